Source: an optimization exercise on an open RTL-to-GDS flow (aim: small area, a short achievable clock period and few clock cycles per item). Production flows keep margins and buffers that such runs may drop. At most, simulation tests tie the RTL to the original design; equivalence was not proved. Runs are listed by start time; runs that overlapped did not see each other's results, and the first one shown may already differ from the original design. Not every run is shown, and edits may drop behaviour that the tests do not exercise. Only the layout flow was run in runs 1 to 7, 9, 19, 20, 23, 32 and 44; the RTL was not checked for function there. Power and IR drop assume default switching activity.

<file path="flow/run.sh">
#!/bin/bash
# synth_recipe.tcl (not shown) runs the flow's synth.tcl, then flattens the netlist and writes it again
# the make line also repeats each setting of config.mk as NAME=value (left out here)
make -C /OpenROAD-flow-scripts/flow DESIGN_CONFIG=/design/flow/config.mk WORK_HOME=/design/flow/orfs CLKGATE_MAP_FILE= SYNTH_SCRIPT=/design/flow/synth_recipe.tcl finish
</file>
<file path="flow/config.mk">
export PLATFORM = sky130hd
export DESIGN_NAME = average
export DESIGN_NICKNAME = average
export VERILOG_FILES = /design/flow/design.v
export SDC_FILE = /design/flow/constraint.sdc
export NUM_CORES = 4
export LEC_CHECK = 0
export CAP_MARGIN = 20
export CORE_MARGIN = 2
export CORE_UTILIZATION = 40
export SLEW_MARGIN = 20
</file>
<file path="flow/constraint.sdc">
create_clock -name core_clock -period 8.0 [get_ports {clk}]
set_input_delay 1.6000 -clock core_clock [delete_from_list [all_inputs] [get_ports {clk}]]
set_output_delay 1.6000 -clock core_clock [all_outputs]
set_load 0.01 [all_outputs]
</file>
<file path="flow/design.v">
`timescale 1ns/1ps
module Sum_mod #(
    parameter NOF_BITS = 32
) (
    input wire clk,
    input wire rst_n,
    input wire data_first,
    input wire data_last,
    input wire [NOF_BITS-1:0] data_in,
    output reg [NOF_BITS:0] data_out,
    output reg busy,    
    output reg done     
);
    reg [NOF_BITS:0] current_total;
    reg [NOF_BITS:0] current_total_next;
    reg [NOF_BITS:0] out_val_next;
    reg busy_flag_next;
    reg done_flag_next;
    always @(posedge clk or negedge rst_n) begin
        if (!rst_n) begin
            busy          <= 1'b0;
            done          <= 1'b0;
            current_total <= {(NOF_BITS+1){1'b0}};
            data_out      <= {(NOF_BITS+1){1'b0}};
        end else begin
            busy          <= busy_flag_next;
            done          <= done_flag_next;
            current_total <= current_total_next;
            data_out      <= out_val_next;
        end
    end
    always @(*) begin
        busy_flag_next = busy; 
        if (data_last) begin
            busy_flag_next = 1'b0;
        end else if (data_first) begin
            busy_flag_next = 1'b1;
        end
    end
    always @(*) begin
        current_total_next = current_total;
        if (data_first) begin
            current_total_next = {1'b0, data_in};
        end else if (busy && !data_last) begin
            current_total_next = current_total + {1'b0, data_in};
        end
    end
    always @(*) begin
        out_val_next = data_out;
        done_flag_next = 1'b0;
        if (data_last) begin
            done_flag_next = 1'b1;  
            if (data_first) begin
                out_val_next = {1'b0, data_in};
            end else begin
                out_val_next = current_total + {1'b0, data_in};
            end
        end
    end
endmodule
module divu_int #(parameter WIDTH=5) (  
    input wire clk,               
    input wire rst_n,               
    input wire start,             
    output reg    busy,              
    output reg    done,              
    output reg    valid,             
    output reg    dbz,               
    input wire [WIDTH-1:0] a,     
    input wire [WIDTH-1:0] b,     
    output     reg [WIDTH-1:0] val,   
    output     reg [WIDTH-1:0] rem    
    );
    reg [WIDTH-1:0] b1;              
    reg [WIDTH-1:0] quo, quo_next;   
    reg [WIDTH:0] acc, acc_next;     
    reg [$clog2(WIDTH)-1:0] i;       
    always_comb begin
        if (acc >= {1'b0, b1}) begin
            acc_next = acc - b1;
            {acc_next, quo_next} = {acc_next[WIDTH-1:0], quo, 1'b1};   
        end else begin
            {acc_next, quo_next} = {acc, quo} << 1;
        end
    end
    always @(posedge clk or negedge rst_n) begin
        if (!rst_n) begin
            busy <= 0;
            done <= 0;
            valid <= 0;
            dbz <= 0;
            val <= 0;
            rem <= 0;
        end else begin
            done <= 0;
            if (start) begin
                valid <= 0;
                if (b == 0) begin   
                    busy <= 0;
                    done <= 1;
                    dbz <= 1;
                end else begin
                    busy <= 1;
                    dbz <= 0;
                end
            end else if (busy) begin
                if (i == WIDTH-1) begin   
                    busy <= 0;
                    done <= 1;
                    valid <= 1;
                    val <= quo_next;
                    rem <= acc_next[WIDTH:1];   
                end
            end
        end
    end
    always @(posedge clk) begin
        if (start) begin
            i <= 0;
            if (b != 0) begin
                b1 <= b;
                {acc, quo} <= {{WIDTH{1'b0}}, a, 1'b0};   
            end
        end else if (busy) begin
            if (i != WIDTH-1) begin   
                i <= i + 1;
                acc <= acc_next;
                quo <= quo_next;
            end
        end
    end
endmodule
`timescale 1ns/1ps
module average #(
    parameter NOF_BITS = 32,
    parameter WIDTH = 32
) (
    input  wire                     clk,
    input  wire                     rst_n,
    input  wire                     start,
    input  wire                     data_first,
    input  wire                     data_last,
    input  wire [NOF_BITS-1:0]      data_in,
    output wire [NOF_BITS:0]        data_out,
    output reg                      busy,
    output reg                      TO,
    output reg                      done
);
    typedef enum logic [1:0] { S_IDLE = 2'b00, S_WAIT = 2'b01, S_BUSY = 2'b10 } state_e;
    state_e state, next_state;
    reg [3:0] timeout_cnt;
    reg [NOF_BITS:0] elem_cnt;
    wire [NOF_BITS:0] sum_out;
    wire              sum_done;
    wire              sum_busy;
    wire              div_done;
    wire              div_valid;
    wire              div_dbz;
    Sum_mod #(.NOF_BITS(NOF_BITS)) u_sum (
        .clk(clk),
        .rst_n(rst_n),
        .data_first(data_first),
        .data_last(data_last),
        .data_in(data_in),
        .data_out(sum_out),
        .busy(sum_busy),
        .done(sum_done)
    );
    divu_int #(.WIDTH(NOF_BITS+1)) u_div (
        .clk(clk),
        .rst_n(rst_n),
        .start(sum_done),
        .busy(),
        .done(div_done),
        .valid(div_valid),
        .dbz(div_dbz),
        .a(sum_out),
        .b(elem_cnt),
        .val(data_out),
        .rem()
    );
    always @(*) begin
        next_state = state;
        case (state)
            S_IDLE: begin
                if (start) next_state = S_WAIT;
            end
            S_WAIT: begin
                if (timeout_cnt == 4'd10) next_state = S_IDLE;  
                else if (data_first) next_state = S_BUSY;      
            end
            S_BUSY: begin
                if (div_done) next_state = S_IDLE;  
            end
            default: next_state = S_IDLE;
        endcase
    end
    always @(posedge clk or negedge rst_n) begin
        if (!rst_n) begin
            timeout_cnt <= 4'd0;
        end else begin
            if (state == S_WAIT) begin
                if (data_first) timeout_cnt <= 4'd0;  
                else if (timeout_cnt < 4'd10) timeout_cnt <= timeout_cnt + 1'b1;
            end else begin
                timeout_cnt <= 4'd0;
            end
        end
    end
    always @(posedge clk or negedge rst_n) begin
        if (!rst_n) begin
            elem_cnt <= {(NOF_BITS+1){1'b0}};
        end else begin
            if (state == S_WAIT && data_first) begin
                elem_cnt <= {{NOF_BITS{1'b0}}, 1'b1};
            end else if (state == S_BUSY) begin
                if (!sum_done && sum_busy) begin
                    elem_cnt <= elem_cnt + 1'b1;
                end
            end else begin
                elem_cnt <= {(NOF_BITS+1){1'b0}};
            end
        end
    end
    reg TO_reg;
    reg done_reg;
    always @(posedge clk or negedge rst_n) begin
        if (!rst_n) begin
            state   <= S_IDLE;
            busy    <= 1'b0;
            TO_reg  <= 1'b0;
            done_reg<= 1'b0;
        end else begin
            state <= next_state;
            busy <= (next_state == S_BUSY) || (state == S_BUSY);
            if (state == S_WAIT && timeout_cnt == 4'd10)
                TO_reg <= 1'b1;
            else
                TO_reg <= 1'b0;
            if (div_done && div_valid && !div_dbz)
                done_reg <= 1'b1;
            else
                done_reg <= 1'b0;
        end
    end
    always @(posedge clk or negedge rst_n) begin
        if (!rst_n) begin
            TO   <= 1'b0;
            done <= 1'b0;
        end else begin
            TO   <= TO_reg;
            done <= done_reg;
        end
    end
endmodule
</file>
==> flow_summary.yaml, run 1 <==
yosys:
  syn_avg_cell_area_um2: 10.3
  synth_edf_count: 100
  synthTopCellsByArea: "dfrtp_1 (26%), edfxtp_1 (21%), ha_1 (6.2%), mux2_2 (5.9%), nor2_1 (4.1%)"
  yosys.area.top_type_share: 0.261
  ys_types: 69
  synth-seq-area-share: 0.480
  ys_ff_latch: 255
  synth_flop_cell: "dfrtp_1"
  syn_nets: 1495
  synth_top_cell_by_area: "dfrtp_1"
  yosys_warnings: 3
  synth_cells: 1385
  synthArstFlopShare: 0.584
  syn_area_um2: 14300
setup_path:
  r2r_end: "u_div.acc[32]$_SDFFCE_PP0P_"
  cpLargestDelayFamily: "compound AO/OA/AOI/OAI gates"
  cp.required_ns: 8.44
  ff2ff_setup_slack_ns: 4.25
  worstPathArrival_ns: 4.65
  crit_cells: 12
  startpoint_type: "input port"
  cp_max_fo: 4
  crit_type: "input port to flip-flop"
  cpPeakStageDelay_ns: 0.43
  timing.rr.start: "u_div.acc[0]$_DFFE_PP_"
  worstPathCellList: "clkdlybuf4s50_1, ha_1, fa_1, a21oi_1, o211ai_1, a31oi_1, a31oi_2, a21boi_1, o21ai_1, o21ai_0, mux2i_1, a311o_1"
  critPathCapture: "u_sum.data_out[22]$_DFFE_PN0P_"
  end_kind: "flip-flop"
  reg2reg_depth: 14
  crit_start: "data_in[0]"
  crit_buf_inv: 1
  crit_slowest_cell: "clkdlybuf4s50_1"
drt:
  routedWlPerCell_um: 16.6
  dr.pass1.iters: 5
  vias_per_cell: 5.31
  final_antenna_net_count: 0
  drc: 0
  dr.first_iter.drc_count: 644
  vias: 10200
  finalWirelength_mm: 31.8
clocking:
  clkSinkCount: 255
  root_buffer: "clkbuf_16"
  clk_latency_ns: 0.56
  cts_inserted_buffers: 29
  ctsHoldBuffers: 0
  cts_tree: "built"
  post_cts_resized: 0
  htree_levels: 1
  clockBufferDepth: 3
  cts_setup_buffers: 0
  path_clk_slew_ns: 0.06
floorplan:
  die_x_um: 193
  rows: 69
  dieArea_um2: 37200
  initial_core_util: 0.404
  ioPinCount: 73
  core-area_um2: 35300
  fp.dieH_um: 193
timing:
  setup_slack_ns: 3.79
  hold_violations: 0
  setup_viol_count_final: 0
  tns_ns: 0
  post-route-period-util: 0.526
  period_minus_slack_ns: 4.21
  drv_slew: 0
  slew_headroom: 0.382
  max_freq_ghz: 0.237
  clock_skew_ns: 0.0189
  grt_setup_unrepaired: "false"
  worst_slew_pin_slew_ns: 0.927
power:
  comb_power_share: 0.324
  seqPwrFrac: 0.385
  p_switching_mw: 1.52
  clock_power_share: 0.291
  power_leakage_nw: 6.79
  p_int_mw: 3.06
  p_per_area_nw_per_um2: 281
  power_mw: 4.58
  ir_drop_mv: 0.172
  sw_frac_of_total: 0.332
global_route:
  antenna_found_initial: 0
  grt_pass1_wl_mm: 52.8
  grt_max_degree: 100
  grt-ovfl-total: 0
  track_usage: 0.176
  grt_pass1_vias: 10200
layout:
  insertedDiodeCount: 0
  syn_to_final_growth_pct: 14.5
  top_register: "u_div.acc"
  post-route-util: 0.463
  final_nets: 1544
  fillers: 3283
  post_route_cells_drive_above_1_share: 0.106
  largest_reg_flops: 34
place:
  dpl.hpwl_mm: 22.3
  dpl_worst_slack_ns: 3.24
  gp_congestion: 0.892
  port-buffer-count: 72
job:
  maxCapViolCount: 0
worst_hold_path:
  hold_path.class: "flip-flop to flip-flop"
outcome:
  status: "no timing/DRC/antenna violations"
Yosys cell counts, drive strengths merged, types with 5 or more instances:
| master | count |
|---|---|
| o21a | 12 |
| dfrtp | 149 |
| nand3 | 37 |
| nand4 | 23 |
| buf | 19 |
| o21bai | 12 |
| clkbuf | 45 |
| a21boi | 5 |
| dfxtp | 6 |
| edfxtp | 100 |
| mux2i | 41 |
| and3 | 14 |
| a21oi | 101 |
| or3 | 10 |
| mux2 | 75 |
| ha | 71 |
| inv | 67 |
| a211oi | 11 |
| a21o | 26 |
| o211ai | 17 |
| nor2b | 13 |
| nor4 | 11 |
| o21ai | 67 |
| xnor2 | 45 |
| nand2 | 84 |
| a31oi | 22 |
| nand2b | 22 |
| xor2 | 42 |
| nor3 | 20 |
| nor2 | 156 |
power by group through the flow:
| stage | Combinational (mW) | Clock (mW) | Sequential, mW |
|---|---|---|---|
| 2_1_floorplan | 1.19 | 0 | 1.74 |
| 3_3_place_gp | 1.47 | 0 | 1.78 |
| 3_5_place_dp | 1.49 | 0 | 1.78 |
| 4_1_cts | 1.50 | 1.38 | 1.76 |
| 5_1_grt | 1.68 | 1.43 | 1.79 |
| 6_report | 1.49 | 1.33 | 1.76 |
layout by cell type, fill, tap and decap left out, drive strengths merged, types with 10 or more instances in the layout:
cell type	n
o211ai	17
a21oi	101
nor3	20
a31oi	22
nand3	37
xor2	42
nand2b	22
o21ai	67
inv	71
nor2b	13
o21bai	12
mux2i	41
nor4	11
dfrtp	149
buf	13
clkdlybuf4s50	69
a21o	26
xnor2	45
nand2	84
a211oi	11
and3	14
ha	71
nor2	156
nand4	23
o21a	12
mux2	75
edfxtp	100
or3	10
clkbuf	42
cells by family (layout without fill, tap and decap cells):
family	after synthesis	after routing	synth area share
compound gates	308	308	0.138
simple gates	415	415	0.139
mux	116	116	0.0880
fa+ha+maj	73	73	0.0651
buf+inv	131	202	0.0368
flops	255	255	0.480
xor+xnor	87	87	0.0534
per-layer routing:
metal / wire [um] / GRT usage / share of wire
met5: 0 / 0 / 0
met4: 784 / 0.0449 / 0.025
met3: 1050 / 0.0231 / 0.033
met2: 15300 / 0.297 / 0.48
met1: 14700 / 0.238 / 0.46
how the worst min path moves through the flow:
stage	depth (start not counted)	end	startpoint	slack, ns
final	0	TO$_DFF_PN0_	TO_reg$_DFF_PN0_	0.35
after global routing	0	TO$_DFF_PN0_	TO_reg$_DFF_PN0_	0.37
after detailed placement	0	TO$_DFF_PN0_	TO_reg$_DFF_PN0_	0.34
after global placement	0	TO$_DFF_PN0_	TO_reg$_DFF_PN0_	0.34
after CTS	0	TO$_DFF_PN0_	TO_reg$_DFF_PN0_	0.36
after floorplan	0	TO$_DFF_PN0_	TO_reg$_DFF_PN0_	0.33
through the flow:
stage	area (um^2)	hold WS (ns)	std cells
2_1_floorplan	14300	0.331	1385
3_3_place_gp	15400	0.335	1864
3_5_place_dp	15400	0.342	1864
4_1_cts	16300	0.357	1917
6_report	16300	0.352	1917
5_1_grt	16300	0.367	1917
cell type report:
class / instances / area, um^2 / share of cell area
multi-input cells: 999 / 6900 / 0.422
flip-flops and latches: 255 / 6850 / 0.420
clock buffers: 42 / 847 / 0.0519
repair buffers: 82 / 787 / 0.0482
well taps: 461 / 577 / 0.0353
inverters: 67 / 251 / 0.0154
clock inverters: 11 / 121 / 0.00743
==> run 2: changes to the inputs <==
==> flow/design.v (replaced) <==
`timescale 1ns/1ps
module average #(
    parameter NOF_BITS = 32,
    parameter WIDTH = 32
) (
    input  wire                     clk,
    input  wire                     rst_n,
    input  wire                     start,
    input  wire                     data_first,
    input  wire                     data_last,
    input  wire [NOF_BITS-1:0]      data_in,
    output wire [NOF_BITS:0]        data_out,
    output reg                      busy,
    output reg                      TO,
    output reg                      done
);
    localparam K  = 5;                     
    localparam QW = ((33 + K - 1) / K) * K;  
    localparam [5:0] LOAD_FAST = QW / K - 1;
    localparam [5:0] LOAD_SLOW = QW - 1;
    reg        wt, dv;
    reg [5:0]  c;           
    reg [16:0] cnt;         
    reg [QW-1:0] q;         
    reg [15:0] r;           
    wire fast = (cnt[16:6] == 11'd0);
    reg [5:0]    fr;
    reg [QW-1:0] fq;
    reg [6:0]    ft;
    integer j;
    always @(*) begin
        fr = r[5:0];
        fq = q;
        for (j = 0; j < K; j = j + 1) begin
            ft = {fr, fq[QW-1]};
            if (ft >= {1'b0, cnt[5:0]}) begin
                ft = ft - {1'b0, cnt[5:0]};
                fq = {fq[QW-2:0], 1'b1};
            end else begin
                fq = {fq[QW-2:0], 1'b0};
            end
            fr = ft[5:0];
        end
    end
    wire [16:0] st = {r, q[QW-1]};
    wire        sge = (st >= cnt);
    wire [16:0] sd = st - cnt;
    wire [15:0] sr = sge ? sd[15:0] : st[15:0];
    wire [QW-1:0] sq = {q[QW-2:0], sge};
    wire [32:0] acc = (q[32:0] & {33{busy}}) + {1'b0, data_in};
    wire cnt_lt63 = fast && (cnt[5:0] != 6'd63);
    wire [5:0] load = (!busy || cnt_lt63) ? LOAD_FAST : LOAD_SLOW;
    always @(posedge clk) begin
        if (dv) begin
            q <= fast ? fq : sq;
            r <= fast ? {sr[15:6], fr} : sr;
        end else begin
            q <= {{(QW-33){1'b0}}, acc};
            r <= 16'd0;
        end
        if (!busy)    cnt <= 17'd1;
        else if (!dv) cnt <= cnt + 17'd1;
        if (wt) begin
            if (data_first) c <= load;
            else            c <= c + 6'd1;
        end else if (busy) begin
            if (dv) c <= c - 6'd1;
            else    c <= load;
        end else begin
            c <= 6'd0;
        end
    end
    always @(posedge clk or negedge rst_n) begin
        if (!rst_n) begin
            wt   <= 1'b0;
            busy <= 1'b0;
            dv   <= 1'b0;
            TO   <= 1'b0;
            done <= 1'b0;
        end else begin
            TO   <= 1'b0;
            done <= 1'b0;
            if (wt) begin
                if (c == 6'd11) begin
                    wt <= 1'b0;
                    TO <= 1'b1;
                end else if (data_first && c < 6'd10) begin
                    wt   <= 1'b0;
                    busy <= 1'b1;
                    dv   <= data_last;
                end
            end else if (busy) begin
                if (dv) begin
                    if (c == 6'd0) begin
                        busy <= 1'b0;
                        dv   <= 1'b0;
                        done <= 1'b1;
                    end
                end else if (data_last) begin
                    dv <= 1'b1;
                end
            end else if (start) begin
                wt <= 1'b1;
            end
        end
    end
    assign data_out = q[32:0];
endmodule
==> run 2 against run 1 <==
Net effect: the layout now fails its checks (setup timing); register-to-register slack worse by 4.7 ns; flip-flop and latch count decreased by 176; first-iteration DRC count decreased by 36%; via count down 28%; critical path depth grew 30; critical path type is now flip-flop to flip-flop.
==> flow_summary.yaml, run 2 <==
layout:
  top_register: "q"
  instances_no_fill: 1376
  insertedDiodeCount: 0
  fillers: 1845
  final_nets: 1257
  post-route-util: 0.529
  largest_reg_flops: 35
  top_regs: "q x35, cnt x17, r x16"
  post_route_cells_drive_above_1_share: 0.189
  final_common_cell: "nand2_1"
  syn_to_final_growth_pct: 30.4
  final_cell_mix: "nand2_1 (125), buf_4 (122), nor2_1 (84)"
timing:
  max_freq_ghz: 0.119
  worst_slew_pin_slew_ns: 1.05
  setup_slack_ns: -0.419
  grt_setup_unrepaired: "true"
  setup_viol_count_final: 7
  hold_violations: 0
  period_minus_slack_ns: 8.42
  post-route-period-util: 1.05
  slew_headroom: 0.301
  drv_slew: 0
  clock_skew_ns: 0.00902
setup_path:
  cp.required_ns: 8.27
  crit_type: "flip-flop to flip-flop"
  crit_slowest_cell: "or3_4"
  worst_path_most_repeated_cell: "ha_4"
  reg2reg_depth: 42
  end_kind: "flip-flop"
  cpPeakStageDelay_ns: 0.41
  cp_max_fo: 7
  startpoint_type: "flip-flop"
  worstPathArrival_ns: 8.69
floorplan:
  fp.dieH_um: 141
  ioPinCount: 73
  initial_core_util: 0.405
  rows: 50
  dieArea_um2: 20000
  core-area_um2: 18600
  die_x_um: 141
yosys:
  syn_area_um2: 7560
  yosysMostFrequentCell: "nand2_1"
  synth_compound_area_frac: 0.226
  synth-adder-area-share: 0.143
  ys_ff_latch: 79
  synth_cells: 995
  yosys_warnings: 1
  synthTopCellsByArea: "dfxtp_1 (20%), ha_1 (13%), nand2_1 (6.3%), xnor2_1 (5.1%), a21oi_1 (4.6%)"
  muxShareOfSynthArea: 0.0336
  synth-seq-area-share: 0.213
  synthArstFlopShare: 0.0633
  synth_top_family_by_area: "simple AND/OR/NAND/NOR gates"
  synth_edf_count: 0
  yosys-top-cells-count: "nand2_1 (127), nor2_1 (85), ha_1 (77)"
  synth_xor_area_frac: 0.0788
  ys_types: 65
  synth_flop_cell: "dfxtp_1"
  syn_nets: 1115
  synth_simple_gate_area_frac: 0.231
  synth_top_cell_by_area: "dfxtp_1"
  yosys.area.top_type_share: 0.196
  syn_avg_cell_area_um2: 7.59
clocking:
  clk_latency_ns: 0.35
  path_clk_slew_ns: 0.07
  cts_tree: "built"
  cts_inserted_buffers: 9
  root_buffer: "clkbuf_16"
  clkSinkCount: 79
  ctsHoldBuffers: 0
  clockBufferDepth: 2
  htree_levels: 3
place:
  placedCellCount: 1339
  dpl.hpwl_mm: 16.0
  port-buffer-count: 72
  gp_congestion: 0.858
drt:
  routedWlPerCell_um: 15.6
  drc: 0
  dr.first_iter.drc_count: 415
  dr.pass1.iters: 5
  vias_per_cell: 5.34
  final_antenna_net_count: 0
  vias: 7353
  finalWirelength_mm: 21.5
outcome:
  status: "finished with violations"
  so_faults: "setup timing"
global_route:
  grt_pass1_wl_mm: 35.2
  grt_pass1_vias: 7009
  track_usage: 0.217
  antenna_found_initial: 0
  grt-ovfl-total: 0
  grt_max_degree: 73
job:
  maxCapViolCount: 0
worst_hold_path:
  worstHoldPathCells: 2
  hold_path.class: "flip-flop to flip-flop"
-- run 2: cell count changes in the layout (fill, tap and decap cells not counted), moves of 41 or more --
cell and delta:
and2_1 +48, buf_4 +112, dfrtp_1 -144, dfxtp_1 +64, edfxtp_1 -100, mux2_2 -72, nand2_1 +41, nor2_1 -71
-- run 2: final cells by class --
class | count | area (um^2) | share of cell area
Sequential cell | 79 | 1620 | 0.164
Clock buffer | 10 | 239 | 0.0242
Tap cell | 234 | 293 | 0.0297
Multi-Input combinational cell | 801 | 5740 | 0.582
Timing Repair Buffer | 199 | 1720 | 0.174
Clock inverter | 6 | 66.3 | 0.00673
Inverter | 47 | 184 | 0.0187
-- run 2: final timing paths --
kind | slack, ns | endpoint | start
worst max-delay path | -0.42 | r[0]$_SDFF_PN0_ | cnt[3]$_SDFFE_PN0N_
worst min-delay path | 0.47 | r[12]$_SDFF_PN0_ | r[11]$_SDFF_PN0_
worst max register to register | -0.42 | r[0]$_SDFF_PN0_ | cnt[3]$_SDFFE_PN0N_
worst min register to register | 0.47 | r[12]$_SDFF_PN0_ | r[11]$_SDFF_PN0_
max in group asynchronous | 6.32 | dv$_DFFE_PN0P_ | rst_n
min in group asynchronous | 1.47 | done$_DFF_PN0_ | rst_n
-- run 2: critical path, delay by kind of cell (launching register included) --
| family | cells | cell delay (ns) |
|---|---|---|
| AND/OR/NAND/NOR | 7 | 1.45 |
| adder cells (fa/ha/maj) | 5 | 1.17 |
| AO/OA/AOI/OAI | 22 | 3.97 |
| flip-flops | 1 | 0.33 |
| buffers and inverters | 5 | 0.62 |
| multiplexers | 3 | 0.80 |
-- run 2: what timing repair did --
item                                    4_1_cts  5_1_grt
pin swaps                                    32       12
resized for setup                            23        7
endpoints found under the setup margin        7        7
setup buffers                                16        4
cloned                                        1        0
-- run 2: cell families after synthesis --
logic type,count (synthesis)
mux,24
simple gates,364
buf+inv,115
flops,79
compound gates,262
xor+xnor,68
fa+ha+maj,83
-- run 2: metrics by stage --
step                      TNS [ns]  worst slack (ns)  area [um^2]  hold WS, ns
after global routing         -5.18            -0.755         9860        0.527
after CTS                    -2.47            -0.399         9780        0.470
final                        -2.62            -0.419         9860        0.472
after floorplan              -7.45             -1.15         7760        0.436
after detailed placement     -4.70            -0.736         9200        0.458
after global placement       -3.52            -0.571         9200        0.461
-- run 2: layer usage --
layer  GRT usage  wire, um  vias up
met3      0.0263       584       22
met4      0.0500       279        0
met5           0         0        -
met1       0.306     10700     3446
li1            -         -     3779
met2       0.354      9970      106
Power of run 2 is left out: the tool's default activity adds up to more than one toggle a clock period on the data nets, which glitch-free logic cannot reach.
==> run 3: changes to the inputs <==
--- a/flow/design.v
+++ b/flow/design.v
@@ -16,3 +16,3 @@
 );
-    localparam K  = 5;                     
+    localparam K  = 1;                     
     localparam QW = ((33 + K - 1) / K) * K;  
@@ -25,3 +25,3 @@
     reg [15:0] r;           
-    wire fast = (cnt[16:6] == 11'd0);
+    wire fast = (K > 1) && (cnt[16:6] == 11'd0);
     reg [5:0]    fr;
--- a/flow/config.mk
+++ b/flow/config.mk
@@ -10,2 +10,3 @@
 export CORE_UTILIZATION = 40
+export SETUP_SLACK_MARGIN = 5
 export SLEW_MARGIN = 20
==> run 3 against run 2 <==
Net effect: the run now finishes clean; register-to-register slack improved by 5.6 ns; global-route usage is 0.43 points higher; via count down 17%.
==> flow_summary.yaml, run 3 <==
global_route:
  grt_pass1_vias: 5952
  grt-ovfl-total: 0
  track_usage: 0.221
  grt_pass1_wl_mm: 29.1
  grt_max_degree: 73
  antenna_found_initial: 1
yosys:
  synth_flop_cell: "dfxtp_1"
  yosys.area.top_type_share: 0.242
  syn_avg_cell_area_um2: 7.85
  syn_nets: 852
  synth_cells: 760
  synth-adder-area-share: 0.118
  synth-seq-area-share: 0.263
  yosys_warnings: 1
  synthArstFlopShare: 0.0649
  ys_types: 82
  yosysMostFrequentCell: "nand2_1"
  synthTopCellsByArea: "dfxtp_1 (24%), ha_1 (11%), a21oi_1 (5.6%), and2_1 (5.5%), nand2_1 (4.7%)"
  synth_top_family_by_area: "compound AO/OA/AOI/OAI gates"
  syn_area_um2: 5970
  muxShareOfSynthArea: 0.0103
  synth_xor_area_frac: 0.0661
  synth_compound_area_frac: 0.262
  synth_simple_gate_area_frac: 0.237
  synth_top_cell_by_area: "dfxtp_1"
  synth_edf_count: 0
  ys_ff_latch: 77
  yosys-top-cells-count: "nand2_1 (75), dfxtp_1 (72), a21oi_1 (67)"
outcome:
  status: "no timing/DRC/antenna violations"
clocking:
  clockBufferDepth: 2
  clk_latency_ns: 0.35
  cts_tree: "built"
  cts_inserted_buffers: 9
  ctsHoldBuffers: 0
  path_clk_slew_ns: 0.06
  htree_levels: 3
  clkSinkCount: 77
  root_buffer: "clkbuf_16"
floorplan:
  rows: 44
  ioPinCount: 73
  dieArea_um2: 15900
  initial_core_util: 0.411
  core-area_um2: 14500
  fp.dieH_um: 126
  die_x_um: 126
worst_hold_path:
  hold_path.class: "flip-flop to flip-flop"
setup_path:
  worstPathArrival_ns: 3.43
  crit_type: "input port to flip-flop"
  end_kind: "flip-flop"
  cp_max_fo: 6
  startpoint_type: "input port"
  cp.required_ns: 8.20
drt:
  finalWirelength_mm: 18.0
  final_antenna_net_count: 0
  dr.first_iter.drc_count: 415
  vias_per_cell: 5.68
  drc: 0
  routedWlPerCell_um: 16.8
  dr.pass1.iters: 5
  vias: 6096
layout:
  final_cell_mix: "dfxtp_1 (71), buf_4 (71), nand2_1 (69)"
  post_route_cells_drive_above_1_share: 0.265
  final_nets: 977
  syn_to_final_growth_pct: 43.7
  largest_reg_flops: 33
  insertedDiodeCount: 0
  top_register: "q"
  top_regs: "q x33, cnt x17, r x16"
timing:
  grt_setup_unrepaired: "true"
  worst_slew_pin_slew_ns: 0.751
  setup_viol_count_final: 0
  period_minus_slack_ns: 3.23
  clock_skew_ns: 0.00782
  post-route-period-util: 0.404
  tns_ns: 0
  slew_headroom: 0.500
  drv_slew: 0
  max_freq_ghz: 0.310
  hold_violations: 0
place:
  port-buffer-count: 72
  gp_congestion: 0.879
  dpl.hpwl_mm: 11.7
job:
  maxCapViolCount: 0
## run 3: path summary, 6_finish.rpt
kind	start	endpoint	slack, ns	depth (start not counted)
setup / recovery	data_in[0]	q[30]$_DFF_P_	4.77	11
max in group asynchronous	rst_n	dv$_DFFE_PN0P_	6.27	1
setup reg to reg	busy$_DFFE_PN0P_	q[21]$_DFF_P_	5.14	13
min in group asynchronous	rst_n	done$_DFF_PN0_	1.49	1
hold reg to reg	q[8]$_DFF_P_	q[9]$_DFF_P_	0.48	2
hold / removal	q[8]$_DFF_P_	q[9]$_DFF_P_	0.48	2
## run 3: cell families after synthesis
| family | Yosys count |
|---|---|
| AO/OA/AOI/OAI | 234 |
| adder cells (fa/ha/maj) | 55 |
| buffers and inverters | 67 |
| AND/OR/NAND/NOR | 276 |
| XOR/XNOR | 45 |
| multiplexers | 6 |
| flip-flops | 77 |
## run 3: critical path, cell delays in order
cell and delay (ns):
buf_6 0.10, ha_4 0.15, fa_2 0.37, a21oi_4 0.16, o21ai_2 0.10, a41oi_4 0.18
a21oi_4 0.12, buf_4 0.16, o2111ai_4 0.22, and3b_1 0.22, o31ai_2 0.06
## run 3: timing repair
item / CTS / global route
cloned: 0 / 0
setup buffers: 42 / 32
gates resized for setup: 146 / 60
setup endpoints to repair: 29 / 25
pin swaps: 75 / 58
## run 3: layer usage
layer,part of all wire,wire length (um),track usage
met1,0.46,8250,0.283
met2,0.47,8520,0.361
met3,0.045,812,0.0484
met4,0.023,411,0.0899
met5,0,0,0
## run 3: through the flow
step	std cells	area [um^2]	worst slack, ns	util	hold slack, ns
finish	1073	8570	4.77	0.590	0.476
global route	1073	8570	4.72	0.590	0.496
CTS	1041	8080	4.71	0.556	0.482
detailed placement	984	6970	3.92	0.479	0.472
global placement	984	6970	3.95	0.479	0.467
floorplan	760	6150	4.58	-	0.453
## run 3: cell type report
type                    count  area (um^2)
well taps                 184          230
clock inverters             2         35.0
clock buffers              13          260
fillers                  1278         5960
inverters                  32          120
repair buffers            149         1320
multi-input cells         616         5040
flip-flops and latches     77         1570
Power of run 3 is not shown: the default activity estimate is doubtful for this run.
==> run 4: changes to the inputs <==
--- a/flow/design.v
+++ b/flow/design.v
@@ -16,3 +16,3 @@
 );
-    localparam K  = 1;                     
+    localparam K  = 3;                     
     localparam QW = ((33 + K - 1) / K) * K;  
==> run 4 against run 3 <==
Net effect: global-route usage is 1.0 points higher; routed wire length is 16% higher; clock skew is 0.0028 ns higher.
==> flow_summary.yaml, run 4 <==
outcome:
  status: "no timing/DRC/antenna violations"
timing:
  max_freq_ghz: 0.190
  period_minus_slack_ns: 5.27
  tns_ns: 0
  worst_slew_pin_slew_ns: 0.839
  drv_slew: 0
  clock_skew_ns: 0.0107
  hold_violations: 0
  setup_viol_count_final: 0
  post-route-period-util: 0.658
  grt_setup_unrepaired: "true"
  hold_slack_ns: 0.488
  slew_headroom: 0.436
job:
  maxCapViolCount: 0
yosys:
  yosysMostFrequentCell: "nand2_1"
  synth_cells: 897
  ys_types: 64
  ys_ff_latch: 77
  synthTopCellsByArea: "dfxtp_1 (21%), ha_1 (12%), nand2_1 (6.5%), xnor2_1 (4.9%), and2_1 (4.3%)"
  syn_avg_cell_area_um2: 7.61
  yosys-top-cells-count: "nand2_1 (119), dfxtp_1 (72), nor2_1 (68)"
  yosys.area.top_type_share: 0.211
  synth_top_cell_by_area: "dfxtp_1"
  yosys_warnings: 1
  synth_flop_cell: "dfxtp_1"
  synth-seq-area-share: 0.230
  syn_area_um2: 6830
  synthArstFlopShare: 0.0649
  syn_nets: 1003
  synth_edf_count: 0
layout:
  fillers: 1462
  final_nets: 1133
  top_register: "q"
  stdcell_area_um2: 9900
  post_route_cells_drive_above_1_share: 0.274
  syn_to_final_growth_pct: 45.1
  largest_reg_flops: 33
  final_common_cell: "nand2_1"
  multi_input_area_um2: 6110
  final_cell_mix: "nand2_1 (115), buf_4 (68), dfxtp_1 (65)"
  instances_no_fill: 1252
  insertedDiodeCount: 0
  top_regs: "q x33, cnt x17, r x16"
  seq_area_um2: 1580
floorplan:
  fp.dieH_um: 135
  core-area_um2: 16600
  die_x_um: 135
  ioPinCount: 73
  initial_core_util: 0.410
  dieArea_um2: 18100
  rows: 47
setup_path:
  reg2reg_depth: 24
  worstPathCellList: "inv_6, ha_4, o21ai_4, a21oi_2, o31a_1, nor2_4, mux2_4, ha_4, o21a_1, o31a_1, o21a_1, o31a_1, nor3_4, buf_6, mux2_4, ha_4, and3_4, a311o_1, o32ai_2, o311ai_2, mux2i_4, buf_12, mux2i_1, mux2_2"
  cp_max_fo: 7
  startpoint_type: "flip-flop"
  worstPathArrival_ns: 5.51
  crit_slowest_cell: "dfxtp_4"
  crit_type: "flip-flop to flip-flop"
  cp.required_ns: 8.24
  timing.rr.start: "cnt[2]$_SDFFE_PN0N_"
  cpPeakStageDelay_ns: 0.37
  r2r_end: "q[0]$_DFF_P_"
  end_kind: "flip-flop"
  ff2ff_setup_slack_ns: 2.73
place:
  placed_area_um2: 8130
  dpl.hpwl_mm: 13.8
  port-buffer-count: 72
  gp_congestion: 0.848
  placedCellCount: 1157
global_route:
  grt_max_degree: 74
  antenna_found_initial: 0
  grt_pass1_vias: 6658
  track_usage: 0.231
  grt-ovfl-total: 0
  grt_pass1_wl_mm: 33.8
drt:
  dr.first_iter.drc_count: 319
  finalWirelength_mm: 20.9
  final_antenna_net_count: 0
  dr.pass1.iters: 5
  routedWlPerCell_um: 16.7
  vias_per_cell: 5.52
  vias: 6916
  drc: 0
clocking:
  clockBufferDepth: 2
  cts_tree: "built"
  root_buffer: "clkbuf_16"
  path_clk_slew_ns: 0.06
  clk_latency_ns: 0.36
  htree_levels: 3
  clkSinkCount: 77
  cts_inserted_buffers: 9
worst_hold_path:
  worstHoldPathCells: 2
  hold_start: "r[13]$_SDFF_PN0_"
  holdPathEnd: "r[14]$_SDFF_PN0_"
  hold_path.class: "flip-flop to flip-flop"
-- run 4: how the worst max path moves through the flow --
stage               slack [ns]  cells after the start                 from               to
global placement          1.95                     22  cnt[4]$_SDFFE_PN0N_     q[0]$_DFF_P_
floorplan                 2.59                     22  cnt[2]$_SDFFE_PN0N_     q[0]$_DFF_P_
finish                    2.73                     24  cnt[2]$_SDFFE_PN0N_     q[0]$_DFF_P_
CTS                       2.79                     24  cnt[2]$_SDFFE_PN0N_     q[0]$_DFF_P_
detailed placement        1.83                     22  cnt[4]$_SDFFE_PN0N_     q[0]$_DFF_P_
global route              2.60                     24        q[32]$_DFF_P_  r[1]$_SDFF_PN0_
-- run 4: layout make-up --
cell class | count | share of cell area
Multi-Input combinational cell | 739 | 0.617
Sequential cell | 77 | 0.160
Timing Repair Buffer | 157 | 0.145
Tap cell | 220 | 0.0278
Clock buffer | 9 | 0.0227
Inverter | 43 | 0.0176
Clock inverter | 7 | 0.00985
-- run 4: logic make-up (layout without fill, tap and decap cells) --
group / count (synthesis) / after routing / share of synthesized area
buffers and inverters: 81 / 216 / 0.0449
and+or+nand+nor: 341 / 341 / 0.244
DFF: 77 / 77 / 0.230
muxes: 35 / 35 / 0.0537
adders and majority gates: 69 / 69 / 0.131
AOI/OAI and AO/OA: 233 / 233 / 0.219
xor gates and xnor gates: 61 / 61 / 0.0783
-- run 4: per-layer routing --
metal,wire (um),part of all wire,track usage
met4,454,0.022,0.0848
met5,0,0,0
met1,9990,0.48,0.313
met2,9760,0.47,0.378
met3,722,0.035,0.0285
-- run 4: critical path: cells and delay by family (launching register included) --
family | cells | cell delay (ns)
AO/OA/AOI/OAI | 10 | 2.02
multiplexers | 5 | 1.20
adder cells (fa/ha/maj) | 3 | 0.71
AND/OR/NAND/NOR | 3 | 0.46
flip-flops | 1 | 0.37
buffers and inverters | 3 | 0.37
-- run 4: per-stage QoR --
step	setup WS, ns	utilization
detailed placement	1.83	0.489
global route	2.60	0.595
global placement	1.95	0.489
CTS	2.79	0.570
floorplan	2.59	-
finish	2.73	0.595
-- run 4: repair_timing --
item | CTS | global route
setup endpoints to repair | 48 | 42
hold buffers | 0 | 0
setup buffers | 53 | 26
resized for setup | 199 | 47
pin swaps | 76 | 46
Power of run 4 is left out: the tool's default activity adds up to more than one toggle a clock period on the data nets, which glitch-free logic cannot reach.
==> run 5: changes to the inputs <==
--- a/flow/design.v
+++ b/flow/design.v
@@ -16,6 +16,2 @@
 );
-    localparam K  = 3;                     
-    localparam QW = ((33 + K - 1) / K) * K;  
-    localparam [5:0] LOAD_FAST = QW / K - 1;
-    localparam [5:0] LOAD_SLOW = QW - 1;
     reg        wt, dv;
@@ -23,41 +19,36 @@
     reg [16:0] cnt;         
-    reg [QW-1:0] q;         
+    reg [7:0]  n3;          
+    reg [33:0] q;           
     reg [15:0] r;           
-    wire fast = (K > 1) && (cnt[16:6] == 11'd0);
-    reg [5:0]    fr;
-    reg [QW-1:0] fq;
-    reg [6:0]    ft;
-    integer j;
-    always @(*) begin
-        fr = r[5:0];
-        fq = q;
-        for (j = 0; j < K; j = j + 1) begin
-            ft = {fr, fq[QW-1]};
-            if (ft >= {1'b0, cnt[5:0]}) begin
-                ft = ft - {1'b0, cnt[5:0]};
-                fq = {fq[QW-2:0], 1'b1};
-            end else begin
-                fq = {fq[QW-2:0], 1'b0};
-            end
-            fr = ft[5:0];
-        end
-    end
-    wire [16:0] st = {r, q[QW-1]};
-    wire        sge = (st >= cnt);
-    wire [16:0] sd = st - cnt;
+    wire fast = (cnt[16:6] == 11'd0);
+    wire [7:0] t  = {r[5:0], q[33:32]};
+    wire [8:0] d1 = {1'b0, t} - {3'b0, cnt[5:0]};
+    wire [8:0] d2 = {1'b0, t} - {2'b0, cnt[5:0], 1'b0};
+    wire [8:0] d3 = {1'b0, t} - {1'b0, n3};
+    wire ge1 = !d1[8];
+    wire ge2 = !d2[8];
+    wire ge3 = !d3[8];
+    wire [5:0] fr = ge3 ? d3[5:0] : ge2 ? d2[5:0] : ge1 ? d1[5:0] : t[5:0];
+    wire [1:0] fd = {ge2, ge3 | (ge1 & !ge2)};
+    wire [16:0] st = {r, q[33]};
+    wire [17:0] sd = {1'b0, st} - {1'b0, cnt};
+    wire        sge = !sd[17];
     wire [15:0] sr = sge ? sd[15:0] : st[15:0];
-    wire [QW-1:0] sq = {q[QW-2:0], sge};
     wire [32:0] acc = (q[32:0] & {33{busy}}) + {1'b0, data_in};
-    wire cnt_lt63 = fast && (cnt[5:0] != 6'd63);
-    wire [5:0] load = (!busy || cnt_lt63) ? LOAD_FAST : LOAD_SLOW;
+    wire [5:0] load = (!busy || (fast && cnt[5:0] != 6'd63)) ? 6'd16 : 6'd33;
     always @(posedge clk) begin
         if (dv) begin
-            q <= fast ? fq : sq;
+            q <= fast ? {q[31:0], fd} : {q[32:0], sge};
             r <= fast ? {sr[15:6], fr} : sr;
         end else begin
-            q <= {{(QW-33){1'b0}}, acc};
+            q <= {1'b0, acc};
             r <= 16'd0;
         end
-        if (!busy)    cnt <= 17'd1;
-        else if (!dv) cnt <= cnt + 17'd1;
+        if (!busy) begin
+            cnt <= 17'd1;
+            n3  <= 8'd3;
+        end else if (!dv) begin
+            cnt <= cnt + 17'd1;
+            n3  <= n3 + 8'd3;
+        end
         if (wt) begin
--- a/flow/config.mk
+++ b/flow/config.mk
@@ -9,3 +9,3 @@
 export CORE_MARGIN = 2
-export CORE_UTILIZATION = 40
+export CORE_UTILIZATION = 60
 export SETUP_SLACK_MARGIN = 5
==> run 5 against run 4 <==
Net effect: global-route usage grew 7.5 points; maximum frequency grew 42%; final cell count shrank 9.0%; cell area shrank 7.6%; synthesized cell count grew 2.7%; highest routed layer unchanged; clock skew shrank 0.0033 ns; area after synthesis grew 5.3%; first-iteration DRC count grew 53%; still clean on timing, DRC and antenna; clock-buffer cell count grew 1; routed wire length shrank 2.3%; non-clock buffer count shrank 32.
==> flow_summary.yaml, run 5 <==
outcome:
  status: "no timing/DRC/antenna violations"
setup_path:
  startpoint_type: "input port"
  crit_slowest_cell: "fa_2"
  worstPathCellList: "buf_6, ha_4, fa_2, a21oi_2, nor2_2, o31a_1, o211ai_2, a31oi_4, a21o_1, a211o_1, a21oi_2, a31oi_1"
  cp_max_fo: 4
  cpPeakStageDelay_ns: 0.36
  crit_type: "input port to flip-flop"
  worstPathArrival_ns: 3.91
  cpLargestDelayFamily: "compound AO/OA/AOI/OAI gates"
  crit_buf_inv: 1
  end_kind: "flip-flop"
  cp.required_ns: 8.19
  worst_path_most_repeated_cell: "a21oi_2"
layout:
  largest_reg_flops: 34
  final_nets: 1100
  instances_no_fill: 1139
  final_common_cell: "nand2_1"
  syn_to_final_growth_pct: 27.3
  top_regs: "q x34, cnt x17, r x16"
  post_route_cells_drive_above_1_share: 0.180
  final_cell_mix: "nand2_1 (106), dfxtp_1 (79), nor2_1 (59)"
  fillers: 787
  top_register: "q"
  insertedDiodeCount: 0
floorplan:
  rows: 39
  dieArea_um2: 12900
  initial_core_util: 0.621
  fp.dieH_um: 113
  core-area_um2: 11600
  die_x_um: 113
  ioPinCount: 73
yosys:
  syn_nets: 1030
  syn_area_um2: 7190
  synth_flop_cell: "dfxtp_1"
  synth-seq-area-share: 0.243
  yosys.area.top_type_share: 0.226
  synth_top_cell_by_area: "dfxtp_1"
  synth_cells: 921
  ys_types: 71
  yosys_warnings: 1
  yosysMostFrequentCell: "nand2_1"
  syn_avg_cell_area_um2: 7.80
  synthTopCellsByArea: "dfxtp_1 (23%), ha_1 (12%), nand2_1 (5.7%), xnor2_1 (5.2%), and2_1 (5.1%)"
  synthArstFlopShare: 0.0581
  yosys-top-cells-count: "nand2_1 (109), dfxtp_1 (81), ha_1 (68)"
  synth_edf_count: 0
  ys_ff_latch: 86
timing:
  clock_skew_ns: 0.00740
  post-route-period-util: 0.465
  max_freq_ghz: 0.269
  slew_headroom: 0.468
  setup_slack_ns: 4.28
  hold_violations: 0
  worst_slew_pin_slew_ns: 0.798
  drv_slew: 0
  grt_setup_unrepaired: "true"
  tns_ns: 0
  period_minus_slack_ns: 3.72
  setup_viol_count_final: 0
clocking:
  path_clk_slew_ns: 0.06
  clockBufferDepth: 2
  clk_latency_ns: 0.36
  ctsHoldBuffers: 0
  clkSinkCount: 86
  htree_levels: 3
  cts_inserted_buffers: 9
  root_buffer: "clkbuf_16"
  cts_tree: "built"
global_route:
  grt_max_degree: 72
  grt_pass1_wl_mm: 32.1
  track_usage: 0.306
  antenna_found_initial: 0
  grt-ovfl-total: 0
  grt_pass1_vias: 6717
drt:
  dr.pass1.iters: 5
  drc: 0
  routedWlPerCell_um: 17.9
  finalWirelength_mm: 20.4
  vias: 6931
  final_antenna_net_count: 0
  vias_per_cell: 6.09
  dr.first_iter.drc_count: 487
place:
  dpl.hpwl_mm: 12.7
  port-buffer-count: 72
  placedCellCount: 1073
  dpl_worst_slack_ns: 3.34
  gp_congestion: 0.866
job:
  maxCapViolCount: 0
worst_hold_path:
  hold_path.class: "flip-flop to flip-flop"
[run 5: tightest hold or removal path, cell delays in order, from the launching register on]
cell,delay (ns)
dfxtp_1,0.33
nand2_1,0.06
a31oi_1,0.06
[run 5: metrics by stage]
step | instance area [um^2] | hold WS, ns | util
after floorplan | 7390 | 0.454 | -
after global placement | 7930 | 0.463 | 0.685
after detailed placement | 7930 | 0.493 | 0.685
after CTS | 8910 | 0.507 | 0.771
after global routing | 9150 | 0.533 | 0.791
final | 9150 | 0.501 | 0.791
[run 5: metal layers]
| layer | GRT usage | up-vias | part of all wire |
|---|---|---|---|
| met1 | 0.392 | 3308 | 0.44 |
| met4 | 0.111 | 0 | 0.024 |
| met5 | 0 | - | 0 |
| li1 | - | 3368 | - |
| met3 | 0.0643 | 42 | 0.052 |
| met2 | 0.511 | 213 | 0.49 |
[run 5: cell type report]
class / instances / area (um^2) / area share
multi-input combinational: 728 / 5530 / 0.605
sequential: 86 / 1750 / 0.192
timing repair buffer: 125 / 1210 / 0.132
clock buffer: 10 / 250 / 0.0274
tap: 143 / 179 / 0.0196
inverter: 41 / 154 / 0.0168
clock inverter: 6 / 72.6 / 0.00793
[run 5: kinds of logic (layout without fill, tap and decap cells)]
group | after synthesis | in the layout | share of synthesized area
AO/OA/AOI/OAI | 229 | 231 | 0.207
XOR/XNOR | 62 | 62 | 0.0756
adder cells (fa/ha/maj) | 72 | 72 | 0.130
buffers and inverters | 109 | 182 | 0.0775
multiplexers | 19 | 19 | 0.0273
flip-flops | 86 | 86 | 0.243
AND/OR/NAND/NOR | 344 | 344 | 0.240
[run 5: path summary, 6_finish.rpt]
| kind | startpoint | endpoint | slack [ns] | cells past startpoint |
|---|---|---|---|---|
| max in group asynchronous | rst_n | busy$_DFFE_PN0P_ | 6.34 | 1 |
| worst max register to register | busy$_DFFE_PN0P_ | q[16]$_DFF_P_ | 4.76 | 13 |
| worst min-delay path | q[14]$_DFF_P_ | q[15]$_DFF_P_ | 0.50 | 2 |
| worst min register to register | q[14]$_DFF_P_ | q[15]$_DFF_P_ | 0.50 | 2 |
| min in group asynchronous | rst_n | TO$_DFF_PN0_ | 1.46 | 1 |
| worst max-delay path | data_in[0] | q[16]$_DFF_P_ | 4.28 | 12 |
[run 5: repair_timing]
item	CTS	global route
setup buffers	39	8
cloned	3	0
setup endpoints to repair	48	43
resized for setup	116	39
pin swaps	59	36
Power of run 5 is not shown: the default activity estimate is doubtful for this run.
==> run 6: changes to the inputs <==
--- a/flow/design.v
+++ b/flow/design.v
@@ -16,4 +16,5 @@
 );
-    reg        wt, dv;
+    reg        wt, dv, fst, lst;
     reg [5:0]  c;           
+    reg [31:0] din;         
     reg [16:0] cnt;         
@@ -36,5 +37,6 @@
     wire [15:0] sr = sge ? sd[15:0] : st[15:0];
-    wire [32:0] acc = (q[32:0] & {33{busy}}) + {1'b0, data_in};
-    wire [5:0] load = (!busy || (fast && cnt[5:0] != 6'd63)) ? 6'd16 : 6'd33;
+    wire [32:0] acc = (q[32:0] & {33{!fst}}) + {1'b0, din};
+    wire [5:0] load = (fst || (fast && cnt[5:0] != 6'd63)) ? 6'd47 : 6'd30;
     always @(posedge clk) begin
+        din <= data_in;
         if (dv) begin
@@ -46,3 +48,3 @@
         end
-        if (!busy) begin
+        if (fst) begin
             cnt <= 17'd1;
@@ -53,11 +55,5 @@
         end
-        if (wt) begin
-            if (data_first) c <= load;
-            else            c <= c + 6'd1;
-        end else if (busy) begin
-            if (dv) c <= c - 6'd1;
-            else    c <= load;
-        end else begin
-            c <= 6'd0;
-        end
+        if (wt || dv) c <= c + 6'd1;
+        else if (busy) c <= load;
+        else c <= 6'd0;
     end
@@ -68,2 +64,4 @@
             dv   <= 1'b0;
+            fst  <= 1'b0;
+            lst  <= 1'b0;
             TO   <= 1'b0;
@@ -73,2 +71,4 @@
             done <= 1'b0;
+            fst  <= 1'b0;
+            lst  <= data_last;
             if (wt) begin
@@ -80,3 +80,3 @@
                     busy <= 1'b1;
-                    dv   <= data_last;
+                    fst  <= 1'b1;
                 end
@@ -84,3 +84,3 @@
                 if (dv) begin
-                    if (c == 6'd0) begin
+                    if (c == 6'd63) begin
                         busy <= 1'b0;
@@ -89,3 +89,3 @@
                     end
-                end else if (data_last) begin
+                end else if (lst) begin
                     dv <= 1'b1;
==> run 6 against run 5 <==
Net effect: die area increased by 14%; final cell count rose by 8.5%; area after synthesis rose by 14%; critical path depth is 11 lower; flip-flop and latch count up 34; via count increased by 5.2%; clock-buffer cell count rose by 12; clock skew fell by 0.0020 ns; maximum frequency grew 25%; global-route usage shrank 2.8 points; highest routed layer unchanged.
==> flow_summary.yaml, run 6 <==
worst_hold_path:
  holdPathEnd: "r[7]$_SDFF_PN0_"
  hold_path.class: "flip-flop to flip-flop"
  worstHoldPathCells: 2
  hold_start: "r[6]$_SDFF_PN0_"
setup_path:
  ff2ff_setup_slack_ns: 5.08
  crit_type: "flip-flop to output port"
  cpLargestDelayFamily: "buffers and inverters"
  r2r_end: "q[32]$_DFF_P_"
  worstPathCellList: "clkdlybuf4s50_1"
  reg2reg_depth: 11
  crit_buf_inv: 1
  crit_slowest_cell: "clkdlybuf4s50_1"
  cp_max_fo: 4
  cpPeakStageDelay_ns: 0.56
  end_kind: "output port"
  worstPathArrival_ns: 1.37
  startpoint_type: "flip-flop"
  cp.required_ns: 6.40
  timing.rr.start: "fst$_DFF_PN0_"
drt:
  routedWlPerCell_um: 16.0
  finalWirelength_mm: 19.8
  vias_per_cell: 5.90
  dr.pass1.iters: 6
  final_antenna_net_count: 0
  dr.first_iter.drc_count: 453
  vias: 7294
  drc: 0
global_route:
  grt-ovfl-total: 0
  track_usage: 0.278
  grt_pass1_wl_mm: 32.7
  antenna_found_initial: 0
  grt_pass1_vias: 6861
  grt_max_degree: 67
yosys:
  synth_edf_count: 0
  yosys_warnings: 1
  syn_avg_cell_area_um2: 8.07
  synth_top_cell_by_area: "dfxtp_1"
  ys_ff_latch: 120
  synth_flop_cell: "dfxtp_1"
  synth_cells: 1017
  syn_nets: 1124
  yosys-top-cells-count: "nand2_1 (126), dfxtp_1 (113), nor2_1 (79)"
  synthTopCellsByArea: "dfxtp_1 (28%), ha_1 (10%), nand2_1 (5.8%), a21oi_1 (4.1%), xnor2_1 (3.6%)"
  synth-seq-area-share: 0.297
  yosysMostFrequentCell: "nand2_1"
  ys_types: 87
  synthArstFlopShare: 0.0583
  yosys.area.top_type_share: 0.276
  syn_area_um2: 8210
timing:
  setup_viol_count_final: 0
  hold_violations: 0
  period_minus_slack_ns: 2.97
  worst_slew_pin_slew_ns: 0.833
  tns_ns: 0
  max_freq_ghz: 0.336
  post-route-period-util: 0.372
  hold_slack_ns: 0.460
  slew_headroom: 0.440
  clock_skew_ns: 0.00536
  drv_slew: 0
  grt_setup_unrepaired: "true"
job:
  maxCapViolCount: 0
outcome:
  status: "no timing/DRC/antenna violations"
clocking:
  cts_tree: "built"
  clk_latency_ns: 0.42
  htree_levels: 4
  root_buffer: "clkbuf_16"
  clockBufferDepth: 2
  path_clk_slew_ns: 0.05
  ctsHoldBuffers: 0
  cts_inserted_buffers: 17
  clkSinkCount: 120
layout:
  insertedDiodeCount: 0
  top_register: "q"
  post_route_cells_drive_above_1_share: 0.0953
  largest_reg_flops: 34
  syn_to_final_growth_pct: 16.6
  final_common_cell: "nand2_1"
  top_regs: "q x34, din x32, cnt x17"
  final_cell_mix: "nand2_1 (125), dfxtp_1 (108), nor2_1 (77)"
  final_nets: 1156
floorplan:
  die_x_um: 121
  ioPinCount: 73
  core-area_um2: 13300
  fp.dieH_um: 121
  rows: 42
  dieArea_um2: 14600
  initial_core_util: 0.617
place:
  port-buffer-count: 72
  dpl.hpwl_mm: 13.8
  gp_congestion: 0.934
run 6: area by class of cell:
type                            instances  area [um^2]
Timing Repair Buffer                   81          867
Clock inverter                          8          120
Sequential cell                       120         2450
Inverter                               45          169
Clock buffer                           22          484
Tap cell                              176          220
Fill cell                            1074         3730
Multi-Input combinational cell        784         5260
run 6: cell families (layout without fill, tap and decap cells):
| kind of cell | count (synthesis) | count (layout) | synth area share |
|---|---|---|---|
| AOI/OAI and AO/OA | 263 | 263 | 0.215 |
| DFF | 120 | 120 | 0.297 |
| buffers and inverters | 113 | 156 | 0.0736 |
| adders and majority gates | 70 | 70 | 0.110 |
| and+or+nand+nor | 381 | 381 | 0.225 |
| muxes | 16 | 16 | 0.0206 |
| xor gates and xnor gates | 54 | 54 | 0.0576 |
run 6: worst max path at each step:
stage	slack, ns	cells past startpoint	from	end
2_1_floorplan	5.10	10	fst$_DFF_PN0_	q[31]$_DFF_P_
3_3_place_gp	4.67	10	fst$_DFF_PN0_	q[31]$_DFF_P_
3_5_place_dp	4.61	11	fst$_DFF_PN0_	q[30]$_DFF_P_
4_1_cts	5.00	11	fst$_DFF_PN0_	q[30]$_DFF_P_
5_1_grt	4.98	9	cnt[1]$_SDFFE_PP0N_	r[4]$_SDFF_PN0_
6_report	5.03	1	q[0]$_DFF_P_	data_out[0]
run 6: repair_timing:
item                                    CTS  global route
endpoints found under the setup margin   30            32
buffers inserted                          0             3
cloned                                    1             1
pin swaps                                 0             6
resized for setup                        16            34
run 6: layer usage:
| metal | track usage | routed length (um) | vias to the layer above |
|---|---|---|---|
| met5 | 0 | 0 | - |
| met2 | 0.442 | 9040 | 194 |
| met1 | 0.380 | 9420 | 3415 |
| met4 | 0.0901 | 412 | 0 |
| met3 | 0.0503 | 944 | 32 |
| li1 | - | - | 3653 |
run 6: stage by stage:
stage          instances  cell area (um^2)  worst slack [ns]  utilization
2_1_floorplan       1017              8210              5.10            -
3_3_place_gp        1201              8750              4.67        0.658
5_1_grt             1236              9570              4.98        0.720
4_1_cts             1232              9420              5.00        0.709
3_5_place_dp        1201              8750              4.61        0.658
6_report            1236              9570              5.03        0.720
run 6: worst min-delay path: cells and delay by family, from the launching register on:
kind	cells	cell delay [ns]
flops	1	0.31
simple gates	1	0.05
compound gates	1	0.05
Power of run 6 is not shown: the default activity estimate is doubtful for this run.
==> run 7: changes to the inputs <==
--- a/flow/design.v
+++ b/flow/design.v
@@ -16,3 +16,3 @@
 );
-    reg        wt, dv, fst, lst;
+    reg        wt, dv, lst;
     reg [5:0]  c;           
@@ -37,4 +37,4 @@
     wire [15:0] sr = sge ? sd[15:0] : st[15:0];
-    wire [32:0] acc = (q[32:0] & {33{!fst}}) + {1'b0, din};
-    wire [5:0] load = (fst || (fast && cnt[5:0] != 6'd63)) ? 6'd47 : 6'd30;
+    wire [32:0] acc = q[32:0] + {1'b0, din};
+    wire [5:0] load = (fast && cnt[5:0] != 6'd63) ? 6'd47 : 6'd30;
     always @(posedge clk) begin
@@ -44,9 +44,12 @@
             r <= fast ? {sr[15:6], fr} : sr;
-        end else begin
+        end else if (busy) begin
             q <= {1'b0, acc};
             r <= 16'd0;
+        end else begin
+            q <= 34'd0;    
+            r <= 16'd0;
         end
-        if (fst) begin
-            cnt <= 17'd1;
-            n3  <= 8'd3;
+        if (!busy) begin
+            cnt <= 17'd0;
+            n3  <= 8'd0;
         end else if (!dv) begin
@@ -64,3 +67,2 @@
             dv   <= 1'b0;
-            fst  <= 1'b0;
             lst  <= 1'b0;
@@ -71,3 +73,2 @@
             done <= 1'b0;
-            fst  <= 1'b0;
             lst  <= data_last;
@@ -80,3 +81,2 @@
                     busy <= 1'b1;
-                    fst  <= 1'b1;
                 end
==> run 7 against run 6 <==
Net effect: via count down 2.6%; largest cell class unchanged; critical path type unchanged; die area decreased by 4.0%; highest routed layer unchanged; maximum frequency rose by 0.20%.
==> flow_summary.yaml, run 7 <==
outcome:
  status: "no timing/DRC/antenna violations"
worst_hold_path:
  hold_path.class: "flip-flop to flip-flop"
  holdPathEnd: "cnt[16]$_SDFFE_PN0N_"
  hold_start: "cnt[16]$_SDFFE_PN0N_"
  worstHoldPathCells: 2
power:
  power_leakage_nw: 3.91
  seqPwrFrac: 0.240
  power_mw: 4.08
  p_int_mw: 2.32
  p_switching_mw: 1.76
  p_per_area_nw_per_um2: 447
  ir_drop_mv: 0.224
  clock_power_share: 0.189
  sw_frac_of_total: 0.432
  comb_power_share: 0.571
timing:
  grt_setup_unrepaired: "true"
  max_freq_ghz: 0.337
  setup_viol_count_final: 0
  clock_skew_ns: 0.00755
  hold_violations: 0
  post-route-period-util: 0.371
  slew_headroom: 0.347
  tns_ns: 0
  drv_slew: 0
  period_minus_slack_ns: 2.97
  worst_slew_pin_slew_ns: 0.979
yosys:
  synth_flop_cell: "dfxtp_1"
  synthArstFlopShare: 0.0504
  synth_simple_gate_area_frac: 0.164
  synth_cells: 940
  syn_nets: 1047
  synth-seq-area-share: 0.307
  ys_types: 66
  ys_ff_latch: 119
  synth_top_family_by_area: "compound AO/OA/AOI/OAI gates"
  synth_edf_count: 0
  yosys-top-cells-count: "dfxtp_1 (113), nand2_1 (75), nor2_1 (73)"
  syn_area_um2: 7870
  synth_top_cell_by_area: "dfxtp_1"
  synth_compound_area_frac: 0.233
  synth-adder-area-share: 0.115
  yosysMostFrequentCell: "dfxtp_1"
  syn_avg_cell_area_um2: 8.37
  synthTopCellsByArea: "dfxtp_1 (29%), ha_1 (10%), mux2i_1 (4.7%), xnor2_1 (3.9%), a21oi_1 (3.6%)"
  muxShareOfSynthArea: 0.0500
  yosys_warnings: 1
  yosys.area.top_type_share: 0.288
  synth_xor_area_frac: 0.0568
clocking:
  cts_inserted_buffers: 17
  path_clk_slew_ns: 0.06
  htree_levels: 4
  clk_latency_ns: 0.42
  root_buffer: "clkbuf_16"
  cts_tree: "built"
  ctsHoldBuffers: 0
  clkSinkCount: 119
  clockBufferDepth: 2
drt:
  dr.pass1.iters: 5
  finalWirelength_mm: 20.1
  vias_per_cell: 6.16
  final_antenna_net_count: 0
  dr.first_iter.drc_count: 683
  routedWlPerCell_um: 17.5
  vias: 7103
  drc: 0
setup_path:
  ff2ff_setup_slack_ns: 5.06
  end_kind: "output port"
  cp_max_fo: 4
  worstPathArrival_ns: 1.37
  cpLargestDelayFamily: "buffers and inverters"
  crit_buf_inv: 1
  startpoint_type: "flip-flop"
  timing.rr.start: "q[0]$_DFF_P_"
  worstPathCellList: "clkdlybuf4s50_1"
  crit_type: "flip-flop to output port"
  crit_slowest_cell: "clkdlybuf4s50_1"
  cp.required_ns: 6.40
  cpPeakStageDelay_ns: 0.56
  reg2reg_depth: 10
  r2r_end: "q[30]$_DFF_P_"
place:
  placedCellCount: 1117
  port-buffer-count: 72
  dpl.hpwl_mm: 14.1
  gp_congestion: 1.02
global_route:
  grt-ovfl-total: 0
  grt_pass1_wl_mm: 32.8
  grt_max_degree: 46
  grt_pass1_vias: 6911
  track_usage: 0.288
  antenna_found_initial: 0
layout:
  post_route_cells_drive_above_1_share: 0.0744
  instances_no_fill: 1153
  syn_to_final_growth_pct: 16.0
  largest_reg_flops: 34
  final_cell_mix: "dfxtp_1 (102), nand2_1 (75), nor2_1 (73)"
  insertedDiodeCount: 0
  final_common_cell: "dfxtp_1"
  top_register: "q"
  final_nets: 1076
  top_regs: "q x34, din x32, cnt x17"
floorplan:
  fp.dieH_um: 118
  die_x_um: 118
  ioPinCount: 73
  core-area_um2: 12700
  rows: 41
  dieArea_um2: 14000
  initial_core_util: 0.618
job:
  maxCapViolCount: 0
run 7: kinds of logic after synthesis:
group                      count (synthesis)
and+or+nand+nor                          272
AOI/OAI and AO/OA                        270
buffers and inverters                    119
DFF                                      119
adders and majority gates                 70
xor gates and xnor gates                  51
muxes                                     39
run 7: worst max path at each step:
stage / from / to / cells past startpoint
2_1_floorplan: cnt[1]$_SDFFE_PN0N_ / r[2]$_SDFF_PN0_ / 9
3_3_place_gp: cnt[1]$_SDFFE_PN0N_ / r[2]$_SDFF_PN0_ / 9
3_5_place_dp: cnt[1]$_SDFFE_PN0N_ / r[2]$_SDFF_PN0_ / 9
4_1_cts: q[31]$_DFF_P_ / data_out[31] / 1
5_1_grt: q[0]$_DFF_P_ / q[32]$_DFF_P_ / 10
6_report: q[8]$_DFF_P_ / data_out[8] / 1
run 7: per-layer routing:
metal	vias up	wire, um	GRT usage	share of wire
li1	3448	-	-	-
met1	3340	8860	0.368	0.44
met2	266	9620	0.484	0.48
met3	49	1220	0.0594	0.060
met4	0	429	0.0945	0.021
met5	-	0	0	0
run 7: repair_timing:
action                                  4_1_cts  5_1_grt
buffers inserted                              4        1
gates resized for setup                      13       20
pin swaps                                     1        1
endpoints found under the setup margin       21       18
run 7: power groups by stage:
stage,Combinational [mW],Clock [mW],Sequential [mW]
2_1_floorplan,1.80,0,0.914
3_3_place_gp,2.18,0,0.977
3_5_place_dp,2.23,0,0.984
4_1_cts,2.29,0.778,0.973
5_1_grt,2.56,0.807,1.00
6_report,2.33,0.771,0.978
run 7: area by class of cell:
| class | count | area (um^2) |
|---|---|---|
| Clock buffer | 18 | 439 |
| Clock inverter | 13 | 156 |
| Fill cell | 1008 | 3600 |
| Inverter | 48 | 180 |
| Multi-Input combinational cell | 702 | 4900 |
| Sequential cell | 119 | 2430 |
| Tap cell | 172 | 215 |
| Timing Repair Buffer | 81 | 803 |
run 7: stage by stage:
step	setup slack, ns	cell area [um^2]	utilization	hold slack (ns)
after floorplan	5.33	7870	-	0.455
after global placement	4.82	8430	0.663	0.486
after detailed placement	4.76	8430	0.663	0.487
after CTS	5.00	9060	0.712	0.510
after global routing	4.95	9120	0.717	0.548
final	5.03	9120	0.717	0.512
==> run 8: changes to the inputs <==
--- a/flow/design.v
+++ b/flow/design.v
@@ -21,6 +21,6 @@
     reg [7:0]  n3;          
-    reg [33:0] q;           
+    reg [32:0] q;           
     reg [15:0] r;           
     wire fast = (cnt[16:6] == 11'd0);
-    wire [7:0] t  = {r[5:0], q[33:32]};
+    wire [7:0] t  = {r[5:0], q[31:30]};
     wire [8:0] d1 = {1'b0, t} - {3'b0, cnt[5:0]};
@@ -33,3 +33,3 @@
     wire [1:0] fd = {ge2, ge3 | (ge1 & !ge2)};
-    wire [16:0] st = {r, q[33]};
+    wire [16:0] st = {r, q[31]};
     wire [17:0] sd = {1'b0, st} - {1'b0, cnt};
@@ -37,4 +37,5 @@
     wire [15:0] sr = sge ? sd[15:0] : st[15:0];
-    wire [32:0] acc = q[32:0] + {1'b0, din};
-    wire [5:0] load = (fast && cnt[5:0] != 6'd63) ? 6'd47 : 6'd30;
+    wire [32:0] acc = q + {1'b0, din};
+    wire [5:0] load = (fast && cnt[5:0] != 6'd63) ? 6'd48 : 6'd32;
+    wire       one  = fast && cnt[5:0] == 6'd0;    
     always @(posedge clk) begin
@@ -42,9 +43,9 @@
         if (dv) begin
-            q <= fast ? {q[31:0], fd} : {q[32:0], sge};
+            q <= fast ? {1'b0, q[29:0], fd} : {1'b0, q[30:0], sge};
             r <= fast ? {sr[15:6], fr} : sr;
         end else if (busy) begin
-            q <= {1'b0, acc};
-            r <= 16'd0;
+            q <= acc;
+            r <= {15'd0, acc[32]};
         end else begin
-            q <= 34'd0;    
+            q <= 33'd0;    
             r <= 16'd0;
@@ -90,3 +91,8 @@
                 end else if (lst) begin
-                    dv <= 1'b1;
+                    if (one) begin
+                        busy <= 1'b0;
+                        done <= 1'b1;
+                    end else begin
+                        dv <= 1'b1;
+                    end
                 end
==> run 8 against run 7 <==
Net effect: still clean on timing, DRC and antenna; non-clock buffer count decreased by 2; clock-buffer cell count grew 2; worst hold slack worse by 0.058 ns; die area shrank 6.0%; core utilization increased by 2.1 points; sequential power hardly changed; cell area shrank 2.9%; first-iteration DRC count shrank 11%; power up 1.1%; clock power increased by 2%; highest routed layer unchanged.
==> flow_summary.yaml, run 8 <==
outcome:
  status: "no timing/DRC/antenna violations"
floorplan:
  fp.dieH_um: 115
  core-area_um2: 12000
  ioPinCount: 73
  dieArea_um2: 13200
  die_x_um: 115
  initial_core_util: 0.614
  rows: 40
yosys:
  yosys-top-cells-count: "dfxtp_1 (112), ha_1 (67), nand2_1 (62)"
  synth_flop_cell: "dfxtp_1"
  yosysMostFrequentCell: "dfxtp_1"
  synthArstFlopShare: 0.0508
  synth_top_cell_by_area: "dfxtp_1"
  synth_edf_count: 0
  ys_ff_latch: 118
  syn_avg_cell_area_um2: 8.77
  synth_cells: 841
  yosys_warnings: 1
  syn_area_um2: 7380
  synthTopCellsByArea: "dfxtp_1 (30%), ha_1 (11%), xnor2_1 (5.0%), mux2i_1 (4.3%), a21oi_1 (4.1%)"
  yosys.area.top_type_share: 0.304
  syn_nets: 949
  ys_types: 80
  synth-seq-area-share: 0.324
timing:
  worst_slew_pin_slew_ns: 0.957
  max_freq_ghz: 0.338
  hold_slack_ns: 0.454
  grt_setup_unrepaired: "true"
  tns_ns: 0
  clock_skew_ns: 0.00436
  setup_viol_count_final: 0
  post-route-period-util: 0.370
  period_minus_slack_ns: 2.96
  slew_headroom: 0.362
  drv_slew: 0
  hold_violations: 0
layout:
  final_cell_mix: "dfxtp_1 (107), ha_1 (67), nand2_1 (62)"
  syn_to_final_growth_pct: 20.1
  top_regs: "q x33, din x32, cnt x17"
  fillers: 956
  final_common_cell: "dfxtp_1"
  insertedDiodeCount: 0
  stdcell_area_um2: 8860
  post-route-util: 0.738
  final_nets: 1018
  seq_area_um2: 2400
  post_route_cells_drive_above_1_share: 0.0845
  largest_reg_flops: 33
  top_register: "q"
  multi_input_area_um2: 4680
global_route:
  grt_max_degree: 44
  antenna_found_initial: 0
  grt-ovfl-total: 0
  grt_pass1_vias: 6508
  grt_pass1_wl_mm: 31.2
  track_usage: 0.298
setup_path:
  startpoint_type: "flip-flop"
  cp_max_fo: 4
  crit_buf_inv: 1
  worstPathArrival_ns: 1.36
  crit_type: "flip-flop to output port"
  cpPeakStageDelay_ns: 0.56
  end_kind: "output port"
  worstPathCellList: "clkdlybuf4s50_1"
  cpLargestDelayFamily: "buffers and inverters"
  cp.required_ns: 6.40
  ff2ff_setup_slack_ns: 5.15
  crit_slowest_cell: "clkdlybuf4s50_1"
power:
  power_mw: 4.12
  p_int_mw: 2.35
  power_leakage_nw: 3.68
  seqPwrFrac: 0.238
  ir_drop_mv: 0.265
  clock_power_share: 0.191
  sw_frac_of_total: 0.429
  p_per_area_nw_per_um2: 465
  p_switching_mw: 1.77
  comb_power_share: 0.571
drt:
  dr.first_iter.drc_count: 606
  routedWlPerCell_um: 17.6
  drc: 0
  final_antenna_net_count: 0
  vias: 6501
  finalWirelength_mm: 18.8
  dr.pass1.iters: 5
  vias_per_cell: 6.08
clocking:
  htree_levels: 4
  clk_latency_ns: 0.43
  cts_tree: "built"
  cts_inserted_buffers: 17
  clockBufferDepth: 2
  clkSinkCount: 118
  ctsHoldBuffers: 0
  path_clk_slew_ns: 0.05
  root_buffer: "clkbuf_16"
job:
  maxCapViolCount: 0
place:
  placed_area_um2: 8160
  gp_congestion: 0.914
  dpl.hpwl_mm: 13.1
  port-buffer-count: 72
worst_hold_path:
  hold_path.class: "flip-flop to flip-flop"
## run 8: routing by layer
metal	track usage	routed length [um]	up-vias
met4	0.126	485	0
met1	0.353	8000	3096
li1	-	-	3193
met3	0.0669	888	33
met5	0	0	-
met2	0.519	9410	179
## run 8: through the flow
stage | instances | setup slack [ns]
5_1_grt | 1070 | 5.00
6_report | 1070 | 5.04
2_1_floorplan | 841 | 5.54
3_3_place_gp | 1035 | 4.81
4_1_cts | 1069 | 5.00
3_5_place_dp | 1035 | 4.81
## run 8: final cells by class
| type | instances | share of cell area |
|---|---|---|
| multi-input cells | 649 | 0.528 |
| flip-flops and latches | 118 | 0.271 |
| repair buffers | 79 | 0.0911 |
| clock buffers | 20 | 0.0527 |
| well taps | 147 | 0.0208 |
| inverters | 44 | 0.0191 |
| clock inverters | 12 | 0.0169 |
| repair inverters | 1 | 0.000565 |
## run 8: path summary, 6_finish.rpt
kind,from,to,depth (start not counted)
worst max-delay path,q[17]$_DFF_P_,data_out[17],1
worst min-delay path,c[0]$_SDFF_PP0_,c[0]$_SDFF_PP0_,1
worst max register to register,q[30]$_DFF_P_,r[0]$_DFF_P_,11
worst min register to register,c[0]$_SDFF_PP0_,c[0]$_SDFF_PP0_,1
max in group asynchronous,rst_n,busy$_DFFE_PN0P_,1
min in group asynchronous,rst_n,lst$_DFF_PN0_,1
## run 8: cells by family (layout without fill, tap and decap cells)
group,count (synthesis),after routing,share of synthesized area
adder cells (fa/ha/maj),71,71,0.124
flip-flops,118,118,0.324
AND/OR/NAND/NOR,240,240,0.164
XOR/XNOR,64,64,0.0760
AO/OA/AOI/OAI,241,241,0.222
multiplexers,33,33,0.0449
buffers and inverters,74,156,0.0443
## run 8: repair_timing
action | in CTS | in global routing
buffers inserted | 2 | 0
gates resized for setup | 13 | 23
endpoints found under the setup margin | 13 | 33
gates cloned | 0 | 1
## run 8: power groups by stage
stage,logic (mW),registers (mW),clock network [mW]
3_5_place_dp,2.28,0.997,0
4_1_cts,2.33,0.977,0.799
2_1_floorplan,1.74,0.960,0
3_3_place_gp,2.22,0.990,0
5_1_grt,2.61,1.01,0.827
6_report,2.35,0.981,0.788
Testbench counts for the RTL of run 8, summed over its fixed seeds: cycles 27,663, items 800.
==> run 9: changes to the inputs <==
--- a/flow/design.v
+++ b/flow/design.v
@@ -25,8 +25,7 @@
     wire [7:0] t  = {r[5:0], q[31:30]};
-    wire [8:0] d1 = {1'b0, t} - {3'b0, cnt[5:0]};
-    wire [8:0] d2 = {1'b0, t} - {2'b0, cnt[5:0], 1'b0};
-    wire [8:0] d3 = {1'b0, t} - {1'b0, n3};
-    wire ge1 = !d1[8];
-    wire ge2 = !d2[8];
-    wire ge3 = !d3[8];
+    wire [7:0] d1, d2, d3;
+    wire ge1, ge2, ge3;
+    pfx_add #(8) u_d1 (.a(t), .b(~{2'b0, cnt[5:0]}),       .ci(1'b1), .s(d1), .co(ge1));
+    pfx_add #(8) u_d2 (.a(t), .b(~{1'b0, cnt[5:0], 1'b0}), .ci(1'b1), .s(d2), .co(ge2));
+    pfx_add #(8) u_d3 (.a(t), .b(~n3),                     .ci(1'b1), .s(d3), .co(ge3));
     wire [5:0] fr = ge3 ? d3[5:0] : ge2 ? d2[5:0] : ge1 ? d1[5:0] : t[5:0];
@@ -34,6 +33,8 @@
     wire [16:0] st = {r, q[31]};
-    wire [17:0] sd = {1'b0, st} - {1'b0, cnt};
-    wire        sge = !sd[17];
+    wire [16:0] sd;
+    wire        sge;
+    pfx_add #(17) u_sd (.a(st), .b(~cnt), .ci(1'b1), .s(sd), .co(sge));
     wire [15:0] sr = sge ? sd[15:0] : st[15:0];
-    wire [32:0] acc = q + {1'b0, din};
+    wire [32:0] acc;
+    pfx_add #(33) u_acc (.a(q), .b({1'b0, din}), .ci(1'b0), .s(acc), .co());
     wire [5:0] load = (fast && cnt[5:0] != 6'd63) ? 6'd48 : 6'd32;
@@ -105 +106,31 @@
 endmodule
+module pfx_add #(
+    parameter W = 8
+) (
+    input  wire [W-1:0] a,
+    input  wire [W-1:0] b,
+    input  wire         ci,
+    output wire [W-1:0] s,
+    output wire         co
+);
+    localparam L = $clog2(W + 1);
+    reg [W:0] g, p, gn, pn;
+    integer i, k;
+    always @(*) begin
+        g = {a & b, ci};
+        p = {a ^ b, 1'b0};
+        for (k = 0; k < L; k = k + 1) begin
+            gn = g;
+            pn = p;
+            for (i = 0; i <= W; i = i + 1)
+                if ((i >> k) & 1) begin
+                    gn[i] = g[i] | (p[i] & g[((i >> k) << k) - 1]);
+                    pn[i] = p[i] & p[((i >> k) << k) - 1];
+                end
+            g = gn;
+            p = pn;
+        end
+    end
+    assign s  = a ^ b ^ g[W-1:0];
+    assign co = g[W];
+endmodule
==> run 9 against run 8 <==
Net effect: sequential share of layout area grew 1.3 points; global-route usage shrank 2.3 points; via count shrank 11%; register-to-register slack lost 0.23 ns; die area shrank 7.2%; clock-buffer cell count grew 5; cell area shrank 4.0%; first-iteration DRC count shrank 30%; flip-flop and latch count is the same; routed wire length shrank 13%; largest cell class unchanged.
==> flow_summary.yaml, run 9 <==
outcome:
  status: "no timing/DRC/antenna violations"
timing:
  period_minus_slack_ns: 3.08
  tns_ns: 0
  setup_viol_count_final: 0
  clock_skew_ns: 0.00942
  max_freq_ghz: 0.324
  hold_violations: 0
  slew_headroom: 0.327
  worst_slew_pin_slew_ns: 1.01
  drv_slew: 0
  grt_setup_unrepaired: "true"
  post-route-period-util: 0.385
global_route:
  grt.busiest_layer: "met2"
  antenna_found_initial: 0
  grt_pass1_wl_mm: 27.6
  grt_use_met2: 0.435
  grt-ovfl-total: 0
  met3_usage: 0.0755
  grt_max_degree: 49
  track_usage: 0.275
  grt_pass1_vias: 5874
  use_met1: 0.355
drt:
  final_antenna_net_count: 0
  dr.pass1.iters: 7
  routedWlPerCell_um: 16.7
  vias: 5764
  drc: 0
  dr.first_iter.drc_count: 425
  finalWirelength_mm: 16.4
  vias_per_cell: 5.88
setup_path:
  crit_buf_inv: 0
  crit_type: "flip-flop to flip-flop"
  crit_start: "q[4]$_DFF_P_"
  cp.required_ns: 8.29
  worstPathCellList: "ha_4, o211ai_1, o211a_1, o21a_2, a211oi_4, o211ai_1, a21boi_1, o21a_1, nor2_1, fa_2, xor2_1, nor2_1, a311oi_2, nand3_1"
  startpoint_type: "flip-flop"
  end_kind: "flip-flop"
  crit_slowest_cell: "dfxtp_4"
  cp_max_fo: 4
  worstPathArrival_ns: 3.37
  cpPeakStageDelay_ns: 0.36
  cpLargestDelayFamily: "compound AO/OA/AOI/OAI gates"
  timing.rr.start: "q[4]$_DFF_P_"
layout:
  final_common_cell: "dfxtp_1"
  syn_to_final_growth_pct: 24.6
  fillers: 760
  final_nets: 946
  insertedDiodeCount: 0
  top_register: "q"
  largest_reg_flops: 33
  post_route_cells_drive_above_1_share: 0.0904
  top_regs: "q x33, din x32, cnt x17"
  final_cell_mix: "dfxtp_1 (99), nor2_1 (66), ha_1 (59)"
place:
  port-buffer-count: 72
  dpl.hpwl_mm: 11.1
  gp_congestion: 0.915
yosys:
  syn_nets: 861
  synth_edf_count: 0
  synth_xor_area_frac: 0.0718
  ys_types: 60
  synthTopCellsByArea: "dfxtp_1 (33%), ha_1 (12%), mux2i_1 (5.9%), xnor2_1 (4.9%), fa_1 (3.8%)"
  synth-seq-area-share: 0.350
  yosys-top-cells-count: "dfxtp_1 (112), ha_1 (67), nor2_1 (66)"
  yosysMostFrequentCell: "dfxtp_1"
  muxShareOfSynthArea: 0.0619
  synth_top_family_by_area: "compound AO/OA/AOI/OAI gates"
  ys_ff_latch: 118
  synth_flop_cell: "dfxtp_1"
  synth_compound_area_frac: 0.181
  yosys.area.top_type_share: 0.328
  yosys_warnings: 4
  synth_top_cell_by_area: "dfxtp_1"
  syn_area_um2: 6830
  syn_avg_cell_area_um2: 9.18
  synth-adder-area-share: 0.161
  synthArstFlopShare: 0.0508
  synth_simple_gate_area_frac: 0.131
  synth_cells: 744
worst_hold_path:
  hold_path.class: "flip-flop to flip-flop"
  hold_start: "r[11]$_SDFF_PN0_"
clocking:
  clk_latency_ns: 0.42
  htree_levels: 4
  cts_tree: "built"
  cts_inserted_buffers: 17
  root_buffer: "clkbuf_16"
  ctsHoldBuffers: 0
  clockBufferDepth: 2
  path_clk_slew_ns: 0.05
  clkSinkCount: 118
job:
  maxCapViolCount: 0
floorplan:
  initial_core_util: 0.622
  ioPinCount: 73
  dieArea_um2: 12300
  rows: 38
  die_x_um: 111
  core-area_um2: 11000
  fp.dieH_um: 111
==> run 9: what timing repair did <==
item	in CTS	in global routing
pin swaps	13	14
gates cloned	0	0
gates resized for setup	28	25
buffers inserted	4	7
endpoints found under the hold margin	0	0
setup endpoints to repair	21	30
==> run 9: worst paths after layout <==
path	to	slack (ns)	cells past startpoint
worst max register to register	r[0]$_DFF_P_	4.92	14
min in group asynchronous	done$_DFF_PN0_	1.42	1
worst min-delay path	r[12]$_SDFF_PN0_	0.46	2
worst max-delay path	r[0]$_DFF_P_	4.92	14
worst min register to register	r[12]$_SDFF_PN0_	0.46	2
max in group asynchronous	busy$_DFFE_PN0P_	6.37	1
==> run 9: cell type report <==
cell class                 count  area (um^2)  area share
timing repair buffer          85          845      0.0993
multi-input combinational    551         4270       0.502
tap                          140          175      0.0206
clock buffer                  25          527      0.0619
inverter                      56          210      0.0247
clock inverter                 6         63.8     0.00750
sequential                   118         2420       0.284
==> run 9: cells by family (layout without fill, tap and decap cells) <==
group | count (synthesis) | count (layout)
AND/OR/NAND/NOR | 194 | 194
AO/OA/AOI/OAI | 179 | 179
flip-flops | 118 | 118
adder cells (fa/ha/maj) | 80 | 80
buffers and inverters | 75 | 172
XOR/XNOR | 56 | 56
multiplexers | 42 | 42
==> run 9: tightest hold or removal path: cells and delay by family, from the launching register on <==
kind | cells | cell delay [ns]
AO/OA/AOI/OAI | 1 | 0.05
AND/OR/NAND/NOR | 1 | 0.05
flip-flops | 1 | 0.31
==> run 9: through the flow <==
| stage | std cells | area [um^2] | hold slack, ns | worst slack [ns] | util |
|---|---|---|---|---|---|
| 2_1_floorplan | 744 | 6830 | 0.430 | 5.01 | - |
| 3_3_place_gp | 939 | 7650 | 0.444 | 4.81 | 0.697 |
| 3_5_place_dp | 939 | 7650 | 0.452 | 4.72 | 0.697 |
| 4_1_cts | 974 | 8390 | 0.460 | 4.91 | 0.764 |
| 5_1_grt | 981 | 8510 | 0.487 | 4.71 | 0.775 |
| 6_report | 981 | 8510 | 0.458 | 4.92 | 0.775 |
==> run 9: per-layer routing <==
metal / routed length, um / vias to the layer above
met5: 0 / -
met4: 467 / 0
met3: 1140 / 45
met2: 7570 / 193
met1: 7210 / 2707
li1: - / 2819
Power of run 9 is not shown: the default activity estimate is doubtful for this run.
==> run 10: changes to the inputs <==
--- a/flow/design.v
+++ b/flow/design.v
@@ -24,3 +24,4 @@
     wire fast = (cnt[16:6] == 11'd0);
-    wire [7:0] t  = {r[5:0], q[31:30]};
+    wire [5:0] r0 = {r[5:1], r[0] | q[32]};    
+    wire [7:0] t  = {r0, q[31:30]};
     wire [7:0] d1, d2, d3;
@@ -32,3 +33,3 @@
     wire [1:0] fd = {ge2, ge3 | (ge1 & !ge2)};
-    wire [16:0] st = {r, q[31]};
+    wire [16:0] st = {r[15:1], r0[0], q[31]};
     wire [16:0] sd;
@@ -48,3 +49,3 @@
             q <= acc;
-            r <= {15'd0, acc[32]};
+            r <= 16'd0;
         end else begin
==> run 10 against run 9 <==
Net effect: flip-flop and latch count unchanged; worst hold slack better by 0.011 ns; area after synthesis up 0.60%; largest cell class unchanged; register-to-register slack better by 0.19 ns; critical path depth down 13; routed wire length down 3.5%; maximum frequency up 3.8%; critical path type is now flip-flop to output port.
==> flow_summary.yaml, run 10 <==
yosys:
  synthArstFlopShare: 0.0508
  synth_cells: 744
  syn_nets: 861
  synth_top_cell_by_area: "dfxtp_1"
  yosys.area.top_type_share: 0.326
  yosysMostFrequentCell: "dfxtp_1"
  ys_types: 68
  synth_edf_count: 0
  synth-seq-area-share: 0.348
  synthTopCellsByArea: "dfxtp_1 (33%), ha_1 (12%), mux2i_1 (6.7%), xnor2_1 (5.6%), fa_1 (3.8%)"
  ys_ff_latch: 118
  yosys-top-cells-count: "dfxtp_1 (112), ha_1 (67), nor2_1 (66)"
  syn_area_um2: 6870
  yosys_warnings: 4
  synth_flop_cell: "dfxtp_1"
  syn_avg_cell_area_um2: 9.23
global_route:
  track_usage: 0.270
  grt_max_degree: 51
  antenna_found_initial: 0
  grt-ovfl-total: 0
  grt_pass1_wl_mm: 27.0
  grt_pass1_vias: 5682
place:
  gp_congestion: 0.897
  port-buffer-count: 72
  dpl.hpwl_mm: 11.0
  placed_area_um2: 7680
clocking:
  ctsHoldBuffers: 0
  path_clk_slew_ns: 0.06
  cts_tree: "built"
  root_buffer: "clkbuf_16"
  clk_latency_ns: 0.43
  clockBufferDepth: 2
  clkSinkCount: 118
  cts_inserted_buffers: 17
  htree_levels: 4
setup_path:
  end_kind: "output port"
  cp_max_fo: 4
  worstPathCellList: "clkdlybuf4s50_1"
  cpLargestDelayFamily: "buffers and inverters"
  worstPathArrival_ns: 1.37
  ff2ff_setup_slack_ns: 5.11
  crit_slowest_cell: "clkdlybuf4s50_1"
  cp.required_ns: 6.40
  cpPeakStageDelay_ns: 0.57
  crit_type: "flip-flop to output port"
  startpoint_type: "flip-flop"
  crit_buf_inv: 1
floorplan:
  initial_core_util: 0.610
  fp.dieH_um: 111
  dieArea_um2: 12300
  ioPinCount: 73
  rows: 39
  die_x_um: 111
  core-area_um2: 11300
outcome:
  status: "no timing/DRC/antenna violations"
timing:
  tns_ns: 0
  max_freq_ghz: 0.337
  slew_headroom: 0.276
  clock_skew_ns: 0.0131
  hold_violations: 0
  worst_slew_pin_slew_ns: 1.09
  grt_setup_unrepaired: "true"
  period_minus_slack_ns: 2.97
  post-route-period-util: 0.371
  setup_viol_count_final: 0
  drv_slew: 0
layout:
  fillers: 836
  syn_to_final_growth_pct: 21.4
  insertedDiodeCount: 0
  final_common_cell: "dfxtp_1"
  top_regs: "q x33, din x32, cnt x17"
  final_nets: 937
  stdcell_area_um2: 8340
  largest_reg_flops: 33
  final_cell_mix: "dfxtp_1 (107), ha_1 (67), nor2_1 (66)"
  top_register: "q"
  post_route_cells_drive_above_1_share: 0.0792
drt:
  final_antenna_net_count: 0
  vias_per_cell: 5.70
  finalWirelength_mm: 15.8
  routedWlPerCell_um: 16.2
  vias: 5566
  dr.first_iter.drc_count: 417
  drc: 0
  dr.pass1.iters: 5
job:
  maxCapViolCount: 0
worst_hold_path:
  hold_path.class: "flip-flop to flip-flop"
==> run 10: final timing paths <==
kind	start	to	cells past startpoint
max reg2reg	q[4]$_DFF_P_	q[31]$_DFF_P_	11
min	c[0]$_SDFF_PP0_	c[0]$_SDFF_PP0_	1
max	q[29]$_DFF_P_	data_out[29]	1
min in group asynchronous	rst_n	wt$_DFF_PN0_	1
max in group asynchronous	rst_n	busy$_DFFE_PN0P_	1
min reg2reg	c[0]$_SDFF_PP0_	c[0]$_SDFF_PP0_	1
==> run 10: cell type report <==
| cell class | count | area, um^2 | share of cell area |
|---|---|---|---|
| clock inverter | 12 | 129 | 0.0154 |
| inverter | 58 | 218 | 0.0261 |
| sequential | 118 | 2400 | 0.288 |
| multi-input combinational | 546 | 4170 | 0.499 |
| clock buffer | 20 | 447 | 0.0535 |
| tap | 143 | 179 | 0.0214 |
| timing repair buffer | 79 | 802 | 0.0961 |
==> run 10: logic make-up (layout without fill, tap and decap cells) <==
logic type | Yosys count | count (layout) | synth area share
XOR/XNOR | 60 | 60 | 0.0765
AND/OR/NAND/NOR | 203 | 203 | 0.141
adder cells (fa/ha/maj) | 80 | 80 | 0.160
AO/OA/AOI/OAI | 155 | 156 | 0.158
flip-flops | 118 | 118 | 0.348
buffers and inverters | 81 | 169 | 0.0481
multiplexers | 47 | 47 | 0.0687
==> run 10: layer usage <==
metal	wire length, um	global-route usage
met1	7120	0.334
met2	7580	0.446
met3	707	0.0733
met4	405	0.114
met5	0	0
==> run 10: through the flow <==
step / cells / utilization / worst slack, ns / hold WS (ns)
2_1_floorplan: 744 / - / 5.28 / 0.430
3_3_place_gp: 939 / 0.681 / 5.08 / 0.442
3_5_place_dp: 939 / 0.681 / 5.02 / 0.465
4_1_cts: 972 / 0.733 / 4.97 / 0.472
5_1_grt: 976 / 0.740 / 4.96 / 0.516
6_report: 976 / 0.740 / 5.03 / 0.470
==> run 10: what timing repair did <==
| action | 4_1_cts | 5_1_grt |
|---|---|---|
| setup endpoints to repair | 15 | 23 |
| buffers inserted | 1 | 3 |
| gates resized for setup | 17 | 19 |
| gates cloned | 0 | 1 |
| pin swaps | 0 | 2 |
| hold endpoints to repair | 0 | 0 |
Testbench counts for the RTL of run 10, summed over its fixed seeds: cycles 27,663, items 800.
Power of run 10 is not shown: the default activity estimate is doubtful for this run.
==> run 11: changes to the inputs <==
==> flow/flow/run.sh (new file) <==
#!/bin/bash
set -euo pipefail
bash standard.sh SETUP_SLACK_MARGIN=5.3 finish > make_finish.log 2>&1
==> flow/standard.sh (new file) <==
#!/bin/bash
# synth_recipe.tcl (not shown) runs the flow's synth.tcl, then flattens the netlist and writes it again
# the make line also repeats each setting of config.mk as NAME=value (left out here)
make -C /OpenROAD-flow-scripts/flow DESIGN_CONFIG=/design/flow/config.mk WORK_HOME=/design/flow/orfs CLKGATE_MAP_FILE= SYNTH_SCRIPT=/design/flow/synth_recipe.tcl "${@:-finish}"
removed: flow/run.sh
==> run 11 against run 10 <==
Net effect: still clean; setup slack better by 0.24 ns; flip-flop and latch count unchanged; area after synthesis unchanged; register-to-register slack better by 0.16 ns; critical path type is now flip-flop to flip-flop.
==> flow_summary.yaml, run 11 <==
place:
  port-buffer-count: 72
  gp_congestion: 0.834
  dpl_worst_slack_ns: 5.02
  placedCellCount: 938
  placed_area_um2: 7670
  dpl.hpwl_mm: 11.6
yosys:
  yosys.area.top_type_share: 0.326
  synthArstFlopShare: 0.0508
  yosysMostFrequentCell: "dfxtp_1"
  syn_avg_cell_area_um2: 9.23
  ys_ff_latch: 118
  synth_edf_count: 0
  synth_cells: 744
  synth_compound_area_frac: 0.158
  synthTopCellsByArea: "dfxtp_1 (33%), ha_1 (12%), mux2i_1 (6.7%), xnor2_1 (5.6%), fa_1 (3.8%)"
  synth_top_family_by_area: "adder cells"
  synth_top_cell_by_area: "dfxtp_1"
  ys_types: 68
  syn_nets: 861
  synth_simple_gate_area_frac: 0.141
  synth-adder-area-share: 0.160
  syn_area_um2: 6870
  synth-seq-area-share: 0.348
  yosys-top-cells-count: "dfxtp_1 (112), ha_1 (67), nor2_1 (66)"
  muxShareOfSynthArea: 0.0687
  synth_xor_area_frac: 0.0765
  synth_flop_cell: "dfxtp_1"
  yosys_warnings: 4
layout:
  final_common_cell: "dfxtp_1"
  final_cell_mix: "dfxtp_1 (78), nor2_1 (64), inv_1 (53)"
  seq_area_um2: 2450
  stdcell_area_um2: 8680
  syn_to_final_growth_pct: 26.3
  final_nets: 946
  fillers: 798
  top_register: "q"
  insertedDiodeCount: 0
  top_regs: "q x33, din x32, cnt x17"
  instances_no_fill: 985
  post_route_cells_drive_above_1_share: 0.191
  largest_reg_flops: 33
  multi_input_area_um2: 4470
floorplan:
  fp.dieH_um: 111
  dieArea_um2: 12300
  ioPinCount: 73
  core-area_um2: 11300
  die_x_um: 111
  rows: 39
  initial_core_util: 0.610
clocking:
  cts_inserted_buffers: 17
  htree_levels: 4
  clockBufferDepth: 2
  clkSinkCount: 118
  cts_tree: "built"
  clk_latency_ns: 0.43
  path_clk_slew_ns: 0.06
  root_buffer: "clkbuf_16"
timing:
  post-route-period-util: 0.341
  tns_ns: 0
  setup_slack_ns: 5.27
  period_minus_slack_ns: 2.73
  drv_slew: 0
  grt_setup_unrepaired: "true"
  max_freq_ghz: 0.366
  slew_headroom: 0.394
  worst_slew_pin_slew_ns: 0.909
  setup_viol_count_final: 0
  hold_violations: 0
  clock_skew_ns: 0.00935
drt:
  dr.pass1.iters: 6
  drc: 0
  vias: 5880
  final_antenna_net_count: 0
  finalWirelength_mm: 17.8
  routedWlPerCell_um: 18.1
  dr.first_iter.drc_count: 373
  vias_per_cell: 5.97
job:
  maxCapViolCount: 0
worst_hold_path:
  hold_path.class: "flip-flop to flip-flop"
setup_path:
  startpoint_type: "flip-flop"
  worstPathArrival_ns: 3.02
  cp_max_fo: 4
  end_kind: "flip-flop"
  crit_type: "flip-flop to flip-flop"
  cp.required_ns: 8.29
outcome:
  status: "no timing/DRC/antenna violations"
global_route:
  grt_pass1_wl_mm: 29.0
  grt_pass1_vias: 6002
  track_usage: 0.292
  grt-ovfl-total: 0
  antenna_found_initial: 0
  grt_max_degree: 51
[run 11: cells by family (layout without fill, tap and decap cells)]
logic type | Yosys count | count (layout)
compound gates | 155 | 158
xor+xnor | 60 | 60
fa+ha+maj | 80 | 80
buf+inv | 81 | 176
flops | 118 | 118
mux | 47 | 47
simple gates | 203 | 203
[run 11: worst paths after layout]
kind | startpoint | endpoint | slack [ns] | cells past startpoint
min | c[0]$_SDFF_PP0_ | c[0]$_SDFF_PP0_ | 0.48 | 1
min reg2reg | c[0]$_SDFF_PP0_ | c[0]$_SDFF_PP0_ | 0.48 | 1
max in group asynchronous | rst_n | busy$_DFFE_PN0P_ | 6.36 | 1
max | q[4]$_DFF_P_ | q[31]$_DFF_P_ | 5.27 | 11
max reg2reg | q[4]$_DFF_P_ | q[31]$_DFF_P_ | 5.27 | 11
min in group asynchronous | rst_n | wt$_DFF_PN0_ | 1.42 | 1
[run 11: cell type report]
type | count | share of cell area
clock buffers | 20 | 0.0538
inverters | 58 | 0.0251
clock inverters | 12 | 0.0117
flip-flops and latches | 118 | 0.282
multi-input cells | 548 | 0.516
repair buffers | 86 | 0.0913
well taps | 143 | 0.0206
[run 11: what timing repair did]
item	CTS	global route
setup buffers	4	8
resized for setup	88	91
gates cloned	2	1
hold buffers	0	0
pin swaps	4	17
setup endpoints to repair	54	52
[run 11: through the flow]
| stage | utilization | hold slack [ns] |
|---|---|---|
| 2_1_floorplan | - | 0.430 |
| 3_3_place_gp | 0.681 | 0.439 |
| 3_5_place_dp | 0.681 | 0.476 |
| 4_1_cts | 0.740 | 0.489 |
| 5_1_grt | 0.770 | 0.525 |
| 6_report | 0.770 | 0.478 |
[run 11: worst max-delay path, stage by stage, from the launching register on]
cell      delay [ns]
dfxtp_4         0.36
ha_4            0.29
nand2_4         0.06
o311a_4         0.37
o211ai_4        0.23
nand3_4         0.13
a211oi_4        0.27
o41ai_2         0.11
o21bai_1        0.20
fa_1            0.44
nand2_1         0.08
o21ai_1         0.07
[run 11: per-layer routing]
metal | up-vias | share of wire | global-route usage | wire, um
met1 | 2815 | 0.43 | 0.355 | 7570
met3 | 51 | 0.056 | 0.0842 | 999
met5 | - | 0 | 0 | 0
li1 | 2819 | - | - | -
met4 | 0 | 0.033 | 0.125 | 588
met2 | 195 | 0.49 | 0.484 | 8650
Power of run 11 is not shown: the default activity estimate is doubtful for this run.
==> run 12: changes to the inputs <==
==> flow/flow/run.sh (replaced) <==
#!/bin/bash
set -euo pipefail
bash standard.sh SETUP_SLACK_MARGIN=5.5 finish > make_finish.log 2>&1
==> run 12 against run 11 <==
Net effect: area after synthesis unchanged; flip-flop and latch count stayed put; first-iteration DRC count rose by 10%; critical path depth unchanged; worst hold slack better by 0.0065 ns; cell area increased by 8.8%; critical endpoint unchanged.
==> flow_summary.yaml, run 12 <==
yosys:
  yosys_warnings: 4
  synth-seq-area-share: 0.348
  yosysMostFrequentCell: "dfxtp_1"
  synthTopCellsByArea: "dfxtp_1 (33%), ha_1 (12%), mux2i_1 (6.7%), xnor2_1 (5.6%), fa_1 (3.8%)"
  yosys.area.top_type_share: 0.326
  synth_edf_count: 0
  syn_nets: 861
  syn_avg_cell_area_um2: 9.23
  syn_area_um2: 6870
  yosys-top-cells-count: "dfxtp_1 (112), ha_1 (67), nor2_1 (66)"
  synthArstFlopShare: 0.0508
  synth_top_cell_by_area: "dfxtp_1"
  ys_types: 68
  synth_flop_cell: "dfxtp_1"
  synth_cells: 744
  ys_ff_latch: 118
timing:
  grt_setup_unrepaired: "true"
  clock_skew_ns: 0.00928
  period_minus_slack_ns: 2.68
  worst_slew_pin_slew_ns: 1.05
  slew_headroom: 0.299
  hold_violations: 0
  setup_viol_count_final: 0
  drv_slew: 0
  post-route-period-util: 0.335
  setup_slack_ns: 5.32
  tns_ns: 0
  max_freq_ghz: 0.373
worst_hold_path:
  worstHoldPathCells: 1
  hold_path.class: "flip-flop to flip-flop"
  hold_start: "c[0]$_SDFF_PP0_"
clocking:
  clockBufferDepth: 2
  clkSinkCount: 118
  clk_latency_ns: 0.42
  ctsHoldBuffers: 0
  cts_tree: "built"
  path_clk_slew_ns: 0.06
  htree_levels: 4
  cts_inserted_buffers: 17
  root_buffer: "clkbuf_16"
setup_path:
  timing.rr.start: "q[2]$_DFF_P_"
  cp.required_ns: 8.29
  worstPathCellList: "ha_4, nor2_1, o311a_1, o211ai_2, nand3_2, a211oi_4, o41ai_2, o21bai_1, fa_2, nand2_1, o21ai_1"
  worstPathArrival_ns: 2.97
  crit_type: "flip-flop to flip-flop"
  crit_slowest_cell: "fa_2"
  crit_start: "q[2]$_DFF_P_"
  startpoint_type: "flip-flop"
  reg2reg_depth: 11
  cp_max_fo: 3
  cpPeakStageDelay_ns: 0.46
  end_kind: "flip-flop"
drt:
  final_antenna_net_count: 0
  dr.first_iter.drc_count: 412
  vias_per_cell: 5.94
  routedWlPerCell_um: 18.3
  dr.pass1.iters: 7
  drc: 0
  finalWirelength_mm: 18.9
  vias: 6119
layout:
  multi_input_area_um2: 4690
  syn_to_final_growth_pct: 37.4
  final_nets: 993
  insertedDiodeCount: 0
  post_route_cells_drive_above_1_share: 0.302
  instances_no_fill: 1030
  stdcell_area_um2: 9440
  fillers: 615
  largest_reg_flops: 33
  final_common_cell: "dfxtp_1"
  top_register: "q"
  final_cell_mix: "dfxtp_1 (67), nor2_1 (63), buf_4 (59)"
  seq_area_um2: 2500
  top_regs: "q x33, din x32, cnt x17"
job:
  maxCapViolCount: 0
global_route:
  grt_pass1_wl_mm: 27.8
  antenna_found_initial: 0
  grt_pass1_vias: 5836
  grt-ovfl-total: 0
  grt_max_degree: 51
  track_usage: 0.278
place:
  placedCellCount: 939
  gp_congestion: 0.924
  port-buffer-count: 72
  placed_area_um2: 7720
  dpl_worst_slack_ns: 5.19
  dpl.hpwl_mm: 11.1
floorplan:
  fp.dieH_um: 111
  core-area_um2: 11300
  dieArea_um2: 12300
  ioPinCount: 73
  initial_core_util: 0.610
  rows: 39
  die_x_um: 111
outcome:
  status: "no timing/DRC/antenna violations"
run 12: cell counts after synthesis:
Identical to the previous run, type by type.
run 12: area by class of cell:
type | instances | share of cell area
multi-input cells | 547 | 0.496
flip-flops and latches | 118 | 0.265
repair buffers | 134 | 0.129
clock buffers | 24 | 0.0543
inverters | 58 | 0.0235
well taps | 143 | 0.0189
clock inverters | 6 | 0.0121
run 12: repair_timing:
item | 4_1_cts | 5_1_grt
buffers inserted | 34 | 25
cloned | 2 | 0
pin swaps | 11 | 33
endpoints found under the setup margin | 55 | 57
hold endpoints to repair | 0 | 0
gates resized for setup | 243 | 88
run 12: final timing paths:
check | end | slack, ns
min in group asynchronous | TO$_DFF_PN0_ | 1.42
min | c[0]$_SDFF_PP0_ | 0.48
max reg2reg | q[31]$_DFF_P_ | 5.32
max | q[31]$_DFF_P_ | 5.32
max in group asynchronous | busy$_DFFE_PN0P_ | 6.35
min reg2reg | c[0]$_SDFF_PP0_ | 0.48
run 12: kinds of logic (layout without fill, tap and decap cells):
family	count (synthesis)	in the layout	synth area share
mux	47	47	0.0687
fa+ha+maj	80	80	0.160
compound gates	155	157	0.158
flops	118	118	0.348
simple gates	203	203	0.141
buf+inv	81	222	0.0481
xor+xnor	60	60	0.0765
run 12: worst max-delay path, delay by kind of cell, from the launching register on:
family                   cells  cell delay, ns
adder cells (fa/ha/maj)      2            0.72
AO/OA/AOI/OAI                6            1.19
flip-flops                   1            0.36
AND/OR/NAND/NOR              3            0.28
run 12: per-layer routing:
metal  GRT usage  wire (um)  vias up
met3      0.0645       1120       47
met5           0          0        -
met4       0.103        535        0
li1            -          -     2913
met2       0.476       9560      226
met1       0.342       7630     2933
run 12: per-stage QoR:
step | utilization | hold slack, ns
5_1_grt | 0.838 | 0.498
6_report | 0.838 | 0.485
2_1_floorplan | - | 0.430
3_3_place_gp | 0.685 | 0.443
3_5_place_dp | 0.685 | 0.476
4_1_cts | 0.784 | 0.488
Power of run 12 is not shown: the default activity estimate is doubtful for this run.
==> run 13: changes to the inputs <==
--- a/flow/design.v
+++ b/flow/design.v
@@ -117,7 +117,9 @@
     localparam L = $clog2(W + 1);
-    reg [W:0] g, p, gn, pn;
+    reg [W:0] g0, p0, g, p, gn, pn;
     integer i, k;
     always @(*) begin
-        g = {a & b, ci};
-        p = {a ^ b, 1'b0};
+        g0 = {a & b, ci};
+        p0 = {a ^ b, 1'b0};
+        g = g0;
+        p = p0;
         for (k = 0; k < L; k = k + 1) begin
@@ -127,3 +129,6 @@
                 if ((i >> k) & 1) begin
-                    gn[i] = g[i] | (p[i] & g[((i >> k) << k) - 1]);
+                    if (k > 0 && i == (1 << k))
+                        gn[i] = (g0[i] | (p0[i] & g0[i-1])) | (p0[i] & p0[i-1] & g[i-2]);
+                    else
+                        gn[i] = g[i] | (p[i] & g[((i >> k) << k) - 1]);
                     pn[i] = p[i] & p[((i >> k) << k) - 1];
==> flow/run.sh (new file) <==
#!/bin/bash
# synth_recipe.tcl (not shown) runs the flow's synth.tcl, then flattens the netlist and writes it again
# the make line also repeats each setting of config.mk as NAME=value (left out here)
make -C /OpenROAD-flow-scripts/flow DESIGN_CONFIG=/design/flow/config.mk WORK_HOME=/design/flow/orfs CLKGATE_MAP_FILE= SYNTH_SCRIPT=/design/flow/synth_recipe.tcl finish
removed: flow/flow/run.sh
removed: flow/standard.sh
==> run 13 against run 12 <==
Net effect: die area is 0.42% higher; register-to-register slack worse by 0.15 ns; maximum frequency is 9.6% lower; global-route usage is 1.0 points lower; critical path type is now flip-flop to output port; via count is 4.9% lower; clock-buffer cell count is 3 lower; core utilization is 8.8 points lower; critical path depth is 10 lower; routed wire length is 15% lower; sequential share of layout area is 1.9 points higher; clock skew is 0.0019 ns lower.
==> flow_summary.yaml, run 13 <==
outcome:
  status: "no timing/DRC/antenna violations"
yosys:
  ys_ff_latch: 118
  synth-seq-area-share: 0.347
  synth_cells: 767
  ys_types: 69
  synth_flop_cell: "dfxtp_1"
  yosysMostFrequentCell: "dfxtp_1"
  syn_avg_cell_area_um2: 9.00
  syn_area_um2: 6900
  yosys.area.top_type_share: 0.325
  yosys_warnings: 4
  synthArstFlopShare: 0.0508
  synth_edf_count: 0
  syn_nets: 875
  synthTopCellsByArea: "dfxtp_1 (32%), ha_1 (13%), mux2i_1 (7.4%), xnor2_1 (5.2%), nor2_1 (4.3%)"
  yosys-top-cells-count: "dfxtp_1 (112), nor2_1 (79), ha_1 (70)"
  synth_top_cell_by_area: "dfxtp_1"
timing:
  period_minus_slack_ns: 2.97
  drv_slew: 0
  post-route-period-util: 0.371
  hold_violations: 0
  tns_ns: 0
  worst_slew_pin_slew_ns: 0.982
  max_freq_ghz: 0.337
  grt_setup_unrepaired: "false"
  slew_headroom: 0.344
  setup_viol_count_final: 0
  clock_skew_ns: 0.00735
floorplan:
  die_x_um: 111
  dieArea_um2: 12400
  core-area_um2: 11300
  rows: 39
  ioPinCount: 73
  initial_core_util: 0.610
  fp.dieH_um: 111
drt:
  routedWlPerCell_um: 16.0
  final_antenna_net_count: 0
  vias_per_cell: 5.79
  drc: 0
  vias: 5819
  dr.first_iter.drc_count: 380
  dr.pass1.iters: 5
  finalWirelength_mm: 16.1
setup_path:
  cp_max_fo: 6
  cpLargestDelayFamily: "buffers and inverters"
  reg2reg_depth: 10
  crit_slowest_cell: "clkdlybuf4s50_1"
  startpoint_type: "flip-flop"
  crit_cells: 1
  end_kind: "output port"
  cp.required_ns: 6.40
  crit_type: "flip-flop to output port"
  cpPeakStageDelay_ns: 0.55
  worstPathArrival_ns: 1.37
  crit_buf_inv: 1
  worstPathCellList: "clkdlybuf4s50_1"
job:
  maxCapViolCount: 0
layout:
  final_cell_mix: "dfxtp_1 (103), nor2_1 (79), ha_1 (70)"
  final_nets: 957
  syn_to_final_growth_pct: 23.0
  largest_reg_flops: 33
  post-route-util: 0.750
  insertedDiodeCount: 0
  final_common_cell: "dfxtp_1"
  top_register: "q"
  top_regs: "q x33, din x32, cnt x17"
  post_route_cells_drive_above_1_share: 0.0916
global_route:
  grt_pass1_vias: 5806
  grt-ovfl-total: 0
  grt_max_degree: 52
  grt_pass1_wl_mm: 27.2
  antenna_found_initial: 0
  track_usage: 0.268
clocking:
  clkSinkCount: 118
  cts_tree: "built"
  path_clk_slew_ns: 0.05
  root_buffer: "clkbuf_16"
  cts_inserted_buffers: 17
  htree_levels: 4
  ctsHoldBuffers: 0
  clockBufferDepth: 2
  clk_latency_ns: 0.42
worst_hold_path:
  worstHoldPathCells: 1
  hold_path.class: "flip-flop to flip-flop"
place:
  port-buffer-count: 72
  gp_congestion: 0.825
  dpl.hpwl_mm: 11.3
## run 13: cell type report
cell class,instances,area (um^2)
multi-input combinational,589,4300
fill,827,2830
timing repair buffer,81,828
sequential,118,2410
clock inverter,11,148
tap,143,179
clock buffer,21,470
inverter,42,158
## run 13: path summary, 6_finish.rpt
check	startpoint	endpoint	slack [ns]
worst max-delay path	q[30]$_DFF_P_	data_out[30]	5.03
worst min-delay path	c[0]$_SDFF_PP0_	c[0]$_SDFF_PP0_	0.46
worst min register to register	c[0]$_SDFF_PP0_	c[0]$_SDFF_PP0_	0.46
min in group asynchronous	rst_n	done$_DFF_PN0_	1.42
max in group asynchronous	rst_n	busy$_DFFE_PN0P_	6.33
worst max register to register	q[32]$_SDFF_PP0_	r[0]$_SDFF_PN0_	5.17
## run 13: repair_timing
action                                  in CTS  in global routing
endpoints found under the setup margin      12                 27
setup buffers                                0                  7
resized for setup                           13                 23
pin swaps                                    0                  0
hold endpoints to repair                     0                  0
## run 13: per-layer routing
metal	wire [um]	track usage	up-vias
li1	-	-	2940
met1	7120	0.330	2733
met2	7940	0.458	119
met3	741	0.0678	27
met4	278	0.0881	0
met5	0	0	-
## run 13: metrics by stage
| stage | instances | hold WS [ns] | worst slack [ns] | cell area, um^2 |
|---|---|---|---|---|
| after floorplan | 767 | 0.426 | 5.42 | 6900 |
| after global placement | 966 | 0.441 | 5.21 | 7740 |
| after global routing | 1005 | 0.506 | 4.99 | 8490 |
| final | 1005 | 0.459 | 5.03 | 8490 |
| after detailed placement | 966 | 0.452 | 5.11 | 7740 |
| after CTS | 998 | 0.465 | 4.96 | 8370 |
## run 13: kinds of logic after synthesis
logic type      synth area share
flops                      0.347
buf+inv                   0.0343
simple gates               0.156
xor+xnor                  0.0838
mux                       0.0789
fa+ha+maj                  0.130
compound gates             0.171
Testbench counts for the RTL of run 13, summed over its fixed seeds: cycles 27,663, items 800.
Power of run 13 is not shown: the default activity estimate is doubtful for this run.
==> run 14: changes to the inputs <==
==> flow/flow/run.sh (new file) <==
#!/bin/bash
set -euo pipefail
bash standard.sh SETUP_SLACK_MARGIN=5.4 finish > make_finish.log 2>&1
==> flow/standard.sh (new file) <==
#!/bin/bash
# synth_recipe.tcl (not shown) runs the flow's synth.tcl, then flattens the netlist and writes it again
# the make line also repeats each setting of config.mk as NAME=value (left out here)
make -C /OpenROAD-flow-scripts/flow DESIGN_CONFIG=/design/flow/config.mk WORK_HOME=/design/flow/orfs CLKGATE_MAP_FILE= SYNTH_SCRIPT=/design/flow/synth_recipe.tcl "${@:-finish}"
removed: flow/run.sh
==> run 14 against run 13 <==
Net effect: maximum frequency up 13%; critical path depth grew 8; clock-buffer cell count is the same; worst hold slack better by 0.00081 ns; die area unchanged; highest routed layer unchanged; sequential share of layout area down 0.56 points; critical path type is now flip-flop to flip-flop; first-iteration DRC count decreased by 5.5%; global-route usage up 1.5 points; via count is 5.4% higher.
==> flow_summary.yaml, run 14 <==
global_route:
  antenna_found_initial: 0
  grt_pass1_vias: 6081
  track_usage: 0.282
  grt_pass1_wl_mm: 28.6
  grt_max_degree: 52
  grt-ovfl-total: 0
layout:
  post-route-util: 0.783
  final_common_cell: "nor2_1"
  syn_to_final_growth_pct: 28.4
  insertedDiodeCount: 0
  final_cell_mix: "nor2_1 (78), dfxtp_1 (76), ha_1 (61)"
  fillers: 758
  multi_input_area_um2: 4540
  top_regs: "q x33, din x32, cnt x17"
  final_nets: 989
  seq_area_um2: 2470
  post_route_cells_drive_above_1_share: 0.230
  stdcell_area_um2: 8860
  top_register: "q"
  largest_reg_flops: 33
yosys:
  synth-seq-area-share: 0.347
  syn_nets: 875
  synth_top_cell_by_area: "dfxtp_1"
  yosysMostFrequentCell: "dfxtp_1"
  ys_types: 69
  yosys-top-cells-count: "dfxtp_1 (112), nor2_1 (79), ha_1 (70)"
  synthArstFlopShare: 0.0508
  ys_ff_latch: 118
  syn_avg_cell_area_um2: 9.00
  synthTopCellsByArea: "dfxtp_1 (32%), ha_1 (13%), mux2i_1 (7.4%), xnor2_1 (5.2%), nor2_1 (4.3%)"
  yosys_warnings: 4
  synth_edf_count: 0
  synth_cells: 767
  synth_flop_cell: "dfxtp_1"
  syn_area_um2: 6900
  yosys.area.top_type_share: 0.325
place:
  port-buffer-count: 72
  placed_area_um2: 7740
  gp_congestion: 0.825
  dpl.hpwl_mm: 11.3
setup_path:
  cp_max_fo: 5
  cp.required_ns: 8.26
  worstPathArrival_ns: 2.89
  crit_start: "q[32]$_SDFF_PP0_"
  timing.rr.start: "q[32]$_SDFF_PP0_"
  crit_type: "flip-flop to flip-flop"
  startpoint_type: "flip-flop"
  end_kind: "flip-flop"
floorplan:
  ioPinCount: 73
  dieArea_um2: 12400
  rows: 39
  die_x_um: 111
  fp.dieH_um: 111
  core-area_um2: 11300
  initial_core_util: 0.610
clocking:
  clockBufferDepth: 2
  clk_latency_ns: 0.42
  root_buffer: "clkbuf_16"
  cts_inserted_buffers: 17
  htree_levels: 4
  clkSinkCount: 118
  cts_tree: "built"
  path_clk_slew_ns: 0.06
timing:
  grt_setup_unrepaired: "true"
  hold_violations: 0
  post-route-period-util: 0.329
  max_freq_ghz: 0.380
  period_minus_slack_ns: 2.63
  tns_ns: 0
  clock_skew_ns: 0.00698
  drv_slew: 0
  setup_viol_count_final: 0
  worst_slew_pin_slew_ns: 0.871
  slew_headroom: 0.417
drt:
  vias_per_cell: 5.92
  drc: 0
  dr.first_iter.drc_count: 359
  wl_met3_um: 806
  final_antenna_net_count: 0
  dr.pass1.iters: 5
  wl_met1_mm: 7.56
  route.met2.wl_mm: 8.89
  vias: 6135
  highest_layer: "met4"
  finalWirelength_mm: 17.7
  routedWlPerCell_um: 17.1
outcome:
  status: "no timing/DRC/antenna violations"
worst_hold_path:
  hold_path.class: "flip-flop to flip-flop"
  hold_start: "c[0]$_SDFF_PP0_"
job:
  maxCapViolCount: 0
==> run 14: logic make-up (layout without fill, tap and decap cells) <==
kind of cell	count (synthesis)	after routing	synth area share
flops	118	118	0.347
buf+inv	60	186	0.0343
mux	54	54	0.0789
simple gates	224	225	0.156
fa+ha+maj	71	71	0.130
compound gates	174	174	0.171
xor+xnor	66	66	0.0838
==> run 14: critical path: stages, from the launching register on <==
cell and delay (ns):
dfxtp_2 0.31, or2_4 0.28, ha_1 0.35, o21a_1 0.21, o31a_1 0.16, o21ai_0 0.33, nor4b_1 0.36, o32ai_1 0.16
a21oi_1 0.24, a211oi_1 0.08
==> run 14: per-layer routing <==
layer / track usage / vias up
li1: - / 3014
met1: 0.341 / 2908
met2: 0.483 / 173
met3: 0.0716 / 40
met4: 0.110 / 0
met5: 0 / -
==> run 14: what timing repair did <==
item,4_1_cts,5_1_grt
buffers inserted,26,12
hold buffers,0,0
cloned,1,0
gates resized for setup,182,51
endpoints found under the setup margin,60,40
pin swaps,2,17
==> run 14: stage by stage <==
step	hold slack (ns)	worst slack, ns	instances
after global placement	0.441	5.21	966
after global routing	0.506	5.16	1037
final	0.460	5.37	1037
after detailed placement	0.452	5.11	966
after CTS	0.465	5.31	1025
after floorplan	0.426	5.42	767
==> run 14: path summary, 6_finish.rpt <==
kind,cells after the start,slack [ns],end
min in group asynchronous,1,1.42,done$_DFF_PN0_
setup reg to reg,9,5.37,r[5]$_SDFF_PN0_
max in group asynchronous,1,6.33,busy$_DFFE_PN0P_
setup / recovery,9,5.37,r[5]$_SDFF_PN0_
hold / removal,1,0.46,c[0]$_SDFF_PP0_
hold reg to reg,1,0.46,c[0]$_SDFF_PP0_
==> run 14: area by class of cell <==
cell class,instances,share of cell area
Clock buffer,21,0.0531
Clock inverter,11,0.0167
Inverter,42,0.0178
Multi-Input combinational cell,590,0.512
Sequential cell,118,0.278
Tap cell,143,0.0202
Timing Repair Buffer,112,0.102
Power of run 14 is not shown: the default activity estimate is doubtful for this run.
==> run 15: changes to the inputs <==
==> flow/flow/run.sh (replaced) <==
#!/bin/bash
set -euo pipefail
bash standard.sh SETUP_SLACK_MARGIN=5.3 finish > make_finish.log 2>&1
==> run 15 against run 14 <==
Net effect: area after synthesis unchanged; cell area decreased by 3.4%; setup slack got worse by 0.036 ns; first-iteration DRC count increased by 10%; critical endpoint is now data_out[12].
==> flow_summary.yaml, run 15 <==
timing:
  grt_setup_unrepaired: "true"
  hold_violations: 0
  slew_headroom: 0.426
  tns_ns: 0
  hold_slack_ns: 0.460
  worst_slew_pin_slew_ns: 0.858
  max_freq_ghz: 0.375
  post-route-period-util: 0.333
  clock_skew_ns: 0.00724
  setup_viol_count_final: 0
  drv_slew: 0
  period_minus_slack_ns: 2.67
clocking:
  clkSinkCount: 118
  path_clk_slew_ns: 0.05
  clockBufferDepth: 2
  root_buffer: "clkbuf_16"
  cts_inserted_buffers: 17
  htree_levels: 4
  clk_latency_ns: 0.42
  cts_tree: "built"
  ctsHoldBuffers: 0
setup_path:
  cp_max_fo: 4
  worstPathCellList: "dlygate4sd2_1"
  cp.required_ns: 6.40
  crit_type: "flip-flop to output port"
  crit_buf_inv: 1
  worstPathArrival_ns: 1.07
  end_kind: "output port"
  cpLargestDelayFamily: "flip-flops"
  crit_slowest_cell: "dfxtp_2"
  cpPeakStageDelay_ns: 0.37
  startpoint_type: "flip-flop"
layout:
  fillers: 825
  top_regs: "q x33, din x32, cnt x17"
  insertedDiodeCount: 0
  post-route-util: 0.756
  final_common_cell: "dfxtp_1"
  largest_reg_flops: 33
  post_route_cells_drive_above_1_share: 0.141
  final_nets: 960
  syn_to_final_growth_pct: 24.0
  final_cell_mix: "dfxtp_1 (84), nor2_1 (78), ha_1 (66)"
  top_register: "q"
global_route:
  grt_max_degree: 52
  grt_pass1_vias: 5900
  grt_pass1_wl_mm: 27.9
  grt-ovfl-total: 0
  antenna_found_initial: 0
  track_usage: 0.275
yosys:
  yosys_warnings: 4
  syn_nets: 875
  synth_top_cell_by_area: "dfxtp_1"
  ys_ff_latch: 118
  ys_types: 69
  synth_flop_cell: "dfxtp_1"
  synthArstFlopShare: 0.0508
  syn_area_um2: 6900
  syn_avg_cell_area_um2: 9.00
  yosys.area.top_type_share: 0.325
  synthTopCellsByArea: "dfxtp_1 (32%), ha_1 (13%), mux2i_1 (7.4%), xnor2_1 (5.2%), nor2_1 (4.3%)"
  synth_edf_count: 0
  yosysMostFrequentCell: "dfxtp_1"
  synth_cells: 767
  yosys-top-cells-count: "dfxtp_1 (112), nor2_1 (79), ha_1 (70)"
  synth-seq-area-share: 0.347
floorplan:
  rows: 39
  ioPinCount: 73
  core-area_um2: 11300
  die_x_um: 111
  initial_core_util: 0.610
  fp.dieH_um: 111
  dieArea_um2: 12400
drt:
  routedWlPerCell_um: 16.4
  finalWirelength_mm: 16.5
  vias_per_cell: 5.88
  dr.first_iter.drc_count: 395
  dr.pass1.iters: 5
  vias: 5924
  drc: 0
  final_antenna_net_count: 0
job:
  maxCapViolCount: 0
place:
  port-buffer-count: 72
  dpl.hpwl_mm: 11.3
  gp_congestion: 0.825
outcome:
  status: "no timing/DRC/antenna violations"
worst_hold_path:
  hold_path.class: "flip-flop to flip-flop"
run 15: cell counts after synthesis:
Identical to the previous run, type by type.
run 15: routing by layer:
layer / track usage / up-vias / part of all wire
li1: - / 2949 / -
met3: 0.0733 / 43 / 0.050
met4: 0.108 / 0 / 0.027
met2: 0.463 / 153 / 0.49
met1: 0.335 / 2779 / 0.43
met5: 0 / - / 0
run 15: cells by family after synthesis:
kind of cell	synth area share
AND/OR/NAND/NOR	0.156
flip-flops	0.347
buffers and inverters	0.0343
adder cells (fa/ha/maj)	0.130
XOR/XNOR	0.0838
multiplexers	0.0789
AO/OA/AOI/OAI	0.171
run 15: final timing paths:
| path | startpoint | end | slack (ns) | cells after the start |
|---|---|---|---|---|
| max | q[12]$_DFF_P_ | data_out[12] | 5.33 | 1 |
| min | c[0]$_SDFF_PP0_ | c[0]$_SDFF_PP0_ | 0.46 | 1 |
| max reg2reg | cnt[3]$_SDFFE_PN0N_ | q[0]$_DFF_P_ | 5.38 | 11 |
| min reg2reg | c[0]$_SDFF_PP0_ | c[0]$_SDFF_PP0_ | 0.46 | 1 |
| max in group asynchronous | rst_n | busy$_DFFE_PN0P_ | 6.34 | 1 |
| min in group asynchronous | rst_n | done$_DFF_PN0_ | 1.42 | 1 |
run 15: stage by stage:
step | setup WS (ns) | instances | instance area, um^2
2_1_floorplan | 5.42 | 767 | 6900
3_3_place_gp | 5.21 | 966 | 7740
3_5_place_dp | 5.11 | 966 | 7740
4_1_cts | 5.24 | 1006 | 8470
5_1_grt | 5.27 | 1008 | 8560
6_report | 5.33 | 1008 | 8560
run 15: timing repair:
action | in CTS | in global routing
endpoints found under the hold margin | 0 | 0
pin swaps | 2 | 5
gates cloned | 1 | 0
gates resized for setup | 71 | 44
endpoints found under the setup margin | 51 | 48
setup buffers | 7 | 2
run 15: layout make-up:
class                      instances  area (um^2)  share of cell area
inverter                          42          158              0.0184
clock buffer                      21          470              0.0550
multi-input combinational        590         4400               0.514
timing repair buffer              83          768              0.0898
clock inverter                    11          148              0.0173
tap                              143          179              0.0209
sequential                       118         2430               0.284
Power of run 15 is not shown: the default activity estimate is doubtful for this run.
==> run 16: changes to the inputs <==
==> flow/flow/run.sh (replaced) <==
#!/bin/bash
set -euo pipefail
bash standard.sh SETUP_SLACK_MARGIN=5.3 "BUFFER_PORTS_ARGS=-buffer_cell sky130_fd_sc_hd__buf_1" finish > make_finish.log 2>&1
==> run 16 against run 15 <==
Net effect: still clean; non-clock buffer count stayed put; critical path depth stayed put; worst hold slack better by 0.027 ns; critical path type unchanged; critical endpoint is now busy.
==> flow_summary.yaml, run 16 <==
place:
  port-buffer-count: 72
  gp_congestion: 0.860
  dpl.hpwl_mm: 11.1
worst_hold_path:
  hold_path.class: "flip-flop to flip-flop"
  hold_start: "n3[1]$_SDFFE_PN0N_"
drt:
  final_antenna_net_count: 0
  drc: 0
  routedWlPerCell_um: 15.8
  finalWirelength_mm: 15.9
  vias: 5825
  vias_per_cell: 5.78
  dr.first_iter.drc_count: 333
  dr.pass1.iters: 4
floorplan:
  initial_core_util: 0.610
  fp.dieH_um: 111
  ioPinCount: 73
  dieArea_um2: 12400
  die_x_um: 111
  rows: 39
  core-area_um2: 11300
timing:
  drv_slew: 0
  post-route-period-util: 0.332
  period_minus_slack_ns: 2.66
  grt_setup_unrepaired: "true"
  slew_headroom: 0.232
  worst_slew_pin_slew_ns: 1.14
  max_freq_ghz: 0.376
  tns_ns: 0
  setup_viol_count_final: 0
  hold_violations: 0
  clock_skew_ns: 0.00448
yosys:
  yosys_warnings: 4
  syn_nets: 875
  ys_ff_latch: 118
  synthArstFlopShare: 0.0508
  yosysMostFrequentCell: "dfxtp_1"
  ys_types: 69
  synth-seq-area-share: 0.347
  synth_top_cell_by_area: "dfxtp_1"
  synth_flop_cell: "dfxtp_1"
  yosys.area.top_type_share: 0.325
  synth_cells: 767
  synthTopCellsByArea: "dfxtp_1 (32%), ha_1 (13%), mux2i_1 (7.4%), xnor2_1 (5.2%), nor2_1 (4.3%)"
  syn_area_um2: 6900
  yosys-top-cells-count: "dfxtp_1 (112), nor2_1 (79), ha_1 (70)"
  synth_edf_count: 0
  syn_avg_cell_area_um2: 9.00
global_route:
  track_usage: 0.263
  grt_max_degree: 52
  grt_pass1_wl_mm: 26.7
  grt-ovfl-total: 0
  antenna_found_initial: 0
  grt_pass1_vias: 5883
layout:
  final_nets: 960
  top_register: "q"
  syn_to_final_growth_pct: 16.5
  top_regs: "q x33, din x32, cnt x17"
  post_route_cells_drive_above_1_share: 0.0971
  largest_reg_flops: 33
  insertedDiodeCount: 0
  final_common_cell: "dfxtp_1"
  final_cell_mix: "dfxtp_1 (109), nor2_1 (78), buf_1 (72)"
  fillers: 888
setup_path:
  startpoint_type: "flip-flop"
  crit_start: "busy$_DFFE_PN0P_"
  cpLargestDelayFamily: "flip-flops"
  crit_slowest_cell: "dfrtp_1"
  worstPathArrival_ns: 1.06
  cpPeakStageDelay_ns: 0.46
  cp.required_ns: 6.40
  crit_type: "flip-flop to output port"
  crit_buf_inv: 1
  worstPathCellList: "buf_1"
  end_kind: "output port"
  cp_max_fo: 6
  timing.rr.start: "q[32]$_SDFF_PP0_"
clocking:
  root_buffer: "clkbuf_16"
  clk_latency_ns: 0.42
  clockBufferDepth: 2
  cts_tree: "built"
  htree_levels: 4
  path_clk_slew_ns: 0.06
  cts_inserted_buffers: 17
  clkSinkCount: 118
job:
  maxCapViolCount: 0
outcome:
  status: "no timing/DRC/antenna violations"
[run 16: logic make-up (layout without fill, tap and decap cells)]
family / Yosys count / in the layout / share of synthesized area
compound gates: 174 / 174 / 0.171
fa+ha+maj: 71 / 71 / 0.130
xor+xnor: 66 / 66 / 0.0838
mux: 54 / 54 / 0.0789
simple gates: 224 / 225 / 0.156
buf+inv: 60 / 157 / 0.0343
flops: 118 / 118 / 0.347
[run 16: worst paths after layout]
path,cells past startpoint,slack [ns],to
worst max-delay path,1,5.34,busy
max in group asynchronous,1,6.72,dv$_DFFE_PN0P_
min in group asynchronous,1,1.04,busy$_DFFE_PN0P_
worst min register to register,2,0.49,n3[1]$_SDFFE_PN0N_
worst max register to register,10,5.37,r[2]$_SDFF_PN0_
worst min-delay path,2,0.49,n3[1]$_SDFFE_PN0N_
[run 16: layout make-up]
type                       count  area (um^2)  area share
inverter                      42          158      0.0196
tap                          143          179      0.0223
clock buffer                  18          439      0.0546
clock inverter                14          148      0.0184
multi-input combinational    590         4350       0.542
timing repair buffer          83          365      0.0454
sequential                   118         2400       0.298
[run 16: what timing repair did]
action,in CTS,in global routing
endpoints found under the setup margin,16,27
resized for setup,7,11
pin swaps,2,2
setup buffers,5,2
hold buffers,0,0
cloned,1,0
[run 16: through the flow]
stage | hold slack [ns] | utilization | cell area [um^2] | worst slack, ns | instances
CTS | 0.484 | 0.705 | 7980 | 5.30 | 1006
global route | 0.522 | 0.710 | 8040 | 5.24 | 1008
finish | 0.486 | 0.710 | 8040 | 5.34 | 1008
global placement | 0.439 | 0.645 | 7300 | 5.23 | 968
floorplan | 0.426 | - | 6900 | 5.42 | 767
detailed placement | 0.459 | 0.645 | 7300 | 5.13 | 968
[run 16: metal layers]
layer,up-vias,global-route usage,wire length (um)
met3,33,0.0651,700
met1,2720,0.315,7140
li1,2944,-,-
met4,0,0.116,479
met2,128,0.446,7620
met5,-,0,0
Power of run 16 is not shown: the default activity estimate is doubtful for this run.
==> run 17: changes to the inputs <==
==> flow/flow/run.sh (replaced) <==
#!/bin/bash
set -euo pipefail
bash standard.sh SETUP_SLACK_MARGIN=5.45 "BUFFER_PORTS_ARGS=-buffer_cell sky130_fd_sc_hd__buf_1" finish > make_finish.log 2>&1
==> run 17 against run 16 <==
Net effect: critical endpoint unchanged; non-clock buffer count increased by 19; area after synthesis unchanged; clock-buffer cell count decreased by 1; register-to-register slack improved by 0.09 ns; largest cell class unchanged; die area unchanged; setup slack improved by 0.11 ns; routed wire length increased by 4.3%.
==> flow_summary.yaml, run 17 <==
outcome:
  status: "no timing/DRC/antenna violations"
timing:
  clock_skew_ns: 0.00728
  hold_violations: 0
  setup_slack_ns: 5.46
  drv_slew: 0
  max_freq_ghz: 0.393
  grt_setup_unrepaired: "true"
  post-route-period-util: 0.318
  period_minus_slack_ns: 2.54
  slew_headroom: 0.427
  worst_slew_pin_slew_ns: 0.857
  setup_viol_count_final: 0
  tns_ns: 0
  hold_slack_ns: 0.462
clocking:
  clockBufferDepth: 2
  root_buffer: "clkbuf_16"
  path_clk_slew_ns: 0.06
  cts_tree: "built"
  cts_inserted_buffers: 17
  clk_latency_ns: 0.42
  htree_levels: 4
  clkSinkCount: 118
place:
  port-buffer-count: 72
  dpl_worst_slack_ns: 5.19
  dpl.hpwl_mm: 11.2
  gp_congestion: 0.867
yosys:
  syn_area_um2: 6900
  synth_top_cell_by_area: "dfxtp_1"
  ys_ff_latch: 118
  syn_nets: 875
  synthArstFlopShare: 0.0508
  yosys.area.top_type_share: 0.325
  synth_edf_count: 0
  yosys-top-cells-count: "dfxtp_1 (112), nor2_1 (79), ha_1 (70)"
  yosysMostFrequentCell: "dfxtp_1"
  yosys_warnings: 4
  syn_avg_cell_area_um2: 9.00
  synth_flop_cell: "dfxtp_1"
  ys_types: 69
  synth-seq-area-share: 0.347
  synthTopCellsByArea: "dfxtp_1 (32%), ha_1 (13%), mux2i_1 (7.4%), xnor2_1 (5.2%), nor2_1 (4.3%)"
  synth_cells: 767
drt:
  vias_per_cell: 5.76
  routedWlPerCell_um: 16.2
  vias: 5914
  dr.first_iter.drc_count: 352
  drc: 0
  final_antenna_net_count: 0
  dr.pass1.iters: 5
  finalWirelength_mm: 16.6
floorplan:
  ioPinCount: 73
  initial_core_util: 0.610
  rows: 39
  core-area_um2: 11300
  dieArea_um2: 12400
  fp.dieH_um: 111
  die_x_um: 111
layout:
  insertedDiodeCount: 0
  post_route_cells_drive_above_1_share: 0.220
  largest_reg_flops: 33
  syn_to_final_growth_pct: 23.9
  seq_area_um2: 2470
  top_regs: "q x33, din x32, cnt x17"
  multi_input_area_um2: 4540
  final_common_cell: "nor2_1"
  top_register: "q"
  fillers: 831
  final_cell_mix: "nor2_1 (78), dfxtp_1 (77), ha_1 (59)"
  final_nets: 978
setup_path:
  cp.required_ns: 6.40
  crit_buf_inv: 1
  crit_slowest_cell: "dfrtp_2"
  startpoint_type: "flip-flop"
  cpLargestDelayFamily: "flip-flops"
  cp_max_fo: 2
  crit_type: "flip-flop to output port"
  end_kind: "output port"
  worstPathArrival_ns: 0.94
  cpPeakStageDelay_ns: 0.40
  worstPathCellList: "clkbuf_2"
global_route:
  grt_pass1_wl_mm: 26.9
  grt-ovfl-total: 0
  antenna_found_initial: 0
  grt_pass1_vias: 5875
  grt_max_degree: 52
  track_usage: 0.265
job:
  maxCapViolCount: 0
worst_hold_path:
  hold_path.class: "flip-flop to flip-flop"
[run 17: cell counts after synthesis]
No cell type changed its count.
[run 17: cell type report]
cell class | instances | area share
clock inverter | 15 | 0.0206
tap | 143 | 0.0209
timing repair buffer | 102 | 0.0699
inverter | 42 | 0.0184
sequential | 118 | 0.289
multi-input combinational | 589 | 0.531
clock buffer | 17 | 0.0498
[run 17: worst paths after layout]
kind,start,end,slack [ns],depth (start not counted)
setup / recovery,busy$_DFFE_PN0P_,busy,5.46,1
hold / removal,c[0]$_SDFF_PP0_,c[0]$_SDFF_PP0_,0.46,1
min in group asynchronous,rst_n,TO$_DFF_PN0_,1.03,1
hold reg to reg,c[0]$_SDFF_PP0_,c[0]$_SDFF_PP0_,0.46,1
max in group asynchronous,rst_n,busy$_DFFE_PN0P_,6.71,1
setup reg to reg,q[2]$_DFF_P_,q[14]$_DFF_P_,5.46,9
[run 17: stage by stage]
step | cells | cell area, um^2 | utilization
2_1_floorplan | 767 | 6910 | -
3_3_place_gp | 968 | 7310 | 0.646
3_5_place_dp | 968 | 7310 | 0.646
4_1_cts | 1008 | 8170 | 0.721
5_1_grt | 1026 | 8550 | 0.755
6_report | 1026 | 8550 | 0.755
[run 17: metal layers]
metal / wire, um / global-route usage / vias up
li1: - / - / 2969
met1: 7320 / 0.318 / 2781
met2: 8090 / 0.456 / 133
met3: 725 / 0.0607 / 31
met4: 478 / 0.111 / 0
met5: 0 / 0 / -
[run 17: cells by family (layout without fill, tap and decap cells)]
family / after synthesis / count (layout) / share of synthesized area
compound gates: 174 / 174 / 0.171
xor+xnor: 66 / 66 / 0.0838
fa+ha+maj: 71 / 71 / 0.130
buf+inv: 60 / 176 / 0.0343
flops: 118 / 118 / 0.347
mux: 54 / 54 / 0.0789
simple gates: 224 / 224 / 0.156
[run 17: timing repair]
item	CTS	global route
setup buffers	8	18
pin swaps	4	17
endpoints found under the setup margin	58	43
resized for setup	81	57
hold buffers	0	0
Power of run 17 is not shown: the default activity estimate is doubtful for this run.
==> run 18: changes to the inputs <==
==> flow/flow/run.sh (replaced) <==
#!/bin/bash
set -euo pipefail
bash standard.sh SETUP_SLACK_MARGIN=5.2 "BUFFER_PORTS_ARGS=-buffer_cell sky130_fd_sc_hd__buf_1" finish > make_finish.log 2>&1
==> run 18 against run 17 <==
Net effect: still clean; critical endpoint is now data_out[31]; via count down 1.1%; final cell count down 1.8%; cell area down 6.1%; flip-flop and latch count unchanged; die area unchanged; sequential share of layout area up 0.84 points.
==> flow_summary.yaml, run 18 <==
setup_path:
  timing.rr.start: "q[31]$_DFF_P_"
  worstPathArrival_ns: 1.14
  end_kind: "output port"
  reg2reg_depth: 10
  ff2ff_setup_slack_ns: 5.29
  cp_max_fo: 8
  worstPathCellList: "buf_1"
  r2r_end: "r[2]$_SDFF_PN0_"
  cp.required_ns: 6.40
  crit_slowest_cell: "dfxtp_1"
  crit_buf_inv: 1
  cpPeakStageDelay_ns: 0.51
  cpLargestDelayFamily: "flip-flops"
  startpoint_type: "flip-flop"
  crit_type: "flip-flop to output port"
layout:
  insertedDiodeCount: 0
  top_register: "q"
  top_regs: "q x33, din x32, cnt x17"
  post_route_cells_drive_above_1_share: 0.0925
  final_nets: 960
  final_cell_mix: "dfxtp_1 (112), nor2_1 (78), buf_1 (72)"
  final_common_cell: "dfxtp_1"
  largest_reg_flops: 33
  syn_to_final_growth_pct: 16.4
yosys:
  ys_types: 69
  syn_nets: 875
  synthArstFlopShare: 0.0508
  syn_avg_cell_area_um2: 9.00
  synthTopCellsByArea: "dfxtp_1 (32%), ha_1 (13%), mux2i_1 (7.4%), xnor2_1 (5.2%), nor2_1 (4.3%)"
  synth_edf_count: 0
  yosys_warnings: 4
  syn_area_um2: 6900
  yosys-top-cells-count: "dfxtp_1 (112), nor2_1 (79), ha_1 (70)"
  synth-seq-area-share: 0.347
  synth_cells: 767
  synth_top_cell_by_area: "dfxtp_1"
  yosysMostFrequentCell: "dfxtp_1"
  synth_flop_cell: "dfxtp_1"
  ys_ff_latch: 118
  yosys.area.top_type_share: 0.325
timing:
  tns_ns: 0
  worst_slew_pin_slew_ns: 1.15
  setup_viol_count_final: 0
  max_freq_ghz: 0.365
  hold_violations: 0
  period_minus_slack_ns: 2.74
  clock_skew_ns: 0.00526
  slew_headroom: 0.226
  drv_slew: 0
  grt_setup_unrepaired: "false"
  post-route-period-util: 0.343
clocking:
  ctsHoldBuffers: 0
  path_clk_slew_ns: 0.06
  clkSinkCount: 118
  cts_tree: "built"
  clockBufferDepth: 2
  root_buffer: "clkbuf_16"
  cts_inserted_buffers: 17
  clk_latency_ns: 0.42
  htree_levels: 4
floorplan:
  initial_core_util: 0.610
  fp.dieH_um: 111
  die_x_um: 111
  ioPinCount: 73
  rows: 39
  dieArea_um2: 12400
  core-area_um2: 11300
drt:
  final_antenna_net_count: 0
  vias_per_cell: 5.80
  dr.first_iter.drc_count: 293
  drc: 0
  routedWlPerCell_um: 15.8
  dr.pass1.iters: 4
  finalWirelength_mm: 15.9
  vias: 5848
global_route:
  track_usage: 0.260
  antenna_found_initial: 0
  grt-ovfl-total: 0
  grt_pass1_vias: 5843
  grt_pass1_wl_mm: 26.4
  grt_max_degree: 52
place:
  dpl.hpwl_mm: 11.1
  gp_congestion: 0.860
  port-buffer-count: 72
worst_hold_path:
  holdPathEnd: "n3[1]$_SDFFE_PN0N_"
  hold_start: "n3[1]$_SDFFE_PN0N_"
  hold_path.class: "flip-flop to flip-flop"
  worstHoldPathCells: 2
outcome:
  status: "no timing/DRC/antenna violations"
job:
  maxCapViolCount: 0
[run 18: changes by cell type in the layout (fill, tap and decap cells not counted), sizes merged]
cell	change
buf	-12
bufinv	-1
clkbuf	-5
clkinv	-3
clkinvlp	+2
inv	+1
[run 18: worst min-delay path: cells and delay by family, from the launching register on]
family           cells  cell delay (ns)
flip-flops           1             0.31
AND/OR/NAND/NOR      1             0.08
AO/OA/AOI/OAI        1             0.05
[run 18: how the worst max path moves through the flow]
stage / start / endpoint / cells past startpoint
after floorplan: q[32]$_SDFF_PP0_ / r[10]$_SDFF_PN0_ / 11
after global placement: q[32]$_SDFF_PP0_ / r[5]$_SDFF_PN0_ / 10
after detailed placement: q[32]$_SDFF_PP0_ / r[5]$_SDFF_PN0_ / 10
after CTS: q[32]$_SDFF_PP0_ / r[9]$_SDFF_PN0_ / 11
after global routing: q[31]$_DFF_P_ / r[2]$_SDFF_PN0_ / 10
final: q[31]$_DFF_P_ / data_out[31] / 1
[run 18: area by class of cell]
type | count | area (um^2)
clock inverter | 14 | 148
sequential | 118 | 2390
timing repair buffer | 84 | 373
multi-input combinational | 589 | 4340
inverter | 42 | 158
clock buffer | 18 | 439
tap | 143 | 179
fill | 892 | 3290
[run 18: through the flow]
stage	utilization	hold WS, ns	setup slack [ns]	cells	cell area (um^2)
5_1_grt	0.709	0.522	5.13	1008	8030
3_5_place_dp	0.645	0.459	5.13	968	7300
3_3_place_gp	0.645	0.439	5.23	968	7300
4_1_cts	0.700	0.484	5.17	1003	7920
6_report	0.709	0.487	5.26	1008	8030
2_1_floorplan	-	0.426	5.42	767	6900
[run 18: logic make-up (layout without fill, tap and decap cells)]
kind of cell | Yosys count | after routing | synth area share
mux | 54 | 54 | 0.0789
simple gates | 224 | 224 | 0.156
buf+inv | 60 | 158 | 0.0343
flops | 118 | 118 | 0.347
xor+xnor | 66 | 66 | 0.0838
compound gates | 174 | 174 | 0.171
fa+ha+maj | 71 | 71 | 0.130
[run 18: timing repair]
action / CTS / global route
hold endpoints to repair: 0 / 0
buffers inserted: 3 / 5
endpoints found under the setup margin: 4 / 18
resized for setup: 0 / 13
pin swaps: 0 / 2
[run 18: metal layers]
layer,part of all wire,wire [um],up-vias,global-route usage
li1,-,-,2937,-
met1,0.44,7030,2745,0.309
met2,0.48,7580,129,0.437
met3,0.048,760,37,0.0678
met4,0.032,512,0,0.122
met5,0,0,-,0
Power of run 18 is not shown: the default activity estimate is doubtful for this run.
==> run 19: changes to the inputs <==
--- a/flow/design.v
+++ b/flow/design.v
@@ -41,2 +41,3 @@
     wire [5:0] load = (fast && cnt[5:0] != 6'd63) ? 6'd48 : 6'd32;
+    wire       skip = fast && r[5:0] == 6'd0 && q[32:24] == 9'd0 && c[5:2] != 4'b1111;
     wire       one  = fast && cnt[5:0] == 6'd0;    
@@ -45,3 +46,3 @@
         if (dv) begin
-            q <= fast ? {1'b0, q[29:0], fd} : {1'b0, q[30:0], sge};
+            q <= skip ? {1'b0, q[23:0], 8'd0} : fast ? {1'b0, q[29:0], fd} : {1'b0, q[30:0], sge};
             r <= fast ? {sr[15:6], fr} : sr;
@@ -61,3 +62,3 @@
         end
-        if (wt || dv) c <= c + 6'd1;
+        if (wt || dv) c <= c + {3'd0, dv && skip, 1'b0, !(dv && skip)};
         else if (busy) c <= load;
==> flow/flow/run.sh (replaced) <==
#!/bin/bash
set -euo pipefail
bash standard.sh SETUP_SLACK_MARGIN=5.3 "BUFFER_PORTS_ARGS=-buffer_cell sky130_fd_sc_hd__buf_1" finish > make_finish.log 2>&1
==> run 19 against run 18 <==
Net effect: sequential share of layout area shrank 2.7 points; global-route usage up 5.8 points; register-to-register slack about the same; highest routed layer unchanged; worst hold slack lost 0.0063 ns; maximum frequency increased by 1.8%; critical endpoint is now q[26]$_DFF_P_.
==> flow_summary.yaml, run 19 <==
outcome:
  status: "no timing/DRC/antenna violations"
drt:
  dr.pass1.iters: 5
  drc: 0
  vias: 6837
  finalWirelength_mm: 20.7
  routedWlPerCell_um: 18.9
  dr.first_iter.drc_count: 460
  final_antenna_net_count: 0
  vias_per_cell: 6.24
floorplan:
  fp.dieH_um: 113
  initial_core_util: 0.618
  die_x_um: 113
  dieArea_um2: 12700
  ioPinCount: 73
  core-area_um2: 11500
  rows: 39
layout:
  instances_no_fill: 1096
  largest_reg_flops: 33
  seq_area_um2: 2430
  syn_to_final_growth_pct: 26.5
  final_common_cell: "dfxtp_1"
  post_route_cells_drive_above_1_share: 0.180
  final_nets: 1051
  fillers: 791
  multi_input_area_um2: 4850
  top_register: "q"
  insertedDiodeCount: 0
  final_cell_mix: "dfxtp_1 (87), nor2_1 (79), buf_1 (72)"
  stdcell_area_um2: 8990
  top_regs: "q x33, din x32, cnt x17"
  post-route-util: 0.781
timing:
  drv_slew: 0
  post-route-period-util: 0.337
  slew_headroom: 0.520
  tns_ns: 0
  worst_slew_pin_slew_ns: 0.718
  setup_viol_count_final: 0
  hold_violations: 0
  grt_setup_unrepaired: "true"
  clock_skew_ns: 0.00897
  max_freq_ghz: 0.371
  period_minus_slack_ns: 2.70
yosys:
  syn_nets: 941
  synth_flop_cell: "dfxtp_1"
  synth_cells: 831
  synth_edf_count: 0
  ys_types: 69
  synthTopCellsByArea: "dfxtp_1 (32%), ha_1 (13%), xnor2_1 (4.7%), nor2_1 (4.3%), nand2_1 (3.5%)"
  synth-seq-area-share: 0.336
  yosys_warnings: 4
  yosysMostFrequentCell: "dfxtp_1"
  yosys.area.top_type_share: 0.315
  syn_area_um2: 7110
  ys_ff_latch: 118
  synth_top_cell_by_area: "dfxtp_1"
  synthArstFlopShare: 0.0508
  yosys-top-cells-count: "dfxtp_1 (112), nor2_1 (81), ha_1 (72)"
  syn_avg_cell_area_um2: 8.56
setup_path:
  ff2ff_setup_slack_ns: 5.30
  cp_max_fo: 6
  worstPathArrival_ns: 3.01
  startpoint_type: "flip-flop"
  crit_type: "flip-flop to flip-flop"
  end_kind: "flip-flop"
  cp.required_ns: 8.31
power:
  p_int_mw: 2.39
  ir_drop_mv: 0.280
  power_leakage_nw: 3.70
  comb_power_share: 0.570
  clock_power_share: 0.186
  p_per_area_nw_per_um2: 475
  p_switching_mw: 1.88
  sw_frac_of_total: 0.441
  seqPwrFrac: 0.244
place:
  placed_area_um2: 7500
  gp_congestion: 0.884
  port-buffer-count: 72
  dpl.hpwl_mm: 12.8
  placedCellCount: 1026
clocking:
  htree_levels: 4
  cts_inserted_buffers: 17
  clk_latency_ns: 0.42
  path_clk_slew_ns: 0.06
  cts_tree: "built"
  ctsHoldBuffers: 0
  clkSinkCount: 118
  root_buffer: "clkbuf_16"
  clockBufferDepth: 2
job:
  maxCapViolCount: 0
global_route:
  track_usage: 0.317
  grt-ovfl-total: 0
  grt_pass1_wl_mm: 32.5
  grt_max_degree: 43
  grt_pass1_vias: 6749
  antenna_found_initial: 0
worst_hold_path:
  hold_path.class: "flip-flop to flip-flop"
==> run 19: worst paths after layout <==
path	start	to	cells past startpoint
setup / recovery	q[1]$_DFF_P_	q[26]$_DFF_P_	10
hold / removal	n3[1]$_SDFFE_PN0N_	n3[1]$_SDFFE_PN0N_	2
setup reg to reg	q[1]$_DFF_P_	q[26]$_DFF_P_	10
hold reg to reg	n3[1]$_SDFFE_PN0N_	n3[1]$_SDFFE_PN0N_	2
max in group asynchronous	rst_n	dv$_DFFE_PN0P_	1
min in group asynchronous	rst_n	TO$_DFF_PN0_	1
==> run 19: layout make-up <==
cell class,count,area share
Multi-Input combinational cell,638,0.539
Clock buffer,23,0.0543
Timing Repair Buffer,115,0.0814
Inverter,51,0.0216
Clock inverter,8,0.0135
Tap cell,143,0.0199
Sequential cell,118,0.271
==> run 19: power groups by stage <==
stage | logic (mW) | clock network (mW) | registers [mW]
floorplan | 1.59 | 0 | 0.954
global placement | 1.93 | 0 | 1.01
detailed placement | 2.01 | 0 | 1.01
CTS | 2.17 | 0.795 | 1.01
global route | 2.66 | 0.825 | 1.06
finish | 2.43 | 0.795 | 1.04
==> run 19: per-layer routing <==
| metal | GRT usage | vias up | routed length (um) |
|---|---|---|---|
| met2 | 0.569 | 282 | 10400 |
| met4 | 0.129 | 0 | 681 |
| met5 | 0 | - | 0 |
| met1 | 0.362 | 3249 | 8350 |
| met3 | 0.0782 | 70 | 1250 |
| li1 | - | 3236 | - |
==> run 19: cells by family (layout without fill, tap and decap cells) <==
kind of cell             Yosys count  after routing  share of synthesized area
buffers and inverters             77            197                     0.0420
flip-flops                       118            118                      0.336
multiplexers                      22             22                     0.0313
AND/OR/NAND/NOR                  262            262                      0.174
XOR/XNOR                          62             62                     0.0764
AO/OA/AOI/OAI                    217            219                      0.210
adder cells (fa/ha/maj)           73             73                      0.129
==> run 19: worst max-delay path: stages, from the launching register on <==
cell and delay (ns):
dfxtp_4 0.37, ha_4 0.26, a211oi_4 0.26, o211a_1 0.29
nor3b_2 0.07, buf_4 0.16, o21a_1 0.18, o21a_1 0.21
o221a_1 0.22, or3_1 0.31, a32o_1 0.24
==> run 19: timing repair <==
item / 4_1_cts / 5_1_grt
buffers inserted: 21 / 12
resized for setup: 25 / 94
endpoints found under the setup margin: 26 / 51
pin swaps: 7 / 21
gates cloned: 5 / 1
==> run 19: through the flow <==
| stage | hold slack [ns] | setup WS, ns | total power, mW |
|---|---|---|---|
| floorplan | 0.436 | 5.40 | 2.55 |
| global placement | 0.449 | 4.92 | 2.94 |
| detailed placement | 0.454 | 4.80 | 3.03 |
| CTS | 0.459 | 5.30 | 3.98 |
| global route | 0.521 | 5.19 | 4.54 |
| finish | 0.480 | 5.30 | 4.27 |
==> run 20: changes to the inputs <==
--- a/flow/config.mk
+++ b/flow/config.mk
@@ -10,3 +10,6 @@
 export CORE_UTILIZATION = 60
+export CTS_BUF_LIST = sky130_fd_sc_hd__clkbuf_4 sky130_fd_sc_hd__clkbuf_8
+export CTS_CLUSTER_SIZE = 30
 export SETUP_SLACK_MARGIN = 5
 export SLEW_MARGIN = 20
+export TNS_END_PERCENT = 0
==> run 20 against run 19 <==
Net effect: still clean on timing, DRC and antenna; core utilization fell by 4.3 points; setup slack worse by 0.028 ns; via count fell by 2.2%; maximum frequency shrank 1.0%; die area did not move; critical endpoint is now data_out[7].
==> flow_summary.yaml, run 20 <==
outcome:
  status: "no timing/DRC/antenna violations"
layout:
  final_nets: 1036
  stdcell_area_um2: 8500
  syn_to_final_growth_pct: 19.5
  post_route_cells_drive_above_1_share: 0.146
  post-route-util: 0.738
  top_regs: "q x33, din x32, cnt x17"
  insertedDiodeCount: 0
  final_cell_mix: "dfxtp_1 (88), nor2_1 (80), buf_1 (72)"
  largest_reg_flops: 33
  final_common_cell: "dfxtp_1"
  top_register: "q"
timing:
  post-route-period-util: 0.340
  slew_headroom: 0.319
  max_freq_ghz: 0.367
  setup_viol_count_final: 0
  grt_setup_unrepaired: "true"
  tns_ns: 0
  period_minus_slack_ns: 2.72
  drv_slew: 0
  clock_skew_ns: 0.0103
  setup_slack_ns: 5.28
  worst_slew_pin_slew_ns: 1.02
  hold_violations: 0
setup_path:
  worstPathCellList: "buf_1"
  crit_type: "flip-flop to output port"
  cpPeakStageDelay_ns: 0.48
  worstPathArrival_ns: 1.12
  startpoint_type: "flip-flop"
  cpLargestDelayFamily: "flip-flops"
  crit_buf_inv: 1
  end_kind: "output port"
  crit_slowest_cell: "dfxtp_1"
  cp.required_ns: 6.40
  cp_max_fo: 5
yosys:
  syn_avg_cell_area_um2: 8.56
  synth-seq-area-share: 0.336
  ys_types: 69
  synth_edf_count: 0
  ys_ff_latch: 118
  synth_flop_cell: "dfxtp_1"
  syn_area_um2: 7110
  syn_nets: 941
  synthArstFlopShare: 0.0508
  synth_top_cell_by_area: "dfxtp_1"
  synth_cells: 831
  yosysMostFrequentCell: "dfxtp_1"
  yosys_warnings: 4
  synthTopCellsByArea: "dfxtp_1 (32%), ha_1 (13%), xnor2_1 (4.7%), nor2_1 (4.3%), nand2_1 (3.5%)"
  yosys-top-cells-count: "dfxtp_1 (112), nor2_1 (81), ha_1 (72)"
  yosys.area.top_type_share: 0.315
drt:
  wl_met3_um: 990
  final_antenna_net_count: 0
  wl_met1_mm: 8.24
  finalWirelength_mm: 19.9
  drc: 0
  vias_per_cell: 6.18
  routedWlPerCell_um: 18.4
  highest_layer: "met4"
  vias: 6684
  dr.first_iter.drc_count: 520
  dr.pass1.iters: 5
  route.met2.wl_mm: 10.2
job:
  maxCapViolCount: 0
global_route:
  grt_pass1_wl_mm: 30.9
  track_usage: 0.303
  grt_max_degree: 45
  grt_pass1_vias: 6452
  antenna_found_initial: 0
  grt-ovfl-total: 0
floorplan:
  dieArea_um2: 12700
  fp.dieH_um: 113
  initial_core_util: 0.618
  rows: 39
  core-area_um2: 11500
  ioPinCount: 73
  die_x_um: 113
clocking:
  cts_inserted_buffers: 17
  cts_tree: "built"
  path_clk_slew_ns: 0.07
  clockBufferDepth: 2
  clk_latency_ns: 0.46
  ctsHoldBuffers: 0
  root_buffer: "clkbuf_8"
  htree_levels: 4
  clkSinkCount: 118
power:
  ir_drop_mv: 0.252
  p_per_area_nw_per_um2: 463
  power_leakage_nw: 3.50
place:
  port-buffer-count: 72
  dpl_worst_slack_ns: 4.80
  placed_area_um2: 7500
  dpl.hpwl_mm: 12.8
  gp_congestion: 0.884
worst_hold_path:
  hold_path.class: "flip-flop to flip-flop"
[run 20: cell types whose count changed in the layout (fill, tap and decap cells not counted), moves of 5 or more]
cell       previous run  this run
buf_4                31        21
clkbuf_16            18         3
o21ai_0              37        44
o21ai_1               9         3
ha_1                 58        64
ha_4                 11         6
clkbuf_8              4        21
[run 20: repair_timing]
action	4_1_cts	5_1_grt
buffers inserted	6	13
gates resized for setup	15	64
cloned	2	3
endpoints found under the hold margin	0	0
pin swaps	4	13
setup endpoints to repair	40	76
[run 20: kinds of logic after synthesis]
family / after synthesis / synth area share
simple gates: 262 / 0.174
compound gates: 217 / 0.210
flops: 118 / 0.336
buf+inv: 77 / 0.0420
fa+ha+maj: 73 / 0.129
xor+xnor: 62 / 0.0764
mux: 22 / 0.0313
[run 20: path summary, 6_finish.rpt]
kind | slack, ns | cells past startpoint | from | to
worst max register to register | 5.30 | 12 | cnt[15]$_SDFFE_PN0N_ | c[4]$_DFF_P_
worst max-delay path | 5.28 | 1 | q[7]$_DFF_P_ | data_out[7]
max in group asynchronous | 6.69 | 1 | rst_n | busy$_DFFE_PN0P_
min in group asynchronous | 1.02 | 1 | rst_n | TO$_DFF_PN0_
worst min-delay path | 0.48 | 2 | n3[1]$_SDFFE_PN0N_ | n3[1]$_SDFFE_PN0N_
worst min register to register | 0.48 | 2 | n3[1]$_SDFFE_PN0N_ | n3[1]$_SDFFE_PN0N_
[run 20: final cells by class]
type / count / area (um^2)
clock buffer: 23 / 304
clock inverter: 8 / 121
fill: 904 / 3020
inverter: 51 / 191
multi-input combinational: 638 / 4710
sequential: 118 / 2420
tap: 143 / 179
timing repair buffer: 100 / 574
[run 20: report_power, final]
group	total, mW	internal, mW	switching (mW)
clock	0.593	0.345	0.248
sequential	1.03	0.778	0.249
combinational	2.32	1.03	1.29
[run 20: routing by layer]
| layer | vias to the layer above | track usage |
|---|---|---|
| li1 | 3198 | - |
| met1 | 3239 | 0.349 |
| met2 | 198 | 0.548 |
| met3 | 49 | 0.0745 |
| met4 | 0 | 0.106 |
| met5 | - | 0 |
[run 20: through the flow]
stage,hold slack [ns],std cells,power (mW)
after floorplan,0.436,831,2.55
after global placement,0.449,1026,2.94
after detailed placement,0.454,1026,3.03
after CTS,0.461,1065,3.75
after global routing,0.524,1081,4.22
final,0.482,1081,3.94
==> run 21: changes to the inputs <==
--- a/flow/design.v
+++ b/flow/design.v
@@ -41,3 +41,2 @@
     wire [5:0] load = (fast && cnt[5:0] != 6'd63) ? 6'd48 : 6'd32;
-    wire       skip = fast && r[5:0] == 6'd0 && q[32:24] == 9'd0 && c[5:2] != 4'b1111;
     wire       one  = fast && cnt[5:0] == 6'd0;    
@@ -46,3 +45,3 @@
         if (dv) begin
-            q <= skip ? {1'b0, q[23:0], 8'd0} : fast ? {1'b0, q[29:0], fd} : {1'b0, q[30:0], sge};
+            q <= fast ? {1'b0, q[29:0], fd} : {1'b0, q[30:0], sge};
             r <= fast ? {sr[15:6], fr} : sr;
@@ -62,3 +61,3 @@
         end
-        if (wt || dv) c <= c + {3'd0, dv && skip, 1'b0, !(dv && skip)};
+        if (wt || dv) c <= c + 6'd1;
         else if (busy) c <= load;
--- a/flow/config.mk
+++ b/flow/config.mk
@@ -14,2 +14 @@
 export SLEW_MARGIN = 20
-export TNS_END_PERCENT = 0
==> run 21 against run 20 <==
Net effect: still clean on timing, DRC and antenna; first-iteration DRC count is 38% lower; core utilization is 4.3 points lower; cell area is 7.4% lower.
==> flow_summary.yaml, run 21 <==
setup_path:
  end_kind: "output port"
  crit_type: "flip-flop to output port"
  cpLargestDelayFamily: "flip-flops"
  startpoint_type: "flip-flop"
  cp_max_fo: 4
  crit_slowest_cell: "dfxtp_1"
  worstPathCellList: "buf_1"
  reg2reg_depth: 11
  r2r_end: "r[1]$_SDFF_PN0_"
  crit_buf_inv: 1
  worstPathArrival_ns: 1.06
  timing.rr.start: "q[32]$_SDFF_PP0_"
  cp.required_ns: 6.40
  ff2ff_setup_slack_ns: 5.41
  cpPeakStageDelay_ns: 0.43
floorplan:
  fp.dieH_um: 111
  rows: 39
  core-area_um2: 11300
  dieArea_um2: 12400
  initial_core_util: 0.610
  die_x_um: 111
  ioPinCount: 73
drt:
  dr.first_iter.drc_count: 322
  routedWlPerCell_um: 15.7
  final_antenna_net_count: 0
  drc: 0
  vias: 5825
  dr.pass1.iters: 4
  finalWirelength_mm: 15.8
  vias_per_cell: 5.77
yosys:
  synth-adder-area-share: 0.130
  synth_top_cell_by_area: "dfxtp_1"
  synth_simple_gate_area_frac: 0.156
  synth-seq-area-share: 0.347
  syn_area_um2: 6900
  synthArstFlopShare: 0.0508
  ys_types: 69
  syn_nets: 875
  synth_edf_count: 0
  synth_xor_area_frac: 0.0838
  yosysMostFrequentCell: "dfxtp_1"
  synth_compound_area_frac: 0.171
  synth_top_family_by_area: "compound AO/OA/AOI/OAI gates"
  synth_cells: 767
  yosys-top-cells-count: "dfxtp_1 (112), nor2_1 (79), ha_1 (70)"
  yosys.area.top_type_share: 0.325
  syn_avg_cell_area_um2: 9.00
  muxShareOfSynthArea: 0.0789
  synthTopCellsByArea: "dfxtp_1 (32%), ha_1 (13%), mux2i_1 (7.4%), xnor2_1 (5.2%), nor2_1 (4.3%)"
  yosys_warnings: 4
  synth_flop_cell: "dfxtp_1"
  ys_ff_latch: 118
place:
  placedCellCount: 968
  port-buffer-count: 72
  dpl.hpwl_mm: 11.1
  gp_congestion: 0.860
timing:
  hold_violations: 0
  period_minus_slack_ns: 2.66
  max_freq_ghz: 0.376
  tns_ns: 0
  setup_viol_count_final: 0
  slew_headroom: 0.225
  drv_slew: 0
  post-route-period-util: 0.332
  worst_slew_pin_slew_ns: 1.15
  clock_skew_ns: 0.00763
  grt_setup_unrepaired: "false"
clocking:
  clk_latency_ns: 0.45
  clockBufferDepth: 2
  cts_tree: "built"
  root_buffer: "clkbuf_8"
  cts_inserted_buffers: 17
  htree_levels: 4
  clkSinkCount: 118
  path_clk_slew_ns: 0.08
global_route:
  grt_pass1_wl_mm: 26.3
  grt-ovfl-total: 0
  grt_max_degree: 52
  antenna_found_initial: 0
  grt_pass1_vias: 5809
  track_usage: 0.260
layout:
  final_common_cell: "dfxtp_1"
  final_cell_mix: "dfxtp_1 (105), nor2_1 (78), buf_1 (71)"
  instances_no_fill: 1009
  top_regs: "q x33, din x32, cnt x17"
  final_nets: 961
  top_register: "q"
  syn_to_final_growth_pct: 14.0
  largest_reg_flops: 33
  insertedDiodeCount: 0
  post_route_cells_drive_above_1_share: 0.107
worst_hold_path:
  worstHoldPathCells: 1
  hold_start: "c[0]$_SDFF_PP0_"
  holdPathEnd: "c[0]$_SDFF_PP0_"
  hold_path.class: "flip-flop to flip-flop"
outcome:
  status: "no timing/DRC/antenna violations"
job:
  maxCapViolCount: 0
[run 21: cell count changes in the layout (fill, tap and decap cells not counted), sizes merged, moves of 6 or more]
cell and change:
o21ai -12, nand2 -19, mux2i +31, nand3 -9, clkbuf -7, nor3 -7
buf -14, o211ai -6
[run 21: worst max path at each step]
stage | end | cells past startpoint | startpoint
after CTS | r[14]$_SDFF_PN0_ | 11 | q[32]$_SDFF_PP0_
final | data_out[28] | 1 | q[28]$_DFF_P_
after detailed placement | r[5]$_SDFF_PN0_ | 10 | q[32]$_SDFF_PP0_
after global placement | r[5]$_SDFF_PN0_ | 10 | q[32]$_SDFF_PP0_
after floorplan | r[10]$_SDFF_PN0_ | 11 | q[32]$_SDFF_PP0_
after global routing | r[1]$_SDFF_PN0_ | 9 | cnt[0]$_SDFFE_PN0N_
[run 21: cell families after synthesis]
group           after synthesis
xor+xnor                     66
flops                       118
buf+inv                      60
simple gates                224
fa+ha+maj                    71
compound gates              174
mux                          54
[run 21: stage by stage]
step	setup WS (ns)	utilization	cell area (um^2)	hold WS (ns)
2_1_floorplan	5.42	-	6900	0.426
3_3_place_gp	5.23	0.645	7300	0.439
3_5_place_dp	5.13	0.645	7300	0.459
4_1_cts	5.30	0.688	7790	0.477
5_1_grt	5.27	0.695	7870	0.520
6_report	5.34	0.695	7870	0.476
[run 21: routing by layer]
layer	GRT usage	share of wire	vias up
met3	0.0683	0.044	29
met5	0	0	-
met1	0.313	0.45	2727
li1	-	-	2941
met2	0.439	0.48	128
met4	0.110	0.025	0
[run 21: cell type report]
class | instances | area [um^2]
clock buffers | 18 | 248
clock inverters | 14 | 148
fillers | 919 | 3450
inverters | 42 | 158
multi-input cells | 590 | 4360
flip-flops and latches | 118 | 2400
well taps | 143 | 179
repair buffers | 84 | 374
[run 21: worst reg2reg max path, cell delays in order, from the launching register on]
cell and delay (ns):
dfxtp_1 0.34, or2_4 0.27, ha_4 0.29, nor2b_4 0.16, o2111ai_2 0.13, and3_4 0.22
o211a_1 0.27, o21ai_4 0.22, buf_4 0.16, nand2_2 0.10, mux2i_1 0.19, a21oi_1 0.08
[run 21: what timing repair did]
| item | 4_1_cts | 5_1_grt |
|---|---|---|
| pin swaps | 2 | 3 |
| endpoints found under the setup margin | 16 | 36 |
| endpoints found under the hold margin | 0 | 0 |
| setup buffers | 5 | 3 |
| resized for setup | 8 | 19 |
| cloned | 1 | 0 |
| hold buffers | 0 | 0 |
Testbench counts for the RTL of run 21, summed over its fixed seeds: cycles 27,663, items 800.
Power of run 21 is not shown: the default activity estimate is doubtful for this run.
==> run 22: changes to the inputs <==
--- a/flow/config.mk
+++ b/flow/config.mk
@@ -14 +14,2 @@
 export SLEW_MARGIN = 20
+export TNS_END_PERCENT = 0
==> run 22 against run 21 <==
Net effect: routed wire length is 0.66% lower; still clean on timing, DRC and antenna; via count grew 0.69%; maximum frequency shrank 1.4%; first-iteration DRC count fell by 11%; global-route usage decreased by 0.16 points; clock-buffer cell count is the same; area after synthesis did not move; largest cell class unchanged.
==> flow_summary.yaml, run 22 <==
outcome:
  status: "no timing/DRC/antenna violations"
drt:
  dr.first_iter.drc_count: 285
  final_antenna_net_count: 0
  drc: 0
  finalWirelength_mm: 15.7
  dr.pass1.iters: 5
  vias: 5865
  vias_per_cell: 5.82
  routedWlPerCell_um: 15.6
setup_path:
  cpPeakStageDelay_ns: 0.46
  cp.required_ns: 6.40
  worstPathCellList: "buf_1"
  worstPathArrival_ns: 1.10
  end_kind: "output port"
  cp_max_fo: 6
  startpoint_type: "flip-flop"
  crit_slowest_cell: "dfrtp_1"
  crit_buf_inv: 1
  cpLargestDelayFamily: "flip-flops"
  crit_type: "flip-flop to output port"
job:
  maxCapViolCount: 0
layout:
  largest_reg_flops: 33
  insertedDiodeCount: 0
  post-route-util: 0.693
  final_common_cell: "dfxtp_1"
  post_route_cells_drive_above_1_share: 0.0936
  final_cell_mix: "dfxtp_1 (110), nor2_1 (79), buf_1 (72)"
  top_register: "q"
  syn_to_final_growth_pct: 13.6
  final_nets: 960
  fillers: 928
  top_regs: "q x33, din x32, cnt x17"
timing:
  setup_slack_ns: 5.30
  drv_slew: 0
  slew_headroom: 0.201
  clock_skew_ns: 0.00821
  period_minus_slack_ns: 2.70
  tns_ns: 0
  max_freq_ghz: 0.371
  setup_viol_count_final: 0
  grt_setup_unrepaired: "true"
  post-route-period-util: 0.337
  hold_violations: 0
  worst_slew_pin_slew_ns: 1.19
yosys:
  yosysMostFrequentCell: "dfxtp_1"
  synth_cells: 767
  synthTopCellsByArea: "dfxtp_1 (32%), ha_1 (13%), mux2i_1 (7.4%), xnor2_1 (5.2%), nor2_1 (4.3%)"
  synth_top_cell_by_area: "dfxtp_1"
  synth_edf_count: 0
  yosys_warnings: 4
  synth_flop_cell: "dfxtp_1"
  yosys-top-cells-count: "dfxtp_1 (112), nor2_1 (79), ha_1 (70)"
  ys_types: 69
  ys_ff_latch: 118
  synthArstFlopShare: 0.0508
  syn_area_um2: 6900
  yosys.area.top_type_share: 0.325
  syn_nets: 875
  syn_avg_cell_area_um2: 9.00
  synth-seq-area-share: 0.347
clocking:
  path_clk_slew_ns: 0.08
  clkSinkCount: 118
  root_buffer: "clkbuf_8"
  cts_inserted_buffers: 17
  cts_tree: "built"
  clk_latency_ns: 0.45
  htree_levels: 4
  clockBufferDepth: 2
global_route:
  grt_pass1_vias: 5809
  track_usage: 0.259
  grt_max_degree: 52
  grt-ovfl-total: 0
  grt_pass1_wl_mm: 26.2
  antenna_found_initial: 0
floorplan:
  die_x_um: 111
  initial_core_util: 0.610
  dieArea_um2: 12400
  ioPinCount: 73
  core-area_um2: 11300
  rows: 39
  fp.dieH_um: 111
place:
  dpl.hpwl_mm: 11.1
  gp_congestion: 0.860
  port-buffer-count: 72
  dpl_worst_slack_ns: 5.13
worst_hold_path:
  hold_path.class: "flip-flop to flip-flop"
-- run 22: metrics by stage --
step | cell area [um^2] | hold WS [ns] | cells
final | 7840 | 0.476 | 1008
after CTS | 7740 | 0.477 | 1003
after floorplan | 6900 | 0.426 | 767
after global placement | 7300 | 0.439 | 968
after global routing | 7840 | 0.520 | 1008
after detailed placement | 7300 | 0.459 | 968
-- run 22: area by class of cell --
cell class	count	area, um^2	share of cell area
multi-input combinational	589	4340	0.554
sequential	118	2390	0.305
inverter	42	158	0.0201
clock buffer	18	248	0.0316
timing repair buffer	84	373	0.0476
tap	143	179	0.0228
clock inverter	14	148	0.0188
-- run 22: path summary, 6_finish.rpt --
path,slack (ns),startpoint,end,depth (start not counted)
max,5.30,busy$_DFFE_PN0P_,busy,1
min,0.48,c[0]$_SDFF_PP0_,c[0]$_SDFF_PP0_,1
max reg2reg,5.37,q[32]$_SDFF_PP0_,r[4]$_SDFF_PN0_,10
min reg2reg,0.48,c[0]$_SDFF_PP0_,c[0]$_SDFF_PP0_,1
max in group asynchronous,6.75,rst_n,dv$_DFFE_PN0P_,1
min in group asynchronous,1.01,rst_n,TO$_DFF_PN0_,1
-- run 22: routing by layer --
metal  GRT usage  part of all wire  up-vias
li1            -                 -     2939
met3      0.0694             0.045       35
met2       0.437              0.48      147
met4       0.111             0.026        0
met5           0                 0        -
met1       0.310              0.45     2744
-- run 22: kinds of logic after synthesis --
logic type | synth area share
flops | 0.347
simple gates | 0.156
mux | 0.0789
buf+inv | 0.0343
compound gates | 0.171
xor+xnor | 0.0838
fa+ha+maj | 0.130
-- run 22: timing repair --
action | in CTS | in global routing
hold buffers | 0 | 0
pin swaps | 0 | 2
resized for setup | 2 | 12
setup buffers | 3 | 5
setup endpoints to repair | 16 | 39
endpoints found under the hold margin | 0 | 0
Power of run 22 is not shown: the default activity estimate is doubtful for this run.
==> run 23: changes to the inputs <==
--- a/flow/design.v
+++ b/flow/design.v
@@ -24,4 +24,3 @@
     wire fast = (cnt[16:6] == 11'd0);
-    wire [5:0] r0 = {r[5:1], r[0] | q[32]};    
-    wire [7:0] t  = {r0, q[31:30]};
+    wire [7:0] t  = {r[5:0], q[31:30]};
     wire [7:0] d1, d2, d3;
@@ -33,3 +32,3 @@
     wire [1:0] fd = {ge2, ge3 | (ge1 & !ge2)};
-    wire [16:0] st = {r[15:1], r0[0], q[31]};
+    wire [16:0] st = {r, q[31]};
     wire [16:0] sd;
@@ -49,3 +48,3 @@
             q <= acc;
-            r <= 16'd0;
+            r <= {15'd0, acc[32]};
         end else begin
--- a/flow/config.mk
+++ b/flow/config.mk
@@ -14,2 +14 @@
 export SLEW_MARGIN = 20
-export TNS_END_PERCENT = 0
==> run 23 against run 22 <==
Net effect: routed wire length up 4.6%; still clean on timing, DRC and antenna; non-clock buffer count up 5; critical path depth stayed put; flip-flop and latch count did not move; area after synthesis rose by 0.74%.
==> flow_summary.yaml, run 23 <==
place:
  placedCellCount: 976
  dpl.hpwl_mm: 11.0
  port-buffer-count: 72
  gp_congestion: 0.882
global_route:
  grt_max_degree: 46
  grt-ovfl-total: 0
  antenna_found_initial: 0
  grt_pass1_vias: 5927
  grt_pass1_wl_mm: 27.5
  track_usage: 0.269
yosys:
  synth_edf_count: 0
  ys_types: 66
  synthArstFlopShare: 0.0508
  yosysMostFrequentCell: "dfxtp_1"
  yosys.area.top_type_share: 0.323
  syn_nets: 888
  synth_flop_cell: "dfxtp_1"
  synth_top_cell_by_area: "dfxtp_1"
  yosys-top-cells-count: "dfxtp_1 (112), ha_1 (70), nor2_1 (50)"
  synth-seq-area-share: 0.344
  syn_area_um2: 6950
  syn_avg_cell_area_um2: 8.91
  yosys_warnings: 4
  ys_ff_latch: 118
  synth_cells: 780
  synthTopCellsByArea: "dfxtp_1 (32%), ha_1 (13%), xnor2_1 (6.2%), mux2i_1 (4.6%), a21oi_1 (3.2%)"
worst_hold_path:
  hold_path.class: "flip-flop to flip-flop"
  worstHoldPathCells: 2
  holdPathEnd: "r[12]$_SDFF_PN0_"
  hold_start: "r[11]$_SDFF_PN0_"
timing:
  period_minus_slack_ns: 2.65
  hold_violations: 0
  max_freq_ghz: 0.377
  clock_skew_ns: 0.00961
  grt_setup_unrepaired: "false"
  setup_viol_count_final: 0
  drv_slew: 0
  slew_headroom: 0.501
  post-route-period-util: 0.331
  worst_slew_pin_slew_ns: 0.746
  tns_ns: 0
clocking:
  root_buffer: "clkbuf_8"
  clk_latency_ns: 0.44
  cts_tree: "built"
  cts_inserted_buffers: 17
  ctsHoldBuffers: 0
  path_clk_slew_ns: 0.07
  clkSinkCount: 118
  htree_levels: 4
  clockBufferDepth: 2
drt:
  final_antenna_net_count: 0
  vias_per_cell: 5.81
  vias: 5932
  drc: 0
  dr.first_iter.drc_count: 361
  routedWlPerCell_um: 16.1
  dr.pass1.iters: 5
  finalWirelength_mm: 16.4
layout:
  instances_no_fill: 1021
  syn_to_final_growth_pct: 16.5
  top_register: "q"
  post_route_cells_drive_above_1_share: 0.116
  top_regs: "q x33, din x32, cnt x17"
  largest_reg_flops: 33
  final_nets: 973
  final_cell_mix: "dfxtp_1 (101), buf_1 (72), ha_1 (61)"
  final_common_cell: "dfxtp_1"
  insertedDiodeCount: 0
floorplan:
  die_x_um: 112
  core-area_um2: 11400
  ioPinCount: 73
  initial_core_util: 0.611
  fp.dieH_um: 112
  dieArea_um2: 12500
  rows: 39
setup_path:
  timing.rr.start: "cnt[9]$_SDFFE_PN0N_"
  cpLargestDelayFamily: "flip-flops"
  worstPathCellList: "buf_1"
  cpPeakStageDelay_ns: 0.41
  crit_type: "flip-flop to output port"
  crit_buf_inv: 1
  worstPathArrival_ns: 1.05
  cp_max_fo: 7
  end_kind: "output port"
  startpoint_type: "flip-flop"
  r2r_end: "r[0]$_DFF_P_"
  ff2ff_setup_slack_ns: 5.40
  crit_slowest_cell: "dfxtp_2"
  reg2reg_depth: 10
  cp.required_ns: 6.40
job:
  maxCapViolCount: 0
outcome:
  status: "no timing/DRC/antenna violations"
run 23: cell types whose count changed after synthesis, sizes merged, moves of 5 or more:
cell | before | now
a211oi | 13 | 18
xnor2 | 41 | 49
and2 | 7 | 26
a31oi | 2 | 9
clkbuf | 12 | 17
mux2i | 51 | 32
nor2 | 79 | 50
xor2 | 25 | 11
nor3b | 1 | 10
run 23: cell families (layout without fill, tap and decap cells):
| kind of cell | count (synthesis) | after routing | synth area share |
|---|---|---|---|
| buffers and inverters | 70 | 167 | 0.0387 |
| XOR/XNOR | 60 | 60 | 0.0756 |
| flip-flops | 118 | 118 | 0.344 |
| AND/OR/NAND/NOR | 234 | 234 | 0.174 |
| multiplexers | 33 | 33 | 0.0477 |
| adder cells (fa/ha/maj) | 71 | 71 | 0.129 |
| AO/OA/AOI/OAI | 194 | 195 | 0.191 |
run 23: area by class of cell:
class	count	area, um^2
Fill cell	904	3270
Inverter	46	173
Sequential cell	118	2410
Clock inverter	7	116
Clock buffer	25	319
Tap cell	143	179
Multi-Input combinational cell	593	4490
Timing Repair Buffer	89	410
run 23: worst register-to-register path, cell delays in order (launching register included):
cell	delay, ns
dfxtp_1	0.41
inv_1	0.06
ha_1	0.36
nand2_1	0.09
o21ai_1	0.10
a31oi_2	0.30
a31oi_4	0.17
a31oi_4	0.28
mux2_1	0.34
a221o_1	0.35
nand3_1	0.08
run 23: metal layers:
metal	track usage	part of all wire	vias up
li1	-	-	3000
met1	0.344	0.46	2760
met2	0.445	0.48	140
met3	0.0621	0.041	32
met4	0.0979	0.019	0
met5	0	0	-
run 23: repair_timing:
action                     in CTS  in global routing
gates cloned                    1                  0
gates resized for setup         8                 32
buffers inserted                3                  9
pin swaps                       2                 11
setup endpoints to repair      20                 18
run 23: worst max-delay path by stage:
| stage | depth (start not counted) | end | slack [ns] | startpoint |
|---|---|---|---|---|
| after floorplan | 10 | r[0]$_DFF_P_ | 5.46 | cnt[4]$_SDFFE_PN0N_ |
| after detailed placement | 10 | r[0]$_DFF_P_ | 4.83 | cnt[10]$_SDFFE_PN0N_ |
| final | 1 | data_out[31] | 5.35 | q[31]$_DFF_P_ |
| after global routing | 10 | r[0]$_DFF_P_ | 5.27 | cnt[6]$_SDFFE_PN0N_ |
| after global placement | 10 | r[0]$_DFF_P_ | 4.92 | cnt[4]$_SDFFE_PN0N_ |
| after CTS | 10 | r[0]$_DFF_P_ | 5.31 | cnt[5]$_SDFFE_PN0N_ |
run 23: per-stage QoR:
| stage | hold slack (ns) | instance area, um^2 | worst slack [ns] | util |
|---|---|---|---|---|
| after global routing | 0.494 | 8100 | 5.27 | 0.712 |
| after floorplan | 0.426 | 6950 | 5.46 | - |
| after CTS | 0.470 | 7850 | 5.31 | 0.690 |
| final | 0.467 | 8100 | 5.35 | 0.712 |
| after global placement | 0.437 | 7340 | 4.92 | 0.646 |
| after detailed placement | 0.458 | 7340 | 4.83 | 0.646 |
Power of run 23 is not shown: the default activity estimate is doubtful for this run.
==> run 24: changes to the inputs <==
--- a/flow/design.v
+++ b/flow/design.v
@@ -24,3 +24,4 @@
     wire fast = (cnt[16:6] == 11'd0);
-    wire [7:0] t  = {r[5:0], q[31:30]};
+    wire [5:0] r0 = {r[5:1], r[0] | q[32]};    
+    wire [7:0] t  = {r0, q[31:30]};
     wire [7:0] d1, d2, d3;
@@ -32,3 +33,3 @@
     wire [1:0] fd = {ge2, ge3 | (ge1 & !ge2)};
-    wire [16:0] st = {r, q[31]};
+    wire [16:0] st = {r[15:1], r0[0], q[31]};
     wire [16:0] sd;
@@ -48,3 +49,3 @@
             q <= acc;
-            r <= {15'd0, acc[32]};
+            r <= 16'd0;
         end else begin
--- a/flow/config.mk
+++ b/flow/config.mk
@@ -9,3 +9,3 @@
 export CORE_MARGIN = 2
-export CORE_UTILIZATION = 60
+export CORE_UTILIZATION = 72
 export CTS_BUF_LIST = sky130_fd_sc_hd__clkbuf_4 sky130_fd_sc_hd__clkbuf_8
==> run 24 against run 23 <==
Net effect: still clean on timing, DRC and antenna; die area down 17%; cell area down 2.1%; area after synthesis down 0.74%; largest cell class unchanged; final cell count down 2.2%; synthesized cell count down 1.7%; routed wire length up 6.9%; flip-flop and latch count unchanged; register-to-register slack worse by 0.10 ns.
==> flow_summary.yaml, run 24 <==
setup_path:
  startpoint_type: "flip-flop"
  crit_slowest_cell: "dfxtp_1"
  cpPeakStageDelay_ns: 0.50
  worstPathArrival_ns: 3.05
  crit_type: "flip-flop to flip-flop"
  cp_max_fo: 8
  end_kind: "flip-flop"
  cp.required_ns: 8.34
  worstPathCellList: "inv_1, ha_1, o21ai_1, a211oi_2, buf_4, a31oi_4, buf_4, mux2i_1, mux2i_1, a21o_1, a21oi_1"
global_route:
  grt-ovfl-total: 0
  track_usage: 0.330
  antenna_found_initial: 0
  grt_pass1_vias: 6077
  grt_pass1_wl_mm: 27.2
  grt_max_degree: 52
place:
  gp_congestion: 0.946
  placedCellCount: 951
  port-buffer-count: 72
  dpl_worst_slack_ns: 5.13
  dpl.hpwl_mm: 11.7
clocking:
  clkSinkCount: 118
  clockBufferDepth: 2
  cts_inserted_buffers: 17
  htree_levels: 4
  root_buffer: "clkbuf_8"
  clk_latency_ns: 0.44
  cts_tree: "built"
  path_clk_slew_ns: 0.08
timing:
  setup_viol_count_final: 0
  period_minus_slack_ns: 2.70
  max_freq_ghz: 0.370
  grt_setup_unrepaired: "true"
  hold_violations: 0
  drv_slew: 0
  setup_slack_ns: 5.30
  tns_ns: 0
  clock_skew_ns: 0.0110
  slew_headroom: 0.169
  worst_slew_pin_slew_ns: 1.24
  post-route-period-util: 0.338
yosys:
  yosys-top-cells-count: "dfxtp_1 (112), nor2_1 (79), ha_1 (70)"
  syn_area_um2: 6900
  yosysMostFrequentCell: "dfxtp_1"
  synth_edf_count: 0
  syn_nets: 875
  synthTopCellsByArea: "dfxtp_1 (32%), ha_1 (13%), mux2i_1 (7.4%), xnor2_1 (5.2%), nor2_1 (4.3%)"
  synth-seq-area-share: 0.347
  synthArstFlopShare: 0.0508
  syn_avg_cell_area_um2: 9.00
  synth_flop_cell: "dfxtp_1"
  yosys_warnings: 4
  synth_top_cell_by_area: "dfxtp_1"
  synth_cells: 767
  ys_ff_latch: 118
  ys_types: 69
  yosys.area.top_type_share: 0.325
drt:
  vias_per_cell: 6.21
  wl_met3_mm: 1.00
  highest_layer: "met4"
  finalWirelength_mm: 17.6
  route.met2.wl_mm: 8.77
  drc: 0
  wl_met1_mm: 7.26
  routedWlPerCell_um: 17.6
  dr.first_iter.drc_count: 324
  final_antenna_net_count: 0
  dr.pass1.iters: 4
  vias: 6204
floorplan:
  initial_core_util: 0.743
  die_x_um: 102
  core-area_um2: 9280
  dieArea_um2: 10400
  rows: 35
  ioPinCount: 73
  fp.dieH_um: 102
layout:
  top_regs: "q x33, din x32, cnt x17"
  syn_to_final_growth_pct: 14.8
  post_route_cells_drive_above_1_share: 0.107
  final_cell_mix: "dfxtp_1 (110), nor2_1 (78), buf_1 (71)"
  instances_no_fill: 999
  final_common_cell: "dfxtp_1"
  insertedDiodeCount: 0
  largest_reg_flops: 33
  final_nets: 965
  top_register: "q"
  fillers: 557
outcome:
  status: "no timing/DRC/antenna violations"
job:
  maxCapViolCount: 0
worst_hold_path:
  hold_path.class: "flip-flop to flip-flop"
-- run 24: critical path: cells and delay by family (launching register included) --
kind	cells	cell delay [ns]
compound gates	5	0.99
fa+ha+maj	1	0.24
buf+inv	3	0.53
flops	1	0.50
mux	2	0.35
-- run 24: final timing paths --
check	start	to	slack, ns	cells after the start
max	cnt[0]$_SDFFE_PN0N_	r[2]$_SDFF_PN0_	5.30	11
min	c[0]$_SDFF_PP0_	c[0]$_SDFF_PP0_	0.46	1
max reg2reg	cnt[0]$_SDFFE_PN0N_	r[2]$_SDFF_PN0_	5.30	11
min reg2reg	c[0]$_SDFF_PP0_	c[0]$_SDFF_PP0_	0.46	1
max in group asynchronous	rst_n	busy$_DFFE_PN0P_	6.72	1
min in group asynchronous	rst_n	wt$_DFF_PN0_	1.02	1
-- run 24: layout make-up --
class / instances / area, um^2 / area share
Clock inverter: 10 / 146 / 0.0185
Sequential cell: 118 / 2400 / 0.302
Multi-Input combinational cell: 590 / 4370 / 0.552
Tap cell: 129 / 161 / 0.0204
Clock buffer: 22 / 284 / 0.0358
Inverter: 42 / 158 / 0.0199
Timing Repair Buffer: 88 / 404 / 0.0510
-- run 24: logic make-up (layout without fill, tap and decap cells) --
logic type / after synthesis / after routing / synth area share
mux: 54 / 54 / 0.0789
xor+xnor: 66 / 66 / 0.0838
simple gates: 224 / 225 / 0.156
flops: 118 / 118 / 0.347
fa+ha+maj: 71 / 71 / 0.130
buf+inv: 60 / 162 / 0.0343
compound gates: 174 / 174 / 0.171
-- run 24: metal layers --
layer	vias up	global-route usage
met1	2978	0.397
met5	-	0
met4	0	0.160
li1	2936	-
met3	55	0.0636
met2	235	0.566
-- run 24: timing repair --
item	CTS	global route
setup endpoints to repair	18	40
gates cloned	1	0
pin swaps	1	6
hold buffers	0	0
resized for setup	8	16
setup buffers	4	11
-- run 24: per-stage QoR --
step	hold WS, ns	cell area [um^2]	util
5_1_grt	0.501	7920	0.854
6_report	0.463	7920	0.854
4_1_cts	0.469	7770	0.837
2_1_floorplan	0.426	6900	-
3_5_place_dp	0.451	7260	0.782
3_3_place_gp	0.441	7260	0.782
Testbench counts for the RTL of run 24, summed over its fixed seeds: cycles 27,663, items 800.
Power of run 24 is not shown: the default activity estimate is doubtful for this run.
==> run 25: changes to the inputs <==
==> flow/flow/run.sh (replaced) <==
#!/bin/bash
set -euo pipefail
bash standard.sh SETUP_SLACK_MARGIN=5.25 "BUFFER_PORTS_ARGS=-buffer_cell sky130_fd_sc_hd__buf_1" finish > make_finish.log 2>&1
--- a/flow/config.mk
+++ b/flow/config.mk
@@ -9,3 +9,3 @@
 export CORE_MARGIN = 2
-export CORE_UTILIZATION = 72
+export CORE_UTILIZATION = 60
 export CTS_BUF_LIST = sky130_fd_sc_hd__clkbuf_4 sky130_fd_sc_hd__clkbuf_8
==> run 25 against run 24 <==
Net effect: worst hold slack improved by 0.014 ns; global-route usage decreased by 7.1 points; maximum frequency is 0.11% higher; critical endpoint is now busy; largest cell class unchanged; highest routed layer unchanged.
==> flow_summary.yaml, run 25 <==
global_route:
  antenna_found_initial: 0
  track_usage: 0.258
  grt-ovfl-total: 0
  grt_pass1_wl_mm: 26.2
  grt_pass1_vias: 5802
  grt_max_degree: 52
yosys:
  syn_avg_cell_area_um2: 9.00
  syn_nets: 875
  synth_top_cell_by_area: "dfxtp_1"
  ys_ff_latch: 118
  synthTopCellsByArea: "dfxtp_1 (32%), ha_1 (13%), mux2i_1 (7.4%), xnor2_1 (5.2%), nor2_1 (4.3%)"
  ys_types: 69
  yosys-top-cells-count: "dfxtp_1 (112), nor2_1 (79), ha_1 (70)"
  synth_cells: 767
  synth_flop_cell: "dfxtp_1"
  syn_area_um2: 6900
  synth_edf_count: 0
  synth-seq-area-share: 0.347
  yosys.area.top_type_share: 0.325
  yosys_warnings: 4
  yosysMostFrequentCell: "dfxtp_1"
  synthArstFlopShare: 0.0508
floorplan:
  core-area_um2: 11300
  ioPinCount: 73
  initial_core_util: 0.610
  dieArea_um2: 12400
  die_x_um: 111
  rows: 39
  fp.dieH_um: 111
timing:
  period_minus_slack_ns: 2.70
  hold_violations: 0
  worst_slew_pin_slew_ns: 1.17
  post-route-period-util: 0.337
  max_freq_ghz: 0.371
  setup_viol_count_final: 0
  clock_skew_ns: 0.00994
  grt_setup_unrepaired: "true"
  drv_slew: 0
  slew_headroom: 0.215
  setup_slack_ns: 5.30
  tns_ns: 0
setup_path:
  cpLargestDelayFamily: "flip-flops"
  cpPeakStageDelay_ns: 0.47
  cp_max_fo: 6
  end_kind: "output port"
  crit_type: "flip-flop to output port"
  worstPathCellList: "buf_1"
  startpoint_type: "flip-flop"
  cp.required_ns: 6.40
  crit_buf_inv: 1
  worstPathArrival_ns: 1.10
  crit_slowest_cell: "dfrtp_1"
layout:
  final_cell_mix: "dfxtp_1 (110), nor2_1 (78), buf_1 (72)"
  largest_reg_flops: 33
  top_regs: "q x33, din x32, cnt x17"
  insertedDiodeCount: 0
  final_common_cell: "dfxtp_1"
  multi_input_area_um2: 4330
  fillers: 931
  post_route_cells_drive_above_1_share: 0.0958
  top_register: "q"
  seq_area_um2: 2390
  instances_no_fill: 1009
  stdcell_area_um2: 7840
  final_nets: 961
  syn_to_final_growth_pct: 13.6
clocking:
  clockBufferDepth: 2
  htree_levels: 4
  cts_inserted_buffers: 17
  ctsHoldBuffers: 0
  path_clk_slew_ns: 0.08
  cts_tree: "built"
  root_buffer: "clkbuf_8"
  clkSinkCount: 118
  clk_latency_ns: 0.46
outcome:
  status: "no timing/DRC/antenna violations"
drt:
  routedWlPerCell_um: 15.6
  dr.pass1.iters: 4
  dr.first_iter.drc_count: 296
  final_antenna_net_count: 0
  drc: 0
  finalWirelength_mm: 15.8
  vias: 5804
  vias_per_cell: 5.75
place:
  placed_area_um2: 7300
  port-buffer-count: 72
  dpl.hpwl_mm: 11.1
  gp_congestion: 0.860
  placedCellCount: 968
  dpl_worst_slack_ns: 5.13
job:
  maxCapViolCount: 0
worst_hold_path:
  hold_path.class: "flip-flop to flip-flop"
run 25: cell counts after synthesis:
Identical to the previous run, type by type.
run 25: final cells by class:
cell class              count  area share
clock buffers              18      0.0316
repair buffers             85      0.0485
well taps                 143      0.0228
clock inverters            14      0.0188
inverters                  42      0.0201
flip-flops and latches    118       0.306
multi-input cells         589       0.552
run 25: logic make-up after synthesis:
| family | after synthesis | share of synthesized area |
|---|---|---|
| muxes | 54 | 0.0789 |
| xor gates and xnor gates | 66 | 0.0838 |
| and+or+nand+nor | 224 | 0.156 |
| DFF | 118 | 0.347 |
| buffers and inverters | 60 | 0.0343 |
| adders and majority gates | 71 | 0.130 |
| AOI/OAI and AO/OA | 174 | 0.171 |
run 25: timing repair:
action                     CTS  global route
gates resized for setup      5             9
pin swaps                    1             2
buffers inserted             3             6
setup endpoints to repair   15            21
run 25: per-layer routing:
metal,part of all wire,global-route usage
met1,0.45,0.310
met2,0.48,0.437
met3,0.037,0.0683
met4,0.025,0.110
met5,0,0
run 25: per-stage QoR:
step           hold slack (ns)  utilization
5_1_grt                  0.520        0.692
4_1_cts                  0.477        0.685
3_5_place_dp             0.459        0.645
2_1_floorplan            0.426            -
3_3_place_gp             0.439        0.645
6_report                 0.477        0.692
run 25: worst paths after layout:
path	cells past startpoint	slack, ns	start	end
worst max-delay path	1	5.30	busy$_DFFE_PN0P_	busy
max in group asynchronous	1	6.76	rst_n	dv$_DFFE_PN0P_
worst min register to register	1	0.48	c[0]$_SDFF_PP0_	c[0]$_SDFF_PP0_
worst min-delay path	1	0.48	c[0]$_SDFF_PP0_	c[0]$_SDFF_PP0_
worst max register to register	11	5.38	q[32]$_SDFF_PP0_	r[1]$_SDFF_PN0_
min in group asynchronous	1	1.00	rst_n	TO$_DFF_PN0_
Power of run 25 is not shown: the default activity estimate is doubtful for this run.
==> run 26: changes to the inputs <==
==> flow/flow/run.sh (replaced) <==
#!/bin/bash
set -euo pipefail
bash standard.sh SETUP_SLACK_MARGIN=5.35 "BUFFER_PORTS_ARGS=-buffer_cell sky130_fd_sc_hd__buf_1" finish > make_finish.log 2>&1
==> run 26 against run 25 <==
Net effect: die area unchanged; flip-flop and latch count unchanged; routed wire length increased by 1.1%.
==> flow_summary.yaml, run 26 <==
setup_path:
  crit_type: "flip-flop to output port"
  crit_slowest_cell: "dfxtp_1"
  cp.required_ns: 6.40
  end_kind: "output port"
  worstPathArrival_ns: 1.00
  r2r_end: "cnt[15]$_SDFFE_PN0N_"
  ff2ff_setup_slack_ns: 5.44
  crit_start: "q[25]$_DFF_P_"
  critPathCapture: "data_out[25]"
  reg2reg_depth: 8
  worstPathCellList: "buf_1"
  crit_cells: 1
  startpoint_type: "flip-flop"
  cp_max_fo: 4
  cpPeakStageDelay_ns: 0.39
  cpLargestDelayFamily: "flip-flops"
  timing.rr.start: "dv$_DFFE_PN0P_"
  crit_buf_inv: 1
floorplan:
  dieArea_um2: 12400
  initial_core_util: 0.610
  rows: 39
  core-area_um2: 11300
  die_x_um: 111
  fp.dieH_um: 111
  ioPinCount: 73
global_route:
  grt_max_degree: 52
  track_usage: 0.261
  grt_pass1_vias: 5813
  grt-ovfl-total: 0
  antenna_found_initial: 0
  grt_pass1_wl_mm: 26.4
timing:
  clock_skew_ns: 0.00813
  tns_ns: 0
  setup_viol_count_final: 0
  hold_slack_ns: 0.476
  post-route-period-util: 0.325
  slew_headroom: 0.203
  hold_violations: 0
  grt_setup_unrepaired: "true"
  max_freq_ghz: 0.384
  worst_slew_pin_slew_ns: 1.18
  drv_slew: 0
  period_minus_slack_ns: 2.60
place:
  dpl.hpwl_mm: 11.1
  port-buffer-count: 72
  gp_congestion: 0.860
yosys:
  yosys-top-cells-count: "dfxtp_1 (112), nor2_1 (79), ha_1 (70)"
  synth_flop_cell: "dfxtp_1"
  syn_area_um2: 6900
  ys_types: 69
  synth_edf_count: 0
  syn_nets: 875
  yosys.area.top_type_share: 0.325
  yosysMostFrequentCell: "dfxtp_1"
  synth_cells: 767
  ys_ff_latch: 118
  synth_top_cell_by_area: "dfxtp_1"
  synthTopCellsByArea: "dfxtp_1 (32%), ha_1 (13%), mux2i_1 (7.4%), xnor2_1 (5.2%), nor2_1 (4.3%)"
  synthArstFlopShare: 0.0508
  syn_avg_cell_area_um2: 9.00
  yosys_warnings: 4
  synth-seq-area-share: 0.347
clocking:
  clk_latency_ns: 0.45
  path_clk_slew_ns: 0.07
  cts_tree: "built"
  ctsHoldBuffers: 0
  root_buffer: "clkbuf_8"
  clkSinkCount: 118
  htree_levels: 4
  clockBufferDepth: 2
  cts_inserted_buffers: 17
drt:
  routedWlPerCell_um: 15.8
  dr.first_iter.drc_count: 311
  finalWirelength_mm: 16.0
  final_antenna_net_count: 0
  dr.pass1.iters: 5
  vias: 5871
  vias_per_cell: 5.80
  drc: 0
layout:
  syn_to_final_growth_pct: 15.7
  largest_reg_flops: 33
  final_cell_mix: "dfxtp_1 (84), nor2_1 (78), ha_1 (66)"
  final_common_cell: "dfxtp_1"
  insertedDiodeCount: 0
  post_route_cells_drive_above_1_share: 0.154
  final_nets: 965
  top_regs: "q x33, din x32, cnt x17"
  post-route-util: 0.705
  top_register: "q"
outcome:
  status: "no timing/DRC/antenna violations"
job:
  maxCapViolCount: 0
worst_hold_path:
  hold_path.class: "flip-flop to flip-flop"
  hold_start: "c[0]$_SDFF_PP0_"
[run 26: timing repair]
action                     CTS  global route
setup buffers                6             6
pin swaps                    2             6
setup endpoints to repair   29            49
gates resized for setup     23            44
cloned                       1             0
[run 26: final cells by class]
class | instances | area, um^2
clock inverters | 14 | 148
repair buffers | 88 | 423
flip-flops and latches | 118 | 2440
well taps | 143 | 179
multi-input cells | 590 | 4400
clock buffers | 18 | 248
fillers | 904 | 3330
inverters | 42 | 158
[run 26: stage by stage]
step,setup slack (ns),area (um^2),instances
after floorplan,5.42,6900,767
after global placement,5.23,7300,968
after detailed placement,5.13,7300,968
after CTS,5.35,7820,1007
after global routing,5.25,7990,1013
final,5.40,7990,1013
[run 26: worst min path at each step]
stage | end | cells after the start
floorplan | c[0]$_SDFF_PP0_ | 1
global placement | c[0]$_SDFF_PP0_ | 1
detailed placement | c[0]$_SDFF_PP0_ | 1
CTS | c[0]$_SDFF_PP0_ | 1
global route | c[0]$_SDFF_PP0_ | 1
finish | c[0]$_SDFF_PP0_ | 1
[run 26: kinds of logic after synthesis]
logic type,after synthesis,synth area share
compound gates,174,0.171
xor+xnor,66,0.0838
fa+ha+maj,71,0.130
buf+inv,60,0.0343
flops,118,0.347
mux,54,0.0789
simple gates,224,0.156
[run 26: per-layer routing]
layer,GRT usage,vias up,wire (um)
met5,0,-,0
met2,0.441,140,7610
met3,0.0683,43,634
li1,-,2953,-
met1,0.314,2735,7180
met4,0.109,0,541
Power of run 26 is not shown: the default activity estimate is doubtful for this run.
==> run 27: changes to the inputs <==
--- a/flow/design.v
+++ b/flow/design.v
@@ -22,3 +22,3 @@
     reg [32:0] q;           
-    reg [15:0] r;           
+    wire [15:0] r = din[15:0];
     wire fast = (cnt[16:6] == 11'd0);
@@ -43,12 +43,12 @@
     always @(posedge clk) begin
-        din <= data_in;
+        din[31:16] <= data_in[31:16];
         if (dv) begin
             q <= fast ? {1'b0, q[29:0], fd} : {1'b0, q[30:0], sge};
-            r <= fast ? {sr[15:6], fr} : sr;
+            din[15:0] <= fast ? {sr[15:6], fr} : sr;
         end else if (busy) begin
             q <= acc;
-            r <= 16'd0;
+            din[15:0] <= lst ? 16'd0 : data_in[15:0];    
         end else begin
             q <= 33'd0;    
-            r <= 16'd0;
+            din[15:0] <= data_in[15:0];
         end
==> flow/flow/run.sh (replaced) <==
#!/bin/bash
set -euo pipefail
bash standard.sh SETUP_SLACK_MARGIN=5.3 "BUFFER_PORTS_ARGS=-buffer_cell sky130_fd_sc_hd__buf_1" finish > make_finish.log 2>&1
==> run 27 against run 26 <==
Net effect: core utilization rose by 0.41 points; worst hold slack got worse by 0.010 ns; clock-buffer cell count decreased by 5; cell area shrank 4.5%; setup slack got worse by 0.13 ns; via count is 0.51% higher; still clean; critical path type is now flip-flop to flip-flop; area after synthesis is 5.3% lower; routed wire length up 7.2%; die area down 5.2%; non-clock buffer count rose by 11.
==> flow_summary.yaml, run 27 <==
clocking:
  path_clk_slew_ns: 0.11
  clockBufferDepth: 2
  root_buffer: "clkbuf_8"
  ctsHoldBuffers: 0
  clkSinkCount: 102
  htree_levels: 3
  clk_latency_ns: 0.40
  cts_inserted_buffers: 9
  cts_tree: "built"
yosys:
  synth_xor_area_frac: 0.0885
  synth_top_family_by_area: "compound AO/OA/AOI/OAI gates"
  yosys.area.top_type_share: 0.294
  yosysMostFrequentCell: "dfxtp_1"
  synth_edf_count: 0
  synth_flop_cell: "dfxtp_1"
  synthTopCellsByArea: "dfxtp_1 (29%), ha_1 (13%), xnor2_1 (6.3%), mux2i_1 (5.4%), nor2_1 (3.4%)"
  yosys-top-cells-count: "dfxtp_1 (96), ha_1 (70), nor2_1 (60)"
  synth_compound_area_frac: 0.208
  muxShareOfSynthArea: 0.0588
  yosys_warnings: 4
  synth_cells: 751
  synth_top_cell_by_area: "dfxtp_1"
  syn_area_um2: 6530
  syn_avg_cell_area_um2: 8.70
  synth-adder-area-share: 0.137
  ys_types: 68
  synthArstFlopShare: 0.0588
  syn_nets: 859
  synth-seq-area-share: 0.317
  ys_ff_latch: 102
  synth_simple_gate_area_frac: 0.149
timing:
  max_freq_ghz: 0.366
  hold_violations: 0
  setup_viol_count_final: 0
  grt_setup_unrepaired: "true"
  tns_ns: 0
  post-route-period-util: 0.342
  period_minus_slack_ns: 2.73
  hold_slack_ns: 0.466
  worst_slew_pin_slew_ns: 1.05
  slew_headroom: 0.298
  drv_slew: 0
  clock_skew_ns: 0.0194
setup_path:
  cpLargestDelayFamily: "compound AO/OA/AOI/OAI gates"
  cp_max_fo: 5
  crit_cells: 12
  worstPathCellList: "nor2_2, inv_2, ha_4, nor2b_4, o2111ai_4, a211oi_2, nor3_2, o21ai_4, a31oi_4, buf_6, a32oi_1, o31ai_1"
  crit_slowest_cell: "dfxtp_2"
  crit_buf_inv: 2
  worstPathArrival_ns: 2.99
  cpPeakStageDelay_ns: 0.35
  cp.required_ns: 8.26
  end_kind: "flip-flop"
  reg2reg_depth: 12
  crit_type: "flip-flop to flip-flop"
  startpoint_type: "flip-flop"
drt:
  vias: 5901
  routedWlPerCell_um: 17.4
  dr.first_iter.drc_count: 329
  dr.pass1.iters: 5
  finalWirelength_mm: 17.1
  final_antenna_net_count: 0
  vias_per_cell: 6.00
  drc: 0
layout:
  stdcell_area_um2: 7620
  final_common_cell: "dfxtp_1"
  largest_reg_flops: 33
  syn_to_final_growth_pct: 16.7
  top_regs: "q x33, din x32, cnt x17"
  insertedDiodeCount: 0
  final_cell_mix: "dfxtp_1 (80), buf_1 (72), nor2_1 (59), ha_1 (59), nand2_1 (48)"
  final_nets: 946
  seq_area_um2: 2100
  fillers: 899
  multi_input_area_um2: 4490
  post_route_cells_drive_above_1_share: 0.133
  top_register: "q"
global_route:
  grt_max_degree: 50
  grt-ovfl-total: 0
  grt_pass1_vias: 5547
  grt_pass1_wl_mm: 26.5
  antenna_found_initial: 0
  track_usage: 0.291
floorplan:
  core-area_um2: 10700
  dieArea_um2: 11700
  die_x_um: 108
  rows: 38
  ioPinCount: 73
  fp.dieH_um: 108
  initial_core_util: 0.608
place:
  placed_area_um2: 6910
  port-buffer-count: 72
  gp_congestion: 0.893
  dpl.hpwl_mm: 11.6
job:
  maxCapViolCount: 0
worst_hold_path:
  hold_path.class: "flip-flop to flip-flop"
  worstHoldPathCells: 1
outcome:
  status: "no timing/DRC/antenna violations"
run 27: cells by family (layout without fill, tap and decap cells):
logic type,count (synthesis),after routing
and+or+nand+nor,205,205
AOI/OAI and AO/OA,199,201
DFF,102,102
adders and majority gates,71,71
buffers and inverters,70,160
xor gates and xnor gates,66,66
muxes,38,38
run 27: worst paths after layout:
kind,startpoint,endpoint,slack [ns]
max in group asynchronous,rst_n,busy$_DFFE_PN0P_,6.67
min in group asynchronous,rst_n,wt$_DFF_PN0_,1.07
min reg2reg,c[0]$_SDFF_PP0_,c[0]$_SDFF_PP0_,0.47
max,q[32]$_SDFF_PP0_,din[13]$_DFF_P_,5.27
max reg2reg,q[32]$_SDFF_PP0_,din[13]$_DFF_P_,5.27
min,c[0]$_SDFF_PP0_,c[0]$_SDFF_PP0_,0.47
run 27: layout make-up:
cell class	count	share of cell area
multi-input cells	581	0.589
clock buffers	13	0.0218
well taps	140	0.0230
clock inverters	3	0.00574
repair buffers	99	0.0635
flip-flops and latches	102	0.275
inverters	45	0.0222
run 27: timing repair:
item | CTS | global route
cloned | 2 | 0
resized for setup | 27 | 41
setup endpoints to repair | 30 | 35
pin swaps | 9 | 20
buffers inserted | 9 | 14
run 27: through the flow:
step | setup slack, ns | instances | util
floorplan | 5.38 | 751 | -
global placement | 4.78 | 942 | 0.643
detailed placement | 4.71 | 942 | 0.643
CTS | 5.30 | 969 | 0.684
global route | 5.20 | 983 | 0.710
finish | 5.27 | 983 | 0.710
run 27: routing by layer:
layer | global-route usage | up-vias | share of wire
met3 | 0.0615 | 22 | 0.042
met5 | 0 | - | 0
li1 | - | 2913 | -
met2 | 0.522 | 116 | 0.51
met4 | 0.0934 | 0 | 0.013
met1 | 0.347 | 2850 | 0.43
Testbench counts for the RTL of run 27, summed over its fixed seeds: cycles 27,663, items 800.
Power of run 27 is not shown: the default activity estimate is doubtful for this run.
==> run 28: changes to the inputs <==
==> flow/flow/run.sh (replaced) <==
#!/bin/bash
set -euo pipefail
bash standard.sh SETUP_SLACK_MARGIN=5.25 "BUFFER_PORTS_ARGS=-buffer_cell sky130_fd_sc_hd__buf_1" finish > make_finish.log 2>&1
==> run 28 against run 27 <==
Net effect: still clean on timing, DRC and antenna; routed wire length down 0.27%; final cell count is 0.61% lower; global-route usage fell by 0.14 points; die area stayed put; area after synthesis is the same; sequential share of layout area up 0.19 points; first-iteration DRC count rose by 21%; clock-buffer cell count stayed put; critical path type unchanged.
==> flow_summary.yaml, run 28 <==
layout:
  insertedDiodeCount: 0
  final_common_cell: "dfxtp_1"
  top_register: "q"
  final_cell_mix: "dfxtp_1 (79), buf_1 (72), ha_1 (63)"
  post_route_cells_drive_above_1_share: 0.122
  syn_to_final_growth_pct: 15.9
  fillers: 889
  final_nets: 940
  largest_reg_flops: 33
  top_regs: "q x33, din x32, cnt x17"
yosys:
  syn_area_um2: 6530
  synth_cells: 751
  synth_flop_cell: "dfxtp_1"
  ys_types: 68
  synth_top_cell_by_area: "dfxtp_1"
  synth_edf_count: 0
  ys_ff_latch: 102
  yosys.area.top_type_share: 0.294
  synth-seq-area-share: 0.317
  yosys_warnings: 4
  syn_nets: 859
  yosysMostFrequentCell: "dfxtp_1"
  syn_avg_cell_area_um2: 8.70
  synthTopCellsByArea: "dfxtp_1 (29%), ha_1 (13%), xnor2_1 (6.3%), mux2i_1 (5.4%), nor2_1 (3.4%)"
  yosys-top-cells-count: "dfxtp_1 (96), ha_1 (70), nor2_1 (60)"
  synthArstFlopShare: 0.0588
place:
  dpl.hpwl_mm: 11.6
  port-buffer-count: 72
  gp_congestion: 0.893
job:
  maxCapViolCount: 0
floorplan:
  dieArea_um2: 11700
  core-area_um2: 10700
  fp.dieH_um: 108
  rows: 38
  ioPinCount: 73
  initial_core_util: 0.608
  die_x_um: 108
global_route:
  grt_pass1_wl_mm: 26.4
  grt-ovfl-total: 0
  grt_pass1_vias: 5520
  grt_max_degree: 50
  antenna_found_initial: 0
  track_usage: 0.290
clocking:
  path_clk_slew_ns: 0.10
  cts_inserted_buffers: 9
  ctsHoldBuffers: 0
  clkSinkCount: 102
  cts_tree: "built"
  clk_latency_ns: 0.39
  clockBufferDepth: 2
  htree_levels: 3
  root_buffer: "clkbuf_8"
drt:
  finalWirelength_mm: 17.1
  vias: 5888
  vias_per_cell: 6.03
  dr.pass1.iters: 5
  final_antenna_net_count: 0
  dr.first_iter.drc_count: 397
  routedWlPerCell_um: 17.5
  drc: 0
setup_path:
  startpoint_type: "flip-flop"
  crit_type: "flip-flop to flip-flop"
  cp.required_ns: 8.26
  cp_max_fo: 5
  cpPeakStageDelay_ns: 0.34
  worst_path_most_repeated_cell: "buf_6"
  worstPathArrival_ns: 2.94
  worstPathCellList: "nor2_2, inv_2, ha_4, nor2b_4, o2111ai_4, a211oi_4, nor3_4, o21ai_4, buf_6, a31oi_4, buf_6, mux2i_1, o21ai_1"
  crit_slowest_cell: "dfxtp_2"
  end_kind: "flip-flop"
timing:
  clock_skew_ns: 0.0172
  post-route-period-util: 0.335
  grt_setup_unrepaired: "true"
  max_freq_ghz: 0.373
  tns_ns: 0
  hold_violations: 0
  drv_slew: 0
  setup_viol_count_final: 0
  slew_headroom: 0.295
  worst_slew_pin_slew_ns: 1.06
  period_minus_slack_ns: 2.68
outcome:
  status: "no timing/DRC/antenna violations"
worst_hold_path:
  hold_path.class: "flip-flop to flip-flop"
==> run 28: cell types whose count changed in the layout (fill, tap and decap cells not counted), sizes merged <==
cell,previous run,this run
buf,99,93
==> run 28: area by class of cell <==
type                            count  area (um^2)  area share
Multi-Input combinational cell    581         4460       0.590
Sequential cell                   102         2100       0.277
Timing Repair Buffer               93          454      0.0600
Tap cell                          140          175      0.0231
Inverter                           45          169      0.0223
Clock buffer                       13          166      0.0220
Clock inverter                      3         43.8     0.00579
==> run 28: cell families (layout without fill, tap and decap cells) <==
| logic type | after synthesis | after routing | share of synthesized area |
|---|---|---|---|
| simple gates | 205 | 205 | 0.149 |
| fa+ha+maj | 71 | 71 | 0.137 |
| xor+xnor | 66 | 66 | 0.0885 |
| flops | 102 | 102 | 0.317 |
| mux | 38 | 38 | 0.0588 |
| compound gates | 199 | 201 | 0.208 |
| buf+inv | 70 | 154 | 0.0410 |
==> run 28: worst paths after layout <==
| check | from | endpoint | slack, ns | depth (start not counted) |
|---|---|---|---|---|
| setup / recovery | din[0]$_DFF_P_ | din[11]$_DFF_P_ | 5.32 | 13 |
| hold / removal | c[0]$_SDFF_PP0_ | c[0]$_SDFF_PP0_ | 0.47 | 1 |
| setup reg to reg | din[0]$_DFF_P_ | din[11]$_DFF_P_ | 5.32 | 13 |
| hold reg to reg | c[0]$_SDFF_PP0_ | c[0]$_SDFF_PP0_ | 0.47 | 1 |
| max in group asynchronous | rst_n | busy$_DFFE_PN0P_ | 6.67 | 1 |
| min in group asynchronous | rst_n | wt$_DFF_PN0_ | 1.07 | 1 |
==> run 28: what timing repair did <==
| item | CTS | global route |
|---|---|---|
| buffers inserted | 9 | 7 |
| resized for setup | 16 | 50 |
| cloned | 2 | 0 |
| endpoints found under the hold margin | 0 | 0 |
| setup endpoints to repair | 28 | 28 |
| pin swaps | 6 | 18 |
==> run 28: routing by layer <==
| metal | part of all wire | wire (um) | GRT usage | vias to the layer above |
|---|---|---|---|---|
| li1 | - | - | - | 2898 |
| met1 | 0.43 | 7350 | 0.347 | 2795 |
| met2 | 0.49 | 8390 | 0.519 | 156 |
| met3 | 0.052 | 879 | 0.0603 | 39 |
| met4 | 0.026 | 435 | 0.0925 | 0 |
| met5 | 0 | 0 | 0 | - |
==> run 28: through the flow <==
stage                     hold slack (ns)  utilization  std cells  area, um^2  setup slack [ns]
final                               0.466        0.704        977        7570              5.32
after global routing                0.509        0.704        977        7570              5.17
after CTS                           0.472        0.678        969        7290              5.25
after detailed placement            0.449        0.643        942        6910              4.71
after global placement              0.447        0.643        942        6910              4.78
after floorplan                     0.426            -        751        6530              5.38
==> run 28: critical path, delay by kind of cell, from the launching register on <==
family          cells  cell delay, ns
mux                 1            0.19
compound gates      5            0.88
buf+inv             3            0.38
fa+ha+maj           1            0.25
flops               1            0.34
simple gates        3            0.49
Power of run 28 is not shown: the default activity estimate is doubtful for this run.
==> run 29: changes to the inputs <==
==> flow/flow/run.sh (replaced) <==
#!/bin/bash
set -euo pipefail
bash standard.sh SETUP_SLACK_MARGIN=5.4 "BUFFER_PORTS_ARGS=-buffer_cell sky130_fd_sc_hd__buf_1" finish > make_finish.log 2>&1
==> run 29 against run 28 <==
Net effect: still clean; flip-flop and latch count stayed put; routed wire length is 4.2% higher; via count is 2.5% higher; non-clock buffer count is 20 higher; final cell count is 2.0% higher; setup slack better by 0.042 ns; worst hold slack better by 0.0063 ns; sequential share of layout area is 0.63 points lower; register-to-register slack better by 0.04 ns; global-route usage is 0.36 points higher; maximum frequency is 1.6% higher.
==> flow_summary.yaml, run 29 <==
job:
  maxCapViolCount: 0
setup_path:
  ff2ff_setup_slack_ns: 5.36
  cpLargestDelayFamily: "compound AO/OA/AOI/OAI gates"
  end_kind: "flip-flop"
  worstPathArrival_ns: 2.92
  cp_max_fo: 6
  startpoint_type: "flip-flop"
  crit_type: "flip-flop to flip-flop"
  cpPeakStageDelay_ns: 0.40
  cp.required_ns: 8.28
  crit_buf_inv: 2
  worstPathCellList: "nor2_2, inv_2, ha_4, nor2b_4, o2111ai_4, a211oi_2, nor3_2, o21ai_2, a31oi_4, buf_12, mux2i_1, o221ai_1"
  crit_slowest_cell: "a31oi_4"
layout:
  post_route_cells_drive_above_1_share: 0.204
  fillers: 806
  top_register: "q"
  final_common_cell: "buf_1"
  insertedDiodeCount: 0
  largest_reg_flops: 33
  top_regs: "q x33, din x32, cnt x17"
  syn_to_final_growth_pct: 21.2
  seq_area_um2: 2140
  final_nets: 960
  final_cell_mix: "buf_1 (61), nor2_1 (58), ha_1 (58)"
  multi_input_area_um2: 4610
timing:
  slew_headroom: 0.226
  drv_slew: 0
  setup_viol_count_final: 0
  clock_skew_ns: 0.0195
  period_minus_slack_ns: 2.64
  tns_ns: 0
  grt_setup_unrepaired: "true"
  setup_slack_ns: 5.36
  post-route-period-util: 0.330
  max_freq_ghz: 0.379
  worst_slew_pin_slew_ns: 1.16
  hold_violations: 0
clocking:
  path_clk_slew_ns: 0.11
  cts_tree: "built"
  clockBufferDepth: 2
  root_buffer: "clkbuf_8"
  clkSinkCount: 102
  htree_levels: 3
  clk_latency_ns: 0.41
  cts_inserted_buffers: 9
yosys:
  synth_flop_cell: "dfxtp_1"
  syn_nets: 859
  yosys-top-cells-count: "dfxtp_1 (96), ha_1 (70), nor2_1 (60)"
  synth_edf_count: 0
  yosysMostFrequentCell: "dfxtp_1"
  ys_types: 68
  synthTopCellsByArea: "dfxtp_1 (29%), ha_1 (13%), xnor2_1 (6.3%), mux2i_1 (5.4%), nor2_1 (3.4%)"
  ys_ff_latch: 102
  syn_area_um2: 6530
  synth_top_cell_by_area: "dfxtp_1"
  synth-seq-area-share: 0.317
  yosys.area.top_type_share: 0.294
  synthArstFlopShare: 0.0588
  yosys_warnings: 4
  syn_avg_cell_area_um2: 8.70
  synth_cells: 751
global_route:
  grt_use_met2: 0.526
  grt.busiest_layer: "met2"
  antenna_found_initial: 0
  use_met1: 0.355
  grt_pass1_vias: 5578
  grt-ovfl-total: 0
  met3_usage: 0.0681
  grt_max_degree: 34
  grt_pass1_wl_mm: 26.8
  track_usage: 0.294
place:
  gp_congestion: 0.915
  port-buffer-count: 72
  dpl.hpwl_mm: 11.7
  dpl_worst_slack_ns: 4.77
floorplan:
  fp.dieH_um: 108
  dieArea_um2: 11700
  die_x_um: 108
  initial_core_util: 0.608
  ioPinCount: 73
  rows: 38
  core-area_um2: 10700
drt:
  vias_per_cell: 6.05
  drc: 0
  final_antenna_net_count: 0
  finalWirelength_mm: 17.8
  dr.first_iter.drc_count: 496
  vias: 6034
  dr.pass1.iters: 5
  routedWlPerCell_um: 17.8
outcome:
  status: "no timing/DRC/antenna violations"
worst_hold_path:
  hold_path.class: "flip-flop to flip-flop"
==> run 29: cell types whose count changed in the layout (fill, tap and decap cells not counted), moves of 4 or more <==
cell,delta
ha_1,-5
dfxtp_1,-23
buf_4,+21
clkbuf_2,+6
dfxtp_2,+16
ha_4,+5
dfxtp_4,+7
o21ai_0,-4
buf_1,-11
buf_2,+6
a21oi_1,-5
a21oi_2,+6
==> run 29: final timing paths <==
check                                 startpoint               end  depth (start not counted)
worst max-delay path            q[32]$_SDFF_PP0_    din[4]$_DFF_P_                         12
max in group asynchronous                  rst_n  busy$_DFFE_PN0P_                          1
min in group asynchronous                  rst_n      TO$_DFF_PN0_                          1
worst max register to register  q[32]$_SDFF_PP0_    din[4]$_DFF_P_                         12
worst min-delay path             c[0]$_SDFF_PP0_   c[0]$_SDFF_PP0_                          1
worst min register to register   c[0]$_SDFF_PP0_   c[0]$_SDFF_PP0_                          1
==> run 29: repair_timing <==
action	in CTS	in global routing
hold buffers	0	0
gates resized for setup	52	79
buffers inserted	20	16
pin swaps	13	37
cloned	1	2
endpoints found under the setup margin	44	59
==> run 29: stage by stage <==
| stage | std cells | area, um^2 | hold WS, ns | util |
|---|---|---|---|---|
| 2_1_floorplan | 751 | 6540 | 0.426 | - |
| 3_3_place_gp | 942 | 6910 | 0.443 | 0.643 |
| 3_5_place_dp | 942 | 6910 | 0.458 | 0.643 |
| 4_1_cts | 979 | 7490 | 0.480 | 0.697 |
| 5_1_grt | 997 | 7920 | 0.503 | 0.737 |
| 6_report | 997 | 7920 | 0.472 | 0.737 |
==> run 29: cell type report <==
type,instances,area share
clock buffer,11,0.0191
clock inverter,5,0.00727
inverter,45,0.0213
multi-input combinational,581,0.582
sequential,102,0.271
tap,140,0.0221
timing repair buffer,113,0.0774
==> run 29: logic make-up after synthesis <==
logic type / share of synthesized area
fa+ha+maj: 0.137
buf+inv: 0.0410
simple gates: 0.149
flops: 0.317
mux: 0.0588
compound gates: 0.208
xor+xnor: 0.0885
==> run 29: routing by layer <==
metal  up-vias  wire length (um)
li1       2925                 -
met3        26              1000
met1      2897              7500
met5         -                 0
met2       186              8950
met4         0               321
==> run 29: worst reg2reg max path, stage by stage, from the launching register on <==
cell,delay (ns)
dfxtp_2,0.36
nor2_2,0.11
inv_2,0.07
ha_4,0.22
nor2b_4,0.14
o2111ai_4,0.20
a211oi_2,0.12
nor3_2,0.23
o21ai_2,0.12
a31oi_4,0.40
buf_12,0.18
mux2i_1,0.21
o221ai_1,0.14
Power of run 29 is not shown: the default activity estimate is doubtful for this run.
==> run 30: changes to the inputs <==
==> flow/flow/run.sh (replaced) <==
#!/bin/bash
set -euo pipefail
bash standard.sh SETUP_SLACK_MARGIN=5.25 "BUFFER_PORTS_ARGS=-buffer_cell sky130_fd_sc_hd__buf_1" finish > make_finish.log 2>&1
--- a/flow/config.mk
+++ b/flow/config.mk
@@ -10,3 +10,3 @@
 export CORE_UTILIZATION = 60
-export CTS_BUF_LIST = sky130_fd_sc_hd__clkbuf_4 sky130_fd_sc_hd__clkbuf_8
+export CTS_BUF_LIST = sky130_fd_sc_hd__clkbuf_8 sky130_fd_sc_hd__clkbuf_16
 export CTS_CLUSTER_SIZE = 30
==> run 30 against run 29 <==
Net effect: worst hold slack got worse by 0.0060 ns; first-iteration DRC count fell by 23%; global-route usage down 0.34 points; critical endpoint is now din[11]$_DFF_P_.
==> flow_summary.yaml, run 30 <==
layout:
  top_register: "q"
  insertedDiodeCount: 0
  final_nets: 940
  largest_reg_flops: 33
  syn_to_final_growth_pct: 15.8
  post_route_cells_drive_above_1_share: 0.119
  final_common_cell: "dfxtp_1"
  top_regs: "q x33, din x32, cnt x17"
  final_cell_mix: "dfxtp_1 (79), buf_1 (72), ha_1 (63)"
global_route:
  grt_pass1_vias: 5517
  track_usage: 0.290
  grt_max_degree: 50
  antenna_found_initial: 0
  grt_pass1_wl_mm: 26.4
  grt-ovfl-total: 0
floorplan:
  core-area_um2: 10700
  ioPinCount: 73
  rows: 38
  initial_core_util: 0.608
  die_x_um: 108
  dieArea_um2: 11700
  fp.dieH_um: 108
worst_hold_path:
  worstHoldPathCells: 1
  hold_start: "c[0]$_SDFF_PP0_"
  holdPathEnd: "c[0]$_SDFF_PP0_"
  hold_path.class: "flip-flop to flip-flop"
drt:
  finalWirelength_mm: 17.1
  routedWlPerCell_um: 17.5
  drc: 0
  vias_per_cell: 6.02
  vias: 5884
  dr.first_iter.drc_count: 383
  final_antenna_net_count: 0
  dr.pass1.iters: 6
yosys:
  synth_cells: 751
  synthTopCellsByArea: "dfxtp_1 (29%), ha_1 (13%), xnor2_1 (6.3%), mux2i_1 (5.4%), nor2_1 (3.4%)"
  yosys-top-cells-count: "dfxtp_1 (96), ha_1 (70), nor2_1 (60)"
  yosysMostFrequentCell: "dfxtp_1"
  syn_avg_cell_area_um2: 8.70
  syn_nets: 859
  synth_top_family_by_area: "compound AO/OA/AOI/OAI gates"
  ys_types: 68
  synth_xor_area_frac: 0.0885
  synth_compound_area_frac: 0.208
  ys_ff_latch: 102
  synth_simple_gate_area_frac: 0.149
  muxShareOfSynthArea: 0.0588
  synth_flop_cell: "dfxtp_1"
  yosys_warnings: 4
  synth_edf_count: 0
  synth-seq-area-share: 0.317
  synth-adder-area-share: 0.137
  yosys.area.top_type_share: 0.294
  synth_top_cell_by_area: "dfxtp_1"
  synthArstFlopShare: 0.0588
  syn_area_um2: 6530
setup_path:
  cp_max_fo: 5
  startpoint_type: "flip-flop"
  end_kind: "flip-flop"
  worstPathArrival_ns: 2.94
  ff2ff_setup_slack_ns: 5.31
  r2r_end: "din[11]$_DFF_P_"
  cp.required_ns: 8.26
  reg2reg_depth: 13
  timing.rr.start: "din[0]$_DFF_P_"
  crit_type: "flip-flop to flip-flop"
timing:
  drv_slew: 0
  slew_headroom: 0.300
  grt_setup_unrepaired: "true"
  post-route-period-util: 0.336
  worst_slew_pin_slew_ns: 1.05
  period_minus_slack_ns: 2.69
  hold_violations: 0
  setup_viol_count_final: 0
  tns_ns: 0
  clock_skew_ns: 0.0168
  max_freq_ghz: 0.372
job:
  maxCapViolCount: 0
place:
  port-buffer-count: 72
  dpl.hpwl_mm: 11.6
  gp_congestion: 0.893
clocking:
  cts_inserted_buffers: 9
  root_buffer: "clkbuf_8"
  clk_latency_ns: 0.39
  cts_tree: "built"
  clkSinkCount: 102
  path_clk_slew_ns: 0.10
  clockBufferDepth: 2
  htree_levels: 3
outcome:
  status: "no timing/DRC/antenna violations"
==> run 30: cell counts after synthesis <==
Identical to the previous run, type by type.
==> run 30: how the worst max path moves through the flow <==
stage | from | endpoint | slack, ns | cells past startpoint
final | din[0]$_DFF_P_ | din[11]$_DFF_P_ | 5.31 | 13
after global routing | q[32]$_SDFF_PP0_ | din[2]$_DFF_P_ | 5.17 | 13
after floorplan | q[32]$_SDFF_PP0_ | din[1]$_DFF_P_ | 5.38 | 11
after global placement | q[32]$_SDFF_PP0_ | din[0]$_DFF_P_ | 4.78 | 11
after detailed placement | q[32]$_SDFF_PP0_ | din[0]$_DFF_P_ | 4.71 | 11
after CTS | din[4]$_DFF_P_ | q[31]$_DFF_P_ | 5.25 | 9
==> run 30: layout make-up <==
cell class / instances / area [um^2]
clock buffer: 11 / 151
clock inverter: 5 / 51.3
fill: 890 / 3180
inverter: 45 / 169
multi-input combinational: 581 / 4460
sequential: 102 / 2100
tap: 140 / 175
timing repair buffer: 93 / 454
==> run 30: kinds of logic (layout without fill, tap and decap cells) <==
logic type,after synthesis,count (layout)
AOI/OAI and AO/OA,199,201
xor gates and xnor gates,66,66
adders and majority gates,71,71
buffers and inverters,70,154
DFF,102,102
muxes,38,38
and+or+nand+nor,205,205
==> run 30: worst max-delay path, cell delays in order, from the launching register on <==
cell and delay (ns):
dfxtp_2 0.34, nor2_2 0.11, inv_2 0.07, ha_4 0.25, nor2b_4 0.14, o2111ai_4 0.26, a211oi_4 0.11, nor3_4 0.24
o21ai_4 0.10, buf_6 0.13, a31oi_4 0.34, buf_6 0.18, mux2i_1 0.19, o21ai_1 0.07
==> run 30: stage by stage <==
stage               instance area (um^2)   util  setup slack, ns  instances  hold WS [ns]
finish                              7560  0.704             5.31        977         0.466
CTS                                 7280  0.678             5.25        969         0.472
global placement                    6910  0.643             4.78        942         0.447
detailed placement                  6910  0.643             4.71        942         0.449
global route                        7560  0.704             5.17        977         0.510
floorplan                           6530      -             5.38        751         0.426
==> run 30: routing by layer <==
| metal | wire (um) | global-route usage |
|---|---|---|
| met1 | 7370 | 0.347 |
| met2 | 8440 | 0.520 |
| met3 | 853 | 0.0603 |
| met4 | 382 | 0.0925 |
| met5 | 0 | 0 |
==> run 30: timing repair <==
item / 4_1_cts / 5_1_grt
endpoints found under the setup margin: 28 / 28
hold buffers: 0 / 0
pin swaps: 6 / 18
cloned: 2 / 0
endpoints found under the hold margin: 0 / 0
resized for setup: 16 / 50
buffers inserted: 9 / 7
Power of run 30 is not shown: the default activity estimate is doubtful for this run.
==> run 31: changes to the inputs <==
--- a/flow/config.mk
+++ b/flow/config.mk
@@ -9,4 +9,4 @@
 export CORE_MARGIN = 2
-export CORE_UTILIZATION = 60
-export CTS_BUF_LIST = sky130_fd_sc_hd__clkbuf_8 sky130_fd_sc_hd__clkbuf_16
+export CORE_UTILIZATION = 50
+export CTS_BUF_LIST = sky130_fd_sc_hd__clkbuf_4 sky130_fd_sc_hd__clkbuf_8
 export CTS_CLUSTER_SIZE = 30
==> run 31 against run 30 <==
Net effect: worst hold slack improved by 0.014 ns; area after synthesis stayed put; register-to-register slack better by 0.02 ns; still clean; critical endpoint is now din[5]$_DFF_P_; clock skew fell by 0.0049 ns; highest routed layer unchanged; core utilization decreased by 10 points.
==> flow_summary.yaml, run 31 <==
drt:
  routedWlPerCell_um: 16.6
  finalWirelength_mm: 16.8
  dr.pass1.iters: 5
  vias: 5845
  vias_per_cell: 5.80
  dr.first_iter.drc_count: 373
  final_antenna_net_count: 0
  drc: 0
clocking:
  clockBufferDepth: 2
  clk_latency_ns: 0.39
  root_buffer: "clkbuf_8"
  path_clk_slew_ns: 0.10
  clkSinkCount: 102
  htree_levels: 3
  ctsHoldBuffers: 0
  cts_tree: "built"
  cts_inserted_buffers: 9
setup_path:
  crit_type: "flip-flop to flip-flop"
  cpLargestDelayFamily: "compound AO/OA/AOI/OAI gates"
  cpPeakStageDelay_ns: 0.35
  worstPathArrival_ns: 2.99
  end_kind: "flip-flop"
  crit_buf_inv: 2
  worstPathCellList: "nor2_2, inv_2, ha_4, nor2b_4, o2111ai_4, a211oi_4, nor3_4, o21ai_4, a31oi_4, buf_4, o21ba_2, a22oi_1"
  crit_slowest_cell: "dfxtp_1"
  cp_max_fo: 5
  cp.required_ns: 8.32
  startpoint_type: "flip-flop"
timing:
  drv_slew: 0
  period_minus_slack_ns: 2.67
  grt_setup_unrepaired: "true"
  hold_violations: 0
  setup_viol_count_final: 0
  max_freq_ghz: 0.375
  tns_ns: 0
  slew_headroom: 0.298
  worst_slew_pin_slew_ns: 1.05
  clock_skew_ns: 0.0120
  setup_slack_ns: 5.33
  post-route-period-util: 0.333
yosys:
  syn_area_um2: 6530
  synthTopCellsByArea: "dfxtp_1 (29%), ha_1 (13%), xnor2_1 (6.3%), mux2i_1 (5.4%), nor2_1 (3.4%)"
  yosys_warnings: 4
  ys_ff_latch: 102
  synth_cells: 751
  synth_top_cell_by_area: "dfxtp_1"
  ys_types: 68
  yosys.area.top_type_share: 0.294
  syn_avg_cell_area_um2: 8.70
  synth-seq-area-share: 0.317
  synth_edf_count: 0
  synthArstFlopShare: 0.0588
  yosysMostFrequentCell: "dfxtp_1"
  syn_nets: 859
  yosys-top-cells-count: "dfxtp_1 (96), ha_1 (70), nor2_1 (60)"
  synth_flop_cell: "dfxtp_1"
layout:
  largest_reg_flops: 33
  post-route-util: 0.600
  insertedDiodeCount: 0
  top_register: "q"
  final_common_cell: "dfxtp_1"
  final_cell_mix: "dfxtp_1 (83), buf_1 (72), ha_1 (64)"
  final_nets: 939
  post_route_cells_drive_above_1_share: 0.114
  fillers: 1214
  syn_to_final_growth_pct: 16.3
  top_regs: "q x33, din x32, cnt x17"
  instances_no_fill: 1008
outcome:
  status: "no timing/DRC/antenna violations"
global_route:
  track_usage: 0.236
  grt_pass1_vias: 5617
  grt_max_degree: 50
  grt_pass1_wl_mm: 26.8
  antenna_found_initial: 0
  grt-ovfl-total: 0
floorplan:
  die_x_um: 118
  dieArea_um2: 14000
  rows: 41
  core-area_um2: 12700
  fp.dieH_um: 118
  initial_core_util: 0.515
  ioPinCount: 73
place:
  gp_congestion: 0.866
  port-buffer-count: 72
  dpl.hpwl_mm: 11.8
  placedCellCount: 974
  dpl_worst_slack_ns: 4.71
job:
  maxCapViolCount: 0
worst_hold_path:
  hold_path.class: "flip-flop to flip-flop"
run 31: cell counts after synthesis:
Identical to the previous run, type by type.
run 31: worst reg2reg max path, cell delays in order (launching register included):
cell and delay, ns:
dfxtp_1 0.35, nor2_2 0.12, inv_2 0.08, ha_4 0.29, nor2b_4 0.20, o2111ai_4 0.15
a211oi_4 0.30, nor3_4 0.08, o21ai_4 0.26, a31oi_4 0.19, buf_4 0.21, o21ba_2 0.20
a22oi_1 0.16
run 31: final cells by class:
cell class	count	area, um^2	share of cell area
flip-flops and latches	102	2090	0.276
clock inverters	6	93.8	0.0124
multi-input cells	581	4460	0.586
well taps	172	215	0.0283
clock buffers	10	138	0.0181
inverters	45	169	0.0222
repair buffers	92	432	0.0568
run 31: stage by stage:
| stage | hold slack [ns] | instance area (um^2) |
|---|---|---|
| finish | 0.480 | 7600 |
| global route | 0.518 | 7600 |
| CTS | 0.484 | 7350 |
| detailed placement | 0.460 | 6950 |
| global placement | 0.449 | 6950 |
| floorplan | 0.426 | 6530 |
run 31: timing repair:
| action | in CTS | in global routing |
|---|---|---|
| gates cloned | 2 | 0 |
| resized for setup | 18 | 41 |
| endpoints found under the setup margin | 30 | 28 |
| pin swaps | 7 | 10 |
| buffers inserted | 7 | 8 |
run 31: per-layer routing:
layer,vias to the layer above,global-route usage,part of all wire
met3,21,0.0565,0.049
met2,134,0.401,0.48
li1,2883,-,-
met4,0,0.0806,0.018
met5,-,0,0
met1,2807,0.293,0.45
run 31: worst paths after layout:
check	from	end	slack (ns)	depth (start not counted)
max	q[32]$_SDFF_PP0_	din[5]$_DFF_P_	5.33	12
min	c[0]$_SDFF_PP0_	c[0]$_SDFF_PP0_	0.48	1
max reg2reg	q[32]$_SDFF_PP0_	din[5]$_DFF_P_	5.33	12
min reg2reg	c[0]$_SDFF_PP0_	c[0]$_SDFF_PP0_	0.48	1
max in group asynchronous	rst_n	busy$_DFFE_PN0P_	6.68	1
min in group asynchronous	rst_n	TO$_DFF_PN0_	1.06	1
run 31: logic make-up (layout without fill, tap and decap cells):
| family | after synthesis | after routing | synth area share |
|---|---|---|---|
| adder cells (fa/ha/maj) | 71 | 71 | 0.137 |
| buffers and inverters | 70 | 153 | 0.0410 |
| AO/OA/AOI/OAI | 199 | 201 | 0.208 |
| AND/OR/NAND/NOR | 205 | 205 | 0.149 |
| flip-flops | 102 | 102 | 0.317 |
| XOR/XNOR | 66 | 66 | 0.0885 |
| multiplexers | 38 | 38 | 0.0588 |
Power of run 31 is not shown: the default activity estimate is doubtful for this run.
==> run 32: changes to the inputs <==
--- a/flow/design.v
+++ b/flow/design.v
@@ -41,2 +41,3 @@
     wire [5:0] load = (fast && cnt[5:0] != 6'd63) ? 6'd48 : 6'd32;
+    wire       skip = fast && r[5:0] == 6'd0 && q[32:24] == 9'd0 && c[5:2] != 4'b1111;
     wire       one  = fast && cnt[5:0] == 6'd0;    
@@ -44,12 +45,14 @@
         din[31:16] <= data_in[31:16];
-        if (dv) begin
-            q <= fast ? {1'b0, q[29:0], fd} : {1'b0, q[30:0], sge};
+        if (dv)
             din[15:0] <= fast ? {sr[15:6], fr} : sr;
-        end else if (busy) begin
+        else if (busy && lst)
+            din[15:0] <= 16'd0;    
+        else
+            din[15:0] <= data_in[15:0];
+        if (busy && !dv)
             q <= acc;
-            din[15:0] <= lst ? 16'd0 : data_in[15:0];    
-        end else begin
-            q <= 33'd0;    
-            din[15:0] <= data_in[15:0];
-        end
+        else if (dv)
+            q <= skip ? {1'b0, q[23:0], 8'd0} : fast ? {1'b0, q[29:0], fd} : {1'b0, q[30:0], sge};
+        else
+            q <= 33'd0;
         if (!busy) begin
@@ -61,3 +64,3 @@
         end
-        if (wt || dv) c <= c + 6'd1;
+        if (wt || dv) c <= c + {3'd0, dv && skip, 1'b0, !(dv && skip)};
         else if (busy) c <= load;
==> run 32 against run 31 <==
Net effect: critical endpoint is now din[15]$_DFF_P_; highest routed layer unchanged; core utilization grew 0.62 points; clock-buffer cell count is the same; largest cell class unchanged; worst hold slack gained 0.025 ns; routed wire length increased by 29%.
==> flow_summary.yaml, run 32 <==
floorplan:
  core-area_um2: 13800
  die_x_um: 122
  rows: 43
  initial_core_util: 0.506
  dieArea_um2: 14900
  fp.dieH_um: 122
  ioPinCount: 73
setup_path:
  crit_type: "flip-flop to flip-flop"
  startpoint_type: "flip-flop"
  cp_max_fo: 5
  end_kind: "flip-flop"
  cp.required_ns: 8.31
  worstPathArrival_ns: 3.07
global_route:
  grt_pass1_vias: 6528
  met3_usage: 0.0698
  grt_max_degree: 44
  track_usage: 0.283
  antenna_found_initial: 0
  grt-ovfl-total: 0
  grt_pass1_wl_mm: 32.8
  grt_use_met2: 0.466
  grt.busiest_layer: "met2"
  use_met1: 0.351
yosys:
  yosys.area.top_type_share: 0.276
  synth_xor_area_frac: 0.0741
  synth_cells: 852
  syn_avg_cell_area_um2: 8.18
  synth_edf_count: 0
  synthTopCellsByArea: "dfxtp_1 (28%), ha_1 (13%), nand2_1 (5.4%), a21oi_1 (5.2%), xnor2_1 (4.8%)"
  synthArstFlopShare: 0.0588
  syn_nets: 962
  yosys-top-cells-count: "nand2_1 (100), dfxtp_1 (96), a21oi_1 (73)"
  ys_ff_latch: 102
  syn_area_um2: 6970
  synth_compound_area_frac: 0.265
  synth-adder-area-share: 0.132
  yosysMostFrequentCell: "nand2_1"
  synth_top_family_by_area: "compound AO/OA/AOI/OAI gates"
  synth_flop_cell: "dfxtp_1"
  ys_types: 67
  muxShareOfSynthArea: 0.0158
  synth-seq-area-share: 0.297
  synth_simple_gate_area_frac: 0.176
  yosys_warnings: 4
  synth_top_cell_by_area: "dfxtp_1"
timing:
  hold_violations: 0
  max_freq_ghz: 0.363
  slew_headroom: 0.252
  setup_viol_count_final: 0
  clock_skew_ns: 0.0117
  drv_slew: 0
  period_minus_slack_ns: 2.76
  post-route-period-util: 0.345
  tns_ns: 0
  grt_setup_unrepaired: "true"
  worst_slew_pin_slew_ns: 1.11
layout:
  post_route_cells_drive_above_1_share: 0.136
  largest_reg_flops: 33
  insertedDiodeCount: 0
  syn_to_final_growth_pct: 19.7
  top_register: "q"
  seq_area_um2: 2120
  fillers: 1243
  stdcell_area_um2: 8340
  final_nets: 1069
  final_cell_mix: "nand2_1 (100), dfxtp_1 (77), buf_1 (72)"
  post-route-util: 0.606
  multi_input_area_um2: 4890
  final_common_cell: "nand2_1"
  top_regs: "q x33, din x32, cnt x17"
  instances_no_fill: 1144
job:
  maxCapViolCount: 0
clocking:
  clkSinkCount: 102
  cts_inserted_buffers: 9
  clockBufferDepth: 2
  path_clk_slew_ns: 0.11
  htree_levels: 3
  ctsHoldBuffers: 0
  clk_latency_ns: 0.40
  cts_tree: "built"
  root_buffer: "clkbuf_8"
drt:
  final_antenna_net_count: 0
  finalWirelength_mm: 21.6
  drc: 0
  vias_per_cell: 6.02
  routedWlPerCell_um: 18.9
  vias: 6891
  dr.first_iter.drc_count: 522
  dr.pass1.iters: 5
place:
  placedCellCount: 1081
  dpl.hpwl_mm: 14.5
  placed_area_um2: 7440
  port-buffer-count: 72
  gp_congestion: 0.886
worst_hold_path:
  hold_path.class: "flip-flop to flip-flop"
outcome:
  status: "no timing/DRC/antenna violations"
[run 32: changes by cell type after synthesis, sizes merged, moves of 11 or more]
cell    change
nor3       +14
nand3      -12
nand2      +51
mux2i      -24
a21oi      +36
o211ai     +12
o21a       +11
[run 32: final cells by class]
class                   count  area share
multi-input cells         680       0.587
flip-flops and latches    102       0.254
inverters                  42      0.0189
repair buffers            124      0.0918
clock buffers              10      0.0157
well taps                 180      0.0270
clock inverters             6     0.00555
[run 32: final timing paths]
path	slack [ns]	cells after the start	startpoint	endpoint
max	5.24	12	din[0]$_DFF_P_	din[15]$_DFF_P_
min	0.50	2	n3[1]$_SDFFE_PN0N_	n3[1]$_SDFFE_PN0N_
max reg2reg	5.24	12	din[0]$_DFF_P_	din[15]$_DFF_P_
min reg2reg	0.50	2	n3[1]$_SDFFE_PN0N_	n3[1]$_SDFFE_PN0N_
max in group asynchronous	6.71	1	rst_n	dv$_DFFE_PN0P_
min in group asynchronous	1.05	1	rst_n	done$_DFF_PN0_
[run 32: cells by family after synthesis]
group	after synthesis
adder cells (fa/ha/maj)	73
AO/OA/AOI/OAI	265
AND/OR/NAND/NOR	269
XOR/XNOR	59
multiplexers	11
buffers and inverters	73
flip-flops	102
[run 32: what timing repair did]
action | CTS | global route
pin swaps | 11 | 37
endpoints found under the hold margin | 0 | 0
buffers inserted | 20 | 21
setup endpoints to repair | 30 | 35
gates cloned | 2 | 4
gates resized for setup | 28 | 52
[run 32: per-layer routing]
layer	share of wire	routed length [um]
met1	0.43	9340
met2	0.47	10100
met3	0.067	1440
met4	0.031	676
met5	0	0
[run 32: worst max-delay path, stage by stage, from the launching register on]
cell and delay, ns:
dfxtp_2 0.36, nor2_4 0.13, inv_2 0.07, ha_4 0.22
nor2b_4 0.13, o31a_1 0.29, o31ai_4 0.32, a21oi_2 0.11
o211ai_2 0.28, a21oi_4 0.13, buf_12 0.18, or2_4 0.25
o211ai_1 0.21
[run 32: metrics by stage]
stage | hold WS, ns | setup slack [ns]
2_1_floorplan | 0.468 | 5.25
3_3_place_gp | 0.479 | 4.87
3_5_place_dp | 0.488 | 4.78
4_1_cts | 0.500 | 5.25
5_1_grt | 0.530 | 5.12
6_report | 0.505 | 5.24
Power of run 32 is not shown: the default activity estimate is doubtful for this run.
==> run 33: changes to the inputs <==
--- a/flow/design.v
+++ b/flow/design.v
@@ -41,3 +41,2 @@
     wire [5:0] load = (fast && cnt[5:0] != 6'd63) ? 6'd48 : 6'd32;
-    wire       skip = fast && r[5:0] == 6'd0 && q[32:24] == 9'd0 && c[5:2] != 4'b1111;
     wire       one  = fast && cnt[5:0] == 6'd0;    
@@ -45,14 +44,12 @@
         din[31:16] <= data_in[31:16];
-        if (dv)
+        if (dv) begin
+            q <= fast ? {1'b0, q[29:0], fd} : {1'b0, q[30:0], sge};
             din[15:0] <= fast ? {sr[15:6], fr} : sr;
-        else if (busy && lst)
-            din[15:0] <= 16'd0;    
-        else
+        end else if (busy) begin
+            q <= acc;
+            din[15:0] <= lst ? 16'd0 : data_in[15:0];    
+        end else begin
+            q <= 33'd0;    
             din[15:0] <= data_in[15:0];
-        if (busy && !dv)
-            q <= acc;
-        else if (dv)
-            q <= skip ? {1'b0, q[23:0], 8'd0} : fast ? {1'b0, q[29:0], fd} : {1'b0, q[30:0], sge};
-        else
-            q <= 33'd0;
+        end
         if (!busy) begin
@@ -64,3 +61,3 @@
         end
-        if (wt || dv) c <= c + {3'd0, dv && skip, 1'b0, !(dv && skip)};
+        if (wt || dv) c <= c + 6'd1;
         else if (busy) c <= load;
--- a/flow/config.mk
+++ b/flow/config.mk
@@ -12,2 +12,3 @@
 export CTS_CLUSTER_SIZE = 30
+export GPL_TIMING_DRIVEN = 1
 export SETUP_SLACK_MARGIN = 5
==> run 33 against run 32 <==
Net effect: first-iteration DRC count shrank 29%; core utilization shrank 0.62 points; global-route usage shrank 4.7 points; via count shrank 15%; clock-buffer cell count is the same; setup slack gained 0.091 ns; clock skew is essentially flat; register-to-register slack gained 0.09 ns; maximum frequency grew 3.4%; synthesized cell count shrank 12%; critical path depth is the same; highest routed layer unchanged.
==> flow_summary.yaml, run 33 <==
outcome:
  status: "no timing/DRC/antenna violations"
global_route:
  track_usage: 0.236
  grt_max_degree: 50
  grt_pass1_vias: 5617
  antenna_found_initial: 0
  grt-ovfl-total: 0
  grt_pass1_wl_mm: 26.8
layout:
  fillers: 1214
  final_nets: 939
  multi_input_area_um2: 4460
  top_regs: "q x33, din x32, cnt x17"
  largest_reg_flops: 33
  syn_to_final_growth_pct: 16.3
  final_common_cell: "dfxtp_1"
  seq_area_um2: 2090
  insertedDiodeCount: 0
  top_register: "q"
  stdcell_area_um2: 7600
  final_cell_mix: "dfxtp_1 (83), buf_1 (72), ha_1 (64)"
  post_route_cells_drive_above_1_share: 0.114
yosys:
  ys_ff_latch: 102
  synth_cells: 751
  yosysMostFrequentCell: "dfxtp_1"
  synth_edf_count: 0
  synth-seq-area-share: 0.317
  syn_area_um2: 6530
  synthArstFlopShare: 0.0588
  yosys_warnings: 4
  synthTopCellsByArea: "dfxtp_1 (29%), ha_1 (13%), xnor2_1 (6.3%), mux2i_1 (5.4%), nor2_1 (3.4%)"
  synth_flop_cell: "dfxtp_1"
  yosys-top-cells-count: "dfxtp_1 (96), ha_1 (70), nor2_1 (60)"
  yosys.area.top_type_share: 0.294
  ys_types: 68
  synth_top_cell_by_area: "dfxtp_1"
  syn_nets: 859
  syn_avg_cell_area_um2: 8.70
timing:
  tns_ns: 0
  clock_skew_ns: 0.0120
  post-route-period-util: 0.333
  grt_setup_unrepaired: "true"
  worst_slew_pin_slew_ns: 1.05
  setup_slack_ns: 5.33
  hold_violations: 0
  drv_slew: 0
  max_freq_ghz: 0.375
  period_minus_slack_ns: 2.67
  slew_headroom: 0.298
  setup_viol_count_final: 0
clocking:
  ctsHoldBuffers: 0
  clockBufferDepth: 2
  clk_latency_ns: 0.39
  htree_levels: 3
  cts_tree: "built"
  clkSinkCount: 102
  cts_inserted_buffers: 9
  path_clk_slew_ns: 0.10
  root_buffer: "clkbuf_8"
place:
  dpl_worst_slack_ns: 4.71
  placed_area_um2: 6950
  dpl.hpwl_mm: 11.8
  port-buffer-count: 72
  gp_congestion: 0.866
setup_path:
  cp.required_ns: 8.32
  end_kind: "flip-flop"
  startpoint_type: "flip-flop"
  timing.rr.start: "q[32]$_SDFF_PP0_"
  crit_type: "flip-flop to flip-flop"
  crit_start: "q[32]$_SDFF_PP0_"
  cp_max_fo: 5
  worstPathArrival_ns: 2.99
drt:
  vias_per_cell: 5.80
  dr.pass1.iters: 5
  routedWlPerCell_um: 16.6
  dr.first_iter.drc_count: 373
  finalWirelength_mm: 16.8
  vias: 5845
  final_antenna_net_count: 0
  drc: 0
floorplan:
  die_x_um: 118
  core-area_um2: 12700
  fp.dieH_um: 118
  dieArea_um2: 14000
  ioPinCount: 73
  initial_core_util: 0.515
  rows: 41
job:
  maxCapViolCount: 0
worst_hold_path:
  hold_path.class: "flip-flop to flip-flop"
  hold_start: "c[0]$_SDFF_PP0_"
[run 33: cell types whose count changed after synthesis, sizes merged, moves of 8 or more]
cell,previous run,this run
nand3,17,29
nand2,100,49
o211ai,19,7
nor3,29,15
nor4,11,3
o21a,22,11
xnor2,38,47
a21oi,77,41
clkbuf,26,17
mux2i,11,35
[run 33: logic make-up (layout without fill, tap and decap cells)]
family | after synthesis | in the layout | share of synthesized area
simple gates | 205 | 205 | 0.149
compound gates | 199 | 201 | 0.208
flops | 102 | 102 | 0.317
fa+ha+maj | 71 | 71 | 0.137
buf+inv | 70 | 153 | 0.0410
xor+xnor | 66 | 66 | 0.0885
mux | 38 | 38 | 0.0588
[run 33: cell type report]
class                           count  area share
Sequential cell                   102       0.276
Inverter                           45      0.0222
Tap cell                          172      0.0283
Multi-Input combinational cell    581       0.586
Clock inverter                      6      0.0124
Clock buffer                       10      0.0181
Timing Repair Buffer               92      0.0568
[run 33: final timing paths]
kind / to / slack, ns / cells past startpoint
max reg2reg: din[5]$_DFF_P_ / 5.33 / 12
max: din[5]$_DFF_P_ / 5.33 / 12
max in group asynchronous: busy$_DFFE_PN0P_ / 6.68 / 1
min reg2reg: c[0]$_SDFF_PP0_ / 0.48 / 1
min: c[0]$_SDFF_PP0_ / 0.48 / 1
min in group asynchronous: TO$_DFF_PN0_ / 1.06 / 1
[run 33: worst max-delay path, cell delays in order (launching register included)]
cell and delay (ns):
dfxtp_1 0.35, nor2_2 0.12, inv_2 0.08, ha_4 0.29
nor2b_4 0.20, o2111ai_4 0.15, a211oi_4 0.30, nor3_4 0.08
o21ai_4 0.26, a31oi_4 0.19, buf_4 0.21, o21ba_2 0.20
a22oi_1 0.16
[run 33: metrics by stage]
stage	cells	hold slack, ns	utilization
final	1008	0.480	0.600
after detailed placement	974	0.460	0.548
after CTS	999	0.484	0.580
after global placement	974	0.449	0.548
after floorplan	751	0.426	-
after global routing	1008	0.518	0.600
[run 33: metal layers]
metal,vias up,track usage,share of wire
met5,-,0,0
met3,21,0.0565,0.049
met4,0,0.0806,0.018
li1,2883,-,-
met2,134,0.401,0.48
met1,2807,0.293,0.45
[run 33: what timing repair did]
| item | 4_1_cts | 5_1_grt |
|---|---|---|
| gates resized for setup | 18 | 41 |
| buffers inserted | 7 | 8 |
| gates cloned | 2 | 0 |
| setup endpoints to repair | 30 | 28 |
| pin swaps | 7 | 10 |
Testbench counts for the RTL of run 33, summed over its fixed seeds: cycles 27,663, items 800.
Power of run 33 is not shown: the default activity estimate is doubtful for this run.
==> run 34: changes to the inputs <==
--- a/flow/config.mk
+++ b/flow/config.mk
@@ -9,6 +9,5 @@
 export CORE_MARGIN = 2
-export CORE_UTILIZATION = 50
+export CORE_UTILIZATION = 42
 export CTS_BUF_LIST = sky130_fd_sc_hd__clkbuf_4 sky130_fd_sc_hd__clkbuf_8
 export CTS_CLUSTER_SIZE = 30
-export GPL_TIMING_DRIVEN = 1
 export SETUP_SLACK_MARGIN = 5
==> run 34 against run 33 <==
Net effect: flip-flop and latch count stayed put; via count is 0.44% lower; area after synthesis stayed put; clock skew hardly changed; routed wire length is 1.9% higher.
==> flow_summary.yaml, run 34 <==
outcome:
  status: "no timing/DRC/antenna violations"
timing:
  period_minus_slack_ns: 2.74
  hold_slack_ns: 0.471
  post-route-period-util: 0.343
  clock_skew_ns: 0.0117
  hold_violations: 0
  drv_slew: 0
  setup_viol_count_final: 0
  slew_headroom: 0.315
  setup_slack_ns: 5.26
  max_freq_ghz: 0.365
  worst_slew_pin_slew_ns: 1.03
  tns_ns: 0
  grt_setup_unrepaired: "true"
drt:
  dr.pass1.iters: 5
  highest_layer: "met4"
  dr.first_iter.drc_count: 333
  routedWlPerCell_um: 16.6
  vias_per_cell: 5.65
  finalWirelength_mm: 17.1
  wl_met3_um: 672
  vias: 5819
  drc: 0
  wl_met1_mm: 8.21
  final_antenna_net_count: 0
  route.met2.wl_mm: 7.94
global_route:
  antenna_found_initial: 0
  grt_max_degree: 49
  grt_pass1_vias: 5494
  grt-ovfl-total: 0
  track_usage: 0.209
  grt_pass1_wl_mm: 27.5
layout:
  post_route_cells_drive_above_1_share: 0.124
  final_cell_mix: "dfxtp_1 (82), buf_1 (72), ha_1 (60)"
  fillers: 1471
  syn_to_final_growth_pct: 17.4
  final_common_cell: "dfxtp_1"
  top_register: "q"
  final_nets: 945
  insertedDiodeCount: 0
  top_regs: "q x33, din x32, cnt x17"
  largest_reg_flops: 33
setup_path:
  ff2ff_setup_slack_ns: 5.26
  r2r_end: "q[31]$_DFF_P_"
  end_kind: "flip-flop"
  cp_max_fo: 5
  worstPathArrival_ns: 3.04
  crit_start: "q[16]$_DFF_P_"
  startpoint_type: "flip-flop"
  cp.required_ns: 8.29
  reg2reg_depth: 9
  timing.rr.start: "q[16]$_DFF_P_"
  crit_type: "flip-flop to flip-flop"
  critPathCapture: "q[31]$_DFF_P_"
clocking:
  clkSinkCount: 102
  htree_levels: 3
  cts_inserted_buffers: 9
  path_clk_slew_ns: 0.10
  root_buffer: "clkbuf_8"
  ctsHoldBuffers: 0
  cts_tree: "built"
  clk_latency_ns: 0.39
  clockBufferDepth: 2
yosys:
  synth_cells: 751
  synth_edf_count: 0
  yosysMostFrequentCell: "dfxtp_1"
  synthArstFlopShare: 0.0588
  yosys-top-cells-count: "dfxtp_1 (96), ha_1 (70), nor2_1 (60)"
  syn_avg_cell_area_um2: 8.70
  syn_nets: 859
  ys_ff_latch: 102
  ys_types: 68
  synthTopCellsByArea: "dfxtp_1 (29%), ha_1 (13%), xnor2_1 (6.3%), mux2i_1 (5.4%), nor2_1 (3.4%)"
  synth_top_cell_by_area: "dfxtp_1"
  yosys_warnings: 4
  syn_area_um2: 6530
  yosys.area.top_type_share: 0.294
  synth-seq-area-share: 0.317
  synth_flop_cell: "dfxtp_1"
floorplan:
  initial_core_util: 0.430
  ioPinCount: 73
  dieArea_um2: 16600
  core-area_um2: 15200
  rows: 45
  fp.dieH_um: 129
  die_x_um: 129
job:
  maxCapViolCount: 0
place:
  port-buffer-count: 72
  dpl_worst_slack_ns: 4.70
  gp_congestion: 0.836
  dpl.hpwl_mm: 12.0
worst_hold_path:
  hold_path.class: "flip-flop to flip-flop"
==> run 34: changes by cell type in the layout (fill, tap and decap cells not counted), moves of 3 or more <==
cell,previous run,this run
ha_4,5,8
o21ai_1,7,4
buf_4,18,22
ha_1,64,60
==> run 34: worst min-delay path by stage <==
stage | slack, ns | depth (start not counted) | from | to
after floorplan | 0.43 | 1 | c[0]$_SDFF_PP0_ | c[0]$_SDFF_PP0_
after global placement | 0.44 | 1 | c[0]$_SDFF_PP0_ | c[0]$_SDFF_PP0_
after detailed placement | 0.46 | 1 | c[0]$_SDFF_PP0_ | c[0]$_SDFF_PP0_
after CTS | 0.48 | 1 | c[0]$_SDFF_PP0_ | c[0]$_SDFF_PP0_
after global routing | 0.50 | 1 | c[0]$_SDFF_PP0_ | c[0]$_SDFF_PP0_
final | 0.47 | 1 | c[0]$_SDFF_PP0_ | c[0]$_SDFF_PP0_
==> run 34: layout make-up <==
class / instances / area (um^2) / area share
clock buffers: 11 / 145 / 0.0189
flip-flops and latches: 102 / 2100 / 0.274
multi-input cells: 581 / 4470 / 0.583
repair buffers: 98 / 489 / 0.0638
inverters: 45 / 169 / 0.0220
well taps: 188 / 235 / 0.0307
clock inverters: 5 / 58.8 / 0.00767
==> run 34: logic make-up (layout without fill, tap and decap cells) <==
| logic type | count (synthesis) | in the layout | synth area share |
|---|---|---|---|
| and+or+nand+nor | 205 | 205 | 0.149 |
| AOI/OAI and AO/OA | 199 | 201 | 0.208 |
| DFF | 102 | 102 | 0.317 |
| adders and majority gates | 71 | 71 | 0.137 |
| buffers and inverters | 70 | 159 | 0.0410 |
| xor gates and xnor gates | 66 | 66 | 0.0885 |
| muxes | 38 | 38 | 0.0588 |
==> run 34: timing repair <==
| action | 4_1_cts | 5_1_grt |
|---|---|---|
| cloned | 2 | 0 |
| endpoints found under the setup margin | 30 | 31 |
| setup buffers | 8 | 14 |
| pin swaps | 5 | 21 |
| resized for setup | 17 | 48 |
==> run 34: layer usage <==
layer | vias to the layer above | track usage
li1 | 2914 | -
met1 | 2769 | 0.281
met2 | 120 | 0.339
met3 | 16 | 0.0428
met4 | 0 | 0.0652
met5 | - | 0
==> run 34: per-stage QoR <==
stage / cell area, um^2 / utilization / instances
2_1_floorplan: 6530 / - / 751
3_3_place_gp: 6970 / 0.458 / 990
3_5_place_dp: 6970 / 0.458 / 990
4_1_cts: 7320 / 0.481 / 1016
5_1_grt: 7670 / 0.504 / 1030
6_report: 7670 / 0.504 / 1030
==> run 34: critical path: stages (launching register included) <==
cell and delay [ns]:
dfxtp_2 0.39, ha_2 0.32, a21o_1 0.22, a31o_1 0.25, nor2b_1 0.15, a2111o_1 0.37
o211ai_2 0.28, a211oi_2 0.13, or3_1 0.32, a41o_1 0.23
Power of run 34 is not shown: the default activity estimate is doubtful for this run.
==> run 35: changes to the inputs <==
==> flow/flow/run.sh (replaced) <==
#!/bin/bash
set -euo pipefail
bash standard.sh SETUP_SLACK_MARGIN=5.3 "BUFFER_PORTS_ARGS=-buffer_cell sky130_fd_sc_hd__buf_1" finish > make_finish.log 2>&1
--- a/flow/config.mk
+++ b/flow/config.mk
@@ -9,3 +9,3 @@
 export CORE_MARGIN = 2
-export CORE_UTILIZATION = 42
+export CORE_UTILIZATION = 50
 export CTS_BUF_LIST = sky130_fd_sc_hd__clkbuf_4 sky130_fd_sc_hd__clkbuf_8
==> run 35 against run 34 <==
Net effect: first-iteration DRC count is 16% higher; sequential share of layout area is 0.49 points lower; core utilization is 12 points higher; still clean on timing, DRC and antenna; highest routed layer unchanged; area after synthesis unchanged; synthesized cell count did not move; clock-buffer cell count decreased by 1; maximum frequency is 2.1% higher; largest cell class unchanged; global-route usage up 2.8 points.
==> flow_summary.yaml, run 35 <==
outcome:
  status: "no timing/DRC/antenna violations"
global_route:
  grt_max_degree: 50
  antenna_found_initial: 0
  grt_pass1_vias: 5635
  grt-ovfl-total: 0
  grt_pass1_wl_mm: 26.8
  track_usage: 0.237
clocking:
  clkSinkCount: 102
  cts_inserted_buffers: 9
  path_clk_slew_ns: 0.10
  root_buffer: "clkbuf_8"
  clk_latency_ns: 0.39
  cts_tree: "built"
  htree_levels: 3
  clockBufferDepth: 2
place:
  gp_congestion: 0.866
  dpl.hpwl_mm: 11.8
  placed_area_um2: 6950
  placedCellCount: 974
  port-buffer-count: 72
setup_path:
  worstPathArrival_ns: 3.00
  cp.required_ns: 8.32
  reg2reg_depth: 12
  cp_max_fo: 5
  crit_type: "flip-flop to flip-flop"
  r2r_end: "din[5]$_DFF_P_"
  startpoint_type: "flip-flop"
  end_kind: "flip-flop"
  timing.rr.start: "q[32]$_SDFF_PP0_"
  ff2ff_setup_slack_ns: 5.31
  crit_start: "q[32]$_SDFF_PP0_"
  critPathCapture: "din[5]$_DFF_P_"
layout:
  post_route_cells_drive_above_1_share: 0.156
  final_nets: 951
  top_register: "q"
  largest_reg_flops: 33
  final_common_cell: "dfxtp_1"
  instances_no_fill: 1020
  insertedDiodeCount: 0
  stdcell_area_um2: 7870
  final_cell_mix: "dfxtp_1 (76), buf_1 (72), nor2_1 (59)"
  syn_to_final_growth_pct: 20.5
  top_regs: "q x33, din x32, cnt x17"
timing:
  worst_slew_pin_slew_ns: 1.05
  setup_viol_count_final: 0
  hold_violations: 0
  period_minus_slack_ns: 2.69
  slew_headroom: 0.302
  tns_ns: 0
  clock_skew_ns: 0.00877
  grt_setup_unrepaired: "true"
  drv_slew: 0
  post-route-period-util: 0.336
  max_freq_ghz: 0.372
  hold_slack_ns: 0.479
floorplan:
  die_x_um: 118
  dieArea_um2: 14000
  initial_core_util: 0.515
  fp.dieH_um: 118
  rows: 41
  ioPinCount: 73
  core-area_um2: 12700
job:
  maxCapViolCount: 0
drt:
  routedWlPerCell_um: 16.8
  highest_layer: "met4"
  dr.first_iter.drc_count: 385
  vias_per_cell: 5.84
  drc: 0
  vias: 5957
  wl_met1_mm: 7.76
  route.met2.wl_mm: 8.31
  final_antenna_net_count: 0
  dr.pass1.iters: 6
  wl_met3_um: 745
  finalWirelength_mm: 17.2
yosys:
  syn_nets: 859
  synth_flop_cell: "dfxtp_1"
  yosysMostFrequentCell: "dfxtp_1"
  synth-seq-area-share: 0.317
  ys_types: 68
  synth_top_cell_by_area: "dfxtp_1"
  synthArstFlopShare: 0.0588
  yosys_warnings: 4
  yosys.area.top_type_share: 0.294
  syn_avg_cell_area_um2: 8.70
  syn_area_um2: 6530
  synth_cells: 751
  ys_ff_latch: 102
  yosys-top-cells-count: "dfxtp_1 (96), ha_1 (70), nor2_1 (60)"
  synthTopCellsByArea: "dfxtp_1 (29%), ha_1 (13%), xnor2_1 (6.3%), mux2i_1 (5.4%), nor2_1 (3.4%)"
  synth_edf_count: 0
worst_hold_path:
  hold_path.class: "flip-flop to flip-flop"
run 35: changes by cell type in the layout (fill, tap and decap cells not counted), moves of 3 or more:
cell / before / now
o311ai_2: 0 / 3
a21oi_1: 40 / 37
o311ai_1: 4 / 1
ha_4: 8 / 12
dfxtp_4: 3 / 7
buf_4: 22 / 29
ha_1: 60 / 55
dfxtp_1: 82 / 76
run 35: through the flow:
step                      setup slack (ns)  utilization
after floorplan                       5.38            -
after global placement                4.76        0.548
after detailed placement              4.71        0.548
after CTS                             5.26        0.584
after global routing                  5.24        0.621
final                                 5.31        0.621
run 35: critical path, cell delays in order, from the launching register on:
cell	delay, ns
dfxtp_2	0.35
nor2_2	0.11
inv_2	0.08
ha_4	0.29
nor2b_4	0.20
o2111ai_4	0.16
a211oi_4	0.30
nor3_4	0.08
o21ai_4	0.27
a31oi_4	0.19
buf_4	0.21
o21ba_2	0.20
a22oi_1	0.16
run 35: cells by family after synthesis:
group	count (synthesis)	share of synthesized area
XOR/XNOR	66	0.0885
buffers and inverters	70	0.0410
AND/OR/NAND/NOR	205	0.149
AO/OA/AOI/OAI	199	0.208
adder cells (fa/ha/maj)	71	0.137
multiplexers	38	0.0588
flip-flops	102	0.317
run 35: per-layer routing:
metal | GRT usage | up-vias
li1 | - | 2922
met1 | 0.295 | 2859
met2 | 0.402 | 144
met3 | 0.0560 | 32
met4 | 0.0798 | 0
met5 | 0 | -
run 35: repair_timing:
action                                  CTS  global route
endpoints found under the setup margin   32            33
gates cloned                              2             1
hold buffers                              0             0
hold endpoints to repair                  0             0
gates resized for setup                  26            67
pin swaps                                 9            23
setup buffers                             7            19
run 35: final cells by class:
class | count | area (um^2)
inverters | 45 | 169
multi-input cells | 582 | 4630
flip-flops and latches | 102 | 2120
well taps | 172 | 215
clock buffers | 10 | 138
fillers | 1168 | 4800
clock inverters | 6 | 93.8
repair buffers | 103 | 514
run 35: how the worst min path moves through the flow:
| stage | start | end | slack [ns] | cells past startpoint |
|---|---|---|---|---|
| final | c[0]$_SDFF_PP0_ | c[0]$_SDFF_PP0_ | 0.48 | 1 |
| after detailed placement | c[0]$_SDFF_PP0_ | c[0]$_SDFF_PP0_ | 0.46 | 1 |
| after global placement | c[0]$_SDFF_PP0_ | c[0]$_SDFF_PP0_ | 0.45 | 1 |
| after CTS | c[0]$_SDFF_PP0_ | c[0]$_SDFF_PP0_ | 0.48 | 1 |
| after global routing | c[0]$_SDFF_PP0_ | c[0]$_SDFF_PP0_ | 0.52 | 1 |
| after floorplan | c[0]$_SDFF_PP0_ | c[0]$_SDFF_PP0_ | 0.43 | 1 |
Power of run 35 is not shown: the default activity estimate is doubtful for this run.
==> run 36: changes to the inputs <==
==> flow/flow/run.sh (replaced) <==
#!/bin/bash
set -euo pipefail
bash standard.sh SETUP_SLACK_MARGIN=5.2 "BUFFER_PORTS_ARGS=-buffer_cell sky130_fd_sc_hd__buf_1" finish > make_finish.log 2>&1
==> run 36 against run 35 <==
Net effect: core utilization shrank 3.1 points; setup slack worse by 0.048 ns; worst hold slack got worse by 0.0010 ns.
==> flow_summary.yaml, run 36 <==
yosys:
  synth_flop_cell: "dfxtp_1"
  yosys_warnings: 4
  yosys.area.top_type_share: 0.294
  synth_cells: 751
  syn_area_um2: 6530
  syn_nets: 859
  muxShareOfSynthArea: 0.0588
  yosys-top-cells-count: "dfxtp_1 (96), ha_1 (70), nor2_1 (60)"
  synth_simple_gate_area_frac: 0.149
  synthArstFlopShare: 0.0588
  syn_avg_cell_area_um2: 8.70
  yosysMostFrequentCell: "dfxtp_1"
  synthTopCellsByArea: "dfxtp_1 (29%), ha_1 (13%), xnor2_1 (6.3%), mux2i_1 (5.4%), nor2_1 (3.4%)"
  synth_xor_area_frac: 0.0885
  ys_types: 68
  synth_compound_area_frac: 0.208
  synth_edf_count: 0
  synth_top_family_by_area: "compound AO/OA/AOI/OAI gates"
  synth-adder-area-share: 0.137
  synth_top_cell_by_area: "dfxtp_1"
  synth-seq-area-share: 0.317
  ys_ff_latch: 102
floorplan:
  die_x_um: 118
  core-area_um2: 12700
  ioPinCount: 73
  fp.dieH_um: 118
  rows: 41
  dieArea_um2: 14000
  initial_core_util: 0.515
job:
  maxCapViolCount: 0
clocking:
  htree_levels: 3
  root_buffer: "clkbuf_8"
  cts_inserted_buffers: 9
  clk_latency_ns: 0.39
  cts_tree: "built"
  clkSinkCount: 102
  path_clk_slew_ns: 0.10
  clockBufferDepth: 2
  ctsHoldBuffers: 0
global_route:
  grt-ovfl-total: 0
  track_usage: 0.235
  grt_max_degree: 50
  antenna_found_initial: 0
  grt_pass1_vias: 5578
  grt_pass1_wl_mm: 26.6
drt:
  wl_met1_mm: 7.44
  vias: 5842
  drc: 0
  final_antenna_net_count: 0
  routedWlPerCell_um: 16.4
  dr.first_iter.drc_count: 358
  highest_layer: "met4"
  finalWirelength_mm: 16.4
  vias_per_cell: 5.84
  route.met2.wl_mm: 7.96
  wl_met3_um: 779
  dr.pass1.iters: 5
setup_path:
  cp_max_fo: 5
  crit_type: "flip-flop to flip-flop"
  cpPeakStageDelay_ns: 0.35
  worstPathArrival_ns: 3.06
  end_kind: "flip-flop"
  cpLargestDelayFamily: "compound AO/OA/AOI/OAI gates"
  worstPathCellList: "nor2_1, inv_2, ha_4, nor2b_4, o2111ai_4, a211oi_2, nor3_2, o21ai_4, a31oi_4, buf_4, o21ba_2, a22oi_1"
  crit_buf_inv: 2
  startpoint_type: "flip-flop"
  cp.required_ns: 8.32
  crit_slowest_cell: "dfxtp_1"
timing:
  worst_slew_pin_slew_ns: 1.04
  post-route-period-util: 0.342
  drv_slew: 0
  tns_ns: 0
  clock_skew_ns: 0.0104
  grt_setup_unrepaired: "true"
  setup_slack_ns: 5.27
  max_freq_ghz: 0.366
  setup_viol_count_final: 0
  hold_violations: 0
  period_minus_slack_ns: 2.73
  slew_headroom: 0.304
layout:
  final_common_cell: "dfxtp_1"
  top_regs: "q x33, din x32, cnt x17"
  largest_reg_flops: 33
  final_cell_mix: "dfxtp_1 (88), buf_1 (72), ha_1 (64)"
  post_route_cells_drive_above_1_share: 0.0929
  stdcell_area_um2: 7480
  insertedDiodeCount: 0
  top_register: "q"
  syn_to_final_growth_pct: 14.6
  final_nets: 932
place:
  port-buffer-count: 72
  dpl.hpwl_mm: 11.8
  dpl_worst_slack_ns: 4.71
  gp_congestion: 0.866
  placed_area_um2: 6950
outcome:
  status: "no timing/DRC/antenna violations"
worst_hold_path:
  hold_path.class: "flip-flop to flip-flop"
-- run 36: cell counts after synthesis --
Identical to the previous run, type by type.
-- run 36: logic make-up after synthesis --
| group | after synthesis |
|---|---|
| multiplexers | 38 |
| flip-flops | 102 |
| buffers and inverters | 70 |
| adder cells (fa/ha/maj) | 71 |
| AO/OA/AOI/OAI | 199 |
| AND/OR/NAND/NOR | 205 |
| XOR/XNOR | 66 |
-- run 36: path summary, 6_finish.rpt --
check                                 start  slack (ns)          endpoint  cells after the start
min in group asynchronous             rst_n        1.06      TO$_DFF_PN0_                      1
min reg2reg                 c[0]$_SDFF_PP0_        0.48   c[0]$_SDFF_PP0_                      1
max in group asynchronous             rst_n        6.68  busy$_DFFE_PN0P_                      1
min                         c[0]$_SDFF_PP0_        0.48   c[0]$_SDFF_PP0_                      1
max reg2reg                q[32]$_SDFF_PP0_        5.27    din[5]$_DFF_P_                     12
max                        q[32]$_SDFF_PP0_        5.27    din[5]$_DFF_P_                     12
-- run 36: final cells by class --
| cell class | count | area [um^2] |
|---|---|---|
| sequential | 102 | 2080 |
| clock inverter | 6 | 93.8 |
| clock buffer | 10 | 138 |
| timing repair buffer | 85 | 379 |
| multi-input combinational | 581 | 4400 |
| tap | 172 | 215 |
| inverter | 45 | 169 |
| fill | 1223 | 5190 |
-- run 36: worst register-to-register path: cells and delay by family (launching register included) --
| family | cells | cell delay (ns) |
|---|---|---|
| AO/OA/AOI/OAI | 6 | 1.30 |
| adder cells (fa/ha/maj) | 1 | 0.29 |
| buffers and inverters | 2 | 0.29 |
| flip-flops | 1 | 0.35 |
| AND/OR/NAND/NOR | 3 | 0.44 |
-- run 36: routing by layer --
layer | track usage | vias up
met4 | 0.0738 | 0
met5 | 0 | -
met3 | 0.0545 | 16
met1 | 0.293 | 2807
met2 | 0.401 | 142
li1 | - | 2877
-- run 36: through the flow --
| stage | util | instances | hold slack [ns] |
|---|---|---|---|
| floorplan | - | 751 | 0.426 |
| CTS | 0.577 | 998 | 0.484 |
| global placement | 0.548 | 974 | 0.449 |
| finish | 0.591 | 1001 | 0.478 |
| global route | 0.591 | 1001 | 0.518 |
| detailed placement | 0.548 | 974 | 0.460 |
-- run 36: what timing repair did --
item	4_1_cts	5_1_grt
endpoints found under the hold margin	0	0
cloned	2	0
gates resized for setup	11	31
setup endpoints to repair	25	26
pin swaps	5	9
buffers inserted	6	2
Power of run 36 is not shown: the default activity estimate is doubtful for this run.
==> run 37: changes to the inputs <==
==> flow/flow/run.sh (replaced) <==
#!/bin/bash
set -euo pipefail
bash standard.sh SETUP_SLACK_MARGIN=5.25 "BUFFER_PORTS_ARGS=-buffer_cell sky130_fd_sc_hd__buf_1" finish > make_finish.log 2>&1
--- a/flow/config.mk
+++ b/flow/config.mk
@@ -7,2 +7,3 @@
 export LEC_CHECK = 0
+export ABC_AREA = 1
 export CAP_MARGIN = 20
==> run 37 against run 36 <==
Net effect: still clean; critical path depth is 11 lower; via count rose by 19%; flip-flop and latch count unchanged; first-iteration DRC count increased by 8.1%; synthesized cell count is 42% higher; register-to-register slack better by 0.25 ns; core utilization fell by 3.4 points; critical endpoint is now busy.
==> flow_summary.yaml, run 37 <==
floorplan:
  rows: 43
  fp.dieH_um: 124
  core-area_um2: 13900
  dieArea_um2: 15300
  ioPinCount: 73
  initial_core_util: 0.513
  die_x_um: 124
setup_path:
  worstPathCellList: "buf_1"
  startpoint_type: "flip-flop"
  end_kind: "output port"
  crit_type: "flip-flop to output port"
  cp_max_fo: 13
  cpLargestDelayFamily: "flip-flops"
  worstPathArrival_ns: 1.12
  crit_slowest_cell: "dfrtp_4"
  cpPeakStageDelay_ns: 0.57
  cp.required_ns: 6.40
  crit_buf_inv: 1
clocking:
  path_clk_slew_ns: 0.10
  cts_tree: "built"
  ctsHoldBuffers: 0
  htree_levels: 3
  root_buffer: "clkbuf_8"
  clk_latency_ns: 0.39
  clockBufferDepth: 2
  cts_inserted_buffers: 9
  clkSinkCount: 102
yosys:
  syn_avg_cell_area_um2: 6.67
  synth_edf_count: 0
  ys_ff_latch: 102
  synth_flop_cell: "dfxtp_1"
  syn_area_um2: 7140
  yosys-top-cells-count: "nand2_1 (271), inv_1 (120), dfxtp_1 (96)"
  synth-seq-area-share: 0.290
  yosys.area.top_type_share: 0.269
  synth_top_cell_by_area: "dfxtp_1"
  synthArstFlopShare: 0.0588
  yosys_warnings: 4
  syn_nets: 1178
  synth_cells: 1070
  ys_types: 46
  yosysMostFrequentCell: "nand2_1"
  synthTopCellsByArea: "dfxtp_1 (27%), nand2_1 (14%), ha_1 (12%), a21oi_1 (6.4%), inv_1 (6.3%)"
layout:
  final_cell_mix: "nand2_1 (271), inv_1 (120), dfxtp_1 (95)"
  fillers: 1488
  final_nets: 1242
  top_register: "q"
  seq_area_um2: 2080
  final_common_cell: "nand2_1"
  syn_to_final_growth_pct: 8.57
  top_regs: "q x33, din x32, cnt x17"
  post_route_cells_drive_above_1_share: 0.0465
  largest_reg_flops: 33
  multi_input_area_um2: 4490
  insertedDiodeCount: 0
drt:
  finalWirelength_mm: 18.8
  dr.pass1.iters: 5
  drc: 0
  vias: 6966
  final_antenna_net_count: 0
  routedWlPerCell_um: 14.3
  dr.first_iter.drc_count: 387
  vias_per_cell: 5.28
job:
  maxCapViolCount: 0
global_route:
  grt_max_degree: 55
  antenna_found_initial: 0
  grt-ovfl-total: 0
  grt_pass1_wl_mm: 29.9
  grt_pass1_vias: 6004
  track_usage: 0.252
timing:
  setup_viol_count_final: 0
  post-route-period-util: 0.339
  period_minus_slack_ns: 2.72
  setup_slack_ns: 5.28
  drv_slew: 0
  tns_ns: 0
  hold_slack_ns: 0.462
  grt_setup_unrepaired: "true"
  max_freq_ghz: 0.368
  hold_violations: 0
  worst_slew_pin_slew_ns: 0.771
  clock_skew_ns: 0.00731
  slew_headroom: 0.486
place:
  dpl.hpwl_mm: 14.1
  gp_congestion: 0.888
  port-buffer-count: 72
  dpl_worst_slack_ns: 5.41
worst_hold_path:
  hold_path.class: "flip-flop to flip-flop"
outcome:
  status: "no timing/DRC/antenna violations"
[run 37: cell count changes after synthesis, sizes merged, moves of 16 or more]
cell,before,now
nand2,49,280
inv,45,121
nand3,29,84
a21oi,41,95
o21ai,31,79
xnor2,47,10
mux2i,35,0
nor2,60,93
a21o,17,1
[run 37: metal layers]
metal  track usage  wire length (um)
met3        0.0341               649
met1         0.351              9430
met2         0.405              8400
met4        0.0767               333
met5             0                 0
[run 37: through the flow]
stage                     utilization  instances  cell area, um^2
after CTS                       0.555       1318             7740
after floorplan                     -       1070             7140
after global placement          0.542       1302             7560
final                           0.556       1319             7750
after global routing            0.556       1319             7750
after detailed placement        0.542       1302             7560
[run 37: final timing paths]
check | start | to | slack [ns] | cells past startpoint
max in group asynchronous | rst_n | busy$_DFFE_PN0P_ | 6.67 | 1
worst min-delay path | c[0]$_SDFF_PP0_ | c[0]$_SDFF_PP0_ | 0.46 | 1
min in group asynchronous | rst_n | busy$_DFFE_PN0P_ | 1.06 | 1
worst min register to register | c[0]$_SDFF_PP0_ | c[0]$_SDFF_PP0_ | 0.46 | 1
worst max register to register | q[32]$_SDFF_PP0_ | din[4]$_DFF_P_ | 5.52 | 15
worst max-delay path | busy$_DFFE_PN0P_ | busy | 5.28 | 1
[run 37: cells by family after synthesis]
group / share of synthesized area
AOI/OAI and AO/OA: 0.165
xor gates and xnor gates: 0.0258
adders and majority gates: 0.125
buffers and inverters: 0.0822
DFF: 0.290
and+or+nand+nor: 0.312
[run 37: cell type report]
cell class              count  area share
multi-input cells         819       0.579
flip-flops and latches    102       0.268
inverters                 124      0.0605
repair buffers             78      0.0407
well taps                 180      0.0290
clock buffers              11      0.0187
clock inverters             5     0.00420
[run 37: repair_timing]
action                     in CTS  in global routing
hold endpoints to repair        0                  0
gates resized for setup         3                  2
setup buffers                   0                  1
setup endpoints to repair       2                  4
Power of run 37 is not shown: the default activity estimate is doubtful for this run.
==> run 38: changes to the inputs <==
--- a/flow/config.mk
+++ b/flow/config.mk
@@ -7,3 +7,3 @@
 export LEC_CHECK = 0
-export ABC_AREA = 1
+export ABC_CLOCK_PERIOD_IN_PS = 2700
 export CAP_MARGIN = 20
==> run 38 against run 37 <==
Net effect: clock-buffer cell count down 1; largest cell class unchanged; first-iteration DRC count down 3.6%; highest routed layer unchanged; core utilization up 4.3 points; worst hold slack improved by 0.018 ns; cell area shrank 2.0%; synthesized cell count fell by 30%.
==> flow_summary.yaml, run 38 <==
layout:
  final_common_cell: "dfxtp_1"
  top_regs: "q x33, din x32, cnt x17"
  insertedDiodeCount: 0
  fillers: 1214
  final_nets: 939
  stdcell_area_um2: 7600
  syn_to_final_growth_pct: 16.3
  multi_input_area_um2: 4460
  seq_area_um2: 2090
  largest_reg_flops: 33
  final_cell_mix: "dfxtp_1 (83), buf_1 (72), ha_1 (64)"
  post_route_cells_drive_above_1_share: 0.114
  top_register: "q"
yosys:
  syn_avg_cell_area_um2: 8.70
  synth_edf_count: 0
  syn_area_um2: 6530
  ys_ff_latch: 102
  yosys_warnings: 4
  syn_nets: 859
  synthArstFlopShare: 0.0588
  synth_flop_cell: "dfxtp_1"
  yosysMostFrequentCell: "dfxtp_1"
  synth_cells: 751
  yosys-top-cells-count: "dfxtp_1 (96), ha_1 (70), nor2_1 (60)"
  synth_top_cell_by_area: "dfxtp_1"
  ys_types: 68
  yosys.area.top_type_share: 0.294
  synthTopCellsByArea: "dfxtp_1 (29%), ha_1 (13%), xnor2_1 (6.3%), mux2i_1 (5.4%), nor2_1 (3.4%)"
  synth-seq-area-share: 0.317
setup_path:
  crit_type: "flip-flop to flip-flop"
  cp_max_fo: 5
  worstPathArrival_ns: 2.99
  end_kind: "flip-flop"
  ff2ff_setup_slack_ns: 5.33
  startpoint_type: "flip-flop"
  cp.required_ns: 8.32
global_route:
  track_usage: 0.236
  grt_max_degree: 50
  grt_pass1_wl_mm: 26.8
  use_met1: 0.293
  grt_use_met2: 0.401
  antenna_found_initial: 0
  grt.busiest_layer: "met2"
  grt_pass1_vias: 5617
  grt-ovfl-total: 0
  met3_usage: 0.0565
timing:
  post-route-period-util: 0.333
  period_minus_slack_ns: 2.67
  setup_viol_count_final: 0
  hold_slack_ns: 0.480
  max_freq_ghz: 0.375
  slew_headroom: 0.298
  worst_slew_pin_slew_ns: 1.05
  hold_violations: 0
  grt_setup_unrepaired: "true"
  clock_skew_ns: 0.0120
  drv_slew: 0
  setup_slack_ns: 5.33
  tns_ns: 0
floorplan:
  fp.dieH_um: 118
  die_x_um: 118
  rows: 41
  initial_core_util: 0.515
  core-area_um2: 12700
  ioPinCount: 73
  dieArea_um2: 14000
drt:
  vias_per_cell: 5.80
  vias: 5845
  finalWirelength_mm: 16.8
  dr.first_iter.drc_count: 373
  final_antenna_net_count: 0
  drc: 0
  dr.pass1.iters: 5
  routedWlPerCell_um: 16.6
place:
  port-buffer-count: 72
  dpl.hpwl_mm: 11.8
  dpl_worst_slack_ns: 4.71
  placed_area_um2: 6950
  gp_congestion: 0.866
clocking:
  htree_levels: 3
  cts_inserted_buffers: 9
  path_clk_slew_ns: 0.10
  clk_latency_ns: 0.39
  clkSinkCount: 102
  clockBufferDepth: 2
  cts_tree: "built"
  root_buffer: "clkbuf_8"
worst_hold_path:
  hold_path.class: "flip-flop to flip-flop"
job:
  maxCapViolCount: 0
outcome:
  status: "no timing/DRC/antenna violations"
-- run 38: changes by cell type in the layout (fill, tap and decap cells not counted), moves of 35 or more --
cell	previous run	this run
nand2_1	271	49
inv_1	120	42
nand3_1	82	28
a21oi_1	92	39
o21ai_0	75	22
xnor2_1	10	47
mux2i_1	0	35
-- run 38: routing by layer --
layer	wire length, um	share of wire	vias up
li1	-	-	2883
met1	7510	0.45	2807
met2	8110	0.48	134
met3	822	0.049	21
met4	306	0.018	0
met5	0	0	-
-- run 38: kinds of logic (layout without fill, tap and decap cells) --
logic type / Yosys count / after routing / share of synthesized area
and+or+nand+nor: 205 / 205 / 0.149
adders and majority gates: 71 / 71 / 0.137
DFF: 102 / 102 / 0.317
xor gates and xnor gates: 66 / 66 / 0.0885
muxes: 38 / 38 / 0.0588
buffers and inverters: 70 / 153 / 0.0410
AOI/OAI and AO/OA: 199 / 201 / 0.208
-- run 38: area by class of cell --
| cell class | instances | area share |
|---|---|---|
| inverters | 45 | 0.0222 |
| flip-flops and latches | 102 | 0.276 |
| repair buffers | 92 | 0.0568 |
| well taps | 172 | 0.0283 |
| clock buffers | 10 | 0.0181 |
| clock inverters | 6 | 0.0124 |
| multi-input cells | 581 | 0.586 |
-- run 38: final timing paths --
path,from,end,cells past startpoint
max in group asynchronous,rst_n,busy$_DFFE_PN0P_,1
worst min register to register,c[0]$_SDFF_PP0_,c[0]$_SDFF_PP0_,1
worst max register to register,q[32]$_SDFF_PP0_,din[5]$_DFF_P_,12
worst max-delay path,q[32]$_SDFF_PP0_,din[5]$_DFF_P_,12
worst min-delay path,c[0]$_SDFF_PP0_,c[0]$_SDFF_PP0_,1
min in group asynchronous,rst_n,TO$_DFF_PN0_,1
-- run 38: stage by stage --
step | util | std cells
final | 0.600 | 1008
after global routing | 0.600 | 1008
after CTS | 0.580 | 999
after detailed placement | 0.548 | 974
after global placement | 0.548 | 974
after floorplan | - | 751
-- run 38: critical path, stage by stage, from the launching register on --
cell       delay (ns)
dfxtp_1          0.35
nor2_2           0.12
inv_2            0.08
ha_4             0.29
nor2b_4          0.20
o2111ai_4        0.15
a211oi_4         0.30
nor3_4           0.08
o21ai_4          0.26
a31oi_4          0.19
buf_4            0.21
o21ba_2          0.20
a22oi_1          0.16
-- run 38: timing repair --
action | CTS | global route
hold endpoints to repair | 0 | 0
setup endpoints to repair | 30 | 28
hold buffers | 0 | 0
resized for setup | 18 | 41
setup buffers | 7 | 8
gates cloned | 2 | 0
pin swaps | 7 | 10
Power of run 38 is not shown: the default activity estimate is doubtful for this run.
==> run 39: changes to the inputs <==
==> flow/flow/run.sh (replaced) <==
#!/bin/bash
set -euo pipefail
bash standard.sh SETUP_SLACK_MARGIN=5.5 "BUFFER_PORTS_ARGS=-buffer_cell sky130_fd_sc_hd__buf_1" finish > make_finish.log 2>&1
--- a/flow/config.mk
+++ b/flow/config.mk
@@ -7,3 +7,3 @@
 export LEC_CHECK = 0
-export ABC_CLOCK_PERIOD_IN_PS = 2700
+export ABC_AREA = 1
 export CAP_MARGIN = 20
==> run 39 against run 38 <==
Net effect: routed wire length grew 17%; via count grew 22%; critical path depth shrank 11; final cell count grew 34%; critical path type is now flip-flop to output port; clock-buffer cell count grew 1; core utilization shrank 1.0 points.
==> flow_summary.yaml, run 39 <==
floorplan:
  fp.dieH_um: 124
  die_x_um: 124
  initial_core_util: 0.513
  rows: 43
  dieArea_um2: 15300
  ioPinCount: 73
  core-area_um2: 13900
yosys:
  ys_ff_latch: 102
  synth_top_cell_by_area: "dfxtp_1"
  synthTopCellsByArea: "dfxtp_1 (27%), nand2_1 (14%), ha_1 (12%), a21oi_1 (6.4%), inv_1 (6.3%)"
  ys_types: 46
  syn_nets: 1178
  syn_area_um2: 7140
  yosys_warnings: 4
  yosysMostFrequentCell: "nand2_1"
  yosys-top-cells-count: "nand2_1 (271), inv_1 (120), dfxtp_1 (96)"
  synth-seq-area-share: 0.290
  yosys.area.top_type_share: 0.269
  synth_flop_cell: "dfxtp_1"
  synthArstFlopShare: 0.0588
  synth_edf_count: 0
  syn_avg_cell_area_um2: 6.67
  synth_cells: 1070
timing:
  tns_ns: 0
  clock_skew_ns: 0.00820
  post-route-period-util: 0.325
  slew_headroom: 0.390
  hold_violations: 0
  drv_slew: 0
  grt_setup_unrepaired: "true"
  setup_viol_count_final: 0
  worst_slew_pin_slew_ns: 0.915
  max_freq_ghz: 0.384
  period_minus_slack_ns: 2.60
setup_path:
  crit_cells: 1
  cp.required_ns: 6.40
  cpLargestDelayFamily: "flip-flops"
  crit_type: "flip-flop to output port"
  worstPathCellList: "buf_6"
  cpPeakStageDelay_ns: 0.49
  cp_max_fo: 2
  end_kind: "output port"
  crit_buf_inv: 1
  startpoint_type: "flip-flop"
  crit_slowest_cell: "dfrtp_4"
  worstPathArrival_ns: 1.00
  reg2reg_depth: 13
outcome:
  status: "no timing/DRC/antenna violations"
clocking:
  cts_inserted_buffers: 9
  clockBufferDepth: 2
  clk_latency_ns: 0.39
  htree_levels: 3
  cts_tree: "built"
  ctsHoldBuffers: 0
  clkSinkCount: 102
  root_buffer: "clkbuf_8"
  path_clk_slew_ns: 0.10
layout:
  post_route_cells_drive_above_1_share: 0.133
  final_common_cell: "nand2_1"
  top_regs: "q x33, din x32, cnt x17"
  largest_reg_flops: 33
  final_cell_mix: "nand2_1 (269), inv_1 (120), a21oi_1 (91)"
  insertedDiodeCount: 0
  final_nets: 1272
  top_register: "q"
  syn_to_final_growth_pct: 15.0
drt:
  routedWlPerCell_um: 14.5
  finalWirelength_mm: 19.6
  vias: 7132
  final_antenna_net_count: 0
  drc: 0
  dr.first_iter.drc_count: 471
  vias_per_cell: 5.29
  dr.pass1.iters: 4
global_route:
  grt_max_degree: 55
  grt_pass1_wl_mm: 31.0
  grt_pass1_vias: 6172
  grt-ovfl-total: 0
  track_usage: 0.263
  antenna_found_initial: 0
place:
  port-buffer-count: 72
  gp_congestion: 0.888
  dpl.hpwl_mm: 14.1
job:
  maxCapViolCount: 0
worst_hold_path:
  worstHoldPathCells: 1
  hold_path.class: "flip-flop to flip-flop"
run 39: cell count changes after synthesis, moves of 16 or more:
cell,before,now
nand2_1,49,271
inv_1,44,120
nand3_1,29,82
a21oi_1,41,92
o21ai_0,24,75
xnor2_1,47,10
mux2i_1,35,0
nor2_1,60,90
a21o_1,17,1
run 39: layer usage:
layer | GRT usage | routed length, um | part of all wire | vias up
li1 | - | - | - | 3764
met1 | 0.361 | 9700 | 0.50 | 3210
met2 | 0.424 | 8870 | 0.45 | 133
met3 | 0.0401 | 644 | 0.033 | 25
met4 | 0.0810 | 367 | 0.019 | 0
met5 | 0 | 0 | 0 | -
run 39: layout make-up:
class                           count  area [um^2]
Fill cell                        1460         5720
Multi-Input combinational cell    819         4520
Sequential cell                   102         2140
Timing Repair Buffer              108          688
Inverter                          124          467
Tap cell                          180          225
Clock buffer                       11          145
Clock inverter                      5         32.5
run 39: kinds of logic (layout without fill, tap and decap cells):
logic type | Yosys count | after routing | share of synthesized area
AOI/OAI and AO/OA | 215 | 215 | 0.165
xor gates and xnor gates | 21 | 21 | 0.0258
adders and majority gates | 71 | 71 | 0.125
buffers and inverters | 149 | 248 | 0.0822
DFF | 102 | 102 | 0.290
and+or+nand+nor | 512 | 512 | 0.312
run 39: what timing repair did:
| action | CTS | global route |
|---|---|---|
| gates cloned | 0 | 0 |
| setup buffers | 30 | 1 |
| gates resized for setup | 80 | 25 |
| setup endpoints to repair | 46 | 48 |
run 39: path summary, 6_finish.rpt:
kind	start	to	slack, ns
max in group asynchronous	rst_n	busy$_DFFE_PN0P_	6.67
hold reg to reg	c[0]$_SDFF_PP0_	c[0]$_SDFF_PP0_	0.46
hold / removal	c[0]$_SDFF_PP0_	c[0]$_SDFF_PP0_	0.46
setup / recovery	busy$_DFFE_PN0P_	busy	5.40
setup reg to reg	cnt[2]$_SDFFE_PN0N_	din[13]$_DFF_P_	5.59
min in group asynchronous	rst_n	busy$_DFFE_PN0P_	1.06
run 39: per-stage QoR:
| stage | utilization | instances | instance area [um^2] | hold slack, ns | setup WS (ns) |
|---|---|---|---|---|---|
| 6_report | 0.589 | 1349 | 8210 | 0.462 | 5.40 |
| 5_1_grt | 0.589 | 1349 | 8210 | 0.488 | 5.36 |
| 4_1_cts | 0.581 | 1348 | 8090 | 0.473 | 5.38 |
| 3_5_place_dp | 0.542 | 1302 | 7560 | 0.449 | 5.41 |
| 3_3_place_gp | 0.542 | 1302 | 7560 | 0.440 | 5.42 |
| 2_1_floorplan | - | 1070 | 7140 | 0.418 | 5.74 |
Power of run 39 is not shown: the default activity estimate is doubtful for this run.
==> run 40: changes to the inputs <==
==> flow/flow/run.sh (replaced) <==
#!/bin/bash
set -euo pipefail
bash standard.sh SETUP_SLACK_MARGIN=5.4 "BUFFER_PORTS_ARGS=-buffer_cell sky130_fd_sc_hd__buf_1" finish > make_finish.log 2>&1
==> run 40 against run 39 <==
Net effect: via count fell by 2.2%; final cell count fell by 2.1%; flip-flop and latch count did not move; cell area fell by 4.5%; synthesized cell count did not move; area after synthesis did not move; worst hold slack barely moved; global-route usage fell by 0.95 points.
==> flow_summary.yaml, run 40 <==
timing:
  max_freq_ghz: 0.385
  period_minus_slack_ns: 2.60
  tns_ns: 0
  drv_slew: 0
  slew_headroom: 0.378
  worst_slew_pin_slew_ns: 0.932
  post-route-period-util: 0.325
  setup_viol_count_final: 0
  setup_slack_ns: 5.40
  hold_violations: 0
  clock_skew_ns: 0.00579
  grt_setup_unrepaired: "true"
floorplan:
  dieArea_um2: 15300
  die_x_um: 124
  fp.dieH_um: 124
  ioPinCount: 73
  core-area_um2: 13900
  rows: 43
  initial_core_util: 0.513
drt:
  finalWirelength_mm: 18.9
  routedWlPerCell_um: 14.3
  vias_per_cell: 5.28
  dr.first_iter.drc_count: 424
  vias: 6978
  final_antenna_net_count: 0
  dr.pass1.iters: 5
  drc: 0
yosys:
  ys_types: 46
  synth_flop_cell: "dfxtp_1"
  synth_cells: 1070
  yosys-top-cells-count: "nand2_1 (271), inv_1 (120), dfxtp_1 (96)"
  syn_area_um2: 7140
  synthTopCellsByArea: "dfxtp_1 (27%), nand2_1 (14%), ha_1 (12%), a21oi_1 (6.4%), inv_1 (6.3%)"
  syn_nets: 1178
  yosysMostFrequentCell: "nand2_1"
  yosys.area.top_type_share: 0.269
  ys_ff_latch: 102
  synth_top_cell_by_area: "dfxtp_1"
  synth-seq-area-share: 0.290
  yosys_warnings: 4
  syn_avg_cell_area_um2: 6.67
  synthArstFlopShare: 0.0588
  synth_edf_count: 0
setup_path:
  cp_max_fo: 2
  crit_buf_inv: 1
  end_kind: "output port"
  cpPeakStageDelay_ns: 0.49
  cp.required_ns: 6.40
  crit_type: "flip-flop to output port"
  crit_slowest_cell: "dfrtp_4"
  worstPathArrival_ns: 1.00
  worstPathCellList: "buf_6"
  startpoint_type: "flip-flop"
  cpLargestDelayFamily: "flip-flops"
clocking:
  clk_latency_ns: 0.39
  path_clk_slew_ns: 0.10
  htree_levels: 3
  clkSinkCount: 102
  clockBufferDepth: 2
  root_buffer: "clkbuf_8"
  cts_inserted_buffers: 9
  ctsHoldBuffers: 0
  cts_tree: "built"
global_route:
  antenna_found_initial: 0
  track_usage: 0.253
  grt_pass1_wl_mm: 30.1
  grt_max_degree: 55
  grt_pass1_vias: 6023
  grt-ovfl-total: 0
layout:
  final_cell_mix: "nand2_1 (271), inv_1 (120), a21oi_1 (92)"
  final_common_cell: "nand2_1"
  insertedDiodeCount: 0
  largest_reg_flops: 33
  multi_input_area_um2: 4520
  fillers: 1478
  top_regs: "q x33, din x32, cnt x17"
  seq_area_um2: 2110
  post_route_cells_drive_above_1_share: 0.0762
  final_nets: 1244
  top_register: "q"
  syn_to_final_growth_pct: 9.88
place:
  dpl.hpwl_mm: 14.1
  port-buffer-count: 72
  dpl_worst_slack_ns: 5.41
  gp_congestion: 0.888
job:
  maxCapViolCount: 0
worst_hold_path:
  hold_path.class: "flip-flop to flip-flop"
outcome:
  status: "no timing/DRC/antenna violations"
[run 40: cell families after synthesis]
logic type / share of synthesized area
AOI/OAI and AO/OA: 0.165
xor gates and xnor gates: 0.0258
adders and majority gates: 0.125
buffers and inverters: 0.0822
DFF: 0.290
and+or+nand+nor: 0.312
[run 40: cell type report]
cell class / count / share of cell area
clock inverters: 5 / 0.00415
repair buffers: 80 / 0.0442
flip-flops and latches: 102 / 0.269
multi-input cells: 819 / 0.576
well taps: 180 / 0.0287
inverters: 124 / 0.0598
clock buffers: 11 / 0.0185
[run 40: repair_timing]
action                                 in CTS  in global routing
setup endpoints to repair                  16                 33
buffers inserted                            3                  0
endpoints found under the hold margin       0                  0
gates resized for setup                    17                 26
[run 40: layer usage]
layer	vias to the layer above	wire [um]	GRT usage
li1	3701	-	-
met2	134	8400	0.406
met3	24	687	0.0341
met4	0	400	0.0767
met1	3119	9370	0.353
met5	-	0	0
[run 40: worst paths after layout]
check | from | end | slack, ns | cells after the start
max reg2reg | cnt[2]$_SDFFE_PN0N_ | din[13]$_DFF_P_ | 5.61 | 13
min in group asynchronous | rst_n | lst$_DFF_PN0_ | 1.07 | 1
min | c[0]$_SDFF_PP0_ | c[0]$_SDFF_PP0_ | 0.46 | 1
max | busy$_DFFE_PN0P_ | busy | 5.40 | 1
min reg2reg | c[0]$_SDFF_PP0_ | c[0]$_SDFF_PP0_ | 0.46 | 1
max in group asynchronous | rst_n | busy$_DFFE_PN0P_ | 6.65 | 1
[run 40: per-stage QoR]
step / utilization / hold slack, ns / cell area [um^2] / instances
floorplan: - / 0.418 / 7140 / 1070
global placement: 0.542 / 0.440 / 7560 / 1302
detailed placement: 0.542 / 0.449 / 7560 / 1302
CTS: 0.558 / 0.473 / 7780 / 1321
global route: 0.563 / 0.488 / 7850 / 1321
finish: 0.563 / 0.462 / 7850 / 1321
Power of run 40 is not shown: the default activity estimate is doubtful for this run.
==> run 41: changes to the inputs <==
--- a/flow/design.v
+++ b/flow/design.v
@@ -16,3 +16,3 @@
 );
-    reg        wt, dv, lst;
+    reg        wt, bz, dv, lst;
     reg [5:0]  c;           
@@ -47,3 +47,3 @@
             din[15:0] <= fast ? {sr[15:6], fr} : sr;
-        end else if (busy) begin
+        end else if (bz) begin
             q <= acc;
@@ -54,3 +54,3 @@
         end
-        if (!busy) begin
+        if (!bz) begin
             cnt <= 17'd0;
@@ -62,4 +62,13 @@
         if (wt || dv) c <= c + 6'd1;
-        else if (busy) c <= load;
+        else if (bz) c <= load;
         else c <= 6'd0;
+    end
+    wire to_n   = wt && c == 6'd11;
+    wire accept = wt && !to_n && data_first && c < 6'd10;
+    wire fin    = bz && (dv ? c == 6'd63 : lst && one);
+    wire bz_n   = accept || (bz && !fin);
+    always @(posedge clk) begin
+        busy <= bz_n;
+        TO   <= to_n;
+        done <= fin;
     end
@@ -67,35 +76,17 @@
         if (!rst_n) begin
-            wt   <= 1'b0;
-            busy <= 1'b0;
-            dv   <= 1'b0;
-            lst  <= 1'b0;
-            TO   <= 1'b0;
-            done <= 1'b0;
+            wt  <= 1'b0;
+            bz  <= 1'b0;
+            dv  <= 1'b0;
+            lst <= 1'b0;
         end else begin
-            TO   <= 1'b0;
-            done <= 1'b0;
-            lst  <= data_last;
+            lst <= data_last;
+            bz  <= bz_n;
             if (wt) begin
-                if (c == 6'd11) begin
+                if (to_n || accept)
                     wt <= 1'b0;
-                    TO <= 1'b1;
-                end else if (data_first && c < 6'd10) begin
-                    wt   <= 1'b0;
-                    busy <= 1'b1;
-                end
-            end else if (busy) begin
-                if (dv) begin
-                    if (c == 6'd63) begin
-                        busy <= 1'b0;
-                        dv   <= 1'b0;
-                        done <= 1'b1;
-                    end
-                end else if (lst) begin
-                    if (one) begin
-                        busy <= 1'b0;
-                        done <= 1'b1;
-                    end else begin
-                        dv <= 1'b1;
-                    end
-                end
+            end else if (bz) begin
+                if (fin)
+                    dv <= 1'b0;
+                else if (!dv && lst)
+                    dv <= 1'b1;
             end else if (start) begin
==> flow/flow/run.sh (replaced) <==
#!/bin/bash
set -euo pipefail
bash standard.sh SETUP_SLACK_MARGIN=5.5 "BUFFER_PORTS_ARGS=-buffer_cell sky130_fd_sc_hd__buf_1" finish > make_finish.log 2>&1
==> run 41 against run 40 <==
Net effect: register-to-register slack better by 0.06 ns; critical path depth unchanged; flip-flop and latch count up 1; global-route usage up 1.1 points; via count up 3.0%; synthesized cell count up 0.19%; die area up 0.17%; largest cell class unchanged.
==> flow_summary.yaml, run 41 <==
clocking:
  ctsHoldBuffers: 0
  htree_levels: 3
  cts_tree: "built"
  clk_latency_ns: 0.39
  root_buffer: "clkbuf_8"
  clkSinkCount: 103
  path_clk_slew_ns: 0.10
  clockBufferDepth: 2
  cts_inserted_buffers: 9
setup_path:
  reg2reg_depth: 15
  worstPathCellList: "buf_6"
  cpPeakStageDelay_ns: 0.37
  startpoint_type: "flip-flop"
  timing.rr.start: "q[32]$_SDFF_PP0_"
  cp_max_fo: 4
  ff2ff_setup_slack_ns: 5.67
  r2r_end: "din[4]$_DFF_P_"
  crit_slowest_cell: "dfxtp_4"
  cp.required_ns: 6.40
  crit_buf_inv: 1
  end_kind: "output port"
  crit_type: "flip-flop to output port"
  cpLargestDelayFamily: "flip-flops"
  worstPathArrival_ns: 0.87
drt:
  vias_per_cell: 5.33
  final_antenna_net_count: 0
  routedWlPerCell_um: 14.9
  drc: 0
  dr.pass1.iters: 5
  finalWirelength_mm: 20.0
  dr.first_iter.drc_count: 544
  vias: 7186
timing:
  tns_ns: 0
  post-route-period-util: 0.309
  max_freq_ghz: 0.404
  drv_slew: 0
  hold_violations: 0
  setup_viol_count_final: 0
  clock_skew_ns: 0.0101
  worst_slew_pin_slew_ns: 0.715
  slew_headroom: 0.523
  period_minus_slack_ns: 2.47
  grt_setup_unrepaired: "true"
global_route:
  grt-ovfl-total: 0
  track_usage: 0.265
  grt_max_degree: 55
  grt_pass1_vias: 6569
  grt_pass1_wl_mm: 31.5
  antenna_found_initial: 0
layout:
  final_common_cell: "nand2_1"
  syn_to_final_growth_pct: 16.6
  post_route_cells_drive_above_1_share: 0.133
  top_register: "q"
  final_nets: 1271
  largest_reg_flops: 33
  final_cell_mix: "nand2_1 (261), inv_1 (126), nor2_1 (91)"
  top_regs: "q x33, din x32, cnt x17"
  insertedDiodeCount: 0
outcome:
  status: "no timing/DRC/antenna violations"
yosys:
  yosys_warnings: 4
  ys_ff_latch: 103
  synth-seq-area-share: 0.291
  synthTopCellsByArea: "dfxtp_1 (28%), nand2_1 (14%), ha_1 (12%), inv_1 (6.7%), a21oi_1 (6.4%)"
  syn_area_um2: 7150
  ys_types: 48
  syn_avg_cell_area_um2: 6.67
  yosys.area.top_type_share: 0.277
  synth_edf_count: 0
  synth_top_cell_by_area: "dfxtp_1"
  yosysMostFrequentCell: "nand2_1"
  yosys-top-cells-count: "nand2_1 (262), inv_1 (128), dfxtp_1 (99)"
  synthArstFlopShare: 0.0388
  synth_cells: 1072
  synth_flop_cell: "dfxtp_1"
  syn_nets: 1180
worst_hold_path:
  worstHoldPathCells: 1
  hold_start: "c[0]$_SDFF_PP0_"
  hold_path.class: "flip-flop to flip-flop"
  holdPathEnd: "c[0]$_SDFF_PP0_"
place:
  port-buffer-count: 72
  dpl.hpwl_mm: 14.0
  gp_congestion: 0.920
floorplan:
  initial_core_util: 0.513
  ioPinCount: 73
  rows: 43
  fp.dieH_um: 124
  core-area_um2: 13900
  die_x_um: 124
  dieArea_um2: 15300
job:
  maxCapViolCount: 0
-- run 41: worst max path at each step --
stage | from | end | depth (start not counted)
floorplan | q[32]$_SDFF_PP0_ | din[11]$_DFF_P_ | 14
global placement | bz$_DFF_PN0_ | q[13]$_DFF_P_ | 6
detailed placement | bz$_DFF_PN0_ | q[18]$_DFF_P_ | 6
CTS | q[31]$_DFF_P_ | data_out[31] | 1
global route | q[8]$_DFF_P_ | data_out[8] | 1
finish | q[8]$_DFF_P_ | data_out[8] | 1
-- run 41: cell type report --
cell class / instances / area, um^2
Tap cell: 180 / 225
Timing Repair inverter: 1 / 5.00
Fill cell: 1403 / 5590
Multi-Input combinational cell: 813 / 4550
Clock inverter: 4 / 51.3
Timing Repair Buffer: 103 / 706
Clock buffer: 12 / 165
Inverter: 132 / 499
Sequential cell: 103 / 2150
-- run 41: repair_timing --
item	in CTS	in global routing
pin swaps	1	0
endpoints found under the setup margin	50	55
setup buffers	27	1
gates cloned	1	2
gates resized for setup	78	44
-- run 41: kinds of logic after synthesis --
family,after synthesis,synth area share
simple gates,508,0.308
compound gates,210,0.161
xor+xnor,22,0.0269
fa+ha+maj,71,0.125
buf+inv,158,0.0874
flops,103,0.291
-- run 41: metal layers --
metal	GRT usage	share of wire	up-vias
met2	0.435	0.45	191
met5	0	0	-
met3	0.0472	0.058	17
met1	0.358	0.48	3217
met4	0.0696	0.014	0
li1	-	-	3761
-- run 41: through the flow --
| stage | hold slack [ns] | worst slack, ns | cell area (um^2) | utilization | cells |
|---|---|---|---|---|---|
| after global placement | 0.440 | 5.16 | 7540 | 0.541 | 1300 |
| after floorplan | 0.418 | 5.79 | 7150 | - | 1072 |
| final | 0.463 | 5.53 | 8350 | 0.599 | 1348 |
| after CTS | 0.468 | 5.50 | 8110 | 0.582 | 1344 |
| after global routing | 0.493 | 5.49 | 8350 | 0.599 | 1348 |
| after detailed placement | 0.443 | 5.00 | 7540 | 0.541 | 1300 |
-- run 41: worst reg2reg max path: cells and delay by family, from the launching register on --
kind | cells | cell delay, ns
buf+inv | 1 | 0.04
simple gates | 13 | 1.54
flops | 1 | 0.33
fa+ha+maj | 1 | 0.33
Testbench counts for the RTL of run 41, summed over its fixed seeds: cycles 27,663, items 800.
Power of run 41 is not shown: the default activity estimate is doubtful for this run.
==> run 42: changes to the inputs <==
==> flow/flow/run.sh (replaced) <==
#!/bin/bash
set -euo pipefail
bash standard.sh SETUP_SLACK_MARGIN=5.4 "BUFFER_PORTS_ARGS=-buffer_cell sky130_fd_sc_hd__buf_1" finish > make_finish.log 2>&1
==> run 42 against run 41 <==
Net effect: non-clock buffer count fell by 26; largest cell class unchanged; worst hold slack barely moved; first-iteration DRC count rose by 2.8%; critical path type unchanged; sequential share of layout area rose by 1.1 points; register-to-register slack got worse by 0.11 ns; setup slack got worse by 0.068 ns; maximum frequency fell by 2.7%; die area did not move; final cell count fell by 2.0%; clock skew rose by 0.0013 ns; via count fell by 2.3%; still clean.
==> flow_summary.yaml, run 42 <==
drt:
  route.met2.wl_mm: 8.47
  final_antenna_net_count: 0
  dr.first_iter.drc_count: 559
  highest_layer: "met4"
  wl_met3_um: 932
  dr.pass1.iters: 7
  finalWirelength_mm: 19.0
  routedWlPerCell_um: 14.4
  vias: 7020
  drc: 0
  vias_per_cell: 5.31
  wl_met1_mm: 9.34
setup_path:
  r2r_end: "cnt[16]$_SDFFE_PN0N_"
  timing.rr.start: "dv$_DFFE_PN0P_"
  ff2ff_setup_slack_ns: 5.56
  crit_type: "flip-flop to output port"
  end_kind: "output port"
  crit_cells: 1
  cpPeakStageDelay_ns: 0.40
  critPathCapture: "data_out[7]"
  crit_start: "q[7]$_DFF_P_"
  crit_buf_inv: 1
  cp.required_ns: 6.40
  worstPathCellList: "buf_2"
  worstPathArrival_ns: 0.94
  reg2reg_depth: 9
  cp_max_fo: 4
  crit_slowest_cell: "dfxtp_1"
  startpoint_type: "flip-flop"
  cpLargestDelayFamily: "flip-flops"
layout:
  final_cell_mix: "nand2_1 (262), inv_1 (127), a21oi_1 (92)"
  top_regs: "q x33, din x32, cnt x17"
  largest_reg_flops: 33
  seq_area_um2: 2120
  syn_to_final_growth_pct: 10.6
  multi_input_area_um2: 4510
  final_nets: 1244
  insertedDiodeCount: 0
  post_route_cells_drive_above_1_share: 0.0780
  fillers: 1431
  top_register: "q"
  final_common_cell: "nand2_1"
clocking:
  cts_tree: "built"
  ctsHoldBuffers: 0
  clk_latency_ns: 0.39
  clockBufferDepth: 2
  cts_inserted_buffers: 9
  htree_levels: 3
  path_clk_slew_ns: 0.10
  root_buffer: "clkbuf_8"
  clkSinkCount: 103
yosys:
  synthArstFlopShare: 0.0388
  synth_top_cell_by_area: "dfxtp_1"
  syn_avg_cell_area_um2: 6.67
  synth_edf_count: 0
  syn_area_um2: 7150
  ys_types: 48
  synth-seq-area-share: 0.291
  ys_ff_latch: 103
  yosys_warnings: 4
  yosys-top-cells-count: "nand2_1 (262), inv_1 (128), dfxtp_1 (99)"
  syn_nets: 1180
  synth_flop_cell: "dfxtp_1"
  yosysMostFrequentCell: "nand2_1"
  synth_cells: 1072
  synthTopCellsByArea: "dfxtp_1 (28%), nand2_1 (14%), ha_1 (12%), inv_1 (6.7%), a21oi_1 (6.4%)"
  yosys.area.top_type_share: 0.277
outcome:
  status: "no timing/DRC/antenna violations"
floorplan:
  dieArea_um2: 15300
  core-area_um2: 13900
  initial_core_util: 0.513
  die_x_um: 124
  rows: 43
  fp.dieH_um: 124
  ioPinCount: 73
timing:
  setup_viol_count_final: 0
  max_freq_ghz: 0.394
  worst_slew_pin_slew_ns: 1.22
  drv_slew: 0
  post-route-period-util: 0.318
  grt_setup_unrepaired: "true"
  period_minus_slack_ns: 2.54
  slew_headroom: 0.184
  clock_skew_ns: 0.0114
  tns_ns: 0
  hold_violations: 0
worst_hold_path:
  worstHoldPathCells: 1
  hold_path.class: "flip-flop to flip-flop"
place:
  dpl.hpwl_mm: 14.0
  port-buffer-count: 72
  gp_congestion: 0.920
job:
  maxCapViolCount: 0
global_route:
  grt_pass1_wl_mm: 30.4
  grt_pass1_vias: 6329
  antenna_found_initial: 0
  track_usage: 0.254
  grt_max_degree: 54
  grt-ovfl-total: 0
## run 42: worst min path at each step
stage	startpoint	to	slack [ns]
2_1_floorplan	c[0]$_SDFF_PP0_	c[0]$_SDFF_PP0_	0.42
3_3_place_gp	c[0]$_SDFF_PP0_	c[0]$_SDFF_PP0_	0.44
3_5_place_dp	c[0]$_SDFF_PP0_	c[0]$_SDFF_PP0_	0.44
4_1_cts	c[0]$_SDFF_PP0_	c[0]$_SDFF_PP0_	0.47
5_1_grt	c[0]$_SDFF_PP0_	c[0]$_SDFF_PP0_	0.49
6_report	c[0]$_SDFF_PP0_	c[0]$_SDFF_PP0_	0.46
## run 42: metal layers
metal  vias to the layer above  track usage
met1                      3148        0.345
met5                         -            0
met3                        15       0.0458
li1                       3700            -
met4                         0       0.0689
met2                       157        0.416
## run 42: final cells by class
| cell class | instances | area share |
|---|---|---|
| Clock buffer | 12 | 0.0209 |
| Clock inverter | 4 | 0.00648 |
| Timing Repair Buffer | 77 | 0.0430 |
| Multi-Input combinational cell | 813 | 0.570 |
| Inverter | 132 | 0.0631 |
| Tap cell | 180 | 0.0285 |
| Sequential cell | 103 | 0.268 |
## run 42: kinds of logic after synthesis
group	share of synthesized area
and+or+nand+nor	0.308
AOI/OAI and AO/OA	0.161
DFF	0.291
adders and majority gates	0.125
xor gates and xnor gates	0.0269
buffers and inverters	0.0874
## run 42: worst reg2reg max path, delay by kind of cell, from the launching register on
kind                   cells  cell delay [ns]
buffers and inverters      2             1.14
AND/OR/NAND/NOR            5             0.69
AO/OA/AOI/OAI              2             0.20
flip-flops                 1             0.35
## run 42: repair_timing
item | CTS | global route
endpoints found under the setup margin | 22 | 53
pin swaps | 0 | 1
setup buffers | 0 | 2
resized for setup | 15 | 33
gates cloned | 0 | 2
## run 42: stage by stage
step	util	hold WS, ns	cell area (um^2)	setup slack (ns)	cells
finish	0.568	0.463	7920	5.46	1321
detailed placement	0.541	0.443	7540	5.00	1300
global route	0.568	0.493	7920	5.34	1321
CTS	0.558	0.468	7780	5.41	1316
global placement	0.541	0.440	7540	5.16	1300
floorplan	-	0.418	7150	5.79	1072
Power of run 42 is not shown: the default activity estimate is doubtful for this run.
==> run 43: changes to the inputs <==
==> flow/flow/run.sh (replaced) <==
#!/bin/bash
set -euo pipefail
bash standard.sh SETUP_SLACK_MARGIN=5.45 "BUFFER_PORTS_ARGS=-buffer_cell sky130_fd_sc_hd__buf_1" finish > make_finish.log 2>&1
==> run 43 against run 42 <==
Net effect: still clean on timing, DRC and antenna; flip-flop and latch count unchanged; clock skew shrank 0.0021 ns; critical path type unchanged; register-to-register slack better by 0.02 ns.
==> flow_summary.yaml, run 43 <==
outcome:
  status: "no timing/DRC/antenna violations"
worst_hold_path:
  hold_path.class: "flip-flop to flip-flop"
  hold_start: "c[0]$_SDFF_PP0_"
layout:
  final_common_cell: "nand2_1"
  top_regs: "q x33, din x32, cnt x17"
  fillers: 1427
  final_nets: 1247
  insertedDiodeCount: 0
  largest_reg_flops: 33
  syn_to_final_growth_pct: 11.9
  top_register: "q"
  final_cell_mix: "nand2_1 (261), inv_1 (127), a21oi_1 (91), nor2_1 (91), nand3_1 (87)"
  post_route_cells_drive_above_1_share: 0.104
clocking:
  path_clk_slew_ns: 0.10
  clockBufferDepth: 2
  root_buffer: "clkbuf_8"
  clkSinkCount: 103
  cts_tree: "built"
  clk_latency_ns: 0.39
  htree_levels: 3
  cts_inserted_buffers: 9
  ctsHoldBuffers: 0
yosys:
  syn_area_um2: 7150
  synth_compound_area_frac: 0.161
  synthTopCellsByArea: "dfxtp_1 (28%), nand2_1 (14%), ha_1 (12%), inv_1 (6.7%), a21oi_1 (6.4%)"
  synth_flop_cell: "dfxtp_1"
  synth_cells: 1072
  synth_xor_area_frac: 0.0269
  yosys-top-cells-count: "nand2_1 (262), inv_1 (128), dfxtp_1 (99)"
  synth-adder-area-share: 0.125
  yosysMostFrequentCell: "nand2_1"
  ys_ff_latch: 103
  synth_edf_count: 0
  muxShareOfSynthArea: 0
  syn_nets: 1180
  yosys.area.top_type_share: 0.277
  ys_types: 48
  synth-seq-area-share: 0.291
  syn_avg_cell_area_um2: 6.67
  synth_simple_gate_area_frac: 0.308
  synth_top_family_by_area: "simple AND/OR/NAND/NOR gates"
  synthArstFlopShare: 0.0388
  synth_top_cell_by_area: "dfxtp_1"
  yosys_warnings: 4
setup_path:
  cp_max_fo: 4
  crit_start: "q[27]$_DFF_P_"
  crit_buf_inv: 1
  crit_type: "flip-flop to output port"
  worstPathCellList: "clkbuf_2"
  cpLargestDelayFamily: "flip-flops"
  worstPathArrival_ns: 0.91
  timing.rr.start: "cnt[16]$_SDFFE_PN0N_"
  cp.required_ns: 6.40
  startpoint_type: "flip-flop"
  end_kind: "output port"
  crit_slowest_cell: "dfxtp_2"
  cpPeakStageDelay_ns: 0.38
floorplan:
  dieArea_um2: 15300
  initial_core_util: 0.513
  core-area_um2: 13900
  ioPinCount: 73
  fp.dieH_um: 124
  die_x_um: 124
  rows: 43
place:
  port-buffer-count: 72
  gp_congestion: 0.920
  dpl.hpwl_mm: 14.0
drt:
  dr.first_iter.drc_count: 526
  vias_per_cell: 5.33
  dr.pass1.iters: 5
  final_antenna_net_count: 0
  finalWirelength_mm: 19.4
  drc: 0
  routedWlPerCell_um: 14.6
  vias: 7061
timing:
  slew_headroom: 0.187
  clock_skew_ns: 0.00931
  drv_slew: 0
  worst_slew_pin_slew_ns: 1.22
  setup_viol_count_final: 0
  max_freq_ghz: 0.399
  hold_violations: 0
  grt_setup_unrepaired: "false"
  period_minus_slack_ns: 2.51
  post-route-period-util: 0.314
  tns_ns: 0
global_route:
  grt_pass1_wl_mm: 30.6
  grt-ovfl-total: 0
  grt_pass1_vias: 6356
  track_usage: 0.256
  grt_max_degree: 55
  antenna_found_initial: 0
job:
  maxCapViolCount: 0
## run 43: cell counts after synthesis
No cell type changed its count.
## run 43: what timing repair did
action                     CTS  global route
setup endpoints to repair   38            55
pin swaps                    1             0
gates cloned                 1             2
gates resized for setup     44            45
buffers inserted             1             3
## run 43: layer usage
metal  share of wire  vias to the layer above  global-route usage
met5               0                        -                   0
met4           0.015                        0              0.0717
met3           0.051                       18              0.0462
met2            0.44                      165               0.415
met1            0.49                     3170               0.350
li1                -                     3708                   -
## run 43: layout make-up
type                    instances  area [um^2]  area share
multi-input cells             813         4520       0.564
flip-flops and latches        103         2160       0.269
inverters                     132          499      0.0623
repair buffers                 79          384      0.0480
well taps                     180          225      0.0281
clock buffers                  12          165      0.0206
clock inverters                 4         51.3     0.00641
repair inverters                1         5.00    0.000625
## run 43: cells by family (layout without fill, tap and decap cells)
| family | Yosys count | after routing |
|---|---|---|
| simple gates | 508 | 510 |
| compound gates | 210 | 210 |
| buf+inv | 158 | 228 |
| flops | 103 | 103 |
| fa+ha+maj | 71 | 71 |
| xor+xnor | 22 | 22 |
## run 43: path summary, 6_finish.rpt
kind,end,slack [ns],cells after the start
hold / removal,c[0]$_SDFF_PP0_,0.46,1
max in group asynchronous,dv$_DFFE_PN0P_,6.77,1
setup reg to reg,din[12]$_DFF_P_,5.58,7
setup / recovery,data_out[27],5.49,1
min in group asynchronous,lst$_DFF_PN0_,1.03,1
hold reg to reg,c[0]$_SDFF_PP0_,0.46,1
## run 43: through the flow
step                instances  instance area (um^2)  utilization  hold WS [ns]  worst slack (ns)
detailed placement       1300                  7540        0.541         0.443              5.00
global route             1324                  8010        0.575         0.493              5.45
CTS                      1318                  7830        0.562         0.468              5.45
finish                   1324                  8010        0.575         0.463              5.49
floorplan                1072                  7150            -         0.418              5.79
global placement         1300                  7540        0.541         0.440              5.16
Power of run 43 is not shown: the default activity estimate is doubtful for this run.
==> run 44: changes to the inputs <==
--- a/flow/design.v
+++ b/flow/design.v
@@ -41,2 +41,3 @@
     wire [5:0] load = (fast && cnt[5:0] != 6'd63) ? 6'd48 : 6'd32;
+    wire       skip = fast && r[5:0] == 6'd0 && q[32:24] == 9'd0 && c[5:2] != 4'b1111;
     wire       one  = fast && cnt[5:0] == 6'd0;    
@@ -45,3 +46,3 @@
         if (dv) begin
-            q <= fast ? {1'b0, q[29:0], fd} : {1'b0, q[30:0], sge};
+            q <= skip ? {1'b0, q[23:0], 8'd0} : fast ? {1'b0, q[29:0], fd} : {1'b0, q[30:0], sge};
             din[15:0] <= fast ? {sr[15:6], fr} : sr;
@@ -61,3 +62,3 @@
         end
-        if (wt || dv) c <= c + 6'd1;
+        if (wt || dv) c <= c + {3'd0, dv && skip, 1'b0, !(dv && skip)};
         else if (bz) c <= load;
==> flow/flow/run.sh (replaced) <==
#!/bin/bash
set -euo pipefail
bash standard.sh SETUP_SLACK_MARGIN=5.4 "BUFFER_PORTS_ARGS=-buffer_cell sky130_fd_sc_hd__buf_1" finish > make_finish.log 2>&1
==> run 44 against run 43 <==
Net effect: sequential share of layout area decreased by 1.9 points; flip-flop and latch count is the same; non-clock buffer count is 11 higher; largest cell class unchanged; clock skew grew 0.010 ns; core utilization down 0.86 points.
==> flow_summary.yaml, run 44 <==
outcome:
  status: "no timing/DRC/antenna violations"
global_route:
  antenna_found_initial: 0
  track_usage: 0.265
  grt-ovfl-total: 0
  grt_pass1_vias: 6900
  grt_max_degree: 42
  grt_pass1_wl_mm: 34.4
clocking:
  htree_levels: 3
  clockBufferDepth: 2
  cts_tree: "built"
  path_clk_slew_ns: 0.11
  cts_inserted_buffers: 9
  clkSinkCount: 103
  root_buffer: "clkbuf_8"
  ctsHoldBuffers: 0
  clk_latency_ns: 0.40
timing:
  hold_violations: 0
  slew_headroom: 0.264
  grt_setup_unrepaired: "true"
  tns_ns: 0
  clock_skew_ns: 0.0197
  drv_slew: 0
  setup_viol_count_final: 0
  worst_slew_pin_slew_ns: 1.10
  post-route-period-util: 0.320
  period_minus_slack_ns: 2.56
  max_freq_ghz: 0.390
setup_path:
  worstPathCellList: "buf_1"
  cp_max_fo: 4
  end_kind: "output port"
  r2r_end: "c[4]$_DFF_P_"
  cp.required_ns: 6.40
  crit_type: "flip-flop to output port"
  ff2ff_setup_slack_ns: 5.54
  cpLargestDelayFamily: "flip-flops"
  cpPeakStageDelay_ns: 0.41
  worstPathArrival_ns: 0.96
  crit_slowest_cell: "dfxtp_4"
  reg2reg_depth: 13
  timing.rr.start: "din[4]$_DFF_P_"
  startpoint_type: "flip-flop"
  crit_buf_inv: 1
yosys:
  ys_types: 54
  synth-seq-area-share: 0.272
  synth_edf_count: 0
  synthArstFlopShare: 0.0388
  ys_ff_latch: 103
  yosys.area.top_type_share: 0.259
  yosys-top-cells-count: "nand2_1 (326), inv_1 (132), dfxtp_1 (99)"
  synth_top_cell_by_area: "dfxtp_1"
  synth_flop_cell: "dfxtp_1"
  syn_area_um2: 7650
  yosysMostFrequentCell: "nand2_1"
  syn_nets: 1255
  syn_avg_cell_area_um2: 6.68
  synth_cells: 1145
  yosys_warnings: 4
  synthTopCellsByArea: "dfxtp_1 (26%), nand2_1 (16%), ha_1 (12%), inv_1 (6.5%), a21oi_1 (5.8%)"
layout:
  post_route_cells_drive_above_1_share: 0.120
  final_cell_mix: "nand2_1 (324), inv_1 (130), a21oi_1 (88)"
  insertedDiodeCount: 0
  top_register: "q"
  largest_reg_flops: 33
  final_nets: 1334
  syn_to_final_growth_pct: 11.7
  final_common_cell: "nand2_1"
  top_regs: "q x33, din x32, cnt x17"
  fillers: 1538
  instances_no_fill: 1417
worst_hold_path:
  hold_path.class: "flip-flop to flip-flop"
  worstHoldPathCells: 2
  hold_start: "cnt[15]$_SDFFE_PN0N_"
  holdPathEnd: "cnt[15]$_SDFFE_PN0N_"
floorplan:
  initial_core_util: 0.507
  rows: 45
  dieArea_um2: 16300
  ioPinCount: 73
  die_x_um: 128
  core-area_um2: 15100
  fp.dieH_um: 128
place:
  dpl.hpwl_mm: 15.6
  placedCellCount: 1382
  port-buffer-count: 72
  gp_congestion: 0.858
drt:
  finalWirelength_mm: 21.2
  drc: 0
  routedWlPerCell_um: 15.0
  vias: 7597
  dr.first_iter.drc_count: 474
  final_antenna_net_count: 0
  dr.pass1.iters: 5
  vias_per_cell: 5.36
job:
  maxCapViolCount: 0
## run 44: metrics by stage
| stage | cell area (um^2) | setup WS, ns | util | hold slack, ns |
|---|---|---|---|---|
| floorplan | 7650 | 5.75 | - | 0.446 |
| CTS | 8400 | 5.33 | 0.556 | 0.497 |
| detailed placement | 8020 | 4.75 | 0.532 | 0.486 |
| finish | 8540 | 5.44 | 0.566 | 0.492 |
| global placement | 8020 | 4.82 | 0.532 | 0.476 |
| global route | 8540 | 5.38 | 0.566 | 0.519 |
## run 44: worst max path at each step
stage / start / to / depth (start not counted)
after global placement: cnt[12]$_SDFFE_PN0N_ / c[4]$_DFF_P_ / 15
after floorplan: q[32]$_SDFF_PP0_ / c[4]$_DFF_P_ / 13
after detailed placement: cnt[12]$_SDFFE_PN0N_ / c[4]$_DFF_P_ / 15
after global routing: din[0]$_DFF_P_ / c[5]$_DFF_P_ / 11
final: q[7]$_DFF_P_ / data_out[7] / 1
after CTS: din[0]$_DFF_P_ / c[4]$_DFF_P_ / 12
## run 44: metal layers
layer,wire length (um),vias to the layer above,global-route usage
met4,496,0,0.0730
met5,0,-,0
met2,9540,175,0.433
met1,10100,3435,0.356
met3,1080,34,0.0576
li1,-,3953,-
## run 44: cell type report
type / instances / area, um^2 / share of cell area
multi-input cells: 877 / 5000 / 0.585
repair buffers: 90 / 415 / 0.0486
clock buffers: 9 / 124 / 0.0145
flip-flops and latches: 103 / 2140 / 0.251
well taps: 188 / 235 / 0.0275
clock inverters: 7 / 77.6 / 0.00908
inverters: 143 / 552 / 0.0646
## run 44: what timing repair did
action                                  CTS  global route
pin swaps                                 4             4
gates cloned                              3             0
setup buffers                             7             9
gates resized for setup                  35            32
endpoints found under the setup margin   42            38
## run 44: cells by family after synthesis
| logic type | after synthesis | synth area share |
|---|---|---|
| DFF | 103 | 0.272 |
| adders and majority gates | 73 | 0.120 |
| and+or+nand+nor | 565 | 0.329 |
| buffers and inverters | 168 | 0.0901 |
| AOI/OAI and AO/OA | 212 | 0.160 |
| xor gates and xnor gates | 22 | 0.0252 |
| muxes | 2 | 0.00262 |
Power of run 44 is not shown: the default activity estimate is doubtful for this run.
==> run 45: changes to the inputs <==
--- a/flow/design.v
+++ b/flow/design.v
@@ -41,3 +41,2 @@
     wire [5:0] load = (fast && cnt[5:0] != 6'd63) ? 6'd48 : 6'd32;
-    wire       skip = fast && r[5:0] == 6'd0 && q[32:24] == 9'd0 && c[5:2] != 4'b1111;
     wire       one  = fast && cnt[5:0] == 6'd0;    
@@ -46,3 +45,3 @@
         if (dv) begin
-            q <= skip ? {1'b0, q[23:0], 8'd0} : fast ? {1'b0, q[29:0], fd} : {1'b0, q[30:0], sge};
+            q <= fast ? {1'b0, q[29:0], fd} : {1'b0, q[30:0], sge};
             din[15:0] <= fast ? {sr[15:6], fr} : sr;
@@ -62,3 +61,3 @@
         end
-        if (wt || dv) c <= c + {3'd0, dv && skip, 1'b0, !(dv && skip)};
+        if (wt || dv) c <= c + 6'd1;
         else if (bz) c <= load;
--- a/flow/config.mk
+++ b/flow/config.mk
@@ -10,3 +10,3 @@
 export CORE_MARGIN = 2
-export CORE_UTILIZATION = 50
+export CORE_UTILIZATION = 58
 export CTS_BUF_LIST = sky130_fd_sc_hd__clkbuf_4 sky130_fd_sc_hd__clkbuf_8
==> run 45 against run 44 <==
Net effect: die area decreased by 19%; sequential share of layout area is 1.9 points higher; cell area is 8.1% lower; critical endpoint is now data_out[3]; still clean; setup slack worse by 0.0035 ns; highest routed layer unchanged; final cell count is 9.1% lower.
==> flow_summary.yaml, run 45 <==
layout:
  final_cell_mix: "nand2_1 (262), inv_1 (128), a21oi_1 (92), nor2_1 (92), nand3_1 (87)"
  multi_input_area_um2: 4510
  final_common_cell: "nand2_1"
  largest_reg_flops: 33
  seq_area_um2: 2120
  post-route-util: 0.654
  top_regs: "q x33, din x32, cnt x17"
  stdcell_area_um2: 7850
  syn_to_final_growth_pct: 9.76
  fillers: 1116
  top_register: "q"
  insertedDiodeCount: 0
  instances_no_fill: 1288
  final_nets: 1244
  post_route_cells_drive_above_1_share: 0.0710
drt:
  vias: 7057
  dr.first_iter.drc_count: 606
  drc: 0
  dr.pass1.iters: 6
  routedWlPerCell_um: 14.2
  finalWirelength_mm: 18.3
  final_antenna_net_count: 0
  vias_per_cell: 5.48
clocking:
  htree_levels: 3
  root_buffer: "clkbuf_8"
  cts_tree: "built"
  path_clk_slew_ns: 0.10
  clockBufferDepth: 2
  cts_inserted_buffers: 9
  clk_latency_ns: 0.39
  clkSinkCount: 103
place:
  dpl.hpwl_mm: 13.4
  port-buffer-count: 72
  placed_area_um2: 7500
  gp_congestion: 0.929
  placedCellCount: 1268
setup_path:
  cp.required_ns: 6.40
  reg2reg_depth: 7
  crit_slowest_cell: "dfxtp_1"
  cp_max_fo: 4
  crit_buf_inv: 1
  startpoint_type: "flip-flop"
  cpLargestDelayFamily: "flip-flops"
  cpPeakStageDelay_ns: 0.41
  crit_type: "flip-flop to output port"
  worstPathCellList: "buf_2"
  worstPathArrival_ns: 0.97
  crit_cells: 1
  end_kind: "output port"
worst_hold_path:
  worstHoldPathCells: 1
  hold_path.class: "flip-flop to flip-flop"
global_route:
  met3_usage: 0.0464
  grt_max_degree: 46
  antenna_found_initial: 0
  grt_use_met2: 0.454
  grt-ovfl-total: 0
  use_met1: 0.400
  track_usage: 0.284
  grt.busiest_layer: "met2"
  grt_pass1_wl_mm: 29.9
  grt_pass1_vias: 6190
floorplan:
  die_x_um: 115
  ioPinCount: 73
  initial_core_util: 0.596
  core-area_um2: 12000
  fp.dieH_um: 115
  rows: 40
  dieArea_um2: 13200
yosys:
  synth_edf_count: 0
  synthArstFlopShare: 0.0388
  synthTopCellsByArea: "dfxtp_1 (28%), nand2_1 (14%), ha_1 (12%), inv_1 (6.7%), a21oi_1 (6.4%)"
  yosys.area.top_type_share: 0.277
  syn_nets: 1180
  synth_cells: 1072
  ys_types: 48
  yosys_warnings: 4
  yosys-top-cells-count: "nand2_1 (262), inv_1 (128), dfxtp_1 (99)"
  synth_flop_cell: "dfxtp_1"
  ys_ff_latch: 103
  synth_top_cell_by_area: "dfxtp_1"
  synth-seq-area-share: 0.291
  yosysMostFrequentCell: "nand2_1"
  syn_avg_cell_area_um2: 6.67
  syn_area_um2: 7150
job:
  maxCapViolCount: 0
timing:
  worst_slew_pin_slew_ns: 1.26
  period_minus_slack_ns: 2.57
  grt_setup_unrepaired: "false"
  post-route-period-util: 0.321
  slew_headroom: 0.157
  max_freq_ghz: 0.390
  setup_viol_count_final: 0
  hold_violations: 0
  drv_slew: 0
  clock_skew_ns: 0.00557
  tns_ns: 0
outcome:
  status: "no timing/DRC/antenna violations"
-- run 45: path summary, 6_finish.rpt --
check / startpoint / endpoint / slack (ns)
max: q[3]$_DFF_P_ / data_out[3] / 5.43
min: c[0]$_SDFF_PP0_ / c[0]$_SDFF_PP0_ / 0.46
max reg2reg: cnt[16]$_SDFFE_PN0N_ / din[12]$_DFF_P_ / 5.57
min reg2reg: c[0]$_SDFF_PP0_ / c[0]$_SDFF_PP0_ / 0.46
max in group asynchronous: rst_n / dv$_DFFE_PN0P_ / 6.79
min in group asynchronous: rst_n / wt$_DFF_PN0_ / 1.01
-- run 45: layout make-up --
cell class / count / share of cell area
clock buffers: 11 / 0.0185
clock inverters: 5 / 0.0104
inverters: 132 / 0.0633
multi-input cells: 813 / 0.574
flip-flops and latches: 103 / 0.270
well taps: 147 / 0.0234
repair buffers: 77 / 0.0402
-- run 45: timing repair --
item,4_1_cts,5_1_grt
hold buffers,0,0
pin swaps,0,1
resized for setup,15,27
gates cloned,0,2
setup buffers,0,2
endpoints found under the setup margin,35,43
-- run 45: per-layer routing --
layer  part of all wire  routed length [um]
met4              0.016                 288
met1               0.48                8810
met2               0.44                8120
met5                  0                   0
met3              0.057                1050
-- run 45: cell families (layout without fill, tap and decap cells) --
kind of cell | count (synthesis) | count (layout) | synth area share
compound gates | 210 | 210 | 0.161
fa+ha+maj | 71 | 71 | 0.125
flops | 103 | 103 | 0.291
xor+xnor | 22 | 22 | 0.0269
simple gates | 508 | 510 | 0.308
buf+inv | 158 | 225 | 0.0874
-- run 45: stage by stage --
step | worst slack, ns | hold slack, ns
detailed placement | 5.03 | 0.441
global route | 5.40 | 0.479
global placement | 5.16 | 0.433
floorplan | 5.79 | 0.418
finish | 5.43 | 0.456
CTS | 5.40 | 0.462
Testbench counts for the RTL of run 45, summed over its fixed seeds: cycles 27,663, items 800.
Power of run 45 is not shown: the default activity estimate is doubtful for this run.
==> run 46: changes to the inputs <==
--- a/flow/config.mk
+++ b/flow/config.mk
@@ -10,3 +10,3 @@
 export CORE_MARGIN = 2
-export CORE_UTILIZATION = 58
+export CORE_UTILIZATION = 45
 export CTS_BUF_LIST = sky130_fd_sc_hd__clkbuf_4 sky130_fd_sc_hd__clkbuf_8
==> run 46 against run 45 <==
Net effect: largest cell class unchanged; non-clock buffer count stayed put; routed wire length rose by 4.1%; highest routed layer unchanged; still clean on timing, DRC and antenna; critical endpoint is now data_out[25]; area after synthesis unchanged.
==> flow_summary.yaml, run 46 <==
outcome:
  status: "no timing/DRC/antenna violations"
yosys:
  yosys_warnings: 4
  syn_nets: 1180
  synth_top_cell_by_area: "dfxtp_1"
  synth-seq-area-share: 0.291
  synthTopCellsByArea: "dfxtp_1 (28%), nand2_1 (14%), ha_1 (12%), inv_1 (6.7%), a21oi_1 (6.4%)"
  synth_flop_cell: "dfxtp_1"
  ys_ff_latch: 103
  syn_avg_cell_area_um2: 6.67
  yosys-top-cells-count: "nand2_1 (262), inv_1 (128), dfxtp_1 (99)"
  synth_edf_count: 0
  ys_types: 48
  yosys.area.top_type_share: 0.277
  yosysMostFrequentCell: "nand2_1"
  syn_area_um2: 7150
  synth_cells: 1072
  synthArstFlopShare: 0.0388
layout:
  final_cell_mix: "nand2_1 (262), inv_1 (128), a21oi_1 (92), nor2_1 (92), nand3_1 (87)"
  syn_to_final_growth_pct: 9.71
  final_common_cell: "nand2_1"
  largest_reg_flops: 33
  final_nets: 1242
  top_register: "q"
  stdcell_area_um2: 7850
  fillers: 1623
  insertedDiodeCount: 0
  post_route_cells_drive_above_1_share: 0.0685
  top_regs: "q x33, din x32, cnt x17"
setup_path:
  crit_start: "q[25]$_DFF_P_"
  crit_buf_inv: 1
  crit_type: "flip-flop to output port"
  crit_cells: 1
  reg2reg_depth: 15
  startpoint_type: "flip-flop"
  cpLargestDelayFamily: "flip-flops"
  cpPeakStageDelay_ns: 0.40
  end_kind: "output port"
  cp_max_fo: 4
  ff2ff_setup_slack_ns: 5.58
  worstPathCellList: "buf_1"
  worstPathArrival_ns: 0.97
  critPathCapture: "data_out[25]"
  r2r_end: "din[4]$_DFF_P_"
  cp.required_ns: 6.40
  crit_slowest_cell: "dfxtp_1"
  timing.rr.start: "q[32]$_SDFF_PP0_"
floorplan:
  dieArea_um2: 16900
  die_x_um: 130
  initial_core_util: 0.455
  core-area_um2: 15700
  ioPinCount: 73
  fp.dieH_um: 130
  rows: 46
global_route:
  grt-ovfl-total: 0
  grt_pass1_vias: 6237
  track_usage: 0.232
  grt_max_degree: 53
  antenna_found_initial: 0
  grt_pass1_wl_mm: 31.1
drt:
  dr.pass1.iters: 5
  vias_per_cell: 5.13
  drc: 0
  vias: 6954
  dr.first_iter.drc_count: 405
  final_antenna_net_count: 0
  routedWlPerCell_um: 14.0
  finalWirelength_mm: 19.0
clocking:
  clkSinkCount: 103
  root_buffer: "clkbuf_8"
  cts_tree: "built"
  cts_inserted_buffers: 9
  clockBufferDepth: 2
  clk_latency_ns: 0.40
  path_clk_slew_ns: 0.10
  htree_levels: 3
job:
  maxCapViolCount: 0
timing:
  tns_ns: 0
  max_freq_ghz: 0.389
  drv_slew: 0
  worst_slew_pin_slew_ns: 1.08
  clock_skew_ns: 0.0153
  hold_violations: 0
  post-route-period-util: 0.321
  grt_setup_unrepaired: "false"
  slew_headroom: 0.279
  setup_viol_count_final: 0
  period_minus_slack_ns: 2.57
place:
  dpl.hpwl_mm: 14.1
  gp_congestion: 0.966
  placed_area_um2: 7600
  port-buffer-count: 72
worst_hold_path:
  hold_path.class: "flip-flop to flip-flop"
-- run 46: changes by cell type in the layout (fill, tap and decap cells not counted), moves of 2 or more --
cell | before | now
bufinv_16 | 2 | 0
dfxtp_2 | 23 | 21
buf_2 | 4 | 6
clkinv_2 | 2 | 0
dfxtp_1 | 74 | 76
clkbuf_4 | 1 | 3
-- run 46: final cells by class --
class	count	area, um^2	share of cell area
Multi-Input combinational cell	811	4470	0.569
Sequential cell	103	2120	0.270
Inverter	132	495	0.0631
Timing Repair Buffer	77	317	0.0403
Tap cell	216	270	0.0344
Clock buffer	12	146	0.0187
Clock inverter	4	32.5	0.00414
-- run 46: per-stage QoR --
stage	worst slack (ns)	cells	util	hold slack, ns
detailed placement	5.48	1338	0.484	0.440
global route	5.40	1355	0.500	0.494
finish	5.43	1355	0.500	0.458
CTS	5.36	1354	0.496	0.466
floorplan	5.79	1072	-	0.418
global placement	5.46	1338	0.484	0.435
-- run 46: cells by family (layout without fill, tap and decap cells) --
group | after synthesis | count (layout) | synth area share
fa+ha+maj | 71 | 71 | 0.125
flops | 103 | 103 | 0.291
buf+inv | 158 | 225 | 0.0874
xor+xnor | 22 | 22 | 0.0269
compound gates | 210 | 210 | 0.161
simple gates | 508 | 508 | 0.308
-- run 46: worst min path at each step --
stage,startpoint,to,slack [ns],cells past startpoint
floorplan,c[0]$_SDFF_PP0_,c[0]$_SDFF_PP0_,0.42,1
finish,c[0]$_SDFF_PP0_,c[0]$_SDFF_PP0_,0.46,1
detailed placement,c[0]$_SDFF_PP0_,c[0]$_SDFF_PP0_,0.44,1
global placement,c[0]$_SDFF_PP0_,c[0]$_SDFF_PP0_,0.43,1
CTS,c[0]$_SDFF_PP0_,c[0]$_SDFF_PP0_,0.47,1
global route,c[0]$_SDFF_PP0_,c[0]$_SDFF_PP0_,0.49,1
-- run 46: what timing repair did --
action,4_1_cts,5_1_grt
hold buffers,0,0
setup buffers,0,1
endpoints found under the setup margin,15,38
gates resized for setup,16,21
-- run 46: layer usage --
metal,GRT usage,wire [um],vias to the layer above
li1,-,-,3674
met1,0.328,9210,3066
met2,0.359,8240,183
met3,0.0312,1050,31
met4,0.0911,531,0
met5,0,0,-
Power of run 46 is not shown: the default activity estimate is doubtful for this run.

[what the ideal ports hide]
No port has a modelled driver above. Below, the same layouts with a new extraction and two added sets of constraints.
Step 1: set_driving_cell puts a clkbuf_16 on clk and a buf_2 on each other input, an assumption about the parent block.
Step 2 moves the port delays by t, midway between the first and last clock arrival at a register: inputs arrive t later, outputs are due t later. That takes back most of the time a late clock gives input paths.
Three values: ideal ports, drivers, drivers and shift; two values: the first two.
| run | t, ns | slack for setup (ns) | worst setup path at the end | clock arrival spread, ns | worst register clock-pin slew, ns |
|---|---|---|---|---|---|
| run 1 | 0.601 | 3.788 / 3.819 / 3.218 | input to register | 0.019 / 0.019 | 0.06 / 0.06 |
| run 2 | 0.385 | -0.419 / -0.419 / -0.419 | register to register | 0.009 / 0.009 | 0.07 / 0.07 |
| run 3 | 0.382 | 4.771 / 4.780 / 4.398 | input to register | 0.008 / 0.008 | 0.06 / 0.06 |
| run 4 | 0.397 | 2.733 / 2.733 / 2.733 | register to register | 0.011 / 0.011 | 0.07 / 0.07 |
| run 5 | 0.399 | 4.281 / 4.284 / 3.886 | input to register | 0.008 / 0.007 | 0.07 / 0.07 |
| run 6 | 0.457 | 5.026 / 4.986 / 5.080 | register to register | 0.005 / 0.006 | 0.05 / 0.05 |
| run 7 | 0.461 | 5.032 / 4.988 / 5.060 | register to register | 0.008 / 0.008 | 0.06 / 0.06 |
| run 8 | 0.464 | 5.042 / 5.003 / 5.150 | register to register | 0.005 / 0.004 | 0.06 / 0.06 |
| run 9 | 0.458 | 4.916 / 4.916 / 4.916 | register to register | 0.009 / 0.010 | 0.05 / 0.05 |
| run 10 | 0.468 | 5.030 / 4.990 / 5.113 | register to register | 0.013 / 0.013 | 0.06 / 0.06 |
| run 11 | 0.462 | 5.271 / 5.271 / 5.271 | register to register | 0.010 / 0.009 | 0.06 / 0.06 |
| run 12 | 0.460 | 5.319 / 5.319 / 5.319 | register to register | 0.009 / 0.009 | 0.06 / 0.06 |
| run 13 | 0.462 | 5.035 / 4.992 / 5.165 | register to register | 0.008 / 0.008 | 0.06 / 0.06 |
| run 14 | 0.463 | 5.370 / 5.354 / 5.370 | register to register | 0.007 / 0.007 | 0.06 / 0.06 |
| run 15 | 0.462 | 5.334 / 5.292 / 5.376 | register to register | 0.007 / 0.007 | 0.06 / 0.06 |
| run 16 | 0.457 | 5.342 / 5.303 / 5.370 | register to register | 0.005 / 0.005 | 0.06 / 0.06 |
| run 17 | 0.457 | 5.455 / 5.415 / 5.461 | register to register | 0.007 / 0.007 | 0.06 / 0.06 |
| run 18 | 0.458 | 5.257 / 5.218 / 5.288 | register to register | 0.006 / 0.006 | 0.06 / 0.06 |
| run 19 | 0.455 | 5.304 / 5.279 / 5.304 | register to register | 0.009 / 0.010 | 0.06 / 0.06 |
| run 20 | 0.488 | 5.277 / 5.242 / 5.298 | register to register | 0.010 / 0.010 | 0.07 / 0.07 |
| run 21 | 0.482 | 5.342 / 5.306 / 5.413 | register to register | 0.007 / 0.007 | 0.08 / 0.08 |
| run 22 | 0.484 | 5.305 / 5.268 / 5.368 | register to register | 0.008 / 0.008 | 0.08 / 0.08 |
| run 23 | 0.476 | 5.350 / 5.312 / 5.400 | register to register | 0.010 / 0.009 | 0.07 / 0.07 |
| run 24 | 0.471 | 5.298 / 5.298 / 5.298 | register to register | 0.011 / 0.011 | 0.08 / 0.08 |
| run 25 | 0.487 | 5.301 / 5.265 / 5.376 | register to register | 0.010 / 0.010 | 0.08 / 0.08 |
| run 26 | 0.479 | 5.399 / 5.363 / 5.439 | register to register | 0.008 / 0.008 | 0.08 / 0.08 |
| run 27 | 0.423 | 5.268 / 5.268 / 5.268 | register to register | 0.020 / 0.019 | 0.11 / 0.11 |
| run 28 | 0.418 | 5.321 / 5.297 / 5.321 | register to register | 0.017 / 0.017 | 0.10 / 0.10 |
| run 29 | 0.433 | 5.363 / 5.363 / 5.363 | register to register | 0.020 / 0.020 | 0.11 / 0.11 |
| run 30 | 0.418 | 5.315 / 5.293 / 5.315 | register to register | 0.017 / 0.017 | 0.10 / 0.10 |
| run 31 | 0.423 | 5.334 / 5.334 / 5.334 | register to register | 0.012 / 0.012 | 0.10 / 0.10 |
| run 32 | 0.433 | 5.242 / 5.242 / 5.242 | register to register | 0.012 / 0.012 | 0.11 / 0.11 |
| run 33 | 0.423 | 5.334 / 5.334 / 5.334 | register to register | 0.012 / 0.012 | 0.10 / 0.10 |
| run 34 | 0.424 | 5.257 / 5.257 / 5.257 | register to register | 0.012 / 0.012 | 0.10 / 0.10 |
| run 35 | 0.425 | 5.313 / 5.309 / 5.313 | register to register | 0.011 / 0.010 | 0.10 / 0.10 |
| run 36 | 0.424 | 5.265 / 5.265 / 5.265 | register to register | 0.011 / 0.010 | 0.10 / 0.10 |
| run 37 | 0.427 | 5.284 / 5.246 / 5.515 | register to register | 0.007 / 0.008 | 0.10 / 0.10 |
| run 38 | 0.423 | 5.334 / 5.334 / 5.334 | register to register | 0.012 / 0.012 | 0.10 / 0.10 |
| run 39 | 0.428 | 5.399 / 5.360 / 5.523 | input to register | 0.008 / 0.008 | 0.10 / 0.10 |
| run 40 | 0.424 | 5.401 / 5.363 / 5.523 | input to register | 0.006 / 0.006 | 0.10 / 0.10 |
| run 41 | 0.424 | 5.528 / 5.488 / 5.666 | register to register | 0.010 / 0.010 | 0.11 / 0.11 |
| run 42 | 0.421 | 5.459 / 5.419 / 5.561 | register to register | 0.012 / 0.011 | 0.11 / 0.11 |
| run 43 | 0.423 | 5.492 / 5.452 / 5.580 | register to register | 0.009 / 0.009 | 0.11 / 0.11 |
| run 44 | 0.428 | 5.437 / 5.398 / 5.535 | register to register | 0.019 / 0.020 | 0.11 / 0.11 |
| run 45 | 0.424 | 5.434 / 5.397 / 5.573 | register to register | 0.006 / 0.007 | 0.10 / 0.10 |
| run 46 | 0.432 | 5.432 / 5.391 / 5.577 | register to register | 0.016 / 0.015 | 0.11 / 0.11 |
The setup slack of run 1, which loses most, moves by +0.031 ns with the drivers and by -0.570 ns with both steps.
